This design comes from an exercise in tuning for small area and a short achievable clock period on the open sky130 flow, not from production work. At most, simulation tests tie the RTL to the original design; equivalence was not proved. Runs are listed by start time; runs that overlapped did not see each other's results, and the first one shown may already differ from the original design. Not every run is shown, and edits may drop behaviour that the tests do not exercise. No functional check of the RTL was part of runs 2, 3, 6, 12 to 17, 25 to 29, 32 and 36 to 38. Power figures rest on the tool's default switching activity, not on a simulated workload.

$ cat design/flow/config.mk
export PLATFORM = sky130hd
export DESIGN_NAME = FPU_top
export DESIGN_NICKNAME = FPU_top
export VERILOG_FILES = /design/flow/design.v
export SDC_FILE = /design/flow/constraint.sdc
export NUM_CORES = 4
export LEC_CHECK = 0
export CAP_MARGIN = 20
export CORE_MARGIN = 2
export CORE_UTILIZATION = 40
export PLACE_DENSITY = 0.6
export SLEW_MARGIN = 20
$ cat design/flow/constraint.sdc
create_clock -name core_clock -period 15.0 [get_ports {i_clk}]
set_input_delay 3.0000 -clock core_clock [delete_from_list [all_inputs] [get_ports {i_clk}]]
set_output_delay 3.0000 -clock core_clock [all_outputs]
set_load 0.01 [all_outputs]
$ cat design/flow/run.sh
#!/bin/bash
# synth_recipe.tcl (not shown) runs the flow's synth.tcl, then flattens the netlist and writes it again
# the make line also repeats each setting of config.mk as NAME=value (left out here)
make -C /OpenROAD-flow-scripts/flow DESIGN_CONFIG=/design/flow/config.mk WORK_HOME=/design/flow/orfs CLKGATE_MAP_FILE= SYNTH_SCRIPT=/design/flow/synth_recipe.tcl finish
$ cat design/flow/design.v
module CLA_4bit (
    input  logic [3:0]  a,
    input  logic [3:0]  b,
    input  logic        cin,
    output logic [3:0]  sum,
    output logic        o_p,
    output logic        o_g
);
    logic [3:0] w_g, w_p;
    logic [3:0] w_c;
    assign w_g = a & b;
    assign w_p = a ^ b;
        assign w_c[0] = cin;
        assign w_c[1] = w_g[0] | (w_p[0] & w_c[0]);
        assign w_c[2] = w_g[1] | (w_p[1] & w_g[0]) | (w_p[1] & w_p[0] & w_c[0]);
        assign w_c[3] = w_g[2] | (w_p[2] & w_g[1]) | (w_p[2] & w_p[1] & w_g[0]) | (w_p[2] & w_p[1] & w_p[0] & w_c[0]);
    assign sum = w_p ^ w_c;
    assign o_p = &w_p;
    assign o_g = w_g[3] | (w_p[3] & w_g[2]) | (w_p[3] & w_p[2] & w_g[1]) | (w_p[3] & w_p[2] & w_p[1] & w_g[0]) | (w_p[3] & w_p[2] & w_p[1] & w_p[0] & w_c[0]);
endmodule
module CLA_8bit(
    input  logic        i_carry,
    input  logic [7:0]  i_data_a,
    input  logic [7:0]  i_data_b,
    output logic [7:0]  o_sum,
    output logic        o_carry
);
    logic [1:0] w_P, w_G;
    logic w_C;
    CLA_4bit CLA_4BIT_UNIT_0 (
        .a      (i_data_a[3:0]),
        .b      (i_data_b[3:0]),
        .cin    (i_carry),
        .sum    (o_sum[3:0]),
        .o_p    (w_P[0]),
        .o_g    (w_G[0])
    );
    assign w_C = w_G[0] | (w_P[0] & i_carry);
    CLA_4bit CLA_4BIT_UNIT_1 (
        .a      (i_data_a[7:4]),
        .b      (i_data_b[7:4]),
        .cin    (w_C),
        .sum    (o_sum[7:4]),
        .o_p    (w_P[1]),
        .o_g    (w_G[1])
    );
    assign o_carry = w_G[1] | (w_P[1] & (w_G[0] | (w_P[0] & i_carry)));
endmodule
module CLA_28bit(
    input logic         i_carry,
    input logic [27:0]  i_data_a,
    input logic [27:0]  i_data_b,
    output logic [27:0] o_sum,
    output logic        o_carry
);
logic [7:0] w_c;
logic [6:0] w_p;
logic [6:0] w_g;
genvar i;
generate
    assign w_c[0] = i_carry;
    CLA_4bit CLA_4BIT_UNIT_0 (
        .a      (i_data_a[3:0]),
        .b      (i_data_b[3:0]),
        .cin    (w_c[0]),
        .sum    (o_sum[3:0]),
        .o_p    (w_p[0]),
        .o_g    (w_g[0])
    );
    assign w_c[1] = w_g[0] | (w_p[0] & w_c[0]);
    for (i = 1; i < 7; i = i + 1) begin : CLA_BLOCK_GEN
        CLA_4bit CLA_4BIT_UNIT_1 (
            .a      (i_data_a[(i*4)+3 : i*4]),
            .b      (i_data_b[(i*4)+3 : i*4]),
            .cin    (w_c[i]),
            .sum    (o_sum[(i*4)+3 : i*4]),
            .o_p    (w_p[i]),
            .o_g    (w_g[i])
        );        
        assign w_c[i+1] = w_g[i] | (w_p[i] & w_c[i]);
    end
endgenerate
assign o_carry = w_c[7];
endmodule
module COMP_2bit(
    input  logic [1:0] i_data_a,
    input  logic [1:0] i_data_b,
    output logic       o_less,
    output logic       o_equal
);
    assign o_less  = ((~(i_data_a[1] | i_data_a[0])) & i_data_b[0]) | (~i_data_a[0] & (i_data_b[1] & i_data_b[0])) | (~i_data_a[1] & i_data_b[1]);
    assign o_equal = ~|(i_data_a ^ i_data_b);
endmodule
module COMP_4bit(
    input  logic [3:0] i_data_a,
    input  logic [3:0] i_data_b,
    output logic       o_less,
    output logic       o_equal
);
    logic w_less_low, w_equal_low;
    logic w_less_high, w_equal_high;
    COMP_2bit u_low (
        .i_data_a (i_data_a[1:0]),
        .i_data_b (i_data_b[1:0]),
        .o_less   (w_less_low),
        .o_equal  (w_equal_low)
    );
    COMP_2bit u_high (
        .i_data_a (i_data_a[3:2]),
        .i_data_b (i_data_b[3:2]),
        .o_less   (w_less_high),
        .o_equal  (w_equal_high)
    );
    assign o_less  = w_less_high | (w_equal_high & w_less_low);
    assign o_equal = w_equal_high & w_equal_low;
endmodule
module COMP_8bit (
    input  logic [7:0] i_data_a,
    input  logic [7:0] i_data_b,
    output logic                 o_less
);
    logic w_less_low, w_equal_low;
    logic w_less_high, w_equal_high;
    COMP_4bit u_low (
        .i_data_a (i_data_a[3:0]),
        .i_data_b (i_data_b[3:0]),
        .o_less   (w_less_low),
        .o_equal  (w_equal_low)
    );
    COMP_4bit u_high (
        .i_data_a (i_data_a[7:4]),
        .i_data_b (i_data_b[7:4]),
        .o_less   (w_less_high),
        .o_equal  (w_equal_high)
    );
    assign o_less = w_less_high | (w_equal_high & w_less_low);
endmodule
module COMP_28bit (
    input  logic [27:0] i_data_a,
    input  logic [27:0] i_data_b,
    output logic                 o_less  
);
    logic w_less_0_0, w_less_0_1, w_less_0_2, w_less_0_3, w_less_0_4, w_less_0_5, w_less_0_6;
    logic w_equal_0_0, w_equal_0_1, w_equal_0_2, w_equal_0_3, w_equal_0_4, w_equal_0_5, w_equal_0_6;
    COMP_4bit u_i_data_0 (
        .i_data_a (i_data_a[3:0]),
        .i_data_b (i_data_b[3:0]),
        .o_less   (w_less_0_0),
        .o_equal  (w_equal_0_0)
    );
    COMP_4bit u_i_data_1 (
        .i_data_a (i_data_a[7:4]),
        .i_data_b (i_data_b[7:4]),
        .o_less   (w_less_0_1),
        .o_equal  (w_equal_0_1)
    );
    COMP_4bit u_i_data_2 (
        .i_data_a (i_data_a[11:8]),
        .i_data_b (i_data_b[11:8]),
        .o_less   (w_less_0_2),
        .o_equal  (w_equal_0_2)
    );
    COMP_4bit u_i_data_3 (
        .i_data_a (i_data_a[15:12]),
        .i_data_b (i_data_b[15:12]),
        .o_less   (w_less_0_3),
        .o_equal  (w_equal_0_3)
    );
    COMP_4bit u_i_data_4 (
        .i_data_a (i_data_a[19:16]),
        .i_data_b (i_data_b[19:16]),
        .o_less   (w_less_0_4),
        .o_equal  (w_equal_0_4)
    );
    COMP_4bit u_i_data_5 (
        .i_data_a (i_data_a[23:20]),
        .i_data_b (i_data_b[23:20]),
        .o_less   (w_less_0_5),
        .o_equal  (w_equal_0_5)
    );
    COMP_4bit u_i_data_6 (
        .i_data_a (i_data_a[27:24]),
        .i_data_b (i_data_b[27:24]),
        .o_less   (w_less_0_6),
        .o_equal  (w_equal_0_6)
    );
    assign o_less = w_less_0_6
                  | (w_equal_0_6 & w_less_0_5)
                  | (w_equal_0_6 & w_equal_0_5 & w_less_0_4)
                  | (w_equal_0_6 & w_equal_0_5 & w_equal_0_4 & w_less_0_3)
                  | (w_equal_0_6 & w_equal_0_5 & w_equal_0_4 & w_equal_0_3 & w_less_0_2)
                  | (w_equal_0_6 & w_equal_0_5 & w_equal_0_4 & w_equal_0_3 & w_equal_0_2 & w_less_0_1)
                  | (w_equal_0_6 & w_equal_0_5 & w_equal_0_4 & w_equal_0_3 & w_equal_0_2 & w_equal_0_1 & w_less_0_0);
endmodule
module EXP_swap (
    input logic [7:0]     i_data_a        ,
    input logic [7:0]     i_data_b        ,
    output logic                    o_compare       ,    
    output logic [7:0]    o_less_data     ,
    output logic [7:0]    o_greater_data  
);
COMP_8bit COMP_LESS_UNIT (
    .i_data_a       (i_data_a),
    .i_data_b       (i_data_b),
    .o_less         (o_compare)
);
always_comb begin
    o_less_data     = (o_compare) ? i_data_a : i_data_b;
    o_greater_data  = (o_compare) ? i_data_b : i_data_a;
end
endmodule
module EXP_sub (
    input logic [7:0]   i_data_a,
    input logic [7:0]   i_data_b,
    output logic [7:0]  o_sub        
);
logic [7:0] w_data_b;
assign w_data_b = ~(i_data_b);
CLA_8bit CLA_8BIT_UNIT (
    .i_carry    (1'b1),
    .i_data_a   (i_data_a),
    .i_data_b   (w_data_b),
    .o_sum      (o_sub),
    .o_carry    ()
);
endmodule
module MAN_swap (
    input logic [23:0]         i_man_a     ,
    input logic [23:0]         i_man_b     ,
    input logic                     i_compare   ,
    output logic [23:0]     o_man_max   ,
    output logic [23:0]     o_man_min   
);
assign o_man_max    = i_compare ? i_man_b : i_man_a;
assign o_man_min    = i_compare ? i_man_a : i_man_b;
endmodule
module MAN_swap_2 (
    input logic [27:0]         i_man_a     ,
    input logic [27:0]         i_man_b     ,
    input logic                     i_compare   ,
    output logic [27:0]     o_man_max   ,
    output logic [27:0]     o_man_min   
);
assign o_man_max    = i_compare ? i_man_b : i_man_a;
assign o_man_min    = i_compare ? i_man_a : i_man_b;
endmodule
module SHF_right_28bit (
    input  logic [4:0] i_shift_number,
    input  logic [27:0]  i_data, 
    output logic [27:0]  o_data
);
localparam  SIZE_SHIFT = 5 ;
localparam  SIZE_DATA  = 28;
    logic [SIZE_DATA-1:0] stage [SIZE_SHIFT:0];
    assign stage[0] = i_data;
    genvar i;
    generate
        for (i = 0; i < SIZE_SHIFT; i++) begin : GEN_SHIFT
            localparam SHIFT_AMT = (1 << i);
            always_comb begin
                if (i_shift_number[i])
                    stage[i+1] = { {SHIFT_AMT{1'b0}}, stage[i][SIZE_DATA-1:SHIFT_AMT] };
                else
                    stage[i+1] = stage[i];
            end
        end
    endgenerate
    assign o_data = stage[SIZE_SHIFT];
endmodule
module SHF_left_28bit (
    input  logic [4:0] i_shift_number,
    input  logic [27:0]  i_data, 
    output logic [27:0]  o_data
);
localparam  SIZE_DATA  = 28;
localparam  SIZE_SHIFT = 5 ;
    logic [SIZE_DATA-1:0] stage [SIZE_SHIFT:0];
    assign stage[0] = i_data;
    genvar i;
    generate
        for (i = 0; i < SIZE_SHIFT; i++) begin : GEN_SHIFT
            localparam SHIFT_AMT = (1 << i);
            always_comb begin
                if (i_shift_number[i])
                    stage[i+1] = { stage[i][SIZE_DATA-1-SHIFT_AMT:0], {SHIFT_AMT{1'b0}} };
                else
                    stage[i+1] = stage[i];
            end
        end
    endgenerate
    assign o_data = stage[SIZE_SHIFT];
endmodule
module SIGN_unit (
    input logic             i_add_sub       ,
    input logic             i_comp_man      ,
    input logic             i_sign_man_a    ,
    input logic             i_sign_man_b    ,
    output logic            o_sign_s        
);
assign o_sign_s = (~i_add_sub & i_sign_man_b & i_comp_man) | (i_add_sub & ~i_sign_man_b & i_comp_man) | (i_sign_man_a & ~i_comp_man);
endmodule
module MAN_ALU #(
    parameter NUM_OP    = 1 
)(
    input logic [NUM_OP-1:0]    i_fpu_op        ,
    input logic                 i_sign_a        ,
    input logic                 i_sign_b        ,
    input logic [27:0]  i_man_max       ,
    input logic [27:0]  i_man_min       ,
    output logic [27:0] o_man_alu       ,
    output logic                o_overflow       
);
logic w_i_carry;
logic [27:0] w_n_man_b;
logic [27:0] w_i_man_b;
logic w_overflow;
assign w_i_carry = i_fpu_op ? ~(i_sign_a ^ i_sign_b) : (i_sign_a ^ i_sign_b);
assign w_n_man_b = ~(i_man_min);
assign w_i_man_b = w_i_carry ? w_n_man_b : i_man_min;
CLA_28bit ALU_SUB_UNIT (
    .i_carry        (w_i_carry),
    .i_data_a       (i_man_max),
    .i_data_b       (w_i_man_b),
    .o_sum          (o_man_alu),
    .o_carry        (w_overflow)
);
assign o_overflow = w_i_carry ? 1'b0 : w_overflow;
endmodule
module LOPD_4bit(
    input logic [3:0]       i_data  ,
    output logic [1:0]      o_pos_one,
    output logic            o_zero_flag
);
assign o_zero_flag = ~(i_data[3]|i_data[2]|(i_data[1]|i_data[0])) ;
assign o_pos_one[1] = (i_data[0] | i_data[1])&(~i_data[2])&(~i_data[3]);
assign o_pos_one[0] = ((~i_data[3])&i_data[2]) | ((~i_data[3])&(~i_data[1])&(i_data[0]));
endmodule
module LOPD_8bit(
    input logic [7:0]       i_data  ,
    output logic [2:0]      o_pos_one,
    output logic            o_zero_flag
);
logic w_zero_flag_0;
logic [1:0] w_pos_one_0;
LOPD_4bit LOPD_4bit_unit_0 (
    .i_data         (i_data[3:0]),
    .o_pos_one      (w_pos_one_0),
    .o_zero_flag    (w_zero_flag_0)
);
logic w_zero_flag_1;
logic [1:0] w_pos_one_1;
LOPD_4bit LOPD_4bit_unit_1 (
    .i_data         (i_data[7:4]),
    .o_pos_one      (w_pos_one_1),
    .o_zero_flag    (w_zero_flag_1)
);
logic [2:0] w_o_pos_one;
assign o_zero_flag = w_zero_flag_0 & w_zero_flag_1;
assign w_o_pos_one[2] = w_zero_flag_1;
assign w_o_pos_one[1] = w_zero_flag_1 ? w_pos_one_0[1] : w_pos_one_1[1];
assign w_o_pos_one[0] = w_zero_flag_1 ? w_pos_one_0[0] : w_pos_one_1[0];
assign o_pos_one = o_zero_flag ? '0 : w_o_pos_one;
endmodule
module LOPD_16bit(
    input logic [15:0]       i_data  ,
    output logic [3:0]      o_pos_one,
    output logic            o_zero_flag
);
logic [2:0]         w_pos_one_0;  
logic               w_zero_flag_0;
LOPD_8bit LOPD_8bit_unit_0(
    .i_data         (i_data[7:0]),
    .o_pos_one      (w_pos_one_0),
    .o_zero_flag    (w_zero_flag_0)
);
logic [2:0]         w_pos_one_1;  
logic               w_zero_flag_1;
LOPD_8bit LOPD_8bit_unit_1(
    .i_data         (i_data[15:8]),
    .o_pos_one      (w_pos_one_1),
    .o_zero_flag    (w_zero_flag_1)
);
logic [3:0] w_o_pos_one;
assign o_zero_flag = w_zero_flag_0 & w_zero_flag_1;
assign w_o_pos_one[3] = w_zero_flag_1;
assign w_o_pos_one[2] = w_zero_flag_1 ? w_pos_one_0[2] : w_pos_one_1[2];
assign w_o_pos_one[1] = w_zero_flag_1 ? w_pos_one_0[1] : w_pos_one_1[1];
assign w_o_pos_one[0] = w_zero_flag_1 ? w_pos_one_0[0] : w_pos_one_1[0];
assign o_pos_one = o_zero_flag ? '0 : w_o_pos_one;
endmodule
module LOPD_24bit (
    input logic [23:0]     i_data          ,
    output logic [4:0]    o_one_position  ,
    output logic                    o_zero_flag      
);
logic [15:0]     LOPD16_i_data;
assign LOPD16_i_data = i_data[23:8];
logic [3:0]      LOPD16_o_pos_one;
logic            LOPD16_o_zero_flag;
LOPD_16bit LOPD_16bit_UNIT_MSB (
    .i_data             (LOPD16_i_data),
    .o_pos_one          (LOPD16_o_pos_one),
    .o_zero_flag        (LOPD16_o_zero_flag)
);
logic [7:0]      LOPD8_i_data;
assign LOPD8_i_data = i_data[7:0];
logic [2:0]      LOPD8_o_pos_one;
logic            LOPD8_o_zero_flag;
LOPD_8bit LOPD_8bit_UNIT_LSB (
    .i_data             (LOPD8_i_data),
    .o_pos_one          (LOPD8_o_pos_one),
    .o_zero_flag        (LOPD8_o_zero_flag)
);
logic [4:0]        w_o_one_position;
assign o_zero_flag         = LOPD16_o_zero_flag & LOPD8_o_zero_flag;
assign w_o_one_position[4] = LOPD16_o_zero_flag;
assign w_o_one_position[3] = LOPD16_o_zero_flag ? 1'b0               : LOPD16_o_pos_one[3];
assign w_o_one_position[2] = LOPD16_o_zero_flag ? LOPD8_o_pos_one[2] : LOPD16_o_pos_one[2];
assign w_o_one_position[1] = LOPD16_o_zero_flag ? LOPD8_o_pos_one[1] : LOPD16_o_pos_one[1];
assign w_o_one_position[0] = LOPD16_o_zero_flag ? LOPD8_o_pos_one[0] : LOPD16_o_pos_one[0];
assign o_one_position = o_zero_flag ? 5'b11111 : w_o_one_position;
endmodule
module EXP_adjust (
    input  logic                    i_overflow  ,
    input  logic                    i_underflow ,
    input  logic                    i_zero_flag ,
    input  logic [7:0]    i_lopd_value,
    input  logic [7:0]     i_exp_value ,
    output logic [7:0]     o_exp_result
);
logic [7:0] w_exp_result;
logic w_i_carry;
assign w_i_carry = ~(i_overflow | i_underflow);
logic [7:0] w_data_b;
assign w_data_b = i_overflow ? 8'b0000_0001 : (i_underflow ? '0 : ~(i_lopd_value));
CLA_8bit CLA_8BIT_UNIT (
    .i_carry    (w_i_carry),
    .i_data_a   (i_exp_value),
    .i_data_b   (w_data_b),
    .o_sum      (w_exp_result),
    .o_carry    ()
);
assign o_exp_result = i_zero_flag ? 8'h00 : w_exp_result;
endmodule
module NORMALIZATION_unit (
    input logic                     i_overflow      ,
    input logic                     i_zero_flag     ,
    input logic [4:0]     i_one_position  ,
    input logic [27:0]     i_mantissa      ,
    output logic [27:0]    o_mantissa       
);
logic [27:0] w_shift_left;
SHF_left_28bit  SHF_left_28bit_unit (
    .i_shift_number     (i_one_position),
    .i_data             (i_mantissa), 
    .o_data             (w_shift_left)
);
assign o_mantissa = i_zero_flag ? '0 : (i_overflow ? {1'b1, i_mantissa[27:1]} : (~i_mantissa[27] ? w_shift_left : i_mantissa) );
endmodule
module RND_add (
    input logic [23:0]     i_data  ,
    input logic                     i_carry ,
    output logic [23:0]    o_data  ,
    output logic                    o_carry  
);
    logic [23:0] w_carry;
    assign w_carry[0] = i_carry;
    genvar i;
    generate
        for (i = 1; i < 24; i++) begin : proc_propage_one
            assign w_carry[i] = (&i_data[i-1:0]) & w_carry[0];
        end
    endgenerate
    assign o_data = i_data ^ w_carry;
    assign o_carry = (&i_data) & w_carry[0];
endmodule
module ROUNDING_unit (
    input logic [27:0]          i_man           ,
    output logic [23:0]  o_man_result    ,
    output logic                        o_ov_flow       
);
localparam SIZE_MAN          = 28;
localparam SIZE_MAN_RESULT   = 24;
logic [SIZE_MAN_RESULT-1:0] w_man_temp;
assign w_man_temp = i_man[SIZE_MAN-1:SIZE_MAN-SIZE_MAN_RESULT];
logic w_guard_bit, w_round_bit, w_sticky_bit;
assign w_guard_bit = i_man[3];
assign w_round_bit = i_man[2];
assign w_sticky_bit= i_man[1] | i_man[0];
logic w_rounding_result;
assign w_rounding_result = (w_guard_bit & w_round_bit) | (w_round_bit & w_sticky_bit);
RND_add  INCREASE_ROUNDING (
    .i_data         (w_man_temp),
    .i_carry        (w_rounding_result),
    .o_data         (o_man_result),
    .o_carry        (o_ov_flow) 
);
endmodule
module PSC_unit(
    input logic                     i_add_sub   ,
    input logic                     i_sign_a    ,
    input logic [7:0]               i_exp_a     ,
    input logic [23:0]              i_man_a     ,
    input logic                     i_sign_b    ,
    input logic [7:0]               i_exp_b     ,
    input logic [23:0]              i_man_b     ,
    output logic                    o_sel_exp   ,
    output logic [1:0]              o_sel_man    
);
logic w_E_one_A, w_E_one_B;
logic w_M_zero_A, w_M_zero_B;
assign w_E_one_A    = &i_exp_a;
assign w_E_one_B    = &i_exp_b;
assign w_M_zero_A   = ~|i_man_a[22:0];
assign w_M_zero_B   = ~|i_man_b[22:0];
assign o_sel_exp = (~i_sign_b & w_E_one_B & ~w_M_zero_B) | (~i_sign_a & w_E_one_A & ~w_M_zero_A) | (w_E_one_A & w_M_zero_A & w_E_one_B & w_M_zero_B);
assign o_sel_man[1] = (~i_sign_b & w_E_one_B & ~w_M_zero_B) | (~i_sign_a & w_E_one_A & ~w_M_zero_A & ~i_sign_b) | (~i_add_sub & ~i_sign_a & w_E_one_A & ~w_M_zero_A & ~w_M_zero_B) | (~i_add_sub & ~i_sign_a & w_E_one_A & w_E_one_B & w_M_zero_B) | (~i_sign_a & w_E_one_A & ~w_M_zero_A & w_E_one_B) | (~i_sign_a & w_E_one_A & ~i_sign_b & w_E_one_B) | (i_add_sub & i_sign_a & w_E_one_A & w_M_zero_A & i_sign_b & w_E_one_B & w_M_zero_B);
assign o_sel_man[0] = (~i_add_sub & ~i_sign_a & w_E_one_A & w_M_zero_A & ~i_sign_b & w_E_one_B & w_M_zero_B) | (~i_add_sub & i_sign_a & w_E_one_A & w_M_zero_A & i_sign_b & w_E_one_B & w_M_zero_B) | (i_add_sub & ~i_sign_a & w_E_one_A & w_M_zero_A & i_sign_b & w_E_one_B & w_M_zero_B) | (i_add_sub & i_sign_a & w_E_one_A & w_M_zero_A & ~i_sign_b & w_E_one_B & w_M_zero_B);
endmodule
module FPU_unit #(
    parameter NUM_OP    = 1
)(
    input logic [NUM_OP-1:0]    i_add_sub       ,
    input logic [31:0]          i_32_a          ,
    input logic [31:0]          i_32_b          ,
    output logic [31:0]         o_32_s          ,
    output logic                o_ov_flag       ,
    output logic                o_un_flag        
);
logic w_sign_a, w_sign_b;
logic [7:0] w_exponent_a, w_exponent_b;
logic [23:0] w_mantissa_a, w_mantissa_b;
assign w_sign_a = i_32_a[31];
assign w_sign_b = i_32_b[31];
assign w_exponent_a = i_32_a[30:23];
assign w_exponent_b = i_32_b[30:23]; 
assign w_mantissa_a = {1'b1, i_32_a[22:0]};
assign w_mantissa_b = {1'b1, i_32_b[22:0]};
logic w_sign_result;
logic [7:0] w_exponent_result;
logic [23:0] w_mantissa_result;
logic w_EXPSWAP_compare;
logic [7:0] w_EXPSWAP_max, w_EXPSWAP_min;
logic [7:0] w_EXPSUB_diff_value;
logic [23:0] w_MAN_SWAP1_max, w_MAN_SWAP1_min;
logic [27:0] w_MAN_SHF_RIGHT_min, w_MAN_SHF_RIGHT_max;
logic w_MAN_COMP_28BIT_less;
logic w_MAN_PRE_SWAP_BY_MAN_compara;
logic [27:0] w_MAN_PRE_SWAP_BY_MAN_max,      w_MAN_PRE_SWAP_BY_MAN_min;
logic [27:0] w_MAN_ALU_man;
logic        w_MAN_ALU_overflow;
logic [4:0] w_LOPD_24BIT_one_position;
logic       w_LOPD_24BIT_zero_flag;
logic [7:0] w_EXP_ADJUST_result;
logic [27:0] w_NORMALIZATION_man;
logic [23:0] w_ROUNDING_man;
logic        w_ROUNDING_ov_flow;
logic                    PSC_o_sel_exp;
logic [1:0]              PSC_o_sel_man;
EXP_swap EXP_SWAP_UNIT (
    .i_data_a           (w_exponent_a),
    .i_data_b           (w_exponent_b),
    .o_compare          (w_EXPSWAP_compare),    
    .o_less_data        (w_EXPSWAP_min),
    .o_greater_data     (w_EXPSWAP_max) 
);
EXP_sub  EXP_SUB_UNIT(
    .i_data_a           (w_EXPSWAP_max),
    .i_data_b           (w_EXPSWAP_min),
    .o_sub              (w_EXPSUB_diff_value)
);
 MAN_swap MAN_PRE_SWAP_BY_EXPONENT_UNIT (
    .i_man_a            (w_mantissa_a),
    .i_man_b            (w_mantissa_b),
    .i_compare          (w_EXPSWAP_compare),
    .o_man_max          (w_MAN_SWAP1_max),
    .o_man_min          (w_MAN_SWAP1_min)
);
assign w_MAN_SHF_RIGHT_max = {w_MAN_SWAP1_max, 4'b0};
SHF_right_28bit  SHF_RIGHT_28BIT_UNIT (
    .i_shift_number     (w_EXPSUB_diff_value[4:0]),
    .i_data             ({w_MAN_SWAP1_min, 4'b0}), 
    .o_data             (w_MAN_SHF_RIGHT_min)
);
COMP_28bit MAN_COMP_28BIT_UNIT (
    .i_data_a           (w_MAN_SHF_RIGHT_max),
    .i_data_b           (w_MAN_SHF_RIGHT_min),
    .o_less             (w_MAN_COMP_28BIT_less)
);
assign w_MAN_PRE_SWAP_BY_MAN_compara = w_MAN_COMP_28BIT_less;
MAN_swap_2  MAN_PRE_SWAP_BY_MAN_UNIT (
    .i_man_a            (w_MAN_SHF_RIGHT_max),   
    .i_man_b            (w_MAN_SHF_RIGHT_min),   
    .i_compare          (w_MAN_PRE_SWAP_BY_MAN_compara),
    .o_man_max          (w_MAN_PRE_SWAP_BY_MAN_max),
    .o_man_min          (w_MAN_PRE_SWAP_BY_MAN_min)
);
SIGN_unit SIGN_OUT(
    .i_add_sub       (i_add_sub),
    .i_comp_man      (w_MAN_COMP_28BIT_less | w_EXPSWAP_compare),
    .i_sign_man_a    (w_sign_a),
    .i_sign_man_b    (w_sign_b),
    .o_sign_s        (w_sign_result) 
);
MAN_ALU #(
    .NUM_OP         (NUM_OP)
) MAN_ALU_UNIT (
    .i_fpu_op           (i_add_sub),
    .i_sign_a           (w_sign_a),
    .i_sign_b           (w_sign_b),
    .i_man_max          (w_MAN_PRE_SWAP_BY_MAN_max),
    .i_man_min          (w_MAN_PRE_SWAP_BY_MAN_min),
    .o_man_alu          (w_MAN_ALU_man),
    .o_overflow         (w_MAN_ALU_overflow)
);
LOPD_24bit LOPD_24BIT_UNIT (
    .i_data             (w_MAN_ALU_man[27:4]),
    .o_one_position     (w_LOPD_24BIT_one_position),
    .o_zero_flag        (w_LOPD_24BIT_zero_flag)
);
EXP_adjust EXP_ADJUST_UNIT (
    .i_overflow         (o_ov_flag),
    .i_underflow        (w_MAN_ALU_man[27]),
    .i_zero_flag        (w_LOPD_24BIT_zero_flag),
    .i_lopd_value       ({3'b0, w_LOPD_24BIT_one_position}),
    .i_exp_value        (w_EXPSWAP_max),
    .o_exp_result       (w_EXP_ADJUST_result)
);
NORMALIZATION_unit NORMALIZATION_UNIT (
    .i_overflow         (w_MAN_ALU_overflow),
    .i_zero_flag        (w_LOPD_24BIT_zero_flag),
    .i_one_position     (w_LOPD_24BIT_one_position),
    .i_mantissa         (w_MAN_ALU_man),
    .o_mantissa         (w_NORMALIZATION_man) 
);
ROUNDING_unit ROUNDING_UNIT (
    .i_man              (w_NORMALIZATION_man),
    .o_man_result       (w_ROUNDING_man),
    .o_ov_flow          (w_ROUNDING_ov_flow)
);
PSC_unit PSC_UNIT(
    .i_add_sub          (i_add_sub),
    .i_sign_a           (w_sign_a),
    .i_exp_a            (w_exponent_a),
    .i_man_a            (w_mantissa_a),
    .i_sign_b           (w_sign_b),
    .i_exp_b            (w_exponent_b),
    .i_man_b            (w_mantissa_b),
    .o_sel_exp          (PSC_o_sel_exp),
    .o_sel_man          (PSC_o_sel_man) 
);
assign w_exponent_result = PSC_o_sel_exp ? 8'hFF : w_EXP_ADJUST_result; 
Mux_4_to_1 SEL_MANTISSA_FOR_RESULT (
    .i_sel          (PSC_o_sel_man),
    .i_data_00      (w_ROUNDING_man),
    .i_data_01      (24'h000000),
    .i_data_10      (24'h000001),
    .i_data_11      (w_ROUNDING_man),
    .o_data         (w_mantissa_result) 
);
assign o_32_s = {w_sign_result, w_exponent_result, w_mantissa_result[22:0]};
assign o_ov_flag = w_MAN_ALU_overflow | w_ROUNDING_ov_flow;
assign o_un_flag = ~w_MAN_ALU_man[27];
endmodule
module Mux_4_to_1 (
    input logic [1:0]               i_sel    ,
    input logic [23:0]     i_data_00,
    input logic [23:0]     i_data_01,
    input logic [23:0]     i_data_10,
    input logic [23:0]     i_data_11,
    output logic [23:0]    o_data    
);
logic [23:0] w_o_data;
always_comb begin : proc_mux_4_to_1
    case (i_sel)
        2'b00: 
            w_o_data = i_data_00;
        2'b01:
            w_o_data = i_data_01;
        2'b10:
            w_o_data = i_data_10;
        2'b11:
            w_o_data = i_data_11; 
        default: 
            w_o_data = i_data_00;
    endcase
end
assign o_data = w_o_data;
endmodule
module FPU_top  #(
    parameter NUM_OP    = 1
)(
    input logic                 i_clk           ,
    input logic                 i_rst_n         ,
    input logic [NUM_OP-1:0]    i_add_sub       ,
    input logic [31:0]          i_32_a          ,
    input logic [31:0]          i_32_b          ,
    output logic [31:0]         o_32_s          ,
    output logic                o_ov_flag       ,
    output logic                o_un_flag        
);
logic [NUM_OP-1:0]    w_i_add_sub;
logic [31:0]          w_i_32_a;
logic [31:0]          w_i_32_b;
logic [31:0]          w_o_32_s;    
logic                 w_o_ov_flag;
logic                 w_o_un_flag;
always_ff @( posedge i_clk or negedge i_rst_n ) begin : proc_est_time
    if(~i_rst_n) begin
        w_i_add_sub         <= '0;
        w_i_32_a            <= '0;
        w_i_32_b            <= '0;
        o_32_s              <= '0;
        o_ov_flag           <= '0;
        o_un_flag           <= '0;
    end else begin
        w_i_add_sub         <= i_add_sub;
        w_i_32_a            <= i_32_a;
        w_i_32_b            <= i_32_b;
        o_32_s              <= w_o_32_s;
        o_ov_flag           <= w_o_ov_flag;
        o_un_flag           <= w_o_un_flag;
    end
end
FPU_unit #(
    .NUM_OP      (NUM_OP)
) FPU_UNIT (
    .i_add_sub          (w_i_add_sub),
    .i_32_a             (w_i_32_a),
    .i_32_b             (w_i_32_b),
    .o_32_s             (w_o_32_s),
    .o_ov_flag          (w_o_ov_flag),
    .o_un_flag          (w_o_un_flag) 
);
endmodule
==> flow_metrics.py, run 1 <==
metrics = {
    "run_status": {
        "outcome": "no timing/DRC/antenna violations",
    },
    "route": {
        "drc": 0,
        "vias": 13700,
        "drt_first_pass_iters": 6,
        "drt-vias-per-instance": 6.21,
        "routedWlPerCell_um": 24.5,
        "first_iter_violations": 1060,
        "drtAntennaViolNets": 0,
        "wirelength_um": 54200,
    },
    "grt": {
        "grtUsageTotal_pct": 32.3,
        "grt_start_max_net_pins": 68,
        "grt_pass1_vias": 13200,
        "grt_pass1_wl_um": 80600,
        "grt-ovfl-total": 0,
        "antenna_found_initial": 0,
    },
    "floorplan": {
        "fp.dieH_um": 180,
        "start_util_pct": 40.4,
        "core_mm2": 0.0305,
        "dieWidth_um": 180,
        "dieArea_mm2": 0.0323,
        "boundaryPins": 101,
        "rows": 64,
    },
    "clock_network": {
        "htreeDepth": 3,
        "cts.sinks": 99,
        "clockBufferDepth": 2,
        "clockRootBuffer": "clkbuf_16",
        "cts_tree": "yes",
        "clock_latency_ns": 0.38,
        "numCtsBuffers": 9,
        "clkTransAtPathRegs_ns": 0.07,
    },
    "hold_path": {
        "whs_endpoint": "o_32_s[31]",
        "worstHoldStart": "w_i_32_a[31]",
        "hold_depth": 1,
        "hold_class": "flip-flop to flip-flop",
    },
    "worst_setup_path": {
        "reg2reg_from": "w_i_32_a[28]",
        "path_class": "flip-flop to flip-flop",
        "path_max_fanout": 8,
        "critPathLaunchType": "flip-flop",
        "reg2reg_depth": 67,
        "slowest_delay_ns": 0.56,
        "cp_slowest_cell": "or4_4",
        "cp.required_ns": 15.30,
        "critPathMostFrequentCell": "buf_4",
        "end_kind": "flip-flop",
        "reg2reg_to": "o_32_s[27]",
        "r2r_slack_ns": 0.59,
        "critPathArrivalTime_ns": 14.70,
    },
    "synthesis": {
        "synth.cell_area_mm2": 0.0123,
        "synth_area_leaders": "dfrtp_1, mux2i_1, xnor2_1",
        "yosys_register_bits": 99,
        "synth.avg_cell_area_um2": 8.00,
        "yosys.area.top_type": "dfrtp_1",
        "synth-edff-count": 0,
        "ys.flop_type": "dfrtp_1",
        "synth.top_cells.by_count": "nand2_1, mux2i_1, nor2_1, a21oi_1, dfrtp_1",
        "ys_seq_area_share_pct": 20.1,
        "ys_warn_count": 7,
        "async_reset_ff_share_pct": 100,
        "synth_most_common_cell": "nand2_1",
        "synth_cell_types": 105,
        "synth_nets": 1665,
        "synth_top_area_share_pct": 20.1,
        "netlist_instances": 1542,
    },
    "timing": {
        "hold_violations": 0,
        "setup-violations-final": 0,
        "fin_crit_ns": 14.41,
        "setup-tns-final_ns": 0,
        "slew_violations": 0,
        "min_period_over_period_pct": 96.0,
        "finClkSkew_ns": 0.0134,
        "setup_ws_ns": 0.593,
        "slew_headroom_pct": 18.5,
        "worst_pin_slew_ns": 1.22,
        "max_freq_mhz": 69.4,
    },
    "power": {
        "ir_drop_uv": 112,
        "powerDensity_mw_per_mm2": 268,
        "p_leak_nw": 7.08,
    },
    "cells_and_area": {
        "num_antenna_cells": 0,
        "stdcell_count": 2210,
        "area_delta_synth_final_pct": 31.7,
        "post-route-util_pct": 53.3,
        "final_layout_size_suffix_gt1_share_pct": 23.3,
        "final_nets": 1932,
    },
    "placed_design": {
        "portBuffers": 100,
        "post-dp-hpwl_um": 43600,
        "gp_congestion": 0.981,
        "placed_cells": 2150,
        "place_ws_ns": -0.243,
    },
    "flow_run": {
        "cap_violations": 0,
    },
}
[final cells by class]
class / instances / area, µm²
Clock buffer: 10 / 239
Clock inverter: 6 / 71.3
Fill cell: 2913 / 14300
Inverter: 53 / 199
Multi-Input combinational cell: 1312 / 9870
Sequential cell: 99 / 2480
Tap cell: 396 / 495
Timing Repair Buffer: 334 / 2900
[critical path, delay by kind of cell (launching register included)]
| family | cells | cell delay, ns |
|---|---|---|
| AND/OR/NAND/NOR | 15 | 3.37 |
| buffers and inverters | 9 | 1.40 |
| multiplexers | 2 | 0.77 |
| AO/OA/AOI/OAI | 36 | 6.81 |
| adder cells (fa/ha/maj) | 5 | 1.61 |
| flip-flops | 1 | 0.37 |
[flip-flops by register name, summed over array words and instances, names as in the netlist]
name,flops
o_32_s,32
w_i_32_b,32
w_i_32_a,32
o_un_flag,1
o_ov_flag,1
w_i_add_sub,1
[kinds of logic (layout without fill, tap and decap cells)]
group	count (synthesis)	after routing	synth area share (%)
adders and majority gates	57	57	6.25
AOI/OAI and AO/OA	471	472	26.7
DFF	99	99	20.1
muxes	166	166	14.7
buffers and inverters	132	403	4.61
xor gates and xnor gates	108	108	7.90
and+or+nand+nor	509	509	19.8
[cells in the final DEF (no fill, tap or decap), types with 24 or more instances in the layout]
master / instances
a31oi_1: 24
nor3_1: 34
mux2i_1: 124
nand2_1: 152
xor2_1: 26
clkdlybuf4s50_1: 99
dfrtp_1: 98
nand3_1: 49
nor2_1: 115
buf_4: 219
a211oi_1: 31
ha_1: 48
xnor2_1: 75
a21oi_1: 94
o21ai_0: 76
inv_1: 52
[worst max path at each step]
stage / from / to / slack [ns] / cells past startpoint
final: w_i_32_a[28] / o_32_s[27] / 0.59 / 67
after global routing: w_i_32_a[29] / o_32_s[27] / -0.1 / 64
after CTS: w_i_32_a[30] / o_32_s[27] / 0.003 / 64
after detailed placement: w_i_32_a[24] / o_32_s[27] / -0.24 / 64
after global placement: w_i_32_a[24] / o_32_s[27] / -0.05 / 64
after floorplan: w_i_32_a[30] / o_32_s[27] / 0.002 / 66
[per-stage QoR]
stage               hold slack, ns  power, mW  cell area [µm²]
CTS                          0.764       4.01            15400
global route                 0.791       4.59            16300
global placement             0.761       3.77            15000
detailed placement           0.747       3.73            15000
finish                       0.761       4.36            16300
floorplan                    0.587       2.32            12300
[timing repair]
action | 4_1_cts | 5_1_grt
cloned | 1 | 2
resized for setup | 18 | 112
buffers inserted | 6 | 35
pin swaps | 2 | 45
setup endpoints to repair | 4 | 9
hold buffers | 0 | 0
[report_power, final]
group | switching, mW | internal (mW)
Sequential | 0.0247 | 0.333
Combinational | 2.25 | 1.51
Clock | 0.107 | 0.135
[routing by layer]
metal	up-vias	track usage [%]	routed length (µm)
li1	6306	-	-
met1	6628	41.2	22600
met2	624	54.4	25500
met3	157	3.14	3010
met4	0	16.6	3050
met5	-	0	0
==> run 2, diff against run 1 <==
--- a/design/flow/design.v
+++ b/design/flow/design.v
@@ -697,39 +697,114 @@
     input logic [31:0]          i_32_b          ,
     output logic [31:0]         o_32_s          ,
     output logic                o_ov_flag       ,
-    output logic                o_un_flag        
+    output logic                o_un_flag
 );
-logic [NUM_OP-1:0]    w_i_add_sub;
-logic [31:0]          w_i_32_a;
-logic [31:0]          w_i_32_b;
-logic [31:0]          w_o_32_s;    
-logic                 w_o_ov_flag;
-logic                 w_o_un_flag;
-always_ff @( posedge i_clk or negedge i_rst_n ) begin : proc_est_time
+logic        w_sa, w_sb, w_sbe, w_eff_sub;
+logic [7:0]  w_ea, w_eb;
+logic [22:0] w_fa, w_fb;
+logic [8:0]  w_dab;
+logic [7:0]  w_dba;
+logic        w_exp_lt;
+logic [4:0]  w_shamt;
+logic        w_sh0, w_f_lt, w_f_gt, w_take_b, w_sign;
+logic [7:0]  w_emax;
+logic [22:0] w_big, w_small;
+logic        w_sel_exp;
+logic [1:0]  w_sel_man;
+assign w_sa = i_32_a[31];
+assign w_sb = i_32_b[31];
+assign w_ea = i_32_a[30:23];
+assign w_eb = i_32_b[30:23];
+assign w_fa = i_32_a[22:0];
+assign w_fb = i_32_b[22:0];
+assign w_sbe     = w_sb ^ i_add_sub[0];
+assign w_eff_sub = w_sa ^ w_sbe;
+assign w_dab    = {1'b0, w_ea} - {1'b0, w_eb};
+assign w_dba    = w_eb - w_ea;
+assign w_exp_lt = w_dab[8];
+assign w_shamt  = w_exp_lt ? w_dba[4:0] : w_dab[4:0];
+assign w_emax   = w_exp_lt ? w_eb : w_ea;
+assign w_sh0    = ~|w_shamt;
+assign w_f_lt   = w_fa < w_fb;
+assign w_f_gt   = w_fb < w_fa;
+assign w_take_b = w_exp_lt ? ~(w_sh0 & w_f_gt) : (w_sh0 & w_f_lt);
+assign w_big    = w_take_b ? w_fb : w_fa;
+assign w_small  = w_take_b ? w_fa : w_fb;
+assign w_sign   = (w_exp_lt | (w_sh0 & w_f_lt)) ? w_sbe : w_sa;
+PSC_unit PSC_UNIT(
+    .i_add_sub          (i_add_sub[0]),
+    .i_sign_a           (w_sa),
+    .i_exp_a            (w_ea),
+    .i_man_a            ({1'b1, w_fa}),
+    .i_sign_b           (w_sb),
+    .i_exp_b            (w_eb),
+    .i_man_b            ({1'b1, w_fb}),
+    .o_sel_exp          (w_sel_exp),
+    .o_sel_man          (w_sel_man)
+);
+logic [22:0] r_big, r_small;
+logic [4:0]  r_shamt;
+logic [7:0]  r_emax;
+logic        r_sign, r_eff_sub, r_sel_exp;
+logic [1:0]  r_sel_man;
+always_ff @( posedge i_clk ) begin
+    r_big       <= w_big;
+    r_small     <= w_small;
+    r_shamt     <= w_shamt;
+    r_emax      <= w_emax;
+    r_sign      <= w_sign;
+    r_eff_sub   <= w_eff_sub;
+    r_sel_exp   <= w_sel_exp;
+    r_sel_man   <= w_sel_man;
+end
+logic [27:0] w_A, w_B, w_R;
+logic        w_cout, w_ov;
+logic [4:0]  w_lz;
+logic        w_zero;
+logic [27:0] w_N;
+logic [23:0] w_M;
+logic        w_rnd, w_rnd_ov, w_ov_flag;
+logic [22:0] w_man;
+logic [7:0]  w_exp;
+assign w_A = {1'b1, r_big, 4'b0};
+assign w_B = {1'b1, r_small, 4'b0} >> r_shamt;
+assign {w_cout, w_R} = r_eff_sub ? ({1'b0, w_A} - {1'b0, w_B}) : ({1'b0, w_A} + {1'b0, w_B});
+assign w_ov = ~r_eff_sub & w_cout;
+always_comb begin
+    w_lz = 5'd31;
+    for (int i = 4; i < 28; i++)
+        if (w_R[i]) w_lz = 5'(27 - i);
+end
+assign w_zero = ~|w_R[27:4];
+assign w_N = w_zero ? 28'b0 : (w_ov ? {1'b1, w_R[27:1]} : (w_R << w_lz));
+assign w_M      = w_N[27:4];
+assign w_rnd    = w_N[2] & (w_N[3] | w_N[1] | w_N[0]);
+assign w_rnd_ov = w_rnd & (&w_M);
+assign w_ov_flag = w_ov | w_rnd_ov;
+assign w_exp = w_sel_exp_r(r_sel_exp, w_zero, w_ov_flag, r_emax, w_lz);
+function automatic [7:0] w_sel_exp_r(input logic sel, input logic zero, input logic ov,
+                                     input logic [7:0] emax, input logic [4:0] lz);
+    if (sel)       w_sel_exp_r = 8'hFF;
+    else if (zero) w_sel_exp_r = 8'h00;
+    else if (ov)   w_sel_exp_r = emax + 8'd1;
+    else           w_sel_exp_r = emax - {3'b0, lz};
+endfunction
+always_comb begin
+    case (r_sel_man)
+        2'b01:   w_man = 23'd0;
+        2'b10:   w_man = 23'd1;
+        default: w_man = w_M[22:0] + {22'd0, w_rnd};
+    endcase
+end
+always_ff @( posedge i_clk or negedge i_rst_n ) begin
     if(~i_rst_n) begin
-        w_i_add_sub         <= '0;
-        w_i_32_a            <= '0;
-        w_i_32_b            <= '0;
         o_32_s              <= '0;
         o_ov_flag           <= '0;
         o_un_flag           <= '0;
     end else begin
-        w_i_add_sub         <= i_add_sub;
-        w_i_32_a            <= i_32_a;
-        w_i_32_b            <= i_32_b;
-        o_32_s              <= w_o_32_s;
-        o_ov_flag           <= w_o_ov_flag;
-        o_un_flag           <= w_o_un_flag;
+        o_32_s              <= {r_sign, w_exp, w_man};
+        o_ov_flag           <= w_ov_flag;
+        o_un_flag           <= ~w_R[27];
     end
 end
-FPU_unit #(
-    .NUM_OP      (NUM_OP)
-) FPU_UNIT (
-    .i_add_sub          (w_i_add_sub),
-    .i_32_a             (w_i_32_a),
-    .i_32_b             (w_i_32_b),
-    .o_32_s             (w_o_32_s),
-    .o_ov_flag          (w_o_ov_flag),
-    .o_un_flag          (w_o_un_flag) 
-);
 endmodule
==> run 2 against run 1 <==
Compared with the run above: die area rose by 6.4%; sequential power rose by 5.9%; critical path depth fell by 31; largest cell class unchanged; critical path type unchanged; clock power rose by 5%; still clean; clock skew fell by 0.0029 ns; routed wire length fell by 4.1%.
==> flow_metrics.py, run 2 <==
metrics = {
    "run_status": {
        "outcome": "no timing/DRC/antenna violations",
    },
    "clock_network": {
        "numCtsBuffers": 9,
        "htreeDepth": 3,
        "clkTransAtPathRegs_ns": 0.07,
        "clockBufferDepth": 2,
        "ctsHoldBuffers": 0,
        "clockRootBuffer": "clkbuf_16",
        "clock_latency_ns": 0.37,
        "ctsResizeCount": 0,
        "post_cts.repair.setup_buffers": 0,
        "cts.sinks": 98,
        "cts_tree": "yes",
    },
    "synthesis": {
        "ys_seq_area_share_pct": 16.2,
        "synth.avg_cell_area_um2": 7.81,
        "async_reset_ff_share_pct": 34.7,
        "synth-simple-area-share_pct": 21.8,
        "synth_most_common_cell": "a21oi_1",
        "synth-edff-count": 0,
        "yosys_register_bits": 98,
        "synth_fa_ha_area_share_pct": 9.65,
        "yosys.area.top_type": "dfxtp_1",
        "netlist_instances": 1684,
        "ys_warn_count": 1,
        "synth.top_cells.by_count": "a21oi_1, nand2_1, nor2_1, inv_1, ha_1",
        "synthMuxAreaShare_pct": 12.6,
        "synth-xor-area-share_pct": 2.98,
        "synth_top_area_share_pct": 9.74,
        "synth_cell_types": 116,
        "synth.cell_area_mm2": 0.0132,
        "synth_top_family_by_area": "compound AO/OA/AOI/OAI gates",
        "synth_compound_gate_area_share_pct": 29.9,
        "synth_area_leaders": "dfxtp_1, ha_1, dfrtp_1",
        "synth_nets": 1850,
        "ys.flop_type": "dfxtp_1",
    },
    "route": {
        "wirelength_um": 51900,
        "drtAntennaViolNets": 0,
        "drc": 0,
        "vias": 14000,
        "first_iter_violations": 1609,
        "drt_first_pass_iters": 6,
        "routedWlPerCell_um": 24.1,
        "drt-vias-per-instance": 6.50,
    },
    "cells_and_area": {
        "nFillCells": 3276,
        "final_cell_mix": "nand2_1, a21oi_1, nor2_1",
        "num_antenna_cells": 0,
        "largestRegisters": "o_32_s: 32 flops, r_big: 23 flops, r_small: 23 flops",
        "largest_reg_flops": 32,
        "seq_area_mm2": 0.00214,
        "final_nets": 1877,
        "area_delta_synth_final_pct": 11.4,
        "final_layout_size_suffix_gt1_share_pct": 11.1,
        "largest-register": "o_32_s",
        "multi_input_area_mm2": 0.0101,
    },
    "worst_setup_path": {
        "end_kind": "flip-flop",
        "critPathArrivalTime_ns": 12.20,
        "reg2reg_to": "o_32_s[30]",
        "path_max_fanout": 26,
        "reg2reg_depth": 36,
        "reg2reg_from": "r_shamt[2]",
        "slowest_delay_ns": 0.78,
        "r2r_slack_ns": 3.05,
        "path_class": "flip-flop to flip-flop",
        "cp.required_ns": 15.25,
        "cp_slowest_cell": "mux2i_1",
        "cp-startpoint": "r_shamt[2]",
        "critPathLaunchType": "flip-flop",
    },
    "timing": {
        "setup-violations-final": 0,
        "worst_pin_slew_ns": 1.02,
        "slew_headroom_pct": 31.2,
        "setup-tns-final_ns": 0,
        "max_freq_mhz": 83.7,
        "slew_violations": 0,
        "finClkSkew_ns": 0.0105,
        "hold_violations": 0,
        "rsz0062_at_grt": "no",
        "min_period_over_period_pct": 79.7,
        "fin_crit_ns": 11.95,
        "hold_slack_ns": 0.331,
    },
    "power": {
        "powerDensity_mw_per_mm2": 237,
        "p_leak_nw": 6.04,
        "ir_drop_uv": 87.5,
    },
    "floorplan": {
        "boundaryPins": 101,
        "core_mm2": 0.0325,
        "fp.dieH_um": 185,
        "dieWidth_um": 185,
        "rows": 66,
        "dieArea_mm2": 0.0343,
        "start_util_pct": 40.5,
    },
    "placed_design": {
        "gp_congestion": 1.02,
        "post-dp-hpwl_um": 41200,
        "portBuffers": 100,
    },
    "grt": {
        "grt-ovfl-total": 0,
        "antenna_found_initial": 0,
        "grtUsageTotal_pct": 30.4,
        "grt_start_max_net_pins": 58,
        "grt_pass1_vias": 13300,
        "grt_pass1_wl_um": 80000,
    },
    "hold_path": {
        "hold_depth": 0,
        "worstHoldStart": "r_sign",
        "hold_class": "flip-flop to flip-flop",
        "whs_endpoint": "o_32_s[31]",
    },
    "flow_run": {
        "cap_violations": 0,
    },
}
-- run 2: report_power, final --
part           internal, mW  switching, mW
Combinational          1.02           1.82
Sequential            0.339         0.0393
Clock                 0.134          0.118
Total                  1.49           1.98
-- run 2: critical path, delay by kind of cell, from the launching register on --
| kind | cells | cell delay (ns) |
|---|---|---|
| multiplexers | 2 | 1.32 |
| buffers and inverters | 3 | 1.14 |
| flip-flops | 1 | 0.66 |
| AO/OA/AOI/OAI | 16 | 4.57 |
| XOR/XNOR | 1 | 0.28 |
| adder cells (fa/ha/maj) | 2 | 0.80 |
| AND/OR/NAND/NOR | 12 | 3.03 |
-- run 2: how the worst max path moves through the flow --
stage	to	slack, ns
after floorplan	o_32_s[30]	5.70
after global placement	o_32_s[30]	3.21
after detailed placement	o_32_s[30]	3.24
after CTS	o_32_s[30]	3.22
after global routing	o_32_s[30]	2.44
final	o_32_s[30]	3.05
-- run 2: cells by family (layout without fill, tap and decap cells) --
family,after synthesis,after routing
adders and majority gates,99,99
DFF,98,98
and+or+nand+nor,544,544
AOI/OAI and AO/OA,557,557
buffers and inverters,204,236
muxes,139,139
xor gates and xnor gates,43,43
-- run 2: layer usage --
metal / vias up / wire, µm / global-route usage [%]
li1: 6404 / - / -
met1: 6746 / 22700 / 42.3
met2: 750 / 22800 / 47.6
met3: 137 / 4830 / 5.35
met4: 0 / 1670 / 9.81
met5: - / 0 / 0
-- run 2: area by class of cell --
type | count | area share, %
Tap cell | 442 | 3.77
Sequential cell | 98 | 14.6
Clock buffer | 9 | 1.54
Inverter | 104 | 2.70
Multi-Input combinational cell | 1382 | 69.1
Clock inverter | 7 | 0.649
Timing Repair Buffer | 116 | 7.62
-- run 2: through the flow --
step                      worst slack (ns)  utilization [%]  instances  total power [mW]  cell area, µm²
final                                 3.05             45.1       2158              3.47           14700
after detailed placement              3.24             44.1       2142              3.11           14300
after CTS                             3.22             45.1       2158              3.38           14600
after floorplan                       5.70                -       1684              2.28           13200
after global routing                  2.44             45.1       2158              3.68           14700
after global placement                3.21             44.1       2142              3.13           14300
==> run 3, diff against run 2 <==
--- a/design/flow/config.mk
+++ b/design/flow/config.mk
@@ -5,8 +5,10 @@
 export SDC_FILE = /design/flow/constraint.sdc
 export NUM_CORES = 4
 export LEC_CHECK = 0
+export ABC_CLOCK_PERIOD_IN_PS = 8000
 export CAP_MARGIN = 20
 export CORE_MARGIN = 2
 export CORE_UTILIZATION = 40
 export PLACE_DENSITY = 0.6
+export SETUP_SLACK_MARGIN = 5
 export SLEW_MARGIN = 20
==> run 3 against run 2 <==
Compared with the run above: register-to-register slack better by 2.2 ns; clock skew is 0.0018 ns lower; clock power about the same; sequential power barely moved; combinational power grew 16%; largest cell class unchanged.
==> flow_metrics.py, run 3 <==
metrics = {
    "synthesis": {
        "synth_area_leaders": "dfxtp_1, ha_1, dfrtp_1",
        "synth-edff-count": 0,
        "ys.flop_type": "dfxtp_1",
        "synth_compound_gate_area_share_pct": 29.9,
        "yosys_register_bits": 98,
        "synth_nets": 1850,
        "netlist_instances": 1684,
        "synth_most_common_cell": "a21oi_1",
        "synth_top_family_by_area": "compound AO/OA/AOI/OAI gates",
        "synth_fa_ha_area_share_pct": 9.65,
        "synth.top_cells.by_count": "a21oi_1, nand2_1, nor2_1, inv_1, ha_1",
        "synth-xor-area-share_pct": 2.98,
        "synth_top_area_share_pct": 9.74,
        "synthMuxAreaShare_pct": 12.6,
        "synth-simple-area-share_pct": 21.8,
        "ys_warn_count": 1,
        "synth.avg_cell_area_um2": 7.81,
        "async_reset_ff_share_pct": 34.7,
        "ys_seq_area_share_pct": 16.2,
        "yosys.area.top_type": "dfxtp_1",
        "synth_cell_types": 116,
        "synth.cell_area_mm2": 0.0132,
    },
    "timing": {
        "hold_violations": 0,
        "setup_ws_ns": 5.28,
        "setup-tns-final_ns": 0,
        "max_freq_mhz": 103,
        "slew_headroom_pct": 26.2,
        "min_period_over_period_pct": 64.8,
        "worst_pin_slew_ns": 1.11,
        "hold_slack_ns": 0.331,
        "rsz0062_at_grt": "no",
        "setup-violations-final": 0,
        "finClkSkew_ns": 0.00862,
        "slew_violations": 0,
        "fin_crit_ns": 9.72,
    },
    "cells_and_area": {
        "post-route-util_pct": 49.5,
        "seq_area_mm2": 0.00214,
        "final_common_cell": "nand2_1",
        "largest-register": "o_32_s",
        "largest_reg_flops": 32,
        "final_cell_mix": "nand2_1, a21oi_1, nor2_1",
        "area_delta_synth_final_pct": 22.2,
        "final_layout_size_suffix_gt1_share_pct": 20.7,
        "final_nets": 1946,
        "largestRegisters": "o_32_s: 32 flops, r_big: 23 flops, r_small: 23 flops",
        "num_antenna_cells": 0,
        "nFillCells": 3162,
        "multi_input_area_mm2": 0.0109,
    },
    "route": {
        "drt-vias-per-instance": 6.49,
        "wirelength_um": 54500,
        "vias": 14400,
        "drtAntennaViolNets": 0,
        "first_iter_violations": 1779,
        "routedWlPerCell_um": 24.5,
        "drt_first_pass_iters": 9,
        "drc": 0,
    },
    "clock_network": {
        "clkTransAtPathRegs_ns": 0.07,
        "cts_tree": "yes",
        "numCtsBuffers": 9,
        "clockRootBuffer": "clkbuf_16",
        "cts.sinks": 98,
        "ctsHoldBuffers": 0,
        "clockBufferDepth": 2,
        "clock_latency_ns": 0.37,
        "htreeDepth": 3,
    },
    "placed_design": {
        "gp_congestion": 1.02,
        "post-dp-hpwl_um": 41200,
        "portBuffers": 100,
        "place_ws_ns": 3.24,
    },
    "grt": {
        "grtUsageTotal_pct": 31.2,
        "antenna_found_initial": 0,
        "grt_pass1_wl_um": 82000,
        "grt_start_max_net_pins": 58,
        "grt_pass1_vias": 13500,
        "grt-ovfl-total": 0,
    },
    "power": {
        "powerDensity_mw_per_mm2": 242,
        "p_leak_nw": 6.54,
        "ir_drop_uv": 102,
    },
    "worst_setup_path": {
        "cp_slowest_cell": "a221oi_1",
        "critPathArrivalTime_ns": 9.97,
        "end_kind": "flip-flop",
        "cp_top_family": "compound AO/OA/AOI/OAI gates",
        "path_class": "flip-flop to flip-flop",
        "path_max_fanout": 20,
        "critPathBufInv": 4,
        "cp.required_ns": 15.25,
        "critPathLaunchType": "flip-flop",
        "slowest_delay_ns": 0.66,
    },
    "hold_path": {
        "hold_class": "flip-flop to flip-flop",
    },
    "flow_run": {
        "cap_violations": 0,
    },
    "floorplan": {
        "dieArea_mm2": 0.0343,
        "boundaryPins": 101,
        "fp.dieH_um": 185,
        "rows": 66,
        "start_util_pct": 40.5,
        "dieWidth_um": 185,
        "core_mm2": 0.0325,
    },
    "run_status": {
        "outcome": "no timing/DRC/antenna violations",
    },
}
[run 3: per-layer routing]
layer  vias to the layer above  global-route usage [%]  wire [µm]
met2                       863                    49.2      24100
met4                         0                    9.71       1820
li1                       6543                       -          -
met5                         -                       0          0
met3                       148                    5.56       5730
met1                      6891                    43.1      22900
[run 3: kinds of logic after synthesis]
group	after synthesis
xor gates and xnor gates	43
and+or+nand+nor	544
adders and majority gates	99
AOI/OAI and AO/OA	557
buffers and inverters	204
DFF	98
muxes	139
[run 3: worst register-to-register path: cells and delay by family, from the launching register on]
| kind | cells | cell delay (ns) |
|---|---|---|
| and+or+nand+nor | 10 | 2.51 |
| xor gates and xnor gates | 1 | 0.28 |
| adders and majority gates | 2 | 0.55 |
| buffers and inverters | 4 | 0.66 |
| DFF | 1 | 0.46 |
| muxes | 2 | 0.88 |
| AOI/OAI and AO/OA | 18 | 4.25 |
[run 3: path summary, 6_finish.rpt]
check	startpoint	to	slack [ns]	cells past startpoint
worst max-delay path	r_shamt[0]	o_32_s[30]	5.28	37
worst min-delay path	r_sign	o_32_s[31]	0.33	0
worst max register to register	r_shamt[0]	o_32_s[30]	5.28	37
worst min register to register	r_sign	o_32_s[31]	0.33	0
max in group asynchronous	i_rst_n	o_32_s[31]	11.80	1
min in group asynchronous	i_rst_n	o_32_s[5]	2.70	1
[run 3: per-stage QoR]
stage	total power, mW	cell area (µm²)	std cells
after detailed placement	3.11	14300	2142
after global placement	3.13	14300	2142
after CTS	3.53	15200	2183
final	3.89	16100	2227
after floorplan	2.28	13200	1684
after global routing	4.10	16100	2227
[run 3: area by class of cell]
type / count / area share (%)
Timing Repair inverter: 1 / 0.0389
Sequential cell: 98 / 13.3
Multi-Input combinational cell: 1382 / 67.5
Clock buffer: 9 / 1.40
Clock inverter: 7 / 0.592
Timing Repair Buffer: 184 / 11.0
Inverter: 104 / 2.65
Tap cell: 442 / 3.44
[run 3: repair_timing]
| item | 4_1_cts | 5_1_grt |
|---|---|---|
| endpoints found under the setup margin | 7 | 1 |
| buffers inserted | 24 | 42 |
| gates cloned | 1 | 2 |
| resized for setup | 82 | 98 |
| pin swaps | 9 | 35 |
[run 3: power by group]
part	internal (mW)	switching (mW)	total [mW]
logic	1.26	2.01	3.27
registers	0.340	0.0359	0.376
clock network	0.134	0.118	0.252
total	1.73	2.16	3.89
==> run 4, diff against run 3 <==
--- a/design/flow/design.v
+++ b/design/flow/design.v
@@ -703,10 +703,10 @@
 logic [7:0]  w_ea, w_eb;
 logic [22:0] w_fa, w_fb;
 logic [8:0]  w_dab;
-logic [7:0]  w_dba;
+logic [4:0]  w_dba;
 logic        w_exp_lt;
 logic [4:0]  w_shamt;
-logic        w_sh0, w_f_lt, w_f_gt, w_take_b, w_sign;
+logic        w_sh0, w_f_lt, w_f_gt, w_swap2, w_sign, w_near;
 logic [7:0]  w_emax;
 logic [22:0] w_big, w_small;
 logic        w_sel_exp;
@@ -720,17 +720,18 @@
 assign w_sbe     = w_sb ^ i_add_sub[0];
 assign w_eff_sub = w_sa ^ w_sbe;
 assign w_dab    = {1'b0, w_ea} - {1'b0, w_eb};
-assign w_dba    = w_eb - w_ea;
+assign w_dba    = w_eb[4:0] - w_ea[4:0];
 assign w_exp_lt = w_dab[8];
-assign w_shamt  = w_exp_lt ? w_dba[4:0] : w_dab[4:0];
+assign w_shamt  = w_exp_lt ? w_dba : w_dab[4:0];
 assign w_emax   = w_exp_lt ? w_eb : w_ea;
-assign w_sh0    = ~|w_shamt;
+assign w_sh0    = (w_ea[4:0] == w_eb[4:0]);
 assign w_f_lt   = w_fa < w_fb;
 assign w_f_gt   = w_fb < w_fa;
-assign w_take_b = w_exp_lt ? ~(w_sh0 & w_f_gt) : (w_sh0 & w_f_lt);
-assign w_big    = w_take_b ? w_fb : w_fa;
-assign w_small  = w_take_b ? w_fa : w_fb;
+assign w_big    = w_exp_lt ? w_fb : w_fa;
+assign w_small  = w_exp_lt ? w_fa : w_fb;
+assign w_swap2  = w_eff_sub & w_sh0 & (w_exp_lt ? w_f_gt : w_f_lt);
 assign w_sign   = (w_exp_lt | (w_sh0 & w_f_lt)) ? w_sbe : w_sa;
+assign w_near   = w_eff_sub & ~|w_shamt[4:1];
 PSC_unit PSC_UNIT(
     .i_add_sub          (i_add_sub[0]),
     .i_sign_a           (w_sa),
@@ -745,7 +746,7 @@
 logic [22:0] r_big, r_small;
 logic [4:0]  r_shamt;
 logic [7:0]  r_emax;
-logic        r_sign, r_eff_sub, r_sel_exp;
+logic        r_sign, r_eff_sub, r_swap2, r_near, r_sel_exp;
 logic [1:0]  r_sel_man;
 always_ff @( posedge i_clk ) begin
     r_big       <= w_big;
@@ -754,57 +755,114 @@
     r_emax      <= w_emax;
     r_sign      <= w_sign;
     r_eff_sub   <= w_eff_sub;
+    r_swap2     <= w_swap2;
+    r_near      <= w_near;
     r_sel_exp   <= w_sel_exp;
     r_sel_man   <= w_sel_man;
 end
-logic [27:0] w_A, w_B, w_R;
-logic        w_cout, w_ov;
-logic [4:0]  w_lz;
-logic        w_zero;
-logic [27:0] w_N;
-logic [23:0] w_M;
-logic        w_rnd, w_rnd_ov, w_ov_flag;
-logic [22:0] w_man;
-logic [7:0]  w_exp;
+logic [27:0] w_A, w_Bf;
+logic [27:0] w_sh [5:0];
+logic [27:0] w_Rf, w_Nf;
+logic        w_coutf, w_ovf, w_zerof, w_rndf, w_rnd_ovf;
+logic [7:0]  w_expf;
 assign w_A = {1'b1, r_big, 4'b0};
-assign w_B = {1'b1, r_small, 4'b0} >> r_shamt;
-assign {w_cout, w_R} = r_eff_sub ? ({1'b0, w_A} - {1'b0, w_B}) : ({1'b0, w_A} + {1'b0, w_B});
-assign w_ov = ~r_eff_sub & w_cout;
+assign w_sh[0] = {1'b1, r_small, 4'b0} ^ {28{r_eff_sub}};
+genvar gi;
+generate
+    for (gi = 0; gi < 5; gi++) begin : GEN_RSHIFT
+        assign w_sh[gi+1] = r_shamt[gi] ? {{(1<<gi){r_eff_sub}}, w_sh[gi][27:(1<<gi)]} : w_sh[gi];
+    end
+endgenerate
+assign w_Bf = w_sh[5];
+assign {w_coutf, w_Rf} = {1'b0, w_A} + {1'b0, w_Bf} + {28'd0, r_eff_sub};
+assign w_ovf   = ~r_eff_sub & w_coutf;
+assign w_zerof = ~|w_Rf[27:4];
+assign w_Nf = w_ovf ? {1'b1, w_Rf[27:1]} : (w_Rf[27] ? w_Rf : {w_Rf[26:0], 1'b0});
+assign w_rndf    = ~w_zerof & w_Nf[2] & (w_Nf[3] | w_Nf[1] | w_Nf[0]);
+assign w_rnd_ovf = w_rndf & (&w_Nf[27:4]);
 always_comb begin
-    w_lz = 5'd31;
-    for (int i = 4; i < 28; i++)
-        if (w_R[i]) w_lz = 5'(27 - i);
+    if (w_zerof)                  w_expf = 8'h00;
+    else if (w_ovf | w_rnd_ovf)   w_expf = r_emax + 8'd1;
+    else if (w_Rf[27])            w_expf = r_emax;
+    else                          w_expf = r_emax - 8'd1;
 end
-assign w_zero = ~|w_R[27:4];
-assign w_N = w_zero ? 28'b0 : (w_ov ? {1'b1, w_R[27:1]} : (w_R << w_lz));
-assign w_M      = w_N[27:4];
-assign w_rnd    = w_N[2] & (w_N[3] | w_N[1] | w_N[0]);
-assign w_rnd_ov = w_rnd & (&w_M);
-assign w_ov_flag = w_ov | w_rnd_ov;
-assign w_exp = w_sel_exp_r(r_sel_exp, w_zero, w_ov_flag, r_emax, w_lz);
-function automatic [7:0] w_sel_exp_r(input logic sel, input logic zero, input logic ov,
-                                     input logic [7:0] emax, input logic [4:0] lz);
-    if (sel)       w_sel_exp_r = 8'hFF;
-    else if (zero) w_sel_exp_r = 8'h00;
-    else if (ov)   w_sel_exp_r = emax + 8'd1;
-    else           w_sel_exp_r = emax - {3'b0, lz};
-endfunction
+logic [27:0] w_Bn, w_Sn, w_Rn, w_Nn;
+logic [4:0]  w_lz;
+logic        w_zeron;
+logic [7:0]  w_expn;
+assign w_Bn = r_shamt[0] ? {1'b0, 1'b1, r_small, 3'b0} : {1'b1, r_small, 4'b0};
+assign w_Sn = w_A + ~w_Bn + {27'd0, ~r_swap2};
+assign w_Rn = w_Sn ^ {28{r_swap2}};
+logic [31:0] w_lzd_in;
+assign w_lzd_in = {w_Rn[27:4], 8'hFF};
+logic [15:0] w_v1;  logic [15:0] w_p1;
+logic [7:0]  w_v2;  logic [1:0]  w_p2 [7:0];
+logic [3:0]  w_v3;  logic [2:0]  w_p3 [3:0];
+logic [1:0]  w_v4;  logic [3:0]  w_p4 [1:0];
+generate
+    for (gi = 0; gi < 16; gi++) begin : GEN_LZ1
+        assign w_v1[gi] = w_lzd_in[2*gi+1] | w_lzd_in[2*gi];
+        assign w_p1[gi] = ~w_lzd_in[2*gi+1];
+    end
+    for (gi = 0; gi < 8; gi++) begin : GEN_LZ2
+        assign w_v2[gi] = w_v1[2*gi+1] | w_v1[2*gi];
+        assign w_p2[gi] = w_v1[2*gi+1] ? {1'b0, w_p1[2*gi+1]} : {1'b1, w_p1[2*gi]};
+    end
+    for (gi = 0; gi < 4; gi++) begin : GEN_LZ3
+        assign w_v3[gi] = w_v2[2*gi+1] | w_v2[2*gi];
+        assign w_p3[gi] = w_v2[2*gi+1] ? {1'b0, w_p2[2*gi+1]} : {1'b1, w_p2[2*gi]};
+    end
+    for (gi = 0; gi < 2; gi++) begin : GEN_LZ4
+        assign w_v4[gi] = w_v3[2*gi+1] | w_v3[2*gi];
+        assign w_p4[gi] = w_v3[2*gi+1] ? {1'b0, w_p3[2*gi+1]} : {1'b1, w_p3[2*gi]};
+    end
+endgenerate
+assign w_lz    = w_v4[1] ? {1'b0, w_p4[1]} : {1'b1, w_p4[0]};
+assign w_zeron = ~|w_Rn[27:4];
+logic [27:0] w_ls [5:0];
+assign w_ls[5] = w_Rn;
+generate
+    for (gi = 4; gi >= 0; gi--) begin : GEN_LSHIFT
+        assign w_ls[gi] = w_lz[gi] ? {w_ls[gi+1][27-(1<<gi):0], {(1<<gi){1'b0}}} : w_ls[gi+1];
+    end
+endgenerate
+assign w_Nn = w_ls[0];
+assign w_expn = w_zeron ? 8'h00 : (r_emax - {3'b0, w_lz});
+logic [22:0] w_man_pre;
+logic        w_rnd_sel, w_ov_flag, w_un_flag;
+logic [7:0]  w_exp;
 always_comb begin
     case (r_sel_man)
-        2'b01:   w_man = 23'd0;
-        2'b10:   w_man = 23'd1;
-        default: w_man = w_M[22:0] + {22'd0, w_rnd};
+        2'b01:   begin w_man_pre = 23'd0; w_rnd_sel = 1'b0;  end
+        2'b10:   begin w_man_pre = 23'd1; w_rnd_sel = 1'b0;  end
+        default: begin
+            w_man_pre = r_near ? w_Nn[26:4] : w_Nf[26:4];
+            w_rnd_sel = ~r_near & w_rndf;
+        end
     endcase
 end
+assign w_exp     = r_sel_exp ? 8'hFF : (r_near ? w_expn : w_expf);
+assign w_ov_flag = ~r_near & (w_ovf | w_rnd_ovf);
+assign w_un_flag = r_near ? ~w_Rn[27] : ~w_Rf[27];
+logic        q_sign, q_rnd;
+logic [7:0]  q_exp;
+logic [22:0] q_man;
 always_ff @( posedge i_clk or negedge i_rst_n ) begin
     if(~i_rst_n) begin
-        o_32_s              <= '0;
+        q_sign              <= '0;
+        q_exp               <= '0;
+        q_man               <= '0;
+        q_rnd               <= '0;
         o_ov_flag           <= '0;
         o_un_flag           <= '0;
     end else begin
-        o_32_s              <= {r_sign, w_exp, w_man};
+        q_sign              <= r_sign;
+        q_exp               <= w_exp;
+        q_man               <= w_man_pre;
+        q_rnd               <= w_rnd_sel;
         o_ov_flag           <= w_ov_flag;
-        o_un_flag           <= ~w_R[27];
+        o_un_flag           <= w_un_flag;
     end
 end
+assign o_32_s = {q_sign, q_exp, q_man + {22'd0, q_rnd}};
 endmodule
==> design/flow/config.mk (replaced) <==
export PLATFORM = sky130hd
export DESIGN_NAME = FPU_top
export DESIGN_NICKNAME = FPU_top
export VERILOG_FILES = /design/flow/design.v
export SDC_FILE = /design/flow/constraint.sdc
export NUM_CORES = 4
export LEC_CHECK = 0
export CAP_MARGIN = 20
export CORE_MARGIN = 2
export CORE_UTILIZATION = 40
export PLACE_DENSITY = 0.6
export SLEW_MARGIN = 20
==> run 4 against run 3 <==
Compared with the run above: global-route usage fell by 3.2 points; total power is 26% lower; still clean; sequential share of layout area grew 1.6 points; die area is 0.71% higher; worst setup slack improved by 2.2 ns.
==> flow_metrics.py, run 4 <==
metrics = {
    "run_status": {
        "outcome": "no timing/DRC/antenna violations",
    },
    "synthesis": {
        "ys_seq_area_share_pct": 16.6,
        "yosys.area.top_type": "dfxtp_1",
        "synth.avg_cell_area_um2": 7.49,
        "async_reset_ff_share_pct": 34.7,
        "synth.top_cells.by_count": "nand2_1, o21ai_0, nor2_1, a21oi_1, ha_1",
        "ys_warn_count": 6,
        "yosys_register_bits": 101,
        "synth-edff-count": 0,
        "synth_nets": 1933,
        "ys.flop_type": "dfxtp_1",
        "synth.cell_area_mm2": 0.0132,
        "synth_area_leaders": "dfxtp_1, ha_1, dfrtp_1",
        "synth_most_common_cell": "nand2_1",
        "synth_cell_types": 102,
        "synth_top_area_share_pct": 9.97,
        "netlist_instances": 1769,
    },
    "route": {
        "drtAntennaViolNets": 0,
        "drc": 0,
        "highest_layer": "met4",
        "drt-vias-per-instance": 6.20,
        "wirelength_um": 48400,
        "route.met3.wl_um": 3550,
        "routedWlPerCell_um": 21.7,
        "wl_met1_um": 21300,
        "vias": 13800,
        "dr_wl_met2_um": 21500,
        "first_iter_violations": 1401,
        "drt_first_pass_iters": 5,
    },
    "timing": {
        "worst_pin_slew_ns": 0.994,
        "setup-violations-final": 0,
        "rsz0062_at_grt": "no",
        "min_period_over_period_pct": 50.0,
        "fin_crit_ns": 7.50,
        "hold_violations": 0,
        "slew_headroom_pct": 32.9,
        "finClkSkew_ns": 0.0153,
        "max_freq_mhz": 133,
        "setup-tns-final_ns": 0,
        "slew_violations": 0,
    },
    "flow_run": {
        "cap_violations": 0,
    },
    "floorplan": {
        "dieArea_mm2": 0.0346,
        "boundaryPins": 101,
        "start_util_pct": 40.7,
        "core_mm2": 0.0325,
        "rows": 66,
        "fp.dieH_um": 186,
        "dieWidth_um": 186,
    },
    "placed_design": {
        "portBuffers": 100,
        "placed_cells": 2216,
        "post-dp-hpwl_um": 39000,
        "gp_congestion": 0.994,
    },
    "grt": {
        "grtUsageTotal_pct": 28.1,
        "grt-ovfl-total": 0,
        "grt_pass1_vias": 12800,
        "grt_start_max_net_pins": 94,
        "grt_pass1_wl_um": 74600,
        "antenna_found_initial": 0,
    },
    "worst_setup_path": {
        "critPathLaunchType": "flip-flop",
        "critPathArrivalTime_ns": 7.75,
        "path_max_fanout": 41,
        "cp.required_ns": 15.25,
        "reg2reg_depth": 25,
        "r2r_slack_ns": 7.50,
        "reg2reg_to": "q_exp[7]",
        "reg2reg_from": "r_swap2",
        "end_kind": "flip-flop",
        "path_class": "flip-flop to flip-flop",
    },
    "clock_network": {
        "clockBufferDepth": 2,
        "clockRootBuffer": "clkbuf_16",
        "post_cts.repair.setup_buffers": 0,
        "clock_latency_ns": 0.38,
        "htreeDepth": 3,
        "cts_tree": "yes",
        "ctsHoldBuffers": 0,
        "numCtsBuffers": 9,
        "ctsResizeCount": 0,
        "cts.sinks": 101,
        "clkTransAtPathRegs_ns": 0.08,
    },
    "hold_path": {
        "hold_class": "flip-flop to flip-flop",
        "whs_endpoint": "q_sign",
        "worstHoldStart": "r_sign",
        "hold_depth": 0,
    },
    "power": {
        "powerDensity_mw_per_mm2": 197,
        "p_leak_nw": 6.08,
        "ir_drop_uv": 83.5,
    },
    "cells_and_area": {
        "area_delta_synth_final_pct": 11.0,
        "final_common_cell": "nand2_1",
        "final_cell_mix": "nand2_1, o21ai_0, nor2_1",
        "largestRegisters": "q_man: 23 flops, r_big: 23 flops, r_small: 23 flops",
        "final_nets": 1949,
        "stdcell_count": 2233,
        "final_layout_size_suffix_gt1_share_pct": 7.26,
    },
}
## run 4: layout make-up
cell class / instances / area [µm²]
Antenna cell: 1 / 2.50
Clock buffer: 10 / 239
Clock inverter: 6 / 51.3
Fill cell: 3313 / 17800
Inverter: 82 / 308
Multi-Input combinational cell: 1479 / 10300
Sequential cell: 101 / 2200
Tap cell: 442 / 553
Timing Repair Buffer: 112 / 1090
## run 4: report_power, final
part	internal [mW]	total (mW)	switching [mW]	leakage, nW
Clock	0.120	0.234	0.114	0.147
Sequential	0.341	0.412	0.0704	0.968
Combinational	0.832	2.25	1.42	4.97
## run 4: how the worst max path moves through the flow
stage | from | end | slack [ns] | cells past startpoint
floorplan | r_shamt[0] | q_exp[7] | 8.80 | 30
global placement | r_shamt[0] | q_exp[6] | 7.59 | 23
detailed placement | r_shamt[0] | q_exp[6] | 7.56 | 23
CTS | r_shamt[0] | q_exp[6] | 7.53 | 23
global route | r_swap2 | q_exp[7] | 6.84 | 25
finish | r_swap2 | q_exp[7] | 7.50 | 25
## run 4: per-stage QoR
| step | utilization, % | cell area, µm² | total power, mW | hold WS (ns) | worst slack [ns] |
|---|---|---|---|---|---|
| detailed placement | 44.3 | 14400 | 2.60 | 0.323 | 7.56 |
| floorplan | - | 13200 | 1.93 | 0.316 | 8.80 |
| finish | 45.2 | 14700 | 2.90 | 0.335 | 7.50 |
| global placement | 44.3 | 14400 | 2.60 | 0.324 | 7.59 |
| global route | 45.2 | 14700 | 3.09 | 0.343 | 6.84 |
| CTS | 45.2 | 14700 | 2.84 | 0.337 | 7.53 |
## run 4: worst max-delay path, cell delays in order, from the launching register on
cell and delay (ns):
dfxtp_2 1.00, inv_1 0.35, ha_1 0.33, a21o_1 0.18, a21o_1 0.17, a21oi_1 0.21, o21ai_0 0.10, a31oi_1 0.45
o21ai_0 0.20, xnor2_1 0.48, nand4bb_1 0.28, o2111ai_1 0.79, o21bai_1 0.22, nand3_1 0.47, inv_2 0.40, ha_1 0.24
nor2b_1 0.05, o21ai_0 0.14, nand2b_1 0.10, a21o_1 0.22, a21o_1 0.21, nor3_1 0.18, xnor2_1 0.14, o21ai_0 0.11
a221oi_1 0.26, nand2b_1 0.08
## run 4: kinds of logic (layout without fill, tap and decap cells)
family / Yosys count / count (layout) / synth area share (%)
flip-flops: 101 / 101 / 16.6
AND/OR/NAND/NOR: 597 / 597 / 22.4
adder cells (fa/ha/maj): 97 / 97 / 9.33
XOR/XNOR: 121 / 121 / 8.06
multiplexers: 118 / 118 / 10.3
other: 0 / 1 / 0
buffers and inverters: 189 / 210 / 6.09
AO/OA/AOI/OAI: 546 / 546 / 27.2
## run 4: per-layer routing
metal | GRT usage, % | vias to the layer above
met5 | 1.63 | -
met4 | 11.9 | 0
met3 | 3.58 | 106
met2 | 44.6 | 672
met1 | 38.0 | 6507
li1 | - | 6550
==> run 5, diff against run 4 <==
--- a/design/flow/config.mk
+++ b/design/flow/config.mk
@@ -5,6 +5,7 @@
 export SDC_FILE = /design/flow/constraint.sdc
 export NUM_CORES = 4
 export LEC_CHECK = 0
+export ABC_AREA = 1
 export CAP_MARGIN = 20
 export CORE_MARGIN = 2
 export CORE_UTILIZATION = 40
==> run 5 against run 4 <==
Compared with the run above: non-clock buffer count shrank 4; first-iteration DRC count fell by 4.6%; sequential power is 2% higher; synthesized area is 1.4% lower; sequential share of layout area up 0.14 points; register-to-register slack gained 1.2 ns; global-route usage grew 0.16 points; largest cell class unchanged.
==> flow_metrics.py, run 5 <==
metrics = {
    "power": {
        "p_leak_nw": 7.19,
        "ir_drop_uv": 80.3,
        "powerDensity_mw_per_mm2": 197,
    },
    "hold_path": {
        "hold_depth": 0,
        "whs_endpoint": "q_sign",
        "worstHoldStart": "r_sign",
        "hold_class": "flip-flop to flip-flop",
    },
    "synthesis": {
        "synth_top_area_share_pct": 18.6,
        "synth_area_leaders": "nand2_1, nand3_1, dfxtp_1",
        "ys_seq_area_share_pct": 16.8,
        "async_reset_ff_share_pct": 34.7,
        "synth_cell_types": 57,
        "synth-edff-count": 0,
        "netlist_instances": 2243,
        "synth_most_common_cell": "nand2_1",
        "synth.top_cells.by_count": "nand2_1, nand3_1, inv_1, nor2_1, o21ai_0",
        "ys_warn_count": 6,
        "ys.flop_type": "dfxtp_1",
        "synth.avg_cell_area_um2": 5.83,
        "synth.cell_area_mm2": 0.0131,
        "yosys.area.top_type": "nand2_1",
        "synth_nets": 2407,
        "yosys_register_bits": 101,
    },
    "clock_network": {
        "clockBufferDepth": 2,
        "ctsResizeCount": 0,
        "cts.sinks": 101,
        "htreeDepth": 3,
        "cts_tree": "yes",
        "clock_latency_ns": 0.37,
        "post_cts.repair.setup_buffers": 0,
        "clockRootBuffer": "clkbuf_16",
        "clkTransAtPathRegs_ns": 0.07,
        "numCtsBuffers": 9,
        "ctsHoldBuffers": 0,
    },
    "worst_setup_path": {
        "path_class": "flip-flop to output pin",
        "path_cells": "ha_1, ha_1, nand3_1, nand3b_1, nor3_1, inv_1, nor4_1, nand3_1, nor2_1, nand3_1, xnor2_1, clkdlybuf4s50_1",
        "cp_top_family": "simple AND/OR/NAND/NOR gates",
        "critPathArrivalTime_ns": 3.41,
        "cp_slowest_cell": "clkdlybuf4s50_1",
        "reg2reg_depth": 34,
        "slowest_delay_ns": 0.55,
        "path_max_fanout": 4,
        "critPathMostFrequentCell": "nand3_1",
        "reg2reg_from": "r_shamt[0]",
        "reg2reg_to": "q_exp[6]",
        "critPathBufInv": 2,
        "end_kind": "output pin",
        "cp.required_ns": 12.00,
        "r2r_slack_ns": 8.68,
        "critPathLaunchType": "flip-flop",
    },
    "timing": {
        "max_freq_mhz": 156,
        "setup-tns-final_ns": 0,
        "rsz0062_at_grt": "no",
        "slew_violations": 0,
        "slew_headroom_pct": 33.8,
        "hold_violations": 0,
        "fin_crit_ns": 6.41,
        "finClkSkew_ns": 0.00963,
        "worst_pin_slew_ns": 0.991,
        "setup-violations-final": 0,
        "min_period_over_period_pct": 42.8,
    },
    "floorplan": {
        "boundaryPins": 101,
        "rows": 66,
        "start_util_pct": 40.4,
        "fp.dieH_um": 185,
        "dieWidth_um": 185,
        "dieArea_mm2": 0.0341,
        "core_mm2": 0.0324,
    },
    "route": {
        "drt_first_pass_iters": 7,
        "wirelength_um": 47700,
        "first_iter_violations": 1337,
        "drt-vias-per-instance": 5.46,
        "drtAntennaViolNets": 0,
        "drc": 0,
        "routedWlPerCell_um": 17.5,
        "vias": 14900,
    },
    "grt": {
        "grt_pass1_vias": 13900,
        "grt-ovfl-total": 0,
        "antenna_found_initial": 0,
        "grt_pass1_wl_um": 75000,
        "grt_start_max_net_pins": 88,
        "grtUsageTotal_pct": 28.2,
    },
    "cells_and_area": {
        "largestRegisters": "q_man: 23 flops, r_big: 23 flops, r_small: 23 flops",
        "final_nets": 2443,
        "final_cell_mix": "nand2_1, nand3_1, inv_1",
        "area_delta_synth_final_pct": 11.3,
        "final_common_cell": "nand2_1",
        "post-route-util_pct": 44.9,
        "final_layout_size_suffix_gt1_share_pct": 3.55,
        "num_antenna_cells": 0,
    },
    "run_status": {
        "outcome": "no timing/DRC/antenna violations",
    },
    "placed_design": {
        "post-dp-hpwl_um": 39600,
        "portBuffers": 100,
        "gp_congestion": 0.998,
    },
    "flow_run": {
        "cap_violations": 0,
    },
}
## run 5: cell families after synthesis
kind of cell             share of synthesized area [%]
AO/OA/AOI/OAI                                     15.9
XOR/XNOR                                          6.36
adder cells (fa/ha/maj)                           9.46
buffers and inverters                             10.5
flip-flops                                        16.8
multiplexers                                     0.306
AND/OR/NAND/NOR                                   40.7
## run 5: worst register-to-register path: cells and delay by family, from the launching register on
kind                     cells  cell delay (ns)
AND/OR/NAND/NOR             22             2.84
buffers and inverters        6             1.49
AO/OA/AOI/OAI                5             1.26
flip-flops                   1             0.32
adder cells (fa/ha/maj)      1             0.31
## run 5: power breakdown
part           switching [mW]  internal, mW
sequential             0.0751         0.346
clock                   0.112         0.114
combinational            1.49         0.736
## run 5: final cells by class
type                       instances  area [µm²]
fill                            3569       17800
multi-input combinational       1807        9510
sequential                       101        2200
timing repair buffer             108        1060
inverter                         252         946
tap                              442         553
clock buffer                       9         225
clock inverter                     7        56.3
## run 5: worst max path at each step
stage | from | endpoint | slack [ns] | cells past startpoint
after floorplan | q_rnd | o_32_s[20] | 9.73 | 11
after global placement | i_32_a[23] | r_near | 8.91 | 12
after detailed placement | i_32_a[23] | r_near | 8.83 | 12
after CTS | q_man[0] | o_32_s[20] | 8.55 | 12
after global routing | r_shamt[0] | q_exp[3] | 8.05 | 34
final | q_rnd | o_32_s[20] | 8.59 | 12
## run 5: routing by layer
metal / GRT usage, % / vias to the layer above / part of all wire (%)
li1: - / 7460 / -
met4: 9.75 / 0 / 3.3
met1: 38.7 / 6848 / 46
met2: 45.7 / 496 / 44
met3: 3.26 / 88 / 6.0
met5: 0 / - / 0
## run 5: stage by stage
stage,area [µm²],power (mW),hold slack (ns),setup WS (ns),instances
CTS,14500,2.83,0.340,8.55,2726
finish,14500,2.87,0.336,8.59,2726
global route,14500,3.15,0.341,8.05,2726
global placement,14300,2.60,0.329,8.91,2710
floorplan,13100,1.95,0.316,9.73,2243
detailed placement,14300,2.60,0.331,8.83,2710
==> run 6, diff against run 5 <==
--- a/design/flow/design.v
+++ b/design/flow/design.v
@@ -725,8 +725,23 @@
 assign w_shamt  = w_exp_lt ? w_dba : w_dab[4:0];
 assign w_emax   = w_exp_lt ? w_eb : w_ea;
 assign w_sh0    = (w_ea[4:0] == w_eb[4:0]);
-assign w_f_lt   = w_fa < w_fb;
-assign w_f_gt   = w_fb < w_fa;
+logic [31:0] w_c_gt [5:0];
+logic [31:0] w_c_lt [5:0];
+assign w_c_gt[0] = {9'b0, w_fa & ~w_fb};
+assign w_c_lt[0] = {9'b0, ~w_fa & w_fb};
+genvar gi;
+generate
+    for (gi = 0; gi < 5; gi++) begin : GEN_CMP
+        for (genvar gj = 0; gj < (16 >> gi); gj++) begin : GEN_CMP_NODE
+            assign w_c_gt[gi+1][gj] = w_c_gt[gi][2*gj+1] | (~w_c_lt[gi][2*gj+1] & w_c_gt[gi][2*gj]);
+            assign w_c_lt[gi+1][gj] = w_c_lt[gi][2*gj+1] | (~w_c_gt[gi][2*gj+1] & w_c_lt[gi][2*gj]);
+        end
+        assign w_c_gt[gi+1][31:(16 >> gi)] = '0;
+        assign w_c_lt[gi+1][31:(16 >> gi)] = '0;
+    end
+endgenerate
+assign w_f_lt   = w_c_lt[5][0];
+assign w_f_gt   = w_c_gt[5][0];
 assign w_big    = w_exp_lt ? w_fb : w_fa;
 assign w_small  = w_exp_lt ? w_fa : w_fb;
 assign w_swap2  = w_eff_sub & w_sh0 & (w_exp_lt ? w_f_gt : w_f_lt);
@@ -746,7 +761,7 @@
 logic [22:0] r_big, r_small;
 logic [4:0]  r_shamt;
 logic [7:0]  r_emax;
-logic        r_sign, r_eff_sub, r_swap2, r_near, r_sel_exp;
+logic        r_sign, r_eff_sub, r_swap2, r_ncin, r_near, r_sel_exp;
 logic [1:0]  r_sel_man;
 always_ff @( posedge i_clk ) begin
     r_big       <= w_big;
@@ -756,6 +771,7 @@
     r_sign      <= w_sign;
     r_eff_sub   <= w_eff_sub;
     r_swap2     <= w_swap2;
+    r_ncin      <= ~w_swap2;
     r_near      <= w_near;
     r_sel_exp   <= w_sel_exp;
     r_sel_man   <= w_sel_man;
@@ -767,7 +783,6 @@
 logic [7:0]  w_expf;
 assign w_A = {1'b1, r_big, 4'b0};
 assign w_sh[0] = {1'b1, r_small, 4'b0} ^ {28{r_eff_sub}};
-genvar gi;
 generate
     for (gi = 0; gi < 5; gi++) begin : GEN_RSHIFT
         assign w_sh[gi+1] = r_shamt[gi] ? {{(1<<gi){r_eff_sub}}, w_sh[gi][27:(1<<gi)]} : w_sh[gi];
@@ -791,7 +806,7 @@
 logic        w_zeron;
 logic [7:0]  w_expn;
 assign w_Bn = r_shamt[0] ? {1'b0, 1'b1, r_small, 3'b0} : {1'b1, r_small, 4'b0};
-assign w_Sn = w_A + ~w_Bn + {27'd0, ~r_swap2};
+assign w_Sn = w_A + ~w_Bn + {27'd0, r_ncin};
 assign w_Rn = w_Sn ^ {28{r_swap2}};
 logic [31:0] w_lzd_in;
 assign w_lzd_in = {w_Rn[27:4], 8'hFF};
@@ -827,7 +842,30 @@
     end
 endgenerate
 assign w_Nn = w_ls[0];
-assign w_expn = w_zeron ? 8'h00 : (r_emax - {3'b0, w_lz});
+logic       w_eborrow;
+logic [2:0] w_elow;
+logic [4:0] w_ehigh;
+logic [4:0] w_ehc [4:0];
+assign w_eborrow = r_emax[2:0] < w_lz[2:0];
+assign w_elow    = r_emax[2:0] - w_lz[2:0];
+generate
+    for (gi = 0; gi < 5; gi++) begin : GEN_EHC
+        assign w_ehc[gi] = r_emax[7:3] - 5'(gi);
+    end
+endgenerate
+always_comb begin
+    case ({w_lz[4:3], w_eborrow})
+        3'b000:  w_ehigh = w_ehc[0];
+        3'b001:  w_ehigh = w_ehc[1];
+        3'b010:  w_ehigh = w_ehc[1];
+        3'b011:  w_ehigh = w_ehc[2];
+        3'b100:  w_ehigh = w_ehc[2];
+        3'b101:  w_ehigh = w_ehc[3];
+        3'b110:  w_ehigh = w_ehc[3];
+        default: w_ehigh = w_ehc[4];
+    endcase
+end
+assign w_expn = w_zeron ? 8'h00 : {w_ehigh, w_elow};
 logic [22:0] w_man_pre;
 logic        w_rnd_sel, w_ov_flag, w_un_flag;
 logic [7:0]  w_exp;
--- a/design/flow/config.mk
+++ b/design/flow/config.mk
@@ -5,7 +5,6 @@
 export SDC_FILE = /design/flow/constraint.sdc
 export NUM_CORES = 4
 export LEC_CHECK = 0
-export ABC_AREA = 1
 export CAP_MARGIN = 20
 export CORE_MARGIN = 2
 export CORE_UTILIZATION = 40
==> run 6 against run 5 <==
Compared with the run above: still clean on timing, DRC and antenna; worst setup slack worse by 2.1 ns; fmax down 25%; critical path depth up 17.
==> flow_metrics.py, run 6 <==
metrics = {
    "run_status": {
        "outcome": "no timing/DRC/antenna violations",
    },
    "synthesis": {
        "synth-edff-count": 0,
        "ys_seq_area_share_pct": 16.1,
        "async_reset_ff_share_pct": 34.3,
        "synth.avg_cell_area_um2": 7.50,
        "netlist_instances": 1836,
        "synth.top_cells.by_count": "nand2_1, nor2_1, a21oi_1, o21ai_0, xnor2_1",
        "yosys.area.top_type": "dfxtp_1",
        "synth_most_common_cell": "nand2_1",
        "synth_nets": 1985,
        "ys_warn_count": 9,
        "synth_cell_types": 102,
        "synth.cell_area_mm2": 0.0138,
        "yosys_register_bits": 102,
        "synth_area_leaders": "dfxtp_1, ha_1, dfrtp_1",
        "ys.flop_type": "dfxtp_1",
        "synth_top_area_share_pct": 9.73,
    },
    "cells_and_area": {
        "final_cell_mix": "nand2_1, nor2_1, a21oi_1",
        "final_nets": 1999,
        "nFillCells": 3420,
        "final_common_cell": "nand2_1",
        "final_layout_size_suffix_gt1_share_pct": 7.39,
        "post-route-util_pct": 45.2,
        "largestRegisters": "q_man: 23 flops, r_big: 23 flops, r_small: 23 flops",
        "area_delta_synth_final_pct": 10.5,
        "num_antenna_cells": 0,
    },
    "clock_network": {
        "clockBufferDepth": 2,
        "post_cts.repair.setup_buffers": 0,
        "ctsResizeCount": 0,
        "cts.sinks": 102,
        "clkTransAtPathRegs_ns": 0.08,
        "htreeDepth": 3,
        "ctsHoldBuffers": 0,
        "clockRootBuffer": "clkbuf_16",
        "numCtsBuffers": 9,
        "clock_latency_ns": 0.37,
        "cts_tree": "yes",
    },
    "worst_setup_path": {
        "cp.required_ns": 15.25,
        "critPathLaunchType": "flip-flop",
        "reg2reg_to": "q_exp[6]",
        "reg2reg_from": "r_shamt[0]",
        "cp_slowest_cell": "dfxtp_2",
        "end_kind": "flip-flop",
        "reg2reg_depth": 29,
        "critPathMostFrequentCell": "ha_1",
        "critPathArrivalTime_ns": 8.78,
        "path_max_fanout": 35,
        "slowest_delay_ns": 0.96,
        "path_class": "flip-flop to flip-flop",
        "r2r_slack_ns": 6.47,
    },
    "floorplan": {
        "core_mm2": 0.0337,
        "dieWidth_um": 190,
        "rows": 67,
        "fp.dieH_um": 190,
        "dieArea_mm2": 0.0359,
        "boundaryPins": 101,
        "start_util_pct": 40.9,
    },
    "power": {
        "ir_drop_uv": 83.9,
        "powerDensity_mw_per_mm2": 198,
        "p_leak_nw": 6.08,
    },
    "grt": {
        "grtUsageTotal_pct": 26.8,
        "grt_pass1_vias": 13400,
        "antenna_found_initial": 0,
        "grt_start_max_net_pins": 83,
        "grt_pass1_wl_um": 76200,
        "grt-ovfl-total": 0,
    },
    "placed_design": {
        "post-dp-hpwl_um": 39400,
        "gp_congestion": 0.975,
        "portBuffers": 100,
        "place_ws_ns": 6.68,
    },
    "timing": {
        "hold_violations": 0,
        "min_period_over_period_pct": 56.9,
        "slew_violations": 0,
        "finClkSkew_ns": 0.0134,
        "setup-violations-final": 0,
        "fin_crit_ns": 8.53,
        "setup_ws_ns": 6.47,
        "setup-tns-final_ns": 0,
        "max_freq_mhz": 117,
        "worst_pin_slew_ns": 1.07,
        "rsz0062_at_grt": "no",
        "slew_headroom_pct": 28.0,
    },
    "route": {
        "wl_met1_um": 22800,
        "highest_layer": "met4",
        "drc": 0,
        "drt-vias-per-instance": 6.26,
        "vias": 14400,
        "route.met3.wl_um": 3350,
        "drtAntennaViolNets": 0,
        "dr_wl_met2_um": 21600,
        "wirelength_um": 49200,
        "first_iter_violations": 1601,
        "routedWlPerCell_um": 21.4,
        "drt_first_pass_iters": 9,
    },
    "flow_run": {
        "cap_violations": 0,
    },
    "hold_path": {
        "worstHoldStart": "r_sign",
        "hold_class": "flip-flop to flip-flop",
        "whs_endpoint": "q_sign",
        "hold_depth": 0,
    },
}
[run 6: cell types whose count changed in the layout (fill, tap and decap cells not counted), sizes merged, moves of 29 or more]
cell   before  now
nor2      218  156
mux2i       4   78
mux2        0   48
xnor2      30   95
inv       255   59
a21o        5   37
o21ai     170  129
nand3     276   59
a21oi     116  158
nand2     662  178
xor2       64   35
[run 6: how the worst max path moves through the flow]
stage,startpoint,to,slack (ns),cells past startpoint
finish,r_shamt[0],q_exp[6],6.47,29
global route,r_shamt[0],q_exp[6],5.83,29
CTS,r_shamt[0],q_exp[6],6.66,29
detailed placement,r_shamt[0],q_exp[6],6.68,29
global placement,r_shamt[0],q_exp[6],6.95,28
floorplan,r_shamt[0],q_exp[6],7.87,34
[run 6: layout make-up]
type | instances | area (µm²) | area share (%)
Sequential cell | 102 | 2220 | 14.6
Timing Repair Buffer | 115 | 1110 | 7.28
Tap cell | 448 | 561 | 3.68
Multi-Input combinational cell | 1563 | 10800 | 71.1
Inverter | 59 | 221 | 1.45
Clock buffer | 10 | 229 | 1.50
Clock inverter | 6 | 60.1 | 0.395
[run 6: critical path, delay by kind of cell, from the launching register on]
family,cells,cell delay [ns]
compound gates,11,2.17
xor+xnor,2,0.70
fa+ha+maj,3,1.01
buf+inv,2,0.51
flops,1,0.96
mux,1,0.56
simple gates,10,2.47
[run 6: cell families (layout without fill, tap and decap cells)]
| kind of cell | after synthesis | after routing | synth area share, % |
|---|---|---|---|
| muxes | 134 | 134 | 11.0 |
| and+or+nand+nor | 640 | 640 | 23.0 |
| xor gates and xnor gates | 130 | 130 | 8.59 |
| buffers and inverters | 171 | 190 | 5.50 |
| DFF | 102 | 102 | 16.1 |
| AOI/OAI and AO/OA | 560 | 560 | 27.0 |
| adders and majority gates | 99 | 99 | 8.90 |
[run 6: power by group]
group | leakage [nW] | switching, mW | total, mW | internal (mW)
Sequential | 0.980 | 0.0649 | 0.411 | 0.347
Clock | 0.142 | 0.107 | 0.236 | 0.129
Combinational | 4.96 | 1.48 | 2.36 | 0.885
Total | 6.08 | 1.65 | 3.01 | 1.36
[run 6: per-stage QoR]
step	hold slack [ns]	instance area, µm²	std cells	power [mW]
3_5_place_dp	0.336	14900	2287	2.71
6_report	0.341	15200	2303	3.01
4_1_cts	0.346	15200	2303	2.95
2_1_floorplan	0.316	13800	1836	2.03
5_1_grt	0.343	15200	2303	3.21
3_3_place_gp	0.339	14900	2287	2.71
[run 6: layer usage]
metal  global-route usage, %  vias to the layer above
met4                    8.74                        0
li1                        -                     6812
met3                    3.73                       84
met5                       0                        -
met1                    37.7                     6895
met2                    42.2                      629
==> run 7, diff against run 6 <==
==> design/flow/design.v: back to that of run 4 <==
==> design/flow/flow/run.sh (new file) <==
#!/bin/bash
set -euo pipefail
bash standard.sh SETUP_SLACK_MARGIN=9 finish > standard_flow.log 2>&1
==> design/flow/standard.sh (new file) <==
#!/bin/bash
# synth_recipe.tcl (not shown) runs the flow's synth.tcl, then flattens the netlist and writes it again
# the make line also repeats each setting of config.mk as NAME=value (left out here)
make -C /OpenROAD-flow-scripts/flow DESIGN_CONFIG=/design/flow/config.mk WORK_HOME=/design/flow/orfs CLKGATE_MAP_FILE= SYNTH_SCRIPT=/design/flow/synth_recipe.tcl "${@:-finish}"
--- a/design/flow/config.mk
+++ b/design/flow/config.mk
@@ -5,6 +5,7 @@
 export SDC_FILE = /design/flow/constraint.sdc
 export NUM_CORES = 4
 export LEC_CHECK = 0
+export ABC_AREA = 1
 export CAP_MARGIN = 20
 export CORE_MARGIN = 2
 export CORE_UTILIZATION = 40
removed: design/flow/run.sh
==> run 7 against run 6 <==
Compared with the run above: register-to-register slack improved by 2.9 ns; global-route usage increased by 1.5 points; via count up 4.1%; still clean; flip-flop and latch count down 1; fmax rose by 41%; sequential share of layout area rose by 0.28 points; synthesized cell count increased by 22%.
==> flow_metrics.py, run 7 <==
metrics = {
    "power": {
        "ir_drop_uv": 79.3,
        "combPwrFrac_pct": 77.6,
        "clock_power_share_pct": 7.8,
        "p_switching_mw": 1.70,
        "p_seq_share_pct": 14.6,
        "p_sw_share_pct": 58.4,
        "p_leak_nw": 7.30,
        "p_int_mw": 1.21,
        "powerDensity_mw_per_mm2": 196,
    },
    "timing": {
        "hold_slack_ns": 0.336,
        "fin_crit_ns": 6.07,
        "min_period_over_period_pct": 40.5,
        "max_freq_mhz": 165,
        "worst_pin_slew_ns": 0.809,
        "setup-violations-final": 0,
        "hold_violations": 0,
        "rsz0062_at_grt": "yes",
        "slew_violations": 0,
        "slew_headroom_pct": 45.5,
        "finClkSkew_ns": 0.00919,
        "setup-tns-final_ns": 0,
    },
    "clock_network": {
        "numCtsBuffers": 9,
        "clockRootBuffer": "clkbuf_16",
        "cts_tree": "yes",
        "clock_latency_ns": 0.37,
        "htreeDepth": 3,
        "clockBufferDepth": 2,
        "cts.sinks": 101,
        "clkTransAtPathRegs_ns": 0.07,
    },
    "grt": {
        "grt-ovfl-total": 0,
        "grt_pass1_wl_um": 75200,
        "antenna_found_initial": 0,
        "grtUsageTotal_pct": 28.3,
        "grt_start_max_net_pins": 88,
        "grt_pass1_vias": 13900,
    },
    "worst_setup_path": {
        "reg2reg_to": "q_exp[6]",
        "critPathArrivalTime_ns": 3.07,
        "path_max_fanout": 4,
        "slowest_delay_ns": 0.56,
        "path_cells": "ha_1, ha_1, nand3_1, nand3b_1, nor3_4, inv_1, nor4_4, nand3_2, nor2_1, xor2_1, clkdlybuf4s50_1",
        "reg2reg_depth": 34,
        "critPathMostFrequentCell": "ha_1",
        "cp_slowest_cell": "clkdlybuf4s50_1",
        "critPathBufInv": 2,
        "end_kind": "output pin",
        "r2r_slack_ns": 9.35,
        "reg2reg_from": "r_eff_sub",
        "critPathLaunchType": "flip-flop",
        "path_class": "flip-flop to output pin",
        "cp.required_ns": 12.00,
        "cp_top_family": "simple AND/OR/NAND/NOR gates",
    },
    "synthesis": {
        "synth_top_area_share_pct": 18.6,
        "synth.top_cells.by_count": "nand2_1, nand3_1, inv_1, nor2_1, o21ai_0",
        "synth_cell_types": 57,
        "ys_warn_count": 6,
        "synth_top_family_by_area": "simple AND/OR/NAND/NOR gates",
        "synth_nets": 2407,
        "synth_compound_gate_area_share_pct": 15.9,
        "synthMuxAreaShare_pct": 0.306,
        "synth.cell_area_mm2": 0.0131,
        "synth-simple-area-share_pct": 40.7,
        "ys.flop_type": "dfxtp_1",
        "synth-xor-area-share_pct": 6.36,
        "synth_most_common_cell": "nand2_1",
        "yosys_register_bits": 101,
        "synth_fa_ha_area_share_pct": 9.46,
        "synth.avg_cell_area_um2": 5.83,
        "yosys.area.top_type": "nand2_1",
        "synth_area_leaders": "nand2_1, nand3_1, dfxtp_1",
        "async_reset_ff_share_pct": 34.7,
        "ys_seq_area_share_pct": 16.8,
        "netlist_instances": 2243,
        "synth-edff-count": 0,
    },
    "cells_and_area": {
        "num_antenna_cells": 0,
        "final_layout_size_suffix_gt1_share_pct": 4.91,
        "largestRegisters": "q_man: 23 flops, r_big: 23 flops, r_small: 23 flops",
        "final_nets": 2459,
        "final_common_cell": "nand2_1",
        "final_cell_mix": "nand2_1, nand3_1, inv_1",
        "area_delta_synth_final_pct": 13.4,
    },
    "route": {
        "drt-vias-per-instance": 5.48,
        "vias": 15000,
        "drt_first_pass_iters": 6,
        "first_iter_violations": 1581,
        "drtAntennaViolNets": 0,
        "wirelength_um": 48200,
        "drc": 0,
        "routedWlPerCell_um": 17.6,
    },
    "flow_run": {
        "cap_violations": 0,
    },
    "hold_path": {
        "worstHoldStart": "r_sign",
        "whs_endpoint": "q_sign",
        "hold_class": "flip-flop to flip-flop",
        "hold_depth": 0,
    },
    "placed_design": {
        "portBuffers": 100,
        "gp_congestion": 0.998,
        "post-dp-hpwl_um": 39600,
    },
    "floorplan": {
        "rows": 66,
        "core_mm2": 0.0324,
        "boundaryPins": 101,
        "fp.dieH_um": 185,
        "start_util_pct": 40.4,
        "dieArea_mm2": 0.0341,
        "dieWidth_um": 185,
    },
    "run_status": {
        "outcome": "no timing/DRC/antenna violations",
    },
}
## run 7: worst reg2reg max path: cells and delay by family (launching register included)
kind                       cells  cell delay [ns]
adders and majority gates      1             0.38
buffers and inverters          5             0.71
AOI/OAI and AO/OA              6             1.22
and+or+nand+nor               22             2.90
DFF                            1             0.32
## run 7: layer usage
layer / vias to the layer above / routed length (µm) / part of all wire (%) / GRT usage (%)
li1: 7489 / - / - / -
met1: 6852 / 21900 / 46 / 38.7
met2: 573 / 21300 / 44 / 46.0
met3: 103 / 3260 / 6.8 / 3.26
met4: 0 / 1710 / 3.6 / 9.75
met5: - / 0 / 0 / 0
## run 7: cell families after synthesis
group / Yosys count
AOI/OAI and AO/OA: 371
and+or+nand+nor: 1241
DFF: 101
muxes: 4
adders and majority gates: 97
xor gates and xnor gates: 94
buffers and inverters: 335
## run 7: per-stage QoR
stage / std cells / worst slack, ns / power (mW) / area (µm²) / util [%]
after floorplan: 2243 / 9.73 / 1.95 / 13100 / -
after global placement: 2710 / 8.91 / 2.60 / 14300 / 44.0
after detailed placement: 2710 / 8.83 / 2.60 / 14300 / 44.0
after CTS: 2727 / 8.94 / 2.84 / 14600 / 45.1
after global routing: 2742 / 8.74 / 3.19 / 14800 / 45.8
final: 2742 / 8.93 / 2.91 / 14800 / 45.8
## run 7: cell type report
cell class	instances	area, µm²
Tap cell	442	553
Inverter	252	963
Sequential cell	101	2200
Timing Repair inverter	2	12.5
Clock buffer	9	225
Clock inverter	7	56.3
Timing Repair Buffer	121	1180
Multi-Input combinational cell	1808	9620
Fill cell	3542	17600
## run 7: how the worst max path moves through the flow
stage	startpoint	cells after the start	slack, ns	endpoint
final	q_rnd	11	8.93	o_32_s[22]
after global routing	q_rnd	11	8.74	o_32_s[22]
after CTS	q_man[0]	12	8.94	o_32_s[20]
after detailed placement	i_32_a[23]	12	8.83	r_near
after global placement	i_32_a[23]	12	8.91	r_near
after floorplan	q_rnd	11	9.73	o_32_s[20]
## run 7: power by group through the flow
stage / sequential, mW / clock, mW / combinational, mW
floorplan: 0.394 / 0 / 1.56
global placement: 0.426 / 0 / 2.17
detailed placement: 0.425 / 0 / 2.17
CTS: 0.420 / 0.231 / 2.19
global route: 0.432 / 0.243 / 2.51
finish: 0.424 / 0.226 / 2.26
## run 7: what timing repair did
action | CTS | global route
cloned | 0 | 3
pin swaps | 1 | 4
setup endpoints to repair | 13 | 17
setup buffers | 1 | 12
resized for setup | 9 | 34
hold buffers | 0 | 0
==> run 8, diff against run 7 <==
==> design/flow/flow/run.sh (replaced) <==
#!/bin/bash
set -euo pipefail
bash standard.sh SETUP_SLACK_MARGIN=10 finish > standard_flow.log 2>&1
==> run 8 against run 7 <==
Compared with the run above: worst setup slack better by 0.54 ns; highest routed layer unchanged; hold slack worse by 0.0033 ns; sequential power up 3%; clock power up 4%; critical endpoint is now o_32_s[18]; still clean; largest power group unchanged; via count up 6.2%; synthesized cell count unchanged; clock skew up 0.0014 ns; register-to-register slack better by 0.74 ns; routed wire length up 11%.
==> flow_metrics.py, run 8 <==
metrics = {
    "run_status": {
        "outcome": "no timing/DRC/antenna violations",
    },
    "synthesis": {
        "synth.avg_cell_area_um2": 5.83,
        "synth_fa_ha_area_share_pct": 9.46,
        "synthMuxAreaShare_pct": 0.306,
        "synth_nets": 2407,
        "synth_compound_gate_area_share_pct": 15.9,
        "synth_area_leaders": "nand2_1, nand3_1, dfxtp_1",
        "yosys.area.top_type": "nand2_1",
        "yosys_register_bits": 101,
        "ys_seq_area_share_pct": 16.8,
        "ys_warn_count": 6,
        "synth-simple-area-share_pct": 40.7,
        "synth.top_cells.by_count": "nand2_1, nand3_1, inv_1, nor2_1, o21ai_0",
        "synth_top_family_by_area": "simple AND/OR/NAND/NOR gates",
        "synth_most_common_cell": "nand2_1",
        "synth_top_area_share_pct": 18.6,
        "netlist_instances": 2243,
        "synth.cell_area_mm2": 0.0131,
        "synth_cell_types": 57,
        "async_reset_ff_share_pct": 34.7,
        "ys.flop_type": "dfxtp_1",
        "synth-xor-area-share_pct": 6.36,
        "synth-edff-count": 0,
    },
    "grt": {
        "met3_usage_pct": 4.31,
        "grt_start_max_net_pins": 44,
        "use_met1_pct": 38.9,
        "grtUsageMet2_pct": 50.1,
        "grt_pass1_wl_um": 79200,
        "grt.busiest_layer": "met2",
        "antenna_found_initial": 0,
        "grtUsageTotal_pct": 29.8,
        "grt_pass1_vias": 14700,
        "grt-ovfl-total": 0,
    },
    "timing": {
        "fin_crit_ns": 5.53,
        "hold_violations": 0,
        "setup-violations-final": 0,
        "hold_slack_ns": 0.332,
        "min_period_over_period_pct": 36.8,
        "worst_pin_slew_ns": 0.842,
        "finClkSkew_ns": 0.0106,
        "slew_headroom_pct": 43.9,
        "rsz0062_at_grt": "yes",
        "max_freq_mhz": 181,
        "slew_violations": 0,
        "setup-tns-final_ns": 0,
    },
    "floorplan": {
        "rows": 66,
        "start_util_pct": 40.4,
        "core_mm2": 0.0324,
        "dieArea_mm2": 0.0341,
        "dieWidth_um": 185,
        "boundaryPins": 101,
        "fp.dieH_um": 185,
    },
    "route": {
        "drtAntennaViolNets": 0,
        "first_iter_violations": 1861,
        "drt-vias-per-instance": 5.63,
        "wirelength_um": 53300,
        "routedWlPerCell_um": 18.8,
        "vias": 15900,
        "drc": 0,
        "drt_first_pass_iters": 6,
    },
    "placed_design": {
        "post-dp-hpwl_um": 39700,
        "portBuffers": 100,
        "place_area_mm2": 0.0143,
        "gp_congestion": 1.01,
    },
    "flow_run": {
        "cap_violations": 0,
    },
    "clock_network": {
        "ctsHoldBuffers": 0,
        "clkTransAtPathRegs_ns": 0.07,
        "cts_tree": "yes",
        "numCtsBuffers": 9,
        "htreeDepth": 3,
        "cts.sinks": 101,
        "clockRootBuffer": "clkbuf_16",
        "clock_latency_ns": 0.37,
        "clockBufferDepth": 2,
    },
    "worst_setup_path": {
        "cp_slowest_cell": "dfrtp_1",
        "critPathArrivalTime_ns": 2.53,
        "end_kind": "output pin",
        "critPathBufInv": 3,
        "cp_top_family": "simple AND/OR/NAND/NOR gates",
        "slowest_delay_ns": 0.34,
        "path_cells": "ha_2, ha_4, nand3_4, nand3b_1, nor3_2, inv_1, nor4_4, nand3_2, buf_6, nor3_4, xor2_1, buf_2",
        "cp.required_ns": 12.00,
        "path_max_fanout": 3,
        "path_class": "flip-flop to output pin",
        "critPathLaunchType": "flip-flop",
    },
    "cells_and_area": {
        "nFillCells": 3279,
        "largestRegisters": "q_man: 23 flops, r_big: 23 flops, r_small: 23 flops",
        "num_antenna_cells": 0,
        "final_layout_size_suffix_gt1_share_pct": 17.0,
        "final_cell_mix": "nand2_1, nand3_1, inv_1",
        "post-route-util_pct": 52.4,
        "design_area_mm2": 0.0170,
        "final_nets": 2550,
        "area_delta_synth_final_pct": 29.8,
        "final_common_cell": "nand2_1",
    },
    "power": {
        "power_mw": 3.35,
        "p_leak_nw": 8.08,
        "ir_drop_uv": 73.4,
        "powerDensity_mw_per_mm2": 197,
    },
    "hold_path": {
        "hold_class": "flip-flop to flip-flop",
    },
}
==> run 8: cell count changes in the layout (fill, tap and decap cells not counted), moves of 15 or more <==
cell             change
buf_4               +64
o21ai_0             -39
ha_1                -33
clkdlybuf4s50_1     -28
o21ai_1             +27
a21oi_1             -26
a21oi_2             +25
nand2_1             -23
nor2_1              -23
ha_4                +18
ha_2                +15
==> run 8: per-stage QoR <==
stage | setup slack (ns) | cells
6_report | 9.47 | 2833
3_5_place_dp | 8.81 | 2710
2_1_floorplan | 9.96 | 2243
4_1_cts | 9.29 | 2775
5_1_grt | 9.27 | 2833
3_3_place_gp | 8.78 | 2710
==> run 8: cell type report <==
cell class                 instances  area, µm²  area share [%]
multi-input combinational       1815      10900            64.2
sequential                       101       2210            13.0
timing repair buffer             203       1990            11.7
inverter                         252       1000            5.90
tap                              442        553            3.26
clock buffer                       9        225            1.33
clock inverter                     7       66.3           0.391
timing repair inverter             4       33.8           0.199
==> run 8: cell families after synthesis <==
logic type / count (synthesis)
multiplexers: 4
AND/OR/NAND/NOR: 1241
XOR/XNOR: 94
buffers and inverters: 335
adder cells (fa/ha/maj): 97
AO/OA/AOI/OAI: 371
flip-flops: 101
==> run 8: final timing paths <==
kind                       startpoint         end  slack, ns  cells past startpoint
hold / removal                 r_sign      q_sign       0.33                      0
max in group asynchronous     i_rst_n      q_sign      11.73                      1
setup / recovery                q_rnd  o_32_s[18]       9.47                     12
hold reg to reg                r_sign      q_sign       0.33                      0
min in group asynchronous     i_rst_n   q_man[13]       2.73                      1
setup reg to reg           r_shamt[0]    q_exp[5]      10.09                     28
==> run 8: routing by layer <==
metal  wire length (µm)  up-vias  part of all wire [%]
met3               4080      140                   7.7
met5                  0        -                     0
li1                   -     7711                     -
met1              22700     7394                    43
met2              24300      704                    46
met4               2210        0                   4.1
==> run 8: what timing repair did <==
item | 4_1_cts | 5_1_grt
gates resized for setup | 169 | 244
endpoints found under the setup margin | 108 | 38
buffers inserted | 37 | 51
cloned | 12 | 7
pin swaps | 39 | 86
==> run 8: report_power, final <==
part,total [mW],leakage [nW],internal (mW),switching (mW)
sequential,0.435,0.950,0.346,0.0892
combinational,2.68,6.98,0.966,1.71
clock,0.234,0.146,0.117,0.117
total,3.35,8.08,1.43,1.92
==> run 9, diff against run 8 <==
--- a/design/flow/design.v
+++ b/design/flow/design.v
@@ -702,7 +702,7 @@
 logic        w_sa, w_sb, w_sbe, w_eff_sub;
 logic [7:0]  w_ea, w_eb;
 logic [22:0] w_fa, w_fb;
-logic [8:0]  w_dab;
+logic [4:0]  w_dab;
 logic [4:0]  w_dba;
 logic        w_exp_lt;
 logic [4:0]  w_shamt;
@@ -719,10 +719,25 @@
 assign w_fb = i_32_b[22:0];
 assign w_sbe     = w_sb ^ i_add_sub[0];
 assign w_eff_sub = w_sa ^ w_sbe;
-assign w_dab    = {1'b0, w_ea} - {1'b0, w_eb};
+assign w_dab    = w_ea[4:0] - w_eb[4:0];
 assign w_dba    = w_eb[4:0] - w_ea[4:0];
-assign w_exp_lt = w_dab[8];
-assign w_shamt  = w_exp_lt ? w_dba : w_dab[4:0];
+assign w_shamt  = w_exp_lt ? w_dba : w_dab;
+logic [7:0] w_e_gt [3:0];
+logic [7:0] w_e_lt [3:0];
+assign w_e_gt[0] = w_ea & ~w_eb;
+assign w_e_lt[0] = ~w_ea & w_eb;
+genvar gi;
+generate
+    for (gi = 0; gi < 3; gi++) begin : GEN_ECMP
+        for (genvar gj = 0; gj < (4 >> gi); gj++) begin : GEN_ECMP_NODE
+            assign w_e_gt[gi+1][gj] = w_e_gt[gi][2*gj+1] | (~w_e_lt[gi][2*gj+1] & w_e_gt[gi][2*gj]);
+            assign w_e_lt[gi+1][gj] = w_e_lt[gi][2*gj+1] | (~w_e_gt[gi][2*gj+1] & w_e_lt[gi][2*gj]);
+        end
+        assign w_e_gt[gi+1][7:(4 >> gi)] = '0;
+        assign w_e_lt[gi+1][7:(4 >> gi)] = '0;
+    end
+endgenerate
+assign w_exp_lt = w_e_lt[3][0];
 assign w_emax   = w_exp_lt ? w_eb : w_ea;
 assign w_sh0    = (w_ea[4:0] == w_eb[4:0]);
 assign w_f_lt   = w_fa < w_fb;
@@ -731,7 +746,7 @@
 assign w_small  = w_exp_lt ? w_fa : w_fb;
 assign w_swap2  = w_eff_sub & w_sh0 & (w_exp_lt ? w_f_gt : w_f_lt);
 assign w_sign   = (w_exp_lt | (w_sh0 & w_f_lt)) ? w_sbe : w_sa;
-assign w_near   = w_eff_sub & ~|w_shamt[4:1];
+assign w_near   = w_eff_sub & ((w_dab == 5'd0) | (w_exp_lt ? (w_dab == 5'd31) : (w_dab == 5'd1)));
 PSC_unit PSC_UNIT(
     .i_add_sub          (i_add_sub[0]),
     .i_sign_a           (w_sa),
@@ -746,7 +761,7 @@
 logic [22:0] r_big, r_small;
 logic [4:0]  r_shamt;
 logic [7:0]  r_emax;
-logic        r_sign, r_eff_sub, r_swap2, r_near, r_sel_exp;
+logic        r_sign, r_eff_sub, r_swap2, r_near, r_sh0n, r_sel_exp;
 logic [1:0]  r_sel_man;
 always_ff @( posedge i_clk ) begin
     r_big       <= w_big;
@@ -757,6 +772,7 @@
     r_eff_sub   <= w_eff_sub;
     r_swap2     <= w_swap2;
     r_near      <= w_near;
+    r_sh0n      <= ~w_shamt[0];
     r_sel_exp   <= w_sel_exp;
     r_sel_man   <= w_sel_man;
 end
@@ -767,7 +783,6 @@
 logic [7:0]  w_expf;
 assign w_A = {1'b1, r_big, 4'b0};
 assign w_sh[0] = {1'b1, r_small, 4'b0} ^ {28{r_eff_sub}};
-genvar gi;
 generate
     for (gi = 0; gi < 5; gi++) begin : GEN_RSHIFT
         assign w_sh[gi+1] = r_shamt[gi] ? {{(1<<gi){r_eff_sub}}, w_sh[gi][27:(1<<gi)]} : w_sh[gi];
@@ -790,7 +805,7 @@
 logic [4:0]  w_lz;
 logic        w_zeron;
 logic [7:0]  w_expn;
-assign w_Bn = r_shamt[0] ? {1'b0, 1'b1, r_small, 3'b0} : {1'b1, r_small, 4'b0};
+assign w_Bn = r_sh0n ? {1'b1, r_small, 4'b0} : {1'b0, 1'b1, r_small, 3'b0};
 assign w_Sn = w_A + ~w_Bn + {27'd0, ~r_swap2};
 assign w_Rn = w_Sn ^ {28{r_swap2}};
 logic [31:0] w_lzd_in;
@@ -864,5 +879,19 @@
         o_un_flag           <= w_un_flag;
     end
 end
-assign o_32_s = {q_sign, q_exp, q_man + {22'd0, q_rnd}};
+logic [22:0] w_pa [5:0];
+assign w_pa[0] = q_man;
+generate
+    for (gi = 0; gi < 5; gi++) begin : GEN_PAND
+        for (genvar gj = 0; gj < 23; gj++) begin : GEN_PAND_BIT
+            if (gj >= (1 << gi))
+                assign w_pa[gi+1][gj] = w_pa[gi][gj] & w_pa[gi][gj - (1 << gi)];
+            else
+                assign w_pa[gi+1][gj] = w_pa[gi][gj];
+        end
+    end
+endgenerate
+logic [22:0] w_inc;
+assign w_inc = {w_pa[5][21:0], 1'b1} & {23{q_rnd}};
+assign o_32_s = {q_sign, q_exp, q_man ^ w_inc};
 endmodule
==> design/flow/flow/run.sh (replaced) <==
#!/bin/bash
set -euo pipefail
bash standard.sh SETUP_SLACK_MARGIN=9 "BUFFER_PORTS_ARGS=-buffer_cell sky130_fd_sc_hd__buf_2" finish > standard_flow.log 2>&1
==> run 9 against run 8 <==
Compared with the run above: still clean on timing, DRC and antenna; synthesized cell count grew 1.5%; flip-flop and latch count rose by 1; non-clock buffer count decreased by 86; die area up 0.56%; clock-buffer cell count is the same; fmax down 4.2%; combinational power decreased by 19%; cell count shrank 2.2%; global-route usage shrank 2.2 points; clock power about the same; hold slack got worse by 0.0038 ns; synthesized area is 0.57% higher.
==> flow_metrics.py, run 9 <==
metrics = {
    "synthesis": {
        "synth.top_cells.by_count": "nand2_1, nand3_1, inv_1, nor2_1, o21ai_0",
        "ys_seq_area_share_pct": 16.9,
        "synth_area_leaders": "nand2_1, nand3_1, dfxtp_1",
        "synth-edff-count": 0,
        "synth_most_common_cell": "nand2_1",
        "synth.avg_cell_area_um2": 5.77,
        "yosys.area.top_type": "nand2_1",
        "async_reset_ff_share_pct": 34.3,
        "synth_top_area_share_pct": 18.7,
        "synth.cell_area_mm2": 0.0131,
        "synth_nets": 2438,
        "ys.flop_type": "dfxtp_1",
        "ys_warn_count": 9,
        "netlist_instances": 2276,
        "synth_cell_types": 54,
        "yosys_register_bits": 102,
    },
    "clock_network": {
        "numCtsBuffers": 9,
        "clkTransAtPathRegs_ns": 0.07,
        "cts.sinks": 102,
        "clockBufferDepth": 2,
        "cts_tree": "yes",
        "htreeDepth": 3,
        "clockRootBuffer": "clkbuf_16",
        "clock_latency_ns": 0.37,
    },
    "timing": {
        "slew_violations": 0,
        "slew_headroom_pct": 28.2,
        "fin_crit_ns": 5.77,
        "setup-tns-final_ns": 0,
        "finClkSkew_ns": 0.0124,
        "worst_pin_slew_ns": 1.07,
        "setup-violations-final": 0,
        "hold_violations": 0,
        "rsz0062_at_grt": "no",
        "max_freq_mhz": 173,
        "min_period_over_period_pct": 38.5,
    },
    "hold_path": {
        "hold_class": "flip-flop to flip-flop",
        "worstHoldStart": "r_sign",
        "hold_depth": 0,
        "whs_endpoint": "q_sign",
    },
    "grt": {
        "grtUsageMet2_pct": 44.8,
        "met3_usage_pct": 3.20,
        "grt_pass1_vias": 14100,
        "use_met1_pct": 37.3,
        "grt-ovfl-total": 0,
        "grtUsageTotal_pct": 27.6,
        "grt.busiest_layer": "met2",
        "grt_start_max_net_pins": 85,
        "antenna_found_initial": 0,
        "grt_pass1_wl_um": 74400,
    },
    "floorplan": {
        "boundaryPins": 101,
        "core_mm2": 0.0325,
        "dieArea_mm2": 0.0343,
        "rows": 66,
        "start_util_pct": 40.5,
        "fp.dieH_um": 185,
        "dieWidth_um": 185,
    },
    "power": {
        "powerDensity_mw_per_mm2": 198,
        "ir_drop_uv": 78.8,
        "p_switching_mw": 1.68,
        "p_seq_share_pct": 15.2,
        "combPwrFrac_pct": 76.6,
        "p_leak_nw": 7.43,
        "p_int_mw": 1.16,
        "clock_power_share_pct": 8.2,
        "p_sw_share_pct": 59.2,
    },
    "route": {
        "vias": 15100,
        "drc": 0,
        "drt-vias-per-instance": 5.45,
        "drt_first_pass_iters": 6,
        "wirelength_um": 47200,
        "first_iter_violations": 1345,
        "routedWlPerCell_um": 17.0,
        "drtAntennaViolNets": 0,
    },
    "worst_setup_path": {
        "reg2reg_from": "r_sh0n",
        "path_class": "flip-flop to output pin",
        "reg2reg_to": "q_exp[6]",
        "reg2reg_depth": 25,
        "path_max_fanout": 5,
        "r2r_slack_ns": 9.36,
        "critPathArrivalTime_ns": 2.77,
        "cp.required_ns": 12.00,
        "path_cells": "nand4_1, nor2_2, inv_1, nor2_4, inv_2, nor2_4, nand2_2, nor2_2, and2_4, nand2_1, inv_1, nand2_1, inv_2, nand2_4, nor3_4, nand3_2, xnor2_1, buf_2",
        "end_kind": "output pin",
        "critPathLaunchType": "flip-flop",
        "cp_slowest_cell": "dfrtp_1",
        "slowest_delay_ns": 0.38,
    },
    "placed_design": {
        "placed_cells": 2741,
        "post-dp-hpwl_um": 38900,
        "place_area_mm2": 0.0138,
        "gp_congestion": 1.02,
        "portBuffers": 100,
    },
    "cells_and_area": {
        "design_area_mm2": 0.0143,
        "final_layout_size_suffix_gt1_share_pct": 8.76,
        "nFillCells": 3546,
        "stdcell_count": 2770,
        "final_cell_mix": "nand2_1, nand3_1, inv_1",
        "num_antenna_cells": 0,
        "largestRegisters": "q_man: 23 flops, r_big: 23 flops, r_small: 23 flops",
        "final_common_cell": "nand2_1",
        "area_delta_synth_final_pct": 9.19,
        "final_nets": 2485,
    },
    "run_status": {
        "outcome": "no timing/DRC/antenna violations",
    },
    "flow_run": {
        "cap_violations": 0,
    },
}
run 9: changes by cell type after synthesis, moves of 4 or more:
cell      before  now
o21ai_0      165  173
nor2_4         4    0
nand2_1      649  656
nor2_1       212  186
a21oi_1      115  130
o22ai_1        7    2
inv_1        239  268
o21bai_1       2    6
o211ai_1       6   17
xnor2_1       29   24
o21ai_1        3   14
o21a_1         6    2
run 9: power by group through the flow:
stage	logic, mW	clock network [mW]	registers, mW
after floorplan	1.56	0	0.398
after global placement	2.09	0	0.431
after detailed placement	2.10	0	0.432
after CTS	2.11	0.236	0.427
after global routing	2.44	0.248	0.438
final	2.18	0.232	0.431
run 9: routing by layer:
layer | wire (µm) | share of wire (%) | up-vias
met4 | 1960 | 4.2 | 0
li1 | - | - | 7564
met2 | 20800 | 44 | 555
met3 | 3080 | 6.5 | 98
met5 | 0 | 0 | -
met1 | 21400 | 45 | 6868
run 9: critical path, delay by kind of cell, from the launching register on:
| family | cells | cell delay [ns] |
|---|---|---|
| and+or+nand+nor | 12 | 1.41 |
| buffers and inverters | 5 | 0.44 |
| DFF | 1 | 0.38 |
| xor gates and xnor gates | 1 | 0.16 |
run 9: cell type report:
cell class,count,area [µm²],area share [%]
Clock inverter,7,66.3,0.462
Inverter,280,1070,7.47
Timing Repair Buffer,117,639,4.46
Tap cell,442,553,3.85
Sequential cell,102,2220,15.5
Multi-Input combinational cell,1810,9560,66.6
Timing Repair inverter,3,15.0,0.105
Clock buffer,9,225,1.57
run 9: through the flow:
step / utilization (%) / total power [mW] / hold slack, ns / setup slack, ns
CTS: 43.6 / 2.78 / 0.330 / 9.00
finish: 44.2 / 2.84 / 0.329 / 9.23
floorplan: - / 1.96 / 0.316 / 9.67
detailed placement: 42.6 / 2.53 / 0.320 / 8.32
global placement: 42.6 / 2.53 / 0.318 / 8.31
global route: 44.2 / 3.13 / 0.342 / 8.99
run 9: repair_timing:
item / in CTS / in global routing
gates resized for setup: 8 / 37
gates cloned: 2 / 2
hold buffers: 0 / 0
pin swaps: 0 / 9
endpoints found under the setup margin: 13 / 29
setup buffers: 1 / 8
endpoints found under the hold margin: 0 / 0
run 9: logic make-up (layout without fill, tap and decap cells):
| kind of cell | Yosys count | count (layout) | synth area share [%] |
|---|---|---|---|
| flops | 102 | 102 | 16.9 |
| xor+xnor | 90 | 90 | 6.00 |
| mux | 1 | 1 | 0.0762 |
| simple gates | 1226 | 1227 | 39.9 |
| fa+ha+maj | 95 | 95 | 9.22 |
| compound gates | 397 | 397 | 16.6 |
| buf+inv | 365 | 416 | 11.4 |
run 9: worst max-delay path by stage:
stage	depth (start not counted)	to	from
after floorplan	17	o_32_s[21]	q_man[1]
after global placement	26	q_exp[6]	r_sh0n
after detailed placement	26	q_exp[6]	r_sh0n
after CTS	26	q_exp[6]	r_sh0n
after global routing	18	o_32_s[21]	q_man[1]
final	18	o_32_s[21]	q_man[1]
==> run 10, diff against run 9 <==
==> design/flow/design.v: back to that of run 4 <==
==> run 10 against run 9 <==
Compared with the run above: highest routed layer unchanged; first-iteration DRC count rose by 19%; critical path type unchanged; clock power grew 4%; non-clock buffer count is the same; combinational power about the same; clock-buffer cell count up 2; routed wire length grew 2.1%; clock skew about the same; total power up 1.2%; utilization hardly changed; sequential power fell by 1%; still clean; die area decreased by 0.56%; flip-flop and latch count shrank 1.
==> flow_metrics.py, run 10 <==
metrics = {
    "worst_setup_path": {
        "end_kind": "output pin",
        "path_class": "flip-flop to output pin",
        "path_max_fanout": 4,
        "crit_cells": 12,
        "cp_top_family": "simple AND/OR/NAND/NOR gates",
        "cp_slowest_cell": "dfrtp_1",
        "critPathBufInv": 2,
        "path_cells": "ha_1, ha_1, nand3_1, nand3b_1, nor3_2, inv_1, nor4_4, nand3_2, nor2_1, nand3_1, xnor2_1, buf_2",
        "critPathLaunchType": "flip-flop",
        "slowest_delay_ns": 0.34,
        "reg2reg_depth": 27,
        "critPathArrivalTime_ns": 2.69,
        "cp.required_ns": 12.00,
    },
    "clock_network": {
        "numCtsBuffers": 9,
        "ctsHoldBuffers": 0,
        "clock_latency_ns": 0.37,
        "cts.sinks": 101,
        "clkTransAtPathRegs_ns": 0.07,
        "clockRootBuffer": "clkbuf_16",
        "clockBufferDepth": 2,
        "cts_tree": "yes",
        "htreeDepth": 3,
    },
    "floorplan": {
        "fp.dieH_um": 185,
        "boundaryPins": 101,
        "dieArea_mm2": 0.0341,
        "dieWidth_um": 185,
        "rows": 66,
        "start_util_pct": 40.4,
        "core_mm2": 0.0324,
    },
    "cells_and_area": {
        "final_nets": 2455,
        "final_common_cell": "nand2_1",
        "nFillCells": 3644,
        "largestRegisters": "q_man: 23 flops, r_big: 23 flops, r_small: 23 flops",
        "stdcell_count": 2738,
        "area_delta_synth_final_pct": 9.60,
        "final_layout_size_suffix_gt1_share_pct": 9.15,
        "final_cell_mix": "nand2_1, nand3_1, inv_1",
        "num_antenna_cells": 0,
    },
    "grt": {
        "grt_pass1_wl_um": 74600,
        "use_met1_pct": 38.6,
        "grt_start_max_net_pins": 88,
        "met3_usage_pct": 4.15,
        "grtUsageTotal_pct": 28.3,
        "grt_pass1_vias": 13800,
        "grt.busiest_layer": "met2",
        "grtUsageMet2_pct": 45.0,
        "antenna_found_initial": 0,
        "grt-ovfl-total": 0,
    },
    "timing": {
        "fin_crit_ns": 5.69,
        "min_period_over_period_pct": 38.0,
        "slew_headroom_pct": 43.2,
        "finClkSkew_ns": 0.0125,
        "hold_violations": 0,
        "slew_violations": 0,
        "setup-violations-final": 0,
        "setup_ws_ns": 9.31,
        "rsz0062_at_grt": "no",
        "setup-tns-final_ns": 0,
        "worst_pin_slew_ns": 0.831,
        "max_freq_mhz": 176,
    },
    "placed_design": {
        "place_ws_ns": 8.67,
        "gp_congestion": 0.997,
        "portBuffers": 100,
        "post-dp-hpwl_um": 39300,
        "placed_cells": 2709,
    },
    "route": {
        "first_iter_violations": 1600,
        "drt-vias-per-instance": 5.48,
        "drc": 0,
        "drt_first_pass_iters": 6,
        "vias": 15000,
        "wirelength_um": 48200,
        "drtAntennaViolNets": 0,
        "routedWlPerCell_um": 17.6,
    },
    "synthesis": {
        "synth_nets": 2407,
        "ys.flop_type": "dfxtp_1",
        "synth_top_area_share_pct": 18.6,
        "yosys.area.top_type": "nand2_1",
        "netlist_instances": 2243,
        "ys_warn_count": 6,
        "ys_seq_area_share_pct": 16.8,
        "yosys_register_bits": 101,
        "synth.top_cells.by_count": "nand2_1, nand3_1, inv_1, nor2_1, o21ai_0",
        "synth_area_leaders": "nand2_1, nand3_1, dfxtp_1",
        "async_reset_ff_share_pct": 34.7,
        "synth_most_common_cell": "nand2_1",
        "synth.cell_area_mm2": 0.0131,
        "synth-edff-count": 0,
        "synth.avg_cell_area_um2": 5.83,
        "synth_cell_types": 57,
    },
    "run_status": {
        "outcome": "no timing/DRC/antenna violations",
    },
    "power": {
        "p_leak_nw": 7.28,
        "ir_drop_uv": 68.2,
        "powerDensity_mw_per_mm2": 201,
    },
    "flow_run": {
        "cap_violations": 0,
    },
    "hold_path": {
        "hold_depth": 0,
        "hold_class": "flip-flop to flip-flop",
    },
}
[run 10: logic make-up after synthesis]
kind of cell / share of synthesized area [%]
AO/OA/AOI/OAI: 15.9
adder cells (fa/ha/maj): 9.46
flip-flops: 16.8
AND/OR/NAND/NOR: 40.7
multiplexers: 0.306
buffers and inverters: 10.5
XOR/XNOR: 6.36
[run 10: through the flow]
stage	hold slack (ns)	power, mW	instance area (µm²)	util, %
2_1_floorplan	0.316	1.95	13100	-
4_1_cts	0.331	2.80	14100	43.6
6_report	0.331	2.87	14300	44.2
3_3_place_gp	0.322	2.54	13800	42.5
3_5_place_dp	0.322	2.53	13800	42.5
5_1_grt	0.343	3.14	14300	44.2
[run 10: worst register-to-register path, cell delays in order, from the launching register on]
cell      delay [ns]
dfxtp_2         0.34
buf_12          0.26
o21ai_1         0.25
ha_1            0.46
nand2_1         0.16
nor2_1          0.13
inv_1           0.06
nor3_1          0.27
nand3_1         0.15
nand3_1         0.14
xor2_1          0.31
nand2_1         0.14
nor2_2          0.31
nand2_4         0.18
nor2_4          0.24
nand2_1         0.21
nand2_8         0.22
ha_1            0.32
nand2_1         0.08
nor2_1          0.04
a211oi_1        0.24
or2_2           0.17
nand2_1         0.04
a21oi_1         0.23
xor2_1          0.25
a21oi_1         0.07
a21oi_1         0.21
nand2_1         0.08
[run 10: layout make-up]
class                      count  area, µm²  area share [%]
clock buffer                  11        243            1.70
clock inverter                 5       60.1           0.419
inverter                     252        961            6.71
multi-input combinational   1809       9650            67.4
sequential                   101       2200            15.4
tap                          442        553            3.86
timing repair buffer         117        644            4.50
timing repair inverter         1       5.00          0.0349
[run 10: path summary, 6_finish.rpt]
path                       slack (ns)         end  startpoint
min                              0.33      q_sign      r_sign
max                              9.31  o_32_s[20]       q_rnd
max in group asynchronous       11.75      q_sign     i_rst_n
min in group asynchronous        2.72   q_man[15]     i_rst_n
min reg2reg                      0.33      q_sign      r_sign
max reg2reg                      9.33    q_exp[5]  r_shamt[0]
[run 10: per-layer routing]
layer	wire length, µm	vias up
met5	0	-
met4	1620	0
met3	3590	89
met2	21100	603
met1	21800	6840
li1	-	7484
[run 10: report_power, final]
group / total [mW] / switching, mW / internal, mW / leakage [nW]
combinational: 2.21 / 1.51 / 0.696 / 6.18
sequential: 0.426 / 0.0799 / 0.346 / 0.950
clock: 0.242 / 0.108 / 0.134 / 0.146
[run 10: repair_timing]
action,CTS,global route
gates cloned,1,2
pin swaps,1,3
resized for setup,7,37
buffers inserted,0,10
setup endpoints to repair,11,15
==> run 11, diff against run 10 <==
==> design/flow/config.mk (replaced) <==
export PLATFORM = sky130hd
export DESIGN_NAME = FPU_top
export DESIGN_NICKNAME = FPU_top
export VERILOG_FILES = /design/flow/design.v
export SDC_FILE = /design/flow/constraint.sdc
export NUM_CORES = 4
export LEC_CHECK = 0
export ABC_AREA = 1
export CAP_MARGIN = 10
export CORE_MARGIN = 2
export CORE_UTILIZATION = 55
export PLACE_DENSITY = 0.75
export SLEW_MARGIN = 10
==> run 11 against run 10 <==
Compared with the run above: still clean on timing, DRC and antenna; clock skew increased by 0.0020 ns; flip-flop and latch count did not move; critical path depth grew 18; global-route usage is 8.6 points higher; clock-buffer cell count stayed put; cell count is 4.6% lower; synthesized cell count stayed put; routed wire length shrank 3.2%; worst setup slack worse by 0.038 ns; fmax down 0.66%; sequential share of layout area rose by 0.18 points; critical endpoint is now q_exp[3]; largest cell class unchanged; highest routed layer unchanged.
==> flow_metrics.py, run 11 <==
metrics = {
    "cells_and_area": {
        "largestRegisters": "q_man: 23 flops, r_big: 23 flops, r_small: 23 flops",
        "area_delta_synth_final_pct": 8.10,
        "nFillCells": 2458,
        "final_nets": 2452,
        "final_cell_mix": "nand2_1, nand3_1, inv_1",
        "design_area_mm2": 0.0141,
        "final_layout_size_suffix_gt1_share_pct": 8.81,
        "final_common_cell": "nand2_1",
    },
    "grt": {
        "grt-ovfl-total": 0,
        "grt_start_max_net_pins": 88,
        "grt_pass1_wl_um": 71700,
        "antenna_found_initial": 0,
        "grt_pass1_vias": 13700,
        "grtUsageTotal_pct": 36.8,
    },
    "placed_design": {
        "gp_congestion": 1.05,
        "place_area_mm2": 0.0136,
        "portBuffers": 100,
        "post-dp-hpwl_um": 37400,
    },
    "timing": {
        "worst_pin_slew_ns": 1.07,
        "min_period_over_period_pct": 38.2,
        "finClkSkew_ns": 0.0145,
        "rsz0062_at_grt": "yes",
        "slew_violations": 0,
        "setup-tns-final_ns": 0,
        "hold_violations": 0,
        "fin_crit_ns": 5.73,
        "setup-violations-final": 0,
        "max_freq_mhz": 174,
        "hold_slack_ns": 0.328,
        "slew_headroom_pct": 28.7,
    },
    "worst_setup_path": {
        "slowest_delay_ns": 0.47,
        "critPathArrivalTime_ns": 5.98,
        "reg2reg_from": "r_shamt[2]",
        "cp-startpoint": "r_shamt[2]",
        "cp.required_ns": 15.24,
        "path_max_fanout": 33,
        "path_class": "flip-flop to flip-flop",
        "critPathLaunchType": "flip-flop",
        "critPathMostFrequentCell": "nand2_1",
        "end_kind": "flip-flop",
        "cp_slowest_cell": "nor3_1",
    },
    "route": {
        "wirelength_um": 46600,
        "vias": 15400,
        "drtAntennaViolNets": 0,
        "drt_first_pass_iters": 6,
        "first_iter_violations": 1759,
        "drt-vias-per-instance": 5.90,
        "routedWlPerCell_um": 17.9,
        "drc": 0,
    },
    "floorplan": {
        "dieArea_mm2": 0.0250,
        "start_util_pct": 55.8,
        "dieWidth_um": 158,
        "rows": 56,
        "boundaryPins": 101,
        "fp.dieH_um": 158,
        "core_mm2": 0.0234,
    },
    "power": {
        "p_leak_nw": 7.26,
        "combPwrFrac_pct": 76.6,
        "p_seq_share_pct": 14.7,
        "p_switching_mw": 1.69,
        "powerDensity_mw_per_mm2": 203,
        "clock_power_share_pct": 8.7,
        "p_sw_share_pct": 58.9,
        "ir_drop_uv": 76.1,
        "p_int_mw": 1.18,
    },
    "clock_network": {
        "numCtsBuffers": 9,
        "htreeDepth": 3,
        "clock_latency_ns": 0.36,
        "clkTransAtPathRegs_ns": 0.08,
        "cts_tree": "yes",
        "clockBufferDepth": 2,
        "cts.sinks": 101,
        "clockRootBuffer": "clkbuf_16",
    },
    "synthesis": {
        "netlist_instances": 2243,
        "synth-simple-area-share_pct": 40.7,
        "synth-xor-area-share_pct": 6.36,
        "synth-edff-count": 0,
        "yosys.area.top_type": "nand2_1",
        "synth_top_area_share_pct": 18.6,
        "synth_fa_ha_area_share_pct": 9.46,
        "synth.avg_cell_area_um2": 5.83,
        "synth_nets": 2407,
        "synth_most_common_cell": "nand2_1",
        "synth_cell_types": 57,
        "synth.cell_area_mm2": 0.0131,
        "ys_seq_area_share_pct": 16.8,
        "synth_compound_gate_area_share_pct": 15.9,
        "synth_area_leaders": "nand2_1, nand3_1, dfxtp_1",
        "synth.top_cells.by_count": "nand2_1, nand3_1, inv_1, nor2_1, o21ai_0",
        "ys_warn_count": 6,
        "synthMuxAreaShare_pct": 0.306,
        "yosys_register_bits": 101,
        "ys.flop_type": "dfxtp_1",
        "async_reset_ff_share_pct": 34.7,
        "synth_top_family_by_area": "simple AND/OR/NAND/NOR gates",
    },
    "hold_path": {
        "hold_class": "flip-flop to flip-flop",
        "worstHoldStart": "r_sign",
    },
    "flow_run": {
        "cap_violations": 0,
    },
    "run_status": {
        "outcome": "no timing/DRC/antenna violations",
    },
}
## run 11: cell count changes in the layout (fill, tap and decap cells not counted), sizes merged
cell / change
nor2: -1
diode: +1
clkinvlp: -1
clkinv: -3
buf: -2
inv: +4
## run 11: through the flow
| step | util [%] | setup slack, ns | total power, mW | cells |
|---|---|---|---|---|
| floorplan | - | 9.73 | 1.95 | 2243 |
| global placement | 58.2 | 8.65 | 2.49 | 2588 |
| detailed placement | 58.2 | 8.70 | 2.50 | 2588 |
| CTS | 59.6 | 8.94 | 2.76 | 2604 |
| global route | 60.3 | 8.95 | 3.12 | 2612 |
| finish | 60.4 | 9.27 | 2.87 | 2613 |
## run 11: cell families after synthesis
group / Yosys count
AOI/OAI and AO/OA: 371
xor gates and xnor gates: 94
adders and majority gates: 97
buffers and inverters: 335
DFF: 101
muxes: 4
and+or+nand+nor: 1241
## run 11: critical path, delay by kind of cell (launching register included)
kind	cells	cell delay [ns]
AND/OR/NAND/NOR	21	2.98
buffers and inverters	5	1.25
AO/OA/AOI/OAI	3	0.54
adder cells (fa/ha/maj)	1	0.45
flip-flops	1	0.32
## run 11: cell type report
| cell class | count | area [µm²] | share of cell area (%) |
|---|---|---|---|
| Inverter | 252 | 957 | 6.78 |
| Timing Repair Buffer | 115 | 629 | 4.46 |
| Antenna cell | 1 | 2.50 | 0.0177 |
| Clock inverter | 5 | 63.8 | 0.452 |
| Tap cell | 319 | 399 | 2.83 |
| Timing Repair inverter | 1 | 5.00 | 0.0354 |
| Clock buffer | 11 | 253 | 1.79 |
| Sequential cell | 101 | 2200 | 15.6 |
| Multi-Input combinational cell | 1808 | 9620 | 68.1 |
## run 11: worst paths after layout
kind | end | cells past startpoint | slack [ns]
min reg2reg | q_sign | 0 | 0.33
max in group asynchronous | q_sign | 1 | 11.78
max | q_exp[3] | 30 | 9.27
min in group asynchronous | q_man[15] | 1 | 2.71
min | q_sign | 0 | 0.33
max reg2reg | q_exp[3] | 30 | 9.27
## run 11: repair_timing
| action | 4_1_cts | 5_1_grt |
|---|---|---|
| pin swaps | 0 | 2 |
| cloned | 0 | 2 |
| hold buffers | 0 | 0 |
| setup endpoints to repair | 11 | 14 |
| buffers inserted | 0 | 6 |
| gates resized for setup | 3 | 32 |
## run 11: metal layers
| layer | vias up | track usage [%] | wire length [µm] |
|---|---|---|---|
| met5 | - | 0 | 0 |
| met4 | 0 | 13.6 | 1720 |
| met3 | 136 | 8.13 | 5140 |
| met2 | 820 | 57.3 | 20100 |
| met1 | 6971 | 49.9 | 19700 |
| li1 | 7489 | - | - |
## run 11: power groups by stage
stage	logic (mW)	clock network [mW]	registers, mW
after global routing	2.43	0.263	0.427
final	2.20	0.250	0.423
after CTS	2.09	0.253	0.416
after floorplan	1.56	0	0.394
after global placement	2.07	0	0.422
after detailed placement	2.08	0	0.422
==> run 12, diff against run 11 <==
--- a/design/flow/design.v
+++ b/design/flow/design.v
@@ -702,7 +702,7 @@
 logic        w_sa, w_sb, w_sbe, w_eff_sub;
 logic [7:0]  w_ea, w_eb;
 logic [22:0] w_fa, w_fb;
-logic [8:0]  w_dab;
+logic [4:0]  w_dab;
 logic [4:0]  w_dba;
 logic        w_exp_lt;
 logic [4:0]  w_shamt;
@@ -719,10 +719,25 @@
 assign w_fb = i_32_b[22:0];
 assign w_sbe     = w_sb ^ i_add_sub[0];
 assign w_eff_sub = w_sa ^ w_sbe;
-assign w_dab    = {1'b0, w_ea} - {1'b0, w_eb};
+assign w_dab    = w_ea[4:0] - w_eb[4:0];
 assign w_dba    = w_eb[4:0] - w_ea[4:0];
-assign w_exp_lt = w_dab[8];
-assign w_shamt  = w_exp_lt ? w_dba : w_dab[4:0];
+assign w_shamt  = w_exp_lt ? w_dba : w_dab;
+logic [7:0] w_e_gt [3:0];
+logic [7:0] w_e_lt [3:0];
+assign w_e_gt[0] = w_ea & ~w_eb;
+assign w_e_lt[0] = ~w_ea & w_eb;
+genvar gi;
+generate
+    for (gi = 0; gi < 3; gi++) begin : GEN_ECMP
+        for (genvar gj = 0; gj < (4 >> gi); gj++) begin : GEN_ECMP_NODE
+            assign w_e_gt[gi+1][gj] = w_e_gt[gi][2*gj+1] | (~w_e_lt[gi][2*gj+1] & w_e_gt[gi][2*gj]);
+            assign w_e_lt[gi+1][gj] = w_e_lt[gi][2*gj+1] | (~w_e_gt[gi][2*gj+1] & w_e_lt[gi][2*gj]);
+        end
+        assign w_e_gt[gi+1][7:(4 >> gi)] = '0;
+        assign w_e_lt[gi+1][7:(4 >> gi)] = '0;
+    end
+endgenerate
+assign w_exp_lt = w_e_lt[3][0];
 assign w_emax   = w_exp_lt ? w_eb : w_ea;
 assign w_sh0    = (w_ea[4:0] == w_eb[4:0]);
 assign w_f_lt   = w_fa < w_fb;
@@ -731,7 +746,7 @@
 assign w_small  = w_exp_lt ? w_fa : w_fb;
 assign w_swap2  = w_eff_sub & w_sh0 & (w_exp_lt ? w_f_gt : w_f_lt);
 assign w_sign   = (w_exp_lt | (w_sh0 & w_f_lt)) ? w_sbe : w_sa;
-assign w_near   = w_eff_sub & ~|w_shamt[4:1];
+assign w_near   = w_eff_sub & ((w_dab == 5'd0) | (w_exp_lt ? (w_dab == 5'd31) : (w_dab == 5'd1)));
 PSC_unit PSC_UNIT(
     .i_add_sub          (i_add_sub[0]),
     .i_sign_a           (w_sa),
@@ -767,14 +782,13 @@
 logic [7:0]  w_expf;
 assign w_A = {1'b1, r_big, 4'b0};
 assign w_sh[0] = {1'b1, r_small, 4'b0} ^ {28{r_eff_sub}};
-genvar gi;
 generate
     for (gi = 0; gi < 5; gi++) begin : GEN_RSHIFT
         assign w_sh[gi+1] = r_shamt[gi] ? {{(1<<gi){r_eff_sub}}, w_sh[gi][27:(1<<gi)]} : w_sh[gi];
     end
 endgenerate
 assign w_Bf = w_sh[5];
-assign {w_coutf, w_Rf} = {1'b0, w_A} + {1'b0, w_Bf} + {28'd0, r_eff_sub};
+PFX_add #(.N(28)) FAR_ADD (.i_a(w_A), .i_b(w_Bf), .i_cin(r_eff_sub), .o_sum(w_Rf), .o_cout(w_coutf));
 assign w_ovf   = ~r_eff_sub & w_coutf;
 assign w_zerof = ~|w_Rf[27:4];
 assign w_Nf = w_ovf ? {1'b1, w_Rf[27:1]} : (w_Rf[27] ? w_Rf : {w_Rf[26:0], 1'b0});
@@ -786,12 +800,11 @@
     else if (w_Rf[27])            w_expf = r_emax;
     else                          w_expf = r_emax - 8'd1;
 end
-logic [27:0] w_Bn, w_Sn, w_Rn, w_Nn;
+logic [27:0] w_Sn, w_Rn, w_Nn;
 logic [4:0]  w_lz;
 logic        w_zeron;
 logic [7:0]  w_expn;
-assign w_Bn = r_shamt[0] ? {1'b0, 1'b1, r_small, 3'b0} : {1'b1, r_small, 4'b0};
-assign w_Sn = w_A + ~w_Bn + {27'd0, ~r_swap2};
+PFX_add #(.N(28)) NEAR_ADD (.i_a(w_A), .i_b(w_sh[1]), .i_cin(~r_swap2), .o_sum(w_Sn), .o_cout());
 assign w_Rn = w_Sn ^ {28{r_swap2}};
 logic [31:0] w_lzd_in;
 assign w_lzd_in = {w_Rn[27:4], 8'hFF};
@@ -864,5 +877,53 @@
         o_un_flag           <= w_un_flag;
     end
 end
-assign o_32_s = {q_sign, q_exp, q_man + {22'd0, q_rnd}};
+logic [22:0] w_pa [5:0];
+assign w_pa[0] = q_man;
+generate
+    for (gi = 0; gi < 5; gi++) begin : GEN_PAND
+        for (genvar gj = 0; gj < 23; gj++) begin : GEN_PAND_BIT
+            if (gj >= (1 << gi))
+                assign w_pa[gi+1][gj] = w_pa[gi][gj] & w_pa[gi][gj - (1 << gi)];
+            else
+                assign w_pa[gi+1][gj] = w_pa[gi][gj];
+        end
+    end
+endgenerate
+logic [22:0] w_inc;
+assign w_inc = {w_pa[5][21:0], 1'b1} & {23{q_rnd}};
+assign o_32_s = {q_sign, q_exp, q_man ^ w_inc};
+endmodule
+module PFX_add #(
+    parameter N = 28
+)(
+    input  logic [N-1:0] i_a,
+    input  logic [N-1:0] i_b,
+    input  logic         i_cin,
+    output logic [N-1:0] o_sum,
+    output logic         o_cout
+);
+    localparam L = $clog2(N);
+    logic [N-1:0] w_p0;
+    logic [N-1:0] w_g [L:0];
+    logic [N-1:0] w_p [L:0];
+    assign w_p0   = i_a ^ i_b;
+    assign w_g[0] = (i_a & i_b) | {{(N-1){1'b0}}, w_p0[0] & i_cin};
+    assign w_p[0] = w_p0;
+    genvar k, i;
+    generate
+        for (k = 0; k < L; k++) begin : GEN_LVL
+            for (i = 0; i < N; i++) begin : GEN_BIT
+                if ((i >> k) & 1) begin : GEN_CMB
+                    localparam int J = ((i >> k) << k) - 1;
+                    assign w_g[k+1][i] = w_g[k][i] | (w_p[k][i] & w_g[k][J]);
+                    assign w_p[k+1][i] = w_p[k][i] & w_p[k][J];
+                end else begin : GEN_PASS
+                    assign w_g[k+1][i] = w_g[k][i];
+                    assign w_p[k+1][i] = w_p[k][i];
+                end
+            end
+        end
+    endgenerate
+    assign o_sum  = w_p0 ^ {w_g[L][N-2:0], i_cin};
+    assign o_cout = w_g[L][N-1];
 endmodule
==> design/flow/config.mk (replaced) <==
export PLATFORM = sky130hd
export DESIGN_NAME = FPU_top
export DESIGN_NICKNAME = FPU_top
export VERILOG_FILES = /design/flow/design.v
export SDC_FILE = /design/flow/constraint.sdc
export NUM_CORES = 4
export LEC_CHECK = 0
export ABC_AREA = 1
export CAP_MARGIN = 20
export CORE_MARGIN = 2
export CORE_UTILIZATION = 40
export PLACE_DENSITY = 0.6
export SLEW_MARGIN = 20
==> run 12 against run 11 <==
Compared with the run above: still clean on timing, DRC and antenna; final area increased by 4.4%; register-to-register slack improved by 0.12 ns; non-clock buffer count grew 84; fmax is 11% lower; largest power group unchanged.
==> flow_metrics.py, run 12 <==
metrics = {
    "run_status": {
        "outcome": "no timing/DRC/antenna violations",
    },
    "clock_network": {
        "clockRootBuffer": "clkbuf_16",
        "clkTransAtPathRegs_ns": 0.07,
        "cts.sinks": 101,
        "ctsHoldBuffers": 0,
        "clockBufferDepth": 2,
        "numCtsBuffers": 9,
        "cts_tree": "yes",
        "htreeDepth": 3,
        "clock_latency_ns": 0.37,
    },
    "timing": {
        "setup-violations-final": 0,
        "slew_headroom_pct": 39.9,
        "rsz0062_at_grt": "yes",
        "worst_pin_slew_ns": 0.900,
        "finClkSkew_ns": 0.0120,
        "setup-tns-final_ns": 0,
        "slew_violations": 0,
        "min_period_over_period_pct": 42.9,
        "max_freq_mhz": 155,
        "fin_crit_ns": 6.43,
        "hold_violations": 0,
        "setup_ws_ns": 8.57,
    },
    "route": {
        "routedWlPerCell_um": 16.1,
        "vias": 14200,
        "drt-vias-per-instance": 5.29,
        "drtAntennaViolNets": 0,
        "drc": 0,
        "drt_first_pass_iters": 5,
        "first_iter_violations": 1125,
        "wirelength_um": 43300,
    },
    "worst_setup_path": {
        "critPathArrivalTime_ns": 3.43,
        "cp_slowest_cell": "dfrtp_1",
        "critPathLaunchType": "flip-flop",
        "reg2reg_from": "r_eff_sub",
        "cp.required_ns": 12.00,
        "path_class": "flip-flop to output pin",
        "path_max_fanout": 3,
        "critPathMostFrequentCell": "inv_2",
        "slowest_delay_ns": 0.36,
        "end_kind": "output pin",
        "reg2reg_to": "q_exp[6]",
        "reg2reg_depth": 31,
        "r2r_slack_ns": 9.39,
    },
    "synthesis": {
        "synth.cell_area_mm2": 0.0126,
        "synth_nets": 2320,
        "synth_cell_types": 58,
        "synthMuxAreaShare_pct": 0,
        "ys_seq_area_share_pct": 17.5,
        "synth_top_family_by_area": "simple AND/OR/NAND/NOR gates",
        "synth_fa_ha_area_share_pct": 10.7,
        "synth-edff-count": 0,
        "async_reset_ff_share_pct": 34.7,
        "synth.avg_cell_area_um2": 5.84,
        "ys.flop_type": "dfxtp_1",
        "synth-simple-area-share_pct": 42.9,
        "synth-xor-area-share_pct": 4.38,
        "synth_most_common_cell": "nand2_1",
        "synth.top_cells.by_count": "nand2_1, nand3_1, inv_1, nor2_1, o21ai_0",
        "synth_area_leaders": "nand2_1, nand3_1, dfxtp_1",
        "yosys.area.top_type": "nand2_1",
        "yosys_register_bits": 101,
        "ys_warn_count": 20,
        "synth_top_area_share_pct": 18.5,
        "netlist_instances": 2151,
        "synth_compound_gate_area_share_pct": 12.6,
    },
    "placed_design": {
        "placed_cells": 2574,
        "post-dp-hpwl_um": 33300,
        "portBuffers": 100,
        "place_ws_ns": 7.90,
        "gp_congestion": 0.940,
    },
    "cells_and_area": {
        "final_layout_size_suffix_gt1_share_pct": 14.6,
        "num_antenna_cells": 0,
        "area_delta_synth_final_pct": 17.4,
        "final_nets": 2456,
        "final_cell_mix": "nand2_1, nand3_1, inv_1",
        "largestRegisters": "q_man: 23 flops, r_big: 23 flops, r_small: 23 flops",
        "stdcell_count": 2688,
        "final_common_cell": "nand2_1",
    },
    "floorplan": {
        "dieWidth_um": 181,
        "boundaryPins": 101,
        "start_util_pct": 40.9,
        "fp.dieH_um": 181,
        "rows": 64,
        "core_mm2": 0.0307,
        "dieArea_mm2": 0.0328,
    },
    "power": {
        "p_leak_nw": 7.87,
        "ir_drop_uv": 74.8,
        "powerDensity_mw_per_mm2": 182,
    },
    "hold_path": {
        "whs_endpoint": "q_sign",
        "worstHoldStart": "r_sign",
        "hold_depth": 0,
        "hold_class": "flip-flop to flip-flop",
    },
    "grt": {
        "grt_pass1_wl_um": 67000,
        "grt_pass1_vias": 13100,
        "grt_start_max_net_pins": 97,
        "antenna_found_initial": 0,
        "grt-ovfl-total": 0,
        "grtUsageTotal_pct": 25.4,
    },
    "flow_run": {
        "cap_violations": 0,
    },
}
==> run 12: cell count changes in the layout (fill, tap and decap cells not counted), moves of 10 or more <==
cell / before / now
nand2_2: 11 / 21
buf_4: 13 / 56
nor2_1: 212 / 171
inv_1: 238 / 272
xor2_1: 64 / 39
o21ai_0: 161 / 137
buf_6: 1 / 43
xnor2_1: 27 / 17
o21ai_1: 7 / 23
a31oi_1: 29 / 6
nand2_1: 646 / 606
nand3_1: 268 / 303
a21oi_1: 113 / 58
==> run 12: cell families after synthesis <==
group	Yosys count
compound gates	284
xor+xnor	62
fa+ha+maj	102
buf+inv	371
flops	101
simple gates	1231
==> run 12: area by class of cell <==
class | count | area [µm²]
fill | 3336 | 16000
multi-input combinational | 1683 | 9170
sequential | 101 | 2200
timing repair buffer | 199 | 1440
inverter | 290 | 1120
tap | 396 | 495
clock buffer | 11 | 243
clock inverter | 5 | 58.8
timing repair inverter | 3 | 17.5
==> run 12: timing repair <==
| action | in CTS | in global routing |
|---|---|---|
| gates resized for setup | 42 | 95 |
| gates cloned | 2 | 6 |
| pin swaps | 15 | 24 |
| buffers inserted | 60 | 30 |
| endpoints found under the hold margin | 0 | 0 |
| setup endpoints to repair | 23 | 22 |
==> run 12: worst max path at each step <==
stage	cells after the start	from	slack (ns)	to
floorplan	31	q_man[1]	9.03	o_32_s[22]
global placement	32	r_eff_sub	8.04	q_exp[6]
detailed placement	32	r_eff_sub	7.90	q_exp[6]
CTS	24	q_man[0]	8.59	o_32_s[3]
global route	32	q_rnd	8.23	o_32_s[20]
finish	32	q_rnd	8.57	o_32_s[20]
==> run 12: routing by layer <==
metal | global-route usage, % | wire length, µm | up-vias
met5 | 0 | 0 | -
met2 | 42.9 | 20100 | 451
met3 | 2.76 | 2280 | 70
met1 | 33.8 | 19600 | 6438
met4 | 8.65 | 1220 | 0
li1 | - | - | 7262
==> run 12: where the power goes <==
part / leakage, nW / internal (mW) / switching (mW) / total [mW]
clock: 0.150 / 0.134 / 0.105 / 0.239
sequential: 0.951 / 0.345 / 0.0666 / 0.412
combinational: 6.77 / 0.698 / 1.34 / 2.04
total: 7.87 / 1.18 / 1.51 / 2.69
==> run 12: worst max-delay path: cells and delay by family (launching register included) <==
family | cells | cell delay (ns)
AND/OR/NAND/NOR | 19 | 1.74
buffers and inverters | 13 | 0.97
flip-flops | 1 | 0.36
==> run 12: through the flow <==
| step | cell area, µm² | power [mW] | util, % | hold slack (ns) |
|---|---|---|---|---|
| finish | 14700 | 2.69 | 48.0 | 0.335 |
| global route | 14700 | 2.96 | 48.0 | 0.350 |
| CTS | 14100 | 2.55 | 45.9 | 0.336 |
| detailed placement | 13200 | 2.24 | 42.9 | 0.325 |
| global placement | 13200 | 2.23 | 42.9 | 0.323 |
| floorplan | 12600 | 1.76 | - | 0.316 |
==> run 13, diff against run 12 <==
==> design/flow/flow/run.sh (replaced) <==
#!/bin/bash
# The standard layout (standard.sh), with three changes to how it is made:
#  - synthesis maps the logic with an area-oriented abc script
#    (flow/abc_map.script); the rest of synth_recipe.tcl is unchanged;
#  - timing repair aims further below the clock period than the 5 ns
#    SETUP_SLACK_MARGIN allows in config.mk;
#  - the port buffers are plain buffers rather than delay cells.
set -euo pipefail
W=$PWD
export FLOW_ABC_SCRIPT=$W/flow/abc_map.script
export FLOW_STD_SYNTH=$W/synth_recipe.tcl
bash standard.sh SYNTH_SCRIPT=$W/flow/synth_abc.tcl SETUP_SLACK_MARGIN=9 \
  "BUFFER_PORTS_ARGS=-buffer_cell sky130_fd_sc_hd__buf_2" finish > standard_flow.log 2>&1
==> design/flow/flow/abc_map.script (new file) <==
strash
dch
amap
topo
stime -c
buffer -c
upsize -c
dnsize -c
==> design/flow/flow/synth_abc.tcl (new file) <==
# The standard synthesis (synth_recipe.tcl, unchanged), with only the
# script that abc maps the logic with replaced by flow/abc_map.script.
proc abc {args} {
  set i [lsearch -exact $args -script]
  if { $i >= 0 } {
    lset args [expr { $i + 1 }] $::env(FLOW_ABC_SCRIPT)
  }
  puts "abc (flow/abc_map.script): $args"
  yosys abc {*}$args
}
source $::env(FLOW_STD_SYNTH)
==> run 13 against run 12 <==
Compared with the run above: utilization grew 4.4 points; cell count shrank 26%; non-clock buffer count grew 24; hold slack gained 0.00069 ns; via count shrank 15%; worst setup slack lost 0.25 ns; fmax shrank 3.7%; routed wire length shrank 11%; final area shrank 8.0%; synthesized cell count shrank 31%.
==> flow_metrics.py, run 13 <==
metrics = {
    "run_status": {
        "outcome": "no timing/DRC/antenna violations",
    },
    "floorplan": {
        "rows": 59,
        "start_util_pct": 40.6,
        "dieArea_mm2": 0.0276,
        "dieWidth_um": 166,
        "boundaryPins": 101,
        "core_mm2": 0.0259,
        "fp.dieH_um": 166,
    },
    "synthesis": {
        "synth-edff-count": 0,
        "synth_area_leaders": "dfxtp_1, ha_1, o22ai_1",
        "ys.flop_type": "dfxtp_1",
        "ys_seq_area_share_pct": 20.9,
        "async_reset_ff_share_pct": 34.7,
        "synth_nets": 1662,
        "synth.cell_area_mm2": 0.0105,
        "synth_cell_types": 77,
        "synth.avg_cell_area_um2": 7.05,
        "synth_top_area_share_pct": 12.6,
        "synth.top_cells.by_count": "nor2_1, inv_1, o22ai_1, a21oi_1, nand2_1",
        "netlist_instances": 1493,
        "synth_most_common_cell": "nor2_1",
        "yosys.area.top_type": "dfxtp_1",
        "yosys_register_bits": 101,
        "ys_warn_count": 20,
    },
    "power": {
        "ir_drop_uv": 101,
        "powerDensity_mw_per_mm2": 190,
        "power_mw": 2.58,
        "p_leak_nw": 5.84,
    },
    "clock_network": {
        "cts.sinks": 101,
        "clockBufferDepth": 2,
        "clock_latency_ns": 0.37,
        "clockRootBuffer": "clkbuf_16",
        "htreeDepth": 3,
        "cts_tree": "yes",
        "ctsHoldBuffers": 0,
        "numCtsBuffers": 9,
        "clkTransAtPathRegs_ns": 0.08,
    },
    "route": {
        "first_iter_violations": 1130,
        "drtAntennaViolNets": 0,
        "drt-vias-per-instance": 6.01,
        "vias": 12000,
        "drt_first_pass_iters": 7,
        "wirelength_um": 38400,
        "drc": 0,
        "routedWlPerCell_um": 19.2,
    },
    "placed_design": {
        "place_area_mm2": 0.0113,
        "placed_cells": 1859,
        "post-dp-hpwl_um": 27800,
        "gp_congestion": 0.932,
        "portBuffers": 100,
    },
    "cells_and_area": {
        "num_antenna_cells": 0,
        "area_delta_synth_final_pct": 29.0,
        "final_cell_mix": "nor2_1, inv_1, o22ai_1",
        "final_layout_size_suffix_gt1_share_pct": 27.7,
        "stdcell_count": 2000,
        "final_common_cell": "nor2_1",
        "post-route-util_pct": 52.4,
        "design_area_mm2": 0.0136,
        "final_nets": 1829,
        "largestRegisters": "q_man: 23 flops, r_big: 23 flops, r_small: 23 flops",
    },
    "grt": {
        "grt_start_max_net_pins": 62,
        "grt_pass1_vias": 11100,
        "antenna_found_initial": 0,
        "grtUsageTotal_pct": 26.2,
        "grt_pass1_wl_um": 58400,
        "grt-ovfl-total": 0,
    },
    "timing": {
        "worst_pin_slew_ns": 0.973,
        "rsz0062_at_grt": "yes",
        "setup-tns-final_ns": 0,
        "hold_violations": 0,
        "finClkSkew_ns": 0.0125,
        "fin_crit_ns": 6.68,
        "slew_headroom_pct": 34.6,
        "min_period_over_period_pct": 44.6,
        "max_freq_mhz": 150,
        "setup-violations-final": 0,
        "slew_violations": 0,
    },
    "worst_setup_path": {
        "critPathLaunchType": "flip-flop",
        "path_class": "flip-flop to flip-flop",
        "path_max_fanout": 12,
        "critPathMostFrequentCell": "nor2_1",
        "cp.required_ns": 15.24,
        "slowest_delay_ns": 0.39,
        "cp_slowest_cell": "or3_1",
        "critPathArrivalTime_ns": 6.92,
        "end_kind": "flip-flop",
    },
    "flow_run": {
        "cap_violations": 0,
    },
    "hold_path": {
        "hold_class": "flip-flop to flip-flop",
    },
}
-- run 13: repair_timing --
action,in CTS,in global routing
pin swaps,37,71
endpoints found under the setup margin,36,62
buffers inserted,79,33
resized for setup,128,110
cloned,12,1
-- run 13: area by class of cell --
type / instances / area (µm²)
Fill cell: 2508 / 12300
Multi-Input combinational cell: 1158 / 8360
Sequential cell: 101 / 2210
Timing Repair Buffer: 223 / 1550
Inverter: 158 / 663
Tap cell: 335 / 419
Clock buffer: 10 / 229
Timing Repair inverter: 9 / 87.6
Clock inverter: 6 / 55.1
-- run 13: routing by layer --
metal / part of all wire, % / up-vias / wire, µm / global-route usage (%)
li1: - / 5854 / - / -
met5: 0 / - / 0 / 0
met3: 6.8 / 119 / 2610 / 3.88
met1: 43 / 5490 / 16600 / 34.4
met4: 5.4 / 0 / 2050 / 14.1
met2: 45 / 565 / 17100 / 41.6
-- run 13: kinds of logic after synthesis --
group           share of synthesized area [%]
simple gates                             21.5
flops                                    20.9
xor+xnor                                0.500
buf+inv                                  9.06
compound gates                           35.3
fa+ha+maj                                12.8
-- run 13: worst paths after layout --
path,from,endpoint,slack (ns),depth (start not counted)
max in group asynchronous,i_rst_n,q_man[5],11.82,1
min in group asynchronous,i_rst_n,q_exp[4],2.70,1
worst min-delay path,r_sign,q_sign,0.34,0
worst max-delay path,r_eff_sub,q_exp[0],8.32,37
worst max register to register,r_eff_sub,q_exp[0],8.32,37
worst min register to register,r_sign,q_sign,0.34,0
-- run 13: worst max-delay path, delay by kind of cell, from the launching register on --
kind | cells | cell delay [ns]
buf+inv | 6 | 0.89
fa+ha+maj | 1 | 0.32
flops | 1 | 0.37
simple gates | 14 | 1.93
compound gates | 16 | 3.03
-- run 13: per-stage QoR --
step	hold slack [ns]	worst slack, ns
after CTS	0.336	8.54
after detailed placement	0.325	6.57
final	0.336	8.32
after global placement	0.321	6.57
after floorplan	0.316	8.78
after global routing	0.342	7.97
-- run 13: power by group --
group	total, mW	internal [mW]	switching [mW]
logic	1.95	0.801	1.15
clock network	0.229	0.116	0.112
registers	0.405	0.340	0.0652
==> run 14, diff against run 13 <==
--- a/design/flow/design.v
+++ b/design/flow/design.v
@@ -788,7 +788,7 @@
     end
 endgenerate
 assign w_Bf = w_sh[5];
-PFX_add #(.N(28)) FAR_ADD (.i_a(w_A), .i_b(w_Bf), .i_cin(r_eff_sub), .o_sum(w_Rf), .o_cout(w_coutf));
+assign {w_coutf, w_Rf} = {1'b0, w_A} + {1'b0, w_Bf} + {28'd0, r_eff_sub};
 assign w_ovf   = ~r_eff_sub & w_coutf;
 assign w_zerof = ~|w_Rf[27:4];
 assign w_Nf = w_ovf ? {1'b1, w_Rf[27:1]} : (w_Rf[27] ? w_Rf : {w_Rf[26:0], 1'b0});
@@ -804,7 +804,7 @@
 logic [4:0]  w_lz;
 logic        w_zeron;
 logic [7:0]  w_expn;
-PFX_add #(.N(28)) NEAR_ADD (.i_a(w_A), .i_b(w_sh[1]), .i_cin(~r_swap2), .o_sum(w_Sn), .o_cout());
+assign w_Sn = w_A + w_sh[1] + {27'd0, ~r_swap2};
 assign w_Rn = w_Sn ^ {28{r_swap2}};
 logic [31:0] w_lzd_in;
 assign w_lzd_in = {w_Rn[27:4], 8'hFF};
@@ -893,37 +893,3 @@
 assign w_inc = {w_pa[5][21:0], 1'b1} & {23{q_rnd}};
 assign o_32_s = {q_sign, q_exp, q_man ^ w_inc};
 endmodule
-module PFX_add #(
-    parameter N = 28
-)(
-    input  logic [N-1:0] i_a,
-    input  logic [N-1:0] i_b,
-    input  logic         i_cin,
-    output logic [N-1:0] o_sum,
-    output logic         o_cout
-);
-    localparam L = $clog2(N);
-    logic [N-1:0] w_p0;
-    logic [N-1:0] w_g [L:0];
-    logic [N-1:0] w_p [L:0];
-    assign w_p0   = i_a ^ i_b;
-    assign w_g[0] = (i_a & i_b) | {{(N-1){1'b0}}, w_p0[0] & i_cin};
-    assign w_p[0] = w_p0;
-    genvar k, i;
-    generate
-        for (k = 0; k < L; k++) begin : GEN_LVL
-            for (i = 0; i < N; i++) begin : GEN_BIT
-                if ((i >> k) & 1) begin : GEN_CMB
-                    localparam int J = ((i >> k) << k) - 1;
-                    assign w_g[k+1][i] = w_g[k][i] | (w_p[k][i] & w_g[k][J]);
-                    assign w_p[k+1][i] = w_p[k][i] & w_p[k][J];
-                end else begin : GEN_PASS
-                    assign w_g[k+1][i] = w_g[k][i];
-                    assign w_p[k+1][i] = w_p[k][i];
-                end
-            end
-        end
-    endgenerate
-    assign o_sum  = w_p0 ^ {w_g[L][N-2:0], i_cin};
-    assign o_cout = w_g[L][N-1];
-endmodule
==> design/flow/flow/abc_map.script (replaced) <==
strash
dch
amap
topo
==> run 14 against run 13 <==
Compared with the run above: still clean; flip-flop and latch count is the same; synthesized cell count up 2.8%; utilization is 3.9 points higher; first-iteration DRC count is 26% higher; register-to-register slack improved by 0.21 ns; sequential share of layout area fell by 1.2 points; critical path depth fell by 5; cell count increased by 6.2%; largest cell class unchanged; largest power group unchanged.
==> flow_metrics.py, run 14 <==
metrics = {
    "timing": {
        "finClkSkew_ns": 0.0116,
        "hold_violations": 0,
        "setup_ws_ns": 8.53,
        "rsz0062_at_grt": "yes",
        "setup-violations-final": 0,
        "setup-tns-final_ns": 0,
        "slew_violations": 0,
        "max_freq_mhz": 155,
        "min_period_over_period_pct": 43.1,
        "slew_headroom_pct": 25.4,
        "fin_crit_ns": 6.47,
        "worst_pin_slew_ns": 1.11,
    },
    "route": {
        "wirelength_um": 42900,
        "drt-vias-per-instance": 6.33,
        "vias": 13400,
        "first_iter_violations": 1420,
        "drtAntennaViolNets": 0,
        "drc": 0,
        "routedWlPerCell_um": 20.2,
        "drt_first_pass_iters": 5,
    },
    "grt": {
        "grtUsageTotal_pct": 29.3,
        "grt_pass1_vias": 12300,
        "grt_start_max_net_pins": 62,
        "grt_pass1_wl_um": 66200,
        "antenna_found_initial": 0,
        "grt-ovfl-total": 0,
    },
    "synthesis": {
        "synth_cell_types": 52,
        "synth.top_cells.by_count": "nor2_1, clkinv_1, o22ai_1, a21oi_1, nand2_1",
        "ys.flop_type": "dfxtp_1",
        "async_reset_ff_share_pct": 34.7,
        "synth-xor-area-share_pct": 0.578,
        "synth_most_common_cell": "nor2_1",
        "synth-simple-area-share_pct": 20.9,
        "synth-edff-count": 0,
        "synthMuxAreaShare_pct": 0,
        "synth_area_leaders": "dfxtp_1, ha_1, o22ai_1",
        "synth.cell_area_mm2": 0.0106,
        "synth.avg_cell_area_um2": 6.91,
        "synth_fa_ha_area_share_pct": 11.3,
        "synth_top_area_share_pct": 12.5,
        "synth_nets": 1696,
        "yosys.area.top_type": "dfxtp_1",
        "yosys_register_bits": 101,
        "synth_top_family_by_area": "compound AO/OA/AOI/OAI gates",
        "ys_seq_area_share_pct": 20.7,
        "synth_compound_gate_area_share_pct": 40.4,
        "netlist_instances": 1535,
        "ys_warn_count": 9,
    },
    "placed_design": {
        "post-dp-hpwl_um": 30500,
        "place_ws_ns": 6.70,
        "place_area_mm2": 0.0119,
        "gp_congestion": 1.01,
        "portBuffers": 100,
    },
    "floorplan": {
        "fp.dieH_um": 167,
        "rows": 59,
        "boundaryPins": 101,
        "dieArea_mm2": 0.0278,
        "start_util_pct": 40.7,
        "core_mm2": 0.0261,
        "dieWidth_um": 167,
    },
    "worst_setup_path": {
        "cp_slowest_cell": "a31oi_1",
        "end_kind": "flip-flop",
        "critPathMostFrequentCell": "clkinv_1",
        "cp_top_family": "compound AO/OA/AOI/OAI gates",
        "path_class": "flip-flop to flip-flop",
        "path_max_fanout": 6,
        "critPathBufInv": 8,
        "critPathLaunchType": "flip-flop",
        "cp.required_ns": 15.25,
        "slowest_delay_ns": 0.70,
        "critPathArrivalTime_ns": 6.72,
    },
    "clock_network": {
        "clockBufferDepth": 2,
        "clock_latency_ns": 0.37,
        "cts_tree": "yes",
        "clockRootBuffer": "clkbuf_16",
        "clkTransAtPathRegs_ns": 0.08,
        "numCtsBuffers": 9,
        "cts.sinks": 101,
        "ctsHoldBuffers": 0,
        "htreeDepth": 3,
    },
    "cells_and_area": {
        "area_delta_synth_final_pct": 38.3,
        "final_cell_mix": "nor2_1, clkinv_1, o22ai_1",
        "largestRegisters": "q_man: 23 flops, r_big: 23 flops, r_small: 23 flops",
        "final_layout_size_suffix_gt1_share_pct": 29.8,
        "design_area_mm2": 0.0147,
        "final_common_cell": "nor2_1",
        "final_nets": 1944,
        "num_antenna_cells": 0,
        "nFillCells": 2452,
    },
    "flow_run": {
        "cap_violations": 0,
    },
    "power": {
        "powerDensity_mw_per_mm2": 185,
        "p_leak_nw": 5.60,
        "ir_drop_uv": 89.5,
    },
    "hold_path": {
        "hold_class": "flip-flop to flip-flop",
    },
    "run_status": {
        "outcome": "no timing/DRC/antenna violations",
    },
}
-- run 14: cell count changes in the layout (fill, tap and decap cells not counted), moves of 12 or more --
cell | previous run | this run
ha_4 | 3 | 15
a21oi_1 | 87 | 105
clkinv_2 | 0 | 19
clkinv_1 | 0 | 133
inv_1 | 139 | 0
o21a_1 | 11 | 28
ha_1 | 90 | 66
o221a_1 | 0 | 16
nand2_1 | 102 | 119
-- run 14: routing by layer --
metal | share of wire [%] | track usage, % | vias to the layer above
met2 | 44 | 46.3 | 636
met5 | 0 | 0 | -
met4 | 4.1 | 12.5 | 0
li1 | - | - | 6406
met1 | 44 | 40.1 | 6268
met3 | 7.8 | 4.06 | 122
-- run 14: cells by family (layout without fill, tap and decap cells) --
logic type | Yosys count | in the layout
compound gates | 659 | 662
simple gates | 503 | 503
buf+inv | 171 | 421
flops | 101 | 101
fa+ha+maj | 94 | 94
xor+xnor | 7 | 7
-- run 14: worst paths after layout --
path                                start   endpoint  slack (ns)  cells after the start
max in group asynchronous         i_rst_n   q_exp[5]       11.77                      1
worst max-delay path            r_eff_sub   q_exp[7]        8.53                     32
worst min register to register     r_sign     q_sign        0.33                      0
worst min-delay path               r_sign     q_sign        0.33                      0
min in group asynchronous         i_rst_n  q_man[13]        2.72                      1
worst max register to register  r_eff_sub   q_exp[7]        8.53                     32
-- run 14: power by group --
group	internal [mW]	switching (mW)
registers	0.339	0.0711
logic	0.824	1.24
clock network	0.115	0.121
total	1.28	1.43
-- run 14: layout make-up --
cell class | instances | area (µm²) | area share (%)
Tap cell | 335 | 419 | 2.86
Clock buffer | 9 | 225 | 1.53
Multi-Input combinational cell | 1266 | 9320 | 63.5
Clock inverter | 7 | 56.3 | 0.384
Timing Repair Buffer | 227 | 1570 | 10.7
Sequential cell | 101 | 2210 | 15.1
Timing Repair inverter | 8 | 83.8 | 0.571
Inverter | 170 | 792 | 5.40
-- run 14: metrics by stage --
step | utilization, % | hold slack, ns | total power, mW | cells
final | 56.3 | 0.330 | 2.71 | 2123
after global routing | 56.3 | 0.339 | 2.87 | 2123
after CTS | 52.4 | 0.332 | 2.45 | 2076
after detailed placement | 45.6 | 0.321 | 1.93 | 1972
after global placement | 45.6 | 0.318 | 1.94 | 1972
after floorplan | - | 0.316 | 1.51 | 1535
-- run 14: what timing repair did --
item                       CTS  global route
resized for setup          188           163
pin swaps                   48            58
gates cloned                11             0
setup buffers               77            47
setup endpoints to repair   36            38
==> run 15, diff against run 14 <==
==> design/flow/flow/run.sh (replaced) <==
#!/bin/bash
set -euo pipefail
bash standard.sh SETUP_SLACK_MARGIN=9 "BUFFER_PORTS_ARGS=-buffer_cell sky130_fd_sc_hd__buf_2" finish > standard_flow.log 2>&1
removed: design/flow/flow/abc_map.script
removed: design/flow/flow/synth_abc.tcl
==> run 15 against run 14 <==
Compared with the run above: utilization down 10 points; combinational power up 12%; final area up 2.4%; die area up 24%; register-to-register slack better by 0.95 ns; clock power about the same; clock-buffer cell count up 1; cell count up 33%; non-clock buffer count down 47; via count up 14%; total power up 8.7%; flip-flop and latch count unchanged; critical endpoint is now o_32_s[8].
==> flow_metrics.py, run 15 <==
metrics = {
    "placed_design": {
        "post-dp-hpwl_um": 39200,
        "gp_congestion": 1.02,
        "portBuffers": 100,
        "place_ws_ns": 7.57,
        "placed_cells": 2736,
    },
    "synthesis": {
        "synth_most_common_cell": "nand2_1",
        "ys_seq_area_share_pct": 16.7,
        "synth_nets": 2431,
        "synth.cell_area_mm2": 0.0132,
        "synth_top_area_share_pct": 18.3,
        "yosys.area.top_type": "nand2_1",
        "netlist_instances": 2270,
        "synth.avg_cell_area_um2": 5.80,
        "async_reset_ff_share_pct": 34.7,
        "ys.flop_type": "dfxtp_1",
        "synth_area_leaders": "nand2_1, nand3_1, dfxtp_1",
        "synth.top_cells.by_count": "nand2_1, nand3_1, inv_1, nor2_1, o21ai_0",
        "ys_warn_count": 9,
        "yosys_register_bits": 101,
        "synth_cell_types": 56,
        "synth-edff-count": 0,
    },
    "cells_and_area": {
        "final_common_cell": "nand2_1",
        "nFillCells": 3488,
        "largestRegisters": "q_man: 23 flops, r_big: 23 flops, r_small: 23 flops",
        "final_nets": 2541,
        "num_antenna_cells": 0,
        "stdcell_count": 2827,
        "final_layout_size_suffix_gt1_share_pct": 12.1,
        "final_cell_mix": "nand2_1, nand3_1, inv_1",
        "area_delta_synth_final_pct": 14.1,
    },
    "hold_path": {
        "hold_class": "flip-flop to flip-flop",
        "hold_depth": 0,
    },
    "power": {
        "p_leak_nw": 7.79,
        "powerDensity_mw_per_mm2": 196,
        "ir_drop_uv": 92.1,
    },
    "route": {
        "routedWlPerCell_um": 17.4,
        "vias": 15300,
        "drtAntennaViolNets": 0,
        "drt_first_pass_iters": 6,
        "drt-vias-per-instance": 5.40,
        "drc": 0,
        "wirelength_um": 49300,
        "first_iter_violations": 1355,
    },
    "floorplan": {
        "dieArea_mm2": 0.0344,
        "dieWidth_um": 185,
        "fp.dieH_um": 185,
        "rows": 66,
        "start_util_pct": 40.6,
        "boundaryPins": 101,
        "core_mm2": 0.0325,
    },
    "clock_network": {
        "htreeDepth": 3,
        "numCtsBuffers": 9,
        "clkTransAtPathRegs_ns": 0.08,
        "clockBufferDepth": 2,
        "cts.sinks": 101,
        "clockRootBuffer": "clkbuf_16",
        "ctsHoldBuffers": 0,
        "clock_latency_ns": 0.37,
        "cts_tree": "yes",
    },
    "worst_setup_path": {
        "critPathLaunchType": "flip-flop",
        "cp.required_ns": 12.00,
        "r2r_slack_ns": 9.48,
        "reg2reg_depth": 36,
        "end_kind": "output pin",
        "path_max_fanout": 2,
        "path_class": "flip-flop to output pin",
        "critPathArrivalTime_ns": 3.20,
    },
    "timing": {
        "setup-tns-final_ns": 0,
        "setup_ws_ns": 8.80,
        "finClkSkew_ns": 0.0127,
        "hold_violations": 0,
        "slew_headroom_pct": 32.1,
        "setup-violations-final": 0,
        "slew_violations": 0,
        "worst_pin_slew_ns": 1.02,
        "fin_crit_ns": 6.20,
        "min_period_over_period_pct": 41.3,
        "rsz0062_at_grt": "yes",
        "max_freq_mhz": 161,
    },
    "flow_run": {
        "cap_violations": 0,
    },
    "grt": {
        "antenna_found_initial": 0,
        "grtUsageTotal_pct": 28.6,
        "grt_pass1_vias": 14100,
        "grt-ovfl-total": 0,
        "grt_start_max_net_pins": 86,
        "grt_pass1_wl_um": 76500,
    },
    "run_status": {
        "outcome": "no timing/DRC/antenna violations",
    },
}
[run 15: changes by cell type after synthesis, sizes merged, moves of 27 or more]
cell / delta
o21ai: +59
o22a: -58
nand2: +536
clkinv: -166
inv: +266
nand3: +309
buf: +49
xor2: +62
o22ai: -150
nor2: -42
xnor2: +27
a211oi: -27
clkbuf: +34
[run 15: stage by stage]
step,power (mW),hold WS (ns),cell area [µm²],util (%)
2_1_floorplan,2.00,0.316,13200,-
3_3_place_gp,2.59,0.336,13800,42.6
3_5_place_dp,2.59,0.338,13800,42.6
4_1_cts,2.86,0.342,14700,45.2
5_1_grt,3.23,0.349,15000,46.3
6_report,2.94,0.335,15000,46.3
[run 15: critical path, cell delays in order, from the launching register on]
cell	delay, ns
dfrtp_1	0.37
nand4_1	0.11
nor2_1	0.15
and2_4	0.18
nand2_4	0.05
nor2_4	0.10
nand2_2	0.09
buf_6	0.13
buf_6	0.11
buf_6	0.11
buf_6	0.11
buf_6	0.10
buf_6	0.10
buf_6	0.10
buf_6	0.10
buf_6	0.10
buf_6	0.10
buf_6	0.10
buf_6	0.10
buf_6	0.10
buf_6	0.10
xor2_1	0.13
buf_2	0.16
[run 15: area by class of cell]
class / count / area (µm²) / area share (%)
repair buffers: 180 / 1240 / 8.27
well taps: 442 / 553 / 3.68
clock buffers: 10 / 239 / 1.59
inverters: 270 / 1040 / 6.93
clock inverters: 6 / 51.3 / 0.341
multi-input cells: 1817 / 9690 / 64.5
repair inverters: 1 / 7.51 / 0.0499
flip-flops and latches: 101 / 2200 / 14.7
[run 15: repair_timing]
item / CTS / global route
gates resized for setup: 46 / 62
gates cloned: 0 / 3
endpoints found under the setup margin: 53 / 30
hold endpoints to repair: 0 / 0
buffers inserted: 56 / 16
pin swaps: 17 / 16
[run 15: final timing paths]
path | start | to
max | q_rnd | o_32_s[8]
min in group asynchronous | i_rst_n | o_un_flag
max reg2reg | r_shamt[0] | q_exp[6]
min | r_sign | q_sign
min reg2reg | r_sign | q_sign
max in group asynchronous | i_rst_n | q_sign
[run 15: power by group]
part / internal, mW / switching (mW) / total [mW]
Sequential: 0.345 / 0.0664 / 0.411
Combinational: 0.741 / 1.56 / 2.30
Clock: 0.120 / 0.114 / 0.234
Total: 1.21 / 1.74 / 2.94
[run 15: cell families after synthesis]
logic type	share of synthesized area, %
and+or+nand+nor	41.2
muxes	0.152
DFF	16.7
AOI/OAI and AO/OA	15.3
buffers and inverters	11.2
xor gates and xnor gates	6.38
adders and majority gates	9.10
[run 15: per-layer routing]
layer	wire length, µm	track usage (%)	vias up
met1	22300	38.9	6903
met3	3260	3.87	114
met4	2010	11.1	0
li1	-	-	7681
met2	21700	45.8	580
met5	0	0	-
==> run 16, diff against run 15 <==
--- a/design/flow/design.v
+++ b/design/flow/design.v
@@ -840,7 +840,7 @@
     end
 endgenerate
 assign w_Nn = w_ls[0];
-assign w_expn = w_zeron ? 8'h00 : (r_emax - {3'b0, w_lz});
+assign w_expn = w_zeron ? 8'd24 : r_emax;
 logic [22:0] w_man_pre;
 logic        w_rnd_sel, w_ov_flag, w_un_flag;
 logic [7:0]  w_exp;
@@ -855,15 +855,19 @@
     endcase
 end
 assign w_exp     = r_sel_exp ? 8'hFF : (r_near ? w_expn : w_expf);
+logic [4:0]  w_lzq;
+assign w_lzq     = (r_near & ~r_sel_exp) ? w_lz : 5'd0;
 assign w_ov_flag = ~r_near & (w_ovf | w_rnd_ovf);
 assign w_un_flag = r_near ? ~w_Rn[27] : ~w_Rf[27];
 logic        q_sign, q_rnd;
 logic [7:0]  q_exp;
+logic [4:0]  q_lz;
 logic [22:0] q_man;
 always_ff @( posedge i_clk or negedge i_rst_n ) begin
     if(~i_rst_n) begin
         q_sign              <= '0;
         q_exp               <= '0;
+        q_lz                <= '0;
         q_man               <= '0;
         q_rnd               <= '0;
         o_ov_flag           <= '0;
@@ -871,6 +875,7 @@
     end else begin
         q_sign              <= r_sign;
         q_exp               <= w_exp;
+        q_lz                <= w_lzq;
         q_man               <= w_man_pre;
         q_rnd               <= w_rnd_sel;
         o_ov_flag           <= w_ov_flag;
@@ -891,5 +896,7 @@
 endgenerate
 logic [22:0] w_inc;
 assign w_inc = {w_pa[5][21:0], 1'b1} & {23{q_rnd}};
-assign o_32_s = {q_sign, q_exp, q_man ^ w_inc};
+logic [7:0] w_exp_out;
+assign w_exp_out = q_exp - {3'b0, q_lz};
+assign o_32_s = {q_sign, w_exp_out, q_man ^ w_inc};
 endmodule
==> run 16 against run 15 <==
Compared with the run above: still clean; worst setup slack worse by 0.022 ns; clock power shrank 2%; fmax fell by 0.35%; utilization shrank 0.77 points.
==> flow_metrics.py, run 16 <==
metrics = {
    "run_status": {
        "outcome": "no timing/DRC/antenna violations",
    },
    "grt": {
        "grt_pass1_vias": 14200,
        "grtUsageTotal_pct": 26.5,
        "antenna_found_initial": 0,
        "grt-ovfl-total": 0,
        "grt_start_max_net_pins": 90,
        "grt_pass1_wl_um": 74700,
    },
    "clock_network": {
        "numCtsBuffers": 9,
        "cts.sinks": 106,
        "htreeDepth": 3,
        "clockBufferDepth": 2,
        "clkTransAtPathRegs_ns": 0.08,
        "ctsHoldBuffers": 0,
        "clock_latency_ns": 0.37,
        "clockRootBuffer": "clkbuf_16",
        "cts_tree": "yes",
    },
    "synthesis": {
        "synth_fa_ha_area_share_pct": 8.98,
        "synth-xor-area-share_pct": 5.91,
        "synth.avg_cell_area_um2": 5.85,
        "synth.cell_area_mm2": 0.0135,
        "synth_area_leaders": "nand2_1, nand3_1, dfxtp_1",
        "synth_top_area_share_pct": 16.9,
        "synth_top_family_by_area": "simple AND/OR/NAND/NOR gates",
        "synth_nets": 2466,
        "yosys.area.top_type": "nand2_1",
        "ys.flop_type": "dfxtp_1",
        "netlist_instances": 2304,
        "async_reset_ff_share_pct": 37.7,
        "synth_compound_gate_area_share_pct": 15.9,
        "ys_seq_area_share_pct": 17.2,
        "synth-simple-area-share_pct": 40.2,
        "synth-edff-count": 0,
        "ys_warn_count": 9,
        "synthMuxAreaShare_pct": 0.0743,
        "yosys_register_bits": 106,
        "synth_cell_types": 60,
        "synth.top_cells.by_count": "nand2_1, nand3_1, inv_1, nor2_1, o21ai_0",
        "synth_most_common_cell": "nand2_1",
    },
    "floorplan": {
        "start_util_pct": 40.4,
        "core_mm2": 0.0334,
        "boundaryPins": 101,
        "dieArea_mm2": 0.0352,
        "fp.dieH_um": 188,
        "rows": 67,
        "dieWidth_um": 188,
    },
    "timing": {
        "worst_pin_slew_ns": 1.02,
        "setup-violations-final": 0,
        "slew_violations": 0,
        "slew_headroom_pct": 32.0,
        "min_period_over_period_pct": 41.5,
        "finClkSkew_ns": 0.0108,
        "fin_crit_ns": 6.22,
        "hold_violations": 0,
        "setup-tns-final_ns": 0,
        "rsz0062_at_grt": "yes",
        "max_freq_mhz": 161,
    },
    "cells_and_area": {
        "nFillCells": 3604,
        "final_common_cell": "nand2_1",
        "final_nets": 2571,
        "final_layout_size_suffix_gt1_share_pct": 12.0,
        "largestRegisters": "q_man: 23 flops, r_big: 23 flops, r_small: 23 flops",
        "area_delta_synth_final_pct": 12.7,
        "final_cell_mix": "nand2_1, nand3_1, inv_1",
        "post-route-util_pct": 45.5,
        "num_antenna_cells": 0,
    },
    "worst_setup_path": {
        "critPathArrivalTime_ns": 3.22,
        "path_class": "flip-flop to output pin",
        "cp.required_ns": 12.00,
        "critPathLaunchType": "flip-flop",
        "end_kind": "output pin",
        "path_max_fanout": 2,
    },
    "hold_path": {
        "hold_class": "flip-flop to flip-flop",
    },
    "route": {
        "highest_layer": "met4",
        "wirelength_um": 47800,
        "drc": 0,
        "drt-vias-per-instance": 5.42,
        "routedWlPerCell_um": 16.7,
        "first_iter_violations": 1290,
        "route.met3.wl_um": 3490,
        "wl_met1_um": 21400,
        "dr_wl_met2_um": 21500,
        "vias": 15500,
        "drtAntennaViolNets": 0,
        "drt_first_pass_iters": 5,
    },
    "power": {
        "ir_drop_uv": 74.4,
        "powerDensity_mw_per_mm2": 204,
        "p_leak_nw": 7.89,
    },
    "placed_design": {
        "portBuffers": 100,
        "gp_congestion": 0.982,
        "post-dp-hpwl_um": 38000,
    },
    "flow_run": {
        "cap_violations": 0,
    },
}
-- run 16: cell count changes in the layout (fill, tap and decap cells not counted), moves of 10 or more --
cell	before	now
nand2_1	632	598
buf_6	34	22
inv_1	249	279
buf_4	46	56
a21oi_1	120	132
-- run 16: cells by family after synthesis --
kind of cell,count (synthesis)
muxes,1
DFF,106
adders and majority gates,95
xor gates and xnor gates,91
AOI/OAI and AO/OA,386
buffers and inverters,385
and+or+nand+nor,1240
-- run 16: worst max-delay path, cell delays in order, from the launching register on --
cell and delay (ns):
dfrtp_1 0.39, nand4_1 0.15, buf_4 0.17, buf_6 0.10
buf_6 0.10, buf_6 0.10, buf_6 0.10, buf_6 0.10
buf_6 0.10, buf_6 0.10, buf_6 0.10, buf_6 0.10
buf_6 0.10, buf_6 0.10, buf_6 0.10, buf_6 0.10
buf_6 0.10, buf_6 0.10, buf_6 0.10, buf_6 0.10
buf_6 0.10, xor2_1 0.14, buf_2 0.15
-- run 16: layout make-up --
| class | instances | area [µm²] | share of cell area [%] |
|---|---|---|---|
| clock buffers | 10 | 229 | 1.51 |
| clock inverters | 6 | 50.0 | 0.329 |
| inverters | 298 | 1140 | 7.50 |
| multi-input cells | 1813 | 9710 | 63.9 |
| flip-flops and latches | 106 | 2320 | 15.3 |
| well taps | 448 | 561 | 3.69 |
| repair buffers | 178 | 1170 | 7.69 |
| repair inverters | 3 | 17.5 | 0.115 |
-- run 16: per-stage QoR --
step                power [mW]  std cells  hold WS, ns  instance area (µm²)  worst slack (ns)
floorplan                 2.12       2304        0.316                13500              9.05
global placement          2.74       2775        0.320                14200              8.74
detailed placement        2.74       2775        0.326                14200              8.69
CTS                       3.03       2854        0.333                15000              8.94
global route              3.39       2862        0.333                15200              8.71
finish                    3.10       2862        0.330                15200              8.78
-- run 16: power by group --
part	leakage [nW]	internal (mW)	switching [mW]
clock network	0.135	0.115	0.115
registers	1.02	0.359	0.0631
logic	6.74	0.791	1.65
total	7.89	1.27	1.83
-- run 16: final timing paths --
| check | startpoint | end | slack (ns) | cells past startpoint |
|---|---|---|---|---|
| worst max-delay path | q_man[2] | o_32_s[3] | 8.78 | 22 |
| worst min-delay path | r_sign | q_sign | 0.33 | 0 |
| worst max register to register | r_eff_sub | q_man[12] | 9.43 | 25 |
| worst min register to register | r_sign | q_sign | 0.33 | 0 |
| max in group asynchronous | i_rst_n | q_sign | 11.67 | 1 |
| min in group asynchronous | i_rst_n | q_man[12] | 2.76 | 1 |
-- run 16: timing repair --
item | in CTS | in global routing
gates cloned | 0 | 3
endpoints found under the hold margin | 0 | 0
setup buffers | 63 | 5
pin swaps | 10 | 10
endpoints found under the setup margin | 16 | 46
gates resized for setup | 34 | 31
-- run 16: metal layers --
metal,vias to the layer above,GRT usage [%]
li1,7790,-
met3,78,3.97
met4,0,9.21
met2,615,44.0
met5,-,0
met1,7038,35.1
==> run 17, diff against run 16 <==
--- a/design/flow/design.v
+++ b/design/flow/design.v
@@ -761,7 +761,7 @@
 logic [22:0] r_big, r_small;
 logic [4:0]  r_shamt;
 logic [7:0]  r_emax;
-logic        r_sign, r_eff_sub, r_swap2, r_near, r_sel_exp;
+logic        r_sign, r_eff_sub, r_swap2, r_near, r_sh0n, r_sel_exp;
 logic [1:0]  r_sel_man;
 always_ff @( posedge i_clk ) begin
     r_big       <= w_big;
@@ -772,6 +772,7 @@
     r_eff_sub   <= w_eff_sub;
     r_swap2     <= w_swap2;
     r_near      <= w_near;
+    r_sh0n      <= ~w_shamt[0];
     r_sel_exp   <= w_sel_exp;
     r_sel_man   <= w_sel_man;
 end
@@ -800,11 +801,12 @@
     else if (w_Rf[27])            w_expf = r_emax;
     else                          w_expf = r_emax - 8'd1;
 end
-logic [27:0] w_Sn, w_Rn, w_Nn;
+logic [27:0] w_Bn, w_Sn, w_Rn, w_Nn;
 logic [4:0]  w_lz;
 logic        w_zeron;
 logic [7:0]  w_expn;
-assign w_Sn = w_A + w_sh[1] + {27'd0, ~r_swap2};
+assign w_Bn = r_sh0n ? {1'b1, r_small, 4'b0} : {1'b0, 1'b1, r_small, 3'b0};
+assign w_Sn = w_A + ~w_Bn + {27'd0, ~r_swap2};
 assign w_Rn = w_Sn ^ {28{r_swap2}};
 logic [31:0] w_lzd_in;
 assign w_lzd_in = {w_Rn[27:4], 8'hFF};
==> run 17 against run 16 <==
Compared with the run above: worst setup slack improved by 0.026 ns; final area decreased by 5.0%; clock power decreased by 3%; combinational power decreased by about 10%; hold slack improved by 0.033 ns; clock skew decreased by 0.0022 ns; via count decreased by 4.2%; largest cell class unchanged.
==> flow_metrics.py, run 17 <==
metrics = {
    "synthesis": {
        "synth_most_common_cell": "nand2_1",
        "ys_seq_area_share_pct": 17.9,
        "synth_area_leaders": "nand2_1, nand3_1, dfxtp_1",
        "yosys_register_bits": 107,
        "synth.cell_area_mm2": 0.0131,
        "synth.avg_cell_area_um2": 5.86,
        "yosys.area.top_type": "nand2_1",
        "ys.flop_type": "dfxtp_1",
        "synth_cell_types": 58,
        "netlist_instances": 2230,
        "synth-edff-count": 0,
        "synth_top_area_share_pct": 17.0,
        "ys_warn_count": 9,
        "async_reset_ff_share_pct": 37.4,
        "synth_nets": 2392,
        "synth.top_cells.by_count": "nand2_1, nand3_1, inv_1, nor2_1, o21ai_0",
    },
    "clock_network": {
        "clkTransAtPathRegs_ns": 0.07,
        "cts_tree": "yes",
        "numCtsBuffers": 9,
        "htreeDepth": 3,
        "clock_latency_ns": 0.37,
        "ctsHoldBuffers": 0,
        "clockRootBuffer": "clkbuf_16",
        "clockBufferDepth": 2,
        "cts.sinks": 107,
    },
    "grt": {
        "grt_pass1_vias": 13700,
        "grt_start_max_net_pins": 93,
        "grt_pass1_wl_um": 71300,
        "grtUsageTotal_pct": 26.6,
        "antenna_found_initial": 0,
        "grt-ovfl-total": 0,
    },
    "placed_design": {
        "gp_congestion": 1.02,
        "placed_cells": 2697,
        "place_area_mm2": 0.0138,
        "portBuffers": 100,
        "post-dp-hpwl_um": 36800,
        "place_ws_ns": 8.76,
    },
    "timing": {
        "setup-tns-final_ns": 0,
        "hold_violations": 0,
        "finClkSkew_ns": 0.00857,
        "max_freq_mhz": 161,
        "worst_pin_slew_ns": 1.10,
        "hold_slack_ns": 0.363,
        "min_period_over_period_pct": 41.3,
        "setup_ws_ns": 8.81,
        "rsz0062_at_grt": "yes",
        "fin_crit_ns": 6.19,
        "setup-violations-final": 0,
        "slew_violations": 0,
        "slew_headroom_pct": 26.3,
    },
    "worst_setup_path": {
        "critPathLaunchType": "flip-flop",
        "reg2reg_to": "q_exp[4]",
        "cp_slowest_cell": "dfrtp_1",
        "slowest_delay_ns": 0.36,
        "r2r_slack_ns": 9.55,
        "reg2reg_depth": 30,
        "end_kind": "output pin",
        "cp_top_family": "simple AND/OR/NAND/NOR gates",
        "reg2reg_from": "r_shamt[2]",
        "cp.required_ns": 12.00,
        "critPathArrivalTime_ns": 3.19,
        "critPathMostFrequentCell": "nand2_2",
        "path_max_fanout": 3,
        "path_class": "flip-flop to output pin",
        "critPathBufInv": 8,
    },
    "route": {
        "first_iter_violations": 1218,
        "routedWlPerCell_um": 16.6,
        "wirelength_um": 45500,
        "drtAntennaViolNets": 0,
        "drc": 0,
        "drt-vias-per-instance": 5.41,
        "vias": 14900,
        "drt_first_pass_iters": 5,
    },
    "floorplan": {
        "rows": 66,
        "boundaryPins": 101,
        "core_mm2": 0.0324,
        "dieWidth_um": 185,
        "start_util_pct": 40.4,
        "dieArea_mm2": 0.0341,
        "fp.dieH_um": 185,
    },
    "run_status": {
        "outcome": "no timing/DRC/antenna violations",
    },
    "cells_and_area": {
        "design_area_mm2": 0.0144,
        "largestRegisters": "q_man: 23 flops, r_big: 23 flops, r_small: 23 flops",
        "final_nets": 2462,
        "num_antenna_cells": 0,
        "stdcell_count": 2747,
        "nFillCells": 3610,
        "final_common_cell": "nand2_1",
        "post-route-util_pct": 44.6,
        "final_layout_size_suffix_gt1_share_pct": 9.98,
        "area_delta_synth_final_pct": 10.5,
        "final_cell_mix": "nand2_1, nand3_1, inv_1",
        "multi_input_area_mm2": 0.00939,
        "seq_area_mm2": 0.00235,
    },
    "power": {
        "p_leak_nw": 7.33,
        "ir_drop_uv": 78.0,
        "power_mw": 2.85,
        "powerDensity_mw_per_mm2": 197,
    },
    "hold_path": {
        "whs_endpoint": "q_sign",
        "hold_class": "flip-flop to flip-flop",
        "hold_depth": 0,
        "worstHoldStart": "r_sign",
    },
    "flow_run": {
        "cap_violations": 0,
    },
}
==> run 17: report_power, final <==
part	leakage [nW]	internal, mW	switching, mW
sequential	1.03	0.364	0.0734
clock	0.133	0.112	0.113
combinational	6.17	0.707	1.48
total	7.33	1.18	1.66
==> run 17: how the worst max path moves through the flow <==
| stage | slack (ns) | cells after the start | from | to |
|---|---|---|---|---|
| 6_report | 8.81 | 27 | q_man[2] | o_32_s[20] |
| 5_1_grt | 8.57 | 28 | q_man[1] | o_32_s[22] |
| 4_1_cts | 8.77 | 28 | q_man[0] | o_32_s[22] |
| 3_5_place_dp | 8.76 | 32 | r_shamt[1] | q_exp[2] |
| 3_3_place_gp | 8.80 | 28 | q_man[1] | o_32_s[22] |
| 2_1_floorplan | 9.10 | 27 | q_man[1] | o_32_s[22] |
==> run 17: repair_timing <==
action,CTS,global route
endpoints found under the hold margin,0,0
pin swaps,13,12
resized for setup,24,23
buffers inserted,22,10
setup endpoints to repair,14,15
gates cloned,0,2
==> run 17: layout make-up <==
cell class,count,share of cell area (%)
Timing Repair Buffer,141,5.68
Tap cell,442,3.83
Clock inverter,7,0.303
Inverter,276,7.28
Sequential cell,107,16.3
Timing Repair inverter,2,0.0693
Multi-Input combinational cell,1763,65.0
Clock buffer,9,1.56
==> run 17: cell families (layout without fill, tap and decap cells) <==
kind of cell	count (synthesis)	after routing	share of synthesized area [%]
and+or+nand+nor	1175	1175	38.4
DFF	107	107	17.9
adders and majority gates	95	95	9.26
muxes	1	1	0.0766
AOI/OAI and AO/OA	395	395	16.8
buffers and inverters	360	435	11.0
xor gates and xnor gates	97	97	6.56
==> run 17: layer usage <==
metal / GRT usage, % / routed length (µm) / vias up
met2: 44.3 / 20800 / 502
met1: 34.8 / 20400 / 6780
met3: 3.19 / 2630 / 90
li1: - / - / 7491
met5: 0 / 0 / -
met4: 10.9 / 1750 / 0
==> run 18, diff against run 17 <==
--- a/design/flow/design.v
+++ b/design/flow/design.v
@@ -842,7 +842,7 @@
     end
 endgenerate
 assign w_Nn = w_ls[0];
-assign w_expn = w_zeron ? 8'd24 : r_emax;
+assign w_expn = w_zeron ? 8'h00 : (r_emax - {3'b0, w_lz});
 logic [22:0] w_man_pre;
 logic        w_rnd_sel, w_ov_flag, w_un_flag;
 logic [7:0]  w_exp;
@@ -857,19 +857,15 @@
     endcase
 end
 assign w_exp     = r_sel_exp ? 8'hFF : (r_near ? w_expn : w_expf);
-logic [4:0]  w_lzq;
-assign w_lzq     = (r_near & ~r_sel_exp) ? w_lz : 5'd0;
 assign w_ov_flag = ~r_near & (w_ovf | w_rnd_ovf);
 assign w_un_flag = r_near ? ~w_Rn[27] : ~w_Rf[27];
 logic        q_sign, q_rnd;
 logic [7:0]  q_exp;
-logic [4:0]  q_lz;
 logic [22:0] q_man;
 always_ff @( posedge i_clk or negedge i_rst_n ) begin
     if(~i_rst_n) begin
         q_sign              <= '0;
         q_exp               <= '0;
-        q_lz                <= '0;
         q_man               <= '0;
         q_rnd               <= '0;
         o_ov_flag           <= '0;
@@ -877,7 +873,6 @@
     end else begin
         q_sign              <= r_sign;
         q_exp               <= w_exp;
-        q_lz                <= w_lzq;
         q_man               <= w_man_pre;
         q_rnd               <= w_rnd_sel;
         o_ov_flag           <= w_ov_flag;
@@ -898,7 +893,5 @@
 endgenerate
 logic [22:0] w_inc;
 assign w_inc = {w_pa[5][21:0], 1'b1} & {23{q_rnd}};
-logic [7:0] w_exp_out;
-assign w_exp_out = q_exp - {3'b0, q_lz};
-assign o_32_s = {q_sign, w_exp_out, q_man ^ w_inc};
+assign o_32_s = {q_sign, q_exp, q_man ^ w_inc};
 endmodule
==> design/flow/flow/run.sh (replaced) <==
#!/bin/bash
set -euo pipefail
bash standard.sh SETUP_SLACK_MARGIN=9.6 "BUFFER_PORTS_ARGS=-buffer_cell sky130_fd_sc_hd__buf_2" finish > standard_flow.log 2>&1
==> run 18 against run 17 <==
Compared with the run above: hold slack worse by 0.035 ns; utilization is 1.9 points higher; clock power is 4% higher; largest cell class unchanged; critical path depth is 10 lower; synthesized cell count is 2.1% higher; combinational power is 6% higher; highest routed layer unchanged; critical path type unchanged; sequential share of layout area is 1.5 points lower; global-route usage is 1.3 points higher; routed wire length is 7.3% higher; die area is 0.50% higher.
==> flow_metrics.py, run 18 <==
metrics = {
    "power": {
        "p_int_mw": 1.24,
        "p_seq_share_pct": 14.6,
        "p_leak_nw": 7.75,
        "ir_drop_uv": 79.0,
        "combPwrFrac_pct": 77.6,
        "power_mw": 2.99,
        "powerDensity_mw_per_mm2": 198,
        "clock_power_share_pct": 7.8,
        "p_switching_mw": 1.75,
        "p_sw_share_pct": 58.6,
    },
    "synthesis": {
        "netlist_instances": 2276,
        "synth_area_leaders": "nand2_1, nand3_1, dfxtp_1",
        "ys_warn_count": 9,
        "ys.flop_type": "dfxtp_1",
        "synth_top_area_share_pct": 18.7,
        "yosys_register_bits": 102,
        "synth_cell_types": 54,
        "synth.top_cells.by_count": "nand2_1, nand3_1, inv_1, nor2_1, o21ai_0",
        "yosys.area.top_type": "nand2_1",
        "synth_most_common_cell": "nand2_1",
        "async_reset_ff_share_pct": 34.3,
        "ys_seq_area_share_pct": 16.9,
        "synth.cell_area_mm2": 0.0131,
        "synth.avg_cell_area_um2": 5.77,
        "synth_nets": 2438,
        "synth-edff-count": 0,
    },
    "timing": {
        "min_period_over_period_pct": 37.6,
        "max_freq_mhz": 177,
        "slew_violations": 0,
        "fin_crit_ns": 5.64,
        "setup_ws_ns": 9.36,
        "setup-tns-final_ns": 0,
        "hold_slack_ns": 0.329,
        "slew_headroom_pct": 37.8,
        "finClkSkew_ns": 0.0114,
        "hold_violations": 0,
        "rsz0062_at_grt": "yes",
        "worst_pin_slew_ns": 0.932,
        "setup-violations-final": 0,
    },
    "route": {
        "wirelength_um": 48800,
        "drtAntennaViolNets": 0,
        "drt_first_pass_iters": 6,
        "drt-vias-per-instance": 5.46,
        "routedWlPerCell_um": 17.3,
        "first_iter_violations": 1453,
        "vias": 15400,
        "drc": 0,
    },
    "worst_setup_path": {
        "critPathArrivalTime_ns": 2.64,
        "path_max_fanout": 2,
        "reg2reg_depth": 29,
        "cp.required_ns": 12.00,
        "path_cells": "nand4_1, nor2_2, inv_2, nor2_4, inv_2, nor2_4, nand2_2, buf_4, buf_6, buf_6, buf_6, buf_6, buf_4, buf_4, buf_4, xor2_1, buf_2",
        "slowest_delay_ns": 0.36,
        "end_kind": "output pin",
        "cp_slowest_cell": "dfrtp_1",
        "critPathLaunchType": "flip-flop",
        "r2r_slack_ns": 9.96,
        "path_class": "flip-flop to output pin",
    },
    "cells_and_area": {
        "multi_input_area_mm2": 0.00979,
        "final_layout_size_suffix_gt1_share_pct": 12.6,
        "nFillCells": 3471,
        "post-route-util_pct": 46.5,
        "design_area_mm2": 0.0151,
        "largestRegisters": "q_man: 23 flops, r_big: 23 flops, r_small: 23 flops",
        "num_antenna_cells": 0,
        "final_cell_mix": "nand2_1, nand3_1, inv_1",
        "final_common_cell": "nand2_1",
        "final_nets": 2539,
        "seq_area_mm2": 0.00223,
        "stdcell_count": 2824,
        "area_delta_synth_final_pct": 14.8,
    },
    "clock_network": {
        "cts_tree": "yes",
        "clockRootBuffer": "clkbuf_16",
        "numCtsBuffers": 9,
        "cts.sinks": 102,
        "clkTransAtPathRegs_ns": 0.08,
        "ctsHoldBuffers": 0,
        "clock_latency_ns": 0.37,
        "htreeDepth": 3,
        "clockBufferDepth": 2,
    },
    "floorplan": {
        "core_mm2": 0.0325,
        "start_util_pct": 40.5,
        "dieArea_mm2": 0.0343,
        "rows": 66,
        "fp.dieH_um": 185,
        "dieWidth_um": 185,
        "boundaryPins": 101,
    },
    "placed_design": {
        "post-dp-hpwl_um": 38900,
        "gp_congestion": 1.02,
        "place_area_mm2": 0.0138,
        "placed_cells": 2741,
        "place_ws_ns": 8.32,
        "portBuffers": 100,
    },
    "hold_path": {
        "hold_depth": 0,
        "hold_class": "flip-flop to flip-flop",
    },
    "grt": {
        "grt_pass1_wl_um": 75000,
        "antenna_found_initial": 0,
        "grt-ovfl-total": 0,
        "grt_start_max_net_pins": 85,
        "grt_pass1_vias": 14300,
        "grtUsageTotal_pct": 27.9,
    },
    "run_status": {
        "outcome": "no timing/DRC/antenna violations",
    },
    "flow_run": {
        "cap_violations": 0,
    },
}
## run 18: cell count changes after synthesis, sizes merged, moves of 6 or more
cell,change
a21oi,+18
a31oi,-14
nand2,+66
nand3,-9
nor2,-10
o211ai,+6
o22ai,-7
xnor2,-9
## run 18: worst max-delay path, delay by kind of cell (launching register included)
family	cells	cell delay (ns)
buffers and inverters	11	1.19
and+or+nand+nor	5	0.55
DFF	1	0.36
xor gates and xnor gates	1	0.15
## run 18: routing by layer
metal  track usage (%)  wire (µm)  vias to the layer above  share of wire (%)
li1                  -          -                     7678                  -
met3              3.19       3290                      111                6.7
met5                 0          0                        -                  0
met4              11.6       2080                        0                4.3
met2              45.3      21600                      597                 44
met1              37.4      21900                     7020                 45
## run 18: logic make-up after synthesis
logic type	share of synthesized area, %
xor+xnor	6.00
mux	0.0762
buf+inv	11.4
flops	16.9
simple gates	39.9
compound gates	16.6
fa+ha+maj	9.22
## run 18: path summary, 6_finish.rpt
path | start | endpoint
max in group asynchronous | i_rst_n | q_sign
hold reg to reg | r_sign | q_sign
min in group asynchronous | i_rst_n | q_man[17]
setup / recovery | q_rnd | o_32_s[8]
hold / removal | r_sign | q_sign
setup reg to reg | r_sh0n | q_exp[6]
## run 18: final cells by class
type | count | share of cell area [%]
Multi-Input combinational cell | 1812 | 64.9
Timing Repair Buffer | 169 | 7.35
Sequential cell | 102 | 14.8
Inverter | 280 | 7.28
Clock buffer | 9 | 1.49
Timing Repair inverter | 3 | 0.133
Clock inverter | 7 | 0.439
Tap cell | 442 | 3.66
## run 18: repair_timing
action	4_1_cts	5_1_grt
setup endpoints to repair	42	40
pin swaps	12	28
buffers inserted	24	35
cloned	3	5
resized for setup	47	88
## run 18: power by group through the flow
stage          clock (mW)  combinational, mW  sequential, mW
3_3_place_gp            0               2.09           0.431
6_report            0.233               2.32           0.436
2_1_floorplan           0               1.56           0.398
5_1_grt             0.248               2.58           0.442
4_1_cts             0.236               2.15           0.428
3_5_place_dp            0               2.10           0.432
==> run 19, diff against run 18 <==
==> design/flow/flow/run.sh (replaced) <==
#!/bin/bash
set -euo pipefail
bash standard.sh SETUP_SLACK_MARGIN=9.9 "BUFFER_PORTS_ARGS=-buffer_cell sky130_fd_sc_hd__buf_2" finish > standard_flow.log 2>&1
==> run 19 against run 18 <==
Compared with the run above: still clean; non-clock buffer count rose by 72; sequential share of layout area fell by 1.5 points; hold slack improved by 0.0047 ns; synthesized area did not move; register-to-register slack improved by 0.20 ns; clock-buffer cell count did not move; sequential power barely moved; global-route usage rose by 1.3 points; flip-flop and latch count did not move; critical path depth did not move; via count rose by 4.7%; fmax fell by 1.8%.
==> flow_metrics.py, run 19 <==
metrics = {
    "run_status": {
        "outcome": "no timing/DRC/antenna violations",
    },
    "placed_design": {
        "post-dp-hpwl_um": 39300,
        "portBuffers": 100,
        "place_ws_ns": 8.29,
        "placed_cells": 2742,
        "gp_congestion": 1.00,
    },
    "cells_and_area": {
        "num_antenna_cells": 0,
        "largestRegisters": "q_man: 23 flops, r_big: 23 flops, r_small: 23 flops",
        "area_delta_synth_final_pct": 27.7,
        "stdcell_count": 2901,
        "final_common_cell": "nand2_1",
        "final_nets": 2616,
        "final_layout_size_suffix_gt1_share_pct": 20.3,
        "final_cell_mix": "nand2_1, nand3_1, inv_1",
    },
    "worst_setup_path": {
        "cp.required_ns": 12.00,
        "path_max_fanout": 2,
        "r2r_slack_ns": 10.16,
        "reg2reg_depth": 28,
        "cp-startpoint": "q_man[3]",
        "critPathLaunchType": "flip-flop",
        "path_class": "flip-flop to output pin",
        "reg2reg_from": "r_sh0n",
        "reg2reg_to": "q_exp[6]",
        "end_kind": "output pin",
        "critPathArrivalTime_ns": 2.74,
    },
    "synthesis": {
        "synth_area_leaders": "nand2_1, nand3_1, dfxtp_1",
        "synth.top_cells.by_count": "nand2_1, nand3_1, inv_1, nor2_1, o21ai_0",
        "yosys.area.top_type": "nand2_1",
        "synth.cell_area_mm2": 0.0131,
        "ys.flop_type": "dfxtp_1",
        "synth-edff-count": 0,
        "synth.avg_cell_area_um2": 5.77,
        "synth_top_area_share_pct": 18.7,
        "yosys_register_bits": 102,
        "synth_nets": 2438,
        "synth_most_common_cell": "nand2_1",
        "synth_cell_types": 54,
        "netlist_instances": 2276,
        "ys_warn_count": 9,
        "async_reset_ff_share_pct": 34.3,
        "ys_seq_area_share_pct": 16.9,
    },
    "grt": {
        "grt_start_max_net_pins": 85,
        "antenna_found_initial": 0,
        "grt-ovfl-total": 0,
        "grt_pass1_wl_um": 78100,
        "grt_pass1_vias": 14600,
        "grtUsageTotal_pct": 29.1,
    },
    "floorplan": {
        "dieArea_mm2": 0.0343,
        "boundaryPins": 101,
        "rows": 66,
        "fp.dieH_um": 185,
        "start_util_pct": 40.5,
        "dieWidth_um": 185,
        "core_mm2": 0.0325,
    },
    "clock_network": {
        "clockBufferDepth": 2,
        "numCtsBuffers": 9,
        "clkTransAtPathRegs_ns": 0.08,
        "cts.sinks": 102,
        "ctsHoldBuffers": 0,
        "cts_tree": "yes",
        "clock_latency_ns": 0.37,
        "htreeDepth": 3,
        "clockRootBuffer": "clkbuf_16",
    },
    "timing": {
        "setup-violations-final": 0,
        "min_period_over_period_pct": 38.3,
        "hold_violations": 0,
        "setup_ws_ns": 9.26,
        "setup-tns-final_ns": 0,
        "worst_pin_slew_ns": 0.936,
        "finClkSkew_ns": 0.0142,
        "fin_crit_ns": 5.74,
        "max_freq_mhz": 174,
        "rsz0062_at_grt": "yes",
        "slew_violations": 0,
        "hold_slack_ns": 0.333,
        "slew_headroom_pct": 37.5,
    },
    "flow_run": {
        "cap_violations": 0,
    },
    "hold_path": {
        "worstHoldStart": "r_sign",
        "whs_endpoint": "q_sign",
        "hold_depth": 0,
        "hold_class": "flip-flop to flip-flop",
    },
    "route": {
        "first_iter_violations": 1751,
        "drc": 0,
        "drt-vias-per-instance": 5.56,
        "drt_first_pass_iters": 7,
        "drtAntennaViolNets": 0,
        "vias": 16100,
        "routedWlPerCell_um": 18.3,
        "wirelength_um": 53000,
    },
    "power": {
        "p_leak_nw": 8.37,
        "powerDensity_mw_per_mm2": 198,
        "ir_drop_uv": 83.8,
        "power_mw": 3.32,
    },
}
## run 19: cell types whose count changed in the layout (fill, tap and decap cells not counted), moves of 9 or more
cell,before,now
buf_4,58,102
a21oi_1,124,109
nor2_1,176,163
buf_6,6,22
o21ai_0,155,134
nor2_2,10,20
nand2_1,648,625
a21oi_2,8,17
nand2_2,11,30
ha_4,0,16
o21ai_4,0,9
o21ai_2,5,20
ha_1,90,67
## run 19: timing repair
action / CTS / global route
gates cloned: 5 / 15
gates resized for setup: 91 / 258
hold endpoints to repair: 0 / 0
endpoints found under the setup margin: 66 / 46
pin swaps: 27 / 80
setup buffers: 64 / 59
## run 19: stage by stage
| step | cell area (µm²) | util, % |
|---|---|---|
| floorplan | 13200 | - |
| detailed placement | 13900 | 42.7 |
| global placement | 13900 | 42.7 |
| global route | 16800 | 51.7 |
| CTS | 15100 | 46.4 |
| finish | 16800 | 51.7 |
## run 19: layer usage
layer | vias to the layer above | GRT usage (%) | share of wire, %
met3 | 144 | 4.90 | 8.2
met5 | - | 0 | 0
met4 | 0 | 9.52 | 3.5
met1 | 7395 | 38.3 | 42
li1 | 7836 | - | -
met2 | 754 | 48.4 | 46
## run 19: layout make-up
class	count	area (µm²)
Fill cell	3266	15700
Sequential cell	102	2230
Inverter	280	1110
Timing Repair inverter	4	25.0
Clock inverter	7	78.8
Tap cell	442	553
Timing Repair Buffer	241	1890
Clock buffer	9	225
Multi-Input combinational cell	1816	10700
## run 19: worst max-delay path: stages, from the launching register on
cell and delay (ns):
dfrtp_1 0.38, inv_1 0.11, nor2_2 0.16, inv_2 0.06, nor2_4 0.09, inv_2 0.06, nor2_4 0.09, nand2_2 0.09
buf_4 0.14, buf_4 0.12, buf_4 0.12, buf_4 0.12, buf_4 0.12, buf_4 0.12, buf_4 0.12, buf_4 0.12
xor2_1 0.17, buf_2 0.18
## run 19: where the power goes
group          switching [mW]  total, mW  internal [mW]
clock network           0.111      0.242          0.132
registers              0.0894      0.439          0.350
logic                    1.69       2.64          0.942
total                    1.89       3.32           1.42
## run 19: cells by family after synthesis
kind of cell	count (synthesis)	share of synthesized area (%)
buffers and inverters	365	11.4
AO/OA/AOI/OAI	397	16.6
adder cells (fa/ha/maj)	95	9.22
flip-flops	102	16.9
XOR/XNOR	90	6.00
AND/OR/NAND/NOR	1226	39.9
multiplexers	1	0.0762
## run 19: worst max-delay path by stage
stage                     slack [ns]          to
final                           9.26   o_32_s[8]
after global routing            9.10  o_32_s[16]
after CTS                       9.31   o_32_s[3]
after detailed placement        8.29    q_exp[6]
after global placement          8.23    q_exp[6]
after floorplan                 9.89  o_32_s[21]
==> run 20, diff against run 19 <==
==> design/flow/flow/run.sh (replaced) <==
#!/bin/bash
set -euo pipefail
bash standard.sh SETUP_SLACK_MARGIN=9.3 "BUFFER_PORTS_ARGS=-buffer_cell sky130_fd_sc_hd__buf_2" finish > standard_flow.log 2>&1
==> run 20 against run 19 <==
Compared with the run above: fmax is 4.4% higher; worst setup slack better by 0.24 ns; die area unchanged; clock skew fell by 0.0024 ns; sequential power decreased by 2%; clock power down 4%; combinational power fell by 16%; utilization fell by 6.8 points; critical path depth up 2; routed wire length fell by 11%; flip-flop and latch count is the same; cell count shrank 4.0%.
==> flow_metrics.py, run 20 <==
metrics = {
    "synthesis": {
        "synth_cell_types": 54,
        "synth.top_cells.by_count": "nand2_1, nand3_1, inv_1, nor2_1, o21ai_0",
        "synth-edff-count": 0,
        "ys_warn_count": 9,
        "yosys.area.top_type": "nand2_1",
        "synth_nets": 2438,
        "yosys_register_bits": 102,
        "synth.avg_cell_area_um2": 5.77,
        "ys_seq_area_share_pct": 16.9,
        "synth_top_area_share_pct": 18.7,
        "synth_area_leaders": "nand2_1, nand3_1, dfxtp_1",
        "ys.flop_type": "dfxtp_1",
        "async_reset_ff_share_pct": 34.3,
        "synth_most_common_cell": "nand2_1",
        "synth.cell_area_mm2": 0.0131,
        "netlist_instances": 2276,
    },
    "cells_and_area": {
        "nFillCells": 3521,
        "num_antenna_cells": 0,
        "final_common_cell": "nand2_1",
        "final_layout_size_suffix_gt1_share_pct": 9.90,
        "area_delta_synth_final_pct": 10.8,
        "final_nets": 2501,
        "post-route-util_pct": 44.9,
        "final_cell_mix": "nand2_1, nand3_1, inv_1",
        "largestRegisters": "q_man: 23 flops, r_big: 23 flops, r_small: 23 flops",
    },
    "worst_setup_path": {
        "critPathArrivalTime_ns": 2.50,
        "critPathMostFrequentCell": "inv_2",
        "reg2reg_depth": 28,
        "end_kind": "output pin",
        "critPathLaunchType": "flip-flop",
        "reg2reg_from": "r_sh0n",
        "path_class": "flip-flop to output pin",
        "cp_slowest_cell": "dfrtp_1",
        "path_cells": "nand4_1, nor2_2, inv_2, nor2_4, inv_2, nor2_4, nand2_2, nor2_2, and2_4, nand2_2, inv_2, nand2_1, inv_2, nand2_4, nor3_4, buf_4, a21oi_1, nor2_1, buf_2",
        "path_max_fanout": 5,
        "cp_top_family": "simple AND/OR/NAND/NOR gates",
        "critPathBufInv": 6,
        "cp-startpoint": "q_rnd",
        "slowest_delay_ns": 0.36,
        "crit_cells": 19,
        "cp.required_ns": 12.00,
    },
    "clock_network": {
        "cts.sinks": 102,
        "numCtsBuffers": 9,
        "clkTransAtPathRegs_ns": 0.08,
        "clockBufferDepth": 2,
        "htreeDepth": 3,
        "clockRootBuffer": "clkbuf_16",
        "ctsHoldBuffers": 0,
        "clock_latency_ns": 0.37,
        "cts_tree": "yes",
    },
    "flow_run": {
        "cap_violations": 0,
    },
    "timing": {
        "worst_pin_slew_ns": 0.891,
        "setup-tns-final_ns": 0,
        "slew_headroom_pct": 40.5,
        "slew_violations": 0,
        "min_period_over_period_pct": 36.7,
        "max_freq_mhz": 182,
        "rsz0062_at_grt": "yes",
        "hold_violations": 0,
        "fin_crit_ns": 5.50,
        "setup-violations-final": 0,
        "finClkSkew_ns": 0.0118,
    },
    "grt": {
        "grtUsageTotal_pct": 27.8,
        "grt_pass1_wl_um": 74700,
        "grt-ovfl-total": 0,
        "antenna_found_initial": 0,
        "grt_start_max_net_pins": 85,
        "grt_pass1_vias": 14200,
    },
    "hold_path": {
        "hold_depth": 0,
        "hold_class": "flip-flop to flip-flop",
        "worstHoldStart": "r_sign",
    },
    "power": {
        "ir_drop_uv": 79.1,
        "powerDensity_mw_per_mm2": 198,
        "power_mw": 2.89,
        "p_leak_nw": 7.53,
    },
    "floorplan": {
        "fp.dieH_um": 185,
        "dieArea_mm2": 0.0343,
        "boundaryPins": 101,
        "core_mm2": 0.0325,
        "rows": 66,
        "dieWidth_um": 185,
        "start_util_pct": 40.5,
    },
    "route": {
        "drc": 0,
        "wirelength_um": 47300,
        "drtAntennaViolNets": 0,
        "vias": 15100,
        "first_iter_violations": 1344,
        "routedWlPerCell_um": 17.0,
        "drt_first_pass_iters": 7,
        "drt-vias-per-instance": 5.43,
    },
    "run_status": {
        "outcome": "no timing/DRC/antenna violations",
    },
    "placed_design": {
        "gp_congestion": 1.02,
        "portBuffers": 100,
        "post-dp-hpwl_um": 38900,
    },
}
-- run 20: worst paths after layout --
kind / end / slack, ns
worst min-delay path: q_sign / 0.33
max in group asynchronous: q_sign / 11.77
worst min register to register: q_sign / 0.33
worst max-delay path: o_32_s[19] / 9.50
worst max register to register: q_exp[6] / 9.59
min in group asynchronous: q_man[18] / 2.72
-- run 20: area by class of cell --
cell class              count  area (µm²)  share of cell area, %
repair buffers            133         776                   5.33
clock buffers               9         225                   1.55
clock inverters             7        66.3                  0.455
flip-flops and latches    102        2220                   15.2
multi-input cells        1810        9630                   66.1
inverters                 280        1080                   7.41
well taps                 442         553                   3.80
repair inverters            3        17.5                  0.120
-- run 20: where the power goes --
group	switching (mW)	internal, mW	total, mW
combinational	1.50	0.721	2.22
sequential	0.0819	0.349	0.431
clock	0.116	0.117	0.233
total	1.70	1.19	2.89
-- run 20: stage by stage --
stage	worst slack, ns	instances	cell area, µm²	hold WS, ns
6_report	9.50	2786	14600	0.329
5_1_grt	9.27	2786	14600	0.342
4_1_cts	9.23	2776	14300	0.330
3_5_place_dp	8.32	2741	13800	0.320
3_3_place_gp	8.31	2741	13800	0.318
2_1_floorplan	9.67	2276	13100	0.316
-- run 20: logic make-up after synthesis --
family	count (synthesis)	share of synthesized area (%)
XOR/XNOR	90	6.00
flip-flops	102	16.9
buffers and inverters	365	11.4
multiplexers	1	0.0762
AO/OA/AOI/OAI	397	16.6
adder cells (fa/ha/maj)	95	9.22
AND/OR/NAND/NOR	1226	39.9
-- run 20: metal layers --
| layer | global-route usage [%] | vias up | share of wire (%) |
|---|---|---|---|
| li1 | - | 7603 | - |
| met1 | 37.4 | 6871 | 45 |
| met2 | 44.9 | 554 | 44 |
| met3 | 3.26 | 93 | 6.5 |
| met4 | 11.5 | 0 | 4.1 |
| met5 | 0 | - | 0 |
-- run 20: worst reg2reg max path: cells and delay by family, from the launching register on --
kind	cells	cell delay, ns
adders and majority gates	3	1.02
DFF	1	0.36
xor gates and xnor gates	1	0.26
and+or+nand+nor	11	1.10
buffers and inverters	3	0.58
AOI/OAI and AO/OA	10	1.99
-- run 20: repair_timing --
item / CTS / global route
setup buffers: 16 / 9
setup endpoints to repair: 36 / 26
pin swaps: 11 / 10
cloned: 3 / 1
gates resized for setup: 29 / 43
==> run 21, diff against run 20 <==
--- a/design/flow/config.mk
+++ b/design/flow/config.mk
@@ -9,5 +9,6 @@
 export CAP_MARGIN = 20
 export CORE_MARGIN = 2
 export CORE_UTILIZATION = 40
+export CTS_BUF_LIST = sky130_fd_sc_hd__clkbuf_4 sky130_fd_sc_hd__clkbuf_8
 export PLACE_DENSITY = 0.6
 export SLEW_MARGIN = 20
==> run 21 against run 20 <==
Compared with the run above: utilization down 0.10 points; highest routed layer unchanged; worst setup slack lost 0.079 ns; total power shrank 2.0%; die area stayed put; flip-flop and latch count did not move.
==> flow_metrics.py, run 21 <==
metrics = {
    "power": {
        "p_seq_share_pct": 15.3,
        "p_sw_share_pct": 59.8,
        "ir_drop_uv": 88.7,
        "p_leak_nw": 7.52,
        "p_switching_mw": 1.69,
        "combPwrFrac_pct": 78.7,
        "powerDensity_mw_per_mm2": 195,
        "p_int_mw": 1.14,
        "clock_power_share_pct": 6.1,
        "power_mw": 2.83,
    },
    "floorplan": {
        "core_mm2": 0.0325,
        "boundaryPins": 101,
        "rows": 66,
        "dieWidth_um": 185,
        "start_util_pct": 40.5,
        "dieArea_mm2": 0.0343,
        "fp.dieH_um": 185,
    },
    "route": {
        "wirelength_um": 47400,
        "routedWlPerCell_um": 17.0,
        "first_iter_violations": 1389,
        "vias": 15200,
        "drtAntennaViolNets": 0,
        "drt-vias-per-instance": 5.45,
        "drt_first_pass_iters": 6,
        "drc": 0,
    },
    "clock_network": {
        "numCtsBuffers": 9,
        "clockRootBuffer": "clkbuf_8",
        "clkTransAtPathRegs_ns": 0.11,
        "cts_tree": "yes",
        "clock_latency_ns": 0.41,
        "htreeDepth": 3,
        "cts.sinks": 102,
        "clockBufferDepth": 2,
    },
    "synthesis": {
        "synth_cell_types": 54,
        "synth_most_common_cell": "nand2_1",
        "yosys_register_bits": 102,
        "synth_area_leaders": "nand2_1, nand3_1, dfxtp_1",
        "synth_top_area_share_pct": 18.7,
        "netlist_instances": 2276,
        "yosys.area.top_type": "nand2_1",
        "synth_nets": 2438,
        "ys.flop_type": "dfxtp_1",
        "ys_seq_area_share_pct": 16.9,
        "async_reset_ff_share_pct": 34.3,
        "ys_warn_count": 9,
        "synth-edff-count": 0,
        "synth.avg_cell_area_um2": 5.77,
        "synth.cell_area_mm2": 0.0131,
        "synth.top_cells.by_count": "nand2_1, nand3_1, inv_1, nor2_1, o21ai_0",
    },
    "worst_setup_path": {
        "critPathLaunchType": "flip-flop",
        "path_class": "flip-flop to output pin",
        "reg2reg_from": "r_sh0n",
        "end_kind": "output pin",
        "cp-startpoint": "q_rnd",
        "cp.required_ns": 12.00,
        "path_max_fanout": 3,
        "critPathArrivalTime_ns": 2.58,
    },
    "grt": {
        "grt_pass1_wl_um": 74900,
        "grt_start_max_net_pins": 85,
        "grt_pass1_vias": 14200,
        "grt-ovfl-total": 0,
        "antenna_found_initial": 0,
        "grtUsageTotal_pct": 27.8,
    },
    "cells_and_area": {
        "nFillCells": 3529,
        "multi_input_area_mm2": 0.00964,
        "final_cell_mix": "nand2_1, nand3_1, inv_1",
        "num_antenna_cells": 0,
        "final_common_cell": "nand2_1",
        "area_delta_synth_final_pct": 10.6,
        "final_layout_size_suffix_gt1_share_pct": 10.3,
        "largestRegisters": "q_man: 23 flops, r_big: 23 flops, r_small: 23 flops",
        "final_nets": 2508,
        "seq_area_mm2": 0.00222,
        "stdcell_count": 2793,
    },
    "timing": {
        "fin_crit_ns": 5.58,
        "setup_ws_ns": 9.42,
        "setup-violations-final": 0,
        "worst_pin_slew_ns": 0.899,
        "finClkSkew_ns": 0.0179,
        "hold_violations": 0,
        "max_freq_mhz": 179,
        "hold_slack_ns": 0.335,
        "setup-tns-final_ns": 0,
        "min_period_over_period_pct": 37.2,
        "rsz0062_at_grt": "yes",
        "slew_violations": 0,
        "slew_headroom_pct": 40.0,
    },
    "placed_design": {
        "post-dp-hpwl_um": 38900,
        "gp_congestion": 1.02,
        "portBuffers": 100,
        "placed_cells": 2741,
        "place_ws_ns": 8.32,
    },
    "run_status": {
        "outcome": "no timing/DRC/antenna violations",
    },
    "hold_path": {
        "worstHoldStart": "r_sign",
        "hold_class": "flip-flop to flip-flop",
    },
    "flow_run": {
        "cap_violations": 0,
    },
}
[run 21: cell counts after synthesis]
No cell type changed its count.
[run 21: worst paths after layout]
kind	slack, ns	cells past startpoint	end
worst max-delay path	9.42	16	o_32_s[8]
min in group asynchronous	2.68	1	q_rnd
max in group asynchronous	11.81	1	q_sign
worst min register to register	0.34	0	q_sign
worst max register to register	9.66	28	q_exp[6]
worst min-delay path	0.34	0	q_sign
[run 21: final cells by class]
class                      count  area share [%]
multi-input combinational   1810            66.4
sequential                   102            15.3
inverter                     280            7.43
timing repair buffer         140            5.70
tap                          442            3.81
clock buffer                   9           0.853
clock inverter                 7           0.456
timing repair inverter         3           0.121
[run 21: logic make-up after synthesis]
group | count (synthesis) | share of synthesized area (%)
adder cells (fa/ha/maj) | 95 | 9.22
buffers and inverters | 365 | 11.4
AO/OA/AOI/OAI | 397 | 16.6
XOR/XNOR | 90 | 6.00
flip-flops | 102 | 16.9
AND/OR/NAND/NOR | 1226 | 39.9
multiplexers | 1 | 0.0762
[run 21: repair_timing]
action                     in CTS  in global routing
buffers inserted               21                 11
hold buffers                    0                  0
resized for setup              31                 44
setup endpoints to repair      37                 25
gates cloned                    3                  1
pin swaps                      11                 10
[run 21: power by group through the flow]
stage,clock network (mW),logic [mW],registers (mW)
after floorplan,0,1.56,0.398
after global routing,0.188,2.49,0.439
after detailed placement,0,2.10,0.432
after global placement,0,2.09,0.431
after CTS,0.176,2.13,0.427
final,0.171,2.22,0.432
[run 21: critical path, cell delays in order (launching register included)]
cell	delay, ns
dfrtp_1	0.38
nand4_1	0.15
nor2_2	0.14
inv_2	0.06
nor2_4	0.09
inv_2	0.06
nor2_4	0.09
nand2_2	0.07
buf_4	0.14
buf_4	0.12
buf_4	0.12
buf_4	0.12
buf_4	0.12
buf_4	0.12
buf_4	0.12
xor2_1	0.12
buf_2	0.15
[run 21: metal layers]
layer / part of all wire (%) / up-vias / routed length, µm / global-route usage (%)
li1: - / 7623 / - / -
met1: 45 / 6939 / 21500 / 37.4
met2: 44 / 554 / 20800 / 44.9
met3: 6.6 / 99 / 3110 / 3.19
met4: 4.2 / 0 / 1990 / 11.8
met5: 0 / - / 0 / 0
[run 21: through the flow]
step	util (%)	instance area, µm²
global placement	42.6	13800
detailed placement	42.6	13800
CTS	44.0	14300
finish	44.8	14500
floorplan	-	13100
global route	44.8	14500
==> run 22, diff against run 21 <==
==> design/flow/flow/run.sh (replaced) <==
#!/bin/bash
set -euo pipefail
bash standard.sh SETUP_SLACK_MARGIN=9.4 "BUFFER_PORTS_ARGS=-buffer_cell sky130_fd_sc_hd__buf_2" finish > standard_flow.log 2>&1
--- a/design/flow/config.mk
+++ b/design/flow/config.mk
@@ -9,6 +9,5 @@
 export CAP_MARGIN = 20
 export CORE_MARGIN = 2
 export CORE_UTILIZATION = 40
-export CTS_BUF_LIST = sky130_fd_sc_hd__clkbuf_4 sky130_fd_sc_hd__clkbuf_8
 export PLACE_DENSITY = 0.6
 export SLEW_MARGIN = 20
==> run 22 against run 21 <==
Compared with the run above: still clean; via count about the same; flip-flop and latch count unchanged; final area grew 1.1%; synthesized area stayed put; critical endpoint is now o_32_s[16]; largest power group unchanged.
==> flow_metrics.py, run 22 <==
metrics = {
    "synthesis": {
        "yosys.area.top_type": "nand2_1",
        "synth_top_area_share_pct": 18.7,
        "synth.avg_cell_area_um2": 5.77,
        "ys_seq_area_share_pct": 16.9,
        "synth_area_leaders": "nand2_1, nand3_1, dfxtp_1",
        "synth-edff-count": 0,
        "async_reset_ff_share_pct": 34.3,
        "synth_cell_types": 54,
        "netlist_instances": 2276,
        "ys.flop_type": "dfxtp_1",
        "synth.top_cells.by_count": "nand2_1, nand3_1, inv_1, nor2_1, o21ai_0",
        "synth.cell_area_mm2": 0.0131,
        "yosys_register_bits": 102,
        "ys_warn_count": 9,
        "synth_most_common_cell": "nand2_1",
        "synth_nets": 2438,
    },
    "grt": {
        "grtUsageMet2_pct": 45.2,
        "met3_usage_pct": 3.30,
        "grtUsageTotal_pct": 27.9,
        "grt.busiest_layer": "met2",
        "grt_pass1_wl_um": 75000,
        "grt_start_max_net_pins": 85,
        "use_met1_pct": 37.4,
        "grt_pass1_vias": 14300,
        "antenna_found_initial": 0,
        "grt-ovfl-total": 0,
    },
    "placed_design": {
        "post-dp-hpwl_um": 38900,
        "portBuffers": 100,
        "place_ws_ns": 8.32,
        "gp_congestion": 1.02,
        "placed_cells": 2741,
    },
    "cells_and_area": {
        "multi_input_area_mm2": 0.00967,
        "nFillCells": 3505,
        "largestRegisters": "q_man: 23 flops, r_big: 23 flops, r_small: 23 flops",
        "stdcell_count": 2796,
        "final_layout_size_suffix_gt1_share_pct": 10.6,
        "area_delta_synth_final_pct": 11.8,
        "num_antenna_cells": 0,
        "seq_area_mm2": 0.00222,
        "final_cell_mix": "nand2_1, nand3_1, inv_1",
        "final_common_cell": "nand2_1",
        "final_nets": 2511,
    },
    "worst_setup_path": {
        "critPathBufInv": 5,
        "critPathMostFrequentCell": "inv_2",
        "slowest_delay_ns": 0.36,
        "cp.required_ns": 12.00,
        "cp_slowest_cell": "dfrtp_1",
        "cp_top_family": "simple AND/OR/NAND/NOR gates",
        "reg2reg_from": "r_sh0n",
        "critPathArrivalTime_ns": 2.56,
        "end_kind": "output pin",
        "critPathLaunchType": "flip-flop",
        "path_class": "flip-flop to output pin",
        "cp-startpoint": "q_rnd",
        "path_max_fanout": 5,
        "path_cells": "nand4_1, nor2_2, inv_2, nor2_4, inv_2, nor2_4, nand2_2, nor2_2, and2_4, nand2_2, inv_2, nand2_2, inv_2, nand2_4, nor3_4, a21oi_2, a21oi_1, buf_2",
    },
    "floorplan": {
        "boundaryPins": 101,
        "rows": 66,
        "dieWidth_um": 185,
        "start_util_pct": 40.5,
        "fp.dieH_um": 185,
        "core_mm2": 0.0325,
        "dieArea_mm2": 0.0343,
    },
    "timing": {
        "worst_pin_slew_ns": 0.917,
        "hold_slack_ns": 0.329,
        "slew_violations": 0,
        "setup-violations-final": 0,
        "rsz0062_at_grt": "yes",
        "finClkSkew_ns": 0.0115,
        "slew_headroom_pct": 38.8,
        "min_period_over_period_pct": 37.0,
        "setup_ws_ns": 9.44,
        "hold_violations": 0,
        "max_freq_mhz": 180,
        "setup-tns-final_ns": 0,
        "fin_crit_ns": 5.56,
    },
    "clock_network": {
        "cts.sinks": 102,
        "clockRootBuffer": "clkbuf_16",
        "htreeDepth": 3,
        "ctsHoldBuffers": 0,
        "clockBufferDepth": 2,
        "cts_tree": "yes",
        "numCtsBuffers": 9,
        "clkTransAtPathRegs_ns": 0.08,
        "clock_latency_ns": 0.37,
    },
    "route": {
        "drt-vias-per-instance": 5.44,
        "drc": 0,
        "first_iter_violations": 1444,
        "wirelength_um": 47800,
        "drtAntennaViolNets": 0,
        "routedWlPerCell_um": 17.1,
        "vias": 15200,
        "drt_first_pass_iters": 8,
    },
    "hold_path": {
        "hold_class": "flip-flop to flip-flop",
        "worstHoldStart": "r_sign",
    },
    "power": {
        "ir_drop_uv": 79.6,
        "p_leak_nw": 7.57,
        "powerDensity_mw_per_mm2": 198,
    },
    "run_status": {
        "outcome": "no timing/DRC/antenna violations",
    },
    "flow_run": {
        "cap_violations": 0,
    },
}
run 22: cell count changes in the layout (fill, tap and decap cells not counted), moves of 2 or more:
cell and change:
clkbuf_16 +9, clkbuf_8 -9, o21ai_0 -3, o21ai_1 +3
a21oi_1 -2, buf_4 +2, inv_6 -2, inv_8 +2
run 22: cells by family after synthesis:
| group | share of synthesized area (%) |
|---|---|
| xor gates and xnor gates | 6.00 |
| AOI/OAI and AO/OA | 16.6 |
| muxes | 0.0762 |
| and+or+nand+nor | 39.9 |
| DFF | 16.9 |
| adders and majority gates | 9.22 |
| buffers and inverters | 11.4 |
run 22: repair_timing:
action | CTS | global route
pin swaps | 10 | 14
resized for setup | 38 | 50
setup endpoints to repair | 40 | 28
buffers inserted | 23 | 12
gates cloned | 3 | 1
run 22: routing by layer:
layer  share of wire [%]  vias up  wire length (µm)
li1                    -     7633                 -
met5                   0        -                 0
met4                 4.0        0              1900
met3                 6.1       94              2920
met1                  46     6940             21800
met2                  44      540             21200
run 22: path summary, 6_finish.rpt:
path	cells past startpoint	slack, ns	to
max	18	9.44	o_32_s[16]
min	0	0.33	q_sign
max reg2reg	26	9.66	q_exp[6]
min reg2reg	0	0.33	q_sign
max in group asynchronous	1	11.77	q_sign
min in group asynchronous	1	2.72	q_man[18]
run 22: stage by stage:
step                power, mW  area [µm²]  util (%)
floorplan                1.96       13100         -
global placement         2.53       13800      42.6
detailed placement       2.53       13800      42.6
CTS                      2.80       14400      44.4
global route             3.19       14700      45.3
finish                   2.90       14700      45.3
run 22: worst register-to-register path: stages (launching register included):
cell        delay (ns)
dfxtp_1           0.37
buf_12            0.21
nand2_1           0.09
o21ai_1           0.22
ha_1              0.37
a21oi_1           0.23
o21ai_0           0.17
nand2_1           0.09
nand2_1           0.05
a31oi_1           0.23
o21ai_1           0.17
a21oi_2           0.20
xor2_1            0.25
nand2_1           0.11
nor2_2            0.23
nand2_8           0.15
nor2_4            0.19
nand2_1           0.16
nand3_4           0.26
clkinvlp_4        0.19
fa_1              0.45
o31ai_2           0.29
nand2_1           0.11
a21oi_1           0.14
nor3_1            0.06
a21oi_1           0.19
nand2_1           0.07
run 22: layout make-up:
type,count,share of cell area [%]
sequential,102,15.1
clock inverter,7,0.451
timing repair inverter,3,0.119
inverter,280,7.41
tap,442,3.76
multi-input combinational,1810,65.8
timing repair buffer,143,5.82
clock buffer,9,1.53
run 22: power breakdown:
part	leakage, nW	switching [mW]	internal, mW
Clock	0.146	0.115	0.117
Combinational	6.47	1.51	0.726
Sequential	0.958	0.0845	0.349
==> run 23, diff against run 22 <==
==> design/flow/flow/run.sh (replaced) <==
#!/bin/bash
set -euo pipefail
bash standard.sh SETUP_SLACK_MARGIN=9.3 "BUFFER_PORTS_ARGS=-buffer_cell sky130_fd_sc_hd__buf_1" finish > standard_flow.log 2>&1
==> run 23 against run 22 <==
Compared with the run above: still clean; total power down 0.55%; flip-flop and latch count unchanged; register-to-register slack worse by 0.07 ns; sequential power down 0.9%; hold slack about the same; final area down 0.38%; worst setup slack worse by 0.025 ns; highest routed layer unchanged.
==> flow_metrics.py, run 23 <==
metrics = {
    "power": {
        "p_int_mw": 1.18,
        "p_switching_mw": 1.71,
        "p_leak_nw": 7.39,
        "p_seq_share_pct": 14.9,
        "combPwrFrac_pct": 77.1,
        "ir_drop_uv": 77.3,
        "powerDensity_mw_per_mm2": 197,
        "clock_power_share_pct": 8.0,
        "power_mw": 2.89,
        "p_sw_share_pct": 59.2,
    },
    "hold_path": {
        "hold_depth": 0,
        "hold_class": "flip-flop to flip-flop",
    },
    "synthesis": {
        "async_reset_ff_share_pct": 34.3,
        "yosys.area.top_type": "nand2_1",
        "yosys_register_bits": 102,
        "synth_cell_types": 54,
        "ys_warn_count": 9,
        "synth-edff-count": 0,
        "netlist_instances": 2276,
        "synth.cell_area_mm2": 0.0131,
        "synth.top_cells.by_count": "nand2_1, nand3_1, inv_1, nor2_1, o21ai_0",
        "synth_most_common_cell": "nand2_1",
        "synth_nets": 2438,
        "synth_top_area_share_pct": 18.7,
        "synth_area_leaders": "nand2_1, nand3_1, dfxtp_1",
        "ys.flop_type": "dfxtp_1",
        "synth.avg_cell_area_um2": 5.77,
        "ys_seq_area_share_pct": 16.9,
    },
    "timing": {
        "rsz0062_at_grt": "yes",
        "slew_headroom_pct": 38.8,
        "setup-violations-final": 0,
        "worst_pin_slew_ns": 0.919,
        "fin_crit_ns": 5.58,
        "max_freq_mhz": 179,
        "hold_slack_ns": 0.328,
        "slew_violations": 0,
        "min_period_over_period_pct": 37.2,
        "setup-tns-final_ns": 0,
        "finClkSkew_ns": 0.0103,
        "hold_violations": 0,
    },
    "grt": {
        "grt_pass1_vias": 14500,
        "grtUsageMet2_pct": 44.3,
        "use_met1_pct": 36.2,
        "met3_usage_pct": 4.94,
        "grt.busiest_layer": "met2",
        "grt_start_max_net_pins": 85,
        "antenna_found_initial": 0,
        "grt_pass1_wl_um": 75100,
        "grt-ovfl-total": 0,
        "grtUsageTotal_pct": 27.7,
    },
    "cells_and_area": {
        "largestRegisters": "q_man: 23 flops, r_big: 23 flops, r_small: 23 flops",
        "final_common_cell": "nand2_1",
        "final_cell_mix": "nand2_1, nand3_1, inv_1",
        "area_delta_synth_final_pct": 11.4,
        "final_nets": 2519,
        "num_antenna_cells": 0,
        "final_layout_size_suffix_gt1_share_pct": 6.86,
    },
    "worst_setup_path": {
        "path_max_fanout": 3,
        "critPathMostFrequentCell": "buf_4",
        "critPathLaunchType": "flip-flop",
        "cp_top_family": "buffers and inverters",
        "crit_cells": 17,
        "reg2reg_depth": 27,
        "cp_slowest_cell": "dfrtp_1",
        "critPathBufInv": 12,
        "cp.required_ns": 12.00,
        "end_kind": "output pin",
        "path_class": "flip-flop to output pin",
        "slowest_delay_ns": 0.40,
        "path_cells": "nand4_1, nor2_2, inv_1, nor2_2, inv_2, nor2_4, buf_4, buf_4, buf_4, buf_4, buf_4, buf_4, buf_4, buf_4, buf_4, xor2_1, clkbuf_2",
        "critPathArrivalTime_ns": 2.58,
    },
    "route": {
        "wirelength_um": 47500,
        "routedWlPerCell_um": 16.9,
        "vias": 15400,
        "drtAntennaViolNets": 0,
        "first_iter_violations": 1383,
        "drt-vias-per-instance": 5.50,
        "drt_first_pass_iters": 8,
        "drc": 0,
    },
    "placed_design": {
        "portBuffers": 100,
        "post-dp-hpwl_um": 38200,
        "gp_congestion": 1.02,
    },
    "floorplan": {
        "dieArea_mm2": 0.0343,
        "rows": 66,
        "boundaryPins": 101,
        "core_mm2": 0.0325,
        "start_util_pct": 40.5,
        "fp.dieH_um": 185,
        "dieWidth_um": 185,
    },
    "flow_run": {
        "cap_violations": 0,
    },
    "clock_network": {
        "clockBufferDepth": 2,
        "clock_latency_ns": 0.37,
        "htreeDepth": 3,
        "cts_tree": "yes",
        "clockRootBuffer": "clkbuf_16",
        "clkTransAtPathRegs_ns": 0.08,
        "numCtsBuffers": 9,
        "cts.sinks": 102,
    },
    "run_status": {
        "outcome": "no timing/DRC/antenna violations",
    },
}
## run 23: routing by layer
metal  wire, µm  up-vias
met5          0        -
li1           -     7644
met2      20700      620
met3       3620      131
met1      20800     7030
met4       2320        0
## run 23: power by group through the flow
stage                     registers [mW]  clock network [mW]  logic [mW]
after floorplan                    0.398                   0        1.56
after global placement             0.429                   0        2.08
after detailed placement           0.430                   0        2.08
after CTS                          0.425               0.238        2.12
after global routing               0.438               0.249        2.48
final                              0.430               0.231        2.23
## run 23: path summary, 6_finish.rpt
kind | from | end | slack [ns]
min in group asynchronous | i_rst_n | q_man[17] | 2.76
setup / recovery | q_rnd | o_32_s[7] | 9.42
hold / removal | r_sign | q_sign | 0.33
max in group asynchronous | i_rst_n | q_exp[5] | 11.66
hold reg to reg | r_sign | q_sign | 0.33
setup reg to reg | r_sh0n | q_exp[6] | 9.59
## run 23: cell families after synthesis
family	after synthesis	share of synthesized area [%]
AO/OA/AOI/OAI	397	16.6
buffers and inverters	365	11.4
flip-flops	102	16.9
adder cells (fa/ha/maj)	95	9.22
XOR/XNOR	90	6.00
multiplexers	1	0.0762
AND/OR/NAND/NOR	1226	39.9
## run 23: through the flow
stage / worst slack [ns] / cells / util [%] / instance area, µm²
floorplan: 9.67 / 2276 / - / 13100
global placement: 8.41 / 2742 / 42.2 / 13700
detailed placement: 8.42 / 2742 / 42.2 / 13700
CTS: 9.27 / 2791 / 44.1 / 14300
global route: 9.19 / 2804 / 45.1 / 14600
finish: 9.42 / 2804 / 45.1 / 14600
## run 23: layout make-up
cell class	instances	area, µm²
well taps	442	553
repair buffers	151	838
clock inverters	7	65.1
clock buffers	9	225
inverters	280	1080
fillers	3517	17800
multi-input cells	1810	9640
flip-flops and latches	102	2220
repair inverters	3	17.5
## run 23: repair_timing
item | CTS | global route
pin swaps | 10 | 15
resized for setup | 31 | 66
hold buffers | 0 | 0
setup buffers | 30 | 12
cloned | 3 | 1
setup endpoints to repair | 25 | 21
## run 23: worst register-to-register path: stages (launching register included)
cell and delay [ns]:
dfxtp_1 0.33, buf_12 0.17, o21ai_0 0.54, ha_1 0.41, a21oi_1 0.15, o21ai_0 0.11, a21oi_2 0.27, nor2_1 0.09
nor2_2 0.15, xor2_1 0.43, nand2_1 0.09, nor2_1 0.11, nand2_1 0.07, inv_1 0.12, nand2_2 0.12, inv_2 0.17
nor3_1 0.07, nor2_1 0.13, o21ai_2 0.08, buf_6 0.18, ha_1 0.24, fa_1 0.42, o31ai_2 0.30, nand2_1 0.10
a21oi_1 0.13, nor3_1 0.06, a21oi_1 0.19, nand2_1 0.07
==> run 24, diff against run 23 <==
==> design/flow/flow/run.sh (replaced) <==
#!/bin/bash
set -euo pipefail
bash standard.sh SETUP_SLACK_MARGIN=9.3 SETUP_MOVE_SEQUENCE=unbuffer,sizeup,swap,clone,split "BUFFER_PORTS_ARGS=-buffer_cell sky130_fd_sc_hd__buf_2" finish > standard_flow.log 2>&1
==> run 24 against run 23 <==
Compared with the run above: still clean on timing, DRC and antenna; largest power group unchanged; routed wire length down 0.23%; critical path type unchanged; worst setup slack got worse by 0.022 ns; via count down 2.1%; clock skew hardly changed.
==> flow_metrics.py, run 24 <==
metrics = {
    "hold_path": {
        "whs_endpoint": "q_sign",
        "hold_class": "flip-flop to flip-flop",
        "hold_depth": 0,
        "worstHoldStart": "r_sign",
    },
    "cells_and_area": {
        "final_nets": 2480,
        "area_delta_synth_final_pct": 9.92,
        "final_layout_size_suffix_gt1_share_pct": 9.34,
        "seq_area_mm2": 0.00222,
        "final_common_cell": "nand2_1",
        "num_antenna_cells": 0,
        "nFillCells": 3534,
        "largestRegisters": "q_man: 23 flops, r_big: 23 flops, r_small: 23 flops",
        "multi_input_area_mm2": 0.00966,
        "final_cell_mix": "nand2_1, nand3_1, inv_1",
    },
    "power": {
        "p_leak_nw": 7.41,
        "powerDensity_mw_per_mm2": 198,
        "ir_drop_uv": 79.2,
    },
    "synthesis": {
        "synth_top_family_by_area": "simple AND/OR/NAND/NOR gates",
        "async_reset_ff_share_pct": 34.3,
        "synth_fa_ha_area_share_pct": 9.22,
        "synth.top_cells.by_count": "nand2_1, nand3_1, inv_1, nor2_1, o21ai_0",
        "yosys.area.top_type": "nand2_1",
        "ys_seq_area_share_pct": 16.9,
        "synth_compound_gate_area_share_pct": 16.6,
        "synth-edff-count": 0,
        "synthMuxAreaShare_pct": 0.0762,
        "yosys_register_bits": 102,
        "synth_nets": 2438,
        "synth_cell_types": 54,
        "synth.cell_area_mm2": 0.0131,
        "synth_most_common_cell": "nand2_1",
        "ys_warn_count": 9,
        "synth_top_area_share_pct": 18.7,
        "synth-xor-area-share_pct": 6.00,
        "synth_area_leaders": "nand2_1, nand3_1, dfxtp_1",
        "netlist_instances": 2276,
        "synth-simple-area-share_pct": 39.9,
        "synth.avg_cell_area_um2": 5.77,
        "ys.flop_type": "dfxtp_1",
    },
    "timing": {
        "finClkSkew_ns": 0.0105,
        "max_freq_mhz": 178,
        "setup-tns-final_ns": 0,
        "rsz0062_at_grt": "yes",
        "worst_pin_slew_ns": 1.11,
        "setup-violations-final": 0,
        "hold_violations": 0,
        "fin_crit_ns": 5.60,
        "slew_violations": 0,
        "slew_headroom_pct": 25.0,
        "min_period_over_period_pct": 37.4,
        "setup_ws_ns": 9.40,
    },
    "clock_network": {
        "cts_tree": "yes",
        "post_cts.repair.setup_buffers": 0,
        "numCtsBuffers": 9,
        "htreeDepth": 3,
        "ctsHoldBuffers": 0,
        "clockRootBuffer": "clkbuf_16",
        "clkTransAtPathRegs_ns": 0.08,
        "clockBufferDepth": 2,
        "cts.sinks": 102,
        "clock_latency_ns": 0.37,
    },
    "floorplan": {
        "dieWidth_um": 185,
        "start_util_pct": 40.5,
        "fp.dieH_um": 185,
        "rows": 66,
        "core_mm2": 0.0325,
        "boundaryPins": 101,
        "dieArea_mm2": 0.0343,
    },
    "worst_setup_path": {
        "reg2reg_depth": 25,
        "slowest_delay_ns": 0.39,
        "critPathArrivalTime_ns": 2.60,
        "path_class": "flip-flop to output pin",
        "cp.required_ns": 12.00,
        "r2r_slack_ns": 9.47,
        "reg2reg_from": "r_sh0n",
        "path_cells": "nand4_1, nor2_2, inv_2, nor2_4, inv_2, nor2_4, nand2_2, nor2_2, and2_4, nand2_2, inv_2, nand2_2, inv_2, nand2_4, nor3_4, nand3_2, xnor2_2, buf_2",
        "reg2reg_to": "q_exp[6]",
        "cp_slowest_cell": "dfrtp_1",
        "end_kind": "output pin",
        "critPathLaunchType": "flip-flop",
        "critPathMostFrequentCell": "inv_2",
        "path_max_fanout": 5,
    },
    "route": {
        "routedWlPerCell_um": 17.1,
        "drc": 0,
        "first_iter_violations": 1323,
        "vias": 15100,
        "wirelength_um": 47400,
        "drt-vias-per-instance": 5.46,
        "drt_first_pass_iters": 6,
        "drtAntennaViolNets": 0,
    },
    "flow_run": {
        "cap_violations": 0,
    },
    "grt": {
        "grt_start_max_net_pins": 85,
        "antenna_found_initial": 0,
        "grt-ovfl-total": 0,
        "grt_pass1_wl_um": 74900,
        "grt_pass1_vias": 14200,
        "grtUsageTotal_pct": 27.9,
    },
    "placed_design": {
        "gp_congestion": 1.02,
        "portBuffers": 100,
        "post-dp-hpwl_um": 38900,
        "place_ws_ns": 8.32,
    },
    "run_status": {
        "outcome": "no timing/DRC/antenna violations",
    },
}
==> run 24: cell count changes in the layout (fill, tap and decap cells not counted), sizes merged <==
cell and change:
clkinv +1, buf -38, nand3 +1, clkbuf -4
nor2 +1
==> run 24: worst max path at each step <==
stage | to | from | cells past startpoint | slack, ns
global placement | q_exp[6] | r_sh0n | 26 | 8.31
detailed placement | q_exp[6] | r_sh0n | 26 | 8.32
global route | o_32_s[16] | q_rnd | 18 | 9.14
finish | o_32_s[21] | q_rnd | 18 | 9.40
CTS | o_32_s[21] | q_rnd | 18 | 9.19
floorplan | o_32_s[21] | q_man[1] | 17 | 9.67
==> run 24: per-layer routing <==
metal / GRT usage (%) / routed length (µm) / share of wire, % / up-vias
met4: 12.1 / 2010 / 4.2 / 0
met2: 44.9 / 20800 / 44 / 570
met3: 3.30 / 3240 / 6.8 / 105
met5: 0 / 0 / 0 / -
li1: - / - / - / 7566
met1: 37.4 / 21400 / 45 / 6862
==> run 24: final cells by class <==
class,instances,share of cell area [%]
Inverter,280,7.48
Timing Repair Buffer,109,4.24
Sequential cell,102,15.4
Tap cell,442,3.83
Clock buffer,9,1.56
Timing Repair inverter,4,0.156
Clock inverter,7,0.459
Multi-Input combinational cell,1812,66.9
==> run 24: report_power, final <==
part / switching, mW / internal [mW] / leakage, nW
clock network: 0.115 / 0.117 / 0.146
registers: 0.0834 / 0.349 / 0.959
logic: 1.50 / 0.698 / 6.31
total: 1.70 / 1.16 / 7.41
==> run 24: repair_timing <==
item / CTS / global route
pin swaps: 10 / 15
gates resized for setup: 33 / 48
endpoints found under the setup margin: 36 / 20
gates cloned: 6 / 2
==> run 24: per-stage QoR <==
stage,total power [mW],utilization (%),hold slack [ns],std cells,instance area [µm²]
finish,2.86,44.5,0.329,2765,14400
global route,3.15,44.5,0.342,2765,14400
global placement,2.53,42.6,0.318,2741,13800
floorplan,1.96,-,0.316,2276,13100
CTS,2.79,43.9,0.330,2763,14300
detailed placement,2.53,42.6,0.320,2741,13800
==> run 24: logic make-up after synthesis <==
logic type	after synthesis
compound gates	397
mux	1
xor+xnor	90
simple gates	1226
buf+inv	365
flops	102
fa+ha+maj	95
==> run 24: critical path: cells and delay by family (launching register included) <==
family	cells	cell delay [ns]
XOR/XNOR	1	0.14
buffers and inverters	5	0.39
AND/OR/NAND/NOR	12	1.31
flip-flops	1	0.39
==> run 25, diff against run 24 <==
--- a/design/flow/design.v
+++ b/design/flow/design.v
@@ -788,8 +788,12 @@
         assign w_sh[gi+1] = r_shamt[gi] ? {{(1<<gi){r_eff_sub}}, w_sh[gi][27:(1<<gi)]} : w_sh[gi];
     end
 endgenerate
-assign w_Bf = w_sh[5];
-assign {w_coutf, w_Rf} = {1'b0, w_A} + {1'b0, w_Bf} + {28'd0, r_eff_sub};
+logic [27:0] w_Bn;
+assign w_Bn = r_sh0n ? {1'b1, r_small, 4'b0} : {1'b0, 1'b1, r_small, 3'b0};
+assign w_Bf = r_near ? ~w_Bn : w_sh[5];
+logic [27:0] w_Sf;
+assign {w_coutf, w_Sf} = {1'b0, w_A} + {1'b0, w_Bf} + {28'd0, r_eff_sub & ~r_swap2};
+assign w_Rf = w_Sf ^ {28{r_swap2}};
 assign w_ovf   = ~r_eff_sub & w_coutf;
 assign w_zerof = ~|w_Rf[27:4];
 assign w_Nf = w_ovf ? {1'b1, w_Rf[27:1]} : (w_Rf[27] ? w_Rf : {w_Rf[26:0], 1'b0});
@@ -801,13 +805,11 @@
     else if (w_Rf[27])            w_expf = r_emax;
     else                          w_expf = r_emax - 8'd1;
 end
-logic [27:0] w_Bn, w_Sn, w_Rn, w_Nn;
+logic [27:0] w_Rn, w_Nn;
 logic [4:0]  w_lz;
 logic        w_zeron;
 logic [7:0]  w_expn;
-assign w_Bn = r_sh0n ? {1'b1, r_small, 4'b0} : {1'b0, 1'b1, r_small, 3'b0};
-assign w_Sn = w_A + ~w_Bn + {27'd0, ~r_swap2};
-assign w_Rn = w_Sn ^ {28{r_swap2}};
+assign w_Rn = w_Rf;
 logic [31:0] w_lzd_in;
 assign w_lzd_in = {w_Rn[27:4], 8'hFF};
 logic [15:0] w_v1;  logic [15:0] w_p1;
==> design/flow/flow/run.sh (replaced) <==
#!/bin/bash
set -euo pipefail
bash standard.sh SETUP_SLACK_MARGIN=9.3 "BUFFER_PORTS_ARGS=-buffer_cell sky130_fd_sc_hd__buf_2" finish > standard_flow.log 2>&1
==> run 25 against run 24 <==
Compared with the run above: still clean; critical path depth is 4 higher; total power is 30% higher; combinational power is 38% higher; clock skew is 0.0056 ns higher; cell count is 4.3% lower.
==> flow_metrics.py, run 25 <==
metrics = {
    "worst_setup_path": {
        "end_kind": "output pin",
        "critPathLaunchType": "flip-flop",
        "critPathArrivalTime_ns": 3.21,
        "cp.required_ns": 12.00,
        "path_class": "flip-flop to output pin",
        "path_max_fanout": 2,
    },
    "timing": {
        "slew_headroom_pct": 47.3,
        "setup-tns-final_ns": 0,
        "worst_pin_slew_ns": 0.791,
        "min_period_over_period_pct": 41.4,
        "slew_violations": 0,
        "setup-violations-final": 0,
        "hold_violations": 0,
        "max_freq_mhz": 161,
        "rsz0062_at_grt": "yes",
        "finClkSkew_ns": 0.0161,
        "fin_crit_ns": 6.21,
    },
    "route": {
        "drc": 0,
        "drtAntennaViolNets": 0,
        "drt_first_pass_iters": 7,
        "vias": 15400,
        "wirelength_um": 52600,
        "first_iter_violations": 2003,
        "routedWlPerCell_um": 19.9,
        "drt-vias-per-instance": 5.81,
    },
    "floorplan": {
        "fp.dieH_um": 179,
        "dieWidth_um": 179,
        "dieArea_mm2": 0.0319,
        "boundaryPins": 101,
        "core_mm2": 0.0298,
        "rows": 63,
        "start_util_pct": 40.9,
    },
    "clock_network": {
        "ctsHoldBuffers": 0,
        "clock_latency_ns": 0.35,
        "cts.sinks": 102,
        "cts_tree": "yes",
        "numCtsBuffers": 9,
        "clockRootBuffer": "clkbuf_16",
        "clkTransAtPathRegs_ns": 0.08,
        "htreeDepth": 3,
        "clockBufferDepth": 2,
    },
    "grt": {
        "grtUsageTotal_pct": 31.2,
        "antenna_found_initial": 0,
        "grt-ovfl-total": 0,
        "grt_start_max_net_pins": 91,
        "grt_pass1_wl_um": 76800,
        "grt_pass1_vias": 13700,
    },
    "flow_run": {
        "cap_violations": 0,
    },
    "synthesis": {
        "ys_warn_count": 9,
        "yosys_register_bits": 102,
        "ys_seq_area_share_pct": 18.2,
        "synth_area_leaders": "nand2_1, nand3_1, dfxtp_1",
        "synth.avg_cell_area_um2": 5.88,
        "yosys.area.top_type": "nand2_1",
        "ys.flop_type": "dfxtp_1",
        "synth.top_cells.by_count": "nand2_1, nand3_1, inv_1, o21ai_0, nor2_1",
        "synth_top_area_share_pct": 17.2,
        "synth.cell_area_mm2": 0.0122,
        "synth_cell_types": 52,
        "async_reset_ff_share_pct": 34.3,
        "synth_most_common_cell": "nand2_1",
        "synth_nets": 2209,
        "synth-edff-count": 0,
        "netlist_instances": 2070,
    },
    "placed_design": {
        "gp_congestion": 1.01,
        "post-dp-hpwl_um": 37600,
        "portBuffers": 100,
        "place_area_mm2": 0.0128,
    },
    "cells_and_area": {
        "largestRegisters": "q_man: 23 flops, r_big: 23 flops, r_small: 23 flops",
        "final_layout_size_suffix_gt1_share_pct": 21.7,
        "num_antenna_cells": 0,
        "design_area_mm2": 0.0154,
        "final_nets": 2391,
        "area_delta_synth_final_pct": 26.8,
        "final_cell_mix": "nand2_1, nand3_1, inv_1",
        "final_common_cell": "nand2_1",
    },
    "hold_path": {
        "hold_class": "flip-flop to flip-flop",
    },
    "power": {
        "p_leak_nw": 7.72,
        "ir_drop_uv": 100,
        "power_mw": 3.71,
        "powerDensity_mw_per_mm2": 240,
    },
    "run_status": {
        "outcome": "no timing/DRC/antenna violations",
    },
}
## run 25: cell families (layout without fill, tap and decap cells)
| logic type | Yosys count | after routing | synth area share, % |
|---|---|---|---|
| AOI/OAI and AO/OA | 333 | 333 | 15.6 |
| muxes | 1 | 1 | 0.0822 |
| xor gates and xnor gates | 65 | 65 | 4.67 |
| adders and majority gates | 72 | 72 | 7.58 |
| DFF | 102 | 102 | 18.2 |
| buffers and inverters | 344 | 527 | 11.5 |
| and+or+nand+nor | 1153 | 1157 | 42.4 |
## run 25: worst max-delay path, cell delays in order (launching register included)
cell,delay [ns]
dfrtp_1,0.39
nand4_1,0.15
buf_4,0.17
buf_6,0.11
buf_6,0.10
buf_6,0.11
buf_6,0.11
buf_6,0.11
buf_6,0.11
buf_6,0.10
buf_6,0.11
buf_6,0.10
buf_6,0.10
buf_6,0.10
buf_6,0.10
buf_6,0.10
buf_6,0.10
buf_6,0.10
buf_6,0.11
buf_6,0.10
buf_6,0.10
xor2_1,0.12
buf_2,0.15
## run 25: power by group
part / internal [mW] / total (mW) / switching (mW) / leakage, nW
combinational: 1.01 / 3.04 / 2.03 / 6.60
sequential: 0.352 / 0.432 / 0.0801 / 0.975
clock: 0.120 / 0.239 / 0.119 / 0.151
## run 25: worst paths after layout
kind | start | end | slack, ns | cells past startpoint
worst max-delay path | q_man[0] | o_32_s[3] | 8.79 | 22
worst min-delay path | r_sign | q_sign | 0.34 | 0
worst max register to register | r_eff_sub | q_exp[4] | 9.48 | 37
worst min register to register | r_sign | q_sign | 0.34 | 0
max in group asynchronous | i_rst_n | q_exp[2] | 11.78 | 1
min in group asynchronous | i_rst_n | q_man[14] | 2.72 | 1
## run 25: routing by layer
metal  up-vias  global-route usage, %  part of all wire (%)
li1       7273                      -                     -
met1      6988                   43.3                    41
met4         0                   9.21                   4.1
met2       948                   49.4                    44
met3       175                   5.35                    10
met5         -                      0                     0
## run 25: final cells by class
class                   count  area [µm²]
flip-flops and latches    102        2230
inverters                 252        1040
clock buffers               9         225
repair buffers            253        1970
fillers                  3039       14300
clock inverters             7        86.3
repair inverters            6        50.0
multi-input cells        1628        9350
well taps                 390         488
## run 25: repair_timing
action                     CTS  global route
pin swaps                   29            65
cloned                       5             8
buffers inserted            92            50
resized for setup          113           204
setup endpoints to repair   42            61
## run 25: per-stage QoR
step           cells  worst slack, ns  hold WS, ns  utilization, %
2_1_floorplan   2070             9.32        0.316               -
5_1_grt         2647             8.69        0.342            51.8
6_report        2647             8.79        0.339            51.8
3_5_place_dp    2476             6.56        0.328            42.9
4_1_cts         2589             8.90        0.339            47.7
3_3_place_gp    2476             6.75        0.321            42.9
==> run 26, diff against run 25 <==
==> design/flow/flow/run.sh (replaced) <==
#!/bin/bash
set -euo pipefail
bash standard.sh SETUP_SLACK_MARGIN=9 "BUFFER_PORTS_ARGS=-buffer_cell sky130_fd_sc_hd__buf_2" finish > standard_flow.log 2>&1
==> run 26 against run 25 <==
Compared with the run above: still clean on timing, DRC and antenna; hold slack better by 0.0020 ns; worst setup slack improved by 0.044 ns; cell count decreased by 0.26%; die area unchanged.
==> flow_metrics.py, run 26 <==
metrics = {
    "synthesis": {
        "netlist_instances": 2070,
        "yosys.area.top_type": "nand2_1",
        "synth_most_common_cell": "nand2_1",
        "ys.flop_type": "dfxtp_1",
        "ys_warn_count": 9,
        "synth_nets": 2209,
        "async_reset_ff_share_pct": 34.3,
        "synth_area_leaders": "nand2_1, nand3_1, dfxtp_1",
        "synth.top_cells.by_count": "nand2_1, nand3_1, inv_1, o21ai_0, nor2_1",
        "synth.cell_area_mm2": 0.0122,
        "synth_top_area_share_pct": 17.2,
        "synth-edff-count": 0,
        "yosys_register_bits": 102,
        "synth.avg_cell_area_um2": 5.88,
        "synth_cell_types": 52,
        "ys_seq_area_share_pct": 18.2,
    },
    "placed_design": {
        "portBuffers": 100,
        "placed_cells": 2474,
        "post-dp-hpwl_um": 38300,
        "place_area_mm2": 0.0128,
        "gp_congestion": 1.05,
        "place_ws_ns": 6.49,
    },
    "flow_run": {
        "cap_violations": 0,
    },
    "cells_and_area": {
        "stdcell_count": 2640,
        "design_area_mm2": 0.0150,
        "num_antenna_cells": 0,
        "final_cell_mix": "nand2_1, nand3_1, inv_1",
        "post-route-util_pct": 50.4,
        "area_delta_synth_final_pct": 23.3,
        "final_common_cell": "nand2_1",
        "largestRegisters": "q_man: 23 flops, r_big: 23 flops, r_small: 23 flops",
        "final_nets": 2384,
        "final_layout_size_suffix_gt1_share_pct": 19.2,
    },
    "floorplan": {
        "dieArea_mm2": 0.0319,
        "fp.dieH_um": 179,
        "rows": 63,
        "core_mm2": 0.0298,
        "dieWidth_um": 179,
        "start_util_pct": 40.9,
        "boundaryPins": 101,
    },
    "grt": {
        "grt_pass1_wl_um": 76800,
        "grt-ovfl-total": 0,
        "grt_start_max_net_pins": 89,
        "grtUsageTotal_pct": 31.2,
        "antenna_found_initial": 0,
        "grt_pass1_vias": 13800,
    },
    "hold_path": {
        "hold_class": "flip-flop to flip-flop",
    },
    "route": {
        "drt_first_pass_iters": 8,
        "drc": 0,
        "wirelength_um": 51700,
        "first_iter_violations": 1861,
        "drt-vias-per-instance": 5.81,
        "drtAntennaViolNets": 0,
        "routedWlPerCell_um": 19.6,
        "vias": 15300,
    },
    "clock_network": {
        "clockBufferDepth": 2,
        "cts_tree": "yes",
        "clock_latency_ns": 0.35,
        "cts.sinks": 102,
        "numCtsBuffers": 9,
        "clkTransAtPathRegs_ns": 0.09,
        "clockRootBuffer": "clkbuf_16",
        "htreeDepth": 3,
    },
    "timing": {
        "slew_violations": 0,
        "hold_violations": 0,
        "fin_crit_ns": 6.16,
        "setup-tns-final_ns": 0,
        "min_period_over_period_pct": 41.1,
        "setup_ws_ns": 8.84,
        "setup-violations-final": 0,
        "max_freq_mhz": 162,
        "rsz0062_at_grt": "yes",
        "slew_headroom_pct": 45.4,
        "worst_pin_slew_ns": 0.817,
        "finClkSkew_ns": 0.0205,
    },
    "worst_setup_path": {
        "path_class": "flip-flop to output pin",
        "critPathLaunchType": "flip-flop",
        "critPathArrivalTime_ns": 3.16,
        "path_max_fanout": 2,
        "cp.required_ns": 12.00,
        "end_kind": "output pin",
    },
    "power": {
        "powerDensity_mw_per_mm2": 235,
        "p_leak_nw": 7.60,
        "ir_drop_uv": 93.8,
    },
    "run_status": {
        "outcome": "no timing/DRC/antenna violations",
    },
}
[run 26: worst paths after layout]
check | from | endpoint | slack (ns) | depth (start not counted)
min | r_sign | q_sign | 0.34 | 0
max | q_man[0] | o_32_s[16] | 8.84 | 25
min reg2reg | r_sign | q_sign | 0.34 | 0
max in group asynchronous | i_rst_n | q_man[5] | 11.75 | 1
max reg2reg | r_shamt[0] | q_exp[4] | 9.27 | 39
min in group asynchronous | i_rst_n | q_man[15] | 2.73 | 1
[run 26: critical path, stage by stage, from the launching register on]
cell and delay (ns):
dfrtp_1 0.39, nand4_1 0.15, buf_4 0.17, nor2_4 0.09, inv_2 0.06, nor2_4 0.10
inv_2 0.07, nor2_4 0.10, inv_2 0.05, nor2_4 0.11, inv_2 0.06, nor2_4 0.09
and2_4 0.18, nand3_4 0.07, inv_2 0.07, nand2_2 0.06, nor2_4 0.12, buf_4 0.12
buf_4 0.09, buf_4 0.09, buf_4 0.09, buf_4 0.09, buf_4 0.10, nor2_1 0.03
nor2_1 0.10, buf_2 0.14
[run 26: cell families (layout without fill, tap and decap cells)]
logic type | Yosys count | in the layout | synth area share, %
and+or+nand+nor | 1153 | 1156 | 42.4
buffers and inverters | 344 | 521 | 11.5
AOI/OAI and AO/OA | 333 | 333 | 15.6
DFF | 102 | 102 | 18.2
adders and majority gates | 72 | 72 | 7.58
xor gates and xnor gates | 65 | 65 | 4.67
muxes | 1 | 1 | 0.0822
[run 26: metal layers]
layer | GRT usage, % | up-vias | part of all wire [%]
met1 | 44.3 | 7063 | 44
met4 | 9.32 | 0 | 3.3
met5 | 0 | - | 0
met2 | 48.5 | 875 | 44
li1 | - | 7260 | -
met3 | 4.90 | 130 | 9.5
[run 26: metrics by stage]
| step | hold slack, ns | power, mW |
|---|---|---|
| floorplan | 0.316 | 2.15 |
| CTS | 0.340 | 3.19 |
| finish | 0.341 | 3.52 |
| detailed placement | 0.328 | 2.83 |
| global route | 0.343 | 3.76 |
| global placement | 0.323 | 2.85 |
[run 26: area by class of cell]
cell class                      count  area (µm²)
Clock buffer                        9         225
Clock inverter                      7        86.3
Fill cell                        3064       14800
Inverter                          252         996
Multi-Input combinational cell   1627        9100
Sequential cell                   102        2230
Tap cell                          390         488
Timing Repair Buffer              251        1880
Timing Repair inverter              2        15.0
[run 26: what timing repair did]
item | 4_1_cts | 5_1_grt
hold endpoints to repair | 0 | 0
pin swaps | 19 | 41
setup endpoints to repair | 40 | 46
gates resized for setup | 72 | 167
hold buffers | 0 | 0
cloned | 4 | 2
buffers inserted | 100 | 44
[run 26: where the power goes]
group          internal, mW  leakage, nW  switching, mW
logic                 0.912         6.48           1.94
clock network         0.119        0.150          0.117
registers             0.352        0.975         0.0854
total                  1.38         7.60           2.14
==> run 27, diff against run 26 <==
--- a/design/flow/design.v
+++ b/design/flow/design.v
@@ -843,7 +843,7 @@
         assign w_ls[gi] = w_lz[gi] ? {w_ls[gi+1][27-(1<<gi):0], {(1<<gi){1'b0}}} : w_ls[gi+1];
     end
 endgenerate
-assign w_Nn = w_ls[0];
+assign w_Nn = w_ovf ? {1'b1, w_Rn[27:1]} : w_ls[0];
 assign w_expn = w_zeron ? 8'h00 : (r_emax - {3'b0, w_lz});
 logic [22:0] w_man_pre;
 logic        w_rnd_sel, w_ov_flag, w_un_flag;
@@ -853,7 +853,7 @@
         2'b01:   begin w_man_pre = 23'd0; w_rnd_sel = 1'b0;  end
         2'b10:   begin w_man_pre = 23'd1; w_rnd_sel = 1'b0;  end
         default: begin
-            w_man_pre = r_near ? w_Nn[26:4] : w_Nf[26:4];
+            w_man_pre = w_Nn[26:4];
             w_rnd_sel = ~r_near & w_rndf;
         end
     endcase
==> design/flow/flow/run.sh (replaced) <==
#!/bin/bash
set -euo pipefail
bash standard.sh SETUP_SLACK_MARGIN=9.3 "BUFFER_PORTS_ARGS=-buffer_cell sky130_fd_sc_hd__buf_2" finish > standard_flow.log 2>&1
==> run 27 against run 26 <==
Compared with the run above: sequential power is 2% lower; final area is 0.42% lower; flip-flop and latch count stayed put; cell count is 4.6% lower; highest routed layer unchanged; die area is 4.7% lower; fmax is 3.8% higher; non-clock buffer count is 3 higher; clock-buffer cell count is 2 higher.
==> flow_metrics.py, run 27 <==
metrics = {
    "power": {
        "p_switching_mw": 1.93,
        "p_seq_share_pct": 12.7,
        "p_int_mw": 1.47,
        "clock_power_share_pct": 6.9,
        "powerDensity_mw_per_mm2": 227,
        "combPwrFrac_pct": 80.4,
        "ir_drop_uv": 111,
        "p_sw_share_pct": 56.6,
        "p_leak_nw": 7.42,
    },
    "synthesis": {
        "ys_warn_count": 9,
        "yosys.area.top_type": "nand2_1",
        "async_reset_ff_share_pct": 34.3,
        "synth.top_cells.by_count": "nand2_1, nand3_1, inv_1, nor2_1, o21ai_0",
        "ys.flop_type": "dfxtp_1",
        "synth_top_area_share_pct": 15.9,
        "netlist_instances": 1934,
        "yosys_register_bits": 102,
        "synth_area_leaders": "nand2_1, nand3_1, dfxtp_1",
        "synth_cell_types": 56,
        "synth.avg_cell_area_um2": 5.99,
        "synth.cell_area_mm2": 0.0116,
        "synth_most_common_cell": "nand2_1",
        "synth-edff-count": 0,
        "synth_nets": 2075,
        "ys_seq_area_share_pct": 19.1,
    },
    "clock_network": {
        "clkTransAtPathRegs_ns": 0.08,
        "ctsHoldBuffers": 0,
        "numCtsBuffers": 9,
        "htreeDepth": 3,
        "cts.sinks": 102,
        "clockBufferDepth": 2,
        "cts_tree": "yes",
        "clock_latency_ns": 0.36,
        "clockRootBuffer": "clkbuf_16",
    },
    "route": {
        "drt_first_pass_iters": 9,
        "first_iter_violations": 1613,
        "vias": 14200,
        "drtAntennaViolNets": 0,
        "routedWlPerCell_um": 18.2,
        "drt-vias-per-instance": 5.64,
        "wirelength_um": 45900,
        "drc": 0,
    },
    "hold_path": {
        "hold_depth": 0,
        "whs_endpoint": "q_sign",
        "hold_class": "flip-flop to flip-flop",
        "worstHoldStart": "r_sign",
    },
    "timing": {
        "slew_violations": 0,
        "max_freq_mhz": 168,
        "min_period_over_period_pct": 39.6,
        "setup-tns-final_ns": 0,
        "setup-violations-final": 0,
        "finClkSkew_ns": 0.0122,
        "rsz0062_at_grt": "yes",
        "hold_violations": 0,
        "worst_pin_slew_ns": 0.823,
        "fin_crit_ns": 5.94,
        "slew_headroom_pct": 45.1,
    },
    "worst_setup_path": {
        "critPathArrivalTime_ns": 2.94,
        "cp-startpoint": "q_rnd",
        "critPathBufInv": 7,
        "path_max_fanout": 3,
        "end_kind": "output pin",
        "path_class": "flip-flop to output pin",
        "reg2reg_to": "q_exp[7]",
        "slowest_delay_ns": 0.35,
        "cp_top_family": "simple AND/OR/NAND/NOR gates",
        "cp_slowest_cell": "dfrtp_1",
        "r2r_slack_ns": 9.47,
        "reg2reg_from": "r_eff_sub",
        "cp.required_ns": 12.00,
        "critPathLaunchType": "flip-flop",
        "crit_cells": 23,
        "reg2reg_depth": 37,
        "path_cells": "nand4_1, nor2_2, inv_1, nor2_2, inv_2, nor2_4, inv_2, nor2_4, inv_2, nor2_4, and2_4, nand3_4, inv_2, nand2_2, nor2_4, nand2_2, inv_2, nand3_4, nor2_4, nand2_2, nor2_2, xor2_1, buf_2",
    },
    "floorplan": {
        "start_util_pct": 40.5,
        "boundaryPins": 101,
        "fp.dieH_um": 174,
        "dieWidth_um": 174,
        "rows": 62,
        "dieArea_mm2": 0.0304,
        "core_mm2": 0.0286,
    },
    "placed_design": {
        "placed_cells": 2348,
        "gp_congestion": 0.998,
        "portBuffers": 100,
        "post-dp-hpwl_um": 33800,
    },
    "run_status": {
        "outcome": "no timing/DRC/antenna violations",
    },
    "grt": {
        "grt_start_max_net_pins": 85,
        "grt_pass1_wl_um": 68500,
        "antenna_found_initial": 0,
        "grt_pass1_vias": 12700,
        "grtUsageTotal_pct": 28.4,
        "grt-ovfl-total": 0,
    },
    "cells_and_area": {
        "area_delta_synth_final_pct": 29.0,
        "seq_area_mm2": 0.00223,
        "final_layout_size_suffix_gt1_share_pct": 24.2,
        "nFillCells": 2905,
        "final_nets": 2271,
        "num_antenna_cells": 0,
        "largestRegisters": "q_man: 23 flops, r_big: 23 flops, r_small: 23 flops",
        "final_cell_mix": "nand2_1, nand3_1, inv_1",
        "stdcell_count": 2519,
        "multi_input_area_mm2": 0.00905,
        "final_common_cell": "nand2_1",
    },
    "flow_run": {
        "cap_violations": 0,
    },
}
## run 27: cell types whose count changed after synthesis, sizes merged, moves of 4 or more
cell    previous run  this run
buf               51        36
inv              252       234
nand2            573       511
nand3            375       330
nand3b            10        17
nor2             132       139
o211ai            21        25
o21ai            149       129
## run 27: worst reg2reg max path: cells and delay by family (launching register included)
kind,cells,cell delay [ns]
buffers and inverters,7,0.90
AND/OR/NAND/NOR,21,1.97
adder cells (fa/ha/maj),2,0.67
flip-flops,1,0.38
AO/OA/AOI/OAI,7,1.49
## run 27: worst max-delay path by stage
stage                 end  slack [ns]
5_1_grt        o_32_s[22]        8.86
6_report       o_32_s[22]        9.06
3_3_place_gp     q_exp[4]        7.29
3_5_place_dp     q_exp[4]        6.93
4_1_cts        o_32_s[22]        8.83
2_1_floorplan  o_32_s[22]        9.32
## run 27: stage by stage
step	area, µm²	setup WS (ns)	total power, mW	utilization [%]	hold slack (ns)
2_1_floorplan	11600	9.32	1.99	-	0.316
3_3_place_gp	12300	7.29	2.55	42.9	0.321
3_5_place_dp	12300	6.93	2.54	42.9	0.320
4_1_cts	13500	8.83	2.94	47.1	0.330
5_1_grt	15000	8.86	3.67	52.3	0.348
6_report	15000	9.06	3.40	52.3	0.329
## run 27: layer usage
metal / up-vias / part of all wire [%] / GRT usage (%)
met5: - / 0 / 0
met4: 0 / 3.4 / 9.63
met3: 106 / 9.8 / 6.89
met2: 752 / 43 / 43.8
met1: 6467 / 44 / 38.6
li1: 6883 / - / -
## run 27: final cells by class
cell class,count,share of cell area (%)
timing repair inverter,7,0.326
multi-input combinational,1519,60.5
inverter,237,6.44
clock inverter,5,0.309
tap,384,3.21
sequential,102,14.9
timing repair buffer,254,12.6
clock buffer,11,1.69
## run 27: cell families after synthesis
kind of cell               share of synthesized area [%]
adders and majority gates                           8.18
AOI/OAI and AO/OA                                   16.0
xor gates and xnor gates                            4.98
and+or+nand+nor                                     40.7
muxes                                             0.0864
DFF                                                 19.1
buffers and inverters                               10.9
## run 27: power groups by stage
stage | Clock [mW] | Sequential, mW | Combinational (mW)
after floorplan | 0 | 0.400 | 1.59
after global placement | 0 | 0.421 | 2.13
after detailed placement | 0 | 0.423 | 2.12
after CTS | 0.241 | 0.422 | 2.28
after global routing | 0.251 | 0.437 | 2.98
final | 0.236 | 0.430 | 2.73
## run 27: repair_timing
item,CTS,global route
setup buffers,71,72
gates resized for setup,103,206
endpoints found under the setup margin,41,45
pin swaps,33,93
gates cloned,6,6
==> run 28, diff against run 27 <==
==> design/flow/flow/run.sh (replaced) <==
#!/bin/bash
set -euo pipefail
bash standard.sh SETUP_SLACK_MARGIN=8.7 "BUFFER_PORTS_ARGS=-buffer_cell sky130_fd_sc_hd__buf_2" finish > standard_flow.log 2>&1
==> run 28 against run 27 <==
Compared with the run above: cell count fell by 3.5%; non-clock buffer count fell by 84; sequential share of layout area rose by 1.6 points; clock skew fell by 0.0024 ns; sequential power fell by 3%; critical endpoint is now o_32_s[3].
==> flow_metrics.py, run 28 <==
metrics = {
    "run_status": {
        "outcome": "no timing/DRC/antenna violations",
    },
    "placed_design": {
        "gp_congestion": 0.977,
        "place_area_mm2": 0.0123,
        "post-dp-hpwl_um": 35700,
        "portBuffers": 100,
    },
    "floorplan": {
        "boundaryPins": 101,
        "rows": 62,
        "dieArea_mm2": 0.0304,
        "core_mm2": 0.0286,
        "start_util_pct": 40.5,
        "dieWidth_um": 174,
        "fp.dieH_um": 174,
    },
    "flow_run": {
        "cap_violations": 0,
    },
    "synthesis": {
        "synth-edff-count": 0,
        "synth_cell_types": 56,
        "synth_most_common_cell": "nand2_1",
        "synth.avg_cell_area_um2": 5.99,
        "synth_area_leaders": "nand2_1, nand3_1, dfxtp_1",
        "synth_top_area_share_pct": 15.9,
        "ys.flop_type": "dfxtp_1",
        "ys_warn_count": 9,
        "synth.top_cells.by_count": "nand2_1, nand3_1, inv_1, nor2_1, o21ai_0",
        "synth_nets": 2075,
        "synth.cell_area_mm2": 0.0116,
        "async_reset_ff_share_pct": 34.3,
        "yosys.area.top_type": "nand2_1",
        "ys_seq_area_share_pct": 19.1,
        "netlist_instances": 1934,
        "yosys_register_bits": 102,
    },
    "cells_and_area": {
        "final_nets": 2184,
        "nFillCells": 3091,
        "largestRegisters": "q_man: 23 flops, r_big: 23 flops, r_small: 23 flops",
        "multi_input_area_mm2": 0.00840,
        "seq_area_mm2": 0.00222,
        "final_common_cell": "nand2_1",
        "design_area_mm2": 0.0135,
        "num_antenna_cells": 0,
        "final_cell_mix": "nand2_1, nand3_1, inv_1",
        "final_layout_size_suffix_gt1_share_pct": 14.9,
        "post-route-util_pct": 47.0,
        "area_delta_synth_final_pct": 16.2,
    },
    "clock_network": {
        "cts_tree": "yes",
        "clkTransAtPathRegs_ns": 0.08,
        "clock_latency_ns": 0.36,
        "numCtsBuffers": 9,
        "ctsHoldBuffers": 0,
        "cts.sinks": 102,
        "htreeDepth": 3,
        "clockRootBuffer": "clkbuf_16",
        "clockBufferDepth": 2,
    },
    "hold_path": {
        "hold_class": "flip-flop to flip-flop",
        "hold_depth": 0,
        "whs_endpoint": "q_sign",
        "worstHoldStart": "r_sign",
    },
    "worst_setup_path": {
        "path_cells": "nand4_1, buf_4, buf_4, buf_4, buf_6, buf_6, buf_4, buf_4, buf_4, buf_4, buf_6, buf_6, buf_4, buf_6, buf_6, buf_6, buf_6, buf_6, buf_6, xor2_2, buf_2",
        "r2r_slack_ns": 9.11,
        "cp.required_ns": 12.00,
        "slowest_delay_ns": 0.37,
        "critPathLaunchType": "flip-flop",
        "reg2reg_to": "q_exp[7]",
        "cp_slowest_cell": "dfrtp_1",
        "reg2reg_from": "r_eff_sub",
        "end_kind": "output pin",
        "critPathArrivalTime_ns": 3.22,
        "path_max_fanout": 2,
        "critPathMostFrequentCell": "buf_6",
        "reg2reg_depth": 33,
        "path_class": "flip-flop to output pin",
    },
    "grt": {
        "grt_start_max_net_pins": 86,
        "antenna_found_initial": 0,
        "grt_pass1_vias": 12800,
        "grt_pass1_wl_um": 70100,
        "grt-ovfl-total": 0,
        "grtUsageTotal_pct": 29.3,
    },
    "power": {
        "power_mw": 3.06,
        "combPwrFrac_pct": 78.7,
        "p_int_mw": 1.27,
        "powerDensity_mw_per_mm2": 227,
        "p_switching_mw": 1.79,
        "p_sw_share_pct": 58.4,
        "ir_drop_uv": 98.5,
        "p_leak_nw": 6.75,
        "p_seq_share_pct": 13.7,
        "clock_power_share_pct": 7.6,
    },
    "timing": {
        "hold_slack_ns": 0.345,
        "rsz0062_at_grt": "no",
        "setup-violations-final": 0,
        "hold_violations": 0,
        "min_period_over_period_pct": 41.5,
        "max_freq_mhz": 161,
        "worst_pin_slew_ns": 0.906,
        "finClkSkew_ns": 0.00987,
        "slew_violations": 0,
        "setup-tns-final_ns": 0,
        "fin_crit_ns": 6.22,
        "slew_headroom_pct": 39.6,
    },
    "route": {
        "vias": 13600,
        "first_iter_violations": 1261,
        "drc": 0,
        "drtAntennaViolNets": 0,
        "routedWlPerCell_um": 18.8,
        "drt_first_pass_iters": 6,
        "drt-vias-per-instance": 5.60,
        "wirelength_um": 45700,
    },
}
[run 28: cell counts after synthesis]
Identical to the previous run, type by type.
[run 28: cells by family (layout without fill, tap and decap cells)]
kind of cell	count (synthesis)	count (layout)	synth area share, %
DFF	102	102	19.1
xor gates and xnor gates	65	65	4.98
AOI/OAI and AO/OA	321	321	16.0
adders and majority gates	74	74	8.18
and+or+nand+nor	1056	1058	40.7
muxes	1	1	0.0864
buffers and inverters	315	427	10.9
[run 28: worst max path at each step]
stage                          from          to  slack (ns)  depth (start not counted)
after detailed placement     r_near    q_exp[4]        7.00                         30
after global placement       r_near    q_exp[4]        7.09                         28
final                         q_rnd   o_32_s[3]        8.78                         21
after global routing      r_eff_sub    q_exp[5]        8.68                         34
after floorplan            q_man[1]  o_32_s[22]        9.15                         22
after CTS                     q_rnd  o_32_s[22]        8.70                         23
[run 28: power by group through the flow]
stage               registers [mW]  clock network (mW)  logic [mW]
floorplan                    0.399                   0        1.59
finish                       0.419               0.231        2.41
CTS                          0.412               0.238        2.24
global route                 0.427               0.248        2.66
detailed placement           0.418                   0        2.17
global placement             0.417                   0        2.19
[run 28: metrics by stage]
stage,setup slack (ns),instances
floorplan,9.15,1934
global placement,7.09,2352
detailed placement,7.00,2352
CTS,8.70,2405
global route,8.68,2432
finish,8.78,2432
[run 28: final cells by class]
class	instances	share of cell area, %
Multi-Input combinational cell	1519	62.4
Inverter	237	6.90
Clock inverter	7	0.483
Timing Repair inverter	4	0.167
Clock buffer	9	1.67
Sequential cell	102	16.5
Tap cell	384	3.57
Timing Repair Buffer	170	8.30
[run 28: what timing repair did]
action	4_1_cts	5_1_grt
pin swaps	10	19
endpoints found under the hold margin	0	0
cloned	3	4
gates resized for setup	45	66
setup endpoints to repair	38	47
buffers inserted	34	23
[run 28: layer usage]
metal  GRT usage [%]  wire, µm
met2            43.8     19100
met4            8.96      1350
met3            5.97      4070
met1            42.1     21100
met5               0         0
[run 28: worst max-delay path: cells and delay by family (launching register included)]
family | cells | cell delay, ns
xor gates and xnor gates | 1 | 0.12
DFF | 1 | 0.37
buffers and inverters | 19 | 2.21
and+or+nand+nor | 1 | 0.15
==> run 29, diff against run 28 <==
--- a/design/flow/design.v
+++ b/design/flow/design.v
@@ -788,12 +788,8 @@
         assign w_sh[gi+1] = r_shamt[gi] ? {{(1<<gi){r_eff_sub}}, w_sh[gi][27:(1<<gi)]} : w_sh[gi];
     end
 endgenerate
-logic [27:0] w_Bn;
-assign w_Bn = r_sh0n ? {1'b1, r_small, 4'b0} : {1'b0, 1'b1, r_small, 3'b0};
-assign w_Bf = r_near ? ~w_Bn : w_sh[5];
-logic [27:0] w_Sf;
-assign {w_coutf, w_Sf} = {1'b0, w_A} + {1'b0, w_Bf} + {28'd0, r_eff_sub & ~r_swap2};
-assign w_Rf = w_Sf ^ {28{r_swap2}};
+assign w_Bf = w_sh[5];
+assign {w_coutf, w_Rf} = {1'b0, w_A} + {1'b0, w_Bf} + {28'd0, r_eff_sub};
 assign w_ovf   = ~r_eff_sub & w_coutf;
 assign w_zerof = ~|w_Rf[27:4];
 assign w_Nf = w_ovf ? {1'b1, w_Rf[27:1]} : (w_Rf[27] ? w_Rf : {w_Rf[26:0], 1'b0});
@@ -805,11 +801,13 @@
     else if (w_Rf[27])            w_expf = r_emax;
     else                          w_expf = r_emax - 8'd1;
 end
-logic [27:0] w_Rn, w_Nn;
+logic [27:0] w_Bn, w_Sn, w_Rn, w_Nn;
 logic [4:0]  w_lz;
 logic        w_zeron;
 logic [7:0]  w_expn;
-assign w_Rn = w_Rf;
+assign w_Bn = r_sh0n ? {1'b1, r_small, 4'b0} : {1'b0, 1'b1, r_small, 3'b0};
+assign w_Sn = w_A + ~w_Bn + {27'd0, ~r_swap2};
+assign w_Rn = w_Sn ^ {28{r_swap2}};
 logic [31:0] w_lzd_in;
 assign w_lzd_in = {w_Rn[27:4], 8'hFF};
 logic [15:0] w_v1;  logic [15:0] w_p1;
@@ -843,7 +841,7 @@
         assign w_ls[gi] = w_lz[gi] ? {w_ls[gi+1][27-(1<<gi):0], {(1<<gi){1'b0}}} : w_ls[gi+1];
     end
 endgenerate
-assign w_Nn = w_ovf ? {1'b1, w_Rn[27:1]} : w_ls[0];
+assign w_Nn = w_ls[0];
 assign w_expn = w_zeron ? 8'h00 : (r_emax - {3'b0, w_lz});
 logic [22:0] w_man_pre;
 logic        w_rnd_sel, w_ov_flag, w_un_flag;
@@ -853,15 +851,19 @@
         2'b01:   begin w_man_pre = 23'd0; w_rnd_sel = 1'b0;  end
         2'b10:   begin w_man_pre = 23'd1; w_rnd_sel = 1'b0;  end
         default: begin
-            w_man_pre = w_Nn[26:4];
+            w_man_pre = r_near ? w_Nn[26:4] : w_Nf[26:4];
             w_rnd_sel = ~r_near & w_rndf;
         end
     endcase
 end
 assign w_exp     = r_sel_exp ? 8'hFF : (r_near ? w_expn : w_expf);
+logic w_c8, w_c16, w_rnd_ok;
+assign w_rnd_ok = ~r_near & ~r_sel_man[0] & ~r_sel_man[1] | ~r_near & r_sel_man[0] & r_sel_man[1];
+assign w_c8  = w_rnd_ok & w_rndf & (&w_Nf[11:4]);
+assign w_c16 = w_rnd_ok & w_rndf & (&w_Nf[19:4]);
 assign w_ov_flag = ~r_near & (w_ovf | w_rnd_ovf);
 assign w_un_flag = r_near ? ~w_Rn[27] : ~w_Rf[27];
-logic        q_sign, q_rnd;
+logic        q_sign, q_rnd, q_c8, q_c16;
 logic [7:0]  q_exp;
 logic [22:0] q_man;
 always_ff @( posedge i_clk or negedge i_rst_n ) begin
@@ -870,6 +872,8 @@
         q_exp               <= '0;
         q_man               <= '0;
         q_rnd               <= '0;
+        q_c8                <= '0;
+        q_c16               <= '0;
         o_ov_flag           <= '0;
         o_un_flag           <= '0;
     end else begin
@@ -877,23 +881,23 @@
         q_exp               <= w_exp;
         q_man               <= w_man_pre;
         q_rnd               <= w_rnd_sel;
+        q_c8                <= w_c8;
+        q_c16               <= w_c16;
         o_ov_flag           <= w_ov_flag;
         o_un_flag           <= w_un_flag;
     end
 end
-logic [22:0] w_pa [5:0];
-assign w_pa[0] = q_man;
+logic [22:0] w_inc;
 generate
-    for (gi = 0; gi < 5; gi++) begin : GEN_PAND
-        for (genvar gj = 0; gj < 23; gj++) begin : GEN_PAND_BIT
-            if (gj >= (1 << gi))
-                assign w_pa[gi+1][gj] = w_pa[gi][gj] & w_pa[gi][gj - (1 << gi)];
-            else
-                assign w_pa[gi+1][gj] = w_pa[gi][gj];
-        end
+    for (gi = 0; gi < 23; gi++) begin : GEN_INC
+        localparam int B = (gi / 8) * 8;
+        logic w_cb;
+        if (gi < 8)       assign w_cb = q_rnd;
+        else if (gi < 16) assign w_cb = q_c8;
+        else              assign w_cb = q_c16;
+        if (gi == B) assign w_inc[gi] = w_cb;
+        else         assign w_inc[gi] = w_cb & (&q_man[gi-1:B]);
     end
 endgenerate
-logic [22:0] w_inc;
-assign w_inc = {w_pa[5][21:0], 1'b1} & {23{q_rnd}};
 assign o_32_s = {q_sign, q_exp, q_man ^ w_inc};
 endmodule
==> design/flow/flow/run.sh (replaced) <==
#!/bin/bash
set -euo pipefail
bash standard.sh SETUP_SLACK_MARGIN=9.3 "BUFFER_PORTS_ARGS=-buffer_cell sky130_fd_sc_hd__buf_2" finish > standard_flow.log 2>&1
==> run 29 against run 28 <==
Compared with the run above: still clean; fmax up 16%; total power down 6.5%; non-clock buffer count down 52; critical path depth up 5; utilization down 2.4 points; global-route usage down 2.0 points; clock skew up 0.0017 ns; final area up 8.4%; routed wire length up 7.3%; synthesized cell count up 19%; via count up 13%; combinational power down 9.5%; critical endpoint is now q_exp[6]; largest cell class unchanged; highest routed layer unchanged.
==> flow_metrics.py, run 29 <==
metrics = {
    "run_status": {
        "outcome": "no timing/DRC/antenna violations",
    },
    "worst_setup_path": {
        "crit_cells": 26,
        "critPathArrivalTime_ns": 5.62,
        "critPathBufInv": 4,
        "cp_top_family": "compound AO/OA/AOI/OAI gates",
        "path_max_fanout": 46,
        "path_class": "flip-flop to flip-flop",
        "cp_slowest_cell": "fa_1",
        "slowest_delay_ns": 0.47,
        "cp.required_ns": 15.27,
        "reg2reg_depth": 26,
        "critPathLaunchType": "flip-flop",
        "end_kind": "flip-flop",
    },
    "cells_and_area": {
        "largestRegisters": "q_man: 23 flops, r_big: 23 flops, r_small: 23 flops",
        "final_layout_size_suffix_gt1_share_pct": 8.58,
        "final_common_cell": "nand2_1",
        "num_antenna_cells": 0,
        "area_delta_synth_final_pct": 9.30,
        "design_area_mm2": 0.0146,
        "nFillCells": 3682,
        "final_cell_mix": "nand2_1, nand3_1, inv_1",
        "final_nets": 2513,
    },
    "hold_path": {
        "hold_depth": 0,
        "hold_class": "flip-flop to flip-flop",
    },
    "grt": {
        "grtUsageTotal_pct": 27.3,
        "grt-ovfl-total": 0,
        "grt_pass1_wl_um": 76100,
        "grt_pass1_vias": 14100,
        "antenna_found_initial": 0,
        "grt_start_max_net_pins": 95,
    },
    "floorplan": {
        "dieWidth_um": 187,
        "rows": 66,
        "fp.dieH_um": 187,
        "dieArea_mm2": 0.0349,
        "start_util_pct": 40.8,
        "boundaryPins": 101,
        "core_mm2": 0.0327,
    },
    "timing": {
        "hold_violations": 0,
        "slew_headroom_pct": 42.4,
        "max_freq_mhz": 187,
        "min_period_over_period_pct": 35.7,
        "setup_ws_ns": 9.65,
        "worst_pin_slew_ns": 0.863,
        "setup-violations-final": 0,
        "slew_violations": 0,
        "fin_crit_ns": 5.35,
        "finClkSkew_ns": 0.0115,
        "setup-tns-final_ns": 0,
        "rsz0062_at_grt": "no",
    },
    "synthesis": {
        "yosys_register_bits": 104,
        "synth.avg_cell_area_um2": 5.80,
        "ys_seq_area_share_pct": 17.0,
        "ys.flop_type": "dfxtp_1",
        "synth_cell_types": 56,
        "synth_most_common_cell": "nand2_1",
        "yosys.area.top_type": "nand2_1",
        "ys_warn_count": 8,
        "synth.cell_area_mm2": 0.0134,
        "async_reset_ff_share_pct": 35.6,
        "netlist_instances": 2302,
        "synth.top_cells.by_count": "nand2_1, nand3_1, inv_1, nor2_1, o21ai_0",
        "synth_nets": 2465,
        "synth-edff-count": 0,
        "synth_top_area_share_pct": 16.8,
        "synth_area_leaders": "nand2_1, nand3_1, dfxtp_1",
    },
    "route": {
        "drt_first_pass_iters": 5,
        "drc": 0,
        "wirelength_um": 49000,
        "drtAntennaViolNets": 0,
        "routedWlPerCell_um": 17.5,
        "vias": 15500,
        "drt-vias-per-instance": 5.52,
        "first_iter_violations": 1490,
    },
    "clock_network": {
        "clock_latency_ns": 0.37,
        "htreeDepth": 3,
        "clockRootBuffer": "clkbuf_16",
        "cts_tree": "yes",
        "clkTransAtPathRegs_ns": 0.07,
        "cts.sinks": 104,
        "ctsHoldBuffers": 0,
        "clockBufferDepth": 2,
        "numCtsBuffers": 9,
    },
    "power": {
        "powerDensity_mw_per_mm2": 196,
        "ir_drop_uv": 76.7,
        "p_leak_nw": 7.44,
    },
    "placed_design": {
        "portBuffers": 100,
        "post-dp-hpwl_um": 39500,
        "place_ws_ns": 8.78,
        "gp_congestion": 0.980,
        "place_area_mm2": 0.0140,
    },
    "flow_run": {
        "cap_violations": 0,
    },
}
==> run 29: final cells by class <==
cell class	instances	area, µm²	share of cell area, %
clock buffers	9	225	1.54
flip-flops and latches	104	2280	15.6
multi-input cells	1826	9680	66.3
clock inverters	7	76.3	0.523
repair buffers	118	667	4.57
inverters	289	1110	7.58
repair inverters	2	12.5	0.0857
well taps	442	553	3.79
==> run 29: per-layer routing <==
| layer | global-route usage (%) | up-vias | wire length (µm) |
|---|---|---|---|
| li1 | - | 7694 | - |
| met1 | 38.4 | 7028 | 22400 |
| met2 | 42.9 | 629 | 21200 |
| met3 | 3.22 | 101 | 3680 |
| met4 | 9.98 | 0 | 1710 |
| met5 | 0 | - | 0 |
==> run 29: final timing paths <==
| kind | endpoint | slack (ns) | start |
|---|---|---|---|
| worst max-delay path | q_exp[6] | 9.65 | r_sh0n |
| worst max register to register | q_exp[6] | 9.65 | r_sh0n |
| worst min-delay path | q_sign | 0.33 | r_sign |
| worst min register to register | q_sign | 0.33 | r_sign |
| min in group asynchronous | q_man[12] | 2.73 | i_rst_n |
| max in group asynchronous | q_sign | 11.71 | i_rst_n |
==> run 29: worst reg2reg max path, cell delays in order (launching register included) <==
cell,delay (ns)
dfxtp_1,0.33
buf_12,0.18
o21ai_0,0.36
ha_1,0.38
nand2_1,0.14
inv_1,0.07
a21oi_1,0.18
o21ai_0,0.15
a21oi_1,0.24
inv_1,0.07
a21oi_1,0.19
o21ai_1,0.12
xor2_2,0.26
nand2_1,0.13
nor2_1,0.11
nand3_1,0.14
nor2_4,0.18
nand2_1,0.17
nand3_4,0.23
clkinvlp_4,0.22
fa_1,0.48
o31ai_1,0.35
nand2_1,0.12
a21oi_1,0.14
nor3_1,0.07
a21oi_1,0.18
nand2_1,0.07
==> run 29: cells by family after synthesis <==
| family | after synthesis | share of synthesized area (%) |
|---|---|---|
| AND/OR/NAND/NOR | 1245 | 40.5 |
| AO/OA/AOI/OAI | 397 | 16.4 |
| buffers and inverters | 373 | 11.3 |
| flip-flops | 104 | 17.0 |
| adder cells (fa/ha/maj) | 96 | 9.16 |
| XOR/XNOR | 86 | 5.64 |
| multiplexers | 1 | 0.0750 |
==> run 29: through the flow <==
step | power (mW) | hold slack [ns] | cells | util (%)
final | 2.86 | 0.329 | 2797 | 44.6
after global routing | 3.12 | 0.341 | 2797 | 44.6
after CTS | 2.78 | 0.332 | 2786 | 44.0
after detailed placement | 2.51 | 0.322 | 2767 | 42.9
after global placement | 2.52 | 0.320 | 2767 | 42.9
after floorplan | 1.94 | 0.316 | 2302 | -
==> run 29: repair_timing <==
item                                    in CTS  in global routing
pin swaps                                    0                  2
cloned                                       2                  1
setup buffers                                1                 10
endpoints found under the hold margin        0                  0
endpoints found under the setup margin      11                 22
resized for setup                           12                 32
==> run 29: power breakdown <==
group / switching [mW] / internal [mW] / total, mW
combinational: 1.49 / 0.692 / 2.18
sequential: 0.0806 / 0.355 / 0.435
clock: 0.112 / 0.131 / 0.243
==> run 30, diff against run 29 <==
--- a/design/flow/design.v
+++ b/design/flow/design.v
@@ -842,7 +842,7 @@
     end
 endgenerate
 assign w_Nn = w_ls[0];
-assign w_expn = w_zeron ? 8'h00 : (r_emax - {3'b0, w_lz});
+assign w_expn = w_zeron ? 8'd24 : r_emax;
 logic [22:0] w_man_pre;
 logic        w_rnd_sel, w_ov_flag, w_un_flag;
 logic [7:0]  w_exp;
@@ -857,6 +857,8 @@
     endcase
 end
 assign w_exp     = r_sel_exp ? 8'hFF : (r_near ? w_expn : w_expf);
+logic [4:0]  w_lzq;
+assign w_lzq     = (r_near & ~r_sel_exp) ? w_lz : 5'd0;
 logic w_c8, w_c16, w_rnd_ok;
 assign w_rnd_ok = ~r_near & ~r_sel_man[0] & ~r_sel_man[1] | ~r_near & r_sel_man[0] & r_sel_man[1];
 assign w_c8  = w_rnd_ok & w_rndf & (&w_Nf[11:4]);
@@ -865,11 +867,13 @@
 assign w_un_flag = r_near ? ~w_Rn[27] : ~w_Rf[27];
 logic        q_sign, q_rnd, q_c8, q_c16;
 logic [7:0]  q_exp;
+logic [4:0]  q_lz;
 logic [22:0] q_man;
 always_ff @( posedge i_clk or negedge i_rst_n ) begin
     if(~i_rst_n) begin
         q_sign              <= '0;
         q_exp               <= '0;
+        q_lz                <= '0;
         q_man               <= '0;
         q_rnd               <= '0;
         q_c8                <= '0;
@@ -879,6 +883,7 @@
     end else begin
         q_sign              <= r_sign;
         q_exp               <= w_exp;
+        q_lz                <= w_lzq;
         q_man               <= w_man_pre;
         q_rnd               <= w_rnd_sel;
         q_c8                <= w_c8;
@@ -899,5 +904,7 @@
         else         assign w_inc[gi] = w_cb & (&q_man[gi-1:B]);
     end
 endgenerate
-assign o_32_s = {q_sign, q_exp, q_man ^ w_inc};
+logic [7:0] w_exp_out;
+assign w_exp_out = q_exp - {3'b0, q_lz};
+assign o_32_s = {q_sign, w_exp_out, q_man ^ w_inc};
 endmodule
==> run 30 against run 29 <==
Compared with the run above: routed wire length fell by 3.2%; highest routed layer unchanged; via count down 3.1%; worst setup slack gained 0.018 ns; die area shrank 1.1%; hold slack about the same; synthesized area decreased by 1.1%; clock skew grew 0.0029 ns; critical endpoint is now o_32_s[30]; largest power group unchanged; non-clock buffer count is 6 lower.
==> flow_metrics.py, run 30 <==
metrics = {
    "run_status": {
        "outcome": "no timing/DRC/antenna violations",
    },
    "worst_setup_path": {
        "path_max_fanout": 4,
        "path_class": "flip-flop to output pin",
        "cp.required_ns": 12.00,
        "critPathArrivalTime_ns": 2.34,
        "end_kind": "output pin",
        "reg2reg_from": "r_shamt[1]",
        "critPathLaunchType": "flip-flop",
        "reg2reg_depth": 29,
        "r2r_slack_ns": 9.74,
        "reg2reg_to": "q_exp[1]",
    },
    "timing": {
        "finClkSkew_ns": 0.0144,
        "rsz0062_at_grt": "no",
        "worst_pin_slew_ns": 0.944,
        "setup-violations-final": 0,
        "min_period_over_period_pct": 35.6,
        "fin_crit_ns": 5.34,
        "hold_violations": 0,
        "max_freq_mhz": 187,
        "slew_headroom_pct": 37.0,
        "setup-tns-final_ns": 0,
        "slew_violations": 0,
    },
    "hold_path": {
        "worstHoldStart": "r_sign",
        "whs_endpoint": "q_sign",
        "hold_depth": 0,
        "hold_class": "flip-flop to flip-flop",
    },
    "cells_and_area": {
        "seq_area_mm2": 0.00239,
        "multi_input_area_mm2": 0.00946,
        "area_delta_synth_final_pct": 8.62,
        "num_antenna_cells": 0,
        "largestRegisters": "q_man: 23 flops, r_big: 23 flops, r_small: 23 flops",
        "post-route-util_pct": 44.1,
        "final_layout_size_suffix_gt1_share_pct": 7.70,
        "nFillCells": 3635,
        "final_cell_mix": "nand2_1, nand3_1, inv_1",
        "final_nets": 2443,
        "final_common_cell": "nand2_1",
        "stdcell_count": 2727,
    },
    "clock_network": {
        "clock_latency_ns": 0.37,
        "cts.sinks": 109,
        "ctsHoldBuffers": 0,
        "cts_tree": "yes",
        "clkTransAtPathRegs_ns": 0.08,
        "clockRootBuffer": "clkbuf_16",
        "clockBufferDepth": 2,
        "numCtsBuffers": 9,
        "htreeDepth": 3,
    },
    "synthesis": {
        "synth-xor-area-share_pct": 6.50,
        "synth_most_common_cell": "nand2_1",
        "synth_top_area_share_pct": 17.5,
        "synth.avg_cell_area_um2": 5.89,
        "ys.flop_type": "dfxtp_1",
        "synth_fa_ha_area_share_pct": 9.27,
        "synth_cell_types": 51,
        "synthMuxAreaShare_pct": 0,
        "synth_compound_gate_area_share_pct": 15.8,
        "synth-simple-area-share_pct": 39.4,
        "synth_top_family_by_area": "simple AND/OR/NAND/NOR gates",
        "ys_warn_count": 8,
        "netlist_instances": 2243,
        "async_reset_ff_share_pct": 38.5,
        "yosys.area.top_type": "nand2_1",
        "synth_nets": 2406,
        "synth-edff-count": 0,
        "ys_seq_area_share_pct": 18.1,
        "synth.top_cells.by_count": "nand2_1, nand3_1, inv_1, o21ai_0, nor2_1",
        "yosys_register_bits": 109,
        "synth_area_leaders": "nand2_1, nand3_1, dfxtp_1",
        "synth.cell_area_mm2": 0.0132,
    },
    "floorplan": {
        "boundaryPins": 101,
        "dieArea_mm2": 0.0345,
        "core_mm2": 0.0325,
        "start_util_pct": 40.6,
        "rows": 66,
        "dieWidth_um": 186,
        "fp.dieH_um": 186,
    },
    "route": {
        "wirelength_um": 47400,
        "drt_first_pass_iters": 6,
        "first_iter_violations": 1466,
        "drc": 0,
        "drt-vias-per-instance": 5.49,
        "drtAntennaViolNets": 0,
        "vias": 15000,
        "routedWlPerCell_um": 17.4,
    },
    "placed_design": {
        "placed_cells": 2707,
        "post-dp-hpwl_um": 38900,
        "gp_congestion": 1.02,
        "portBuffers": 100,
    },
    "grt": {
        "grt_start_max_net_pins": 94,
        "grt_pass1_wl_um": 74500,
        "grt_pass1_vias": 13700,
        "grtUsageTotal_pct": 27.9,
        "antenna_found_initial": 0,
        "grt-ovfl-total": 0,
    },
    "power": {
        "p_leak_nw": 7.18,
        "ir_drop_uv": 96.2,
        "powerDensity_mw_per_mm2": 203,
        "power_mw": 2.91,
    },
    "flow_run": {
        "cap_violations": 0,
    },
}
-- run 30: area by class of cell --
type                       count  share of cell area (%)
inverter                     265                    7.13
timing repair inverter         2                  0.0872
tap                          442                    3.86
multi-input combinational   1781                    65.9
sequential                   109                    16.7
clock inverter                 6                   0.436
clock buffer                  10                    1.67
timing repair buffer         112                    4.20
-- run 30: metrics by stage --
| step | cell area (µm²) | hold WS, ns | worst slack, ns |
|---|---|---|---|
| 2_1_floorplan | 13200 | 0.316 | 10.18 |
| 3_3_place_gp | 13900 | 0.317 | 8.71 |
| 3_5_place_dp | 13900 | 0.320 | 8.54 |
| 4_1_cts | 14200 | 0.331 | 9.34 |
| 5_1_grt | 14300 | 0.338 | 9.26 |
| 6_report | 14300 | 0.329 | 9.66 |
-- run 30: report_power, final --
| group | leakage, nW | internal, mW | switching [mW] |
|---|---|---|---|
| clock network | 0.149 | 0.122 | 0.121 |
| logic | 5.97 | 0.700 | 1.53 |
| registers | 1.05 | 0.369 | 0.0653 |
| total | 7.18 | 1.19 | 1.72 |
-- run 30: kinds of logic (layout without fill, tap and decap cells) --
kind of cell | after synthesis | after routing
simple gates | 1207 | 1207
flops | 109 | 109
xor+xnor | 98 | 98
fa+ha+maj | 96 | 96
buf+inv | 353 | 395
compound gates | 380 | 380
-- run 30: per-layer routing --
metal	wire, µm	GRT usage [%]	vias to the layer above
met3	3690	3.48	61
met1	21900	39.9	6814
met2	20600	43.8	603
li1	-	-	7490
met5	0	0	-
met4	1180	8.16	0
-- run 30: repair_timing --
action / in CTS / in global routing
pin swaps: 0 / 0
endpoints found under the setup margin: 13 / 34
gates cloned: 1 / 1
buffers inserted: 0 / 2
gates resized for setup: 10 / 28
-- run 30: how the worst max path moves through the flow --
stage                    start    endpoint  slack (ns)  depth (start not counted)
finish                 q_lz[2]  o_32_s[30]        9.66                         11
global placement    r_shamt[4]    q_exp[3]        8.71                         26
detailed placement  r_shamt[4]    q_exp[1]        8.54                         26
global route        r_shamt[1]    q_exp[1]        9.26                         30
floorplan           i_32_a[23]   r_emax[0]       10.18                         13
CTS                  r_eff_sub    q_exp[1]        9.34                         30
-- run 30: worst max-delay path: stages, from the launching register on --
cell	delay, ns
dfrtp_1	0.37
inv_1	0.09
ha_1	0.28
nand2_1	0.08
nor2_1	0.04
a211oi_1	0.29
nor2_1	0.08
o21ai_0	0.15
nand2_1	0.10
nor3_1	0.18
xor2_1	0.15
buf_2	0.15
==> run 31, diff against run 30 <==
==> design/flow/flow/run.sh (replaced) <==
#!/bin/bash
set -euo pipefail
bash standard.sh SETUP_SLACK_MARGIN=9.6 "BUFFER_PORTS_ARGS=-buffer_cell sky130_fd_sc_hd__buf_2" finish > standard_flow.log 2>&1
==> run 31 against run 30 <==
Compared with the run above: via count is 0.65% higher; still clean on timing, DRC and antenna; die area stayed put; clock-buffer cell count stayed put; first-iteration DRC count is 2.2% lower; critical path depth stayed put; synthesized cell count stayed put; hold slack hardly changed; sequential power hardly changed; clock skew is 0.00052 ns lower; non-clock buffer count is 5 higher; register-to-register slack better by 0.12 ns; fmax is 1.2% higher.
==> flow_metrics.py, run 31 <==
metrics = {
    "route": {
        "drtAntennaViolNets": 0,
        "wirelength_um": 48200,
        "drc": 0,
        "vias": 15100,
        "routedWlPerCell_um": 17.6,
        "drt_first_pass_iters": 6,
        "drt-vias-per-instance": 5.50,
        "first_iter_violations": 1434,
    },
    "synthesis": {
        "synth.top_cells.by_count": "nand2_1, nand3_1, inv_1, o21ai_0, nor2_1",
        "async_reset_ff_share_pct": 38.5,
        "ys_warn_count": 8,
        "ys.flop_type": "dfxtp_1",
        "synth-edff-count": 0,
        "synth.cell_area_mm2": 0.0132,
        "netlist_instances": 2243,
        "synth_nets": 2406,
        "synth_cell_types": 51,
        "ys_seq_area_share_pct": 18.1,
        "synth_area_leaders": "nand2_1, nand3_1, dfxtp_1",
        "yosys.area.top_type": "nand2_1",
        "synth_most_common_cell": "nand2_1",
        "synth_top_area_share_pct": 17.5,
        "yosys_register_bits": 109,
        "synth.avg_cell_area_um2": 5.89,
    },
    "placed_design": {
        "portBuffers": 100,
        "gp_congestion": 1.02,
        "post-dp-hpwl_um": 38900,
    },
    "timing": {
        "finClkSkew_ns": 0.0139,
        "setup-violations-final": 0,
        "rsz0062_at_grt": "no",
        "setup-tns-final_ns": 0,
        "worst_pin_slew_ns": 0.935,
        "fin_crit_ns": 5.27,
        "slew_headroom_pct": 37.7,
        "slew_violations": 0,
        "hold_violations": 0,
        "max_freq_mhz": 190,
        "min_period_over_period_pct": 35.2,
    },
    "power": {
        "p_leak_nw": 7.25,
        "ir_drop_uv": 98.5,
        "powerDensity_mw_per_mm2": 205,
    },
    "grt": {
        "grt-ovfl-total": 0,
        "grt_pass1_vias": 13700,
        "antenna_found_initial": 0,
        "grtUsageTotal_pct": 27.9,
        "grt_pass1_wl_um": 74600,
        "grt_start_max_net_pins": 94,
    },
    "worst_setup_path": {
        "critPathLaunchType": "flip-flop",
        "path_max_fanout": 4,
        "critPathArrivalTime_ns": 2.27,
        "reg2reg_depth": 29,
        "reg2reg_to": "q_exp[2]",
        "endpoint": "o_32_s[30]",
        "r2r_slack_ns": 9.86,
        "reg2reg_from": "r_shamt[1]",
        "cp-startpoint": "q_lz[2]",
        "path_class": "flip-flop to output pin",
        "end_kind": "output pin",
        "cp.required_ns": 12.00,
    },
    "clock_network": {
        "clock_latency_ns": 0.37,
        "clkTransAtPathRegs_ns": 0.08,
        "htreeDepth": 3,
        "cts_tree": "yes",
        "clockRootBuffer": "clkbuf_16",
        "ctsHoldBuffers": 0,
        "numCtsBuffers": 9,
        "clockBufferDepth": 2,
        "cts.sinks": 109,
    },
    "cells_and_area": {
        "area_delta_synth_final_pct": 10.1,
        "final_nets": 2453,
        "final_cell_mix": "nand2_1, nand3_1, inv_1",
        "num_antenna_cells": 0,
        "final_layout_size_suffix_gt1_share_pct": 8.76,
        "post-route-util_pct": 44.7,
        "nFillCells": 3617,
        "final_common_cell": "nand2_1",
        "largestRegisters": "q_man: 23 flops, r_big: 23 flops, r_small: 23 flops",
    },
    "floorplan": {
        "core_mm2": 0.0325,
        "start_util_pct": 40.6,
        "fp.dieH_um": 186,
        "dieArea_mm2": 0.0345,
        "rows": 66,
        "dieWidth_um": 186,
        "boundaryPins": 101,
    },
    "hold_path": {
        "hold_class": "flip-flop to flip-flop",
    },
    "run_status": {
        "outcome": "no timing/DRC/antenna violations",
    },
    "flow_run": {
        "cap_violations": 0,
    },
}
## run 31: cell counts after synthesis
Identical to the previous run, type by type.
## run 31: kinds of logic (layout without fill, tap and decap cells)
| kind of cell | after synthesis | count (layout) | synth area share [%] |
|---|---|---|---|
| simple gates | 1207 | 1211 | 39.4 |
| flops | 109 | 109 | 18.1 |
| buf+inv | 353 | 401 | 10.9 |
| compound gates | 380 | 380 | 15.8 |
| xor+xnor | 98 | 98 | 6.50 |
| fa+ha+maj | 96 | 96 | 9.27 |
## run 31: how the worst min path moves through the flow
stage,cells after the start,slack [ns],startpoint,to
global placement,0,0.32,r_sign,q_sign
finish,0,0.33,r_sign,q_sign
CTS,0,0.33,r_sign,q_sign
floorplan,0,0.32,r_sign,q_sign
detailed placement,0,0.32,r_sign,q_sign
global route,0,0.34,r_sign,q_sign
## run 31: per-layer routing
| metal | track usage (%) | up-vias | wire (µm) |
|---|---|---|---|
| met4 | 7.94 | 0 | 1210 |
| li1 | - | 7515 | - |
| met1 | 39.9 | 6864 | 22200 |
| met5 | 0 | - | 0 |
| met3 | 3.44 | 78 | 3830 |
| met2 | 43.9 | 609 | 21000 |
## run 31: worst max-delay path, cell delays in order, from the launching register on
cell      delay [ns]
dfrtp_1         0.37
inv_1           0.09
ha_1            0.29
nand2_1         0.08
nor2_1          0.04
a211oi_2        0.21
nor2_1          0.07
o21ai_0         0.15
nand2_1         0.10
nor3_1          0.18
xor2_1          0.15
buf_2           0.15
## run 31: timing repair
action / CTS / global route
resized for setup: 16 / 58
buffers inserted: 0 / 7
cloned: 1 / 6
pin swaps: 0 / 6
setup endpoints to repair: 35 / 39
## run 31: per-stage QoR
step           hold slack, ns  setup WS, ns  cells  area [µm²]  total power [mW]
3_3_place_gp            0.317          8.71   2707       13900              2.60
3_5_place_dp            0.320          8.54   2707       13900              2.59
4_1_cts                 0.331          9.59   2724       14200              2.85
6_report                0.329          9.73   2737       14500              2.98
2_1_floorplan           0.316         10.18   2243       13200              1.99
5_1_grt                 0.338          9.56   2737       14500              3.25
## run 31: area by class of cell
cell class / instances / area, µm² / area share [%]
Tap cell: 442 / 553 / 3.80
Timing Repair inverter: 3 / 22.5 / 0.155
Clock buffer: 10 / 239 / 1.64
Inverter: 265 / 1040 / 7.14
Clock inverter: 6 / 62.6 / 0.430
Timing Repair Buffer: 117 / 651 / 4.48
Multi-Input combinational cell: 1785 / 9580 / 65.9
Sequential cell: 109 / 2390 / 16.5
## run 31: where the power goes
part           leakage (nW)  switching (mW)  internal, mW
combinational          6.05            1.58         0.722
sequential             1.05          0.0661         0.369
clock                 0.149           0.121         0.122
total                  7.25            1.77          1.21
==> run 32, diff against run 31 <==
--- a/design/flow/design.v
+++ b/design/flow/design.v
@@ -708,7 +708,6 @@
 logic [4:0]  w_shamt;
 logic        w_sh0, w_f_lt, w_f_gt, w_swap2, w_sign, w_near;
 logic [7:0]  w_emax;
-logic [22:0] w_big, w_small;
 logic        w_sel_exp;
 logic [1:0]  w_sel_man;
 assign w_sa = i_32_a[31];
@@ -742,8 +741,6 @@
 assign w_sh0    = (w_ea[4:0] == w_eb[4:0]);
 assign w_f_lt   = w_fa < w_fb;
 assign w_f_gt   = w_fb < w_fa;
-assign w_big    = w_exp_lt ? w_fb : w_fa;
-assign w_small  = w_exp_lt ? w_fa : w_fb;
 assign w_swap2  = w_eff_sub & w_sh0 & (w_exp_lt ? w_f_gt : w_f_lt);
 assign w_sign   = (w_exp_lt | (w_sh0 & w_f_lt)) ? w_sbe : w_sa;
 assign w_near   = w_eff_sub & ((w_dab == 5'd0) | (w_exp_lt ? (w_dab == 5'd31) : (w_dab == 5'd1)));
@@ -758,14 +755,17 @@
     .o_sel_exp          (w_sel_exp),
     .o_sel_man          (w_sel_man)
 );
-logic [22:0] r_big, r_small;
+logic [22:0] r_fa, r_fb, r_big, r_small;
+logic        r_xlt, r_xltn;
 logic [4:0]  r_shamt;
 logic [7:0]  r_emax;
 logic        r_sign, r_eff_sub, r_swap2, r_near, r_sh0n, r_sel_exp;
 logic [1:0]  r_sel_man;
 always_ff @( posedge i_clk ) begin
-    r_big       <= w_big;
-    r_small     <= w_small;
+    r_fa        <= w_fa;
+    r_fb        <= w_fb;
+    r_xlt       <= w_exp_lt;
+    r_xltn      <= ~w_exp_lt;
     r_shamt     <= w_shamt;
     r_emax      <= w_emax;
     r_sign      <= w_sign;
@@ -781,6 +781,8 @@
 logic [27:0] w_Rf, w_Nf;
 logic        w_coutf, w_ovf, w_zerof, w_rndf, w_rnd_ovf;
 logic [7:0]  w_expf;
+assign r_big   = r_xlt  ? r_fb : r_fa;
+assign r_small = r_xltn ? r_fb : r_fa;
 assign w_A = {1'b1, r_big, 4'b0};
 assign w_sh[0] = {1'b1, r_small, 4'b0} ^ {28{r_eff_sub}};
 generate
==> run 32 against run 31 <==
Compared with the run above: global-route usage is 0.10 points higher; total power is 0.30% higher; register-to-register slack better by 0.02 ns.
==> flow_metrics.py, run 32 <==
metrics = {
    "route": {
        "vias": 15600,
        "drtAntennaViolNets": 0,
        "wirelength_um": 50900,
        "drt_first_pass_iters": 6,
        "first_iter_violations": 1711,
        "routedWlPerCell_um": 18.2,
        "drt-vias-per-instance": 5.60,
        "drc": 0,
    },
    "cells_and_area": {
        "final_cell_mix": "nand2_1, nand3_1, inv_1",
        "post-route-util_pct": 45.2,
        "final_nets": 2501,
        "num_antenna_cells": 0,
        "final_layout_size_suffix_gt1_share_pct": 11.7,
        "area_delta_synth_final_pct": 11.1,
        "final_common_cell": "nand2_1",
        "largestRegisters": "q_man: 23 flops, r_fa: 23 flops, r_fb: 23 flops",
    },
    "power": {
        "powerDensity_mw_per_mm2": 197,
        "power_mw": 2.99,
        "p_seq_share_pct": 13.8,
        "ir_drop_uv": 85.7,
        "p_leak_nw": 7.51,
        "clock_power_share_pct": 8.2,
        "p_sw_share_pct": 58.6,
        "p_int_mw": 1.24,
        "combPwrFrac_pct": 78.0,
        "p_switching_mw": 1.75,
    },
    "synthesis": {
        "yosys.area.top_type": "nand2_1",
        "synth.avg_cell_area_um2": 5.97,
        "async_reset_ff_share_pct": 37.8,
        "ys_seq_area_share_pct": 17.8,
        "synth_cell_types": 64,
        "ys_warn_count": 8,
        "netlist_instances": 2283,
        "synth.top_cells.by_count": "nand2_1, nand3_1, inv_1, nor2_1, o21ai_0",
        "synth-edff-count": 0,
        "synth_nets": 2446,
        "yosys_register_bits": 111,
        "synth_top_area_share_pct": 15.9,
        "synth_area_leaders": "nand2_1, nand3_1, dfxtp_1",
        "synth.cell_area_mm2": 0.0136,
        "ys.flop_type": "dfxtp_1",
        "synth_most_common_cell": "nand2_1",
    },
    "placed_design": {
        "portBuffers": 100,
        "post-dp-hpwl_um": 41000,
        "place_ws_ns": 8.88,
        "gp_congestion": 1.01,
    },
    "timing": {
        "setup_ws_ns": 9.81,
        "slew_headroom_pct": 39.5,
        "hold_slack_ns": 0.332,
        "setup-tns-final_ns": 0,
        "worst_pin_slew_ns": 0.907,
        "rsz0062_at_grt": "yes",
        "fin_crit_ns": 5.19,
        "min_period_over_period_pct": 34.6,
        "finClkSkew_ns": 0.00860,
        "setup-violations-final": 0,
        "hold_violations": 0,
        "max_freq_mhz": 193,
        "slew_violations": 0,
    },
    "grt": {
        "grt_pass1_vias": 14300,
        "grt_pass1_wl_um": 78200,
        "grtUsageTotal_pct": 28.0,
        "grt-ovfl-total": 0,
        "grt_start_max_net_pins": 47,
        "antenna_found_initial": 0,
    },
    "clock_network": {
        "clockRootBuffer": "clkbuf_16",
        "numCtsBuffers": 9,
        "cts_tree": "yes",
        "clockBufferDepth": 2,
        "htreeDepth": 3,
        "cts.sinks": 111,
        "clock_latency_ns": 0.39,
        "ctsHoldBuffers": 0,
        "clkTransAtPathRegs_ns": 0.07,
    },
    "floorplan": {
        "boundaryPins": 101,
        "dieArea_mm2": 0.0356,
        "fp.dieH_um": 189,
        "dieWidth_um": 189,
        "start_util_pct": 40.7,
        "core_mm2": 0.0335,
        "rows": 67,
    },
    "worst_setup_path": {
        "slowest_delay_ns": 0.62,
        "cp.required_ns": 15.28,
        "path_cells": "buf_2, inv_1, ha_1, nand2_1, o21ai_0, a21oi_1, o21a_1, nor2_1, o2111ai_1, nand2_1, a41oi_1, o2111ai_1, nand3_1, a31oi_1",
        "critPathLaunchType": "input pin",
        "path_class": "input pin to flip-flop",
        "critPathArrivalTime_ns": 5.47,
        "end_kind": "flip-flop",
        "path_max_fanout": 3,
        "cp_slowest_cell": "o2111ai_1",
    },
    "flow_run": {
        "cap_violations": 0,
    },
    "hold_path": {
        "hold_class": "flip-flop to flip-flop",
    },
    "run_status": {
        "outcome": "no timing/DRC/antenna violations",
    },
}
## run 32: cell types whose count changed in the layout (fill, tap and decap cells not counted), moves of 7 or more
cell / change
nand2_1: -38
nor2_1: +31
mux2_2: +10
a21oi_2: +11
nand2_2: +18
nand3_1: +44
a21oi_1: -18
nor3_1: -7
o21ai_0: -44
## run 32: power groups by stage
stage          Sequential (mW)  Combinational [mW]  Clock, mW
6_report                 0.413                2.33      0.246
5_1_grt                  0.421                2.59      0.259
4_1_cts                  0.407                2.19      0.250
3_5_place_dp             0.413                2.14          0
3_3_place_gp             0.412                2.15          0
2_1_floorplan            0.396                1.59          0
## run 32: what timing repair did
action,CTS,global route
resized for setup,25,86
endpoints found under the setup margin,36,37
pin swaps,2,12
gates cloned,4,3
buffers inserted,0,14
## run 32: metal layers
metal / vias to the layer above / global-route usage (%) / part of all wire, %
met1: 7213 / 36.0 / 43
li1: 7701 / - / -
met2: 618 / 48.2 / 48
met3: 95 / 2.74 / 5.2
met5: - / 0 / 0
met4: 0 / 11.0 / 3.8
## run 32: final cells by class
type / count / area, µm²
clock buffer: 10 / 250
clock inverter: 6 / 50.0
fill: 3680 / 18400
inverter: 265 / 1060
multi-input combinational: 1824 / 10000
sequential: 111 / 2440
tap: 448 / 561
timing repair buffer: 123 / 728
timing repair inverter: 4 / 27.5
## run 32: final timing paths
kind	to	from	cells past startpoint	slack (ns)
max in group asynchronous	q_exp[6]	i_rst_n	1	11.69
min in group asynchronous	q_man[19]	i_rst_n	1	2.74
worst max register to register	q_man[3]	r_xlt	22	9.88
worst min register to register	q_sign	r_sign	0	0.33
worst max-delay path	r_sign	i_32_a[1]	14	9.81
worst min-delay path	q_sign	r_sign	0	0.33
## run 32: cells by family after synthesis
| family | after synthesis | synth area share, % |
|---|---|---|
| multiplexers | 10 | 0.826 |
| XOR/XNOR | 95 | 6.10 |
| adder cells (fa/ha/maj) | 96 | 8.97 |
| AO/OA/AOI/OAI | 353 | 14.6 |
| flip-flops | 111 | 17.8 |
| buffers and inverters | 350 | 10.7 |
| AND/OR/NAND/NOR | 1268 | 40.9 |
## run 32: worst max-delay path: cells and delay by family
kind	cells	cell delay [ns]
buf+inv	2	0.17
simple gates	4	0.45
compound gates	7	1.58
fa+ha+maj	1	0.28
## run 32: metrics by stage
step,std cells,cell area [µm²]
4_1_cts,2774,14700
2_1_floorplan,2283,13600
5_1_grt,2791,15100
6_report,2791,15100
3_3_place_gp,2754,14300
3_5_place_dp,2754,14300
==> run 33, diff against run 32 <==
--- a/design/flow/design.v
+++ b/design/flow/design.v
@@ -708,6 +708,7 @@
 logic [4:0]  w_shamt;
 logic        w_sh0, w_f_lt, w_f_gt, w_swap2, w_sign, w_near;
 logic [7:0]  w_emax;
+logic [22:0] w_big, w_small;
 logic        w_sel_exp;
 logic [1:0]  w_sel_man;
 assign w_sa = i_32_a[31];
@@ -741,6 +742,8 @@
 assign w_sh0    = (w_ea[4:0] == w_eb[4:0]);
 assign w_f_lt   = w_fa < w_fb;
 assign w_f_gt   = w_fb < w_fa;
+assign w_big    = w_exp_lt ? w_fb : w_fa;
+assign w_small  = w_exp_lt ? w_fa : w_fb;
 assign w_swap2  = w_eff_sub & w_sh0 & (w_exp_lt ? w_f_gt : w_f_lt);
 assign w_sign   = (w_exp_lt | (w_sh0 & w_f_lt)) ? w_sbe : w_sa;
 assign w_near   = w_eff_sub & ((w_dab == 5'd0) | (w_exp_lt ? (w_dab == 5'd31) : (w_dab == 5'd1)));
@@ -755,17 +758,14 @@
     .o_sel_exp          (w_sel_exp),
     .o_sel_man          (w_sel_man)
 );
-logic [22:0] r_fa, r_fb, r_big, r_small;
-logic        r_xlt, r_xltn;
+logic [22:0] r_big, r_small;
 logic [4:0]  r_shamt;
 logic [7:0]  r_emax;
 logic        r_sign, r_eff_sub, r_swap2, r_near, r_sh0n, r_sel_exp;
 logic [1:0]  r_sel_man;
 always_ff @( posedge i_clk ) begin
-    r_fa        <= w_fa;
-    r_fb        <= w_fb;
-    r_xlt       <= w_exp_lt;
-    r_xltn      <= ~w_exp_lt;
+    r_big       <= w_big;
+    r_small     <= w_small;
     r_shamt     <= w_shamt;
     r_emax      <= w_emax;
     r_sign      <= w_sign;
@@ -781,8 +781,6 @@
 logic [27:0] w_Rf, w_Nf;
 logic        w_coutf, w_ovf, w_zerof, w_rndf, w_rnd_ovf;
 logic [7:0]  w_expf;
-assign r_big   = r_xlt  ? r_fb : r_fa;
-assign r_small = r_xltn ? r_fb : r_fa;
 assign w_A = {1'b1, r_big, 4'b0};
 assign w_sh[0] = {1'b1, r_small, 4'b0} ^ {28{r_eff_sub}};
 generate
==> design/flow/flow/run.sh (replaced) <==
#!/bin/bash
set -euo pipefail
bash standard.sh SETUP_SLACK_MARGIN=10.1 "BUFFER_PORTS_ARGS=-buffer_cell sky130_fd_sc_hd__buf_2" finish > standard_flow.log 2>&1
==> run 33 against run 32 <==
Compared with the run above: largest cell class unchanged; clock-buffer cell count unchanged; combinational power increased by 8%; register-to-register slack better by 0.40 ns.
==> flow_metrics.py, run 33 <==
metrics = {
    "floorplan": {
        "boundaryPins": 101,
        "rows": 66,
        "fp.dieH_um": 186,
        "start_util_pct": 40.6,
        "dieWidth_um": 186,
        "core_mm2": 0.0325,
        "dieArea_mm2": 0.0345,
    },
    "synthesis": {
        "synth.top_cells.by_count": "nand2_1, nand3_1, inv_1, o21ai_0, nor2_1",
        "synth_area_leaders": "nand2_1, nand3_1, dfxtp_1",
        "synth_nets": 2406,
        "ys_seq_area_share_pct": 18.1,
        "synth-edff-count": 0,
        "synth_top_area_share_pct": 17.5,
        "synth_cell_types": 51,
        "yosys.area.top_type": "nand2_1",
        "ys.flop_type": "dfxtp_1",
        "yosys_register_bits": 109,
        "netlist_instances": 2243,
        "async_reset_ff_share_pct": 38.5,
        "synth_most_common_cell": "nand2_1",
        "synth.avg_cell_area_um2": 5.89,
        "synth.cell_area_mm2": 0.0132,
        "ys_warn_count": 8,
    },
    "grt": {
        "grtUsageTotal_pct": 28.3,
        "grt-ovfl-total": 0,
        "grt_pass1_vias": 13900,
        "grt_pass1_wl_um": 75600,
        "grt_start_max_net_pins": 94,
        "antenna_found_initial": 0,
    },
    "cells_and_area": {
        "final_layout_size_suffix_gt1_share_pct": 14.5,
        "area_delta_synth_final_pct": 18.3,
        "final_cell_mix": "nand2_1, nand3_1, inv_1",
        "design_area_mm2": 0.0156,
        "post-route-util_pct": 48.0,
        "num_antenna_cells": 0,
        "largestRegisters": "q_man: 23 flops, r_big: 23 flops, r_small: 23 flops",
        "stdcell_count": 2780,
        "final_nets": 2496,
        "final_common_cell": "nand2_1",
        "multi_input_area_mm2": 0.0102,
        "seq_area_mm2": 0.00240,
        "nFillCells": 3484,
    },
    "route": {
        "first_iter_violations": 1573,
        "drt-vias-per-instance": 5.54,
        "routedWlPerCell_um": 17.9,
        "vias": 15400,
        "drt_first_pass_iters": 6,
        "wirelength_um": 49600,
        "drtAntennaViolNets": 0,
        "drc": 0,
    },
    "clock_network": {
        "numCtsBuffers": 9,
        "clkTransAtPathRegs_ns": 0.07,
        "htreeDepth": 3,
        "cts.sinks": 109,
        "clockRootBuffer": "clkbuf_16",
        "clockBufferDepth": 2,
        "cts_tree": "yes",
        "clock_latency_ns": 0.38,
    },
    "worst_setup_path": {
        "end_kind": "output pin",
        "reg2reg_depth": 33,
        "path_max_fanout": 2,
        "critPathArrivalTime_ns": 2.10,
        "critPathLaunchType": "flip-flop",
        "cp.required_ns": 12.00,
        "path_class": "flip-flop to output pin",
    },
    "timing": {
        "slew_headroom_pct": 35.6,
        "worst_pin_slew_ns": 0.960,
        "fin_crit_ns": 5.10,
        "setup_ws_ns": 9.90,
        "setup-tns-final_ns": 0,
        "min_period_over_period_pct": 34.0,
        "slew_violations": 0,
        "finClkSkew_ns": 0.0142,
        "setup-violations-final": 0,
        "rsz0062_at_grt": "yes",
        "max_freq_mhz": 196,
        "hold_violations": 0,
    },
    "power": {
        "powerDensity_mw_per_mm2": 205,
        "p_leak_nw": 7.59,
        "ir_drop_uv": 99.6,
    },
    "placed_design": {
        "place_area_mm2": 0.0139,
        "portBuffers": 100,
        "placed_cells": 2707,
        "place_ws_ns": 8.54,
        "post-dp-hpwl_um": 38900,
        "gp_congestion": 1.02,
    },
    "run_status": {
        "outcome": "no timing/DRC/antenna violations",
    },
    "hold_path": {
        "hold_class": "flip-flop to flip-flop",
        "hold_depth": 0,
    },
    "flow_run": {
        "cap_violations": 0,
    },
}
==> run 33: worst paths after layout <==
path | slack, ns | startpoint | to
min in group asynchronous | 2.76 | i_rst_n | q_man[15]
worst min register to register | 0.33 | r_sign | q_sign
worst min-delay path | 0.33 | r_sign | q_sign
worst max register to register | 10.28 | r_eff_sub | q_c16
max in group asynchronous | 11.66 | i_rst_n | o_ov_flag
worst max-delay path | 9.90 | q_exp[1] | o_32_s[30]
==> run 33: where the power goes <==
part	total, mW	switching [mW]	leakage, nW	internal, mW
Combinational	2.52	1.69	6.39	0.837
Clock	0.245	0.123	0.149	0.122
Sequential	0.437	0.0674	1.05	0.369
==> run 33: area by class of cell <==
class	count	share of cell area, %
Tap cell	442	3.54
Inverter	265	6.86
Timing Repair inverter	4	0.216
Multi-Input combinational cell	1789	65.2
Timing Repair Buffer	155	6.87
Clock buffer	10	1.53
Sequential cell	109	15.4
Clock inverter	6	0.401
==> run 33: kinds of logic (layout without fill, tap and decap cells) <==
| kind of cell | Yosys count | in the layout | share of synthesized area, % |
|---|---|---|---|
| xor gates and xnor gates | 98 | 98 | 6.50 |
| AOI/OAI and AO/OA | 380 | 380 | 15.8 |
| and+or+nand+nor | 1207 | 1215 | 39.4 |
| buffers and inverters | 353 | 440 | 10.9 |
| DFF | 109 | 109 | 18.1 |
| adders and majority gates | 96 | 96 | 9.27 |
==> run 33: worst max-delay path: stages (launching register included) <==
cell,delay (ns)
dfrtp_1,0.43
ha_1,0.31
nand2_1,0.06
nor2_1,0.04
a211oi_2,0.18
nor2_1,0.07
o21ai_1,0.12
nand2_1,0.10
nor3_2,0.13
xor2_1,0.15
buf_2,0.15
==> run 33: routing by layer <==
| layer | wire [µm] | GRT usage [%] |
|---|---|---|
| met1 | 22200 | 39.7 |
| met2 | 21600 | 44.4 |
| met3 | 4520 | 4.62 |
| met4 | 1310 | 8.16 |
| met5 | 0 | 0 |
==> run 33: repair_timing <==
item                       4_1_cts  5_1_grt
setup endpoints to repair       79       64
gates resized for setup         67      180
pin swaps                        8       57
setup buffers                   10       33
gates cloned                     5        9
hold buffers                     0        0
==> run 33: metrics by stage <==
step	hold slack (ns)	power, mW
3_5_place_dp	0.320	2.59
3_3_place_gp	0.317	2.60
2_1_floorplan	0.316	1.99
5_1_grt	0.338	3.47
4_1_cts	0.331	2.91
6_report	0.329	3.21
==> run 34, diff against run 33 <==
==> design/flow/flow/run.sh (replaced) <==
#!/bin/bash
set -euo pipefail
bash standard.sh SETUP_SLACK_MARGIN=9.8 "BUFFER_PORTS_ARGS=-buffer_cell sky130_fd_sc_hd__buf_2" finish > standard_flow.log 2>&1
--- a/design/flow/config.mk
+++ b/design/flow/config.mk
@@ -8,6 +8,6 @@
 export ABC_AREA = 1
 export CAP_MARGIN = 20
 export CORE_MARGIN = 2
-export CORE_UTILIZATION = 40
-export PLACE_DENSITY = 0.6
+export CORE_UTILIZATION = 50
+export PLACE_DENSITY = 0.65
 export SLEW_MARGIN = 20
==> run 34 against run 33 <==
Compared with the run above: non-clock buffer count shrank 24; clock-buffer cell count up 2; sequential share of layout area rose by 0.99 points; flip-flop and latch count did not move; die area decreased by 20%; clock skew about the same; via count is 0.70% higher; highest routed layer is now met5; fmax shrank 0.46%; sequential power about the same; synthesized cell count unchanged; synthesized area unchanged; utilization up 8.6 points.
==> flow_metrics.py, run 34 <==
metrics = {
    "clock_network": {
        "clockBufferDepth": 2,
        "clock_latency_ns": 0.37,
        "cts.sinks": 109,
        "numCtsBuffers": 9,
        "htreeDepth": 3,
        "clockRootBuffer": "clkbuf_16",
        "cts_tree": "yes",
        "clkTransAtPathRegs_ns": 0.08,
    },
    "timing": {
        "min_period_over_period_pct": 34.2,
        "worst_pin_slew_ns": 0.901,
        "hold_slack_ns": 0.331,
        "setup-violations-final": 0,
        "finClkSkew_ns": 0.0140,
        "slew_violations": 0,
        "slew_headroom_pct": 39.4,
        "fin_crit_ns": 5.13,
        "rsz0062_at_grt": "yes",
        "hold_violations": 0,
        "max_freq_mhz": 195,
        "setup-tns-final_ns": 0,
        "setup_ws_ns": 9.87,
    },
    "power": {
        "p_leak_nw": 7.38,
        "ir_drop_uv": 90.2,
        "powerDensity_mw_per_mm2": 207,
    },
    "grt": {
        "antenna_found_initial": 1,
        "grt_pass1_vias": 13800,
        "grt-ovfl-total": 0,
        "grt_pass1_wl_um": 73900,
        "grt_start_max_net_pins": 95,
        "grtUsageTotal_pct": 33.1,
    },
    "floorplan": {
        "rows": 59,
        "dieWidth_um": 166,
        "boundaryPins": 101,
        "dieArea_mm2": 0.0277,
        "start_util_pct": 50.8,
        "fp.dieH_um": 166,
        "core_mm2": 0.0260,
    },
    "cells_and_area": {
        "nFillCells": 2664,
        "largestRegisters": "q_man: 23 flops, r_big: 23 flops, r_small: 23 flops",
        "design_area_mm2": 0.0147,
        "final_common_cell": "nand2_1",
        "area_delta_synth_final_pct": 11.3,
        "num_antenna_cells": 0,
        "final_cell_mix": "nand2_1, nand3_1, inv_1",
        "seq_area_mm2": 0.00240,
        "stdcell_count": 2644,
        "final_layout_size_suffix_gt1_share_pct": 9.87,
        "multi_input_area_mm2": 0.00969,
        "final_nets": 2467,
    },
    "synthesis": {
        "ys_seq_area_share_pct": 18.1,
        "yosys_register_bits": 109,
        "synth-edff-count": 0,
        "synth.top_cells.by_count": "nand2_1, nand3_1, inv_1, o21ai_0, nor2_1",
        "yosys.area.top_type": "nand2_1",
        "synth_area_leaders": "nand2_1, nand3_1, dfxtp_1",
        "synth_top_area_share_pct": 17.5,
        "ys.flop_type": "dfxtp_1",
        "synth_cell_types": 51,
        "synth.avg_cell_area_um2": 5.89,
        "ys_warn_count": 8,
        "netlist_instances": 2243,
        "synth_most_common_cell": "nand2_1",
        "synth_nets": 2406,
        "synth.cell_area_mm2": 0.0132,
        "async_reset_ff_share_pct": 38.5,
    },
    "worst_setup_path": {
        "path_class": "flip-flop to output pin",
        "endpoint": "o_32_s[26]",
        "cp.required_ns": 12.00,
        "r2r_slack_ns": 10.08,
        "critPathArrivalTime_ns": 2.13,
        "end_kind": "output pin",
        "critPathLaunchType": "flip-flop",
        "cp-startpoint": "q_lz[2]",
        "reg2reg_from": "r_eff_sub",
        "reg2reg_to": "q_exp[1]",
        "reg2reg_depth": 35,
        "path_max_fanout": 4,
    },
    "placed_design": {
        "portBuffers": 100,
        "post-dp-hpwl_um": 37200,
        "placed_cells": 2600,
        "place_ws_ns": 8.39,
        "place_area_mm2": 0.0137,
        "gp_congestion": 1.06,
    },
    "route": {
        "vias": 15500,
        "drc": 0,
        "first_iter_violations": 2051,
        "drtAntennaViolNets": 0,
        "drt-vias-per-instance": 5.87,
        "routedWlPerCell_um": 18.2,
        "drt_first_pass_iters": 10,
        "wirelength_um": 48100,
    },
    "run_status": {
        "outcome": "no timing/DRC/antenna violations",
    },
    "hold_path": {
        "hold_class": "flip-flop to flip-flop",
    },
    "flow_run": {
        "cap_violations": 0,
    },
}
## run 34: cell counts after synthesis
No cell type changed its count.
## run 34: per-stage QoR
stage,total power [mW],utilization [%]
final,3.04,56.6
after global routing,3.28,56.6
after CTS,2.87,54.9
after detailed placement,2.56,52.9
after global placement,2.56,52.9
after floorplan,1.99,-
## run 34: what timing repair did
action | 4_1_cts | 5_1_grt
resized for setup | 33 | 74
hold buffers | 0 | 0
setup endpoints to repair | 53 | 49
pin swaps | 4 | 10
cloned | 2 | 7
buffers inserted | 6 | 13
## run 34: layout make-up
class / count / area share, %
multi-input combinational: 1786 / 66.0
sequential: 109 / 16.3
inverter: 265 / 7.13
timing repair buffer: 131 / 5.58
tap: 335 / 2.85
clock buffer: 12 / 1.68
clock inverter: 4 / 0.366
timing repair inverter: 2 / 0.102
## run 34: cell families after synthesis
kind of cell	Yosys count	synth area share, %
compound gates	380	15.8
xor+xnor	98	6.50
fa+ha+maj	96	9.27
buf+inv	353	10.9
flops	109	18.1
simple gates	1207	39.4
## run 34: critical path, stage by stage, from the launching register on
cell and delay (ns):
dfrtp_1 0.39, inv_1 0.09, ha_4 0.29, nand2_1 0.05, nor2_1 0.14, a211oi_2 0.06, buf_4 0.13, buf_4 0.12
buf_4 0.12, buf_4 0.12, xor2_1 0.13, buf_2 0.13
## run 34: per-layer routing
metal / routed length (µm) / GRT usage, % / vias to the layer above
met5: 13 / 0 / -
met4: 1730 / 10.2 / 2
met3: 5080 / 5.73 / 118
met2: 20300 / 50.5 / 804
met1: 21000 / 47.6 / 7024
li1: - / - / 7561
## run 34: how the worst min path moves through the flow
stage / to / slack (ns) / cells after the start / start
after CTS: q_sign / 0.33 / 0 / r_sign
after global routing: q_sign / 0.34 / 0 / r_sign
final: q_sign / 0.33 / 0 / r_sign
after global placement: q_sign / 0.32 / 0 / r_sign
after floorplan: q_sign / 0.32 / 0 / r_sign
after detailed placement: q_sign / 0.33 / 0 / r_sign
## run 34: power breakdown
part	internal, mW	total [mW]	switching [mW]
logic	0.756	2.34	1.59
clock network	0.136	0.254	0.119
registers	0.369	0.440	0.0711
total	1.26	3.04	1.78
==> run 35, diff against run 34 <==
--- a/design/flow/config.mk
+++ b/design/flow/config.mk
@@ -8,6 +8,6 @@
 export ABC_AREA = 1
 export CAP_MARGIN = 20
 export CORE_MARGIN = 2
-export CORE_UTILIZATION = 50
-export PLACE_DENSITY = 0.65
+export CORE_UTILIZATION = 40
+export PLACE_DENSITY = 0.6
 export SLEW_MARGIN = 20
==> run 35 against run 34 <==
Compared with the run above: total power is 0.13% lower; fmax is 0.41% lower; final area is 0.39% higher; flip-flop and latch count stayed put; register-to-register slack hardly changed; hold slack worse by 0.0024 ns; cell count is 3.8% higher; synthesized area stayed put; largest power group unchanged.
==> flow_metrics.py, run 35 <==
metrics = {
    "run_status": {
        "outcome": "no timing/DRC/antenna violations",
    },
    "clock_network": {
        "numCtsBuffers": 9,
        "clkTransAtPathRegs_ns": 0.07,
        "ctsHoldBuffers": 0,
        "clockBufferDepth": 2,
        "cts.sinks": 109,
        "cts_tree": "yes",
        "clockRootBuffer": "clkbuf_16",
        "htreeDepth": 3,
        "clock_latency_ns": 0.37,
    },
    "worst_setup_path": {
        "path_max_fanout": 2,
        "critPathLaunchType": "flip-flop",
        "end_kind": "output pin",
        "cp.required_ns": 12.00,
        "path_class": "flip-flop to output pin",
        "critPathArrivalTime_ns": 2.15,
    },
    "route": {
        "routedWlPerCell_um": 17.8,
        "vias": 15200,
        "wirelength_um": 48900,
        "drt-vias-per-instance": 5.55,
        "first_iter_violations": 1661,
        "drtAntennaViolNets": 0,
        "drt_first_pass_iters": 6,
        "drc": 0,
    },
    "timing": {
        "slew_violations": 0,
        "fin_crit_ns": 5.15,
        "setup-violations-final": 0,
        "min_period_over_period_pct": 34.3,
        "finClkSkew_ns": 0.0134,
        "worst_pin_slew_ns": 0.951,
        "setup-tns-final_ns": 0,
        "hold_violations": 0,
        "hold_slack_ns": 0.328,
        "rsz0062_at_grt": "yes",
        "max_freq_mhz": 194,
        "slew_headroom_pct": 36.6,
    },
    "synthesis": {
        "synth_compound_gate_area_share_pct": 15.8,
        "synth.avg_cell_area_um2": 5.89,
        "synth-simple-area-share_pct": 39.4,
        "synth_fa_ha_area_share_pct": 9.27,
        "yosys_register_bits": 109,
        "synth_top_family_by_area": "simple AND/OR/NAND/NOR gates",
        "ys.flop_type": "dfxtp_1",
        "synth.cell_area_mm2": 0.0132,
        "synth-xor-area-share_pct": 6.50,
        "synth_top_area_share_pct": 17.5,
        "yosys.area.top_type": "nand2_1",
        "synth_nets": 2406,
        "ys_warn_count": 8,
        "async_reset_ff_share_pct": 38.5,
        "synth_most_common_cell": "nand2_1",
        "synth-edff-count": 0,
        "netlist_instances": 2243,
        "synthMuxAreaShare_pct": 0,
        "ys_seq_area_share_pct": 18.1,
        "synth_cell_types": 51,
        "synth.top_cells.by_count": "nand2_1, nand3_1, inv_1, o21ai_0, nor2_1",
        "synth_area_leaders": "nand2_1, nand3_1, dfxtp_1",
    },
    "power": {
        "ir_drop_uv": 97.5,
        "p_leak_nw": 7.33,
        "powerDensity_mw_per_mm2": 206,
    },
    "placed_design": {
        "post-dp-hpwl_um": 38900,
        "gp_congestion": 1.02,
        "place_area_mm2": 0.0139,
        "portBuffers": 100,
    },
    "floorplan": {
        "start_util_pct": 40.6,
        "dieArea_mm2": 0.0345,
        "rows": 66,
        "boundaryPins": 101,
        "dieWidth_um": 186,
        "fp.dieH_um": 186,
        "core_mm2": 0.0325,
    },
    "cells_and_area": {
        "seq_area_mm2": 0.00239,
        "largestRegisters": "q_man: 23 flops, r_big: 23 flops, r_small: 23 flops",
        "area_delta_synth_final_pct": 11.8,
        "final_common_cell": "nand2_1",
        "final_nets": 2461,
        "final_layout_size_suffix_gt1_share_pct": 9.86,
        "final_cell_mix": "nand2_1, nand3_1, inv_1",
        "nFillCells": 3598,
        "multi_input_area_mm2": 0.00972,
        "design_area_mm2": 0.0148,
        "num_antenna_cells": 0,
    },
    "flow_run": {
        "cap_violations": 0,
    },
    "grt": {
        "grt_pass1_wl_um": 74800,
        "grtUsageTotal_pct": 28.0,
        "antenna_found_initial": 0,
        "grt-ovfl-total": 0,
        "grt_start_max_net_pins": 94,
        "grt_pass1_vias": 13800,
    },
    "hold_path": {
        "hold_class": "flip-flop to flip-flop",
    },
}
-- run 35: cell counts after synthesis --
Identical to the previous run, type by type.
-- run 35: logic make-up after synthesis --
| kind of cell | Yosys count |
|---|---|
| and+or+nand+nor | 1207 |
| adders and majority gates | 96 |
| buffers and inverters | 353 |
| xor gates and xnor gates | 98 |
| DFF | 109 |
| AOI/OAI and AO/OA | 380 |
-- run 35: where the power goes --
group / switching, mW / total, mW / internal, mW
clock: 0.121 / 0.243 / 0.122
sequential: 0.0677 / 0.437 / 0.369
combinational: 1.61 / 2.35 / 0.741
total: 1.80 / 3.03 / 1.23
-- run 35: critical path: stages, from the launching register on --
cell	delay (ns)
dfrtp_1	0.42
ha_1	0.30
nand2_1	0.06
nor2_1	0.04
a211oi_2	0.19
nor2_1	0.07
o21ai_0	0.14
nand2_1	0.11
nor3_2	0.14
xor2_1	0.15
buf_2	0.15
-- run 35: through the flow --
step / total power, mW / setup WS, ns / util [%] / instances
6_report: 3.03 / 9.85 / 45.3 / 2745
5_1_grt: 3.30 / 9.73 / 45.3 / 2745
4_1_cts: 2.87 / 9.79 / 44.0 / 2726
3_5_place_dp: 2.59 / 8.54 / 42.7 / 2707
3_3_place_gp: 2.60 / 8.71 / 42.7 / 2707
2_1_floorplan: 1.99 / 10.18 / - / 2243
-- run 35: cell type report --
type	count	share of cell area, %
Multi-Input combinational cell	1788	65.9
Sequential cell	109	16.2
Inverter	265	7.11
Timing Repair Buffer	122	4.84
Tap cell	442	3.75
Clock buffer	10	1.62
Clock inverter	6	0.424
Timing Repair inverter	3	0.153
-- run 35: metal layers --
metal  GRT usage (%)  routed length [µm]
met5               0                   0
met1            40.0               22200
met4            8.03                1360
met2            43.9               21100
met3            3.62                4170
-- run 35: path summary, 6_finish.rpt --
path,start,end,cells past startpoint,slack [ns]
max,q_exp[1],o_32_s[30],10,9.85
min,r_sign,q_sign,0,0.33
max reg2reg,r_shamt[1],q_c16,28,10.07
min reg2reg,r_sign,q_sign,0,0.33
max in group asynchronous,i_rst_n,q_sign,1,11.63
min in group asynchronous,i_rst_n,q_man[15],1,2.77
-- run 35: timing repair --
action,4_1_cts,5_1_grt
gates resized for setup,33,81
cloned,3,8
setup endpoints to repair,37,54
pin swaps,1,9
setup buffers,0,11
==> run 36, diff against run 35 <==
--- a/design/flow/design.v
+++ b/design/flow/design.v
@@ -905,6 +905,8 @@
     end
 endgenerate
 logic [7:0] w_exp_out;
-assign w_exp_out = q_exp - {3'b0, q_lz};
+logic [5:0] w_elo;
+assign w_elo     = {1'b0, q_exp[4:0]} - {1'b0, q_lz};
+assign w_exp_out = {w_elo[5] ? q_exp[7:5] - 3'd1 : q_exp[7:5], w_elo[4:0]};
 assign o_32_s = {q_sign, w_exp_out, q_man ^ w_inc};
 endmodule
==> run 36 against run 35 <==
Compared with the run above: sequential share of layout area fell by 0.061 points; critical path type unchanged; clock skew rose by 0.0029 ns; final area rose by 0.48%; critical endpoint unchanged; first-iteration DRC count fell by 13%.
==> flow_metrics.py, run 36 <==
metrics = {
    "synthesis": {
        "ys_warn_count": 8,
        "yosys.area.top_type": "nand2_1",
        "synth_top_area_share_pct": 17.6,
        "yosys_register_bits": 109,
        "synth.top_cells.by_count": "nand2_1, nand3_1, inv_1, o21ai_0, nor2_1",
        "synth_nets": 2415,
        "synth_cell_types": 52,
        "ys_seq_area_share_pct": 18.0,
        "netlist_instances": 2251,
        "ys.flop_type": "dfxtp_1",
        "synth-edff-count": 0,
        "synth.cell_area_mm2": 0.0133,
        "synth.avg_cell_area_um2": 5.89,
        "synth_most_common_cell": "nand2_1",
        "async_reset_ff_share_pct": 38.5,
        "synth_area_leaders": "nand2_1, nand3_1, dfxtp_1",
    },
    "clock_network": {
        "clockRootBuffer": "clkbuf_16",
        "cts_tree": "yes",
        "numCtsBuffers": 9,
        "htreeDepth": 3,
        "clock_latency_ns": 0.38,
        "cts.sinks": 109,
        "ctsHoldBuffers": 0,
        "clockBufferDepth": 2,
        "clkTransAtPathRegs_ns": 0.08,
    },
    "cells_and_area": {
        "area_delta_synth_final_pct": 11.7,
        "num_antenna_cells": 0,
        "largestRegisters": "q_man: 23 flops, r_big: 23 flops, r_small: 23 flops",
        "final_common_cell": "nand2_1",
        "post-route-util_pct": 45.5,
        "design_area_mm2": 0.0148,
        "final_layout_size_suffix_gt1_share_pct": 10.6,
        "stdcell_count": 2755,
        "final_nets": 2472,
        "final_cell_mix": "nand2_1, nand3_1, inv_1",
    },
    "worst_setup_path": {
        "reg2reg_from": "r_shamt[0]",
        "r2r_slack_ns": 10.05,
        "critPathArrivalTime_ns": 2.02,
        "end_kind": "output pin",
        "critPathLaunchType": "flip-flop",
        "path_max_fanout": 4,
        "reg2reg_depth": 31,
        "cp.required_ns": 12.00,
        "reg2reg_to": "q_exp[2]",
        "path_class": "flip-flop to output pin",
    },
    "timing": {
        "setup-tns-final_ns": 0,
        "max_freq_mhz": 199,
        "min_period_over_period_pct": 33.5,
        "worst_pin_slew_ns": 1.06,
        "slew_violations": 0,
        "fin_crit_ns": 5.02,
        "rsz0062_at_grt": "no",
        "hold_violations": 0,
        "finClkSkew_ns": 0.0163,
        "slew_headroom_pct": 29.4,
        "setup-violations-final": 0,
    },
    "grt": {
        "grt-ovfl-total": 0,
        "grtUsageTotal_pct": 28.0,
        "grt_pass1_vias": 14100,
        "grt_pass1_wl_um": 75300,
        "grt_start_max_net_pins": 88,
        "antenna_found_initial": 0,
    },
    "power": {
        "powerDensity_mw_per_mm2": 201,
        "p_leak_nw": 7.38,
        "power_mw": 2.99,
        "ir_drop_uv": 84.9,
    },
    "placed_design": {
        "place_area_mm2": 0.0140,
        "gp_congestion": 1.04,
        "portBuffers": 100,
        "post-dp-hpwl_um": 39200,
        "placed_cells": 2715,
    },
    "route": {
        "drc": 0,
        "routedWlPerCell_um": 17.7,
        "drt_first_pass_iters": 6,
        "vias": 15300,
        "drtAntennaViolNets": 0,
        "drt-vias-per-instance": 5.55,
        "first_iter_violations": 1443,
        "wirelength_um": 48700,
    },
    "floorplan": {
        "rows": 66,
        "boundaryPins": 101,
        "dieWidth_um": 186,
        "core_mm2": 0.0326,
        "start_util_pct": 40.7,
        "dieArea_mm2": 0.0346,
        "fp.dieH_um": 186,
    },
    "hold_path": {
        "worstHoldStart": "r_sign",
        "hold_class": "flip-flop to flip-flop",
        "hold_depth": 0,
        "whs_endpoint": "q_sign",
    },
    "run_status": {
        "outcome": "no timing/DRC/antenna violations",
    },
    "flow_run": {
        "cap_violations": 0,
    },
}
-- run 36: logic make-up after synthesis --
kind of cell / after synthesis / synth area share [%]
buf+inv: 342 / 10.6
fa+ha+maj: 97 / 9.32
simple gates: 1206 / 39.1
flops: 109 / 18.0
xor+xnor: 96 / 6.34
compound gates: 401 / 16.7
-- run 36: metrics by stage --
step	hold slack, ns	setup WS, ns
2_1_floorplan	0.316	10.13
3_3_place_gp	0.384	8.30
3_5_place_dp	0.384	8.32
4_1_cts	0.373	9.78
5_1_grt	0.377	9.78
6_report	0.377	9.98
-- run 36: where the power goes --
group          internal [mW]  switching (mW)  total [mW]
clock                  0.115           0.117       0.232
combinational          0.743            1.58        2.32
sequential             0.369          0.0655       0.434
total                   1.23            1.76        2.99
-- run 36: critical path: stages (launching register included) --
cell      delay [ns]
dfrtp_1         0.39
inv_1           0.09
ha_4            0.21
a21oi_1         0.11
o21ai_1         0.12
a21oi_2         0.21
o21bai_4        0.10
nor2_2          0.10
xor2_1          0.16
buf_2           0.15
-- run 36: final cells by class --
type	count	area, µm²
Clock buffer	10	229
Clock inverter	6	46.3
Fill cell	3604	17800
Inverter	254	1010
Multi-Input combinational cell	1803	9810
Sequential cell	109	2400
Tap cell	442	553
Timing Repair Buffer	128	767
Timing Repair inverter	3	20.0
-- run 36: worst max path at each step --
| stage | start | to | slack [ns] | cells past startpoint |
|---|---|---|---|---|
| 2_1_floorplan | i_32_a[23] | r_big[22] | 10.13 | 12 |
| 3_3_place_gp | r_eff_sub | q_exp[4] | 8.30 | 33 |
| 3_5_place_dp | r_eff_sub | q_exp[4] | 8.32 | 33 |
| 4_1_cts | r_shamt[2] | q_exp[4] | 9.78 | 31 |
| 5_1_grt | r_shamt[0] | q_exp[6] | 9.78 | 29 |
| 6_report | q_lz[2] | o_32_s[30] | 9.98 | 9 |
-- run 36: per-layer routing --
layer / GRT usage, % / part of all wire, % / vias to the layer above
met1: 37.6 / 45 / 7025
met2: 46.4 / 45 / 573
met4: 10.8 / 3.7 / 0
li1: - / - / 7602
met5: 0 / 0 / -
met3: 2.88 / 6.0 / 91
-- run 36: repair_timing --
item                       in CTS  in global routing
buffers inserted                6                 11
resized for setup              34                 88
setup endpoints to repair      56                 56
hold endpoints to repair        0                  0
pin swaps                       3                  8
cloned                          4                  3
==> run 37, diff against run 36 <==
--- a/design/flow/design.v
+++ b/design/flow/design.v
@@ -761,7 +761,7 @@
 logic [22:0] r_big, r_small;
 logic [4:0]  r_shamt;
 logic [7:0]  r_emax;
-logic        r_sign, r_eff_sub, r_swap2, r_near, r_sh0n, r_sel_exp;
+logic        r_sign, r_eff_sub, r_swap2, r_near, r_sh0n, r_sh0, r_sel_exp;
 logic [1:0]  r_sel_man;
 always_ff @( posedge i_clk ) begin
     r_big       <= w_big;
@@ -773,6 +773,7 @@
     r_swap2     <= w_swap2;
     r_near      <= w_near;
     r_sh0n      <= ~w_shamt[0];
+    r_sh0       <= w_shamt[0];
     r_sel_exp   <= w_sel_exp;
     r_sel_man   <= w_sel_man;
 end
@@ -805,7 +806,8 @@
 logic [4:0]  w_lz;
 logic        w_zeron;
 logic [7:0]  w_expn;
-assign w_Bn = r_sh0n ? {1'b1, r_small, 4'b0} : {1'b0, 1'b1, r_small, 3'b0};
+assign w_Bn[27:14] = r_sh0n ? {1'b1, r_small[22:10]} : {1'b0, 1'b1, r_small[22:11]};
+assign w_Bn[13:0]  = r_sh0  ? {r_small[10:0], 3'b0} : {r_small[9:0], 4'b0};
 assign w_Sn = w_A + ~w_Bn + {27'd0, ~r_swap2};
 assign w_Rn = w_Sn ^ {28{r_swap2}};
 logic [31:0] w_lzd_in;
@@ -905,8 +907,6 @@
     end
 endgenerate
 logic [7:0] w_exp_out;
-logic [5:0] w_elo;
-assign w_elo     = {1'b0, q_exp[4:0]} - {1'b0, q_lz};
-assign w_exp_out = {w_elo[5] ? q_exp[7:5] - 3'd1 : q_exp[7:5], w_elo[4:0]};
+assign w_exp_out = q_exp - {3'b0, q_lz};
 assign o_32_s = {q_sign, w_exp_out, q_man ^ w_inc};
 endmodule
==> run 37 against run 36 <==
Compared with the run above: clock-buffer cell count stayed put; clock skew is 0.0021 ns lower; combinational power hardly changed; worst setup slack worse by 0.079 ns; synthesized cell count is 1.2% lower; sequential power is 3% higher; die area is 1.6% lower; cell count is 0.62% lower; fmax is 1.5% lower; non-clock buffer count is 7 higher; first-iteration DRC count is 39% higher; total power is 1.1% higher.
==> flow_metrics.py, run 37 <==
metrics = {
    "floorplan": {
        "rows": 66,
        "dieArea_mm2": 0.0341,
        "start_util_pct": 40.3,
        "fp.dieH_um": 185,
        "dieWidth_um": 185,
        "core_mm2": 0.0324,
        "boundaryPins": 101,
    },
    "route": {
        "routedWlPerCell_um": 17.6,
        "first_iter_violations": 2000,
        "drt_first_pass_iters": 6,
        "drt-vias-per-instance": 5.54,
        "drtAntennaViolNets": 0,
        "drc": 0,
        "wirelength_um": 48300,
        "vias": 15200,
    },
    "placed_design": {
        "portBuffers": 100,
        "placed_cells": 2687,
        "post-dp-hpwl_um": 38500,
        "gp_congestion": 0.988,
    },
    "clock_network": {
        "clockRootBuffer": "clkbuf_16",
        "cts_tree": "yes",
        "numCtsBuffers": 9,
        "htreeDepth": 3,
        "clkTransAtPathRegs_ns": 0.07,
        "clock_latency_ns": 0.38,
        "clockBufferDepth": 2,
        "cts.sinks": 109,
    },
    "synthesis": {
        "synth_most_common_cell": "nand2_1",
        "synth.cell_area_mm2": 0.0131,
        "synth.top_cells.by_count": "nand2_1, nand3_1, inv_1, nor2_1, o21ai_0",
        "yosys.area.top_type": "nand2_1",
        "async_reset_ff_share_pct": 38.5,
        "synth_nets": 2386,
        "synth_cell_types": 50,
        "synth-edff-count": 0,
        "synth_area_leaders": "nand2_1, nand3_1, dfxtp_1",
        "yosys_register_bits": 109,
        "ys_warn_count": 8,
        "synth_top_area_share_pct": 17.8,
        "netlist_instances": 2223,
        "ys_seq_area_share_pct": 18.3,
        "synth.avg_cell_area_um2": 5.87,
        "ys.flop_type": "dfxtp_1",
    },
    "worst_setup_path": {
        "path_cells": "ha_1, nand2_1, nor2_1, a211oi_2, nor2_1, o21ai_1, nand2_1, nor3_2, xor2_1, buf_2",
        "path_class": "flip-flop to output pin",
        "path_max_fanout": 2,
        "critPathBufInv": 1,
        "cp.required_ns": 12.00,
        "critPathLaunchType": "flip-flop",
        "slowest_delay_ns": 0.39,
        "end_kind": "output pin",
        "cp_top_family": "simple AND/OR/NAND/NOR gates",
        "critPathArrivalTime_ns": 2.10,
        "cp_slowest_cell": "dfrtp_1",
    },
    "timing": {
        "max_freq_mhz": 196,
        "slew_headroom_pct": 39.5,
        "fin_crit_ns": 5.10,
        "rsz0062_at_grt": "yes",
        "min_period_over_period_pct": 34.0,
        "setup-tns-final_ns": 0,
        "hold_violations": 0,
        "worst_pin_slew_ns": 0.908,
        "setup-violations-final": 0,
        "finClkSkew_ns": 0.0143,
        "slew_violations": 0,
        "hold_slack_ns": 0.361,
    },
    "power": {
        "p_sw_share_pct": 58.8,
        "power_mw": 3.02,
        "ir_drop_uv": 100,
        "combPwrFrac_pct": 77.4,
        "powerDensity_mw_per_mm2": 205,
        "p_seq_share_pct": 14.9,
        "p_leak_nw": 7.31,
        "p_int_mw": 1.24,
        "p_switching_mw": 1.77,
        "clock_power_share_pct": 7.7,
    },
    "grt": {
        "grt-ovfl-total": 0,
        "grtUsageTotal_pct": 27.9,
        "antenna_found_initial": 0,
        "grt_pass1_wl_um": 73900,
        "grt_start_max_net_pins": 94,
        "grt_pass1_vias": 13700,
    },
    "cells_and_area": {
        "final_layout_size_suffix_gt1_share_pct": 10.1,
        "area_delta_synth_final_pct": 12.8,
        "largestRegisters": "q_man: 23 flops, r_big: 23 flops, r_small: 23 flops",
        "num_antenna_cells": 0,
        "post-route-util_pct": 45.5,
        "stdcell_count": 2738,
        "final_common_cell": "nand2_1",
        "final_nets": 2454,
        "final_cell_mix": "nand2_1, nand3_1, inv_1",
    },
    "hold_path": {
        "hold_class": "flip-flop to flip-flop",
    },
    "flow_run": {
        "cap_violations": 0,
    },
    "run_status": {
        "outcome": "no timing/DRC/antenna violations",
    },
}
-- run 37: cell types whose count changed after synthesis, sizes merged, moves of 6 or more --
cell / previous run / this run
o21ai: 195 / 179
nand2: 635 / 622
xnor2: 28 / 40
nand3: 312 / 301
nor2: 175 / 183
o21bai: 11 / 3
o22ai: 1 / 8
xor2: 68 / 61
a21oi: 121 / 115
nand4: 30 / 24
-- run 37: final cells by class --
cell class / count / area, µm²
sequential: 109 / 2410
multi-input combinational: 1774 / 9610
clock inverter: 6 / 57.6
tap: 442 / 553
fill: 3568 / 17600
timing repair inverter: 4 / 27.5
clock buffer: 10 / 229
timing repair buffer: 135 / 842
inverter: 258 / 1000
-- run 37: kinds of logic (layout without fill, tap and decap cells) --
logic type | after synthesis | after routing | share of synthesized area (%)
XOR/XNOR | 101 | 101 | 6.77
adder cells (fa/ha/maj) | 96 | 96 | 9.37
multiplexers | 1 | 1 | 0.0767
buffers and inverters | 344 | 413 | 10.6
AND/OR/NAND/NOR | 1187 | 1190 | 38.6
AO/OA/AOI/OAI | 385 | 386 | 16.3
flip-flops | 109 | 109 | 18.3
-- run 37: per-stage QoR --
stage	setup slack, ns	cell area (µm²)
2_1_floorplan	10.18	13100
3_3_place_gp	8.59	13800
3_5_place_dp	8.36	13800
4_1_cts	9.80	14300
5_1_grt	9.75	14700
6_report	9.90	14700
-- run 37: final timing paths --
check	startpoint	endpoint	slack, ns	cells past startpoint
max	q_exp[1]	o_32_s[30]	9.90	10
min	r_sign	q_sign	0.36	0
max reg2reg	r_shamt[0]	q_exp[2]	10.01	30
min reg2reg	r_sign	q_sign	0.36	0
max in group asynchronous	i_rst_n	q_exp[2]	11.67	1
min in group asynchronous	i_rst_n	q_man[14]	2.75	1
-- run 37: metal layers --
layer  share of wire [%]  GRT usage (%)
met5                   0              0
met4                 3.1           9.71
met3                 8.1           3.38
met2                  43           43.7
met1                  45           39.3
-- run 37: power by group through the flow --
stage | sequential, mW | combinational, mW | clock (mW)
after floorplan | 0.411 | 1.57 | 0
after global placement | 0.447 | 2.14 | 0
after detailed placement | 0.447 | 2.13 | 0
after CTS | 0.445 | 2.18 | 0.239
after global routing | 0.457 | 2.58 | 0.251
final | 0.449 | 2.34 | 0.234
-- run 37: repair_timing --
item	4_1_cts	5_1_grt
cloned	4	6
buffers inserted	2	23
endpoints found under the setup margin	41	40
resized for setup	48	71
pin swaps	1	9
hold buffers	0	0
hold endpoints to repair	0	0
==> run 38, diff against run 37 <==
--- a/design/flow/design.v
+++ b/design/flow/design.v
@@ -761,7 +761,7 @@
 logic [22:0] r_big, r_small;
 logic [4:0]  r_shamt;
 logic [7:0]  r_emax;
-logic        r_sign, r_eff_sub, r_swap2, r_near, r_sh0n, r_sh0, r_sel_exp;
+logic        r_sign, r_eff_sub, r_swap2, r_near, r_sh0n, r_sel_exp;
 logic [1:0]  r_sel_man;
 always_ff @( posedge i_clk ) begin
     r_big       <= w_big;
@@ -773,7 +773,6 @@
     r_swap2     <= w_swap2;
     r_near      <= w_near;
     r_sh0n      <= ~w_shamt[0];
-    r_sh0       <= w_shamt[0];
     r_sel_exp   <= w_sel_exp;
     r_sel_man   <= w_sel_man;
 end
@@ -806,8 +805,7 @@
 logic [4:0]  w_lz;
 logic        w_zeron;
 logic [7:0]  w_expn;
-assign w_Bn[27:14] = r_sh0n ? {1'b1, r_small[22:10]} : {1'b0, 1'b1, r_small[22:11]};
-assign w_Bn[13:0]  = r_sh0  ? {r_small[10:0], 3'b0} : {r_small[9:0], 4'b0};
+assign w_Bn = r_sh0n ? {1'b1, r_small, 4'b0} : {1'b0, 1'b1, r_small, 3'b0};
 assign w_Sn = w_A + ~w_Bn + {27'd0, ~r_swap2};
 assign w_Rn = w_Sn ^ {28{r_swap2}};
 logic [31:0] w_lzd_in;
@@ -907,6 +905,8 @@
     end
 endgenerate
 logic [7:0] w_exp_out;
-assign w_exp_out = q_exp - {3'b0, q_lz};
+logic [5:0] w_elo;
+assign w_elo     = {1'b0, q_exp[4:0]} - {1'b0, q_lz};
+assign w_exp_out = {w_elo[5] ? q_exp[7:5] - 3'd1 : q_exp[7:5], w_elo[4:0]};
 assign o_32_s = {q_sign, w_exp_out, q_man ^ w_inc};
 endmodule
==> design/flow/flow/run.sh (replaced) <==
#!/bin/bash
set -euo pipefail
bash standard.sh SETUP_SLACK_MARGIN=10 "BUFFER_PORTS_ARGS=-buffer_cell sky130_fd_sc_hd__buf_2" finish > standard_flow.log 2>&1
==> run 38 against run 37 <==
Compared with the run above: via count up 2.2%; fmax up 1.9%; routed wire length increased by 3.6%; global-route usage rose by 0.36 points; largest cell class unchanged.
==> flow_metrics.py, run 38 <==
metrics = {
    "timing": {
        "worst_pin_slew_ns": 1.05,
        "slew_violations": 0,
        "min_period_over_period_pct": 33.4,
        "finClkSkew_ns": 0.0191,
        "max_freq_mhz": 200,
        "setup-tns-final_ns": 0,
        "setup-violations-final": 0,
        "hold_violations": 0,
        "hold_slack_ns": 0.376,
        "slew_headroom_pct": 29.8,
        "fin_crit_ns": 5.01,
        "rsz0062_at_grt": "yes",
    },
    "route": {
        "first_iter_violations": 1426,
        "drt_first_pass_iters": 6,
        "drc": 0,
        "drtAntennaViolNets": 0,
        "vias": 15500,
        "wirelength_um": 50100,
        "routedWlPerCell_um": 18.0,
        "drt-vias-per-instance": 5.57,
    },
    "placed_design": {
        "post-dp-hpwl_um": 39200,
        "gp_congestion": 1.04,
        "portBuffers": 100,
        "placed_cells": 2715,
    },
    "grt": {
        "grt_pass1_vias": 14200,
        "grtUsageTotal_pct": 28.2,
        "grt-ovfl-total": 0,
        "grt_start_max_net_pins": 88,
        "grt_pass1_wl_um": 75900,
        "antenna_found_initial": 0,
    },
    "worst_setup_path": {
        "cp.required_ns": 12.00,
        "reg2reg_depth": 32,
        "critPathLaunchType": "flip-flop",
        "path_class": "flip-flop to output pin",
        "end_kind": "output pin",
        "reg2reg_from": "r_eff_sub",
        "critPathArrivalTime_ns": 2.01,
        "reg2reg_to": "q_exp[2]",
        "r2r_slack_ns": 10.26,
        "path_max_fanout": 3,
    },
    "floorplan": {
        "dieArea_mm2": 0.0346,
        "core_mm2": 0.0326,
        "rows": 66,
        "start_util_pct": 40.7,
        "boundaryPins": 101,
        "fp.dieH_um": 186,
        "dieWidth_um": 186,
    },
    "clock_network": {
        "cts_tree": "yes",
        "clockBufferDepth": 2,
        "numCtsBuffers": 9,
        "cts.sinks": 109,
        "clock_latency_ns": 0.38,
        "clkTransAtPathRegs_ns": 0.08,
        "clockRootBuffer": "clkbuf_16",
        "htreeDepth": 3,
        "ctsHoldBuffers": 0,
    },
    "cells_and_area": {
        "final_cell_mix": "nand2_1, nand3_1, inv_1",
        "largestRegisters": "q_man: 23 flops, r_big: 23 flops, r_small: 23 flops",
        "final_layout_size_suffix_gt1_share_pct": 13.3,
        "final_nets": 2498,
        "num_antenna_cells": 0,
        "final_common_cell": "nand2_1",
        "area_delta_synth_final_pct": 15.8,
        "stdcell_count": 2781,
    },
    "synthesis": {
        "ys_seq_area_share_pct": 18.0,
        "synth_top_area_share_pct": 17.6,
        "synth_most_common_cell": "nand2_1",
        "ys_warn_count": 8,
        "yosys_register_bits": 109,
        "synth_nets": 2415,
        "synth_area_leaders": "nand2_1, nand3_1, dfxtp_1",
        "netlist_instances": 2251,
        "synth.top_cells.by_count": "nand2_1, nand3_1, inv_1, o21ai_0, nor2_1",
        "synth.cell_area_mm2": 0.0133,
        "synth_cell_types": 52,
        "yosys.area.top_type": "nand2_1",
        "synth.avg_cell_area_um2": 5.89,
        "ys.flop_type": "dfxtp_1",
        "synth-edff-count": 0,
        "async_reset_ff_share_pct": 38.5,
    },
    "hold_path": {
        "hold_depth": 0,
        "hold_class": "flip-flop to flip-flop",
        "whs_endpoint": "q_sign",
        "worstHoldStart": "r_sign",
    },
    "power": {
        "power_mw": 3.12,
        "powerDensity_mw_per_mm2": 203,
        "ir_drop_uv": 86.2,
        "p_leak_nw": 7.59,
    },
    "flow_run": {
        "cap_violations": 0,
    },
    "run_status": {
        "outcome": "no timing/DRC/antenna violations",
    },
}
[run 38: cell families (layout without fill, tap and decap cells)]
kind of cell / after synthesis / after routing / synth area share (%)
xor gates and xnor gates: 96 / 96 / 6.34
DFF: 109 / 109 / 18.0
buffers and inverters: 342 / 424 / 10.6
and+or+nand+nor: 1206 / 1212 / 39.1
adders and majority gates: 97 / 97 / 9.32
AOI/OAI and AO/OA: 401 / 401 / 16.7
[run 38: report_power, final]
part	switching (mW)	total (mW)	internal [mW]
combinational	1.64	2.45	0.818
clock	0.119	0.234	0.115
sequential	0.0670	0.436	0.369
total	1.82	3.12	1.30
[run 38: worst max-delay path by stage]
stage / startpoint / end / slack (ns) / cells past startpoint
global route: q_exp[1] / o_32_s[28] / 9.86 / 8
detailed placement: r_eff_sub / q_exp[4] / 8.32 / 33
finish: q_exp[1] / o_32_s[28] / 9.99 / 8
floorplan: i_32_a[23] / r_big[22] / 10.13 / 12
CTS: r_eff_sub / q_exp[4] / 9.98 / 36
global placement: r_eff_sub / q_exp[4] / 8.30 / 33
[run 38: critical path, stage by stage, from the launching register on]
cell	delay (ns)
dfrtp_1	0.41
ha_1	0.31
nand2_2	0.07
o21ai_2	0.17
a21oi_2	0.08
o21bai_2	0.17
buf_4	0.14
xor2_1	0.13
buf_2	0.15
[run 38: repair_timing]
action	4_1_cts	5_1_grt
gates cloned	5	7
endpoints found under the setup margin	58	53
pin swaps	9	18
gates resized for setup	61	128
buffers inserted	17	21
[run 38: final cells by class]
class,count,area (µm²)
Multi-Input combinational cell,1806,10100
Inverter,254,1020
Timing Repair Buffer,151,1020
Clock inverter,6,46.3
Fill cell,3547,17300
Clock buffer,10,229
Tap cell,442,553
Timing Repair inverter,3,20.0
Sequential cell,109,2400
[run 38: per-layer routing]
layer  vias to the layer above  track usage (%)  wire (µm)
met5                         -                0          0
met4                         0             11.2       2080
met3                       104             3.15       3550
met2                       623             46.5      22600
met1                      7118             37.8      21800
li1                       7654                -          -
[run 38: through the flow]
step	setup WS, ns	utilization, %	area [µm²]
2_1_floorplan	10.13	-	13300
3_3_place_gp	8.30	42.8	14000
3_5_place_dp	8.32	42.8	14000
4_1_cts	9.98	44.9	14600
5_1_grt	9.86	47.1	15400
6_report	9.99	47.1	15400
==> run 39, diff against run 38 <==
--- a/design/flow/design.v
+++ b/design/flow/design.v
@@ -761,7 +761,7 @@
 logic [22:0] r_big, r_small;
 logic [4:0]  r_shamt;
 logic [7:0]  r_emax;
-logic        r_sign, r_eff_sub, r_swap2, r_near, r_sh0n, r_sel_exp;
+logic        r_sign, r_eff_sub, r_swap2, r_near, r_sh0n, r_sh0, r_sel_exp;
 logic [1:0]  r_sel_man;
 always_ff @( posedge i_clk ) begin
     r_big       <= w_big;
@@ -773,6 +773,7 @@
     r_swap2     <= w_swap2;
     r_near      <= w_near;
     r_sh0n      <= ~w_shamt[0];
+    r_sh0       <= w_shamt[0];
     r_sel_exp   <= w_sel_exp;
     r_sel_man   <= w_sel_man;
 end
@@ -805,7 +806,8 @@
 logic [4:0]  w_lz;
 logic        w_zeron;
 logic [7:0]  w_expn;
-assign w_Bn = r_sh0n ? {1'b1, r_small, 4'b0} : {1'b0, 1'b1, r_small, 3'b0};
+assign w_Bn[27:14] = r_sh0n ? {1'b1, r_small[22:10]} : {1'b0, 1'b1, r_small[22:11]};
+assign w_Bn[13:0]  = r_sh0  ? {r_small[10:0], 3'b0} : {r_small[9:0], 4'b0};
 assign w_Sn = w_A + ~w_Bn + {27'd0, ~r_swap2};
 assign w_Rn = w_Sn ^ {28{r_swap2}};
 logic [31:0] w_lzd_in;
==> design/flow/flow/run.sh (replaced) <==
#!/bin/bash
set -euo pipefail
bash standard.sh SETUP_SLACK_MARGIN=9.7 "BUFFER_PORTS_ARGS=-buffer_cell sky130_fd_sc_hd__buf_2" finish > standard_flow.log 2>&1
==> run 39 against run 38 <==
Compared with the run above: die area fell by 0.28%; critical path type unchanged; routed wire length fell by 4.0%; largest power group unchanged; fmax fell by 1.5%; highest routed layer unchanged; clock-buffer cell count did not move; combinational power fell by 7%; utilization fell by 2.0 points; sequential share of layout area rose by 0.79 points.
==> flow_metrics.py, run 39 <==
metrics = {
    "synthesis": {
        "async_reset_ff_share_pct": 38.5,
        "yosys.area.top_type": "nand2_1",
        "ys.flop_type": "dfxtp_1",
        "synth_nets": 2414,
        "synth.cell_area_mm2": 0.0132,
        "netlist_instances": 2250,
        "synth_cell_types": 57,
        "ys_warn_count": 8,
        "ys_seq_area_share_pct": 18.1,
        "synth_top_area_share_pct": 17.9,
        "synth_most_common_cell": "nand2_1",
        "synth.avg_cell_area_um2": 5.88,
        "synth.top_cells.by_count": "nand2_1, nand3_1, inv_1, nor2_1, o21ai_0",
        "synth-edff-count": 0,
        "yosys_register_bits": 109,
        "synth_area_leaders": "nand2_1, dfxtp_1, nand3_1",
    },
    "floorplan": {
        "start_util_pct": 40.7,
        "fp.dieH_um": 186,
        "core_mm2": 0.0325,
        "rows": 66,
        "dieWidth_um": 186,
        "dieArea_mm2": 0.0345,
        "boundaryPins": 101,
    },
    "clock_network": {
        "clock_latency_ns": 0.37,
        "cts.sinks": 109,
        "ctsHoldBuffers": 0,
        "numCtsBuffers": 9,
        "clockRootBuffer": "clkbuf_16",
        "clkTransAtPathRegs_ns": 0.08,
        "htreeDepth": 3,
        "cts_tree": "yes",
        "clockBufferDepth": 2,
    },
    "worst_setup_path": {
        "path_max_fanout": 4,
        "path_cells": "ha_1, nand2_1, o21ai_0, a21oi_1, o21bai_2, nor2_1, xor2_1, buf_2",
        "end_kind": "output pin",
        "reg2reg_to": "q_exp[5]",
        "r2r_slack_ns": 9.97,
        "reg2reg_from": "r_eff_sub",
        "path_class": "flip-flop to output pin",
        "cp.required_ns": 12.00,
        "cp_slowest_cell": "dfrtp_1",
        "slowest_delay_ns": 0.37,
        "reg2reg_depth": 33,
        "critPathArrivalTime_ns": 2.08,
        "critPathLaunchType": "flip-flop",
    },
    "grt": {
        "grt-ovfl-total": 0,
        "grtUsageTotal_pct": 27.6,
        "grt_pass1_vias": 13900,
        "grt_pass1_wl_um": 74200,
        "grt_start_max_net_pins": 94,
        "antenna_found_initial": 0,
    },
    "cells_and_area": {
        "final_common_cell": "nand2_1",
        "num_antenna_cells": 0,
        "nFillCells": 3556,
        "final_nets": 2470,
        "area_delta_synth_final_pct": 11.0,
        "post-route-util_pct": 45.1,
        "largestRegisters": "q_man: 23 flops, r_big: 23 flops, r_small: 23 flops",
        "final_layout_size_suffix_gt1_share_pct": 9.82,
        "final_cell_mix": "nand2_1, nand3_1, inv_1",
    },
    "timing": {
        "hold_violations": 0,
        "slew_violations": 0,
        "max_freq_mhz": 197,
        "rsz0062_at_grt": "no",
        "setup-tns-final_ns": 0,
        "fin_crit_ns": 5.08,
        "finClkSkew_ns": 0.0131,
        "min_period_over_period_pct": 33.9,
        "setup-violations-final": 0,
        "worst_pin_slew_ns": 0.971,
        "setup_ws_ns": 9.92,
        "slew_headroom_pct": 34.7,
    },
    "power": {
        "combPwrFrac_pct": 77.1,
        "p_switching_mw": 1.74,
        "p_leak_nw": 7.42,
        "clock_power_share_pct": 7.8,
        "p_int_mw": 1.22,
        "ir_drop_uv": 98.6,
        "powerDensity_mw_per_mm2": 202,
        "p_sw_share_pct": 58.7,
        "p_seq_share_pct": 15.0,
    },
    "route": {
        "drtAntennaViolNets": 0,
        "drt_first_pass_iters": 6,
        "first_iter_violations": 1634,
        "vias": 15200,
        "routedWlPerCell_um": 17.5,
        "drc": 0,
        "drt-vias-per-instance": 5.52,
        "wirelength_um": 48100,
    },
    "hold_path": {
        "hold_class": "flip-flop to flip-flop",
        "whs_endpoint": "q_sign",
        "worstHoldStart": "r_sign",
        "hold_depth": 0,
    },
    "placed_design": {
        "gp_congestion": 1.00,
        "post-dp-hpwl_um": 39200,
        "portBuffers": 100,
        "place_ws_ns": 8.82,
    },
    "flow_run": {
        "cap_violations": 0,
    },
    "run_status": {
        "outcome": "no timing/DRC/antenna violations",
    },
}
==> run 39: changes by cell type after synthesis, sizes merged, moves of 4 or more <==
cell	change
buf	-7
nor4	-4
o21bai	-7
o211ai	+6
nand4	-7
nor2	+40
nand3	-42
o22ai	+6
nand2	+7
clkbuf	+4
o21ai	-5
nand3b	+6
a21oi	-7
o21a	+7
==> run 39: per-layer routing <==
| layer | wire [µm] | part of all wire, % | vias up | track usage [%] |
|---|---|---|---|---|
| met5 | 0 | 0 | - | 0 |
| met4 | 1990 | 4.1 | 0 | 11.4 |
| met3 | 3710 | 7.7 | 113 | 3.40 |
| met2 | 21200 | 44 | 632 | 44.8 |
| met1 | 21200 | 44 | 6925 | 37.1 |
| li1 | - | - | 7529 | - |
==> run 39: cells by family after synthesis <==
family	share of synthesized area (%)
simple gates	39.0
compound gates	16.7
buf+inv	10.5
flops	18.1
xor+xnor	6.42
fa+ha+maj	9.34
==> run 39: critical path: cells and delay by family (launching register included) <==
kind / cells / cell delay [ns]
and+or+nand+nor: 2 / 0.14
xor gates and xnor gates: 1 / 0.13
AOI/OAI and AO/OA: 3 / 0.59
DFF: 1 / 0.37
buffers and inverters: 1 / 0.14
adders and majority gates: 1 / 0.34
==> run 39: per-stage QoR <==
step	cells	cell area [µm²]	total power, mW	hold WS (ns)
floorplan	2250	13200	1.99	0.316
global placement	2713	13900	2.58	0.358
detailed placement	2713	13900	2.57	0.364
CTS	2734	14300	2.83	0.377
global route	2753	14700	3.24	0.371
finish	2753	14700	2.96	0.367
==> run 39: timing repair <==
action	in CTS	in global routing
setup buffers	2	15
cloned	3	4
pin swaps	0	7
resized for setup	24	77
setup endpoints to repair	38	42
==> run 39: worst max-delay path by stage <==
| stage | start | to | slack [ns] |
|---|---|---|---|
| after CTS | r_shamt[0] | q_man[22] | 9.72 |
| after global placement | r_shamt[1] | q_exp[1] | 8.92 |
| after global routing | r_eff_sub | q_exp[5] | 9.68 |
| after floorplan | i_32_a[2] | r_sign | 10.18 |
| final | q_exp[2] | o_32_s[30] | 9.92 |
| after detailed placement | r_shamt[1] | q_exp[2] | 8.82 |
==> run 39: layout make-up <==
type / instances / area [µm²] / area share, %
clock buffer: 10 / 229 / 1.56
timing repair buffer: 124 / 731 / 4.98
tap: 442 / 553 / 3.77
timing repair inverter: 4 / 27.5 / 0.187
multi-input combinational: 1804 / 9680 / 65.9
inverter: 254 / 1000 / 6.84
sequential: 109 / 2410 / 16.4
clock inverter: 6 / 55.1 / 0.375
==> run 39: power by group through the flow <==
stage | Combinational (mW) | Clock (mW) | Sequential [mW]
floorplan | 1.58 | 0 | 0.411
global placement | 2.13 | 0 | 0.446
detailed placement | 2.13 | 0 | 0.446
CTS | 2.15 | 0.240 | 0.442
global route | 2.54 | 0.249 | 0.452
finish | 2.28 | 0.232 | 0.445
==> run 40, diff against run 39 <==
==> design/flow/flow/run.sh (replaced) <==
#!/bin/bash
set -euo pipefail
bash standard.sh SETUP_SLACK_MARGIN=9.8 "BUFFER_PORTS_ARGS=-buffer_cell sky130_fd_sc_hd__buf_2" finish > standard_flow.log 2>&1
==> run 40 against run 39 <==
Compared with the run above: routed wire length is 0.91% higher; worst setup slack better by 0.028 ns; fmax increased by 0.55%; clock-buffer cell count did not move; utilization grew 0.47 points; critical endpoint is now r_sign; largest power group unchanged.
==> flow_metrics.py, run 40 <==
metrics = {
    "worst_setup_path": {
        "reg2reg_depth": 31,
        "cp.required_ns": 15.25,
        "cp-startpoint": "i_32_a[2]",
        "path_cells": "buf_2, inv_1, ha_1, a21oi_1, o21ai_0, a21oi_1, nor2_1, o21a_1, o21a_1, o21ai_0, o2111a_1, o21ai_1, a21oi_1, a21oi_1, nor2_1, a21oi_1",
        "path_class": "input pin to flip-flop",
        "cp_slowest_cell": "ha_1",
        "r2r_slack_ns": 10.07,
        "critPathArrivalTime_ns": 5.30,
        "endpoint": "r_sign",
        "crit_cells": 16,
        "slowest_delay_ns": 0.30,
        "reg2reg_from": "r_shamt[0]",
        "cp_top_family": "compound AO/OA/AOI/OAI gates",
        "reg2reg_to": "q_exp[5]",
        "end_kind": "flip-flop",
        "critPathBufInv": 2,
        "critPathMostFrequentCell": "a21oi_1",
        "path_max_fanout": 3,
        "critPathLaunchType": "input pin",
    },
    "cells_and_area": {
        "largestRegisters": "q_man: 23 flops, r_big: 23 flops, r_small: 23 flops",
        "num_antenna_cells": 0,
        "final_layout_size_suffix_gt1_share_pct": 10.4,
        "final_common_cell": "nand2_1",
        "post-route-util_pct": 45.6,
        "area_delta_synth_final_pct": 12.1,
        "final_nets": 2473,
        "nFillCells": 3565,
        "final_cell_mix": "nand2_1, nand3_1, inv_1",
    },
    "clock_network": {
        "htreeDepth": 3,
        "cts.sinks": 109,
        "numCtsBuffers": 9,
        "clock_latency_ns": 0.37,
        "ctsHoldBuffers": 0,
        "clockRootBuffer": "clkbuf_16",
        "clkTransAtPathRegs_ns": 0.08,
        "clockBufferDepth": 2,
        "cts_tree": "yes",
    },
    "grt": {
        "met3_usage_pct": 3.27,
        "grt_start_max_net_pins": 94,
        "grt.busiest_layer": "met2",
        "grt_pass1_vias": 13900,
        "grtUsageTotal_pct": 27.7,
        "use_met1_pct": 37.2,
        "antenna_found_initial": 0,
        "grt-ovfl-total": 0,
        "grtUsageMet2_pct": 44.8,
        "grt_pass1_wl_um": 74300,
    },
    "synthesis": {
        "synth-edff-count": 0,
        "synth_cell_types": 57,
        "async_reset_ff_share_pct": 38.5,
        "synth.top_cells.by_count": "nand2_1, nand3_1, inv_1, nor2_1, o21ai_0",
        "synth_most_common_cell": "nand2_1",
        "netlist_instances": 2250,
        "synth.cell_area_mm2": 0.0132,
        "synth_top_area_share_pct": 17.9,
        "synth.avg_cell_area_um2": 5.88,
        "synth_nets": 2414,
        "yosys.area.top_type": "nand2_1",
        "ys.flop_type": "dfxtp_1",
        "yosys_register_bits": 109,
        "ys_seq_area_share_pct": 18.1,
        "ys_warn_count": 8,
        "synth_area_leaders": "nand2_1, dfxtp_1, nand3_1",
    },
    "placed_design": {
        "gp_congestion": 1.00,
        "post-dp-hpwl_um": 39200,
        "place_ws_ns": 8.82,
        "portBuffers": 100,
    },
    "hold_path": {
        "hold_class": "flip-flop to flip-flop",
    },
    "timing": {
        "slew_headroom_pct": 40.9,
        "setup_ws_ns": 9.94,
        "finClkSkew_ns": 0.0130,
        "setup-violations-final": 0,
        "slew_violations": 0,
        "min_period_over_period_pct": 33.7,
        "setup-tns-final_ns": 0,
        "worst_pin_slew_ns": 0.887,
        "rsz0062_at_grt": "no",
        "fin_crit_ns": 5.06,
        "max_freq_mhz": 198,
        "hold_violations": 0,
    },
    "route": {
        "routedWlPerCell_um": 17.6,
        "first_iter_violations": 1632,
        "drc": 0,
        "wirelength_um": 48500,
        "vias": 15200,
        "drt-vias-per-instance": 5.52,
        "drtAntennaViolNets": 0,
        "drt_first_pass_iters": 6,
    },
    "flow_run": {
        "cap_violations": 0,
    },
    "power": {
        "p_int_mw": 1.24,
        "power_mw": 3.01,
        "clock_power_share_pct": 7.7,
        "p_seq_share_pct": 14.9,
        "ir_drop_uv": 99.7,
        "p_switching_mw": 1.76,
        "p_leak_nw": 7.46,
        "combPwrFrac_pct": 77.4,
        "p_sw_share_pct": 58.6,
        "powerDensity_mw_per_mm2": 203,
    },
    "run_status": {
        "outcome": "no timing/DRC/antenna violations",
    },
    "floorplan": {
        "start_util_pct": 40.7,
        "core_mm2": 0.0325,
        "dieWidth_um": 186,
        "dieArea_mm2": 0.0345,
        "fp.dieH_um": 186,
        "rows": 66,
        "boundaryPins": 101,
    },
}
==> run 40: power by group through the flow <==
stage / clock, mW / sequential, mW / combinational (mW)
after floorplan: 0 / 0.411 / 1.58
after global placement: 0 / 0.446 / 2.13
after detailed placement: 0 / 0.446 / 2.13
after CTS: 0.240 / 0.442 / 2.16
after global routing: 0.249 / 0.454 / 2.57
final: 0.232 / 0.447 / 2.33
==> run 40: timing repair <==
action / CTS / global route
setup buffers: 4 / 14
endpoints found under the setup margin: 41 / 41
hold endpoints to repair: 0 / 0
pin swaps: 0 / 14
gates resized for setup: 29 / 103
cloned: 3 / 6
==> run 40: through the flow <==
| stage | instances | hold WS [ns] | area (µm²) |
|---|---|---|---|
| detailed placement | 2713 | 0.364 | 13900 |
| global placement | 2713 | 0.358 | 13900 |
| global route | 2756 | 0.371 | 14800 |
| CTS | 2736 | 0.377 | 14300 |
| finish | 2756 | 0.363 | 14800 |
| floorplan | 2250 | 0.316 | 13200 |
==> run 40: area by class of cell <==
class	count	area, µm²	share of cell area [%]
Inverter	254	1000	6.74
Timing Repair Buffer	126	768	5.18
Clock buffer	10	229	1.54
Tap cell	442	553	3.73
Multi-Input combinational cell	1805	9790	66.0
Sequential cell	109	2410	16.3
Timing Repair inverter	4	30.0	0.202
Clock inverter	6	55.1	0.371
==> run 40: cell families (layout without fill, tap and decap cells) <==
logic type / after synthesis / in the layout / share of synthesized area [%]
simple gates: 1209 / 1212 / 39.0
flops: 109 / 109 / 18.1
compound gates: 399 / 399 / 16.7
fa+ha+maj: 97 / 97 / 9.34
buf+inv: 339 / 400 / 10.5
xor+xnor: 97 / 97 / 6.42
==> run 40: worst min path at each step <==
stage,startpoint,depth (start not counted),end,slack [ns]
after floorplan,r_sign,0,q_sign,0.32
after global placement,r_sign,0,q_sign,0.36
after detailed placement,r_sign,0,q_sign,0.36
after CTS,r_sign,0,q_sign,0.38
after global routing,r_sign,0,q_sign,0.37
final,r_sign,0,q_sign,0.36
==> run 40: layer usage <==
metal  share of wire (%)  vias to the layer above
li1                    -                     7539
met1                  44                     6913
met2                  44                      640
met3                 7.3                      131
met4                 4.3                        0
met5                   0                        -
==> run 40: worst register-to-register path, delay by kind of cell (launching register included) <==
| kind | cells | cell delay (ns) |
|---|---|---|
| AO/OA/AOI/OAI | 7 | 1.46 |
| adder cells (fa/ha/maj) | 1 | 0.31 |
| buffers and inverters | 5 | 0.75 |
| flip-flops | 1 | 0.40 |
| AND/OR/NAND/NOR | 18 | 1.96 |
==> run 41, diff against run 40 <==
--- a/design/flow/config.mk
+++ b/design/flow/config.mk
@@ -9,5 +9,6 @@
 export CAP_MARGIN = 20
 export CORE_MARGIN = 2
 export CORE_UTILIZATION = 40
+export GPL_ROUTABILITY_DRIVEN = 0
 export PLACE_DENSITY = 0.6
 export SLEW_MARGIN = 20
==> run 41 against run 40 <==
Compared with the run above: still clean on timing, DRC and antenna; total power fell by 2.2%; combinational power fell by 3%; worst setup slack gained 0.014 ns; synthesized cell count unchanged; synthesized area unchanged; cell count down 0.18%; non-clock buffer count fell by 3; fmax increased by 0.27%; hold slack worse by 0.0088 ns; clock power is 2% higher; via count is 0.64% lower; largest power group unchanged.
==> flow_metrics.py, run 41 <==
metrics = {
    "hold_path": {
        "hold_class": "flip-flop to flip-flop",
    },
    "synthesis": {
        "synth_top_family_by_area": "simple AND/OR/NAND/NOR gates",
        "async_reset_ff_share_pct": 38.5,
        "synth_top_area_share_pct": 17.9,
        "synth_cell_types": 57,
        "yosys.area.top_type": "nand2_1",
        "synth.cell_area_mm2": 0.0132,
        "synth-edff-count": 0,
        "synth_fa_ha_area_share_pct": 9.34,
        "synth-xor-area-share_pct": 6.42,
        "netlist_instances": 2250,
        "ys_seq_area_share_pct": 18.1,
        "ys_warn_count": 8,
        "ys.flop_type": "dfxtp_1",
        "yosys_register_bits": 109,
        "synth_compound_gate_area_share_pct": 16.7,
        "synth-simple-area-share_pct": 39.0,
        "synth_area_leaders": "nand2_1, dfxtp_1, nand3_1",
        "synth.avg_cell_area_um2": 5.88,
        "synth_most_common_cell": "nand2_1",
        "synth.top_cells.by_count": "nand2_1, nand3_1, inv_1, nor2_1, o21ai_0",
        "synthMuxAreaShare_pct": 0,
        "synth_nets": 2414,
    },
    "route": {
        "drt-vias-per-instance": 5.50,
        "drt_first_pass_iters": 6,
        "first_iter_violations": 1433,
        "vias": 15100,
        "wirelength_um": 45800,
        "drc": 0,
        "routedWlPerCell_um": 16.6,
        "drtAntennaViolNets": 0,
    },
    "worst_setup_path": {
        "slowest_delay_ns": 0.29,
        "path_class": "input pin to flip-flop",
        "path_max_fanout": 3,
        "critPathBufInv": 2,
        "critPathArrivalTime_ns": 5.34,
        "cp_top_family": "compound AO/OA/AOI/OAI gates",
        "path_cells": "buf_2, inv_1, ha_1, a21oi_1, o21ai_0, a21oi_1, nor2_1, o21a_1, o21a_1, o21ai_0, o2111a_1, o21ai_0, a21oi_1, a21oi_2, a21oi_1",
        "end_kind": "flip-flop",
        "critPathLaunchType": "input pin",
        "critPathMostFrequentCell": "a21oi_1",
        "cp.required_ns": 15.30,
        "cp_slowest_cell": "ha_1",
    },
    "floorplan": {
        "start_util_pct": 40.7,
        "dieArea_mm2": 0.0345,
        "core_mm2": 0.0325,
        "dieWidth_um": 186,
        "rows": 66,
        "boundaryPins": 101,
        "fp.dieH_um": 186,
    },
    "timing": {
        "max_freq_mhz": 198,
        "slew_violations": 0,
        "setup-violations-final": 0,
        "setup-tns-final_ns": 0,
        "hold_violations": 0,
        "slew_headroom_pct": 31.0,
        "fin_crit_ns": 5.04,
        "hold_slack_ns": 0.354,
        "min_period_over_period_pct": 33.6,
        "rsz0062_at_grt": "yes",
        "worst_pin_slew_ns": 1.03,
        "finClkSkew_ns": 0.0181,
    },
    "grt": {
        "grtUsageTotal_pct": 26.3,
        "grt-ovfl-total": 0,
        "antenna_found_initial": 0,
        "grt_pass1_wl_um": 71500,
        "grt_start_max_net_pins": 94,
        "grt_pass1_vias": 13700,
    },
    "clock_network": {
        "htreeDepth": 3,
        "clock_latency_ns": 0.38,
        "cts_tree": "yes",
        "clockRootBuffer": "clkbuf_16",
        "clockBufferDepth": 2,
        "numCtsBuffers": 9,
        "cts.sinks": 109,
        "clkTransAtPathRegs_ns": 0.08,
    },
    "placed_design": {
        "portBuffers": 100,
        "post-dp-hpwl_um": 36700,
    },
    "power": {
        "p_leak_nw": 7.44,
        "ir_drop_uv": 73.9,
        "powerDensity_mw_per_mm2": 200,
    },
    "cells_and_area": {
        "final_common_cell": "nand2_1",
        "largestRegisters": "q_man: 23 flops, r_big: 23 flops, r_small: 23 flops",
        "num_antenna_cells": 0,
        "nFillCells": 3595,
        "final_nets": 2468,
        "final_cell_mix": "nand2_1, nand3_1, inv_1",
        "area_delta_synth_final_pct": 11.2,
        "final_layout_size_suffix_gt1_share_pct": 9.57,
    },
    "flow_run": {
        "cap_violations": 0,
    },
    "run_status": {
        "outcome": "no timing/DRC/antenna violations",
    },
}
[run 41: cell counts after synthesis]
Identical to the previous run, type by type.
[run 41: where the power goes]
group | leakage (nW) | total (mW) | switching (mW) | internal [mW]
Sequential | 1.06 | 0.436 | 0.0660 | 0.370
Combinational | 6.23 | 2.27 | 1.52 | 0.743
Clock | 0.141 | 0.237 | 0.120 | 0.116
[run 41: area by class of cell]
type	count	area [µm²]	area share, %
Sequential cell	109	2400	16.3
Inverter	254	1000	6.82
Clock inverter	6	55.1	0.374
Multi-Input combinational cell	1804	9670	65.7
Clock buffer	10	229	1.56
Timing Repair Buffer	123	779	5.30
Timing Repair inverter	3	22.5	0.153
Tap cell	442	553	3.76
[run 41: kinds of logic after synthesis]
group	Yosys count
buffers and inverters	339
AND/OR/NAND/NOR	1209
adder cells (fa/ha/maj)	97
AO/OA/AOI/OAI	399
flip-flops	109
XOR/XNOR	97
[run 41: stage by stage]
step | area, µm² | worst slack (ns) | power, mW | cells | util [%]
after floorplan | 13200 | 10.18 | 1.99 | 2250 | -
after global placement | 13900 | 9.22 | 2.54 | 2716 | 42.8
after detailed placement | 13900 | 9.12 | 2.55 | 2716 | 42.8
after CTS | 14300 | 9.80 | 2.81 | 2735 | 44.0
after global routing | 14700 | 9.78 | 3.23 | 2751 | 45.2
final | 14700 | 9.96 | 2.94 | 2751 | 45.2
[run 41: routing by layer]
layer	track usage [%]	wire, µm	vias to the layer above	share of wire, %
met5	0	0	-	0
met4	12.6	2180	0	4.8
met3	3.46	4040	116	8.8
met2	41.1	19700	672	43
met1	35.7	19900	6814	43
li1	-	-	7523	-
[run 41: path summary, 6_finish.rpt]
kind,startpoint,end,depth (start not counted),slack [ns]
max in group asynchronous,i_rst_n,q_exp[7],1,11.68
setup / recovery,i_32_a[2],r_sign,15,9.96
hold / removal,r_sign,q_sign,0,0.35
setup reg to reg,r_sh0n,q_man[16],26,10.15
min in group asynchronous,i_rst_n,q_man[1],1,2.75
hold reg to reg,r_sign,q_sign,0,0.35
[run 41: worst reg2reg max path, cell delays in order, from the launching register on]
cell	delay, ns
dfxtp_1	0.30
buf_4	0.21
o21ai_0	0.43
ha_1	0.38
a21oi_1	0.21
o21ai_0	0.19
a21oi_1	0.16
nand3_1	0.13
nand2_1	0.12
nand2_1	0.08
a21oi_1	0.22
nor2_1	0.08
o21ai_0	0.14
nand2_1	0.11
nand2_1	0.11
nor2_2	0.07
nand2_4	0.15
clkinv_2	0.23
nand2_2	0.25
nand3_1	0.22
nand2_8	0.23
clkinvlp_4	0.12
buf_4	0.18
nand3_1	0.09
nand2_1	0.05
nor2_1	0.21
nor2_1	0.07
[run 41: what timing repair did]
action	CTS	global route
pin swaps	0	4
buffers inserted	0	11
hold endpoints to repair	0	0
hold buffers	0	0
resized for setup	24	64
cloned	3	5
setup endpoints to repair	37	40
==> run 42, diff against run 41 <==
--- a/design/flow/config.mk
+++ b/design/flow/config.mk
@@ -8,7 +8,6 @@
 export ABC_AREA = 1
 export CAP_MARGIN = 20
 export CORE_MARGIN = 2
-export CORE_UTILIZATION = 40
-export GPL_ROUTABILITY_DRIVEN = 0
-export PLACE_DENSITY = 0.6
+export CORE_UTILIZATION = 45
+export PLACE_DENSITY = 0.7
 export SLEW_MARGIN = 20
==> run 42 against run 41 <==
Compared with the run above: clock skew is 0.0045 ns lower; synthesized area unchanged; flip-flop and latch count did not move; final area is 0.52% higher; largest power group unchanged.
==> flow_metrics.py, run 42 <==
metrics = {
    "cells_and_area": {
        "nFillCells": 3091,
        "final_nets": 2481,
        "multi_input_area_mm2": 0.00975,
        "stdcell_count": 2706,
        "final_cell_mix": "nand2_1, nand3_1, inv_1",
        "num_antenna_cells": 0,
        "seq_area_mm2": 0.00241,
        "final_common_cell": "nand2_1",
        "design_area_mm2": 0.0148,
        "final_layout_size_suffix_gt1_share_pct": 10.5,
        "largestRegisters": "q_man: 23 flops, r_big: 23 flops, r_small: 23 flops",
        "post-route-util_pct": 51.2,
        "area_delta_synth_final_pct": 11.7,
    },
    "placed_design": {
        "post-dp-hpwl_um": 38400,
        "portBuffers": 100,
        "gp_congestion": 1.04,
        "place_area_mm2": 0.0138,
        "place_ws_ns": 8.83,
        "placed_cells": 2656,
    },
    "worst_setup_path": {
        "cp_top_family": "compound AO/OA/AOI/OAI gates",
        "cp_slowest_cell": "dfrtp_1",
        "path_class": "flip-flop to output pin",
        "slowest_delay_ns": 0.41,
        "critPathMostFrequentCell": "a21oi_1",
        "cp.required_ns": 12.00,
        "critPathLaunchType": "flip-flop",
        "critPathArrivalTime_ns": 2.07,
        "end_kind": "output pin",
        "path_max_fanout": 4,
        "critPathBufInv": 1,
        "path_cells": "ha_1, a21oi_1, o21ai_1, a21oi_1, o21bai_2, nor2_1, xor2_1, buf_2",
    },
    "clock_network": {
        "ctsHoldBuffers": 0,
        "clockRootBuffer": "clkbuf_16",
        "clockBufferDepth": 2,
        "cts.sinks": 109,
        "numCtsBuffers": 9,
        "clock_latency_ns": 0.37,
        "cts_tree": "yes",
        "clkTransAtPathRegs_ns": 0.07,
        "htreeDepth": 3,
    },
    "timing": {
        "rsz0062_at_grt": "yes",
        "fin_crit_ns": 5.07,
        "slew_headroom_pct": 42.2,
        "setup-violations-final": 0,
        "slew_violations": 0,
        "setup-tns-final_ns": 0,
        "finClkSkew_ns": 0.0136,
        "worst_pin_slew_ns": 0.860,
        "hold_slack_ns": 0.358,
        "setup_ws_ns": 9.93,
        "min_period_over_period_pct": 33.8,
        "max_freq_mhz": 197,
        "hold_violations": 0,
    },
    "power": {
        "p_leak_nw": 7.49,
        "powerDensity_mw_per_mm2": 205,
        "ir_drop_uv": 85.0,
        "power_mw": 3.03,
    },
    "grt": {
        "antenna_found_initial": 0,
        "grt_pass1_wl_um": 74500,
        "grtUsageTotal_pct": 30.4,
        "grt_start_max_net_pins": 94,
        "grt_pass1_vias": 14100,
        "grt-ovfl-total": 0,
    },
    "floorplan": {
        "dieWidth_um": 175,
        "boundaryPins": 101,
        "rows": 62,
        "dieArea_mm2": 0.0308,
        "core_mm2": 0.0289,
        "fp.dieH_um": 175,
        "start_util_pct": 45.9,
    },
    "synthesis": {
        "netlist_instances": 2250,
        "async_reset_ff_share_pct": 38.5,
        "synth.top_cells.by_count": "nand2_1, nand3_1, inv_1, nor2_1, o21ai_0",
        "synth-edff-count": 0,
        "synth.cell_area_mm2": 0.0132,
        "ys_seq_area_share_pct": 18.1,
        "synth_nets": 2414,
        "synth_cell_types": 57,
        "synth_most_common_cell": "nand2_1",
        "synth_area_leaders": "nand2_1, dfxtp_1, nand3_1",
        "synth.avg_cell_area_um2": 5.88,
        "synth_top_area_share_pct": 17.9,
        "ys_warn_count": 8,
        "yosys.area.top_type": "nand2_1",
        "ys.flop_type": "dfxtp_1",
        "yosys_register_bits": 109,
    },
    "route": {
        "drc": 0,
        "drt_first_pass_iters": 8,
        "routedWlPerCell_um": 17.7,
        "first_iter_violations": 1766,
        "drtAntennaViolNets": 0,
        "drt-vias-per-instance": 5.68,
        "vias": 15400,
        "wirelength_um": 47900,
    },
    "flow_run": {
        "cap_violations": 0,
    },
    "hold_path": {
        "hold_class": "flip-flop to flip-flop",
    },
    "run_status": {
        "outcome": "no timing/DRC/antenna violations",
    },
}
run 42: final timing paths:
| path | startpoint | to | slack (ns) | cells past startpoint |
|---|---|---|---|---|
| worst max-delay path | q_exp[2] | o_32_s[30] | 9.93 | 8 |
| max in group asynchronous | i_rst_n | q_exp[2] | 11.71 | 1 |
| worst max register to register | r_eff_sub | q_exp[1] | 10.11 | 35 |
| worst min register to register | r_sign | q_sign | 0.36 | 0 |
| worst min-delay path | r_sign | q_sign | 0.36 | 0 |
| min in group asynchronous | i_rst_n | q_man[6] | 2.74 | 1 |
run 42: area by class of cell:
type / count / share of cell area (%)
Clock inverter: 7 / 0.499
Multi-Input combinational cell: 1807 / 66.0
Tap cell: 384 / 3.25
Timing Repair inverter: 3 / 0.152
Sequential cell: 109 / 16.3
Inverter: 254 / 6.75
Timing Repair Buffer: 133 / 5.55
Clock buffer: 9 / 1.52
run 42: metal layers:
layer,GRT usage [%],vias up,share of wire (%)
met5,0,-,0
met2,48.4,744,43
met3,5.17,122,9.6
met4,12.8,0,4.4
li1,-,7561,-
met1,40.5,6955,43
run 42: worst reg2reg max path: cells and delay by family, from the launching register on:
family          cells  cell delay [ns]
fa+ha+maj           1             0.35
compound gates      8             1.26
simple gates       21             2.09
flops               1             0.38
buf+inv             5             0.77
run 42: cells by family (layout without fill, tap and decap cells):
kind of cell,count (synthesis),in the layout,synth area share [%]
simple gates,1209,1214,39.0
compound gates,399,399,16.7
buf+inv,339,406,10.5
flops,109,109,18.1
fa+ha+maj,97,97,9.34
xor+xnor,97,97,6.42
run 42: report_power, final:
part	switching (mW)	internal [mW]	leakage [nW]	total (mW)
clock	0.112	0.130	0.141	0.242
sequential	0.0759	0.371	1.06	0.447
combinational	1.58	0.764	6.28	2.35
total	1.77	1.27	7.49	3.03
run 42: repair_timing:
action,4_1_cts,5_1_grt
gates cloned,3,7
setup buffers,2,22
endpoints found under the hold margin,0,0
pin swaps,0,10
setup endpoints to repair,40,40
gates resized for setup,31,82
==> run 43, diff against run 42 <==
==> design/flow/config.mk (replaced) <==
export PLATFORM = sky130hd
export DESIGN_NAME = FPU_top
export DESIGN_NICKNAME = FPU_top
export VERILOG_FILES = /design/flow/design.v
export SDC_FILE = /design/flow/constraint.sdc
export NUM_CORES = 4
export LEC_CHECK = 0
export CAP_MARGIN = 20
export CORE_MARGIN = 2
export CORE_UTILIZATION = 40
export PLACE_DENSITY = 0.6
export SLEW_MARGIN = 20
==> run 43 against run 42 <==
Compared with the run above: utilization rose by 2.5 points; worst setup slack got worse by 1.2 ns; critical endpoint is now q_exp[7]; non-clock buffer count rose by 124; critical path type is now flip-flop to flip-flop; sequential share of layout area shrank 2.9 points; register-to-register slack lost 1.4 ns; synthesized area is 1.5% higher; first-iteration DRC count rose by 1.8%; critical path depth grew 19; still clean; global-route usage shrank 2.1 points.
==> flow_metrics.py, run 43 <==
metrics = {
    "worst_setup_path": {
        "slowest_delay_ns": 0.53,
        "reg2reg_to": "q_exp[7]",
        "critPathBufInv": 5,
        "cp_slowest_cell": "mux4_2",
        "end_kind": "flip-flop",
        "critPathLaunchType": "flip-flop",
        "r2r_slack_ns": 8.75,
        "reg2reg_depth": 27,
        "cp.required_ns": 15.27,
        "cp-startpoint": "r_shamt[0]",
        "path_max_fanout": 7,
        "critPathArrivalTime_ns": 6.52,
        "path_class": "flip-flop to flip-flop",
        "cp_top_family": "compound AO/OA/AOI/OAI gates",
        "reg2reg_from": "r_shamt[0]",
    },
    "grt": {
        "grtUsageMet2_pct": 45.4,
        "grt.busiest_layer": "met2",
        "grt_pass1_wl_um": 78700,
        "grt-ovfl-total": 0,
        "grt_pass1_vias": 13700,
        "antenna_found_initial": 0,
        "grtUsageTotal_pct": 28.3,
        "use_met1_pct": 37.0,
        "met3_usage_pct": 4.41,
        "grt_start_max_net_pins": 44,
    },
    "synthesis": {
        "yosys.area.top_type": "dfxtp_1",
        "async_reset_ff_share_pct": 38.5,
        "synth_top_area_share_pct": 9.99,
        "ys.flop_type": "dfxtp_1",
        "synth.cell_area_mm2": 0.0134,
        "netlist_instances": 1770,
        "synth.top_cells.by_count": "nand2_1, a21oi_1, nor2_1, o21ai_0, ha_1",
        "ys_seq_area_share_pct": 17.8,
        "synth.avg_cell_area_um2": 7.59,
        "synth-edff-count": 0,
        "synth_most_common_cell": "nand2_1",
        "ys_warn_count": 8,
        "yosys_register_bits": 109,
        "synth_nets": 1934,
        "synth_cell_types": 93,
        "synth_area_leaders": "dfxtp_1, ha_1, dfrtp_1",
    },
    "cells_and_area": {
        "area_delta_synth_final_pct": 33.1,
        "num_antenna_cells": 0,
        "largestRegisters": "q_man: 23 flops, r_big: 23 flops, r_small: 23 flops",
        "final_nets": 2105,
        "nFillCells": 3065,
        "final_common_cell": "nand2_1",
        "final_cell_mix": "nand2_1, nor2_1, buf_4",
        "final_layout_size_suffix_gt1_share_pct": 31.2,
        "design_area_mm2": 0.0179,
    },
    "floorplan": {
        "rows": 67,
        "fp.dieH_um": 187,
        "start_util_pct": 40.4,
        "core_mm2": 0.0333,
        "dieArea_mm2": 0.0351,
        "dieWidth_um": 187,
        "boundaryPins": 101,
    },
    "placed_design": {
        "place_area_mm2": 0.0143,
        "portBuffers": 100,
        "gp_congestion": 0.955,
        "post-dp-hpwl_um": 36200,
    },
    "clock_network": {
        "numCtsBuffers": 9,
        "clockRootBuffer": "clkbuf_16",
        "clock_latency_ns": 0.38,
        "clkTransAtPathRegs_ns": 0.08,
        "cts_tree": "yes",
        "cts.sinks": 109,
        "htreeDepth": 3,
        "clockBufferDepth": 2,
    },
    "timing": {
        "fin_crit_ns": 6.25,
        "rsz0062_at_grt": "yes",
        "max_freq_mhz": 160,
        "slew_headroom_pct": 29.1,
        "finClkSkew_ns": 0.0106,
        "min_period_over_period_pct": 41.7,
        "slew_violations": 0,
        "setup-violations-final": 0,
        "worst_pin_slew_ns": 1.06,
        "hold_violations": 0,
        "setup-tns-final_ns": 0,
    },
    "run_status": {
        "outcome": "no timing/DRC/antenna violations",
    },
    "route": {
        "drc": 0,
        "vias": 15000,
        "wirelength_um": 52900,
        "routedWlPerCell_um": 22.1,
        "drtAntennaViolNets": 0,
        "drt_first_pass_iters": 6,
        "drt-vias-per-instance": 6.28,
        "first_iter_violations": 1798,
    },
    "flow_run": {
        "cap_violations": 0,
    },
    "hold_path": {
        "whs_endpoint": "q_sign",
        "worstHoldStart": "r_sign",
        "hold_class": "flip-flop to flip-flop",
        "hold_depth": 0,
    },
    "power": {
        "powerDensity_mw_per_mm2": 201,
        "p_leak_nw": 7.45,
        "power_mw": 3.59,
        "ir_drop_uv": 102,
    },
}
-- run 43: cell count changes after synthesis, sizes merged, moves of 18 or more --
cell,change
nor2,-82
nand2,-460
inv,-164
o21ai,-58
a21oi,+27
nand3,-229
xnor2,+56
mux2i,+93
clkbuf,+29
a211oi,+18
and3,+21
a21o,+26
mux2,+38
-- run 43: cells by family (layout without fill, tap and decap cells) --
kind of cell    count (synthesis)  count (layout)  share of synthesized area, %
compound gates                530             535                          25.8
xor+xnor                      136             136                          8.93
fa+ha+maj                     100             100                          9.43
buf+inv                       192             363                          5.78
flops                         109             109                          17.8
mux                           140             140                          11.8
simple gates                  563             563                          20.4
-- run 43: per-stage QoR --
step | util [%] | cells | hold WS, ns | setup WS (ns)
2_1_floorplan | - | 1770 | 0.316 | 9.02
3_3_place_gp | 42.9 | 2230 | 0.320 | 7.57
3_5_place_dp | 42.9 | 2230 | 0.320 | 7.37
4_1_cts | 50.0 | 2342 | 0.337 | 8.96
5_1_grt | 53.7 | 2394 | 0.349 | 8.65
6_report | 53.7 | 2394 | 0.337 | 8.75
-- run 43: timing repair --
item,4_1_cts,5_1_grt
gates resized for setup,217,179
setup endpoints to repair,99,96
hold buffers,0,0
cloned,13,10
pin swaps,71,57
buffers inserted,83,42
-- run 43: cell type report --
type | count | area [µm²] | share of cell area [%]
Multi-Input combinational cell | 1474 | 11900 | 66.6
Sequential cell | 109 | 2410 | 13.5
Inverter | 90 | 368 | 2.06
Tap cell | 448 | 561 | 3.14
Timing Repair Buffer | 257 | 2330 | 13.0
Clock buffer | 9 | 225 | 1.26
Clock inverter | 7 | 91.3 | 0.511
-- run 43: worst max-delay path by stage --
stage / to / slack (ns) / cells after the start
floorplan: q_exp[7] / 9.02 / 26
global placement: q_exp[7] / 7.57 / 23
detailed placement: q_exp[7] / 7.37 / 23
CTS: q_exp[7] / 8.96 / 24
global route: q_exp[7] / 8.65 / 26
finish: q_exp[7] / 8.75 / 27
-- run 43: power by group --
| part | switching, mW | leakage (nW) | total, mW | internal, mW |
|---|---|---|---|---|
| Sequential | 0.0721 | 1.08 | 0.434 | 0.361 |
| Combinational | 1.69 | 6.22 | 2.91 | 1.22 |
| Clock | 0.121 | 0.151 | 0.254 | 0.133 |
| Total | 1.88 | 7.45 | 3.59 | 1.71 |
-- run 43: routing by layer --
metal	part of all wire [%]	wire length [µm]	vias up
li1	-	-	6852
met1	41	21600	7114
met2	45	23700	828
met3	8.1	4260	230
met4	6.5	3430	0
met5	0	0	-

-- static timing again, ports no longer ideal --
The results above use ideal ports. As a check the final layouts listed here were re-extracted and re-timed, cells and wires unchanged.
Step 1 (the two cells are an assumption about what drives the block):
set clk [get_ports {i_clk}]
set_driving_cell -lib_cell sky130_fd_sc_hd__clkbuf_16 $clk
set_driving_cell -lib_cell sky130_fd_sc_hd__buf_2 [delete_from_list [all_inputs] $clk]
Step 2 times the ports against the registers' clock, not the clock port: input delays grow and output delays shrink by t, the midpoint of the rising clock arrivals with the driver on.
a / b / c = no drivers / after step 1 / after step 2; a / b = the first two.
run | t, ns | setup WS [ns] | worst setup path at the end | slew at the worst register clock pin (ns) | worst slew at a driven data input, ns
run 1 | 0.426 | 0.593 / 0.593 / 0.593 | register to register | 0.08 / 0.08 | 0.07
run 2 | 0.414 | 3.049 / 3.049 / 3.049 | register to register | 0.08 / 0.08 | 0.05
run 3 | 0.418 | 5.284 / 5.284 / 5.284 | register to register | 0.08 / 0.08 | 0.05
run 4 | 0.421 | 7.505 / 7.505 / 7.505 | register to register | 0.08 / 0.08 | 0.04
run 5 | 0.411 | 8.587 / 8.541 / 8.678 | register to register | 0.07 / 0.07 | 0.05
run 6 | 0.421 | 6.469 / 6.469 / 6.469 | register to register | 0.08 / 0.08 | 0.04
run 7 | 0.412 | 8.929 / 8.882 / 8.989 | input to register | 0.07 / 0.07 | 0.05
run 8 | 0.416 | 9.473 / 9.422 / 9.677 | input to register | 0.08 / 0.08 | 0.05
run 9 | 0.414 | 9.232 / 9.183 / 9.251 | input to register | 0.08 / 0.08 | 0.05
run 10 | 0.409 | 9.305 / 9.259 / 9.232 | input to register | 0.07 / 0.07 | 0.05
run 11 | 0.402 | 9.267 / 9.242 / 9.267 | register to register | 0.08 / 0.08 | 0.05
run 12 | 0.410 | 8.566 / 8.517 / 8.927 | register to output | 0.07 / 0.07 | 0.03
run 13 | 0.411 | 8.317 / 8.317 / 8.317 | register to register | 0.08 / 0.08 | 0.03
run 14 | 0.410 | 8.532 / 8.532 / 8.532 | register to register | 0.08 / 0.08 | 0.03
run 15 | 0.420 | 8.802 / 8.749 / 9.118 | input to register | 0.08 / 0.08 | 0.04
run 16 | 0.412 | 8.780 / 8.729 / 9.142 | register to output | 0.08 / 0.08 | 0.04
run 17 | 0.418 | 8.806 / 8.758 / 9.176 | register to output | 0.07 / 0.07 | 0.05
run 18 | 0.418 | 9.358 / 9.306 / 9.487 | input to register | 0.08 / 0.08 | 0.05
run 19 | 0.412 | 9.255 / 9.205 / 9.617 | register to output | 0.08 / 0.08 | 0.04
run 20 | 0.417 | 9.497 / 9.447 / 9.238 | input to register | 0.08 / 0.08 | 0.05
run 21 | 0.442 | 9.418 / 9.373 / 9.311 | input to register | 0.11 / 0.11 | 0.05
run 22 | 0.415 | 9.443 / 9.394 / 9.465 | input to register | 0.08 / 0.08 | 0.05
run 23 | 0.411 | 9.418 / 9.370 / 9.253 | input to register | 0.08 / 0.08 | 0.05
run 24 | 0.416 | 9.396 / 9.347 / 9.286 | input to register | 0.08 / 0.08 | 0.05
run 25 | 0.396 | 8.791 / 8.743 / 9.138 | register to output | 0.08 / 0.08 | 0.05
run 26 | 0.393 | 8.835 / 8.787 / 9.179 | register to output | 0.09 / 0.09 | 0.04
run 27 | 0.408 | 9.061 / 9.012 / 9.285 | input to register | 0.08 / 0.08 | 0.05
run 28 | 0.409 | 8.780 / 8.730 / 8.852 | input to register | 0.08 / 0.08 | 0.04
run 29 | 0.417 | 9.645 / 9.645 / 9.310 | input to register | 0.08 / 0.08 | 0.03
run 30 | 0.412 | 9.663 / 9.616 / 9.393 | input to register | 0.08 / 0.08 | 0.04
run 31 | 0.412 | 9.725 / 9.679 / 9.471 | input to register | 0.08 / 0.08 | 0.04
run 32 | 0.435 | 9.807 / 9.776 / 9.396 | input to register | 0.08 / 0.08 | 0.04
run 33 | 0.416 | 9.897 / 9.850 / 9.862 | input to register | 0.08 / 0.08 | 0.05
run 34 | 0.412 | 9.874 / 9.821 / 9.612 | input to register | 0.08 / 0.08 | 0.03
run 35 | 0.413 | 9.852 / 9.806 / 9.654 | input to register | 0.08 / 0.08 | 0.04
run 36 | 0.420 | 9.976 / 9.926 / 9.645 | input to register | 0.08 / 0.08 | 0.04
run 37 | 0.417 | 9.897 / 9.848 / 9.586 | input to register | 0.08 / 0.08 | 0.04
run 38 | 0.420 | 9.993 / 9.943 / 9.775 | input to register | 0.08 / 0.08 | 0.04
run 39 | 0.412 | 9.915 / 9.864 / 9.546 | input to register | 0.08 / 0.08 | 0.04
run 40 | 0.414 | 9.943 / 9.976 / 9.561 | input to register | 0.08 / 0.08 | 0.04
run 41 | 0.420 | 9.957 / 9.913 / 9.553 | input to register | 0.08 / 0.08 | 0.03
run 42 | 0.410 | 9.925 / 9.879 / 9.585 | input to register | 0.07 / 0.07 | 0.04
run 43 | 0.432 | 8.747 / 8.747 / 8.747 | register to register | 0.08 / 0.08 | 0.06
After both steps every run listed still meets setup and hold. For run 32, which loses most, drivers alone change the setup slack by -0.031 ns; drivers and shift together by -0.411 ns.
